This is an optimization exercise on Yosys and OpenROAD, whose aim is small area, a short achievable clock period and few clock cycles, not a production implementation. RTL that was checked went through simulation tests only; none was proved equivalent to the original. Order is by start time. A run may have started before the one above it ended, and the first run may already hold edits. The series may have gaps, and a smaller design here may also do less where the tests do not look. Function not checked in runs 2 to 15, 21, 27 to 31, 35 to 37, 39 and 42: the RTL went through the layout flow alone. No activity file was given, so power comes from the tool's default toggle rates.

$ cat design/flow/config.mk
export PLATFORM = sky130hd
export DESIGN_NAME = SimpleCPU
export DESIGN_NICKNAME = SimpleCPU
export VERILOG_FILES = /design/flow/design.v
export SDC_FILE = /design/flow/constraint.sdc
export NUM_CORES = 4
export LEC_CHECK = 0
export CAP_MARGIN = 20
export CORE_MARGIN = 2
export CORE_UTILIZATION = 40
export SLEW_MARGIN = 20
$ cat design/flow/constraint.sdc
create_clock -name core_clock -period 10.0 [get_ports {clk}]
set_input_delay 2.0000 -clock core_clock [delete_from_list [all_inputs] [get_ports {clk}]]
set_output_delay 2.0000 -clock core_clock [all_outputs]
set_load 0.01 [all_outputs]
$ cat design/flow/design.v
`timescale 1ns / 1ps
module SimpleCPU(clk, rst, data_fromRAM, wrEn, addr_toRAM, data_toRAM);
parameter SIZE = 10;
parameter ADD 	= 0;
parameter NAND	= 1;
parameter SRL 	= 2;
parameter LT 	= 3;
parameter CP 	= 4;
parameter CPI 	= 5;
parameter BZJ 	= 6;
parameter MUL 	= 7;
parameter FETCH			= 0;  
parameter DECODE 		= 1;  
parameter GET_DATA_1 	= 2;  
parameter GET_DATA_2 	= 3;  
parameter EXECUTE 		= 4;  
parameter WRITE 		= 5;  
input clk, rst;
input wire [31:0] data_fromRAM;
output reg wrEn;
output reg [SIZE-1:0] addr_toRAM;
output reg [31:0] data_toRAM;
reg [2:0] state, stateNext;
reg [SIZE-1:0] PC, PCNext;
reg [31:0] R1, R1Next;
reg [31:0] R2, R2Next;
reg [31:0] IW, IWNext;
reg CPIdata, CPIdataNext;
wire [2:0] opcode;
wire immediate;
wire [SIZE-1:0] addrA;
wire [SIZE-1:0] addrB;
assign opcode 		= IW[31:29];
assign immediate 	= IW[28];
assign addrA 		= IW[27:14];
assign addrB 		= IW[13:0];
always@(posedge clk) begin
	state 	<= stateNext;
	PC 		<= PCNext;
	R1 		<= R1Next;
	R2 		<= R2Next;
	IW 		<= IWNext;
	CPIdata <= CPIdataNext;
end
always@(*) begin
	stateNext	= state;
	PCNext 		= PC;
	R1Next 		= R1;
	R2Next 		= R2;
	IWNext 		= IW;
	wrEn 		= 0;
	addr_toRAM 	= 0;
	data_toRAM 	= 0;
	CPIdataNext = CPIdata;
	if(rst) begin
		wrEn 		= 0;
		PCNext 		= 0;
		R1Next 		= 0;
		R2Next 		= 0;
		IWNext 		= 0;
		stateNext 	= 0;
		addr_toRAM 	= 0;
		data_toRAM 	= 0;
		CPIdataNext = 0;
	end
	else begin
		case(state)
			FETCH : begin
				wrEn 		= 0;
				addr_toRAM	= PC;
				stateNext 	= DECODE;
			end
			DECODE : begin
				IWNext		= data_fromRAM;
				addr_toRAM 	= data_fromRAM[27:14];
				if(data_fromRAM[28]) R2Next = data_fromRAM[13:0];
				stateNext = GET_DATA_1;
				case(data_fromRAM[31:29])
					CP : begin
						if(data_fromRAM[28]) stateNext = EXECUTE;
						else begin
							addr_toRAM = data_fromRAM[13:0];
							stateNext 	= GET_DATA_2;
						end
					end
					CPI : begin
						if(!data_fromRAM[28]) begin
							addr_toRAM 	= data_fromRAM[13:0];
							stateNext 	= GET_DATA_2;
						end
					end
				endcase
			end
			GET_DATA_1 : begin
				R1Next = data_fromRAM;
				if(immediate && ~(opcode == CPI)) stateNext = EXECUTE;
				else begin
					addr_toRAM = addrB;
					stateNext  = GET_DATA_2;
				end
				case(opcode)
						CPI : IWNext = {IW[31:28], 4'b0000, data_fromRAM[SIZE-1:0], IW[13:0]};
				endcase
			end
			GET_DATA_2 : begin
				R2Next 		= data_fromRAM;
				stateNext 	= EXECUTE;
				case(opcode)
					CPI : begin
						if(~immediate && ~CPIdata) begin
							 IWNext 			= {IW[31:14], 4'b0000, data_fromRAM[SIZE-1:0]};
							 addr_toRAM 	= data_fromRAM[SIZE-1:0];
							 stateNext 		= GET_DATA_2;
							 CPIdataNext 	= 1;
						end
					end
				endcase
			end
			EXECUTE : begin
				stateNext = WRITE;
				case(opcode)
					ADD 	: 	R1Next = R1 + R2;
					NAND 	: 	R1Next = ~(R1 & R2);
					SRL 	: 	R1Next = (R2<32)?(R1 >> R2):(R1 << (R2 - 32));   
					LT 		: 	R1Next = (R1 < R2)?1:0;  
					CP 		: 	R1Next = R2;
					CPI 	: 	begin
									CPIdataNext = 0;
									R1Next = R2;
								end
					BZJ 	: 	begin 
									PCNext = (immediate) ? (R1 + addrB) : (R2==0) ? R1 : (PC + 1);	
									stateNext = FETCH;
								end
					MUL 	: R1Next = R1 * R2;                    
				endcase
			end
			WRITE : begin
				PCNext 		= PC + 1;
				wrEn 		= 1;
				data_toRAM	= R1;
				addr_toRAM	= addrA;
				stateNext 	= FETCH;
			end
		endcase
	end
end
endmodule
$ cat design/flow/run.sh
#!/bin/bash
# synth_recipe.tcl (not shown) runs the flow's synth.tcl, then flattens the netlist and writes it again
# the make line also repeats each setting of config.mk as NAME=value (left out here)
make -C /OpenROAD-flow-scripts/flow DESIGN_CONFIG=/design/flow/config.mk WORK_HOME=/design/flow/orfs CLKGATE_MAP_FILE= SYNTH_SCRIPT=/design/flow/synth_recipe.tcl finish
==> results.sh, run 1 <==
export IMPL_worstSetupPathType="reg2reg"
export IMPL_ys_seq_elements=102
export IMPL_avgSynthCellArea_um2=7.929
export IMPL_power_uw=3243
export IMPL_p_per_area_nw_per_um2=108.6
export IMPL_r2r_setup_slack_ns=1.26
export IMPL_num_rows=96
export IMPL_synth_cell_types=86
export IMPL_mostFrequentLayoutCell="inv_1"
export IMPL_regToRegEndpoint="R1[31]"
export IMPL_grt_max_degree=74
export IMPL_worstSkewPairLatency_ns=0.38
export IMPL_p_int_uw=1333
export IMPL_grt_pass1_vias=26530
export IMPL_cts_buffers=9
export IMPL_synthArstFlopShare_pct=0
export IMPL_holdPathEnd="IW[9]"
export IMPL_yosys_warnings=1
export IMPL_combPwrFrac_pct=68.6
export IMPL_run_status="no timing/DRC/antenna violations"
export IMPL_htree_levels=3
export IMPL_cts_root_buf="clkbuf_16"
export IMPL_ys_flop_type="dfxtp_1"
export IMPL_critPathMostFrequentCell="fa_1"
export IMPL_hpwl_mm=92.99
export IMPL_synth_edf_count=0
export IMPL_holdPathStages=2
export IMPL_cts_hold_buffers=0
export IMPL_firstDrtPassIters=6
export IMPL_synth_xor_area_share_pct=3.656
export IMPL_place_area_um2=29580
export IMPL_path_delay_family="adder cells"
export IMPL_hold_violations=0
export IMPL_antenna_found_initial=1
export IMPL_clock_skew_ns=0.01800
export IMPL_rsz0062_at_grt="no"
export IMPL_vias=26680
export IMPL_start_kind="flip-flop"
export IMPL_ys_seq_area_share_pct=7.348
export IMPL_globalplace_congestion=1.066
export IMPL_clk_path_buf_depth=2
export IMPL_path_max_fanout=17
export IMPL_fin_area_um2=29870
export IMPL_setup_violations=0
export IMPL_hold_start="IW[9]"
export IMPL_core_um2=68710
export IMPL_clock_fmax_mhz=114.4
export IMPL_path_clk_slew_ns=0.10
export IMPL_grt_pass1_wl_mm=179.0
export IMPL_ff2ff_path_depth=25
export IMPL_drc=0
export IMPL_synth_top_family_by_area="adder cells"
export IMPL_grt_use_total_pct=34.16
export IMPL_postCtsSetupBuffers=0
export IMPL_cts_sinks=102
export IMPL_endpoint_kind="flip-flop"
export IMPL_leakagePower_uw=0.01311
export IMPL_drive_above_1_share_pct=5.678
export IMPL_drt_iter0_markers=3135
export IMPL_dieArea_um2=71600
export IMPL_p_switching_uw=1910
export IMPL_die_x_um=267.6
export IMPL_ant_nets=0
export IMPL_drv_cap=0
export IMPL_max_slew_margin_rel_pct=18.55
export IMPL_r2r_start="R1[12]"
export IMPL_fin_crit_sh_pct=87.40
export IMPL_slowest_stage="dfxtp_1"
export IMPL_grt_ovfl_total=0
export IMPL_ctsResizeCount=0
export IMPL_post_synth_fa_ha_maj_area_fraction_pct=38.45
export IMPL_synth_area_mux_share_pct=5.092
export IMPL_wl_mm=121.5
export IMPL_worst_ep_arrival_time_ns=9.02
export IMPL_vias_per_cell=6.086
export IMPL_synth_compound_gate_area_share_pct=15.91
export IMPL_syn_to_final_growth_pct=7.478
export IMPL_vdd_ir_drop_worst_v=0.00009055
export IMPL_synthCells=3505
export IMPL_wire_per_inst_um=27.72
export IMPL_cts_tree="yes"
export IMPL_start_util_pct=40.45
export IMPL_slew_violations=0
export IMPL_fin_crit_ns=8.740
export IMPL_setup_tns_ns=0
export IMPL_syn_cell_area_um2=27790
export IMPL_worst_slack_ns=1.260
export IMPL_post_place_ws_ns=1.474
export IMPL_hold_path_class="reg2reg"
export IMPL_tightest_slew_ns=1.211
export IMPL_port_buffers=76
export IMPL_power_frac_clock_pct=12.1
export IMPL_critical_path_buf_inv_count=6
export IMPL_die_y_um=267.6
export IMPL_worstPathRequired_ns=10.28
export IMPL_seqPwrFrac_pct=19.4
export IMPL_num_io_pins=77
export IMPL_yosys_area_share_simple_pct=19.80
export IMPL_finalNetCount=4089
export IMPL_crit_path_max_incr_delay_ns=0.96
export IMPL_layout_common_cells="454 x inv_1, 410 x fa_1, 384 x nand2_1"
export IMPL_switching_share_pct=58.89
[cell usage after synthesis, types with 12 or more instances]
master	count	share of area, %
nor3_1	62	1.1
a21oi_1	225	4.1
nand2_1	384	5.2
clkbuf_1	217	2.9
o21ai_0	115	2.1
o31ai_1	21	0.57
buf_1	20	0.27
ha_1	198	8.9
o221ai_1	13	0.41
a221oi_1	15	0.47
a31oi_1	40	0.90
and3_1	44	0.99
mux2i_1	66	2.4
mux4_2	26	2.1
mux2_2	15	0.61
a211oi_1	43	1.2
xnor2_1	93	2.9
a22oi_1	26	0.70
inv_1	455	6.1
nor3b_1	12	0.32
a21o_1	17	0.46
o21ai_1	26	0.47
o22ai_1	31	0.70
nor2_1	309	4.2
and2_1	216	4.9
nand3_1	41	0.74
nand2b_1	25	0.56
fa_1	410	30
xor2_1	23	0.72
dfxtp_1	102	7.3
or3_1	15	0.34
[state kept, by name, indices dropped and copies added, names as in the netlist]
register	cells
CPIdata	1
IW	24
PC	10
R1	32
R2	32
state	3
[power groups by stage]
stage | Combinational (uW) | Clock [uW] | Sequential, uW
after global routing | 2340 | 397 | 633
final | 2220 | 391 | 628
after global placement | 2130 | 0 | 632
after detailed placement | 2120 | 0 | 631
after CTS | 2130 | 385 | 622
after floorplan | 1380 | 0 | 520
[worst min-delay path: cells and delay by family, from the launching register on]
kind               cells  cell delay (ns)
and+or+nand+nor        1             0.06
AOI/OAI and AO/OA      1             0.05
DFF                    1             0.34
[final cells by class]
cell class | instances | area [um2]
antenna | 1 | 2.502
clock buffer | 10 | 229.0
clock inverter | 6 | 55.05
fill | 7096 | 38840
inverter | 464 | 1742
multi-input combinational | 2689 | 23050
sequential | 102 | 2062
tap | 931 | 1165
timing repair buffer | 181 | 1559
[kinds of logic (layout without fill, tap and decap cells)]
family	Yosys count	count (layout)
buffers and inverters	714	661
AO/OA/AOI/OAI	695	695
flip-flops	102	102
XOR/XNOR	116	116
adder cells (fa/ha/maj)	608	608
other	0	1
AND/OR/NAND/NOR	1163	1163
multiplexers	107	107
[per-stage QoR]
step	hold WS, ns	std cells	utilization [%]
floorplan	0.4488	3505	-
global placement	0.4747	4367	43.05
detailed placement	0.4785	4367	43.05
CTS	0.4904	4383	43.46
global route	0.5170	4383	43.47
finish	0.4869	4384	43.47
[how the worst max path moves through the flow]
stage | startpoint | end | slack (ns) | depth (start not counted)
after floorplan | R2[2] | R1[31] | 2.04 | 26
after global placement | R1[12] | R1[31] | 1.44 | 25
after detailed placement | R1[12] | R1[31] | 1.47 | 25
after CTS | R1[12] | R1[31] | 1.42 | 25
after global routing | R1[12] | R1[29] | 1.05 | 24
final | R1[12] | R1[31] | 1.26 | 25
[layer usage]
layer | wire [um] | track usage [%]
met5 | 293 | 2.911
met4 | 6795 | 15.16
met3 | 13570 | 7.788
met2 | 53070 | 52.78
met1 | 47810 | 45.36
Testbench counts, summed over its fixed seeds: cycles 240,137.
==> run 2, diff against run 1 <==
==> design/flow/design.v (replaced) <==
`timescale 1ns / 1ps
module SimpleCPU(clk, rst, data_fromRAM, wrEn, addr_toRAM, data_toRAM);
input clk, rst;
input wire [31:0] data_fromRAM;
output wire wrEn;
output wire [9:0] addr_toRAM;
output wire [31:0] data_toRAM;
localparam ADD = 3'd0, NAND = 3'd1, SRL = 3'd2, LT = 3'd3,
           CP  = 3'd4, CPI  = 3'd5, BZJ = 3'd6, MUL = 3'd7;
localparam S_FW  = 3'd0,   
           S_DEC = 3'd1,   
           S_G1  = 3'd2,
           S_G2  = 3'd3,
           S_G3  = 3'd4,
           S_EX  = 3'd5,   
           S_M   = 3'd6,   
           S_BT  = 3'd7;   
reg [2:0]  state;
reg [9:0]  pc;
reg [9:0]  addr;
reg        wr;
reg [2:0]  op;
reg        im;
reg [9:0]  fa;
reg [31:0] r1, r2;
reg [4:0]  cnt;
reg        sdir;
reg        bt2;
wire [31:0] d = data_fromRAM;
assign wrEn       = wr & ~rst;
assign addr_toRAM = addr;
assign data_toRAM = r2;
reg  [31:0] ax, ay;
reg         acin;
wire [32:0] asum = {1'b0, ax} + {1'b0, ay} + {32'd0, acin};
wire [9:0] pc1 = pc + 10'd1;
wire [2:0]  dop = d[31:29];
wire        dim = d[28];
reg        n_big;
reg [4:0]  n_k;
reg        n_left;
reg [2:0]  state_n;
reg [9:0]  pc_n, addr_n, fa_n;
reg        wr_n, im_n, sdir_n, bt2_n;
reg [2:0]  op_n;
reg [31:0] r1_n, r2_n;
reg [4:0]  cnt_n;
always @(*) begin
	state_n = state;
	pc_n    = pc;
	addr_n  = addr;
	wr_n    = 1'b0;
	op_n    = op;
	im_n    = im;
	fa_n    = fa;
	r1_n    = r1;
	r2_n    = r2;
	cnt_n   = cnt;
	sdir_n  = sdir;
	bt2_n   = bt2;
	ax      = d;
	ay      = 32'd0;
	acin    = 1'b0;
	n_big   = 1'b0;
	n_k     = 5'd0;
	n_left  = 1'b0;
	case (state)
	S_FW: begin
		state_n = S_DEC;
	end
	S_DEC: begin
		op_n = dop;
		im_n = dim;
		fa_n = d[23:14];
		ax   = {18'd0, d[13:0]};
		if (wr && addr == pc) begin
			addr_n  = pc;
			state_n = S_FW;
		end else begin
			state_n = S_G1;
			addr_n  = d[9:0];
			if (dim) begin
				case (dop)
				ADD, NAND, LT, BZJ: begin
					r2_n   = asum[31:0];
					addr_n = d[23:14];
				end
				MUL: begin
					r1_n   = {d[13:0], 18'd0};
					r2_n   = 32'd0;
					cnt_n  = 5'd13;
					sdir_n = 1'b0;
					addr_n = d[23:14];
				end
				SRL: begin
					n_big  = |d[13:6];
					n_k    = d[4:0];
					n_left = d[5];
					r1_n   = n_big ? 32'd0 : 32'h8000_0000;
					r2_n   = 32'd0;
					cnt_n  = n_big ? 5'd0 : n_k;
					sdir_n = ~n_left;
					addr_n = d[23:14];
				end
				CP: begin
					r2_n    = asum[31:0];
					addr_n  = pc1;
					pc_n    = pc1;
					state_n = S_EX;
				end
				default: ;  
				endcase
			end
		end
	end
	S_G1: begin
		state_n = S_G2;
		addr_n  = fa;
		case (op)
		ADD, NAND, LT: if (im) begin
			addr_n  = pc1;
			pc_n    = pc1;
			state_n = S_EX;
		end
		MUL, SRL: if (im) begin
			if (cnt == 5'd0) begin
				addr_n = pc1;
				pc_n   = pc1;
			end
			state_n = S_M;
		end
		CP: begin
			addr_n  = pc1;
			pc_n    = pc1;
			state_n = S_EX;
		end
		BZJ: if (!im) begin
			addr_n = pc1;
			pc_n   = pc1;
		end
		default: ;
		endcase
	end
	S_G2: begin
		state_n = S_EX;
		addr_n  = pc1;
		pc_n    = pc1;
		case (op)
		ADD, NAND, LT: r2_n = asum[31:0];
		MUL: begin
			r1_n    = d;
			r2_n    = 32'd0;
			cnt_n   = 5'd31;
			sdir_n  = 1'b0;
			addr_n  = fa;
			pc_n    = pc;
			state_n = S_M;
		end
		SRL: begin
			n_big  = |d[31:6];
			n_k    = d[4:0];
			n_left = d[5];
			r1_n   = n_big ? 32'd0 : 32'h8000_0000;
			r2_n   = 32'd0;
			cnt_n  = n_big ? 5'd0 : n_k;
			sdir_n = ~n_left;
			if (n_big || n_k == 5'd0) begin
				addr_n = pc1;
				pc_n   = pc1;
			end else begin
				addr_n = fa;
				pc_n   = pc;
			end
			state_n = S_M;
		end
		CPI: if (im) begin
			r2_n = asum[31:0];
		end else begin
			addr_n  = d[9:0];
			pc_n    = pc;
			state_n = S_G3;
		end
		BZJ: if (im) begin
			ay      = r2;
			pc_n    = asum[9:0];
			addr_n  = asum[9:0];
			state_n = S_FW;
		end else if (d != 32'd0) begin
			addr_n  = fa;
			pc_n    = pc;
			state_n = S_DEC;
		end else begin
			addr_n  = fa;
			pc_n    = pc;
			bt2_n   = 1'b0;
			state_n = S_BT;
		end
		default: ;
		endcase
	end
	S_G3: begin
		addr_n  = pc1;
		pc_n    = pc1;
		state_n = S_EX;
	end
	S_EX: begin
		wr_n    = 1'b1;
		addr_n  = fa;
		state_n = S_DEC;
		case (op)
		ADD: begin
			ay   = r2;
			r2_n = asum[31:0];
		end
		LT: begin
			ay   = ~r2;
			acin = 1'b1;
			r2_n = {31'd0, ~asum[32]};
		end
		NAND: r2_n = ~(d & r2);
		CP:   if (!im) r2_n = asum[31:0];
		CPI:  if (im) addr_n = d[9:0]; else r2_n = asum[31:0];
		default: ;
		endcase
	end
	S_M: begin
		ax    = d & {32{r1[31]}};
		ay    = {r2[30:0], 1'b0};
		r1_n  = {r1[30:0], 1'b0};
		r2_n  = (sdir && !r1[31]) ? {1'b0, r2[31:1]} : asum[31:0];
		cnt_n = cnt - 5'd1;
		if (cnt == 5'd1) begin
			addr_n = pc1;
			pc_n   = pc1;
		end
		if (cnt == 5'd0) begin
			wr_n    = 1'b1;
			addr_n  = fa;
			state_n = S_DEC;
		end
	end
	S_BT: begin
		bt2_n = 1'b1;
		if (bt2) begin
			pc_n    = d[9:0];
			addr_n  = d[9:0];
			state_n = S_FW;
		end
	end
	endcase
	if (rst) begin
		state_n = S_FW;
		pc_n    = 10'd0;
		addr_n  = 10'd0;
		wr_n    = 1'b0;
	end
end
always @(posedge clk) begin
	state <= state_n;
	pc    <= pc_n;
	addr  <= addr_n;
	wr    <= wr_n;
	op    <= op_n;
	im    <= im_n;
	fa    <= fa_n;
	r1    <= r1_n;
	r2    <= r2_n;
	cnt   <= cnt_n;
	sdir  <= sdir_n;
	bt2   <= bt2_n;
end
endmodule
==> run 2 against run 1 <==
  * Hold slack improved by 0.017 ns
  * Combinational power fell by 51%
  * Critical path depth fell by 12
  * Largest power group unchanged
==> results.sh, run 2 <==
export IMPL_run_status="no timing/DRC/antenna violations"
export IMPL_worst_ep_arrival_time_ns=5.79
export IMPL_core_um2=24960
export IMPL_tightest_slew_ns=1.196
export IMPL_hold_path_class="reg2reg"
export IMPL_place_area_um2=11190
export IMPL_antenna_found_initial=0
export IMPL_synth_edf_count=85
export IMPL_globalplace_congestion=0.9864
export IMPL_slew_violations=0
export IMPL_power_uw=2276
export IMPL_wl_mm=43.18
export IMPL_mostFrequentLayoutCell="a21oi_1"
export IMPL_fin_area_um2=11520
export IMPL_crit_path_max_incr_delay_ns=0.67
export IMPL_start_util_pct=40.50
export IMPL_synthCells=1276
export IMPL_yosysMostFrequentCell="a21oi_1"
export IMPL_cts_tree="yes"
export IMPL_r2r_start="op[0]"
export IMPL_vias=11010
export IMPL_clock_skew_ns=0.01937
export IMPL_grt_max_degree=67
export IMPL_rsz0062_at_grt="no"
export IMPL_worstPathRequired_ns=10.21
export IMPL_ctsResizeCount=0
export IMPL_grt_pass1_vias=10190
export IMPL_drt_iter0_markers=1424
export IMPL_port_buffers=76
export IMPL_worstSetupPathType="in2reg"
export IMPL_endpoint_kind="flip-flop"
export IMPL_top_regs="r1 x32, r2 x32"
export IMPL_worstSkewPairLatency_ns=0.39
export IMPL_cts_hold_buffers=0
export IMPL_postCtsSetupBuffers=0
export IMPL_ys_seq_area_share_pct=30.00
export IMPL_wire_per_inst_um=26.41
export IMPL_setup_violations=0
export IMPL_drv_cap=0
export IMPL_num_io_pins=77
export IMPL_ys_seq_elements=109
export IMPL_drive_above_1_share_pct=6.130
export IMPL_start_kind="primary input"
export IMPL_cts_sinks=109
export IMPL_yosysTopAreaCell="edfxtp_1"
export IMPL_num_antenna_cells=0
export IMPL_num_rows=58
export IMPL_vdd_ir_drop_worst_v=0.00009536
export IMPL_clock_fmax_mhz=179.1
export IMPL_firstDrtPassIters=8
export IMPL_finalNetCount=1370
export IMPL_clk_path_buf_depth=2
export IMPL_htree_levels=3
export IMPL_leakagePower_uw=0.004149
export IMPL_die_y_um=163.0
export IMPL_vias_per_cell=6.731
export IMPL_layout_common_cells="135 x a21oi_1, 131 x nor2_1, 113 x nand2_1"
export IMPL_grt_ovfl_total=0
export IMPL_cp_cell_sequence="clkdlybuf4s50_1, nor2b_1, fa_1, fa_1, a21oi_1, nor3_1, o21bai_1, a21oi_1, a221o_1, o31ai_1, nor2b_1, nor3_1, a311oi_1"
export IMPL_cts_buffers=9
export IMPL_synthTopCellsByCount="137 x a21oi_1, 132 x nor2_1, 113 x nand2_1"
export IMPL_path_max_fanout=11
export IMPL_max_slew_margin_rel_pct=19.67
export IMPL_path_clk_slew_ns=0.09
export IMPL_setup_tns_ns=0
export IMPL_hold_start="addr[0]"
export IMPL_p_per_area_nw_per_um2=197.6
export IMPL_fin_crit_ns=5.584
export IMPL_synth_cell_types=79
export IMPL_slowest_stage="clkdlybuf4s50_1"
export IMPL_fin_util_pct=46.15
export IMPL_ys_flop_type="edfxtp_1"
export IMPL_syn_cell_area_um2=10110
export IMPL_startpoint="data_fromRAM[0]"
export IMPL_synthArstFlopShare_pct=0
export IMPL_grt_use_total_pct=32.01
export IMPL_ant_nets=0
export IMPL_syn_to_final_growth_pct=13.96
export IMPL_hold_violations=0
export IMPL_avgSynthCellArea_um2=7.923
export IMPL_hpwl_mm=29.56
export IMPL_synthTopCellsByArea="edfxtp_1 25%, a21oi_1 6.8%, nor2_1 4.9%"
export IMPL_grt_pass1_wl_mm=64.06
export IMPL_synth_top_area_share_pct=25.25
export IMPL_die_x_um=163.0
export IMPL_fin_crit_sh_pct=55.84
export IMPL_cts_root_buf="clkbuf_16"
export IMPL_yosys_warnings=1
export IMPL_dieArea_um2=26560
export IMPL_drc=0
[run 2: power breakdown]
| part | switching, uW | total (uW) | internal [uW] |
|---|---|---|---|
| Clock | 225 | 410 | 186 |
| Sequential | 139 | 782 | 643 |
| Combinational | 685 | 1080 | 399 |
[run 2: final timing paths]
path                                 to  slack (ns)  cells past startpoint
worst max-delay path              r2[0]        4.42                     13
worst min-delay path            addr[0]        0.50                      2
worst max register to register   r2[29]        4.64                     16
worst min register to register  addr[0]        0.50                      2
[run 2: final cells by class]
cell class | count | area [um2]
multi-input cells | 1032 | 6580
clock inverters | 7 | 103.9
well taps | 330 | 412.9
flip-flops and latches | 109 | 3033
repair buffers | 112 | 1031
clock buffers | 9 | 225.2
fillers | 2555 | 13440
inverters | 36 | 135.1
[run 2: stage by stage]
step                      hold WS (ns)  std cells  setup WS, ns
after global placement          0.4973       1619         4.148
after global routing            0.5399       1635         4.132
after floorplan                 0.4938       1276         4.564
after detailed placement        0.4962       1619         4.022
after CTS                       0.5091       1635         4.415
final                           0.5040       1635         4.416
[run 2: worst max-delay path, delay by kind of cell]
family | cells | cell delay [ns]
buf+inv | 1 | 0.67
fa+ha+maj | 2 | 0.91
compound gates | 6 | 1.55
simple gates | 4 | 0.65
[run 2: logic make-up after synthesis]
group,synth area share (%)
xor gates and xnor gates,4.678
and+or+nand+nor,19.43
muxes,0.4951
DFF,30.00
AOI/OAI and AO/OA,35.62
adders and majority gates,4.604
buffers and inverters,5.173
[run 2: metal layers]
layer,vias to the layer above,share of wire [%],routed length (um),track usage [%]
li1,4934,-,-,-
met1,5255,41,17570,42.14
met2,684,44,19140,50.13
met3,133,9.3,4006,5.780
met4,0,5.7,2458,16.69
met5,-,0,0,0
==> run 3, diff against run 2 <==
--- a/design/flow/config.mk
+++ b/design/flow/config.mk
@@ -5,7 +5,9 @@
 export SDC_FILE = /design/flow/constraint.sdc
 export NUM_CORES = 4
 export LEC_CHECK = 0
+export ABC_CLOCK_PERIOD_IN_PS = 2500
 export CAP_MARGIN = 20
 export CORE_MARGIN = 2
-export CORE_UTILIZATION = 40
+export CORE_UTILIZATION = 60
+export SETUP_SLACK_MARGIN = 5
 export SLEW_MARGIN = 20
==> run 3 against run 2 <==
  * Die area down 33%
  * Combinational power about the same
  * Highest routed layer unchanged
  * Synthesized area did not move
  * Routed wire length is 5.2% lower
  * Clock power down 6.6%
  * Sequential power grew 1%
==> results.sh, run 3 <==
export IMPL_syn_to_final_growth_pct=13.19
export IMPL_grt_max_degree=68
export IMPL_synthCells=1276
export IMPL_hold_path_class="reg2reg"
export IMPL_worstSkewPairLatency_ns=0.38
export IMPL_mostFrequentLayoutCell="a21oi_1"
export IMPL_fin_util_pct=69.25
export IMPL_synth_compound_gate_area_share_pct=35.62
export IMPL_die_y_um=133.8
export IMPL_drt_iter0_markers=2156
export IMPL_tightest_slew_ns=1.018
export IMPL_wire_per_inst_um=26.87
export IMPL_avgSynthCellArea_um2=7.923
export IMPL_worstSetupPathType="in2reg"
export IMPL_finalNetCount=1370
export IMPL_vdd_ir_drop_worst_v=0.0001343
export IMPL_synth_edf_count=85
export IMPL_ys_seq_elements=109
export IMPL_place_area_um2=10990
export IMPL_fin_area_um2=11440
export IMPL_yosysMostFrequentCell="a21oi_1"
export IMPL_htree_levels=3
export IMPL_grt_use_total_pct=44.38
export IMPL_synthTopCellsByCount="137 x a21oi_1, 132 x nor2_1, 113 x nand2_1"
export IMPL_worst_slack_ns=4.993
export IMPL_endpoint_kind="flip-flop"
export IMPL_p_per_area_nw_per_um2=198.7
export IMPL_start_util_pct=61.18
export IMPL_ant_nets=0
export IMPL_clk_path_buf_depth=2
export IMPL_dieArea_um2=17900
export IMPL_max_slew_margin_rel_pct=31.65
export IMPL_hpwl_mm=27.67
export IMPL_synthArstFlopShare_pct=0
export IMPL_yosys_warnings=1
export IMPL_wl_mm=40.95
export IMPL_antenna_found_initial=0
export IMPL_synth_top_area_share_pct=25.25
export IMPL_grt_pass1_vias=10280
export IMPL_grt_pass1_wl_mm=60.84
export IMPL_drc=0
export IMPL_setup_tns_ns=0
export IMPL_fill_cells=1386
export IMPL_syn_cell_area_um2=10110
export IMPL_synth_area_mux_share_pct=0.4950
export IMPL_fin_crit_sh_pct=50.07
export IMPL_num_antenna_cells=0
export IMPL_slew_violations=0
export IMPL_cts_buffers=9
export IMPL_die_x_um=133.8
export IMPL_rsz0062_at_grt="yes"
export IMPL_ys_seq_area_share_pct=30.00
export IMPL_synth_top_family_by_area="compound AO/OA/AOI/OAI gates"
export IMPL_top_regs="r1 x32, r2 x32"
export IMPL_run_status="no timing/DRC/antenna violations"
export IMPL_fin_crit_ns=5.007
export IMPL_yosys_area_share_simple_pct=19.43
export IMPL_cts_sinks=109
export IMPL_start_kind="primary input"
export IMPL_ys_flop_type="edfxtp_1"
export IMPL_post_synth_fa_ha_maj_area_fraction_pct=4.604
export IMPL_grt_ovfl_total=0
export IMPL_drv_cap=0
export IMPL_multi_input_area_um2=6663
export IMPL_setup_violations=0
export IMPL_yosysTopAreaCell="edfxtp_1"
export IMPL_synth_cell_types=79
export IMPL_seqCellArea_um2=3034
export IMPL_post_place_ws_ns=4.096
export IMPL_worst_ep_arrival_time_ns=5.13
export IMPL_drive_above_1_share_pct=7.745
export IMPL_num_rows=47
export IMPL_worstPathRequired_ns=10.12
export IMPL_cts_tree="yes"
export IMPL_cts_root_buf="clkbuf_16"
export IMPL_clock_skew_ns=0.01430
export IMPL_core_um2=16520
export IMPL_port_buffers=76
export IMPL_vias_per_cell=7.547
export IMPL_layout_common_cells="134 x a21oi_1, 129 x nor2_1, 112 x nand2_1"
export IMPL_clock_fmax_mhz=199.7
export IMPL_synthTopCellsByArea="edfxtp_1 25%, a21oi_1 6.8%, nor2_1 4.9%"
export IMPL_cts_hold_buffers=0
export IMPL_path_clk_slew_ns=0.09
export IMPL_synth_xor_area_share_pct=4.678
export IMPL_num_io_pins=77
export IMPL_path_max_fanout=9
export IMPL_hold_violations=0
export IMPL_firstDrtPassIters=8
export IMPL_leakagePower_uw=0.004184
export IMPL_globalplace_congestion=1.023
export IMPL_vias=11500
-- run 3: cell counts after synthesis --
No cell type changed its count.
-- run 3: cell type report --
cell class	instances	area share (%)
clock buffers	10	2.001
clock inverters	5	0.5248
inverters	36	1.214
multi-input cells	1032	58.22
flip-flops and latches	109	26.51
well taps	220	2.405
repair buffers	112	9.119
-- run 3: cell families after synthesis --
| family | Yosys count |
|---|---|
| AOI/OAI and AO/OA | 525 |
| xor gates and xnor gates | 54 |
| adders and majority gates | 36 |
| buffers and inverters | 135 |
| DFF | 109 |
| muxes | 5 |
| and+or+nand+nor | 412 |
-- run 3: final timing paths --
path | startpoint | end | slack, ns | cells after the start
worst min register to register | addr[0] | addr[0] | 0.50 | 2
worst max register to register | state[1] | r2[29] | 5.19 | 14
worst min-delay path | addr[0] | addr[0] | 0.50 | 2
worst max-delay path | data_fromRAM[8] | r2[29] | 4.99 | 12
-- run 3: per-layer routing --
layer | wire length [um] | track usage, %
met5 | 0 | 0
met4 | 2870 | 24.29
met3 | 6019 | 12.21
met2 | 17620 | 67.55
met1 | 14440 | 57.38
-- run 3: power by group --
part / total, uW / internal [uW] / switching, uW
clock network: 383 / 195 / 188
registers: 792 / 644 / 148
logic: 1100 / 408 / 691
-- run 3: what timing repair did --
item,in CTS,in global routing
gates resized for setup,26,31
endpoints found under the hold margin,0,0
pin swaps,1,3
setup endpoints to repair,32,21
setup buffers,2,6
-- run 3: stage by stage --
stage	instances	hold WS [ns]	power, uW
after detailed placement	1500	0.4936	1814
after floorplan	1276	0.4938	1408
after global placement	1500	0.4749	1802
final	1524	0.5007	2274
after global routing	1524	0.5352	2351
after CTS	1517	0.5047	2189
-- run 3: worst max-delay path, stage by stage --
cell           delay [ns]
dlygate4sd2_1        0.61
nor2b_1              0.22
ha_1                 0.31
nand4_1              0.13
and4b_4              0.29
a2bb2oi_4            0.17
a21oi_2              0.08
a311oi_2             0.34
a21oi_2              0.17
a311o_1              0.39
xor2_1               0.15
o32a_1               0.28
==> run 4, diff against run 3 <==
==> design/flow/config.mk (replaced) <==
export PLATFORM = sky130hd
export DESIGN_NAME = SimpleCPU
export DESIGN_NICKNAME = SimpleCPU
export VERILOG_FILES = /design/flow/design.v
export SDC_FILE = /design/flow/constraint.sdc
export NUM_CORES = 4
export LEC_CHECK = 0
export CAP_MARGIN = 20
export CORE_MARGIN = 2
export CORE_UTILIZATION = 40
export SETUP_SLACK_MARGIN = 5
export SLEW_MARGIN = 20
==> run 4 against run 3 <==
  * Still clean on timing, DRC and antenna
  * Synthesized cell count stayed put
  * Synthesized area stayed put
  * Hold slack better by 0.032 ns
  * Clock-buffer cell count is 1 lower
  * First-iteration DRC count is 27% lower
  * Largest power group unchanged
==> results.sh, run 4 <==
export IMPL_run_status="no timing/DRC/antenna violations"
export IMPL_worstSetupPathType="in2reg"
export IMPL_synth_top_area_share_pct=25.25
export IMPL_ys_seq_elements=109
export IMPL_wl_mm=43.48
export IMPL_globalplace_congestion=0.9956
export IMPL_layout_common_cells="134 x a21oi_1, 129 x nor2_1, 112 x nand2_1"
export IMPL_num_rows=58
export IMPL_fill_cells=2520
export IMPL_path_clk_slew_ns=0.09
export IMPL_grt_use_total_pct=32.23
export IMPL_grt_pass1_vias=10470
export IMPL_tightest_slew_ns=1.113
export IMPL_ys_seq_area_share_pct=30.00
export IMPL_p_per_area_nw_per_um2=196.2
export IMPL_grt_pass1_wl_mm=64.87
export IMPL_port_buffers=76
export IMPL_worst_ep_arrival_time_ns=5.08
export IMPL_crit_path_max_incr_delay_ns=0.87
export IMPL_start_util_pct=40.50
export IMPL_drt_iter0_markers=1584
export IMPL_yosysMostFrequentCell="a21oi_1"
export IMPL_drc=0
export IMPL_fin_crit_sh_pct=49.71
export IMPL_synthTopCellsByCount="137 x a21oi_1, 132 x nor2_1, 113 x nand2_1"
export IMPL_syn_cell_area_um2=10110
export IMPL_clock_skew_ns=0.02480
export IMPL_core_um2=24960
export IMPL_setup_tns_ns=0
export IMPL_cts_tree="yes"
export IMPL_cts_sinks=109
export IMPL_synthArstFlopShare_pct=0
export IMPL_htree_levels=3
export IMPL_cts_hold_buffers=0
export IMPL_worstSkewPairLatency_ns=0.39
export IMPL_max_slew_margin_rel_pct=25.25
export IMPL_leakagePower_uw=0.004231
export IMPL_clock_fmax_mhz=201.2
export IMPL_num_io_pins=77
export IMPL_worstPathRequired_ns=10.11
export IMPL_top_regs="r1 x32, r2 x32"
export IMPL_drv_cap=0
export IMPL_synth_cell_types=79
export IMPL_mostFrequentLayoutCell="a21oi_1"
export IMPL_grt_max_degree=57
export IMPL_synthCells=1276
export IMPL_antenna_found_initial=0
export IMPL_hpwl_mm=29.35
export IMPL_firstDrtPassIters=6
export IMPL_hold_path_class="reg2reg"
export IMPL_vdd_ir_drop_worst_v=0.0001314
export IMPL_die_x_um=163.0
export IMPL_hold_violations=0
export IMPL_slowest_stage="clkdlybuf4s50_1"
export IMPL_avgSynthCellArea_um2=7.923
export IMPL_setup_violations=0
export IMPL_synthTopCellsByArea="edfxtp_1 25%, a21oi_1 6.8%, nor2_1 4.9%"
export IMPL_start_kind="primary input"
export IMPL_yosysTopAreaCell="edfxtp_1"
export IMPL_vias=11020
export IMPL_clk_path_buf_depth=2
export IMPL_endpoint_kind="flip-flop"
export IMPL_cp_cell_sequence="clkdlybuf4s50_1, nor3b_2, a21oi_1, a311o_1, o221a_2, a221oi_1, nand3_1, nor3_1, a311oi_1"
export IMPL_cts_buffers=9
export IMPL_cts_root_buf="clkbuf_16"
export IMPL_rsz0062_at_grt="yes"
export IMPL_syn_to_final_growth_pct=15.14
export IMPL_finalNetCount=1374
export IMPL_synth_edf_count=85
export IMPL_yosys_warnings=1
export IMPL_vias_per_cell=6.717
export IMPL_wire_per_inst_um=26.51
export IMPL_whs_ns=0.5332
export IMPL_grt_ovfl_total=0
export IMPL_drive_above_1_share_pct=8.327
export IMPL_die_y_um=163.0
export IMPL_path_max_fanout=10
export IMPL_ys_flop_type="edfxtp_1"
export IMPL_slew_violations=0
export IMPL_fin_crit_ns=4.971
export IMPL_dieArea_um2=26560
export IMPL_ant_nets=0
run 4: layout make-up:
class,instances,area [um2],share of cell area [%]
Multi-Input combinational cell,1033,6661,57.23
Sequential cell,109,3033,26.06
Timing Repair Buffer,115,1065,9.148
Tap cell,330,412.9,3.547
Clock buffer,9,225.2,1.935
Inverter,36,138.9,1.193
Clock inverter,7,101.3,0.8707
Antenna cell,1,2.502,0.02150
run 4: path summary, 6_finish.rpt:
check | endpoint | slack [ns] | cells past startpoint | from
setup / recovery | r2[0] | 5.03 | 9 | data_fromRAM[30]
hold / removal | addr[0] | 0.53 | 2 | addr[0]
setup reg to reg | r2[29] | 5.20 | 18 | state[2]
hold reg to reg | addr[0] | 0.53 | 2 | addr[0]
run 4: cell families (layout without fill, tap and decap cells):
| family | Yosys count | after routing | share of synthesized area, % |
|---|---|---|---|
| multiplexers | 5 | 5 | 0.4951 |
| AND/OR/NAND/NOR | 412 | 413 | 19.43 |
| flip-flops | 109 | 109 | 30.00 |
| adder cells (fa/ha/maj) | 36 | 36 | 4.604 |
| XOR/XNOR | 54 | 54 | 4.678 |
| other | 0 | 1 | 0 |
| AO/OA/AOI/OAI | 525 | 525 | 35.62 |
| buffers and inverters | 135 | 167 | 5.173 |
run 4: worst max-delay path: cells and delay by family:
family                 cells  cell delay [ns]
AO/OA/AOI/OAI              5             1.49
buffers and inverters      1             0.87
AND/OR/NAND/NOR            3             0.68
run 4: metrics by stage:
stage | area, um2 | power (uW) | std cells | utilization [%] | setup slack (ns)
floorplan | 10110 | 1408 | 1276 | - | 5.037
global placement | 11180 | 1839 | 1616 | 44.77 | 4.116
detailed placement | 11180 | 1835 | 1616 | 44.77 | 4.049
CTS | 11550 | 2245 | 1636 | 46.25 | 4.946
global route | 11640 | 2395 | 1639 | 46.62 | 4.974
finish | 11640 | 2284 | 1640 | 46.63 | 5.029
run 4: report_power, final:
part | internal, uW | switching (uW)
Clock | 186 | 223
Combinational | 404 | 684
Sequential | 643 | 143
Total | 1230 | 1050
run 4: timing repair:
action                                  4_1_cts  5_1_grt
endpoints found under the setup margin       32       23
pin swaps                                     2        1
setup buffers                                 4        2
resized for setup                            29       34
gates cloned                                  0        1
run 4: metal layers:
layer | up-vias | GRT usage (%) | share of wire, %
met4 | 0 | 16.49 | 5.4
li1 | 4949 | - | -
met2 | 694 | 50.39 | 45
met1 | 5222 | 42.26 | 40
met3 | 151 | 6.443 | 9.6
met5 | - | 0 | 0
==> run 5, diff against run 4 <==
==> design/flow/design.v (replaced) <==
`timescale 1ns / 1ps
module SimpleCPU(clk, rst, data_fromRAM, wrEn, addr_toRAM, data_toRAM);
input clk, rst;
input wire [31:0] data_fromRAM;
output wire wrEn;
output wire [9:0] addr_toRAM;
output wire [31:0] data_toRAM;
localparam ADD = 3'd0, NAND = 3'd1, SRL = 3'd2, LT = 3'd3,
           CP  = 3'd4, CPI  = 3'd5, BZJ = 3'd6, MUL = 3'd7;
localparam S_FW  = 3'd0,   
           S_DEC = 3'd1,   
           S_G1  = 3'd2,
           S_G2  = 3'd3,
           S_G3  = 3'd4,
           S_EX  = 3'd5,   
           S_M   = 3'd6,   
           S_BT  = 3'd7;   
reg [2:0]  state;
reg [9:0]  pc;
reg [9:0]  addr;
reg        wr;
reg [2:0]  op;
reg        im;
reg [9:0]  fa;
reg [31:0] r1, r2;
reg [4:0]  cnt;
reg        first, sleft, sodd, sbig, bt2;
wire [31:0] d = data_fromRAM;
assign wrEn       = wr & ~rst;
assign addr_toRAM = addr;
assign data_toRAM = r2;
wire [9:0] pc1 = pc + 10'd1;
reg  [1:0]  xsel;    
reg         xand;    
reg         xneg;
reg  [2:0]  ysel;    
reg         cin;
reg  [31:0] ax, ay;
always @(*) begin
	case (xsel)
	2'd0: ax = 32'd0;
	2'd1: ax = d;
	2'd2: ax = {d[30:0], 1'b0};
	default: ax = {18'd0, d[13:0]};
	endcase
	if (xand) ax = ax & r2;
	if (xneg) ax = ~ax;
	case (ysel)
	3'd1: ay = r2;
	3'd2: ay = {r2[29:0], 2'b00};
	3'd3: ay = {1'b0, r2[31:1]};
	3'd4: ay = {2'b00, r2[31:2]};
	default: ay = 32'd0;
	endcase
end
wire [33:0] asum0 = {1'b0, ax, 1'b1} + {1'b0, ay, cin};
wire [32:0] asum = asum0[33:1];
wire [2:0] bd = r1[31:29];
wire booth_zero = (bd == 3'b000) || (bd == 3'b111);
wire booth_two  = (bd == 3'b011) || (bd == 3'b100);
wire booth_neg  = bd[2] && !booth_zero;
function [4:0] srl_cnt(input [5:0] n);
	srl_cnt = {1'b0, n[4:1]} + {4'd0, n[0] & ~n[5]};
endfunction
localparam R_HOLD = 2'd0, R_SUM = 2'd1, R_LT = 2'd2;
reg [1:0]  r2sel;
reg [2:0]  state_n;
reg [9:0]  pc_n, addr_n;
reg        wr_n;
reg        r1_ld_d, r1_ld_imm, r1_shift;
reg [4:0]  cnt_n;
reg        first_n, sleft_n, sodd_n, sbig_n, bt2_n;
wire dec_big = |d[13:6];
wire dop_is_mul = (d[31:29] == MUL);
wire g2_big  = |d[31:6];
always @(*) begin
	state_n   = state;
	pc_n      = pc;
	addr_n    = addr;
	wr_n      = 1'b0;
	r1_ld_d   = 1'b0;
	r1_ld_imm = 1'b0;
	r1_shift  = 1'b0;
	cnt_n     = cnt;
	first_n   = first;
	sleft_n   = sleft;
	sodd_n    = sodd;
	sbig_n    = sbig;
	bt2_n     = bt2;
	xsel      = 2'd1;
	xneg      = 1'b0;
	xand      = 1'b0;
	ysel      = 3'd0;
	cin       = 1'b0;
	r2sel     = R_HOLD;
	case (state)
	S_FW: begin
		state_n = S_DEC;
	end
	S_DEC: begin
		xsel      = 2'd3;
		r2sel     = R_SUM;
		r1_ld_imm = 1'b1;
		first_n   = 1'b1;
		sleft_n   = d[5];
		sodd_n    = d[0];
		sbig_n    = dec_big;
		cnt_n     = (dop_is_mul) ? 5'd7 : (dec_big ? 5'd0 : srl_cnt(d[5:0]));
		if (wr && addr == pc) begin
			addr_n  = pc;
			state_n = S_FW;
		end else begin
			state_n = S_G1;
			addr_n  = d[9:0];
			if (d[28]) begin
				case (d[31:29])
				ADD, NAND, LT, BZJ, MUL, SRL: addr_n = d[23:14];
				CP: begin
					addr_n  = pc1;
					pc_n    = pc1;
					state_n = S_EX;
				end
				default: ;  
				endcase
			end
		end
	end
	S_G1: begin
		state_n = S_G2;
		addr_n  = fa;
		case (op)
		ADD, NAND, LT: if (im) begin
			addr_n  = pc1;
			pc_n    = pc1;
			state_n = S_EX;
		end
		MUL, SRL: if (im) begin
			if (cnt == 5'd0) begin
				addr_n = pc1;
				pc_n   = pc1;
			end
			state_n = S_M;
		end
		CP: begin
			addr_n  = pc1;
			pc_n    = pc1;
			state_n = S_EX;
		end
		BZJ: if (!im) begin
			addr_n = pc1;
			pc_n   = pc1;
		end
		default: ;
		endcase
	end
	S_G2: begin
		state_n = S_EX;
		addr_n  = pc1;
		pc_n    = pc1;
		case (op)
		ADD, NAND, LT: begin
			r2sel = R_SUM;
		end
		MUL: begin
			r1_ld_d = 1'b1;
			cnt_n   = 5'd15;
			addr_n  = fa;
			pc_n    = pc;
			state_n = S_M;
		end
		SRL: begin
			sleft_n = d[5];
			sodd_n  = d[0];
			cnt_n   = g2_big ? 5'd0 : srl_cnt(d[5:0]);
			if (g2_big || srl_cnt(d[5:0]) == 5'd0) begin
				addr_n = pc1;
				pc_n   = pc1;
			end else begin
				addr_n = fa;
				pc_n   = pc;
			end
			sbig_n  = g2_big;
			state_n = S_M;
		end
		CPI: if (im) begin
			r2sel = R_SUM;
		end else begin
			addr_n  = d[9:0];
			pc_n    = pc;
			state_n = S_G3;
		end
		BZJ: if (im) begin
			ysel    = 3'd1;
			pc_n    = asum[9:0];
			addr_n  = asum[9:0];
			state_n = S_FW;
		end else if (d != 32'd0) begin
			addr_n  = fa;
			pc_n    = pc;
			state_n = S_DEC;
		end else begin
			addr_n  = fa;
			pc_n    = pc;
			bt2_n   = 1'b0;
			state_n = S_BT;
		end
		default: ;
		endcase
	end
	S_G3: begin
		addr_n  = pc1;
		pc_n    = pc1;
		state_n = S_EX;
	end
	S_EX: begin
		wr_n    = 1'b1;
		addr_n  = fa;
		state_n = S_DEC;
		case (op)
		ADD: begin
			ysel  = 3'd1;
			r2sel = R_SUM;
		end
		LT: begin
			xneg  = 1'b1;
			ysel  = 3'd1;
			r2sel = R_LT;
		end
		NAND: begin
			xand  = 1'b1;
			xneg  = 1'b1;
			r2sel = R_SUM;
		end
		CP:   if (!im) r2sel = R_SUM;
		CPI:  if (im) addr_n = d[9:0]; else r2sel = R_SUM;
		default: ;
		endcase
	end
	S_M: begin
		first_n = 1'b0;
		if (op == MUL) begin
			xsel     = booth_zero ? 2'd0 : (booth_two ? 2'd2 : 2'd1);
			xneg     = booth_neg;
			cin      = booth_neg;
			ysel     = first ? 3'd0 : 3'd2;
			r1_shift = 1'b1;
			r2sel    = R_SUM;
		end else if (sbig) begin
			xsel  = 2'd0;
			r2sel = R_SUM;
		end else if (first) begin
			xsel  = (sleft && sodd) ? 2'd2 : 2'd1;
			r2sel = R_SUM;
		end else begin
			xsel   = 2'd0;
			ysel   = sleft ? 3'd2 : (sodd ? 3'd3 : 3'd4);
			r2sel  = R_SUM;
			sodd_n = 1'b0;
		end
		cnt_n = cnt - 5'd1;
		if (cnt == 5'd1) begin
			addr_n = pc1;
			pc_n   = pc1;
		end
		if (cnt == 5'd0) begin
			wr_n    = 1'b1;
			addr_n  = fa;
			state_n = S_DEC;
		end
	end
	S_BT: begin
		bt2_n = 1'b1;
		if (bt2) begin
			pc_n    = d[9:0];
			addr_n  = d[9:0];
			state_n = S_FW;
		end
	end
	endcase
	if (rst) begin
		state_n = S_FW;
		pc_n    = 10'd0;
		addr_n  = 10'd0;
		wr_n    = 1'b0;
	end
end
always @(posedge clk) begin
	state <= state_n;
	pc    <= pc_n;
	addr  <= addr_n;
	wr    <= wr_n;
	cnt   <= cnt_n;
	first <= first_n;
	sleft <= sleft_n;
	sodd  <= sodd_n;
	sbig  <= sbig_n;
	bt2   <= bt2_n;
	if (state == S_DEC) begin
		op <= d[31:29];
		im <= d[28];
		fa <= d[23:14];
	end
	if (r1_ld_imm)     r1 <= {2'b00, d[13:0], 16'd0};
	else if (r1_ld_d)  r1 <= d;
	else if (r1_shift) r1 <= {r1[29:0], 2'b00};
	case (r2sel)
	R_SUM:  r2 <= asum[31:0];
	R_LT:   r2 <= {31'd0, asum[32]};
	default: ;
	endcase
end
endmodule
==> design/flow/flow/run.sh (new file) <==
#!/bin/bash
# Standard ORFS layout, with repair_timing aiming past the clock period the
# SDC states so that the achieved period gets as short as the design allows.
set -euo pipefail
export SETUP_SLACK_MARGIN=5.6
bash standard.sh > standard.log 2>&1
==> design/flow/standard.sh (new file) <==
#!/bin/bash
# synth_recipe.tcl (not shown) runs the flow's synth.tcl, then flattens the netlist and writes it again
# the make line also repeats each setting of config.mk as NAME=value (left out here)
make -C /OpenROAD-flow-scripts/flow DESIGN_CONFIG=/design/flow/config.mk WORK_HOME=/design/flow/orfs CLKGATE_MAP_FILE= SYNTH_SCRIPT=/design/flow/synth_recipe.tcl "${@:-finish}"
--- a/design/flow/config.mk
+++ b/design/flow/config.mk
@@ -8,5 +8,4 @@
 export CAP_MARGIN = 20
 export CORE_MARGIN = 2
 export CORE_UTILIZATION = 40
-export SETUP_SLACK_MARGIN = 5
 export SLEW_MARGIN = 20
removed: design/flow/run.sh
==> run 5 against run 4 <==
  * Still clean on timing, DRC and antenna
  * Die area rose by 7.6%
  * Final area rose by 15%
  * Combinational power rose by 61%
  * Clock skew rose by 0.0072 ns
  * Largest cell class unchanged
==> results.sh, run 5 <==
export IMPL_run_status="no timing/DRC/antenna violations"
export IMPL_port_buffers=76
export IMPL_r2r_setup_slack_ns=5.53
export IMPL_seqCellArea_um2=2943
export IMPL_globalplace_congestion=1.003
export IMPL_drive_above_1_share_pct=17.27
export IMPL_finalNetCount=1529
export IMPL_hpwl_mm=30.19
export IMPL_worst_path_stages=15
export IMPL_num_io_pins=77
export IMPL_vias=11840
export IMPL_grt_pass1_wl_mm=65.73
export IMPL_rsz0062_at_grt="yes"
export IMPL_drt_iter0_markers=1582
export IMPL_die_x_um=169.0
export IMPL_slowest_stage="mux2_2"
export IMPL_start_kind="primary input"
export IMPL_place_area_um2=11900
export IMPL_hold_violations=0
export IMPL_start_util_pct=40.54
export IMPL_wl_mm=44.89
export IMPL_worstSkewPairLatency_ns=0.40
export IMPL_avgSynthCellArea_um2=7.946
export IMPL_path_clk_slew_ns=0.10
export IMPL_vias_per_cell=6.571
export IMPL_cts_hold_buffers=0
export IMPL_fin_area_um2=13360
export IMPL_r2r_start="op[1]"
export IMPL_clock_skew_ns=0.03199
export IMPL_firstDrtPassIters=6
export IMPL_grt_max_degree=50
export IMPL_wire_per_inst_um=24.91
export IMPL_synthTopCellsByArea="edfxtp_1 19%, dfxtp_1 7.7%, mux2i_1 6.5%"
export IMPL_drv_cap=0
export IMPL_synthArstFlopShare_pct=0
export IMPL_critPathCapture="r2[21]"
export IMPL_p_per_area_nw_per_um2=228.7
export IMPL_regToRegEndpoint="r2[21]"
export IMPL_grt_use_total_pct=29.97
export IMPL_ff2ff_path_depth=20
export IMPL_tightest_slew_ns=0.9216
export IMPL_fill_cells=2595
export IMPL_fin_crit_sh_pct=45.67
export IMPL_endpoint_kind="flip-flop"
export IMPL_critPathMostFrequentCell="buf_4"
export IMPL_die_y_um=169.0
export IMPL_ys_flop_type="edfxtp_1"
export IMPL_cts_tree="yes"
export IMPL_htree_levels=3
export IMPL_synth_cell_types=86
export IMPL_cts_buffers=9
export IMPL_dieArea_um2=28570
export IMPL_worstSetupPathType="in2reg"
export IMPL_syn_cell_area_um2=10890
export IMPL_cp_cell_sequence="buf_6, a22o_1, o21ai_2, xnor2_2, ha_4, buf_4, o21ai_0, nand2b_1, nand4_1, a21o_1, buf_4, nand2_2, a311o_1, a21oi_1, mux2_2"
export IMPL_worst_ep_arrival_time_ns=4.71
export IMPL_layout_common_cells="146 x nor2_1, 124 x o21ai_0, 118 x nand2_1"
export IMPL_slew_violations=0
export IMPL_setup_tns_ns=0
export IMPL_core_um2=26880
export IMPL_cts_root_buf="clkbuf_16"
export IMPL_num_rows=60
export IMPL_synth_top_area_share_pct=19.29
export IMPL_clock_fmax_mhz=219.0
export IMPL_multi_input_area_um2=7925
export IMPL_synthCells=1371
export IMPL_synthTopCellsByCount="149 x nor2_1, 137 x o21ai_0, 122 x nand2_1"
export IMPL_yosysTopAreaCell="edfxtp_1"
export IMPL_ant_nets=0
export IMPL_yosysMostFrequentCell="nor2_1"
export IMPL_path_delay_family="compound AO/OA/AOI/OAI gates"
export IMPL_holdPathStages=2
export IMPL_clk_path_buf_depth=2
export IMPL_yosys_warnings=1
export IMPL_antenna_found_initial=2
export IMPL_startpoint="data_fromRAM[7]"
export IMPL_leakagePower_uw=0.004927
export IMPL_syn_to_final_growth_pct=22.65
export IMPL_ys_seq_elements=112
export IMPL_cts_sinks=112
export IMPL_mostFrequentLayoutCell="nor2_1"
export IMPL_ys_seq_area_share_pct=27.01
export IMPL_crit_path_max_incr_delay_ns=0.34
export IMPL_grt_ovfl_total=0
export IMPL_vdd_ir_drop_worst_v=0.0001107
export IMPL_top_regs="r1 x32, r2 x32"
export IMPL_worstPathRequired_ns=10.15
export IMPL_hold_path_class="reg2reg"
export IMPL_grt_pass1_vias=10800
export IMPL_max_slew_margin_rel_pct=38.56
export IMPL_drc=0
export IMPL_critical_path_buf_inv_count=3
export IMPL_fin_crit_ns=4.567
export IMPL_synth_edf_count=70
export IMPL_path_max_fanout=10
export IMPL_setup_violations=0
[run 5: routing by layer]
metal  wire (um)  GRT usage, %
met1       18720         41.09
met2       19180         45.31
met3        5101         7.225
met4        1895         12.15
met5           0             0
[run 5: power breakdown]
part / switching [uW] / internal [uW] / leakage, uW
combinational: 1020 / 735 / 0.00377
sequential: 201 / 689 / 0.00100
clock: 231 / 186 / 0.000156
total: 1450 / 1610 / 0.00493
[run 5: kinds of logic (layout without fill, tap and decap cells)]
kind of cell,count (synthesis),after routing,synth area share (%)
other,0,2,0
and+or+nand+nor,424,425,18.25
adders and majority gates,41,41,4.916
muxes,78,78,7.247
AOI/OAI and AO/OA,495,495,30.81
DFF,112,112,27.01
xor gates and xnor gates,84,84,6.753
buffers and inverters,137,224,5.008
[run 5: per-stage QoR]
step	util, %	setup slack [ns]	power [uW]	instances	hold slack [ns]
2_1_floorplan	-	5.299	1819	1371	0.4244
5_1_grt	49.70	5.334	3201	1800	0.5010
6_report	49.72	5.433	3056	1802	0.4697
3_3_place_gp	44.24	4.097	2372	1705	0.4366
4_1_cts	47.72	5.507	2926	1775	0.4727
3_5_place_dp	44.27	3.936	2380	1706	0.4488
[run 5: what timing repair did]
item,CTS,global route
buffers inserted,53,21
endpoints found under the setup margin,54,35
cloned,0,3
pin swaps,55,43
gates resized for setup,206,71
[run 5: area by class of cell]
cell class,count,area share [%]
clock inverters,7,0.7210
inverters,33,0.9739
well taps,341,3.193
clock buffers,9,1.686
flip-flops and latches,112,22.02
diodes,2,0.03746
repair buffers,175,12.05
multi-input cells,1123,59.31
[run 5: worst min-delay path by stage]
stage | slack [ns] | endpoint | startpoint
finish | 0.47 | r1[4] | r1[4]
global route | 0.50 | r1[8] | r1[8]
CTS | 0.47 | r1[10] | r1[10]
detailed placement | 0.45 | r1[10] | r1[10]
global placement | 0.44 | r1[6] | r1[6]
floorplan | 0.42 | r1[10] | r1[10]
[run 5: worst min-delay path, cell delays in order (launching register included)]
cell     delay, ns
dfxtp_1       0.34
nand2_1       0.04
o21ai_0       0.06
==> run 6, diff against run 5 <==
==> design/flow/flow/run.sh (replaced) <==
#!/bin/bash
# Standard ORFS layout, with repair_timing aiming past the clock period the
# SDC states so that the achieved period gets as short as the design allows.
set -euo pipefail
export SETUP_SLACK_MARGIN=5.3
bash standard.sh > standard.log 2>&1
==> run 6 against run 5 <==
  * First-iteration DRC count is 6.7% lower
  * Sequential power shrank 0.4%
  * Critical path depth decreased by 6
  * Sequential share of layout area rose by 0.52 points
  * Routed wire length down 1.9%
  * Final cell count fell by 0.67%
  * Combinational power fell by 5%
==> results.sh, run 6 <==
export IMPL_startpoint="data_fromRAM[29]"
export IMPL_vdd_ir_drop_worst_v=0.00009547
export IMPL_synth_top_area_share_pct=19.29
export IMPL_hold_path_class="reg2reg"
export IMPL_worst_ep_arrival_time_ns=4.97
export IMPL_drive_above_1_share_pct=15.04
export IMPL_critPathCapture="addr[5]"
export IMPL_drc=0
export IMPL_port_buffers=76
export IMPL_top_regs="r1 x32, r2 x32"
export IMPL_die_y_um=169.0
export IMPL_grt_ovfl_total=0
export IMPL_gr_max_usage_layer="met2"
export IMPL_tightest_slew_ns=1.098
export IMPL_num_rows=60
export IMPL_drv_cap=0
export IMPL_start_kind="primary input"
export IMPL_worst_slack_ns=5.314
export IMPL_dieArea_um2=28570
export IMPL_p_switching_uw=1418
export IMPL_ys_seq_area_share_pct=27.01
export IMPL_synthArstFlopShare_pct=0
export IMPL_ys_flop_type="edfxtp_1"
export IMPL_mostFrequentLayoutCell="nor2_1"
export IMPL_fill_cells=2670
export IMPL_clk_path_buf_depth=2
export IMPL_hpwl_mm=30.32
export IMPL_yosysTopAreaCell="edfxtp_1"
export IMPL_grtUsageMet2_pct=44.23
export IMPL_setup_tns_ns=0
export IMPL_num_io_pins=77
export IMPL_fin_crit_sh_pct=46.86
export IMPL_yosysMostFrequentCell="nor2_1"
export IMPL_synthTopCellsByArea="edfxtp_1 19%, dfxtp_1 7.7%, mux2i_1 6.5%"
export IMPL_synthTopCellsByCount="149 x nor2_1, 137 x o21ai_0, 122 x nand2_1"
export IMPL_wl_mm=44.03
export IMPL_power_frac_clock_pct=13.9
export IMPL_p_per_area_nw_per_um2=227.9
export IMPL_max_slew_margin_rel_pct=26.64
export IMPL_path_max_fanout=9
export IMPL_synthCells=1371
export IMPL_drt_iter0_markers=1476
export IMPL_ys_seq_elements=112
export IMPL_setup_violations=0
export IMPL_seqPwrFrac_pct=29.8
export IMPL_switching_share_pct=47.64
export IMPL_run_status="no timing/DRC/antenna violations"
export IMPL_layout_common_cells="146 x nor2_1, 128 x o21ai_0, 119 x nand2_1"
export IMPL_num_antenna_cells=0
export IMPL_syn_to_final_growth_pct=19.85
export IMPL_fin_crit_ns=4.686
export IMPL_multi_input_area_um2=7802
export IMPL_grt_pass1_vias=10740
export IMPL_worstPathRequired_ns=10.29
export IMPL_avgSynthCellArea_um2=7.946
export IMPL_grt_max_degree=50
export IMPL_antenna_found_initial=1
export IMPL_yosys_warnings=1
export IMPL_cts_root_buf="clkbuf_16"
export IMPL_fin_area_um2=13060
export IMPL_endpoint_kind="flip-flop"
export IMPL_path_clk_slew_ns=0.10
export IMPL_met1_usage_pct=42.37
export IMPL_start_util_pct=40.54
export IMPL_seqCellArea_um2=2943
export IMPL_synth_edf_count=70
export IMPL_hold_violations=0
export IMPL_synth_cell_types=86
export IMPL_grt_pass1_wl_mm=65.11
export IMPL_grt_use_total_pct=29.75
export IMPL_leakagePower_uw=0.004808
export IMPL_r2r_setup_slack_ns=5.44
export IMPL_cts_sinks=112
export IMPL_wire_per_inst_um=24.60
export IMPL_cts_tree="yes"
export IMPL_ant_nets=0
export IMPL_vias=11680
export IMPL_place_area_um2=11920
export IMPL_core_um2=26880
export IMPL_syn_cell_area_um2=10890
export IMPL_regToRegEndpoint="r2[31]"
export IMPL_vias_per_cell=6.525
export IMPL_combPwrFrac_pct=56.3
export IMPL_htree_levels=3
export IMPL_ff2ff_path_depth=18
export IMPL_worstSkewPairLatency_ns=0.39
export IMPL_finalNetCount=1519
export IMPL_die_x_um=169.0
export IMPL_globalplace_congestion=0.9943
export IMPL_firstDrtPassIters=5
export IMPL_fin_util_pct=48.58
export IMPL_rsz0062_at_grt="yes"
export IMPL_post_place_ws_ns=3.917
export IMPL_clock_fmax_mhz=213.4
export IMPL_worstSetupPathType="in2reg"
export IMPL_cts_buffers=9
export IMPL_met3_usage_pct=5.378
export IMPL_r2r_start="op[0]"
export IMPL_whs_ns=0.4711
export IMPL_clock_skew_ns=0.02178
export IMPL_p_int_uw=1558
export IMPL_slew_violations=0
-- run 6: how the worst min path moves through the flow --
stage / end / slack, ns / from / cells after the start
4_1_cts: r1[2] / 0.47 / r1[2] / 2
3_5_place_dp: r1[9] / 0.45 / r1[9] / 2
6_report: r1[8] / 0.47 / r1[8] / 2
3_3_place_gp: r1[15] / 0.44 / r1[15] / 2
2_1_floorplan: r1[10] / 0.42 / r1[10] / 2
5_1_grt: r1[1] / 0.48 / r1[1] / 1
-- run 6: power groups by stage --
stage | Clock [uW] | Combinational (uW) | Sequential, uW
final | 415 | 1670 | 886
after global routing | 432 | 1790 | 902
after CTS | 421 | 1580 | 880
after detailed placement | 0 | 1480 | 902
after global placement | 0 | 1470 | 902
after floorplan | 0 | 978 | 839
-- run 6: per-stage QoR --
| step | cells | power [uW] |
|---|---|---|
| 2_1_floorplan | 1371 | 1816 |
| 3_3_place_gp | 1709 | 2374 |
| 3_5_place_dp | 1709 | 2380 |
| 4_1_cts | 1762 | 2880 |
| 5_1_grt | 1790 | 3128 |
| 6_report | 1790 | 2976 |
-- run 6: final cells by class --
type	instances	share of cell area (%)
Clock buffer	9	1.725
Clock inverter	7	0.7379
Inverter	33	0.9966
Multi-Input combinational cell	1123	59.76
Sequential cell	112	22.54
Tap cell	341	3.268
Timing Repair Buffer	165	10.97
-- run 6: layer usage --
layer  routed length [um]  part of all wire (%)
met5                    0                     0
met4                 1654                   3.8
met3                 4375                   9.9
met2                18820                    43
met1                19180                    44
-- run 6: logic make-up after synthesis --
family          after synthesis  share of synthesized area [%]
compound gates              495                          30.81
xor+xnor                     84                          6.753
fa+ha+maj                    41                          4.916
buf+inv                     137                          5.008
flops                       112                          27.01
mux                          78                          7.247
simple gates                424                          18.25
-- run 6: what timing repair did --
action | CTS | global route
setup endpoints to repair | 49 | 32
hold buffers | 0 | 0
gates cloned | 0 | 2
setup buffers | 37 | 25
pin swaps | 38 | 53
gates resized for setup | 114 | 98
-- run 6: critical path, stage by stage --
cell and delay [ns]:
clkdlybuf4s50_1 0.63, nor4_1 0.34, nand4_1 0.42, a2111oi_4 0.57
o21a_1 0.24, nor2_1 0.07, o21ai_2 0.19, a2111oi_1 0.16
a211oi_1 0.35
==> run 7, diff against run 6 <==
==> design/flow/flow/run.sh (replaced) <==
#!/bin/bash
# Standard ORFS layout, with repair_timing aiming past the clock period the
# SDC states so that the achieved period gets as short as the design allows.
set -euo pipefail
export SETUP_SLACK_MARGIN=5.0
bash standard.sh > standard.log 2>&1
==> run 7 against run 6 <==
  * Sequential share of layout area grew 0.65 points
  * Routed wire length shrank 0.97%
  * Hold slack lost 0.0070 ns
  * First-iteration DRC count shrank 3.9%
  * Final cell count shrank 1.7%
  * Synthesized area is the same
  * Clock skew is essentially flat
  * Critical path type is now in2out
  * Clock-buffer cell count is the same
  * Core utilization shrank 1.4 points
  * Still clean
  * Die area is the same
  * Largest cell class unchanged
  * Sequential cell count is the same
==> results.sh, run 7 <==
export IMPL_syn_to_final_growth_pct=16.47
export IMPL_synthArstFlopShare_pct=0
export IMPL_synthTopCellsByCount="149 x nor2_1, 137 x o21ai_0, 122 x nand2_1"
export IMPL_num_antenna_cells=0
export IMPL_max_slew_margin_rel_pct=33.31
export IMPL_tightest_slew_ns=1.000
export IMPL_die_y_um=169.0
export IMPL_num_io_pins=77
export IMPL_top_regs="r1 x32, r2 x32"
export IMPL_drive_above_1_share_pct=10.71
export IMPL_ant_nets=0
export IMPL_slowest_stage="clkdlybuf4s50_1"
export IMPL_startpoint="rst"
export IMPL_syn_cell_area_um2=10890
export IMPL_grt_pass1_vias=10410
export IMPL_worst_ep_arrival_time_ns=2.92
export IMPL_worstPathRequired_ns=8.00
export IMPL_ys_flop_type="edfxtp_1"
export IMPL_grt_pass1_wl_mm=64.74
export IMPL_fin_crit_ns=4.916
export IMPL_r2r_start="state[2]"
export IMPL_switching_share_pct=47.74
export IMPL_critical_path_buf_inv_count=2
export IMPL_grt_max_degree=50
export IMPL_finalNetCount=1489
export IMPL_drt_iter0_markers=1418
export IMPL_clock_skew_ns=0.02187
export IMPL_power_frac_clock_pct=14.1
export IMPL_port_buffers=76
export IMPL_grt_ovfl_total=0
export IMPL_cp_cell_sequence="buf_2, nor2b_1, clkdlybuf4s50_1"
export IMPL_endpoint_kind="output port"
export IMPL_clock_fmax_mhz=203.4
export IMPL_seqPwrFrac_pct=30.4
export IMPL_post_place_ws_ns=3.929
export IMPL_setup_tns_ns=0
export IMPL_globalplace_congestion=0.9848
export IMPL_path_max_fanout=16
export IMPL_synth_cell_types=86
export IMPL_core_um2=26880
export IMPL_p_switching_uw=1395
export IMPL_synthTopCellsByArea="edfxtp_1 19%, dfxtp_1 7.7%, mux2i_1 6.5%"
export IMPL_fin_crit_sh_pct=49.16
export IMPL_worstSetupPathType="in2out"
export IMPL_vias=11550
export IMPL_synth_top_area_share_pct=19.29
export IMPL_path_delay_family="buffers and inverters"
export IMPL_path_clk_slew_ns=0.10
export IMPL_leakagePower_uw=0.004716
export IMPL_vdd_ir_drop_worst_v=0.0001218
export IMPL_run_status="no timing/DRC/antenna violations"
export IMPL_clk_path_buf_depth=2
export IMPL_hold_path_class="reg2reg"
export IMPL_drc=0
export IMPL_p_per_area_nw_per_um2=230.3
export IMPL_ys_seq_elements=112
export IMPL_grt_use_total_pct=29.76
export IMPL_synthCells=1371
export IMPL_cts_sinks=112
export IMPL_worst_path_stages=3
export IMPL_synth_edf_count=70
export IMPL_layout_common_cells="146 x nor2_1, 134 x o21ai_0, 120 x nand2_1"
export IMPL_start_util_pct=40.54
export IMPL_vias_per_cell=6.565
export IMPL_cts_tree="yes"
export IMPL_drv_cap=0
export IMPL_htree_levels=3
export IMPL_yosysMostFrequentCell="nor2_1"
export IMPL_yosys_warnings=1
export IMPL_wire_per_inst_um=24.78
export IMPL_ff2ff_path_depth=16
export IMPL_setup_violations=0
export IMPL_critPathCapture="wrEn"
export IMPL_start_kind="primary input"
export IMPL_wl_mm=43.60
export IMPL_worst_slack_ns=5.084
export IMPL_firstDrtPassIters=6
export IMPL_hpwl_mm=30.49
export IMPL_avgSynthCellArea_um2=7.946
export IMPL_hold_violations=0
export IMPL_cts_root_buf="clkbuf_16"
export IMPL_num_rows=60
export IMPL_mostFrequentLayoutCell="nor2_1"
export IMPL_crit_path_max_incr_delay_ns=0.54
export IMPL_cts_hold_buffers=0
export IMPL_die_x_um=169.0
export IMPL_combPwrFrac_pct=55.5
export IMPL_slew_violations=0
export IMPL_p_int_uw=1527
export IMPL_antenna_found_initial=0
export IMPL_worstSkewPairLatency_ns=0.39
export IMPL_ys_seq_area_share_pct=27.01
export IMPL_dieArea_um2=28570
export IMPL_rsz0062_at_grt="yes"
export IMPL_cts_buffers=9
export IMPL_r2r_setup_slack_ns=5.17
export IMPL_regToRegEndpoint="r2[21]"
export IMPL_yosysTopAreaCell="edfxtp_1"
[run 7: power by group through the flow]
stage	Sequential (uW)	Combinational, uW	Clock, uW
floorplan	839	974	0
global placement	896	1490	0
detailed placement	896	1490	0
CTS	881	1530	415
global route	905	1740	429
finish	888	1620	412
[run 7: worst register-to-register path: cells and delay by family (launching register included)]
| family | cells | cell delay [ns] |
|---|---|---|
| multiplexers | 1 | 0.34 |
| AND/OR/NAND/NOR | 4 | 1.07 |
| adder cells (fa/ha/maj) | 1 | 0.49 |
| buffers and inverters | 2 | 0.57 |
| AO/OA/AOI/OAI | 7 | 1.68 |
| XOR/XNOR | 1 | 0.14 |
| flip-flops | 1 | 0.32 |
[run 7: stage by stage]
| stage | hold WS [ns] | instances | power (uW) | cell area, um2 | utilization (%) |
|---|---|---|---|---|---|
| floorplan | 0.4244 | 1371 | 1812 | 10900 | - |
| global placement | 0.4393 | 1706 | 2382 | 11870 | 44.15 |
| detailed placement | 0.4450 | 1707 | 2387 | 11880 | 44.20 |
| CTS | 0.4691 | 1738 | 2828 | 12400 | 46.14 |
| global route | 0.4940 | 1760 | 3070 | 12690 | 47.21 |
| finish | 0.4641 | 1760 | 2923 | 12690 | 47.21 |
[run 7: logic make-up (layout without fill, tap and decap cells)]
logic type	after synthesis	count (layout)	synth area share (%)
AO/OA/AOI/OAI	495	495	30.81
XOR/XNOR	84	84	6.753
adder cells (fa/ha/maj)	41	41	4.916
buffers and inverters	137	184	5.008
flip-flops	112	112	27.01
multiplexers	78	78	7.247
AND/OR/NAND/NOR	424	425	18.25
[run 7: area by class of cell]
cell class | count | area [um2]
clock buffer | 9 | 225.2
clock inverter | 7 | 96.34
fill | 2687 | 14190
inverter | 33 | 127.6
multi-input combinational | 1123 | 7639
sequential | 112 | 2943
tap | 341 | 426.7
timing repair buffer | 135 | 1231
[run 7: routing by layer]
layer | share of wire, % | routed length (um) | global-route usage [%] | up-vias
met1 | 43 | 18870 | 42.68 | 5566
met4 | 3.4 | 1481 | 9.848 | 0
met2 | 43 | 18790 | 44.30 | 659
li1 | - | - | - | 5231
met3 | 10 | 4461 | 6.453 | 98
met5 | 0 | 0 | 0 | -
[run 7: timing repair]
| action | 4_1_cts | 5_1_grt |
|---|---|---|
| resized for setup | 58 | 62 |
| hold endpoints to repair | 0 | 0 |
| pin swaps | 8 | 16 |
| setup endpoints to repair | 47 | 28 |
| cloned | 1 | 0 |
| setup buffers | 14 | 20 |
[run 7: how the worst min path moves through the flow]
stage | from | end | slack [ns] | cells after the start
2_1_floorplan | r1[10] | r1[10] | 0.42 | 2
3_3_place_gp | r1[8] | r1[8] | 0.44 | 2
3_5_place_dp | r1[6] | r1[6] | 0.44 | 2
4_1_cts | r1[9] | r1[9] | 0.47 | 2
5_1_grt | r1[9] | r1[9] | 0.49 | 2
6_report | r1[9] | r1[9] | 0.46 | 2
==> run 8, diff against run 7 <==
--- a/design/flow/design.v
+++ b/design/flow/design.v
@@ -65,21 +65,24 @@
 localparam R_HOLD = 2'd0, R_SUM = 2'd1, R_LT = 2'd2;
 reg [1:0]  r2sel;
 reg [2:0]  state_n;
-reg [9:0]  pc_n, addr_n;
 reg        wr_n;
-reg        r1_ld_d, r1_ld_imm, r1_shift;
+reg        r1_ld_d, r1_ld_imm, r1_b14, r1_shift;
 reg [4:0]  cnt_n;
 reg        first_n, sleft_n, sodd_n, sbig_n, bt2_n;
+reg        a_A, a_B, a_pc1, a_pc, a_sum;
+reg [9:0]  addr_n;
 wire dec_big = |d[13:6];
+wire g2_big  = |d[31:6];
+wire g2_short = ~|d[31:15];
 wire dop_is_mul = (d[31:29] == MUL);
-wire g2_big  = |d[31:6];
+wire [4:0] g2_cnt = g2_big ? 5'd0 : srl_cnt(d[5:0]);
+wire is_alu = (op == ADD) || (op == NAND) || (op == LT);
 always @(*) begin
 	state_n   = state;
-	pc_n      = pc;
-	addr_n    = addr;
 	wr_n      = 1'b0;
 	r1_ld_d   = 1'b0;
 	r1_ld_imm = 1'b0;
+	r1_b14    = 1'b0;
 	r1_shift  = 1'b0;
 	cnt_n     = cnt;
 	first_n   = first;
@@ -87,6 +90,11 @@
 	sodd_n    = sodd;
 	sbig_n    = sbig;
 	bt2_n     = bt2;
+	a_A       = 1'b0;
+	a_B       = 1'b0;
+	a_pc1     = 1'b0;
+	a_pc      = 1'b0;
+	a_sum     = 1'b0;
 	xsel      = 2'd1;
 	xneg      = 1'b0;
 	xand      = 1'b0;
@@ -94,9 +102,7 @@
 	cin       = 1'b0;
 	r2sel     = R_HOLD;
 	case (state)
-	S_FW: begin
-		state_n = S_DEC;
-	end
+	S_FW: state_n = S_DEC;
 	S_DEC: begin
 		xsel      = 2'd3;
 		r2sel     = R_SUM;
@@ -105,102 +111,70 @@
 		sleft_n   = d[5];
 		sodd_n    = d[0];
 		sbig_n    = dec_big;
-		cnt_n     = (dop_is_mul) ? 5'd7 : (dec_big ? 5'd0 : srl_cnt(d[5:0]));
+		cnt_n     = dop_is_mul ? 5'd7 : (dec_big ? 5'd0 : srl_cnt(d[5:0]));
 		if (wr && addr == pc) begin
-			addr_n  = pc;
+			a_pc    = 1'b1;
 			state_n = S_FW;
-		end else begin
+		end else if (d[28] && d[31:29] == CP) begin
+			a_pc1   = 1'b1;
+			state_n = S_EX;
+		end else begin
+			a_A     = d[28] && d[31:29] != CPI;
+			a_B     = !(d[28] && d[31:29] != CPI);
 			state_n = S_G1;
-			addr_n  = d[9:0];
-			if (d[28]) begin
-				case (d[31:29])
-				ADD, NAND, LT, BZJ, MUL, SRL: addr_n = d[23:14];
-				CP: begin
-					addr_n  = pc1;
-					pc_n    = pc1;
-					state_n = S_EX;
-				end
-				default: ;  
-				endcase
-			end
 		end
 	end
 	S_G1: begin
 		state_n = S_G2;
-		addr_n  = fa;
-		case (op)
-		ADD, NAND, LT: if (im) begin
-			addr_n  = pc1;
-			pc_n    = pc1;
+		if (im && is_alu) begin
+			a_pc1   = 1'b1;
 			state_n = S_EX;
-		end
-		MUL, SRL: if (im) begin
-			if (cnt == 5'd0) begin
-				addr_n = pc1;
-				pc_n   = pc1;
-			end
+		end else if (im && (op == MUL || op == SRL)) begin
+			a_pc1   = (cnt == 5'd0);
 			state_n = S_M;
-		end
-		CP: begin
-			addr_n  = pc1;
-			pc_n    = pc1;
+		end else if (op == CP) begin
+			a_pc1   = 1'b1;
 			state_n = S_EX;
-		end
-		BZJ: if (!im) begin
-			addr_n = pc1;
-			pc_n   = pc1;
-		end
-		default: ;
-		endcase
+		end else if (op == BZJ && !im) begin
+			a_pc1   = 1'b1;
+		end
 	end
 	S_G2: begin
 		state_n = S_EX;
-		addr_n  = pc1;
-		pc_n    = pc1;
 		case (op)
 		ADD, NAND, LT: begin
 			r2sel = R_SUM;
+			a_pc1 = 1'b1;
 		end
 		MUL: begin
-			r1_ld_d = 1'b1;
-			cnt_n   = 5'd15;
-			addr_n  = fa;
-			pc_n    = pc;
-			state_n = S_M;
+			r1_ld_d   = !g2_short;
+			r1_ld_imm = g2_short;
+			r1_b14    = 1'b1;
+			cnt_n     = g2_short ? 5'd7 : 5'd15;
+			state_n   = S_M;
 		end
 		SRL: begin
 			sleft_n = d[5];
 			sodd_n  = d[0];
-			cnt_n   = g2_big ? 5'd0 : srl_cnt(d[5:0]);
-			if (g2_big || srl_cnt(d[5:0]) == 5'd0) begin
-				addr_n = pc1;
-				pc_n   = pc1;
-			end else begin
-				addr_n = fa;
-				pc_n   = pc;
-			end
 			sbig_n  = g2_big;
+			cnt_n   = g2_cnt;
+			a_pc1   = (g2_cnt == 5'd0);
 			state_n = S_M;
 		end
 		CPI: if (im) begin
 			r2sel = R_SUM;
-		end else begin
-			addr_n  = d[9:0];
-			pc_n    = pc;
+			a_pc1 = 1'b1;
+		end else begin
+			a_B     = 1'b1;
 			state_n = S_G3;
 		end
 		BZJ: if (im) begin
 			ysel    = 3'd1;
-			pc_n    = asum[9:0];
-			addr_n  = asum[9:0];
+			a_sum   = 1'b1;
 			state_n = S_FW;
 		end else if (d != 32'd0) begin
-			addr_n  = fa;
-			pc_n    = pc;
 			state_n = S_DEC;
 		end else begin
-			addr_n  = fa;
-			pc_n    = pc;
 			bt2_n   = 1'b0;
 			state_n = S_BT;
 		end
@@ -208,13 +182,11 @@
 		endcase
 	end
 	S_G3: begin
-		addr_n  = pc1;
-		pc_n    = pc1;
+		a_pc1   = 1'b1;
 		state_n = S_EX;
 	end
 	S_EX: begin
 		wr_n    = 1'b1;
-		addr_n  = fa;
 		state_n = S_DEC;
 		case (op)
 		ADD: begin
@@ -232,7 +204,7 @@
 			r2sel = R_SUM;
 		end
 		CP:   if (!im) r2sel = R_SUM;
-		CPI:  if (im) addr_n = d[9:0]; else r2sel = R_SUM;
+		CPI:  if (im) a_B = 1'b1; else r2sel = R_SUM;
 		default: ;
 		endcase
 	end
@@ -258,36 +230,36 @@
 			sodd_n = 1'b0;
 		end
 		cnt_n = cnt - 5'd1;
-		if (cnt == 5'd1) begin
-			addr_n = pc1;
-			pc_n   = pc1;
-		end
+		a_pc1 = (cnt == 5'd1);
 		if (cnt == 5'd0) begin
 			wr_n    = 1'b1;
-			addr_n  = fa;
 			state_n = S_DEC;
 		end
 	end
 	S_BT: begin
 		bt2_n = 1'b1;
 		if (bt2) begin
-			pc_n    = d[9:0];
-			addr_n  = d[9:0];
+			a_B     = 1'b1;
 			state_n = S_FW;
 		end
 	end
 	endcase
 	if (rst) begin
 		state_n = S_FW;
-		pc_n    = 10'd0;
-		addr_n  = 10'd0;
 		wr_n    = 1'b0;
 	end
+	addr_n = ({10{a_A}}   & d[23:14])
+	       | ({10{a_B}}   & d[9:0])
+	       | ({10{a_pc1}} & pc1)
+	       | ({10{a_pc}}  & pc)
+	       | ({10{a_sum}} & asum[9:0])
+	       | ({10{!(a_A || a_B || a_pc1 || a_pc || a_sum)}} & fa);
+	if (rst) addr_n = 10'd0;
 end
 always @(posedge clk) begin
 	state <= state_n;
-	pc    <= pc_n;
 	addr  <= addr_n;
+	if (rst || a_pc1 || a_sum || (state == S_BT && bt2)) pc <= addr_n;
 	wr    <= wr_n;
 	cnt   <= cnt_n;
 	first <= first_n;
@@ -300,7 +272,7 @@
 		im <= d[28];
 		fa <= d[23:14];
 	end
-	if (r1_ld_imm)     r1 <= {2'b00, d[13:0], 16'd0};
+	if (r1_ld_imm)     r1 <= {1'b0, d[14] & r1_b14, d[13:0], 16'd0};
 	else if (r1_ld_d)  r1 <= d;
 	else if (r1_shift) r1 <= {r1[29:0], 2'b00};
 	case (r2sel)
==> design/flow/flow/run.sh (replaced) <==
#!/bin/bash
# Standard ORFS layout, with repair_timing aiming past the clock period the
# SDC states so that the achieved period gets as short as the design allows.
set -euo pipefail
export SETUP_SLACK_MARGIN=5.6
bash standard.sh > standard.log 2>&1
==> run 8 against run 7 <==
  * Highest routed layer unchanged
  * Largest cell class unchanged
  * Global-route usage down 4.3 points
  * Final area down 12%
  * Non-clock buffer count up 19
  * Maximum frequency up 11%
  * Synthesized area down 16%
==> results.sh, run 8 <==
export IMPL_run_status="no timing/DRC/antenna violations"
export IMPL_grt_pass1_vias=8524
export IMPL_p_int_uw=1437
export IMPL_hold_path_class="reg2reg"
export IMPL_synth_edf_count=81
export IMPL_rsz0062_at_grt="yes"
export IMPL_vdd_ir_drop_worst_v=0.00009050
export IMPL_highest_layer="met4"
export IMPL_cts_tree="yes"
export IMPL_setup_violations=0
export IMPL_core_um2=22500
export IMPL_place_area_um2=10070
export IMPL_regToRegEndpoint="r2[20]"
export IMPL_ys_seq_area_share_pct=33.50
export IMPL_yosys_area_share_simple_pct=20.35
export IMPL_syn_to_final_growth_pct=22.72
export IMPL_hpwl_mm=20.78
export IMPL_leakagePower_uw=0.004495
export IMPL_met2WireLength_mm=14.03
export IMPL_slew_violations=0
export IMPL_crit_path_max_incr_delay_ns=0.45
export IMPL_holdPathStages=2
export IMPL_firstDrtPassIters=10
export IMPL_hold_violations=0
export IMPL_grt_max_degree=49
export IMPL_worst_path_stages=12
export IMPL_cts_buffers=9
export IMPL_vias=9011
export IMPL_critPathMostFrequentCell="a21o_1"
export IMPL_ant_nets=0
export IMPL_startpoint="data_fromRAM[7]"
export IMPL_p_switching_uw=1008
export IMPL_drive_above_1_share_pct=18.58
export IMPL_dpl_cell_count=1355
export IMPL_max_slew_margin_rel_pct=34.68
export IMPL_synthTopCellsByCount="158 x nand2_1, 85 x o21ai_0, 81 x edfxtp_1"
export IMPL_synth_top_area_share_pct=26.69
export IMPL_post_place_ws_ns=4.228
export IMPL_setup_tns_ns=0
export IMPL_r2r_setup_slack_ns=5.67
export IMPL_num_antenna_cells=0
export IMPL_seqPwrFrac_pct=36.4
export IMPL_path_clk_slew_ns=0.08
export IMPL_mostFrequentLayoutCell="nand2_1"
export IMPL_cts_hold_buffers=0
export IMPL_met3_length_mm=2.277
export IMPL_syn_cell_area_um2=9112
export IMPL_ys_flop_type="edfxtp_1"
export IMPL_num_io_pins=77
export IMPL_worstSkewPairLatency_ns=0.37
export IMPL_synthCells=1051
export IMPL_wl_mm=30.90
export IMPL_critical_path_buf_inv_count=1
export IMPL_synth_cell_types=82
export IMPL_globalplace_congestion=0.8873
export IMPL_antenna_found_initial=0
export IMPL_wire_per_inst_um=21.50
export IMPL_synthTopCellsByArea="edfxtp_1 27%, dfxtp_1 6.8%, nand2_1 6.5%"
export IMPL_start_kind="primary input"
export IMPL_start_util_pct=40.49
export IMPL_port_buffers=76
export IMPL_post_synth_fa_ha_maj_area_fraction_pct=6.014
export IMPL_yosys_warnings=1
export IMPL_critPathCapture="r2[20]"
export IMPL_p_per_area_nw_per_um2=218.7
export IMPL_r2r_start="state[0]"
export IMPL_die_x_um=154.9
export IMPL_synthArstFlopShare_pct=0
export IMPL_cts_sinks=112
export IMPL_cp_cell_sequence="buf_4, a22o_1, o21ai_0, xnor2_1, ha_1, a21o_1, a21o_1, a221o_2, a31oi_4, a21boi_2, o41ai_2, mux2_2"
export IMPL_die_y_um=154.9
export IMPL_path_delay_family="compound AO/OA/AOI/OAI gates"
export IMPL_finalNetCount=1223
export IMPL_m1WireLength_mm=13.49
export IMPL_power_frac_clock_pct=15.9
export IMPL_grt_pass1_wl_mm=48.03
export IMPL_fin_crit_sh_pct=44.10
export IMPL_ff2ff_path_depth=18
export IMPL_whs_ns=0.4789
export IMPL_synth_top_family_by_area="compound AO/OA/AOI/OAI gates"
export IMPL_synth_area_mux_share_pct=2.623
export IMPL_slowest_stage="a221o_2"
export IMPL_endpoint_kind="flip-flop"
export IMPL_htree_levels=3
export IMPL_fin_crit_ns=4.410
export IMPL_worst_slack_ns=5.590
export IMPL_worstPathRequired_ns=10.12
export IMPL_dieArea_um2=24000
export IMPL_clock_fmax_mhz=226.7
export IMPL_switching_share_pct=41.21
export IMPL_cts_root_buf="clkbuf_16"
export IMPL_combPwrFrac_pct=47.7
export IMPL_grt_ovfl_total=0
export IMPL_num_rows=55
export IMPL_drt_iter0_markers=915
export IMPL_worst_ep_arrival_time_ns=4.53
export IMPL_vias_per_cell=6.271
export IMPL_yosysMostFrequentCell="nand2_1"
export IMPL_synth_compound_gate_area_share_pct=26.06
export IMPL_synth_xor_area_share_pct=7.112
export IMPL_avgSynthCellArea_um2=8.670
export IMPL_fin_area_um2=11180
export IMPL_worstSetupPathType="in2reg"
export IMPL_layout_common_cells="155 x nand2_1, 81 x edfxtp_1, 79 x o21ai_0"
export IMPL_top_regs="r1 x32, r2 x32"
export IMPL_ys_seq_elements=112
export IMPL_path_max_fanout=6
export IMPL_clk_path_buf_depth=2
export IMPL_yosysTopAreaCell="edfxtp_1"
export IMPL_drc=0
export IMPL_finalNonFillerCells=1437
export IMPL_fill_cells=2152
export IMPL_drv_cap=0
export IMPL_clock_skew_ns=0.01499
export IMPL_grt_use_total_pct=25.43
export IMPL_tightest_slew_ns=0.9662
[run 8: cell types whose count changed after synthesis, moves of 14 or more]
cell,change
nor2_1,-74
nand2_1,+36
buf_2,-14
a21oi_1,-55
a221o_1,-25
a222oi_1,+30
clkbuf_1,-23
o21ai_0,-52
xnor2_1,-18
mux2i_1,-55
[run 8: logic make-up after synthesis]
group                      count (synthesis)
buffers and inverters                     89
muxes                                     23
adders and majority gates                 42
DFF                                      112
AOI/OAI and AO/OA                        330
and+or+nand+nor                          381
xor gates and xnor gates                  74
[run 8: power groups by stage]
stage | clock, uW | combinational, uW | sequential, uW
4_1_cts | 395 | 1090 | 890
5_1_grt | 411 | 1270 | 910
3_5_place_dp | 0 | 1010 | 907
6_report | 389 | 1170 | 891
3_3_place_gp | 0 | 1010 | 907
2_1_floorplan | 0 | 681 | 855
[run 8: metal layers]
metal | vias up | GRT usage (%)
met1 | 4385 | 35.27
met3 | 53 | 3.398
met2 | 389 | 40.42
met5 | - | 0
met4 | 0 | 9.832
li1 | 4184 | -
[run 8: cell type report]
type / count / area [um2] / area share [%]
repair buffers: 154 / 1393 / 12.45
clock buffers: 9 / 225.2 / 2.014
clock inverters: 7 / 77.57 / 0.6937
inverters: 19 / 71.32 / 0.6377
multi-input cells: 851 / 5996 / 53.61
flip-flops and latches: 112 / 3064 / 27.40
well taps: 285 / 356.6 / 3.189
[run 8: worst reg2reg max path: stages, from the launching register on]
cell and delay (ns):
dfxtp_4 0.39, nand3b_2 0.22, buf_8 0.19, nor2_1 0.15, nand2_1 0.13, nor3b_2 0.21, clkbuf_8 0.32, nor4bb_4 0.10
buf_12 0.18, nand2_1 0.09, nand2_1 0.08, ha_1 0.34, a21o_1 0.18, a21o_1 0.15, a221o_2 0.45, a31oi_4 0.25
a21boi_2 0.10, o41ai_2 0.22, mux2_2 0.36
[run 8: per-stage QoR]
| stage | total power [uW] | util, % |
|---|---|---|
| 6_report | 2445 | 49.70 |
| 4_1_cts | 2372 | 48.17 |
| 3_3_place_gp | 1920 | 44.75 |
| 2_1_floorplan | 1536 | - |
| 5_1_grt | 2596 | 49.70 |
| 3_5_place_dp | 1921 | 44.75 |
[run 8: timing repair]
action	CTS	global route
pin swaps	39	41
gates resized for setup	184	65
gates cloned	1	0
buffers inserted	43	22
setup endpoints to repair	67	40
[run 8: how the worst min path moves through the flow]
stage / slack (ns) / from / end
6_report: 0.48 / r1[10] / r1[12]
2_1_floorplan: 0.44 / r1[0] / r1[0]
3_3_place_gp: 0.46 / r1[10] / r1[12]
3_5_place_dp: 0.47 / r1[0] / r1[0]
4_1_cts: 0.48 / r1[11] / r1[13]
5_1_grt: 0.49 / r1[14] / r1[14]
==> run 9, diff against run 8 <==
==> design/flow/flow/run.sh (replaced) <==
#!/bin/bash
# Standard ORFS layout, with repair_timing aiming past the clock period the
# SDC states so that the achieved period gets as short as the design allows.
set -euo pipefail
export SETUP_SLACK_MARGIN=5.8
bash standard.sh > standard.log 2>&1
==> run 9 against run 8 <==
  * Global-route usage rose by 0.90 points
  * Die area did not move
  * Sequential share of layout area fell by 0.89 points
  * Final cell count rose by 0.35%
  * Synthesized area did not move
  * Hold slack barely moved
  * Clock power fell by 7.5%
  * Critical path type unchanged
  * Critical endpoint is now r2[24]
  * Largest cell class unchanged
  * Largest power group unchanged
==> results.sh, run 9 <==
export IMPL_gr_max_usage_layer="met2"
export IMPL_p_int_uw=1439
export IMPL_crit_path_max_incr_delay_ns=0.37
export IMPL_p_switching_uw=1040
export IMPL_synth_top_area_share_pct=26.69
export IMPL_grt_ovfl_total=0
export IMPL_cts_sinks=112
export IMPL_synthCells=1051
export IMPL_ant_nets=0
export IMPL_vdd_ir_drop_worst_v=0.00009284
export IMPL_finalNetCount=1228
export IMPL_wl_mm=32.06
export IMPL_die_y_um=154.9
export IMPL_num_io_pins=77
export IMPL_grtUsageMet2_pct=42.29
export IMPL_switching_share_pct=41.94
export IMPL_place_area_um2=10090
export IMPL_synth_top_family_by_area="compound AO/OA/AOI/OAI gates"
export IMPL_drt_iter0_markers=939
export IMPL_drc=0
export IMPL_antenna_found_initial=0
export IMPL_post_place_ws_ns=4.331
export IMPL_worstSetupPathType="in2reg"
export IMPL_cts_hold_buffers=0
export IMPL_top_regs="r1 x32, r2 x32"
export IMPL_hold_violations=0
export IMPL_clk_path_buf_depth=2
export IMPL_port_buffers=76
export IMPL_grt_pass1_wl_mm=49.60
export IMPL_fin_crit_ns=4.436
export IMPL_mostFrequentLayoutCell="nand2_1"
export IMPL_htree_levels=3
export IMPL_hpwl_mm=21.12
export IMPL_start_util_pct=40.49
export IMPL_clock_skew_ns=0.01621
export IMPL_leakagePower_uw=0.004606
export IMPL_run_status="no timing/DRC/antenna violations"
export IMPL_avgSynthCellArea_um2=8.670
export IMPL_synthTopCellsByCount="158 x nand2_1, 85 x o21ai_0, 81 x edfxtp_1"
export IMPL_wire_per_inst_um=22.23
export IMPL_slew_violations=0
export IMPL_fin_util_pct=51.36
export IMPL_r2r_start="state[0]"
export IMPL_cp_cell_sequence="buf_4, a22o_1, o21ai_0, xnor2_1, ha_1, buf_4, buf_4, a31oi_1, a21oi_1, a211oi_2, a22oi_2, a31oi_1, mux2_2"
export IMPL_power_frac_clock_pct=14.5
export IMPL_critPathMostFrequentCell="buf_4"
export IMPL_startpoint="data_fromRAM[16]"
export IMPL_vias=9029
export IMPL_grt_max_degree=49
export IMPL_cts_tree="yes"
export IMPL_synthArstFlopShare_pct=0
export IMPL_core_um2=22500
export IMPL_clock_fmax_mhz=225.4
export IMPL_drv_cap=0
export IMPL_worst_ep_arrival_time_ns=4.57
export IMPL_setup_violations=0
export IMPL_num_rows=55
export IMPL_syn_cell_area_um2=9112
export IMPL_seqPwrFrac_pct=36.2
export IMPL_yosys_area_share_simple_pct=20.35
export IMPL_yosysTopAreaCell="edfxtp_1"
export IMPL_post_synth_fa_ha_maj_area_fraction_pct=6.014
export IMPL_path_max_fanout=6
export IMPL_tightest_slew_ns=0.9199
export IMPL_yosysMostFrequentCell="nand2_1"
export IMPL_slowest_stage="ha_1"
export IMPL_synth_area_mux_share_pct=2.623
export IMPL_grt_use_total_pct=26.33
export IMPL_rsz0062_at_grt="yes"
export IMPL_synthTopCellsByArea="edfxtp_1 27%, dfxtp_1 6.8%, nand2_1 6.5%"
export IMPL_ys_flop_type="edfxtp_1"
export IMPL_layout_common_cells="153 x nand2_1, 81 x edfxtp_1, 77 x buf_4"
export IMPL_ff2ff_path_depth=18
export IMPL_worstSkewPairLatency_ns=0.37
export IMPL_combPwrFrac_pct=49.3
export IMPL_ys_seq_elements=112
export IMPL_met1_usage_pct=36.39
export IMPL_fin_area_um2=11560
export IMPL_worstPathRequired_ns=10.13
export IMPL_path_clk_slew_ns=0.09
export IMPL_synth_xor_area_share_pct=7.112
export IMPL_critPathCapture="r2[24]"
export IMPL_fin_crit_sh_pct=44.36
export IMPL_met3_usage_pct=3.955
export IMPL_endpoint_kind="flip-flop"
export IMPL_yosys_warnings=1
export IMPL_firstDrtPassIters=9
export IMPL_start_kind="primary input"
export IMPL_cts_buffers=9
export IMPL_grt_pass1_vias=8724
export IMPL_synth_cell_types=82
export IMPL_num_antenna_cells=0
export IMPL_dieArea_um2=24000
export IMPL_synth_compound_gate_area_share_pct=26.06
export IMPL_worst_slack_ns=5.564
export IMPL_r2r_setup_slack_ns=5.72
export IMPL_vias_per_cell=6.261
export IMPL_die_x_um=154.9
export IMPL_setup_tns_ns=0
export IMPL_globalplace_congestion=0.8731
export IMPL_hold_path_class="reg2reg"
export IMPL_synth_edf_count=81
export IMPL_drive_above_1_share_pct=22.30
export IMPL_p_per_area_nw_per_um2=214.5
export IMPL_ys_seq_area_share_pct=33.50
export IMPL_max_slew_margin_rel_pct=37.81
export IMPL_cts_root_buf="clkbuf_16"
export IMPL_regToRegEndpoint="r2[24]"
export IMPL_syn_to_final_growth_pct=26.83
run 9: area by class of cell:
type | count | area [um2]
Fill cell | 2061 | 10950
Multi-Input combinational cell | 850 | 6264
Sequential cell | 112 | 3064
Timing Repair Buffer | 160 | 1530
Tap cell | 285 | 356.6
Clock buffer | 10 | 229.0
Inverter | 19 | 71.32
Clock inverter | 6 | 42.54
run 9: repair_timing:
item,4_1_cts,5_1_grt
hold endpoints to repair,0,0
gates resized for setup,230,107
endpoints found under the setup margin,73,42
setup buffers,41,27
gates cloned,1,1
pin swaps,52,61
run 9: cell families (layout without fill, tap and decap cells):
family                   Yosys count  after routing
AND/OR/NAND/NOR                  381            381
AO/OA/AOI/OAI                    330            330
flip-flops                       112            112
buffers and inverters             89            195
XOR/XNOR                          74             74
adder cells (fa/ha/maj)           42             42
multiplexers                      23             23
run 9: power by group through the flow:
stage	logic (uW)	registers, uW	clock network, uW
2_1_floorplan	684	855	0
3_3_place_gp	1020	906	0
3_5_place_dp	1020	906	0
4_1_cts	1110	888	365
5_1_grt	1330	920	383
6_report	1220	897	360
run 9: metal layers:
layer  up-vias  share of wire (%)  wire length (um)
met5         -                  0                 0
met1      4353                 43             13770
met4         0                3.3              1061
met2       421                 46             14760
li1       4193                  -                 -
met3        62                7.7              2468
run 9: worst min path at each step:
stage	from	to	slack, ns	cells past startpoint
after floorplan	r1[0]	r1[0]	0.44	1
after global placement	r1[0]	r1[0]	0.46	1
after detailed placement	r1[1]	r1[1]	0.47	1
after CTS	r1[13]	r1[15]	0.48	2
after global routing	r1[11]	r1[13]	0.51	2
final	r1[13]	r1[15]	0.48	2
run 9: critical path, delay by kind of cell:
| kind | cells | cell delay [ns] |
|---|---|---|
| AO/OA/AOI/OAI | 7 | 1.25 |
| XOR/XNOR | 1 | 0.13 |
| adder cells (fa/ha/maj) | 1 | 0.37 |
| buffers and inverters | 3 | 0.45 |
| multiplexers | 1 | 0.36 |
run 9: stage by stage:
stage	cells	hold slack, ns	total power, uW
finish	1442	0.4794	2479
global route	1442	0.5147	2635
CTS	1414	0.4825	2367
detailed placement	1356	0.4687	1928
global placement	1356	0.4573	1929
floorplan	1051	0.4423	1539
==> run 10, diff against run 9 <==
--- a/design/flow/design.v
+++ b/design/flow/design.v
@@ -55,7 +55,8 @@
 end
 wire [33:0] asum0 = {1'b0, ax, 1'b1} + {1'b0, ay, cin};
 wire [32:0] asum = asum0[33:1];
-wire [2:0] bd = r1[31:29];
+reg        mwin;
+wire [2:0] bd = mwin ? {r1[15:14] & {2{~first}}, r1[13]} : r1[31:29];
 wire booth_zero = (bd == 3'b000) || (bd == 3'b111);
 wire booth_two  = (bd == 3'b011) || (bd == 3'b100);
 wire booth_neg  = bd[2] && !booth_zero;
@@ -66,23 +67,20 @@
 reg [1:0]  r2sel;
 reg [2:0]  state_n;
 reg        wr_n;
-reg        r1_ld_d, r1_ld_imm, r1_b14, r1_shift;
+reg        r1_shift;
 reg [4:0]  cnt_n;
-reg        first_n, sleft_n, sodd_n, sbig_n, bt2_n;
+reg        first_n, sleft_n, sodd_n, sbig_n, bt2_n, mwin_n;
 reg        a_A, a_B, a_pc1, a_pc, a_sum;
 reg [9:0]  addr_n;
 wire dec_big = |d[13:6];
 wire g2_big  = |d[31:6];
-wire g2_short = ~|d[31:15];
+wire g2_short = ~|d[31:14];
 wire dop_is_mul = (d[31:29] == MUL);
 wire [4:0] g2_cnt = g2_big ? 5'd0 : srl_cnt(d[5:0]);
 wire is_alu = (op == ADD) || (op == NAND) || (op == LT);
 always @(*) begin
 	state_n   = state;
 	wr_n      = 1'b0;
-	r1_ld_d   = 1'b0;
-	r1_ld_imm = 1'b0;
-	r1_b14    = 1'b0;
 	r1_shift  = 1'b0;
 	cnt_n     = cnt;
 	first_n   = first;
@@ -90,6 +88,7 @@
 	sodd_n    = sodd;
 	sbig_n    = sbig;
 	bt2_n     = bt2;
+	mwin_n    = mwin;
 	a_A       = 1'b0;
 	a_B       = 1'b0;
 	a_pc1     = 1'b0;
@@ -106,7 +105,7 @@
 	S_DEC: begin
 		xsel      = 2'd3;
 		r2sel     = R_SUM;
-		r1_ld_imm = 1'b1;
+		mwin_n    = 1'b1;
 		first_n   = 1'b1;
 		sleft_n   = d[5];
 		sodd_n    = d[0];
@@ -137,6 +136,10 @@
 			state_n = S_EX;
 		end else if (op == BZJ && !im) begin
 			a_pc1   = 1'b1;
+		end else if (op == BZJ) begin
+			xsel    = 2'd0;
+			ysel    = 3'd1;
+			a_sum   = 1'b1;
 		end
 	end
 	S_G2: begin
@@ -147,11 +150,9 @@
 			a_pc1 = 1'b1;
 		end
 		MUL: begin
-			r1_ld_d   = !g2_short;
-			r1_ld_imm = g2_short;
-			r1_b14    = 1'b1;
-			cnt_n     = g2_short ? 5'd7 : 5'd15;
-			state_n   = S_M;
+			mwin_n  = g2_short;
+			cnt_n   = g2_short ? 5'd7 : 5'd15;
+			state_n = S_M;
 		end
 		SRL: begin
 			sleft_n = d[5];
@@ -171,7 +172,7 @@
 		BZJ: if (im) begin
 			ysel    = 3'd1;
 			a_sum   = 1'b1;
-			state_n = S_FW;
+			state_n = (d[9:0] == 10'd0) ? S_DEC : S_FW;
 		end else if (d != 32'd0) begin
 			state_n = S_DEC;
 		end else begin
@@ -272,9 +273,9 @@
 		im <= d[28];
 		fa <= d[23:14];
 	end
-	if (r1_ld_imm)     r1 <= {1'b0, d[14] & r1_b14, d[13:0], 16'd0};
-	else if (r1_ld_d)  r1 <= d;
-	else if (r1_shift) r1 <= {r1[29:0], 2'b00};
+	if (state == S_DEC || state == S_G2) r1 <= d;
+	else if (r1_shift)                   r1 <= {r1[29:0], 2'b00};
+	mwin  <= mwin_n;
 	case (r2sel)
 	R_SUM:  r2 <= asum[31:0];
 	R_LT:   r2 <= {31'd0, asum[32]};
==> design/flow/flow/run.sh (replaced) <==
#!/bin/bash
# Standard ORFS layout, with repair_timing aiming past the clock period the
# SDC states so that the achieved period gets as short as the design allows.
set -euo pipefail
export SETUP_SLACK_MARGIN=5.6
bash standard.sh > standard.log 2>&1
==> run 10 against run 9 <==
  * Global-route usage about the same
  * Critical path depth down 1
  * Non-clock buffer count up 1
  * First-iteration DRC count down 2.6%
  * Clock-buffer cell count up 7
  * Worst setup slack worse by 0.14 ns
  * Clock skew down 0.0046 ns
  * Hold slack better by 0.035 ns
  * Combinational power down 48%
  * Critical path type unchanged
  * Largest power group is now sequential cells
==> results.sh, run 10 <==
export IMPL_run_status="no timing/DRC/antenna violations"
export IMPL_synthTopCellsByCount="140 x nand2_1, 99 x edfxtp_1, 79 x nor2_1"
export IMPL_worstSkewPairLatency_ns=0.43
export IMPL_synthCells=1051
export IMPL_drv_cap=0
export IMPL_cts_hold_buffers=0
export IMPL_vias_per_cell=6.291
export IMPL_num_antenna_cells=0
export IMPL_wire_per_inst_um=22.26
export IMPL_clock_skew_ns=0.01164
export IMPL_finalNetCount=1243
export IMPL_clk_path_buf_depth=2
export IMPL_synthArstFlopShare_pct=0
export IMPL_globalplace_congestion=0.9081
export IMPL_drc=0
export IMPL_max_slew_margin_rel_pct=36.12
export IMPL_die_x_um=156.4
export IMPL_firstDrtPassIters=6
export IMPL_hpwl_mm=21.25
export IMPL_fin_util_pct=53.65
export IMPL_dieArea_um2=24470
export IMPL_path_clk_slew_ns=0.07
export IMPL_endpoint_kind="flip-flop"
export IMPL_cts_buffers=17
export IMPL_wl_mm=32.60
export IMPL_start_util_pct=40.93
export IMPL_worstPathRequired_ns=10.18
export IMPL_setup_violations=0
export IMPL_grt_ovfl_total=0
export IMPL_port_buffers=76
export IMPL_ys_seq_area_share_pct=35.00
export IMPL_start_kind="primary input"
export IMPL_syn_to_final_growth_pct=31.08
export IMPL_ys_flop_type="edfxtp_1"
export IMPL_yosys_warnings=1
export IMPL_cts_tree="yes"
export IMPL_layout_common_cells="138 x nand2_1, 99 x edfxtp_1, 75 x nor2_1"
export IMPL_fin_crit_sh_pct=45.73
export IMPL_fin_crit_ns=4.573
export IMPL_drt_iter0_markers=915
export IMPL_vias=9216
export IMPL_place_area_um2=10340
export IMPL_worstSetupPathType="in2reg"
export IMPL_tightest_slew_ns=0.9448
export IMPL_ant_nets=0
export IMPL_worst_ep_arrival_time_ns=4.76
export IMPL_leakagePower_uw=0.004768
export IMPL_vdd_ir_drop_worst_v=0.00008083
export IMPL_grt_pass1_vias=8717
export IMPL_clock_fmax_mhz=218.7
export IMPL_cts_sinks=113
export IMPL_power_uw=1989
export IMPL_die_y_um=156.4
export IMPL_ys_seq_elements=113
export IMPL_synth_cell_types=85
export IMPL_yosysTopAreaCell="edfxtp_1"
export IMPL_grt_use_total_pct=26.37
export IMPL_mostFrequentLayoutCell="nand2_1"
export IMPL_syn_cell_area_um2=9295
export IMPL_yosysMostFrequentCell="nand2_1"
export IMPL_p_per_area_nw_per_um2=163.3
export IMPL_synth_top_area_share_pct=31.98
export IMPL_num_rows=55
export IMPL_htree_levels=4
export IMPL_rsz0062_at_grt="yes"
export IMPL_fin_area_um2=12180
export IMPL_synth_edf_count=99
export IMPL_cts_root_buf="clkbuf_16"
export IMPL_num_io_pins=77
export IMPL_setup_tns_ns=0
export IMPL_drive_above_1_share_pct=23.81
export IMPL_antenna_found_initial=0
export IMPL_grt_pass1_wl_mm=49.97
export IMPL_slew_violations=0
export IMPL_path_max_fanout=8
export IMPL_hold_violations=0
export IMPL_top_regs="r1 x32, r2 x32"
export IMPL_core_um2=22710
export IMPL_grt_max_degree=40
export IMPL_synthTopCellsByArea="edfxtp_1 32%, nand2_1 5.7%, ha_1 5.5%"
export IMPL_avgSynthCellArea_um2=8.844
export IMPL_hold_path_class="reg2reg"
==> run 10: cells by family after synthesis <==
logic type                 count (synthesis)  share of synthesized area [%]
and+or+nand+nor                          422                          22.72
AOI/OAI and AO/OA                        297                          23.75
DFF                                      113                          35.00
buffers and inverters                     85                          3.756
xor gates and xnor gates                  71                          6.690
adders and majority gates                 42                          5.734
muxes                                     21                          2.356
==> run 10: final timing paths <==
kind	from	to	slack, ns	depth (start not counted)
worst min-delay path	r1[0]	r1[2]	0.51	2
worst max register to register	mwin	r2[28]	5.45	19
worst max-delay path	data_fromRAM[9]	r2[28]	5.43	12
worst min register to register	r1[0]	r1[2]	0.51	2
==> run 10: routing by layer <==
layer	track usage [%]	wire (um)	up-vias
met5	0	0	-
met4	11.27	1393	0
met1	36.09	13710	4453
li1	-	-	4215
met3	3.600	2597	93
met2	41.85	14910	455
==> run 10: critical path, stage by stage <==
cell and delay [ns]:
clkdlybuf4s18_2 0.32, mux2i_1 0.13, nor3_1 0.19, xnor2_1 0.15, ha_2 0.35, a211oi_1 0.33
o211ai_1 0.21, o2111ai_4 0.19, o2111ai_4 0.24, a31oi_4 0.26, a21boi_2 0.10, mux2_2 0.28
==> run 10: area by class of cell <==
| class | count | area (um2) |
|---|---|---|
| sequential | 113 | 3264 |
| clock inverter | 15 | 167.7 |
| multi-input combinational | 854 | 6395 |
| tap | 285 | 356.6 |
| clock buffer | 17 | 425.4 |
| fill | 2030 | 10530 |
| timing repair buffer | 161 | 1500 |
| inverter | 20 | 75.07 |
==> run 10: metrics by stage <==
step	setup WS, ns	hold WS [ns]	cells
CTS	5.600	0.5187	1442
floorplan	5.559	0.4905	1051
finish	5.427	0.5142	1465
global placement	4.459	0.4969	1362
detailed placement	4.404	0.5032	1362
global route	5.264	0.5354	1465
==> run 10: what timing repair did <==
item	4_1_cts	5_1_grt
pin swaps	32	35
gates cloned	6	3
buffers inserted	42	20
hold endpoints to repair	0	0
resized for setup	181	93
setup endpoints to repair	61	36
==> run 10: where the power goes <==
part           internal [uW]  total, uW  switching, uW
clock                    389        625            236
sequential               636        731           95.7
combinational            275        632            358
==> run 11, diff against run 10 <==
--- a/design/flow/design.v
+++ b/design/flow/design.v
@@ -136,10 +136,6 @@
 			state_n = S_EX;
 		end else if (op == BZJ && !im) begin
 			a_pc1   = 1'b1;
-		end else if (op == BZJ) begin
-			xsel    = 2'd0;
-			ysel    = 3'd1;
-			a_sum   = 1'b1;
 		end
 	end
 	S_G2: begin
@@ -172,7 +168,7 @@
 		BZJ: if (im) begin
 			ysel    = 3'd1;
 			a_sum   = 1'b1;
-			state_n = (d[9:0] == 10'd0) ? S_DEC : S_FW;
+			state_n = S_FW;
 		end else if (d != 32'd0) begin
 			state_n = S_DEC;
 		end else begin
==> run 11 against run 10 <==
  * Power grew 79%
  * Routed wire length shrank 0.18%
  * Sequential share of layout area grew 0.23 points
  * Critical path type is now reg2reg
  * Largest cell class unchanged
==> results.sh, run 11 <==
export IMPL_cts_sinks=113
export IMPL_hpwl_mm=20.57
export IMPL_dieArea_um2=23480
export IMPL_firstDrtPassIters=8
export IMPL_p_per_area_nw_per_um2=294.1
export IMPL_num_rows=54
export IMPL_met3_length_mm=2.723
export IMPL_cts_root_buf="clkbuf_16"
export IMPL_grt_pass1_vias=8458
export IMPL_worstPathRequired_ns=10.17
export IMPL_fin_crit_sh_pct=46.93
export IMPL_post_place_ws_ns=3.979
export IMPL_highest_layer="met5"
export IMPL_start_kind="flip-flop"
export IMPL_path_max_fanout=5
export IMPL_cts_tree="yes"
export IMPL_ys_seq_area_share_pct=36.52
export IMPL_synth_top_area_share_pct=33.37
export IMPL_path_clk_slew_ns=0.06
export IMPL_worstSetupPathType="reg2reg"
export IMPL_die_y_um=153.2
export IMPL_cts_hold_buffers=0
export IMPL_leakagePower_uw=0.004783
export IMPL_mostFrequentLayoutCell="nand2_1"
export IMPL_syn_to_final_growth_pct=35.60
export IMPL_core_um2=21820
export IMPL_clock_skew_ns=0.008965
export IMPL_synthCells=1073
export IMPL_power_uw=3553
export IMPL_met2WireLength_mm=14.86
export IMPL_worst_ep_arrival_time_ns=4.87
export IMPL_clock_fmax_mhz=213.1
export IMPL_htree_levels=4
export IMPL_drv_cap=0
export IMPL_top_regs="r1 x32, r2 x32"
export IMPL_vias_per_cell=6.078
export IMPL_num_io_pins=77
export IMPL_ant_nets=0
export IMPL_cts_buffers=17
export IMPL_run_status="no timing/DRC/antenna violations"
export IMPL_hold_path_class="reg2reg"
export IMPL_num_antenna_cells=0
export IMPL_grt_ovfl_total=0
export IMPL_layout_common_cells="215 x nand2_1, 99 x edfxtp_1, 93 x buf_4"
export IMPL_yosysMostFrequentCell="nand2_1"
export IMPL_clk_path_buf_depth=2
export IMPL_synth_cell_types=69
export IMPL_max_slew_margin_rel_pct=57.87
export IMPL_vdd_ir_drop_worst_v=0.0001402
export IMPL_vias=9141
export IMPL_fin_crit_ns=4.693
export IMPL_synthTopCellsByCount="221 x nand2_1, 99 x edfxtp_1, 92 x nor2_1"
export IMPL_drive_above_1_share_pct=24.84
export IMPL_die_x_um=153.2
export IMPL_grt_pass1_wl_mm=49.40
export IMPL_port_buffers=76
export IMPL_drt_iter0_markers=1219
export IMPL_wire_per_inst_um=21.64
export IMPL_avgSynthCellArea_um2=8.302
export IMPL_grt_max_degree=38
export IMPL_tightest_slew_ns=0.6296
export IMPL_yosys_warnings=1
export IMPL_antenna_found_initial=1
export IMPL_worstSkewPairLatency_ns=0.42
export IMPL_m1WireLength_mm=14.16
export IMPL_ys_flop_type="edfxtp_1"
export IMPL_syn_cell_area_um2=8909
export IMPL_rsz0062_at_grt="yes"
export IMPL_worst_slack_ns=5.307
export IMPL_synthTopCellsByArea="edfxtp_1 33%, nand2_1 9.3%, ha_1 5.6%"
export IMPL_drc=0
export IMPL_endpoint_kind="flip-flop"
export IMPL_wl_mm=32.55
export IMPL_synthArstFlopShare_pct=0
export IMPL_yosysTopAreaCell="edfxtp_1"
export IMPL_hold_violations=0
export IMPL_start_util_pct=40.82
export IMPL_synth_edf_count=99
export IMPL_finalNetCount=1288
export IMPL_globalplace_congestion=0.9111
export IMPL_slew_violations=0
export IMPL_setup_violations=0
export IMPL_ys_seq_elements=113
export IMPL_grt_use_total_pct=26.60
export IMPL_setup_tns_ns=0
==> run 11: cell count changes in the layout (fill, tap and decap cells not counted), sizes merged, moves of 15 or more <==
cell and change:
nand2 +80, a221o -29, a222oi +29, a21oi +22, buf +22, nor3 -21
inv +15
==> run 11: timing repair <==
| item | in CTS | in global routing |
|---|---|---|
| endpoints found under the hold margin | 0 | 0 |
| pin swaps | 50 | 49 |
| gates cloned | 3 | 0 |
| setup buffers | 57 | 34 |
| endpoints found under the setup margin | 62 | 51 |
| resized for setup | 188 | 65 |
==> run 11: cell families after synthesis <==
| group | Yosys count | share of synthesized area, % |
|---|---|---|
| flip-flops | 113 | 36.52 |
| AO/OA/AOI/OAI | 280 | 21.91 |
| buffers and inverters | 102 | 4.410 |
| adder cells (fa/ha/maj) | 43 | 6.292 |
| multiplexers | 3 | 0.3652 |
| AND/OR/NAND/NOR | 457 | 23.13 |
| XOR/XNOR | 75 | 7.374 |
==> run 11: per-stage QoR <==
stage          cell area (um2)  std cells  hold WS, ns  utilization, %
2_1_floorplan             9084       1073       0.4905               -
3_3_place_gp             10020       1378       0.4983           45.91
3_5_place_dp             10020       1378       0.4988           45.91
4_1_cts                  11440       1470       0.5077           52.42
5_1_grt                  12080       1504       0.5336           55.35
6_report                 12080       1504       0.5067           55.35
==> run 11: final cells by class <==
type                            instances  area [um2]
Clock buffer                           24       524.3
Clock inverter                          8       50.05
Fill cell                            1937        9743
Inverter                               36       135.1
Multi-Input combinational cell        861        6131
Sequential cell                       113        3264
Tap cell                              280       350.3
Timing Repair Buffer                  182        1625
==> run 11: path summary, 6_finish.rpt <==
check / start / end / slack, ns / depth (start not counted)
max: mwin / r2[25] / 5.31 / 19
max reg2reg: mwin / r2[25] / 5.31 / 19
min: r1[1] / r1[3] / 0.51 / 2
min reg2reg: r1[1] / r1[3] / 0.51 / 2
==> run 11: report_power, final <==
group / total, uW / internal [uW] / switching, uW
Combinational: 1850 / 825 / 1020
Clock: 595 / 364 / 231
Sequential: 1110 / 854 / 257
Total: 3550 / 2040 / 1510
==> run 11: critical path, cell delays in order, from the launching register on <==
cell	delay (ns)
edfxtp_1	0.47
mux2i_2	0.30
buf_4	0.16
ha_4	0.14
and4b_1	0.21
o21ai_2	0.17
a21oi_4	0.10
or2_4	0.28
buf_6	0.14
nand3_2	0.07
a21oi_2	0.06
xor2_1	0.15
ha_2	0.20
or3_4	0.39
a211o_1	0.29
o211ai_1	0.40
a21oi_2	0.13
a21o_1	0.19
a221oi_2	0.25
mux2_4	0.32
==> run 11: metal layers <==
metal	up-vias	global-route usage, %
met5	-	0
met4	2	8.862
met3	59	4.877
met2	476	40.45
met1	4389	38.18
li1	4215	-
==> run 12, diff against run 11 <==
--- a/design/flow/design.v
+++ b/design/flow/design.v
@@ -55,8 +55,7 @@
 end
 wire [33:0] asum0 = {1'b0, ax, 1'b1} + {1'b0, ay, cin};
 wire [32:0] asum = asum0[33:1];
-reg        mwin;
-wire [2:0] bd = mwin ? {r1[15:14] & {2{~first}}, r1[13]} : r1[31:29];
+wire [2:0] bd = r1[31:29];
 wire booth_zero = (bd == 3'b000) || (bd == 3'b111);
 wire booth_two  = (bd == 3'b011) || (bd == 3'b100);
 wire booth_neg  = bd[2] && !booth_zero;
@@ -67,20 +66,23 @@
 reg [1:0]  r2sel;
 reg [2:0]  state_n;
 reg        wr_n;
-reg        r1_shift;
+reg        r1_ld_d, r1_ld_imm, r1_b14, r1_shift;
 reg [4:0]  cnt_n;
-reg        first_n, sleft_n, sodd_n, sbig_n, bt2_n, mwin_n;
+reg        first_n, sleft_n, sodd_n, sbig_n, bt2_n;
 reg        a_A, a_B, a_pc1, a_pc, a_sum;
 reg [9:0]  addr_n;
 wire dec_big = |d[13:6];
 wire g2_big  = |d[31:6];
-wire g2_short = ~|d[31:14];
+wire g2_short = ~|d[31:15];
 wire dop_is_mul = (d[31:29] == MUL);
 wire [4:0] g2_cnt = g2_big ? 5'd0 : srl_cnt(d[5:0]);
 wire is_alu = (op == ADD) || (op == NAND) || (op == LT);
 always @(*) begin
 	state_n   = state;
 	wr_n      = 1'b0;
+	r1_ld_d   = 1'b0;
+	r1_ld_imm = 1'b0;
+	r1_b14    = 1'b0;
 	r1_shift  = 1'b0;
 	cnt_n     = cnt;
 	first_n   = first;
@@ -88,7 +90,6 @@
 	sodd_n    = sodd;
 	sbig_n    = sbig;
 	bt2_n     = bt2;
-	mwin_n    = mwin;
 	a_A       = 1'b0;
 	a_B       = 1'b0;
 	a_pc1     = 1'b0;
@@ -105,7 +106,7 @@
 	S_DEC: begin
 		xsel      = 2'd3;
 		r2sel     = R_SUM;
-		mwin_n    = 1'b1;
+		r1_ld_imm = 1'b1;
 		first_n   = 1'b1;
 		sleft_n   = d[5];
 		sodd_n    = d[0];
@@ -146,9 +147,11 @@
 			a_pc1 = 1'b1;
 		end
 		MUL: begin
-			mwin_n  = g2_short;
-			cnt_n   = g2_short ? 5'd7 : 5'd15;
-			state_n = S_M;
+			r1_ld_d   = !g2_short;
+			r1_ld_imm = g2_short;
+			r1_b14    = 1'b1;
+			cnt_n     = g2_short ? 5'd7 : 5'd15;
+			state_n   = S_M;
 		end
 		SRL: begin
 			sleft_n = d[5];
@@ -269,9 +272,9 @@
 		im <= d[28];
 		fa <= d[23:14];
 	end
-	if (state == S_DEC || state == S_G2) r1 <= d;
-	else if (r1_shift)                   r1 <= {r1[29:0], 2'b00};
-	mwin  <= mwin_n;
+	if (r1_ld_imm)     r1 <= {1'b0, d[14] & r1_b14, d[13:0], 16'd0};
+	else if (r1_ld_d)  r1 <= d;
+	else if (r1_shift) r1 <= {r1[29:0], 2'b00};
 	case (r2sel)
 	R_SUM:  r2 <= asum[31:0];
 	R_LT:   r2 <= {31'd0, asum[32]};
==> design/flow/flow/run.sh (replaced) <==
#!/bin/bash
# Standard ORFS layout, with repair_timing aiming past the clock period the
# SDC states so that the achieved period gets as short as the design allows,
# and plain buffers on the ports.
set -euo pipefail
export SETUP_SLACK_MARGIN=5.6
export BUFFER_PORTS_ARGS="-buffer_cell sky130_fd_sc_hd__buf_2"
bash standard.sh > standard.log 2>&1
==> run 12 against run 11 <==
  * Clock skew is 0.00098 ns higher
  * Critical path type is now in2reg
  * Clock power is 36% lower
  * Routed wire length is 5.8% lower
  * Power is 34% lower
==> results.sh, run 12 <==
export IMPL_grt_ovfl_total=0
export IMPL_leakagePower_uw=0.004366
export IMPL_regToRegEndpoint="r2[28]"
export IMPL_grt_pass1_vias=8290
export IMPL_die_y_um=154.9
export IMPL_critical_path_buf_inv_count=1
export IMPL_drc=0
export IMPL_yosysTopAreaCell="edfxtp_1"
export IMPL_clock_skew_ns=0.009947
export IMPL_drv_cap=0
export IMPL_core_um2=22500
export IMPL_power_frac_clock_pct=16.3
export IMPL_seqPwrFrac_pct=38.3
export IMPL_yosys_warnings=1
export IMPL_r2r_setup_slack_ns=5.65
export IMPL_hpwl_mm=20.51
export IMPL_top_regs="r1 x32, r2 x32"
export IMPL_path_clk_slew_ns=0.08
export IMPL_ys_seq_elements=112
export IMPL_synth_edf_count=81
export IMPL_avgSynthCellArea_um2=8.670
export IMPL_synthTopCellsByCount="158 x nand2_1, 85 x o21ai_0, 81 x edfxtp_1"
export IMPL_p_per_area_nw_per_um2=218.0
export IMPL_cts_tree="yes"
export IMPL_max_slew_margin_rel_pct=39.48
export IMPL_synthTopCellsByArea="edfxtp_1 27%, dfxtp_1 6.8%, nand2_1 6.5%"
export IMPL_vias=8940
export IMPL_endpoint_kind="flip-flop"
export IMPL_num_antenna_cells=0
export IMPL_worst_ep_arrival_time_ns=4.60
export IMPL_hold_path_class="reg2reg"
export IMPL_tightest_slew_ns=0.8952
export IMPL_num_rows=55
export IMPL_cp_cell_sequence="buf_6, a22o_1, o21ai_2, xnor2_1, ha_1, nand2_1, o41a_1, o211ai_2, nand3_1, a22oi_2, a31o_2, mux2_2"
export IMPL_combPwrFrac_pct=45.4
export IMPL_finalNetCount=1208
export IMPL_switching_share_pct=42.27
export IMPL_htree_levels=3
export IMPL_worst_path_stages=12
export IMPL_startpoint="data_fromRAM[1]"
export IMPL_ys_seq_area_share_pct=33.50
export IMPL_met1_usage_pct=34.86
export IMPL_synth_top_area_share_pct=26.69
export IMPL_syn_to_final_growth_pct=18.01
export IMPL_syn_cell_area_um2=9112
export IMPL_drt_iter0_markers=990
export IMPL_r2r_start="op[0]"
export IMPL_start_kind="primary input"
export IMPL_fin_crit_sh_pct=44.82
export IMPL_globalplace_congestion=0.8967
export IMPL_critPathCapture="r2[28]"
export IMPL_setup_violations=0
export IMPL_rsz0062_at_grt="yes"
export IMPL_dieArea_um2=24000
export IMPL_synth_cell_types=82
export IMPL_whs_ns=0.4736
export IMPL_vdd_ir_drop_worst_v=0.0001136
export IMPL_synthCells=1051
export IMPL_drive_above_1_share_pct=20.67
export IMPL_yosysMostFrequentCell="nand2_1"
export IMPL_die_x_um=154.9
export IMPL_synthArstFlopShare_pct=0
export IMPL_num_io_pins=77
export IMPL_grtUsageMet2_pct=39.70
export IMPL_p_switching_uw=990.9
export IMPL_cts_root_buf="clkbuf_16"
export IMPL_worstPathRequired_ns=10.12
export IMPL_cts_sinks=112
export IMPL_ant_nets=0
export IMPL_p_int_uw=1353
export IMPL_met3_usage_pct=3.259
export IMPL_grt_max_degree=49
export IMPL_vias_per_cell=6.287
export IMPL_wire_per_inst_um=21.56
export IMPL_clk_path_buf_depth=2
export IMPL_setup_tns_ns=0
export IMPL_fin_crit_ns=4.482
export IMPL_path_delay_family="compound AO/OA/AOI/OAI gates"
export IMPL_run_status="no timing/DRC/antenna violations"
export IMPL_wl_mm=30.66
export IMPL_layout_common_cells="154 x nand2_1, 81 x edfxtp_1, 79 x o21ai_0"
export IMPL_gr_max_usage_layer="met2"
export IMPL_worstSetupPathType="in2reg"
export IMPL_slowest_stage="o41a_1"
export IMPL_path_max_fanout=7
export IMPL_ff2ff_path_depth=16
export IMPL_clock_fmax_mhz=223.1
export IMPL_firstDrtPassIters=8
export IMPL_grt_pass1_wl_mm=47.44
export IMPL_ys_flop_type="edfxtp_1"
export IMPL_grt_use_total_pct=25.09
export IMPL_hold_violations=0
export IMPL_start_util_pct=40.49
export IMPL_cts_buffers=9
export IMPL_antenna_found_initial=0
export IMPL_mostFrequentLayoutCell="nand2_1"
export IMPL_port_buffers=76
export IMPL_slew_violations=0
export IMPL_crit_path_max_incr_delay_ns=0.45
export IMPL_worstSkewPairLatency_ns=0.36
export IMPL_cts_hold_buffers=0
## run 12: worst min-delay path: stages (launching register included)
cell      delay [ns]
dfxtp_1         0.31
nand2_1         0.05
a311oi_1        0.07
## run 12: power groups by stage
| stage | Clock [uW] | Combinational (uW) | Sequential (uW) |
|---|---|---|---|
| after CTS | 388 | 1000 | 894 |
| after global placement | 0 | 938 | 906 |
| after global routing | 406 | 1170 | 920 |
| after detailed placement | 0 | 941 | 907 |
| final | 383 | 1060 | 898 |
| after floorplan | 0 | 681 | 855 |
## run 12: how the worst min path moves through the flow
stage,from,end,depth (start not counted)
floorplan,r1[0],r1[0],1
CTS,r1[13],r1[15],2
finish,r1[13],r1[15],2
global route,r1[0],r1[0],1
detailed placement,r1[0],r1[0],1
global placement,r1[8],r1[10],2
## run 12: routing by layer
layer	up-vias	part of all wire, %
li1	4156	-
met1	4313	44
met2	408	45
met3	63	6.6
met4	0	3.6
met5	-	0
## run 12: logic make-up (layout without fill, tap and decap cells)
logic type	count (synthesis)	after routing	synth area share (%)
AO/OA/AOI/OAI	330	331	26.06
XOR/XNOR	74	74	7.112
adder cells (fa/ha/maj)	42	42	6.014
buffers and inverters	89	172	4.339
flip-flops	112	112	33.50
multiplexers	23	23	2.623
AND/OR/NAND/NOR	381	383	20.35
## run 12: per-stage QoR
step | area (um2) | total power (uW) | setup slack (ns) | cells | util, %
after CTS | 10470 | 2281 | 5.557 | 1407 | 46.51
after detailed placement | 9668 | 1848 | 3.842 | 1352 | 42.96
after global routing | 10750 | 2497 | 5.432 | 1422 | 47.79
after global placement | 9668 | 1844 | 4.019 | 1352 | 42.96
final | 10750 | 2344 | 5.518 | 1422 | 47.79
after floorplan | 9149 | 1536 | 5.406 | 1051 | -
## run 12: repair_timing
action / CTS / global route
resized for setup: 48 / 47
endpoints found under the hold margin: 0 / 0
setup endpoints to repair: 53 / 33
gates cloned: 2 / 1
pin swaps: 24 / 35
setup buffers: 37 / 14
## run 12: final cells by class
class                      instances  area, um2
tap                              285      356.6
timing repair buffer             137      975.9
inverter                          19      71.32
clock buffer                      11      275.3
fill                            2137      11750
multi-input combinational        853       5977
sequential                       112       3064
clock inverter                     5      33.78
==> run 13, diff against run 12 <==
--- a/design/flow/flow/run.sh
+++ b/design/flow/flow/run.sh
@@ -4,5 +4,5 @@
 # and plain buffers on the ports.
 set -euo pipefail
 export SETUP_SLACK_MARGIN=5.6
-export BUFFER_PORTS_ARGS="-buffer_cell sky130_fd_sc_hd__buf_2"
+export BUFFER_PORTS_ARGS="-buffer_cell sky130_fd_sc_hd__buf_1"
 bash standard.sh > standard.log 2>&1
==> run 13 against run 12 <==
  * Critical path depth unchanged
  * Die area unchanged
  * Final cell count is 1.1% higher
  * Maximum frequency down 1.0%
  * Sequential power grew 1%
  * Power increased by 0.15%
  * Sequential cell count unchanged
  * Clock power down 3%
  * Sequential share of layout area fell by 0.35 points
  * Synthesized cell count did not move
  * Global-route usage is 0.17 points higher
  * Clock-buffer cell count unchanged
  * Largest cell class unchanged
==> results.sh, run 13 <==
export IMPL_seqPwrFrac_pct=38.6
export IMPL_endpoint_kind="flip-flop"
export IMPL_drc=0
export IMPL_ys_seq_elements=112
export IMPL_grt_use_total_pct=25.26
export IMPL_start_util_pct=40.49
export IMPL_globalplace_congestion=0.9004
export IMPL_top_regs="r1 x32, r2 x32"
export IMPL_cts_root_buf="clkbuf_16"
export IMPL_cts_hold_buffers=0
export IMPL_p_switching_uw=1007
export IMPL_path_clk_slew_ns=0.08
export IMPL_worstSetupPathType="in2reg"
export IMPL_regToRegEndpoint="r2[20]"
export IMPL_leakagePower_uw=0.004324
export IMPL_wl_mm=31.02
export IMPL_critPathCapture="r2[20]"
export IMPL_setup_tns_ns=0
export IMPL_hpwl_mm=20.62
export IMPL_synthTopCellsByCount="158 x nand2_1, 85 x o21ai_0, 81 x edfxtp_1"
export IMPL_drive_above_1_share_pct=18.14
export IMPL_mostFrequentLayoutCell="nand2_1"
export IMPL_path_max_fanout=6
export IMPL_worstPathRequired_ns=10.12
export IMPL_die_y_um=154.9
export IMPL_fin_crit_sh_pct=45.27
export IMPL_firstDrtPassIters=8
export IMPL_slew_violations=0
export IMPL_hold_violations=0
export IMPL_startpoint="data_fromRAM[7]"
export IMPL_start_kind="primary input"
export IMPL_avgSynthCellArea_um2=8.670
export IMPL_dieArea_um2=24000
export IMPL_fin_crit_ns=4.527
export IMPL_clock_fmax_mhz=220.9
export IMPL_synthArstFlopShare_pct=0
export IMPL_yosysTopAreaCell="edfxtp_1"
export IMPL_cts_buffers=9
export IMPL_grt_pass1_wl_mm=47.38
export IMPL_r2r_setup_slack_ns=5.57
export IMPL_synth_edf_count=81
export IMPL_cts_tree="yes"
export IMPL_hold_start="r1[13]"
export IMPL_vias_per_cell=6.253
export IMPL_layout_common_cells="153 x nand2_1, 81 x edfxtp_1, 74 x nor2_1"
export IMPL_yosysMostFrequentCell="nand2_1"
export IMPL_grt_max_degree=49
export IMPL_rsz0062_at_grt="yes"
export IMPL_port_buffers=76
export IMPL_setup_violations=0
export IMPL_num_antenna_cells=0
export IMPL_synth_cell_types=82
export IMPL_yosys_warnings=1
export IMPL_place_area_um2=9618
export IMPL_p_int_uw=1340
export IMPL_power_frac_clock_pct=15.9
export IMPL_hold_path_class="reg2reg"
export IMPL_ff2ff_path_depth=16
export IMPL_finalNetCount=1224
export IMPL_fin_area_um2=10890
export IMPL_vdd_ir_drop_worst_v=0.00009813
export IMPL_drv_cap=0
export IMPL_clock_skew_ns=0.01256
export IMPL_max_slew_margin_rel_pct=28.76
export IMPL_num_io_pins=77
export IMPL_drt_iter0_markers=920
export IMPL_clk_path_buf_depth=2
export IMPL_syn_cell_area_um2=9112
export IMPL_vias=8985
export IMPL_combPwrFrac_pct=45.5
export IMPL_cts_sinks=112
export IMPL_ant_nets=0
export IMPL_synthCells=1051
export IMPL_core_um2=22500
export IMPL_grt_ovfl_total=0
export IMPL_wire_per_inst_um=21.59
export IMPL_grt_pass1_vias=8251
export IMPL_run_status="no timing/DRC/antenna violations"
export IMPL_syn_to_final_growth_pct=19.47
export IMPL_num_rows=55
export IMPL_ys_flop_type="edfxtp_1"
export IMPL_switching_share_pct=42.90
export IMPL_antenna_found_initial=0
export IMPL_ys_seq_area_share_pct=33.50
export IMPL_worstSkewPairLatency_ns=0.37
export IMPL_die_x_um=154.9
export IMPL_synthTopCellsByArea="edfxtp_1 27%, dfxtp_1 6.8%, nand2_1 6.5%"
export IMPL_worst_ep_arrival_time_ns=4.65
export IMPL_htree_levels=3
export IMPL_r2r_start="op[1]"
export IMPL_synth_top_area_share_pct=26.69
export IMPL_p_per_area_nw_per_um2=215.6
export IMPL_tightest_slew_ns=1.054
[run 13: cell count changes in the layout (fill, tap and decap cells not counted), sizes merged]
cell    delta
a211oi     -1
buf       +17
inv        -1
[run 13: stage by stage]
stage	setup slack [ns]	instances	power, uW	util, %	hold slack, ns
after floorplan	5.406	1051	1536	-	0.4423
after global placement	4.296	1358	1827	42.74	0.4589
after detailed placement	4.198	1358	1836	42.74	0.4662
after CTS	5.539	1409	2264	46.24	0.4754
after global routing	5.446	1437	2497	48.38	0.5079
final	5.473	1437	2348	48.38	0.4751
[run 13: per-layer routing]
layer | part of all wire, % | up-vias | track usage, % | wire length, um
li1 | - | 4182 | - | -
met1 | 43 | 4306 | 34.74 | 13270
met2 | 47 | 440 | 40.06 | 14480
met3 | 7.7 | 57 | 4.011 | 2387
met4 | 2.9 | 0 | 9.656 | 885
met5 | 0 | - | 0 | 0
[run 13: kinds of logic (layout without fill, tap and decap cells)]
group                      Yosys count  in the layout  share of synthesized area [%]
DFF                                112            112                          33.50
AOI/OAI and AO/OA                  330            330                          26.06
buffers and inverters               89            188                          4.339
xor gates and xnor gates            74             74                          7.112
muxes                               23             23                          2.623
and+or+nand+nor                    381            383                          20.35
adders and majority gates           42             42                          6.014
[run 13: layout make-up]
| cell class | instances | area (um2) |
|---|---|---|
| clock buffers | 11 | 264.0 |
| clock inverters | 4 | 26.28 |
| fillers | 2147 | 11620 |
| inverters | 19 | 71.32 |
| multi-input cells | 852 | 6017 |
| flip-flops and latches | 112 | 3064 |
| well taps | 285 | 356.6 |
| repair buffers | 154 | 1087 |
[run 13: power groups by stage]
stage / logic, uW / registers (uW) / clock network [uW]
2_1_floorplan: 681 / 855 / 0
3_3_place_gp: 920 / 907 / 0
3_5_place_dp: 926 / 910 / 0
4_1_cts: 992 / 896 / 377
5_1_grt: 1180 / 924 / 394
6_report: 1070 / 907 / 372
[run 13: worst min path at each step]
stage / endpoint / slack, ns / cells past startpoint
2_1_floorplan: r1[0] / 0.44 / 1
3_3_place_gp: r1[0] / 0.46 / 1
3_5_place_dp: r1[0] / 0.47 / 1
4_1_cts: r1[15] / 0.48 / 2
5_1_grt: r1[14] / 0.51 / 2
6_report: r1[15] / 0.48 / 2
[run 13: what timing repair did]
item                                    CTS  global route
buffers inserted                         34            27
resized for setup                        75            71
pin swaps                                29            58
endpoints found under the setup margin   62            27
gates cloned                              2             1
[run 13: worst max-delay path: stages]
cell	delay (ns)
buf_6	0.13
a22o_1	0.17
o21ai_0	0.12
xnor2_1	0.17
ha_2	0.19
a21o_1	0.19
a21o_1	0.15
a221o_1	0.40
a31oi_2	0.28
a21boi_2	0.10
o41ai_2	0.36
mux2_2	0.37
==> run 14, diff against run 13 <==
--- a/design/flow/design.v
+++ b/design/flow/design.v
@@ -24,7 +24,7 @@
 reg [9:0]  fa;
 reg [31:0] r1, r2;
 reg [4:0]  cnt;
-reg        first, sleft, sodd, sbig, bt2;
+reg        first, sleft, sodd, sbig, bt2, ltf;
 wire [31:0] d = data_fromRAM;
 assign wrEn       = wr & ~rst;
 assign addr_toRAM = addr;
@@ -35,16 +35,12 @@
 reg         xneg;
 reg  [2:0]  ysel;    
 reg         cin;
-reg  [31:0] ax, ay;
+reg  [31:0] ay;
+wire [31:0] m1 = ({32{xsel == 2'd1}} & ({32{~xand}} | r2))
+               | ({32{xsel == 2'd3}} & {18'd0, 14'h3fff});
+wire [31:0] m2 = {32{xsel == 2'd2}};
+wire [31:0] ax = ((d & m1) | ({d[30:0], 1'b0} & m2)) ^ {32{xneg}};
 always @(*) begin
-	case (xsel)
-	2'd0: ax = 32'd0;
-	2'd1: ax = d;
-	2'd2: ax = {d[30:0], 1'b0};
-	default: ax = {18'd0, d[13:0]};
-	endcase
-	if (xand) ax = ax & r2;
-	if (xneg) ax = ~ax;
 	case (ysel)
 	3'd1: ay = r2;
 	3'd2: ay = {r2[29:0], 2'b00};
@@ -55,34 +51,30 @@
 end
 wire [33:0] asum0 = {1'b0, ax, 1'b1} + {1'b0, ay, cin};
 wire [32:0] asum = asum0[33:1];
-wire [2:0] bd = r1[31:29];
+reg        mwin;
+wire [2:0] bd = mwin ? {r1[15:14] & {2{~first}}, r1[13]} : r1[31:29];
 wire booth_zero = (bd == 3'b000) || (bd == 3'b111);
 wire booth_two  = (bd == 3'b011) || (bd == 3'b100);
 wire booth_neg  = bd[2] && !booth_zero;
 function [4:0] srl_cnt(input [5:0] n);
 	srl_cnt = {1'b0, n[4:1]} + {4'd0, n[0] & ~n[5]};
 endfunction
-localparam R_HOLD = 2'd0, R_SUM = 2'd1, R_LT = 2'd2;
-reg [1:0]  r2sel;
 reg [2:0]  state_n;
 reg        wr_n;
-reg        r1_ld_d, r1_ld_imm, r1_b14, r1_shift;
+reg        r1_shift;
 reg [4:0]  cnt_n;
-reg        first_n, sleft_n, sodd_n, sbig_n, bt2_n;
+reg        first_n, sleft_n, sodd_n, sbig_n, bt2_n, mwin_n, ltf_n;
 reg        a_A, a_B, a_pc1, a_pc, a_sum;
 reg [9:0]  addr_n;
 wire dec_big = |d[13:6];
 wire g2_big  = |d[31:6];
-wire g2_short = ~|d[31:15];
+wire g2_short = ~|d[31:14];
 wire dop_is_mul = (d[31:29] == MUL);
 wire [4:0] g2_cnt = g2_big ? 5'd0 : srl_cnt(d[5:0]);
 wire is_alu = (op == ADD) || (op == NAND) || (op == LT);
 always @(*) begin
 	state_n   = state;
 	wr_n      = 1'b0;
-	r1_ld_d   = 1'b0;
-	r1_ld_imm = 1'b0;
-	r1_b14    = 1'b0;
 	r1_shift  = 1'b0;
 	cnt_n     = cnt;
 	first_n   = first;
@@ -90,23 +82,24 @@
 	sodd_n    = sodd;
 	sbig_n    = sbig;
 	bt2_n     = bt2;
+	mwin_n    = mwin;
 	a_A       = 1'b0;
 	a_B       = 1'b0;
 	a_pc1     = 1'b0;
 	a_pc      = 1'b0;
 	a_sum     = 1'b0;
-	xsel      = 2'd1;
+	xsel      = 2'd0;
 	xneg      = 1'b0;
 	xand      = 1'b0;
-	ysel      = 3'd0;
+	ysel      = 3'd1;
 	cin       = 1'b0;
-	r2sel     = R_HOLD;
+	ltf_n     = ltf;
 	case (state)
 	S_FW: state_n = S_DEC;
 	S_DEC: begin
 		xsel      = 2'd3;
-		r2sel     = R_SUM;
-		r1_ld_imm = 1'b1;
+		ysel      = 3'd0;
+		mwin_n    = 1'b1;
 		first_n   = 1'b1;
 		sleft_n   = d[5];
 		sodd_n    = d[0];
@@ -126,8 +119,10 @@
 	end
 	S_G1: begin
 		state_n = S_G2;
-		if (im && is_alu) begin
-			a_pc1   = 1'b1;
+		if (im && is_alu && op != LT) begin
+			a_pc1   = 1'b1;
+			state_n = S_EX;
+		end else if (im && op == LT) begin
 			state_n = S_EX;
 		end else if (im && (op == MUL || op == SRL)) begin
 			a_pc1   = (cnt == 5'd0);
@@ -137,21 +132,24 @@
 			state_n = S_EX;
 		end else if (op == BZJ && !im) begin
 			a_pc1   = 1'b1;
+		end else if (op == BZJ) begin
+			xsel    = 2'd0;
+			ysel    = 3'd1;
+			a_sum   = 1'b1;
 		end
 	end
 	S_G2: begin
 		state_n = S_EX;
 		case (op)
 		ADD, NAND, LT: begin
-			r2sel = R_SUM;
-			a_pc1 = 1'b1;
+			xsel  = 2'd1;
+			ysel  = 3'd0;
+			a_pc1 = (op != LT);
 		end
 		MUL: begin
-			r1_ld_d   = !g2_short;
-			r1_ld_imm = g2_short;
-			r1_b14    = 1'b1;
-			cnt_n     = g2_short ? 5'd7 : 5'd15;
-			state_n   = S_M;
+			mwin_n  = g2_short;
+			cnt_n   = g2_short ? 5'd7 : 5'd15;
+			state_n = S_M;
 		end
 		SRL: begin
 			sleft_n = d[5];
@@ -162,16 +160,17 @@
 			state_n = S_M;
 		end
 		CPI: if (im) begin
-			r2sel = R_SUM;
+			xsel  = 2'd1;
+			ysel  = 3'd0;
 			a_pc1 = 1'b1;
 		end else begin
 			a_B     = 1'b1;
 			state_n = S_G3;
 		end
 		BZJ: if (im) begin
-			ysel    = 3'd1;
+			xsel    = 2'd1;
 			a_sum   = 1'b1;
-			state_n = S_FW;
+			state_n = (d[9:0] == 10'd0) ? S_DEC : S_FW;
 		end else if (d != 32'd0) begin
 			state_n = S_DEC;
 		end else begin
@@ -189,44 +188,51 @@
 		wr_n    = 1'b1;
 		state_n = S_DEC;
 		case (op)
-		ADD: begin
-			ysel  = 3'd1;
-			r2sel = R_SUM;
-		end
+		ADD: xsel = 2'd1;
 		LT: begin
-			xneg  = 1'b1;
-			ysel  = 3'd1;
-			r2sel = R_LT;
+			xsel    = 2'd1;
+			xneg    = 1'b1;
+			ltf_n   = asum[32];
+			wr_n    = 1'b0;
+			a_pc1   = 1'b1;
+			cnt_n   = 5'd0;
+			state_n = S_M;
 		end
 		NAND: begin
+			xsel  = 2'd1;
 			xand  = 1'b1;
 			xneg  = 1'b1;
-			r2sel = R_SUM;
-		end
-		CP:   if (!im) r2sel = R_SUM;
-		CPI:  if (im) a_B = 1'b1; else r2sel = R_SUM;
+			ysel  = 3'd0;
+		end
+		CP: if (!im) begin
+			xsel  = 2'd1;
+			ysel  = 3'd0;
+		end
+		CPI: if (im) a_B = 1'b1; else begin
+			xsel  = 2'd1;
+			ysel  = 3'd0;
+		end
 		default: ;
 		endcase
 	end
 	S_M: begin
 		first_n = 1'b0;
-		if (op == MUL) begin
+		if (op == LT) begin
+			ysel     = 3'd0;
+			cin      = ltf;
+		end else if (op == MUL) begin
 			xsel     = booth_zero ? 2'd0 : (booth_two ? 2'd2 : 2'd1);
 			xneg     = booth_neg;
 			cin      = booth_neg;
 			ysel     = first ? 3'd0 : 3'd2;
 			r1_shift = 1'b1;
-			r2sel    = R_SUM;
 		end else if (sbig) begin
-			xsel  = 2'd0;
-			r2sel = R_SUM;
+			ysel  = 3'd0;
 		end else if (first) begin
 			xsel  = (sleft && sodd) ? 2'd2 : 2'd1;
-			r2sel = R_SUM;
-		end else begin
-			xsel   = 2'd0;
+			ysel  = 3'd0;
+		end else begin
 			ysel   = sleft ? 3'd2 : (sodd ? 3'd3 : 3'd4);
-			r2sel  = R_SUM;
 			sodd_n = 1'b0;
 		end
 		cnt_n = cnt - 5'd1;
@@ -272,13 +278,10 @@
 		im <= d[28];
 		fa <= d[23:14];
 	end
-	if (r1_ld_imm)     r1 <= {1'b0, d[14] & r1_b14, d[13:0], 16'd0};
-	else if (r1_ld_d)  r1 <= d;
-	else if (r1_shift) r1 <= {r1[29:0], 2'b00};
-	case (r2sel)
-	R_SUM:  r2 <= asum[31:0];
-	R_LT:   r2 <= {31'd0, asum[32]};
-	default: ;
-	endcase
+	if (state == S_DEC || state == S_G2) r1 <= d;
+	else if (r1_shift)                   r1 <= {r1[29:0], 2'b00};
+	mwin  <= mwin_n;
+	r2    <= asum[31:0];
+	ltf   <= ltf_n;
 end
 endmodule
--- a/design/flow/flow/run.sh
+++ b/design/flow/flow/run.sh
@@ -4,5 +4,5 @@
 # and plain buffers on the ports.
 set -euo pipefail
 export SETUP_SLACK_MARGIN=5.6
-export BUFFER_PORTS_ARGS="-buffer_cell sky130_fd_sc_hd__buf_1"
+export BUFFER_PORTS_ARGS="-buffer_cell sky130_fd_sc_hd__buf_2"
 bash standard.sh > standard.log 2>&1
==> run 14 against run 13 <==
  * Die area is 6.0% lower
  * Hold slack improved by 0.067 ns
  * Sequential power decreased by about 10%
  * Non-clock buffer count fell by 23
  * Register-to-register slack improved by 0.06 ns
  * Critical path depth rose by 4
  * Largest cell class unchanged
  * Largest power group unchanged
==> results.sh, run 14 <==
export IMPL_run_status="no timing/DRC/antenna violations"
export IMPL_path_clk_slew_ns=0.06
export IMPL_ant_nets=0
export IMPL_synthArstFlopShare_pct=0
export IMPL_start_util_pct=40.70
export IMPL_startpoint="data_fromRAM[16]"
export IMPL_synthCells=952
export IMPL_met2WireLength_mm=12.03
export IMPL_num_rows=53
export IMPL_met3_length_mm=1.903
export IMPL_die_y_um=150.3
export IMPL_setup_tns_ns=0
export IMPL_drc=0
export IMPL_synth_cell_types=71
export IMPL_grt_ovfl_total=0
export IMPL_post_synth_fa_ha_maj_area_fraction_pct=5.791
export IMPL_rsz0062_at_grt="yes"
export IMPL_ys_seq_area_share_pct=34.63
export IMPL_firstDrtPassIters=5
export IMPL_wl_mm=26.40
export IMPL_finalNetCount=1123
export IMPL_cts_sinks=114
export IMPL_tightest_slew_ns=0.7513
export IMPL_die_x_um=150.3
export IMPL_htree_levels=4
export IMPL_clock_fmax_mhz=225.9
export IMPL_hold_start="fa[7]"
export IMPL_yosys_area_share_simple_pct=16.54
export IMPL_hold_path_class="reg2reg"
export IMPL_layout_common_cells="103 x nor2_1, 72 x a21oi_1, 71 x nand2_1"
export IMPL_wire_per_inst_um=19.74
export IMPL_synthTopCellsByArea="edfxtp_1 24%, dfxtp_1 11%, xnor2_1 6.9%"
export IMPL_mostFrequentLayoutCell="nor2_1"
export IMPL_grt_pass1_wl_mm=40.29
export IMPL_ys_flop_type="edfxtp_1"
export IMPL_num_io_pins=77
export IMPL_synthTopCellsByCount="108 x nor2_1, 85 x a21oi_1, 73 x nand2_1"
export IMPL_fin_util_pct=49.90
export IMPL_clk_path_buf_depth=2
export IMPL_leakagePower_uw=0.004361
export IMPL_drive_above_1_share_pct=25.05
export IMPL_syn_cell_area_um2=8556
export IMPL_grt_pass1_vias=7177
export IMPL_vdd_ir_drop_worst_v=0.0001143
export IMPL_hold_violations=0
export IMPL_syn_to_final_growth_pct=22.59
export IMPL_synth_edf_count=68
export IMPL_highest_layer="met4"
export IMPL_avgSynthCellArea_um2=8.987
export IMPL_grt_use_total_pct=23.03
export IMPL_yosysMostFrequentCell="nor2_1"
export IMPL_worstSetupPathType="in2reg"
export IMPL_start_kind="primary input"
export IMPL_setup_violations=0
export IMPL_port_buffers=76
export IMPL_ys_seq_elements=114
export IMPL_globalplace_congestion=0.8901
export IMPL_synth_area_mux_share_pct=7.692
export IMPL_grt_max_degree=34
export IMPL_max_slew_margin_rel_pct=49.38
export IMPL_yosysTopAreaCell="edfxtp_1"
export IMPL_num_antenna_cells=0
export IMPL_clock_skew_ns=0.01729
export IMPL_synth_top_area_share_pct=23.87
export IMPL_worstPathRequired_ns=10.29
export IMPL_top_regs="r1 x32, r2 x32"
export IMPL_synth_compound_gate_area_share_pct=23.02
export IMPL_dieArea_um2=22580
export IMPL_cts_buffers=17
export IMPL_worst_ep_arrival_time_ns=4.72
export IMPL_path_max_fanout=6
export IMPL_endpoint_kind="flip-flop"
export IMPL_vias=7893
export IMPL_drv_cap=0
export IMPL_cts_root_buf="clkbuf_16"
export IMPL_m1WireLength_mm=11.74
export IMPL_vias_per_cell=5.904
export IMPL_core_um2=21020
export IMPL_synth_top_family_by_area="compound AO/OA/AOI/OAI gates"
export IMPL_antenna_found_initial=1
export IMPL_hpwl_mm=18.05
export IMPL_fin_crit_sh_pct=44.28
export IMPL_fin_crit_ns=4.428
export IMPL_cts_tree="yes"
export IMPL_r2r_start="op[2]"
export IMPL_p_per_area_nw_per_um2=236.4
export IMPL_yosys_warnings=1
export IMPL_slew_violations=0
export IMPL_synth_xor_area_share_pct=8.804
export IMPL_cts_hold_buffers=0
export IMPL_drt_iter0_markers=784
export IMPL_worstSkewPairLatency_ns=0.43
## run 14: path summary, 6_finish.rpt
kind	cells past startpoint	endpoint	slack, ns
hold reg to reg	2	addr[7]	0.54
setup / recovery	16	r2[31]	5.57
setup reg to reg	17	r2[31]	5.63
hold / removal	2	addr[7]	0.54
## run 14: report_power, final
part           switching, uW  internal, uW  leakage (uW)
registers                163           653       0.00103
logic                    544           469       0.00303
clock network            230           421      0.000301
## run 14: per-layer routing
metal / track usage [%] / vias to the layer above
met1: 31.78 / 3780
met4: 8.302 / 0
met5: 0 / -
met3: 4.515 / 49
li1: - / 3755
met2: 35.91 / 309
## run 14: through the flow
stage / worst slack (ns) / area [um2] / power, uW / hold slack, ns / instances
after detailed placement: 4.195 / 9191 / 1701 / 0.5296 / 1261
after global routing: 5.404 / 10490 / 2616 / 0.5656 / 1337
final: 5.572 / 10490 / 2479 / 0.5419 / 1337
after CTS: 5.533 / 10160 / 2413 / 0.5423 / 1313
after global placement: 4.270 / 9191 / 1700 / 0.5258 / 1261
after floorplan: 5.382 / 8579 / 1430 / 0.4926 / 952
## run 14: area by class of cell
cell class / count / area (um2)
well taps: 275 / 344.1
clock inverters: 11 / 148.9
inverters: 20 / 82.58
clock buffers: 20 / 479.2
flip-flops and latches: 114 / 2974
fillers: 1957 / 10530
repair buffers: 131 / 890.9
multi-input cells: 766 / 5569
## run 14: logic make-up after synthesis
kind of cell	Yosys count
and+or+nand+nor	293
AOI/OAI and AO/OA	285
DFF	114
xor gates and xnor gates	86
buffers and inverters	73
muxes	62
adders and majority gates	39
## run 14: timing repair
item	in CTS	in global routing
setup endpoints to repair	56	22
gates resized for setup	44	41
pin swaps	23	35
gates cloned	1	1
setup buffers	20	23
## run 14: worst max-delay path, cell delays in order
cell and delay, ns:
buf_12 0.10, o21ai_2 0.05, nor2_2 0.12, a21oi_2 0.05, xnor2_1 0.20, ha_1 0.27, a21o_1 0.19, a21o_1 0.16
a21oi_2 0.14, nor3b_4 0.22, nor3_2 0.06, a211oi_2 0.30, a311oi_4 0.17, a221oi_4 0.33, mux2i_1 0.23, o2111ai_1 0.11
==> run 15, diff against run 14 <==
==> design/flow/flow/run.sh (replaced) <==
#!/bin/bash
# Standard ORFS layout, with repair_timing aiming past the clock period the
# SDC states so that the achieved period gets as short as the design allows,
# and plain buffers on the ports.
set -euo pipefail
export SETUP_SLACK_MARGIN=5.4
export BUFFER_PORTS_ARGS="-buffer_cell sky130_fd_sc_hd__buf_2"
bash standard.sh > standard.log 2>&1
==> run 15 against run 14 <==
  * Sequential power barely moved
  * Still clean on timing, DRC and antenna
  * Largest cell class unchanged
  * Die area unchanged
  * Maximum frequency is 2.7% lower
==> results.sh, run 15 <==
export IMPL_holdPathStages=1
export IMPL_die_x_um=150.3
export IMPL_synthArstFlopShare_pct=0
export IMPL_synthCells=952
export IMPL_drv_cap=0
export IMPL_hold_path_class="reg2reg"
export IMPL_port_buffers=76
export IMPL_worst_ep_arrival_time_ns=4.84
export IMPL_cts_tree="yes"
export IMPL_synth_top_family_by_area="compound AO/OA/AOI/OAI gates"
export IMPL_p_per_area_nw_per_um2=235.3
export IMPL_synthTopCellsByCount="108 x nor2_1, 85 x a21oi_1, 73 x nand2_1"
export IMPL_synth_edf_count=68
export IMPL_setup_tns_ns=0
export IMPL_grt_use_total_pct=22.97
export IMPL_startpoint="data_fromRAM[1]"
export IMPL_ant_nets=0
export IMPL_endpoint_kind="flip-flop"
export IMPL_synth_xor_area_share_pct=8.804
export IMPL_fin_crit_sh_pct=45.50
export IMPL_top_regs="r1 x32, r2 x32"
export IMPL_synth_compound_gate_area_share_pct=23.02
export IMPL_layout_common_cells="106 x nor2_1, 77 x a21oi_1, 71 x nand2_1"
export IMPL_max_slew_margin_rel_pct=45.68
export IMPL_holdPathEnd="r1[2]"
export IMPL_ys_seq_area_share_pct=34.63
export IMPL_met3_usage_pct=4.394
export IMPL_tightest_slew_ns=0.8073
export IMPL_num_io_pins=77
export IMPL_globalplace_congestion=0.8888
export IMPL_post_synth_fa_ha_maj_area_fraction_pct=5.791
export IMPL_fin_util_pct=48.68
export IMPL_die_y_um=150.3
export IMPL_grt_pass1_wl_mm=39.96
export IMPL_synth_top_area_share_pct=23.87
export IMPL_worstPathRequired_ns=10.29
export IMPL_met1_usage_pct=31.98
export IMPL_ys_seq_elements=114
export IMPL_yosysMostFrequentCell="nor2_1"
export IMPL_syn_to_final_growth_pct=19.60
export IMPL_antenna_found_initial=1
export IMPL_setup_violations=0
export IMPL_yosysTopAreaCell="edfxtp_1"
export IMPL_path_max_fanout=6
export IMPL_synth_cell_types=71
export IMPL_ff2ff_path_depth=19
export IMPL_gr_max_usage_layer="met2"
export IMPL_num_rows=53
export IMPL_synthTopCellsByArea="edfxtp_1 24%, dfxtp_1 11%, xnor2_1 6.9%"
export IMPL_clk_path_buf_depth=2
export IMPL_yosys_area_share_simple_pct=16.54
export IMPL_rsz0062_at_grt="yes"
export IMPL_cts_root_buf="clkbuf_16"
export IMPL_firstDrtPassIters=5
export IMPL_synth_area_mux_share_pct=7.692
export IMPL_dieArea_um2=22580
export IMPL_path_clk_slew_ns=0.05
export IMPL_hold_violations=0
export IMPL_wl_mm=26.13
export IMPL_wire_per_inst_um=19.73
export IMPL_worstSetupPathType="in2reg"
export IMPL_mostFrequentLayoutCell="nor2_1"
export IMPL_hpwl_mm=18.02
export IMPL_run_status="no timing/DRC/antenna violations"
export IMPL_grt_pass1_vias=7107
export IMPL_r2r_start="op[1]"
export IMPL_vias=7783
export IMPL_start_kind="primary input"
export IMPL_ys_flop_type="edfxtp_1"
export IMPL_grt_ovfl_total=0
export IMPL_finalNetCount=1110
export IMPL_fill_cells=1978
export IMPL_slew_violations=0
export IMPL_drt_iter0_markers=659
export IMPL_syn_cell_area_um2=8556
export IMPL_clock_fmax_mhz=219.8
export IMPL_drive_above_1_share_pct=22.59
export IMPL_vias_per_cell=5.878
export IMPL_cts_buffers=17
export IMPL_hold_start="r1[0]"
export IMPL_vdd_ir_drop_worst_v=0.0001608
export IMPL_htree_levels=4
export IMPL_num_antenna_cells=0
export IMPL_drc=0
export IMPL_regToRegEndpoint="r2[31]"
export IMPL_clock_skew_ns=0.009745
export IMPL_grtUsageMet2_pct=36.35
export IMPL_grt_max_degree=34
export IMPL_cts_sinks=114
export IMPL_fin_crit_ns=4.550
export IMPL_r2r_setup_slack_ns=5.53
export IMPL_core_um2=21020
export IMPL_worstSkewPairLatency_ns=0.42
export IMPL_start_util_pct=40.70
export IMPL_leakagePower_uw=0.004234
export IMPL_avgSynthCellArea_um2=8.987
export IMPL_yosys_warnings=1
[run 15: cell counts after synthesis]
Identical to the previous run, type by type.
[run 15: stage by stage]
step           power [uW]  instance area (um2)  std cells  worst slack [ns]  hold slack, ns
2_1_floorplan        1429                 8573        952             5.382          0.4926
4_1_cts              2354                 9971       1303             5.277          0.5472
3_5_place_dp         1704                 9185       1261             4.181          0.5334
5_1_grt              2553                10230       1324             5.266          0.5624
3_3_place_gp         1698                 9185       1261             4.305          0.5242
6_report             2408                10230       1324             5.450          0.5482
[run 15: per-layer routing]
layer | part of all wire, % | wire (um) | up-vias
li1 | - | - | 3722
met3 | 6.2 | 1608 | 46
met2 | 46 | 11890 | 278
met5 | 0 | 0 | -
met4 | 2.3 | 593 | 0
met1 | 46 | 12040 | 3737
[run 15: power by group]
part	switching, uW	internal, uW	leakage (uW)
combinational	529	450	0.00291
sequential	165	652	0.00103
clock	226	386	0.000293
total	920	1490	0.00423
[run 15: worst max-delay path: stages]
cell and delay (ns):
buf_2 0.21, o211a_1 0.18, a21oi_1 0.05, xnor2_1 0.15, ha_1 0.36, nor2b_1 0.16
o21a_1 0.19, o21ai_2 0.18, a21oi_2 0.10, a41o_1 0.32, nand2_2 0.12, a311oi_2 0.13
a221oi_2 0.34, mux2i_1 0.22, o2111ai_1 0.12
[run 15: layout make-up]
| cell class | count | area, um2 | share of cell area, % |
|---|---|---|---|
| timing repair buffer | 119 | 774.5 | 7.569 |
| sequential | 114 | 2972 | 29.04 |
| tap | 275 | 344.1 | 3.363 |
| clock buffer | 21 | 504.2 | 4.928 |
| clock inverter | 10 | 95.09 | 0.9293 |
| multi-input combinational | 765 | 5460 | 53.36 |
| inverter | 20 | 82.58 | 0.8070 |
[run 15: how the worst max path moves through the flow]
| stage | end | slack (ns) | depth (start not counted) |
|---|---|---|---|
| 2_1_floorplan | r2[31] | 5.38 | 14 |
| 3_5_place_dp | r2[31] | 4.18 | 22 |
| 6_report | r2[31] | 5.45 | 15 |
| 3_3_place_gp | r2[31] | 4.31 | 22 |
| 4_1_cts | r2[31] | 5.28 | 15 |
| 5_1_grt | r2[31] | 5.27 | 21 |
[run 15: repair_timing]
action,CTS,global route
endpoints found under the setup margin,48,18
hold buffers,0,0
buffers inserted,10,21
cloned,1,0
resized for setup,21,38
pin swaps,4,10
[run 15: cells by family (layout without fill, tap and decap cells)]
group,Yosys count,count (layout)
buffers and inverters,73,170
flip-flops,114,114
multiplexers,62,62
AND/OR/NAND/NOR,293,293
AO/OA/AOI/OAI,285,285
XOR/XNOR,86,86
adder cells (fa/ha/maj),39,39
==> run 16, diff against run 15 <==
--- a/design/flow/design.v
+++ b/design/flow/design.v
@@ -24,7 +24,7 @@
 reg [9:0]  fa;
 reg [31:0] r1, r2;
 reg [4:0]  cnt;
-reg        first, sleft, sodd, sbig, bt2, ltf;
+reg        first, sleft, sodd, sbig, ltf;
 wire [31:0] d = data_fromRAM;
 assign wrEn       = wr & ~rst;
 assign addr_toRAM = addr;
@@ -52,7 +52,7 @@
 wire [33:0] asum0 = {1'b0, ax, 1'b1} + {1'b0, ay, cin};
 wire [32:0] asum = asum0[33:1];
 reg        mwin;
-wire [2:0] bd = mwin ? {r1[15:14] & {2{~first}}, r1[13]} : r1[31:29];
+wire [2:0] bd = mwin ? {r1[17:16] & {2{~first}}, r1[15]} : r1[31:29];
 wire booth_zero = (bd == 3'b000) || (bd == 3'b111);
 wire booth_two  = (bd == 3'b011) || (bd == 3'b100);
 wire booth_neg  = bd[2] && !booth_zero;
@@ -61,27 +61,24 @@
 endfunction
 reg [2:0]  state_n;
 reg        wr_n;
-reg        r1_shift;
 reg [4:0]  cnt_n;
-reg        first_n, sleft_n, sodd_n, sbig_n, bt2_n, mwin_n, ltf_n;
+reg        first_n, sleft_n, sodd_n, sbig_n, mwin_n, ltf_n;
 reg        a_A, a_B, a_pc1, a_pc, a_sum;
 reg [9:0]  addr_n;
 wire dec_big = |d[13:6];
 wire g2_big  = |d[31:6];
-wire g2_short = ~|d[31:14];
+wire g2_short = ~|d[31:16];
 wire dop_is_mul = (d[31:29] == MUL);
 wire [4:0] g2_cnt = g2_big ? 5'd0 : srl_cnt(d[5:0]);
 wire is_alu = (op == ADD) || (op == NAND) || (op == LT);
 always @(*) begin
 	state_n   = state;
 	wr_n      = 1'b0;
-	r1_shift  = 1'b0;
 	cnt_n     = cnt;
 	first_n   = first;
 	sleft_n   = sleft;
 	sodd_n    = sodd;
 	sbig_n    = sbig;
-	bt2_n     = bt2;
 	mwin_n    = mwin;
 	a_A       = 1'b0;
 	a_B       = 1'b0;
@@ -148,7 +145,7 @@
 		end
 		MUL: begin
 			mwin_n  = g2_short;
-			cnt_n   = g2_short ? 5'd7 : 5'd15;
+			cnt_n   = g2_short ? 5'd8 : 5'd15;
 			state_n = S_M;
 		end
 		SRL: begin
@@ -174,7 +171,6 @@
 		end else if (d != 32'd0) begin
 			state_n = S_DEC;
 		end else begin
-			bt2_n   = 1'b0;
 			state_n = S_BT;
 		end
 		default: ;
@@ -225,7 +221,6 @@
 			xneg     = booth_neg;
 			cin      = booth_neg;
 			ysel     = first ? 3'd0 : 3'd2;
-			r1_shift = 1'b1;
 		end else if (sbig) begin
 			ysel  = 3'd0;
 		end else if (first) begin
@@ -243,8 +238,8 @@
 		end
 	end
 	S_BT: begin
-		bt2_n = 1'b1;
-		if (bt2) begin
+		first_n = 1'b0;
+		if (!first) begin
 			a_B     = 1'b1;
 			state_n = S_FW;
 		end
@@ -265,21 +260,20 @@
 always @(posedge clk) begin
 	state <= state_n;
 	addr  <= addr_n;
-	if (rst || a_pc1 || a_sum || (state == S_BT && bt2)) pc <= addr_n;
+	if (rst || a_pc1 || a_sum || (state == S_BT && !first)) pc <= addr_n;
 	wr    <= wr_n;
 	cnt   <= cnt_n;
 	first <= first_n;
 	sleft <= sleft_n;
 	sodd  <= sodd_n;
 	sbig  <= sbig_n;
-	bt2   <= bt2_n;
 	if (state == S_DEC) begin
 		op <= d[31:29];
 		im <= d[28];
 		fa <= d[23:14];
 	end
 	if (state == S_DEC || state == S_G2) r1 <= d;
-	else if (r1_shift)                   r1 <= {r1[29:0], 2'b00};
+	else                                 r1 <= {r1[29:0], 2'b00};
 	mwin  <= mwin_n;
 	r2    <= asum[31:0];
 	ltf   <= ltf_n;
==> design/flow/flow/run.sh (replaced) <==
#!/bin/bash
# Standard ORFS layout, with repair_timing aiming past the clock period the
# SDC states so that the achieved period gets as short as the design allows,
# and plain buffers on the ports.
set -euo pipefail
export SETUP_SLACK_MARGIN=5.7
export BUFFER_PORTS_ARGS="-buffer_cell sky130_fd_sc_hd__buf_2"
bash standard.sh > standard.log 2>&1
==> run 16 against run 15 <==
  * Synthesized area down 3.5%
  * Non-clock buffer count increased by 18
  * Core utilization up 1.8 points
  * Final area shrank 0.16%
==> results.sh, run 16 <==
export IMPL_run_status="no timing/DRC/antenna violations"
export IMPL_rsz0062_at_grt="yes"
export IMPL_avgSynthCellArea_um2=8.076
export IMPL_ys_flop_type="dfxtp_1"
export IMPL_critPathMostFrequentCell="xnor2_1"
export IMPL_worstSkewPairLatency_ns=0.43
export IMPL_synth_edf_count=35
export IMPL_ant_nets=0
export IMPL_num_rows=52
export IMPL_globalplace_congestion=0.8798
export IMPL_drt_iter0_markers=694
export IMPL_worst_path_stages=11
export IMPL_start_util_pct=40.79
export IMPL_setup_violations=0
export IMPL_finalNonFillerCells=1401
export IMPL_cts_hold_buffers=0
export IMPL_port_buffers=76
export IMPL_vias=8296
export IMPL_worstSetupPathType="in2reg"
export IMPL_die_y_um=147.7
export IMPL_cp_cell_sequence="buf_4, o211a_1, a21oi_1, xnor2_1, ha_1, nand4_1, o41a_1, o31ai_4, a311oi_2, or3_1, xnor2_1"
export IMPL_worstPathRequired_ns=10.32
export IMPL_switching_share_pct=45.07
export IMPL_mostFrequentLayoutCell="nand2_1"
export IMPL_cts_sinks=113
export IMPL_max_slew_margin_rel_pct=55.66
export IMPL_p_per_area_nw_per_um2=328.0
export IMPL_finalNetCount=1191
export IMPL_hold_path_class="reg2reg"
export IMPL_vias_per_cell=5.921
export IMPL_seqPwrFrac_pct=28.0
export IMPL_hold_violations=0
export IMPL_dpl_cell_count=1315
export IMPL_critical_path_buf_inv_count=1
export IMPL_worst_ep_arrival_time_ns=4.67
export IMPL_ys_seq_area_share_pct=31.65
export IMPL_drc=0
export IMPL_holdPathStages=2
export IMPL_wire_per_inst_um=20.43
export IMPL_drv_cap=0
export IMPL_path_clk_slew_ns=0.06
export IMPL_fin_crit_ns=4.353
export IMPL_synth_cell_types=76
export IMPL_grt_pass1_vias=7768
export IMPL_grt_use_total_pct=25.59
export IMPL_slew_violations=0
export IMPL_num_io_pins=77
export IMPL_htree_levels=4
export IMPL_power_frac_clock_pct=17.5
export IMPL_synthCells=1022
export IMPL_syn_cell_area_um2=8254
export IMPL_p_switching_uw=1510
export IMPL_yosysTopAreaCell="dfxtp_1"
export IMPL_drive_above_1_share_pct=21.40
export IMPL_fin_crit_sh_pct=43.53
export IMPL_endpoint_kind="flip-flop"
export IMPL_grt_max_degree=37
export IMPL_combPwrFrac_pct=54.5
export IMPL_clock_fmax_mhz=229.7
export IMPL_synthTopCellsByArea="dfxtp_1 19%, edfxtp_1 13%, nand2_1 8.4%"
export IMPL_antenna_found_initial=0
export IMPL_num_antenna_cells=0
export IMPL_core_um2=20230
export IMPL_path_max_fanout=7
export IMPL_synthTopCellsByCount="184 x nand2_1, 78 x dfxtp_1, 78 x nor2_1"
export IMPL_cts_tree="yes"
export IMPL_syn_to_final_growth_pct=23.77
export IMPL_grt_pass1_wl_mm=43.59
export IMPL_cts_buffers=17
export IMPL_top_regs="r1 x32, r2 x32"
export IMPL_slowest_stage="o41a_1"
export IMPL_wl_mm=28.62
export IMPL_yosysMostFrequentCell="nand2_1"
export IMPL_clk_path_buf_depth=2
export IMPL_setup_tns_ns=0
export IMPL_die_x_um=147.7
export IMPL_synth_top_area_share_pct=18.92
export IMPL_p_int_uw=1841
export IMPL_start_kind="primary input"
export IMPL_ys_seq_elements=113
export IMPL_fill_cells=1961
export IMPL_leakagePower_uw=0.004563
export IMPL_firstDrtPassIters=5
export IMPL_dieArea_um2=21800
export IMPL_yosys_warnings=1
export IMPL_vdd_ir_drop_worst_v=0.0001124
export IMPL_cts_root_buf="clkbuf_16"
export IMPL_synthArstFlopShare_pct=0
export IMPL_layout_common_cells="180 x nand2_1, 76 x nor2_1, 75 x dfxtp_1"
export IMPL_clock_skew_ns=0.01356
export IMPL_whs_ns=0.4231
export IMPL_grt_ovfl_total=0
export IMPL_path_delay_family="compound AO/OA/AOI/OAI gates"
export IMPL_ff2ff_path_depth=17
export IMPL_hpwl_mm=19.31
export IMPL_tightest_slew_ns=0.6638
export IMPL_crit_path_max_incr_delay_ns=0.53
-- run 16: stage by stage --
| step | power, uW | utilization [%] | setup slack [ns] | instance area, um2 |
|---|---|---|---|---|
| floorplan | 2025 | - | 5.526 | 8333 |
| global placement | 2489 | 43.79 | 4.590 | 8860 |
| detailed placement | 2491 | 43.79 | 4.572 | 8860 |
| CTS | 3186 | 48.39 | 5.660 | 9791 |
| global route | 3561 | 50.49 | 5.569 | 10220 |
| finish | 3351 | 50.49 | 5.647 | 10220 |
-- run 16: worst paths after layout --
path	startpoint	endpoint	slack (ns)
worst max-delay path	data_fromRAM[2]	r2[22]	5.65
worst min-delay path	r1[23]	r1[25]	0.42
worst max register to register	op[1]	r2[22]	5.77
worst min register to register	r1[23]	r1[25]	0.42
-- run 16: layer usage --
metal  up-vias  GRT usage (%)  share of wire [%]
li1       3947              -                  -
met1      3972          33.20                 43
met2       311          41.91                 47
met3        66          5.031                6.7
met4         0          10.29                3.3
met5         -              0                  0
-- run 16: what timing repair did --
action / 4_1_cts / 5_1_grt
setup buffers: 24 / 28
setup endpoints to repair: 54 / 29
pin swaps: 13 / 25
gates resized for setup: 45 / 49
gates cloned: 1 / 1
-- run 16: worst reg2reg max path, stage by stage (launching register included) --
cell	delay, ns
edfxtp_1	0.51
buf_4	0.20
a21oi_2	0.23
a32oi_1	0.15
o21ai_1	0.19
buf_6	0.18
clkbuf_4	0.22
o211a_1	0.16
a21oi_1	0.05
xnor2_1	0.14
ha_1	0.43
a21oi_1	0.13
a211o_1	0.31
buf_4	0.17
o31ai_4	0.31
a311oi_2	0.18
or3_1	0.42
xnor2_1	0.14
-- run 16: kinds of logic after synthesis --
group                      Yosys count  share of synthesized area, %
muxes                               30                         3.638
buffers and inverters               74                         3.471
DFF                                113                         31.65
and+or+nand+nor                    390                         21.66
AOI/OAI and AO/OA                  295                         24.98
xor gates and xnor gates            81                         8.595
adders and majority gates           39                         6.003
-- run 16: final cells by class --
| cell class | count | area, um2 | area share (%) |
|---|---|---|---|
| Tap cell | 270 | 337.8 | 3.307 |
| Clock buffer | 23 | 478.0 | 4.679 |
| Timing Repair Buffer | 137 | 957.2 | 9.369 |
| Inverter | 13 | 48.80 | 0.4777 |
| Sequential cell | 113 | 2621 | 25.66 |
| Multi-Input combinational cell | 836 | 5690 | 55.70 |
| Clock inverter | 9 | 82.58 | 0.8083 |
-- run 16: power by group through the flow --
stage / Clock [uW] / Sequential (uW) / Combinational, uW
after floorplan: 0 / 869 / 1160
after global placement: 0 / 956 / 1530
after detailed placement: 0 / 955 / 1540
after CTS: 590 / 934 / 1660
after global routing: 613 / 967 / 1980
final: 585 / 939 / 1830
Testbench counts for the RTL of run 16, summed over its fixed seeds: cycles 204,733.
==> run 17, diff against run 16 <==
==> design/flow/flow/run.sh (replaced) <==
#!/bin/bash
# Standard ORFS layout, with repair_timing aiming past the clock period the
# SDC states so that the achieved period gets as short as the design allows,
# and plain buffers on the ports.
set -euo pipefail
export SETUP_SLACK_MARGIN=5.5
export BUFFER_PORTS_ARGS="-buffer_cell sky130_fd_sc_hd__buf_2"
bash standard.sh > standard.log 2>&1
==> run 17 against run 16 <==
  * Critical path depth shrank 8
  * Maximum frequency shrank 1.9%
  * Core utilization shrank 1.6 points
  * Combinational power shrank 5%
  * Routed wire length shrank 2.7%
  * Critical path type is now in2out
  * Critical endpoint is now wrEn
  * Highest routed layer unchanged
==> results.sh, run 17 <==
export IMPL_worstSkewPairLatency_ns=0.43
export IMPL_ys_flop_type="dfxtp_1"
export IMPL_globalplace_congestion=0.9069
export IMPL_yosysTopAreaCell="dfxtp_1"
export IMPL_worst_slack_ns=5.565
export IMPL_rsz0062_at_grt="yes"
export IMPL_ant_nets=0
export IMPL_setup_violations=0
export IMPL_slew_violations=0
export IMPL_drc=0
export IMPL_synthTopCellsByCount="184 x nand2_1, 78 x dfxtp_1, 78 x nor2_1"
export IMPL_leakagePower_uw=0.004432
export IMPL_ys_seq_elements=113
export IMPL_synthTopCellsByArea="dfxtp_1 19%, edfxtp_1 13%, nand2_1 8.4%"
export IMPL_firstDrtPassIters=5
export IMPL_drive_above_1_share_pct=17.71
export IMPL_post_place_ws_ns=4.136
export IMPL_fin_crit_ns=4.435
export IMPL_path_max_fanout=16
export IMPL_mostFrequentLayoutCell="nand2_1"
export IMPL_endpoint_kind="output port"
export IMPL_synth_cell_types=76
export IMPL_cts_root_buf="clkbuf_16"
export IMPL_vias_per_cell=5.960
export IMPL_die_y_um=147.7
export IMPL_worstSetupPathType="in2out"
export IMPL_run_status="no timing/DRC/antenna violations"
export IMPL_hpwl_mm=19.43
export IMPL_synthArstFlopShare_pct=0
export IMPL_p_per_area_nw_per_um2=338.4
export IMPL_p_int_uw=1856
export IMPL_seqPwrFrac_pct=28.0
export IMPL_yosysMostFrequentCell="nand2_1"
export IMPL_worst_ep_arrival_time_ns=2.44
export IMPL_drt_iter0_markers=789
export IMPL_vias=8207
export IMPL_switching_share_pct=44.50
export IMPL_vdd_ir_drop_worst_v=0.0001723
export IMPL_synth_top_area_share_pct=18.92
export IMPL_die_x_um=147.7
export IMPL_synth_edf_count=35
export IMPL_layout_common_cells="182 x nand2_1, 76 x nor2_1, 75 x dfxtp_1"
export IMPL_start_util_pct=40.79
export IMPL_tightest_slew_ns=0.6632
export IMPL_grt_pass1_wl_mm=43.17
export IMPL_clock_fmax_mhz=225.5
export IMPL_fin_util_pct=48.84
export IMPL_syn_cell_area_um2=8254
export IMPL_drv_cap=0
export IMPL_synthCells=1022
export IMPL_power_frac_clock_pct=20.0
export IMPL_dieArea_um2=21800
export IMPL_avgSynthCellArea_um2=8.076
export IMPL_hold_path_class="reg2reg"
export IMPL_clock_skew_ns=0.008450
export IMPL_cts_buffers=17
export IMPL_max_slew_margin_rel_pct=55.70
export IMPL_cts_tree="yes"
export IMPL_ys_seq_area_share_pct=31.65
export IMPL_start_kind="primary input"
export IMPL_p_switching_uw=1488
export IMPL_cts_sinks=113
export IMPL_worstPathRequired_ns=8.00
export IMPL_combPwrFrac_pct=52.1
export IMPL_path_clk_slew_ns=0.06
export IMPL_htree_levels=4
export IMPL_wire_per_inst_um=20.23
export IMPL_num_antenna_cells=0
export IMPL_cts_hold_buffers=0
export IMPL_hold_violations=0
export IMPL_yosys_warnings=1
export IMPL_clk_path_buf_depth=2
export IMPL_grt_pass1_vias=7656
export IMPL_syn_to_final_growth_pct=19.74
export IMPL_setup_tns_ns=0
export IMPL_fin_crit_sh_pct=44.35
export IMPL_core_um2=20230
export IMPL_grt_ovfl_total=0
export IMPL_num_io_pins=77
export IMPL_finalNetCount=1167
export IMPL_wl_mm=27.86
export IMPL_grt_max_degree=37
export IMPL_top_regs="r1 x32, r2 x32"
export IMPL_num_rows=52
export IMPL_antenna_found_initial=0
export IMPL_port_buffers=76
export IMPL_grt_use_total_pct=25.50
-- run 17: worst paths after layout --
kind | from | cells past startpoint | slack [ns] | to
setup / recovery | rst | 3 | 5.56 | wrEn
hold reg to reg | r1[0] | 2 | 0.42 | r1[2]
hold / removal | r1[0] | 2 | 0.42 | r1[2]
setup reg to reg | state[2] | 17 | 5.70 | ltf
-- run 17: layout make-up --
| type | count | area (um2) |
|---|---|---|
| clock buffer | 17 | 425.4 |
| clock inverter | 15 | 203.9 |
| fill | 1970 | 10350 |
| inverter | 13 | 48.80 |
| multi-input combinational | 836 | 5538 |
| sequential | 113 | 2619 |
| tap | 270 | 337.8 |
| timing repair buffer | 113 | 710.7 |
-- run 17: worst max-delay path: stages --
cell and delay (ns):
buf_4 0.18, nor2b_1 0.12, buf_2 0.13
-- run 17: routing by layer --
metal,up-vias,wire length (um),global-route usage (%)
met5,-,0,0
met4,0,897,11.15
met3,58,1877,4.383
met2,349,13260,42.93
met1,3894,11830,32.15
li1,3906,-,-
-- run 17: power groups by stage --
stage,clock (uW),sequential (uW),combinational (uW)
3_3_place_gp,0,949,1530
3_5_place_dp,0,948,1530
2_1_floorplan,0,869,1150
5_1_grt,689,958,1910
6_report,667,935,1740
4_1_cts,669,930,1650
-- run 17: logic make-up after synthesis --
| logic type | share of synthesized area, % |
|---|---|
| compound gates | 24.98 |
| xor+xnor | 8.595 |
| fa+ha+maj | 6.003 |
| buf+inv | 3.471 |
| flops | 31.65 |
| mux | 3.638 |
| simple gates | 21.66 |
-- run 17: per-stage QoR --
| stage | hold slack [ns] | cell area, um2 | total power [uW] | std cells |
|---|---|---|---|---|
| floorplan | 0.3988 | 8275 | 2017 | 1022 |
| global placement | 0.4026 | 8826 | 2480 | 1315 |
| detailed placement | 0.4043 | 8826 | 2478 | 1315 |
| CTS | 0.4195 | 9676 | 3246 | 1363 |
| global route | 0.4353 | 9883 | 3557 | 1377 |
| finish | 0.4188 | 9883 | 3345 | 1377 |
-- run 17: repair_timing --
action | in CTS | in global routing
pin swaps | 5 | 14
gates resized for setup | 21 | 29
hold endpoints to repair | 0 | 0
cloned | 1 | 0
setup buffers | 15 | 14
setup endpoints to repair | 59 | 32
==> run 18, diff against run 17 <==
--- a/design/flow/flow/run.sh
+++ b/design/flow/flow/run.sh
@@ -4,5 +4,6 @@
 # and plain buffers on the ports.
 set -euo pipefail
 export SETUP_SLACK_MARGIN=5.5
+export REMOVE_ABC_BUFFERS=1
 export BUFFER_PORTS_ARGS="-buffer_cell sky130_fd_sc_hd__buf_2"
 bash standard.sh > standard.log 2>&1
==> run 18 against run 17 <==
  * Still clean on timing, DRC and antenna
  * Register-to-register slack about the same
  * Synthesized cell count did not move
  * Synthesized area unchanged
  * Sequential share of layout area shrank 0.15 points
  * Final cell count grew 0.80%
  * Power shrank 2.0%
  * Sequential power fell by 1%
  * Combinational power is essentially flat
  * Hold slack about the same
  * Non-clock buffer count up 11
  * Critical path type unchanged
==> results.sh, run 18 <==
export IMPL_drv_cap=0
export IMPL_power_uw=3277
export IMPL_synth_top_area_share_pct=18.92
export IMPL_synthTopCellsByArea="dfxtp_1 19%, edfxtp_1 13%, nand2_1 8.4%"
export IMPL_worstSkewPairLatency_ns=0.42
export IMPL_p_switching_uw=1435
export IMPL_synthArstFlopShare_pct=0
export IMPL_die_x_um=147.7
export IMPL_synthTopCellsByCount="184 x nand2_1, 78 x dfxtp_1, 78 x nor2_1"
export IMPL_cts_sinks=113
export IMPL_r2r_setup_slack_ns=5.69
export IMPL_ys_seq_area_share_pct=31.65
export IMPL_avgSynthCellArea_um2=8.076
export IMPL_synth_edf_count=35
export IMPL_run_status="no timing/DRC/antenna violations"
export IMPL_drt_iter0_markers=638
export IMPL_tightest_slew_ns=0.6856
export IMPL_globalplace_congestion=0.9078
export IMPL_switching_share_pct=43.78
export IMPL_dieArea_um2=21800
export IMPL_dpl_cell_count=1316
export IMPL_path_max_fanout=16
export IMPL_start_kind="primary input"
export IMPL_path_delay_family="buffers and inverters"
export IMPL_clk_path_buf_depth=2
export IMPL_vias=8181
export IMPL_seqCellArea_um2=2619
export IMPL_p_per_area_nw_per_um2=329.6
export IMPL_cts_hold_buffers=0
export IMPL_p_int_uw=1842
export IMPL_cts_root_buf="clkbuf_16"
export IMPL_firstDrtPassIters=7
export IMPL_crit_path_max_incr_delay_ns=0.18
export IMPL_fill_cells=1972
export IMPL_finalNonFillerCells=1388
export IMPL_hpwl_mm=18.56
export IMPL_drc=0
export IMPL_num_io_pins=77
export IMPL_setup_violations=0
export IMPL_vias_per_cell=5.894
export IMPL_hold_start="r1[28]"
export IMPL_setup_tns_ns=0
export IMPL_worst_ep_arrival_time_ns=2.41
export IMPL_worstPathRequired_ns=8.00
export IMPL_htree_levels=4
export IMPL_seqPwrFrac_pct=28.2
export IMPL_regToRegEndpoint="r2[26]"
export IMPL_path_clk_slew_ns=0.05
export IMPL_ys_seq_elements=113
export IMPL_synthCells=1022
export IMPL_grt_pass1_wl_mm=42.01
export IMPL_grt_ovfl_total=0
export IMPL_wl_mm=27.05
export IMPL_antenna_found_initial=0
export IMPL_slowest_stage="buf_4"
export IMPL_critical_path_buf_inv_count=2
export IMPL_ant_nets=0
export IMPL_start_util_pct=40.79
export IMPL_fin_crit_sh_pct=44.15
export IMPL_r2r_start="op[1]"
export IMPL_leakagePower_uw=0.004459
export IMPL_port_buffers=76
export IMPL_power_frac_clock_pct=19.3
export IMPL_worstSetupPathType="in2out"
export IMPL_num_rows=52
export IMPL_grt_max_degree=36
export IMPL_cts_tree="yes"
export IMPL_num_antenna_cells=0
export IMPL_grt_pass1_vias=7479
export IMPL_max_slew_margin_rel_pct=54.20
export IMPL_mostFrequentLayoutCell="nand2_1"
export IMPL_slew_violations=0
export IMPL_synth_cell_types=76
export IMPL_syn_to_final_growth_pct=20.43
export IMPL_vdd_ir_drop_worst_v=0.0001447
export IMPL_yosysTopAreaCell="dfxtp_1"
export IMPL_layout_common_cells="182 x nand2_1, 76 x nor2_1, 75 x dfxtp_1"
export IMPL_top_regs="r1 x32, r2 x32"
export IMPL_fin_crit_ns=4.415
export IMPL_grt_use_total_pct=24.61
export IMPL_holdPathStages=2
export IMPL_clock_fmax_mhz=226.5
export IMPL_place_area_um2=8825
export IMPL_yosys_warnings=1
export IMPL_rsz0062_at_grt="yes"
export IMPL_hold_violations=0
export IMPL_combPwrFrac_pct=52.5
export IMPL_finalNetCount=1178
export IMPL_core_um2=20230
export IMPL_cp_cell_sequence="buf_4, nor2b_1, buf_2"
export IMPL_cts_buffers=17
export IMPL_fin_area_um2=9941
export IMPL_wire_per_inst_um=19.49
export IMPL_hold_path_class="reg2reg"
export IMPL_holdPathEnd="r1[30]"
export IMPL_clock_skew_ns=0.01085
export IMPL_yosysMostFrequentCell="nand2_1"
export IMPL_endpoint_kind="output port"
export IMPL_ys_flop_type="dfxtp_1"
export IMPL_syn_cell_area_um2=8254
export IMPL_ff2ff_path_depth=17
export IMPL_drive_above_1_share_pct=17.98
export IMPL_multi_input_area_um2=5523
export IMPL_die_y_um=147.7
==> run 18: cells by family after synthesis <==
kind of cell | count (synthesis) | synth area share [%]
AO/OA/AOI/OAI | 295 | 24.98
XOR/XNOR | 81 | 8.595
buffers and inverters | 74 | 3.471
AND/OR/NAND/NOR | 390 | 21.66
adder cells (fa/ha/maj) | 39 | 6.003
flip-flops | 113 | 31.65
multiplexers | 30 | 3.638
==> run 18: how the worst max path moves through the flow <==
stage / cells past startpoint / start / slack, ns / end
2_1_floorplan: 17 / state[0] / 4.46 / r2[30]
5_1_grt: 11 / data_fromRAM[2] / 5.48 / r2[26]
3_3_place_gp: 15 / op[2] / 4.05 / r2[30]
3_5_place_dp: 7 / data_fromRAM[13] / 4.40 / pc[9]
4_1_cts: 12 / data_fromRAM[1] / 5.53 / pc[8]
6_report: 3 / rst / 5.59 / wrEn
==> run 18: routing by layer <==
metal	track usage (%)	share of wire, %
met4	6.875	1.9
met5	0	0
met1	34.08	46
met3	4.414	6.7
met2	39.49	45
==> run 18: metrics by stage <==
| step | worst slack (ns) | util, % | hold slack (ns) |
|---|---|---|---|
| after CTS | 5.533 | 47.84 | 0.4214 |
| final | 5.585 | 49.13 | 0.4192 |
| after global routing | 5.478 | 49.13 | 0.4420 |
| after detailed placement | 4.401 | 43.61 | 0.4077 |
| after global placement | 4.049 | 43.59 | 0.4031 |
| after floorplan | 4.458 | - | 0.3988 |
==> run 18: final cells by class <==
type                            count  area share [%]
Multi-Input combinational cell    836           55.56
Sequential cell                   113           26.34
Timing Repair Buffer              124           8.018
Clock buffer                       20           4.594
Tap cell                          270           3.398
Clock inverter                     12           1.598
Inverter                           13          0.4909
==> run 18: worst reg2reg max path: stages (launching register included) <==
cell and delay, ns:
edfxtp_1 0.55, nor2b_1 0.26, o21bai_1 0.15, a21oi_1 0.09
a21oi_1 0.23, o21ai_4 0.10, buf_12 0.16, buf_4 0.15
o211a_1 0.12, a21oi_1 0.14, xnor2_1 0.09, ha_2 0.38
nand4_1 0.18, o41a_1 0.53, o31ai_4 0.35, a311oi_2 0.18
o41ai_2 0.39, xor2_1 0.20
==> run 18: power by group through the flow <==
stage               combinational (uW)  clock (uW)  sequential (uW)
finish                            1720         632              924
global route                      1880         664              949
CTS                               1620         642              922
detailed placement                1510           0              940
global placement                  1520           0              942
floorplan                         1070           0              914
==> run 18: repair_timing <==
| item | in CTS | in global routing |
|---|---|---|
| resized for setup | 21 | 31 |
| gates cloned | 1 | 0 |
| pin swaps | 3 | 16 |
| endpoints found under the hold margin | 0 | 0 |
| setup buffers | 18 | 21 |
| endpoints found under the setup margin | 55 | 18 |
==> run 19, diff against run 18 <==
--- a/design/flow/design.v
+++ b/design/flow/design.v
@@ -24,7 +24,8 @@
 reg [9:0]  fa;
 reg [31:0] r1, r2;
 reg [4:0]  cnt;
-reg        first, sleft, sodd, sbig, ltf;
+reg        first, sleft, sodd, sbig;
+wire       ltf = sodd;    
 wire [31:0] d = data_fromRAM;
 assign wrEn       = wr & ~rst;
 assign addr_toRAM = addr;
@@ -51,7 +52,7 @@
 end
 wire [33:0] asum0 = {1'b0, ax, 1'b1} + {1'b0, ay, cin};
 wire [32:0] asum = asum0[33:1];
-reg        mwin;
+wire       mwin = sleft;
 wire [2:0] bd = mwin ? {r1[17:16] & {2{~first}}, r1[15]} : r1[31:29];
 wire booth_zero = (bd == 3'b000) || (bd == 3'b111);
 wire booth_two  = (bd == 3'b011) || (bd == 3'b100);
@@ -62,7 +63,7 @@
 reg [2:0]  state_n;
 reg        wr_n;
 reg [4:0]  cnt_n;
-reg        first_n, sleft_n, sodd_n, sbig_n, mwin_n, ltf_n;
+reg        first_n, sleft_n, sodd_n, sbig_n;
 reg        a_A, a_B, a_pc1, a_pc, a_sum;
 reg [9:0]  addr_n;
 wire dec_big = |d[13:6];
@@ -74,12 +75,11 @@
 always @(*) begin
 	state_n   = state;
 	wr_n      = 1'b0;
-	cnt_n     = cnt;
+	cnt_n     = cnt - 5'd1;
 	first_n   = first;
 	sleft_n   = sleft;
 	sodd_n    = sodd;
 	sbig_n    = sbig;
-	mwin_n    = mwin;
 	a_A       = 1'b0;
 	a_B       = 1'b0;
 	a_pc1     = 1'b0;
@@ -90,18 +90,16 @@
 	xand      = 1'b0;
 	ysel      = 3'd1;
 	cin       = 1'b0;
-	ltf_n     = ltf;
 	case (state)
 	S_FW: state_n = S_DEC;
 	S_DEC: begin
 		xsel      = 2'd3;
 		ysel      = 3'd0;
-		mwin_n    = 1'b1;
 		first_n   = 1'b1;
-		sleft_n   = d[5];
+		sleft_n   = dop_is_mul | d[5];
 		sodd_n    = d[0];
 		sbig_n    = dec_big;
-		cnt_n     = dop_is_mul ? 5'd7 : (dec_big ? 5'd0 : srl_cnt(d[5:0]));
+		cnt_n     = dop_is_mul ? 5'd8 : (dec_big ? 5'd1 : srl_cnt(d[5:0]) + 5'd1);
 		if (wr && addr == pc) begin
 			a_pc    = 1'b1;
 			state_n = S_FW;
@@ -122,7 +120,7 @@
 		end else if (im && op == LT) begin
 			state_n = S_EX;
 		end else if (im && (op == MUL || op == SRL)) begin
-			a_pc1   = (cnt == 5'd0);
+			a_pc1   = (cnt == 5'd1);
 			state_n = S_M;
 		end else if (op == CP) begin
 			a_pc1   = 1'b1;
@@ -144,7 +142,7 @@
 			a_pc1 = (op != LT);
 		end
 		MUL: begin
-			mwin_n  = g2_short;
+			sleft_n = g2_short;
 			cnt_n   = g2_short ? 5'd8 : 5'd15;
 			state_n = S_M;
 		end
@@ -188,7 +186,7 @@
 		LT: begin
 			xsel    = 2'd1;
 			xneg    = 1'b1;
-			ltf_n   = asum[32];
+			sodd_n  = asum[32];
 			wr_n    = 1'b0;
 			a_pc1   = 1'b1;
 			cnt_n   = 5'd0;
@@ -230,7 +228,6 @@
 			ysel   = sleft ? 3'd2 : (sodd ? 3'd3 : 3'd4);
 			sodd_n = 1'b0;
 		end
-		cnt_n = cnt - 5'd1;
 		a_pc1 = (cnt == 5'd1);
 		if (cnt == 5'd0) begin
 			wr_n    = 1'b1;
@@ -274,8 +271,6 @@
 	end
 	if (state == S_DEC || state == S_G2) r1 <= d;
 	else                                 r1 <= {r1[29:0], 2'b00};
-	mwin  <= mwin_n;
 	r2    <= asum[31:0];
-	ltf   <= ltf_n;
 end
 endmodule
--- a/design/flow/flow/run.sh
+++ b/design/flow/flow/run.sh
@@ -4,6 +4,5 @@
 # and plain buffers on the ports.
 set -euo pipefail
 export SETUP_SLACK_MARGIN=5.5
-export REMOVE_ABC_BUFFERS=1
 export BUFFER_PORTS_ARGS="-buffer_cell sky130_fd_sc_hd__buf_2"
 bash standard.sh > standard.log 2>&1
==> run 19 against run 18 <==
  * Global-route usage grew 1.1 points
  * Clock skew is essentially flat
  * Via count grew 2.1%
  * Worst setup slack lost 0.024 ns
  * Power shrank 32%
  * Maximum frequency shrank 0.53%
  * Clock power shrank about 40%
  * Critical path depth is the same
  * Non-clock buffer count shrank 19
  * Routed wire length grew 3.0%
  * Final area shrank 4.9%
  * Highest routed layer unchanged
==> results.sh, run 19 <==
export IMPL_finalNetCount=1205
export IMPL_top_regs="r1 x32, r2 x32"
export IMPL_setup_violations=0
export IMPL_fin_crit_ns=4.438
export IMPL_critical_path_buf_inv_count=2
export IMPL_wl_mm=27.85
export IMPL_die_y_um=147.2
export IMPL_yosys_warnings=1
export IMPL_vias_per_cell=5.940
export IMPL_ys_flop_type="dfxtp_1"
export IMPL_clock_skew_ns=0.01081
export IMPL_grt_max_degree=34
export IMPL_syn_to_final_growth_pct=15.17
export IMPL_drc=0
export IMPL_slew_violations=0
export IMPL_worstPathRequired_ns=8.00
export IMPL_port_buffers=76
export IMPL_wire_per_inst_um=19.81
export IMPL_synth_edf_count=28
export IMPL_combPwrFrac_pct=46.0
export IMPL_antenna_found_initial=0
export IMPL_cp_cell_sequence="buf_4, nor2b_1, buf_2"
export IMPL_synthArstFlopShare_pct=0
export IMPL_globalplace_congestion=0.9498
export IMPL_ys_seq_elements=111
export IMPL_ant_nets=0
export IMPL_dpl_cell_count=1372
export IMPL_fin_crit_sh_pct=44.38
export IMPL_path_max_fanout=16
export IMPL_p_switching_uw=1005
export IMPL_cts_root_buf="clkbuf_16"
export IMPL_vdd_ir_drop_worst_v=0.0001009
export IMPL_endpoint_kind="output port"
export IMPL_num_rows=52
export IMPL_clk_path_buf_depth=2
export IMPL_slowest_stage="buf_4"
export IMPL_synthTopCellsByArea="dfxtp_1 20%, nand2_1 12%, edfxtp_1 10%"
export IMPL_synthCells=1076
export IMPL_synthTopCellsByCount="254 x nand2_1, 102 x o21ai_0, 83 x dfxtp_1"
export IMPL_avgSynthCellArea_um2=7.627
export IMPL_grt_pass1_wl_mm=43.99
export IMPL_syn_cell_area_um2=8207
export IMPL_die_x_um=147.2
export IMPL_finalNonFillerCells=1406
export IMPL_hold_violations=0
export IMPL_max_slew_margin_rel_pct=30.00
export IMPL_holdPathStages=2
export IMPL_switching_share_pct=44.80
export IMPL_tightest_slew_ns=1.046
export IMPL_mostFrequentLayoutCell="nand2_1"
export IMPL_num_io_pins=77
export IMPL_num_antenna_cells=0
export IMPL_p_int_uw=1238
export IMPL_worst_ep_arrival_time_ns=2.44
export IMPL_hold_path_class="reg2reg"
export IMPL_grt_use_total_pct=25.70
export IMPL_cts_buffers=9
export IMPL_path_delay_family="buffers and inverters"
export IMPL_drt_iter0_markers=874
export IMPL_layout_common_cells="251 x nand2_1, 92 x o21ai_0, 81 x dfxtp_1"
export IMPL_ff2ff_path_depth=15
export IMPL_worst_path_stages=3
export IMPL_cts_tree="yes"
export IMPL_grt_ovfl_total=0
export IMPL_vias=8352
export IMPL_worstSetupPathType="in2out"
export IMPL_dieArea_um2=21680
export IMPL_yosysTopAreaCell="dfxtp_1"
export IMPL_r2r_setup_slack_ns=5.67
export IMPL_rsz0062_at_grt="yes"
export IMPL_firstDrtPassIters=8
export IMPL_cts_sinks=111
export IMPL_core_um2=20170
export IMPL_drive_above_1_share_pct=16.02
export IMPL_p_per_area_nw_per_um2=237.3
export IMPL_setup_tns_ns=0
export IMPL_grt_pass1_vias=7798
export IMPL_hpwl_mm=19.71
export IMPL_yosysMostFrequentCell="nand2_1"
export IMPL_fill_cells=2049
export IMPL_worstSkewPairLatency_ns=0.37
export IMPL_path_clk_slew_ns=0.09
export IMPL_synth_cell_types=80
export IMPL_power_frac_clock_pct=17.0
export IMPL_seqPwrFrac_pct=37.0
export IMPL_crit_path_max_incr_delay_ns=0.19
export IMPL_start_kind="primary input"
export IMPL_htree_levels=3
export IMPL_run_status="no timing/DRC/antenna violations"
export IMPL_start_util_pct=40.69
export IMPL_synth_top_area_share_pct=20.25
export IMPL_drv_cap=0
export IMPL_leakagePower_uw=0.003956
export IMPL_clock_fmax_mhz=225.3
export IMPL_ys_seq_area_share_pct=30.49
run 19: changes by cell type after synthesis, sizes merged, moves of 12 or more:
cell,change
xnor2,+27
xor2,-24
nand3,+13
a222oi,+31
a221o,-33
o211a,-12
nand2,+70
mux2i,-30
o21ai,+31
nor2,-25
run 19: final timing paths:
check	to	from
max	wrEn	rst
min reg2reg	r1[2]	r1[0]
min	r1[2]	r1[0]
max reg2reg	r2[21]	first
run 19: repair_timing:
item | CTS | global route
hold buffers | 0 | 0
setup endpoints to repair | 44 | 46
resized for setup | 14 | 44
pin swaps | 0 | 8
setup buffers | 8 | 10
run 19: stage by stage:
stage	utilization, %	instance area [um2]	hold slack (ns)	worst slack (ns)	power, uW
after floorplan	-	8212	0.3988	5.502	1463
after global placement	43.55	8783	0.4016	4.837	1790
after detailed placement	43.55	8783	0.4058	4.626	1788
after CTS	45.68	9213	0.4266	5.445	2188
after global routing	46.86	9452	0.4420	5.438	2401
final	46.86	9452	0.4215	5.562	2243
run 19: power groups by stage:
stage	sequential (uW)	clock [uW]	combinational [uW]
after floorplan	796	0	666
after global placement	844	0	946
after detailed placement	841	0	947
after CTS	826	388	974
after global routing	852	404	1150
final	830	382	1030
run 19: worst min-delay path, cell delays in order (launching register included):
cell and delay, ns:
dfxtp_1 0.30, nand2_1 0.05, nand2_1 0.04
run 19: area by class of cell:
type | instances | area, um2 | area share [%]
Clock buffer | 9 | 225.2 | 2.383
Sequential cell | 111 | 2507 | 26.53
Timing Repair Buffer | 105 | 641.9 | 6.791
Tap cell | 270 | 337.8 | 3.574
Clock inverter | 7 | 86.33 | 0.9134
Multi-Input combinational cell | 882 | 5562 | 58.84
Inverter | 22 | 91.34 | 0.9664
run 19: per-layer routing:
layer  wire length, um  up-vias  track usage, %
met5                 0        -               0
met4               767        0           9.904
met3              2052       43           5.031
met2             12620      340           40.33
met1             12420     3950           34.96
li1                  -     4019               -
run 19: kinds of logic after synthesis:
kind of cell / share of synthesized area (%)
simple gates: 24.97
compound gates: 25.08
flops: 30.49
xor+xnor: 8.965
buf+inv: 4.162
fa+ha+maj: 6.190
mux: 0.1372
Testbench counts for the RTL of run 19, summed over its fixed seeds: cycles 204,733.
==> run 20, diff against run 19 <==
--- a/design/flow/config.mk
+++ b/design/flow/config.mk
@@ -8,4 +8,7 @@
 export CAP_MARGIN = 20
 export CORE_MARGIN = 2
 export CORE_UTILIZATION = 40
+export CTS_BUF_LIST = sky130_fd_sc_hd__clkbuf_16
+export CTS_CLUSTER_DIAMETER = 100
+export CTS_CLUSTER_SIZE = 30
 export SLEW_MARGIN = 20
==> run 20 against run 19 <==
  * Non-clock buffer count is the same
  * Final cell count unchanged
  * Sequential share of layout area stayed put
  * Critical path depth unchanged
  * Final area unchanged
  * Routed wire length stayed put
  * Power unchanged
  * Largest cell class unchanged
  * Critical path type unchanged
  * Hold slack unchanged
  * Register-to-register slack is essentially flat
  * Clock-buffer cell count stayed put
  * Synthesized area unchanged
==> results.sh, run 20 <==
export IMPL_num_io_pins=77
export IMPL_grt_max_degree=34
export IMPL_leakagePower_uw=0.003956
export IMPL_run_status="no timing/DRC/antenna violations"
export IMPL_ys_seq_area_share_pct=30.49
export IMPL_drt_iter0_markers=874
export IMPL_worstPathRequired_ns=8.00
export IMPL_globalplace_congestion=0.9498
export IMPL_grt_ovfl_total=0
export IMPL_hold_path_class="reg2reg"
export IMPL_ys_seq_elements=111
export IMPL_antenna_found_initial=0
export IMPL_grt_use_total_pct=25.70
export IMPL_core_um2=20170
export IMPL_worstSetupPathType="in2out"
export IMPL_drv_cap=0
export IMPL_vdd_ir_drop_worst_v=0.0001009
export IMPL_worstSkewPairLatency_ns=0.37
export IMPL_rsz0062_at_grt="yes"
export IMPL_port_buffers=76
export IMPL_path_max_fanout=16
export IMPL_firstDrtPassIters=8
export IMPL_clock_skew_ns=0.01081
export IMPL_tightest_slew_ns=1.046
export IMPL_num_rows=52
export IMPL_htree_levels=3
export IMPL_clock_fmax_mhz=225.3
export IMPL_worst_ep_arrival_time_ns=2.44
export IMPL_synth_edf_count=28
export IMPL_drc=0
export IMPL_finalNetCount=1205
export IMPL_vias_per_cell=5.940
export IMPL_yosys_warnings=1
export IMPL_synthTopCellsByCount="254 x nand2_1, 102 x o21ai_0, 83 x dfxtp_1"
export IMPL_ant_nets=0
export IMPL_setup_violations=0
export IMPL_yosysMostFrequentCell="nand2_1"
export IMPL_avgSynthCellArea_um2=7.627
export IMPL_endpoint_kind="output port"
export IMPL_drive_above_1_share_pct=16.02
export IMPL_dieArea_um2=21680
export IMPL_start_util_pct=40.69
export IMPL_fin_util_pct=46.86
export IMPL_num_antenna_cells=0
export IMPL_cts_buffers=9
export IMPL_cts_root_buf="clkbuf_16"
export IMPL_cts_hold_buffers=0
export IMPL_syn_to_final_growth_pct=15.17
export IMPL_yosysTopAreaCell="dfxtp_1"
export IMPL_clk_path_buf_depth=2
export IMPL_syn_cell_area_um2=8207
export IMPL_hold_violations=0
export IMPL_cts_sinks=111
export IMPL_wl_mm=27.85
export IMPL_slew_violations=0
export IMPL_hpwl_mm=19.71
export IMPL_max_slew_margin_rel_pct=30.00
export IMPL_fin_crit_ns=4.438
export IMPL_wire_per_inst_um=19.81
export IMPL_die_y_um=147.2
export IMPL_fin_crit_sh_pct=44.38
export IMPL_die_x_um=147.2
export IMPL_layout_common_cells="251 x nand2_1, 92 x o21ai_0, 81 x dfxtp_1"
export IMPL_p_per_area_nw_per_um2=237.3
export IMPL_top_regs="r1 x32, r2 x32"
export IMPL_synthTopCellsByArea="dfxtp_1 20%, nand2_1 12%, edfxtp_1 10%"
export IMPL_setup_tns_ns=0
export IMPL_synth_cell_types=80
export IMPL_path_clk_slew_ns=0.09
export IMPL_grt_pass1_wl_mm=43.99
export IMPL_cts_tree="yes"
export IMPL_synth_top_area_share_pct=20.25
export IMPL_ys_flop_type="dfxtp_1"
export IMPL_synthCells=1076
export IMPL_mostFrequentLayoutCell="nand2_1"
export IMPL_vias=8352
export IMPL_synthArstFlopShare_pct=0
export IMPL_grt_pass1_vias=7798
export IMPL_start_kind="primary input"
run 20: cell counts in the layout (fill, tap and decap cells not counted):
No cell type changed its count.
run 20: layout make-up:
cell class                      instances  area, um2
Fill cell                            2049      10720
Multi-Input combinational cell        882       5562
Sequential cell                       111       2507
Timing Repair Buffer                  105      641.9
Tap cell                              270      337.8
Clock buffer                            9      225.2
Inverter                               22      91.34
Clock inverter                          7      86.33
run 20: repair_timing:
| action | CTS | global route |
|---|---|---|
| setup endpoints to repair | 44 | 46 |
| setup buffers | 8 | 10 |
| resized for setup | 14 | 44 |
| pin swaps | 0 | 8 |
run 20: layer usage:
metal	GRT usage, %	routed length [um]	part of all wire (%)	vias up
met5	0	0	0	-
met2	40.33	12620	45	340
met4	9.904	767	2.8	0
li1	-	-	-	4019
met3	5.031	2052	7.4	43
met1	34.96	12420	45	3950
run 20: final timing paths:
kind / from / endpoint / slack, ns / cells after the start
min reg2reg: r1[0] / r1[2] / 0.42 / 2
max reg2reg: first / r2[21] / 5.67 / 15
max: rst / wrEn / 5.56 / 3
min: r1[0] / r1[2] / 0.42 / 2
run 20: metrics by stage:
step           setup slack, ns  hold slack (ns)  std cells  instance area (um2)  power, uW
2_1_floorplan            5.502           0.3988       1076                 8212       1463
3_3_place_gp             4.837           0.4016       1372                 8783       1790
3_5_place_dp             4.626           0.4058       1372                 8783       1788
4_1_cts                  5.445           0.4266       1396                 9213       2188
5_1_grt                  5.438           0.4420       1406                 9452       2401
6_report                 5.562           0.4215       1406                 9452       2243
run 20: cell families after synthesis:
family | share of synthesized area [%]
AOI/OAI and AO/OA | 25.08
xor gates and xnor gates | 8.965
adders and majority gates | 6.190
buffers and inverters | 4.162
DFF | 30.49
muxes | 0.1372
and+or+nand+nor | 24.97
run 20: where the power goes:
group | switching (uW) | internal (uW) | leakage (uW) | total (uW)
combinational | 616 | 416 | 0.00285 | 1030
sequential | 187 | 643 | 0.000959 | 830
clock | 202 | 180 | 0.000150 | 382
run 20: worst max-delay path: stages:
cell and delay [ns]:
buf_4 0.19, nor2b_1 0.11, buf_2 0.14
==> run 21, diff against run 20 <==
--- a/design/flow/design.v
+++ b/design/flow/design.v
@@ -25,7 +25,8 @@
 reg [31:0] r1, r2;
 reg [4:0]  cnt;
 reg        first, sleft, sodd, sbig;
-wire       ltf = sodd;    
+reg        rs;            
+reg        ltf;           
 wire [31:0] d = data_fromRAM;
 assign wrEn       = wr & ~rst;
 assign addr_toRAM = addr;
@@ -186,7 +187,6 @@
 		LT: begin
 			xsel    = 2'd1;
 			xneg    = 1'b1;
-			sodd_n  = asum[32];
 			wr_n    = 1'b0;
 			a_pc1   = 1'b1;
 			cnt_n   = 5'd0;
@@ -242,7 +242,8 @@
 		end
 	end
 	endcase
-	if (rst) begin
+	if (rst) wr_n = 1'b0;
+	if (rs) begin
 		state_n = S_FW;
 		wr_n    = 1'b0;
 	end
@@ -252,17 +253,19 @@
 	       | ({10{a_pc}}  & pc)
 	       | ({10{a_sum}} & asum[9:0])
 	       | ({10{!(a_A || a_B || a_pc1 || a_pc || a_sum)}} & fa);
-	if (rst) addr_n = 10'd0;
+	if (rs) addr_n = 10'd0;
 end
 always @(posedge clk) begin
 	state <= state_n;
 	addr  <= addr_n;
-	if (rst || a_pc1 || a_sum || (state == S_BT && !first)) pc <= addr_n;
+	if (rs || a_pc1 || a_sum || (state == S_BT && !first)) pc <= addr_n;
+	rs    <= rst;
 	wr    <= wr_n;
 	cnt   <= cnt_n;
 	first <= first_n;
 	sleft <= sleft_n;
 	sodd  <= sodd_n;
+	ltf   <= asum[32];
 	sbig  <= sbig_n;
 	if (state == S_DEC) begin
 		op <= d[31:29];
--- a/design/flow/flow/run.sh
+++ b/design/flow/flow/run.sh
@@ -4,5 +4,6 @@
 # and plain buffers on the ports.
 set -euo pipefail
 export SETUP_SLACK_MARGIN=5.5
+export CTS_ARGS="-sink_clustering_enable -repair_clock_nets -dont_use_dummy_load"
 export BUFFER_PORTS_ARGS="-buffer_cell sky130_fd_sc_hd__buf_2"
 bash standard.sh > standard.log 2>&1
--- a/design/flow/config.mk
+++ b/design/flow/config.mk
@@ -8,7 +8,4 @@
 export CAP_MARGIN = 20
 export CORE_MARGIN = 2
 export CORE_UTILIZATION = 40
-export CTS_BUF_LIST = sky130_fd_sc_hd__clkbuf_16
-export CTS_CLUSTER_DIAMETER = 100
-export CTS_CLUSTER_SIZE = 30
 export SLEW_MARGIN = 20
==> run 21 against run 20 <==
  * Largest power group unchanged
  * Critical path depth is 10 higher
  * Critical endpoint is now pc[8]
  * Clock-buffer cell count is 8 higher
  * Clock power is 26% higher
  * Worst setup slack worse by 0.019 ns
==> results.sh, run 21 <==
export IMPL_path_delay_family="compound AO/OA/AOI/OAI gates"
export IMPL_path_clk_slew_ns=0.06
export IMPL_num_io_pins=77
export IMPL_clock_fmax_mhz=224.4
export IMPL_antenna_found_initial=0
export IMPL_synthTopCellsByCount="107 x nand2_1, 99 x o21ai_0, 85 x dfxtp_1"
export IMPL_hold_path_class="reg2reg"
export IMPL_cts_root_buf="clkbuf_16"
export IMPL_syn_cell_area_um2=8283
export IMPL_wire_per_inst_um=20.21
export IMPL_slowest_stage="nor4b_2"
export IMPL_fin_crit_ns=4.457
export IMPL_setup_violations=0
export IMPL_startpoint="data_fromRAM[1]"
export IMPL_worst_slack_ns=5.543
export IMPL_finalNetCount=1177
export IMPL_ys_seq_area_share_pct=30.69
export IMPL_globalplace_congestion=0.9196
export IMPL_gr_max_usage_layer="met2"
export IMPL_r2r_setup_slack_ns=5.61
export IMPL_fin_area_um2=10080
export IMPL_start_kind="primary input"
export IMPL_whs_ns=0.4456
export IMPL_grt_use_total_pct=25.25
export IMPL_fin_crit_sh_pct=44.57
export IMPL_run_status="no timing/DRC/antenna violations"
export IMPL_synthArstFlopShare_pct=0
export IMPL_grt_pass1_wl_mm=43.50
export IMPL_cts_buffers=17
export IMPL_vias=8210
export IMPL_hold_start="r1[10]"
export IMPL_drc=0
export IMPL_drive_above_1_share_pct=24.52
export IMPL_r2r_start="op[2]"
export IMPL_met3_usage_pct=3.981
export IMPL_num_antenna_cells=0
export IMPL_drt_iter0_markers=993
export IMPL_holdPathStages=1
export IMPL_rsz0062_at_grt="yes"
export IMPL_ys_seq_elements=113
export IMPL_core_um2=20300
export IMPL_cts_tree="yes"
export IMPL_endpoint_kind="flip-flop"
export IMPL_cts_sinks=113
export IMPL_critPathMostFrequentCell="nor2_1"
export IMPL_hold_violations=0
export IMPL_p_per_area_nw_per_um2=237.4
export IMPL_worstSetupPathType="in2reg"
export IMPL_synth_cell_types=76
export IMPL_worst_ep_arrival_time_ns=4.60
export IMPL_yosysMostFrequentCell="nand2_1"
export IMPL_synthTopCellsByArea="dfxtp_1 21%, edfxtp_1 10%, xnor2_1 7.6%"
export IMPL_place_area_um2=8831
export IMPL_layout_common_cells="106 x nand2_1, 82 x dfxtp_1, 81 x o21ai_0"
export IMPL_avgSynthCellArea_um2=8.283
export IMPL_setup_tns_ns=0
export IMPL_hpwl_mm=18.98
export IMPL_met1_usage_pct=35.48
export IMPL_slew_violations=0
export IMPL_synth_edf_count=28
export IMPL_grt_max_degree=40
export IMPL_clk_path_buf_depth=2
export IMPL_ff2ff_path_depth=21
export IMPL_regToRegEndpoint="r2[29]"
export IMPL_post_place_ws_ns=4.525
export IMPL_grtUsageMet2_pct=39.77
export IMPL_die_x_um=147.9
export IMPL_ys_flop_type="dfxtp_1"
export IMPL_port_buffers=76
export IMPL_worstSkewPairLatency_ns=0.42
export IMPL_top_regs="r1 x32, r2 x32"
export IMPL_critical_path_buf_inv_count=1
export IMPL_path_max_fanout=6
export IMPL_yosysTopAreaCell="dfxtp_1"
export IMPL_cp_cell_sequence="buf_4, o21ai_0, o21ai_1, xnor2_1, ha_1, nor2_1, nor4b_2, o21ai_2, nor2_1, o21bai_2, xor2_2, a221oi_1, a21oi_1"
export IMPL_wl_mm=27.71
export IMPL_grt_pass1_vias=7680
export IMPL_dieArea_um2=21870
export IMPL_crit_path_max_incr_delay_ns=0.45
export IMPL_ant_nets=0
export IMPL_synthCells=1000
export IMPL_drv_cap=0
export IMPL_start_util_pct=40.80
export IMPL_worstPathRequired_ns=10.14
export IMPL_synth_top_area_share_pct=20.54
export IMPL_holdPathEnd="r1[12]"
export IMPL_num_rows=52
export IMPL_vdd_ir_drop_worst_v=0.0001286
export IMPL_firstDrtPassIters=6
export IMPL_leakagePower_uw=0.004009
export IMPL_htree_levels=4
export IMPL_clock_skew_ns=0.02160
export IMPL_yosys_warnings=1
export IMPL_mostFrequentLayoutCell="nand2_1"
export IMPL_vias_per_cell=5.988
export IMPL_die_y_um=147.9
export IMPL_grt_ovfl_total=0
export IMPL_syn_to_final_growth_pct=21.65
export IMPL_max_slew_margin_rel_pct=26.58
export IMPL_tightest_slew_ns=1.097
[run 21: cell count changes after synthesis, sizes merged, moves of 12 or more]
cell and change:
o21ai +44, nand3 -12, mux2i +29, clkbuf -23
nand2 -144, buf +12, a222oi -31, mux2 +28
nor2 +16, a22oi +26
[run 21: layout make-up]
cell class                 count  area [um2]
clock buffer                  17       425.4
timing repair buffer         134       947.2
sequential                   113        2554
multi-input combinational    814        5723
inverter                      23       88.84
fill                        1970       10220
tap                          270       337.8
[run 21: layer usage]
| layer | vias up | part of all wire [%] |
|---|---|---|
| met2 | 372 | 45 |
| met4 | 0 | 2.8 |
| met1 | 3912 | 45 |
| met5 | - | 0 |
| met3 | 59 | 6.9 |
| li1 | 3867 | - |
[run 21: worst max path at each step]
| stage | to | slack (ns) | cells after the start |
|---|---|---|---|
| global route | ltf | 5.42 | 19 |
| finish | pc[8] | 5.54 | 13 |
| global placement | ltf | 4.62 | 19 |
| CTS | ltf | 5.46 | 19 |
| floorplan | r2[31] | 5.46 | 14 |
| detailed placement | ltf | 4.52 | 19 |
[run 21: timing repair]
item	CTS	global route
setup buffers	25	24
cloned	1	1
setup endpoints to repair	47	36
resized for setup	46	66
hold buffers	0	0
pin swaps	15	28
[run 21: report_power, final]
group / switching (uW) / internal [uW] / total, uW
registers: 195 / 634 / 830
logic: 592 / 487 / 1080
clock network: 191 / 292 / 483
total: 979 / 1410 / 2390
[run 21: per-stage QoR]
step / total power (uW) / cells / utilization, %
2_1_floorplan: 1465 / 1000 / -
3_3_place_gp: 1766 / 1302 / 43.50
3_5_place_dp: 1768 / 1302 / 43.50
4_1_cts: 2310 / 1345 / 47.49
5_1_grt: 2540 / 1371 / 49.64
6_report: 2392 / 1371 / 49.64
[run 21: worst register-to-register path, cell delays in order (launching register included)]
cell and delay, ns:
edfxtp_1 0.46, buf_4 0.21, nand2_1 0.14, o21ai_1 0.12
a221oi_4 0.35, nor2_4 0.10, buf_12 0.16, nor3_4 0.23
buf_12 0.18, a22oi_1 0.07, o21ai_0 0.10, ha_2 0.34
o21a_1 0.20, o31a_1 0.19, o311ai_4 0.28, o31a_1 0.23
o31ai_4 0.09, buf_4 0.17, a21o_1 0.16, a211o_1 0.26
a21oi_1 0.17, xnor2_1 0.13
[run 21: cells by family (layout without fill, tap and decap cells)]
| family | Yosys count | after routing | synth area share, % |
|---|---|---|---|
| AND/OR/NAND/NOR | 288 | 288 | 16.83 |
| AO/OA/AOI/OAI | 340 | 340 | 25.65 |
| multiplexers | 58 | 58 | 7.447 |
| buffers and inverters | 73 | 174 | 3.943 |
| adder cells (fa/ha/maj) | 40 | 40 | 6.133 |
| XOR/XNOR | 88 | 88 | 9.305 |
| flip-flops | 113 | 113 | 30.69 |
==> run 22, diff against run 21 <==
--- a/design/flow/design.v
+++ b/design/flow/design.v
@@ -26,7 +26,7 @@
 reg [4:0]  cnt;
 reg        first, sleft, sodd, sbig;
 reg        rs;            
-reg        ltf;           
+wire       ltf = sodd;    
 wire [31:0] d = data_fromRAM;
 assign wrEn       = wr & ~rst;
 assign addr_toRAM = addr;
@@ -187,6 +187,7 @@
 		LT: begin
 			xsel    = 2'd1;
 			xneg    = 1'b1;
+			sodd_n  = asum[32];
 			wr_n    = 1'b0;
 			a_pc1   = 1'b1;
 			cnt_n   = 5'd0;
@@ -265,7 +266,6 @@
 	first <= first_n;
 	sleft <= sleft_n;
 	sodd  <= sodd_n;
-	ltf   <= asum[32];
 	sbig  <= sbig_n;
 	if (state == S_DEC) begin
 		op <= d[31:29];
==> run 22 against run 21 <==
  * Hold slack gained 0.0062 ns
  * Non-clock buffer count down 19
  * Clock-buffer cell count is 8 lower
  * Still clean on timing, DRC and antenna
  * Via count decreased by 4.0%
  * Power is 16% lower
  * Sequential power fell by 4.2%
  * Sequential share of layout area is 1.4 points higher
  * Die area is 1.5% lower
  * Sequential cell count shrank 1
  * First-iteration DRC count fell by 30%
==> results.sh, run 22 <==
export IMPL_firstDrtPassIters=7
export IMPL_yosys_warnings=1
export IMPL_die_x_um=146.8
export IMPL_ant_nets=0
export IMPL_die_y_um=146.8
export IMPL_hold_violations=0
export IMPL_worstPathRequired_ns=10.24
export IMPL_ys_flop_type="dfxtp_1"
export IMPL_synth_top_area_share_pct=20.61
export IMPL_fin_crit_sh_pct=44.35
export IMPL_worst_slack_ns=5.565
export IMPL_synthCells=952
export IMPL_worstSkewPairLatency_ns=0.36
export IMPL_synth_edf_count=28
export IMPL_synthArstFlopShare_pct=0
export IMPL_ys_seq_area_share_pct=30.92
export IMPL_whs_ns=0.4518
export IMPL_finalNetCount=1091
export IMPL_hold_path_class="reg2reg"
export IMPL_fin_crit_ns=4.435
export IMPL_ys_seq_elements=112
export IMPL_layout_common_cells="82 x dfxtp_1, 81 x nor2_1, 77 x nand2_1"
export IMPL_drive_above_1_share_pct=20.30
export IMPL_max_slew_margin_rel_pct=34.45
export IMPL_yosysTopAreaCell="dfxtp_1"
export IMPL_fin_util_pct=47.04
export IMPL_htree_levels=3
export IMPL_ff2ff_path_depth=16
export IMPL_leakagePower_uw=0.004048
export IMPL_setup_tns_ns=0
export IMPL_worst_ep_arrival_time_ns=4.67
export IMPL_num_rows=52
export IMPL_regToRegEndpoint="r2[27]"
export IMPL_grt_pass1_wl_mm=40.97
export IMPL_cts_hold_buffers=0
export IMPL_rsz0062_at_grt="yes"
export IMPL_drv_cap=0
export IMPL_avgSynthCellArea_um2=8.569
export IMPL_slew_violations=0
export IMPL_yosysMostFrequentCell="nor2_1"
export IMPL_clock_skew_ns=0.02516
export IMPL_grt_ovfl_total=0
export IMPL_num_antenna_cells=0
export IMPL_globalplace_congestion=0.9583
export IMPL_grt_use_total_pct=23.94
export IMPL_clk_path_buf_depth=2
export IMPL_synthTopCellsByCount="87 x nor2_1, 84 x dfxtp_1, 80 x a21oi_1"
export IMPL_cts_buffers=9
export IMPL_worstSetupPathType="in2reg"
export IMPL_vdd_ir_drop_worst_v=0.00008064
export IMPL_tightest_slew_ns=0.9832
export IMPL_holdPathEnd="r1[30]"
export IMPL_port_buffers=76
export IMPL_vias_per_cell=6.136
export IMPL_p_per_area_nw_per_um2=213.7
export IMPL_run_status="no timing/DRC/antenna violations"
export IMPL_setup_violations=0
export IMPL_cts_sinks=112
export IMPL_wl_mm=26.51
export IMPL_syn_to_final_growth_pct=15.92
export IMPL_path_clk_slew_ns=0.07
export IMPL_cts_root_buf="clkbuf_16"
export IMPL_r2r_setup_slack_ns=5.71
export IMPL_fin_area_um2=9457
export IMPL_wire_per_inst_um=20.63
export IMPL_start_kind="primary input"
export IMPL_post_place_ws_ns=4.677
export IMPL_mostFrequentLayoutCell="dfxtp_1"
export IMPL_grt_max_degree=39
export IMPL_top_regs="r1 x32, r2 x32"
export IMPL_vias=7885
export IMPL_holdPathStages=1
export IMPL_start_util_pct=40.58
export IMPL_clock_fmax_mhz=225.5
export IMPL_grt_pass1_vias=7184
export IMPL_core_um2=20100
export IMPL_syn_cell_area_um2=8158
export IMPL_endpoint_kind="flip-flop"
export IMPL_drc=0
export IMPL_synth_cell_types=67
export IMPL_place_area_um2=8792
export IMPL_hpwl_mm=18.63
export IMPL_dieArea_um2=21550
export IMPL_num_io_pins=77
export IMPL_fill_cells=1976
export IMPL_drt_iter0_markers=699
export IMPL_path_max_fanout=6
export IMPL_synthTopCellsByArea="dfxtp_1 21%, edfxtp_1 10%, xnor2_1 6.9%"
export IMPL_hold_start="r1[28]"
export IMPL_r2r_start="state[0]"
export IMPL_cts_tree="yes"
export IMPL_antenna_found_initial=0
## run 22: changes by cell type in the layout (fill, tap and decap cells not counted), sizes merged, moves of 8 or more
cell	previous run	this run
o211a	0	20
xnor2	72	64
a222oi	0	9
a22oi	31	15
a221o	2	30
clkbuf	21	12
a21oi	58	80
buf	129	111
nand2b	12	4
o21ai	147	40
nor2	69	87
a31oi	21	9
o21a	4	20
nand2	110	77
## run 22: timing repair
item | CTS | global route
endpoints found under the setup margin | 39 | 37
setup buffers | 10 | 14
resized for setup | 19 | 41
pin swaps | 6 | 26
gates cloned | 0 | 1
## run 22: how the worst max path moves through the flow
stage,from,to,depth (start not counted)
final,data_fromRAM[7],r2[27],14
after global routing,data_fromRAM[6],r2[27],14
after CTS,data_fromRAM[7],sodd,13
after detailed placement,state[2],r2[27],16
after global placement,state[2],r2[27],16
after floorplan,data_fromRAM[3],r2[27],14
## run 22: area by class of cell
cell class / count / area, um2 / area share [%]
repair buffers: 115 / 715.7 / 7.568
multi-input cells: 762 / 5587 / 59.08
well taps: 270 / 337.8 / 3.572
inverters: 17 / 63.81 / 0.6748
clock buffers: 9 / 225.2 / 2.382
flip-flops and latches: 112 / 2527 / 26.73
## run 22: metal layers
metal / track usage, % / wire, um / share of wire (%)
met4: 10.10 / 879 / 3.3
met1: 34.11 / 11940 / 45
met2: 37.11 / 11920 / 45
met5: 0 / 0 / 0
met3: 2.298 / 1777 / 6.7
## run 22: power breakdown
group	switching (uW)	total, uW	leakage (uW)	internal (uW)
registers	175	795	0.000968	620
clock network	156	316	0.000111	160
logic	500	910	0.00297	410
## run 22: worst max-delay path, cell delays in order
cell and delay (ns):
buf_4 0.15, o21a_1 0.11, a22oi_2 0.15, xnor2_1 0.10, ha_1 0.34, and2_4 0.16
a221o_1 0.35, a21oi_2 0.16, o21ai_2 0.10, a31oi_4 0.27, o41ai_4 0.12, a31oi_4 0.21
nor4b_1 0.07, or3_1 0.37
## run 22: cell families (layout without fill, tap and decap cells)
kind of cell	count (synthesis)	after routing	share of synthesized area (%)
AOI/OAI and AO/OA	296	296	25.95
and+or+nand+nor	279	279	16.14
DFF	112	112	30.92
xor gates and xnor gates	87	87	9.340
buffers and inverters	78	141	3.604
muxes	60	60	7.822
adders and majority gates	40	40	6.227
## run 22: per-stage QoR
stage / total power [uW] / cells
floorplan: 1355 / 952
global placement: 1637 / 1251
detailed placement: 1638 / 1251
CTS: 1968 / 1270
global route: 2141 / 1285
finish: 2021 / 1285
Testbench counts for the RTL of run 22, summed over its fixed seeds: cycles 205,053.
==> run 23, diff against run 22 <==
--- a/design/flow/config.mk
+++ b/design/flow/config.mk
@@ -7,5 +7,6 @@
 export LEC_CHECK = 0
 export CAP_MARGIN = 20
 export CORE_MARGIN = 2
-export CORE_UTILIZATION = 40
+export CORE_UTILIZATION = 50
+export GPL_TIMING_DRIVEN = 1
 export SLEW_MARGIN = 20
==> run 23 against run 22 <==
  * Maximum frequency decreased by 1.3%
  * Final cell count shrank 3.7%
  * Sequential share of layout area shrank 0.061 points
  * Power increased by 1.7%
  * Sequential cell count did not move
  * Final area rose by 0.28%
  * Non-clock buffer count grew 7
  * Combinational power rose by 3.1%
  * Hold slack improved by 0.0015 ns
  * Critical path depth did not move
  * Core utilization increased by 12 points
  * Global-route usage rose by 5.1 points
==> results.sh, run 23 <==
export IMPL_num_io_pins=77
export IMPL_whs_ns=0.4533
export IMPL_num_antenna_cells=0
export IMPL_path_max_fanout=4
export IMPL_run_status="no timing/DRC/antenna violations"
export IMPL_syn_cell_area_um2=8158
export IMPL_synth_edf_count=28
export IMPL_setup_violations=0
export IMPL_drc=0
export IMPL_grt_max_degree=39
export IMPL_cts_hold_buffers=0
export IMPL_hold_path_class="reg2reg"
export IMPL_antenna_found_initial=0
export IMPL_leakagePower_uw=0.004080
export IMPL_fill_cells=1456
export IMPL_die_y_um=131.7
export IMPL_start_util_pct=51.17
export IMPL_combPwrFrac_pct=45.6
export IMPL_vias_per_cell=6.363
export IMPL_finalNonFillerCells=1238
export IMPL_wl_mm=26.25
export IMPL_synthArstFlopShare_pct=0
export IMPL_wire_per_inst_um=21.20
export IMPL_endpoint_kind="flip-flop"
export IMPL_yosys_warnings=1
export IMPL_switching_share_pct=41.23
export IMPL_syn_to_final_growth_pct=16.24
export IMPL_tightest_slew_ns=0.9752
export IMPL_worstSetupPathType="in2reg"
export IMPL_p_int_uw=1208
export IMPL_met1_usage_pct=38.82
export IMPL_rsz0062_at_grt="yes"
export IMPL_hold_violations=0
export IMPL_grtUsageMet2_pct=50.17
export IMPL_synthTopCellsByArea="dfxtp_1 21%, edfxtp_1 10%, xnor2_1 6.9%"
export IMPL_layout_common_cells="81 x nor2_1, 81 x dfxtp_1, 77 x nand2_1"
export IMPL_grt_pass1_wl_mm=40.61
export IMPL_die_x_um=131.7
export IMPL_start_kind="primary input"
export IMPL_globalplace_congestion=0.8921
export IMPL_synth_top_area_share_pct=20.61
export IMPL_firstDrtPassIters=7
export IMPL_max_slew_margin_rel_pct=34.99
export IMPL_clk_path_buf_depth=2
export IMPL_worstPathRequired_ns=10.24
export IMPL_worstSkewPairLatency_ns=0.37
export IMPL_grt_pass1_vias=7492
export IMPL_ys_seq_elements=112
export IMPL_grt_ovfl_total=0
export IMPL_cts_buffers=9
export IMPL_port_buffers=76
export IMPL_met3_usage_pct=2.845
export IMPL_htree_levels=3
export IMPL_p_per_area_nw_per_um2=216.7
export IMPL_fin_crit_sh_pct=44.91
export IMPL_ant_nets=0
export IMPL_vias=7877
export IMPL_setup_tns_ns=0
export IMPL_fin_crit_ns=4.491
export IMPL_worst_ep_arrival_time_ns=4.73
export IMPL_vdd_ir_drop_worst_v=0.0001104
export IMPL_ys_flop_type="dfxtp_1"
export IMPL_dpl_cell_count=1195
export IMPL_dieArea_um2=17350
export IMPL_drive_above_1_share_pct=21.43
export IMPL_yosysTopAreaCell="dfxtp_1"
export IMPL_core_um2=15940
export IMPL_seqPwrFrac_pct=38.7
export IMPL_synthCells=952
export IMPL_drv_cap=0
export IMPL_synthTopCellsByCount="87 x nor2_1, 84 x dfxtp_1, 80 x a21oi_1"
export IMPL_path_clk_slew_ns=0.07
export IMPL_synth_cell_types=67
export IMPL_p_switching_uw=847.3
export IMPL_avgSynthCellArea_um2=8.569
export IMPL_yosysMostFrequentCell="nor2_1"
export IMPL_top_regs="r1 x32, r2 x32"
export IMPL_clock_skew_ns=0.02394
export IMPL_finalNetCount=1098
export IMPL_num_rows=46
export IMPL_slew_violations=0
export IMPL_cts_sinks=112
export IMPL_cts_tree="yes"
export IMPL_clock_fmax_mhz=222.6
export IMPL_cts_root_buf="clkbuf_16"
export IMPL_grt_use_total_pct=29.03
export IMPL_drt_iter0_markers=801
export IMPL_ys_seq_area_share_pct=30.92
export IMPL_power_frac_clock_pct=15.6
export IMPL_gr_max_usage_layer="met2"
export IMPL_hpwl_mm=18.75
run 23: critical path: stages:
cell and delay, ns:
buf_12 0.11, o21a_1 0.10, a22oi_2 0.13, xnor2_1 0.10, ha_1 0.37, and2_4 0.18
a221o_1 0.37, a21oi_2 0.16, o21ai_2 0.11, a31oi_4 0.28, o41ai_4 0.11, a31oi_2 0.26
nor4b_2 0.08, or3_1 0.35
run 23: timing repair:
item,CTS,global route
pin swaps,16,39
buffers inserted,17,17
setup endpoints to repair,47,36
resized for setup,29,45
run 23: worst paths after layout:
kind	startpoint	to	cells after the start	slack (ns)
worst max-delay path	data_fromRAM[7]	r2[27]	14	5.51
worst min-delay path	r1[27]	r1[29]	1	0.45
worst max register to register	op[2]	r2[27]	18	5.60
worst min register to register	r1[27]	r1[29]	1	0.45
run 23: power by group through the flow:
stage / clock network, uW / registers (uW) / logic, uW
floorplan: 0 / 760 / 595
global placement: 0 / 802 / 819
detailed placement: 0 / 804 / 828
CTS: 328 / 791 / 874
global route: 340 / 815 / 1020
finish: 321 / 796 / 938
run 23: routing by layer:
| layer | share of wire [%] | vias to the layer above |
|---|---|---|
| met1 | 44 | 3809 |
| met4 | 1.7 | 0 |
| met5 | 0 | - |
| li1 | - | 3717 |
| met2 | 49 | 316 |
| met3 | 6.2 | 35 |
run 23: cell families after synthesis:
| group | after synthesis | synth area share, % |
|---|---|---|
| mux | 60 | 7.822 |
| compound gates | 296 | 25.95 |
| buf+inv | 78 | 3.604 |
| xor+xnor | 87 | 9.340 |
| simple gates | 279 | 16.14 |
| fa+ha+maj | 40 | 6.227 |
| flops | 112 | 30.92 |
run 23: area by class of cell:
class	instances	area [um2]	share of cell area, %
Timing Repair Buffer	122	775.7	8.181
Clock buffer	9	225.2	2.375
Tap cell	216	270.3	2.850
Sequential cell	112	2529	26.67
Inverter	17	63.81	0.6729
Multi-Input combinational cell	762	5619	59.26
run 23: metrics by stage:
stage | util, % | power [uW] | cell area [um2] | setup slack [ns]
after floorplan | - | 1355 | 8199 | 5.347
after global routing | 59.48 | 2172 | 9483 | 5.365
after CTS | 57.54 | 1993 | 9174 | 5.494
after detailed placement | 54.61 | 1632 | 8707 | 4.270
after global placement | 54.61 | 1621 | 8707 | 4.327
final | 59.48 | 2055 | 9483 | 5.509
==> run 24, diff against run 23 <==
==> design/flow/flow/run.sh (replaced) <==
#!/bin/bash
# Standard ORFS layout, with repair_timing aiming past the clock period the
# SDC states so that the achieved period gets as short as the design allows,
# and plain buffers on the ports.
set -euo pipefail
export SETUP_SLACK_MARGIN=5.6
export CTS_ARGS="-sink_clustering_enable -repair_clock_nets -dont_use_dummy_load -sink_clustering_size 12 -sink_clustering_max_diameter 40 -buf_list sky130_fd_sc_hd__clkbuf_8"
export BUFFER_PORTS_ARGS="-buffer_cell sky130_fd_sc_hd__buf_2"
bash standard.sh > standard.log 2>&1
--- a/design/flow/config.mk
+++ b/design/flow/config.mk
@@ -7,6 +7,5 @@
 export LEC_CHECK = 0
 export CAP_MARGIN = 20
 export CORE_MARGIN = 2
-export CORE_UTILIZATION = 50
-export GPL_TIMING_DRIVEN = 1
+export CORE_UTILIZATION = 40
 export SLEW_MARGIN = 20
==> run 24 against run 23 <==
  * Largest cell class unchanged
  * Highest routed layer unchanged
  * Critical endpoint is now sodd
  * Hold slack better by 0.0016 ns
  * Synthesized area stayed put
  * Die area is 24% higher
  * Via count is 3.4% higher
  * Routed wire length is 5.6% higher
  * Critical path depth is 1 lower
  * Clock power is 28% lower
==> results.sh, run 24 <==
export IMPL_yosysTopAreaCell="dfxtp_1"
export IMPL_finalNetCount=1125
export IMPL_syn_cell_area_um2=8158
export IMPL_synth_edf_count=28
export IMPL_synth_cell_types=67
export IMPL_power_uw=2009
export IMPL_rsz0062_at_grt="yes"
export IMPL_worst_slack_ns=5.576
export IMPL_worstSetupPathType="in2reg"
export IMPL_cts_sinks=112
export IMPL_globalplace_congestion=0.9512
export IMPL_drt_iter0_markers=710
export IMPL_leakagePower_uw=0.004208
export IMPL_drive_above_1_share_pct=25.17
export IMPL_drv_cap=0
export IMPL_finalNonFillerCells=1319
export IMPL_clock_skew_ns=0.03724
export IMPL_vias_per_cell=6.177
export IMPL_grt_max_degree=39
export IMPL_worst_ep_arrival_time_ns=4.56
export IMPL_setup_violations=0
export IMPL_num_antenna_cells=0
export IMPL_slew_violations=0
export IMPL_fin_crit_sh_pct=44.24
export IMPL_dieArea_um2=21550
export IMPL_grt_use_total_pct=24.82
export IMPL_whs_ns=0.4550
export IMPL_endpoint_kind="flip-flop"
export IMPL_wire_per_inst_um=21.02
export IMPL_post_place_ws_ns=4.739
export IMPL_yosysMostFrequentCell="nor2_1"
export IMPL_ant_nets=0
export IMPL_path_max_fanout=5
export IMPL_grt_pass1_wl_mm=42.48
export IMPL_vdd_ir_drop_worst_v=0.00009935
export IMPL_hold_start="r1[21]"
export IMPL_top_regs="r1 x32, r2 x32"
export IMPL_cts_root_buf="clkbuf_8"
export IMPL_drc=0
export IMPL_synthTopCellsByCount="87 x nor2_1, 84 x dfxtp_1, 80 x a21oi_1"
export IMPL_grt_pass1_vias=7490
export IMPL_avgSynthCellArea_um2=8.569
export IMPL_synthArstFlopShare_pct=0
export IMPL_ys_flop_type="dfxtp_1"
export IMPL_antenna_found_initial=0
export IMPL_hold_violations=0
export IMPL_num_io_pins=77
export IMPL_htree_levels=3
export IMPL_wl_mm=27.73
export IMPL_port_buffers=76
export IMPL_syn_to_final_growth_pct=20.72
export IMPL_synthTopCellsByArea="dfxtp_1 21%, edfxtp_1 10%, xnor2_1 6.9%"
export IMPL_worstPathRequired_ns=10.13
export IMPL_hold_path_class="reg2reg"
export IMPL_hpwl_mm=18.91
export IMPL_ys_seq_area_share_pct=30.92
export IMPL_cts_buffers=9
export IMPL_cts_tree="yes"
export IMPL_vias=8148
export IMPL_clk_path_buf_depth=2
export IMPL_start_util_pct=40.58
export IMPL_dpl_cell_count=1248
export IMPL_r2r_start="state[2]"
export IMPL_die_y_um=146.8
export IMPL_r2r_setup_slack_ns=5.71
export IMPL_core_um2=20100
export IMPL_clock_fmax_mhz=226.1
export IMPL_tightest_slew_ns=0.9875
export IMPL_startpoint="data_fromRAM[7]"
export IMPL_firstDrtPassIters=7
export IMPL_yosys_warnings=1
export IMPL_layout_common_cells="81 x dfxtp_1, 79 x nor2_1, 76 x nand2_1"
export IMPL_mostFrequentLayoutCell="dfxtp_1"
export IMPL_fin_crit_ns=4.424
export IMPL_setup_tns_ns=0
export IMPL_synth_top_area_share_pct=20.61
export IMPL_ys_seq_elements=112
export IMPL_start_kind="primary input"
export IMPL_run_status="no timing/DRC/antenna violations"
export IMPL_max_slew_margin_rel_pct=33.92
export IMPL_fill_cells=1949
export IMPL_die_x_um=146.8
export IMPL_grt_ovfl_total=0
export IMPL_worstSkewPairLatency_ns=0.40
export IMPL_num_rows=52
export IMPL_p_per_area_nw_per_um2=204.0
export IMPL_synthCells=952
export IMPL_path_clk_slew_ns=0.11
run 24: cell count changes in the layout (fill, tap and decap cells not counted), sizes merged:
cell	change
buf	+27
clkbuf	-1
nor3	+1
run 24: cells by family after synthesis:
logic type	after synthesis	share of synthesized area, %
DFF	112	30.92
adders and majority gates	40	6.227
buffers and inverters	78	3.604
AOI/OAI and AO/OA	296	25.95
xor gates and xnor gates	87	9.340
muxes	60	7.822
and+or+nand+nor	279	16.14
run 24: layer usage:
metal	up-vias	track usage (%)	share of wire, %
met4	0	9.563	3.3
li1	3763	-	-
met3	54	4.441	8.7
met1	3921	34.54	44
met5	-	0	0
met2	410	38.38	44
run 24: what timing repair did:
item	in CTS	in global routing
gates cloned	0	1
hold buffers	0	0
endpoints found under the hold margin	0	0
pin swaps	22	47
resized for setup	42	71
endpoints found under the setup margin	46	34
buffers inserted	41	20
run 24: cell type report:
type | instances | area, um2 | share of cell area (%)
clock buffer | 9 | 123.9 | 1.258
multi-input combinational | 763 | 5754 | 58.43
timing repair buffer | 148 | 1035 | 10.51
sequential | 112 | 2529 | 25.68
inverter | 17 | 68.82 | 0.6988
tap | 270 | 337.8 | 3.430
run 24: final timing paths:
path | endpoint | cells past startpoint
setup / recovery | sodd | 13
hold / removal | r1[23] | 1
setup reg to reg | sodd | 15
hold reg to reg | r1[23] | 1
run 24: power breakdown:
part / internal (uW) / total (uW) / switching, uW
Clock: 81.6 / 231 / 149
Sequential: 619 / 802 / 182
Combinational: 451 / 976 / 524
Total: 1150 / 2010 / 856
run 24: critical path, stage by stage:
cell and delay, ns:
buf_12 0.11, o21a_1 0.10, a22oi_2 0.15, xnor2_1 0.17
ha_1 0.31, and2_4 0.18, a221o_1 0.38, a22oi_2 0.27
o221a_4 0.25, o31a_1 0.18, o21a_2 0.18, o211a_1 0.20
o22ai_1 0.08
run 24: per-stage QoR:
stage	utilization, %	instance area (um2)
floorplan	-	8240
detailed placement	43.82	8810
CTS	46.69	9387
global placement	43.82	8810
finish	48.99	9848
global route	48.99	9848
==> run 25, diff against run 24 <==
--- a/design/flow/design.v
+++ b/design/flow/design.v
@@ -25,7 +25,6 @@
 reg [31:0] r1, r2;
 reg [4:0]  cnt;
 reg        first, sleft, sodd, sbig;
-reg        rs;            
 wire       ltf = sodd;    
 wire [31:0] d = data_fromRAM;
 assign wrEn       = wr & ~rst;
@@ -243,8 +242,7 @@
 		end
 	end
 	endcase
-	if (rst) wr_n = 1'b0;
-	if (rs) begin
+	if (rst) begin
 		state_n = S_FW;
 		wr_n    = 1'b0;
 	end
@@ -254,13 +252,12 @@
 	       | ({10{a_pc}}  & pc)
 	       | ({10{a_sum}} & asum[9:0])
 	       | ({10{!(a_A || a_B || a_pc1 || a_pc || a_sum)}} & fa);
-	if (rs) addr_n = 10'd0;
+	if (rst) addr_n = 10'd0;
 end
 always @(posedge clk) begin
 	state <= state_n;
 	addr  <= addr_n;
-	if (rs || a_pc1 || a_sum || (state == S_BT && !first)) pc <= addr_n;
-	rs    <= rst;
+	if (rst || a_pc1 || a_sum || (state == S_BT && !first)) pc <= addr_n;
 	wr    <= wr_n;
 	cnt   <= cnt_n;
 	first <= first_n;
==> design/flow/flow/run.sh (replaced) <==
#!/bin/bash
# Standard ORFS layout, with repair_timing aiming past the clock period the
# SDC states so that the achieved period gets as short as the design allows,
# and plain buffers on the ports.
set -euo pipefail
export SETUP_SLACK_MARGIN=5.5
export CTS_ARGS="-sink_clustering_enable -repair_clock_nets -dont_use_dummy_load"
export BUFFER_PORTS_ARGS="-buffer_cell sky130_fd_sc_hd__buf_2"
bash standard.sh > standard.log 2>&1
==> run 25 against run 24 <==
  * Sequential share of layout area rose by 0.97 points
  * Via count rose by 1.4%
  * Final cell count rose by 5.9%
  * Critical path depth fell by 10
  * Clock skew fell by 0.012 ns
  * Combinational power rose by 7%
  * Largest cell class unchanged
  * Largest power group unchanged
==> results.sh, run 25 <==
export IMPL_run_status="no timing/DRC/antenna violations"
export IMPL_leakagePower_uw=0.003919
export IMPL_firstDrtPassIters=7
export IMPL_syn_cell_area_um2=8207
export IMPL_vdd_ir_drop_worst_v=0.0001073
export IMPL_globalplace_congestion=0.9498
export IMPL_r2r_start="first"
export IMPL_avgSynthCellArea_um2=7.627
export IMPL_grt_max_degree=34
export IMPL_synth_compound_gate_area_share_pct=25.08
export IMPL_clock_skew_ns=0.02487
export IMPL_synth_top_family_by_area="compound AO/OA/AOI/OAI gates"
export IMPL_ant_nets=0
export IMPL_max_slew_margin_rel_pct=34.38
export IMPL_finalNetCount=1203
export IMPL_fill_cells=2057
export IMPL_seqCellArea_um2=2507
export IMPL_r2r_setup_slack_ns=5.65
export IMPL_grt_use_total_pct=25.63
export IMPL_cts_root_buf="clkbuf_16"
export IMPL_hold_start="r1[0]"
export IMPL_worst_ep_arrival_time_ns=2.44
export IMPL_setup_violations=0
export IMPL_dieArea_um2=21680
export IMPL_p_per_area_nw_per_um2=233.1
export IMPL_synthArstFlopShare_pct=0
export IMPL_endpoint_kind="output port"
export IMPL_synthCells=1076
export IMPL_yosysMostFrequentCell="nand2_1"
export IMPL_cts_buffers=9
export IMPL_worstSetupPathType="in2out"
export IMPL_ys_flop_type="dfxtp_1"
export IMPL_cp_cell_sequence="buf_4, nor2b_1, buf_2"
export IMPL_vias=8265
export IMPL_hold_violations=0
export IMPL_hpwl_mm=19.71
export IMPL_rsz0062_at_grt="yes"
export IMPL_clock_fmax_mhz=225.4
export IMPL_grt_pass1_wl_mm=43.90
export IMPL_core_um2=20170
export IMPL_worstPathRequired_ns=8.00
export IMPL_tightest_slew_ns=0.9807
export IMPL_worstSkewPairLatency_ns=0.37
export IMPL_clk_path_buf_depth=2
export IMPL_vias_per_cell=5.916
export IMPL_synth_top_area_share_pct=20.25
export IMPL_start_kind="primary input"
export IMPL_yosysTopAreaCell="dfxtp_1"
export IMPL_post_synth_fa_ha_maj_area_fraction_pct=6.190
export IMPL_top_regs="r1 x32, r2 x32"
export IMPL_regToRegEndpoint="r2[21]"
export IMPL_wl_mm=27.86
export IMPL_path_delay_family="buffers and inverters"
export IMPL_yosys_area_share_simple_pct=24.97
export IMPL_crit_path_max_incr_delay_ns=0.19
export IMPL_synth_edf_count=28
export IMPL_slew_violations=0
export IMPL_drv_cap=0
export IMPL_drive_above_1_share_pct=15.62
export IMPL_layout_common_cells="251 x nand2_1, 92 x o21ai_0, 81 x dfxtp_1"
export IMPL_num_io_pins=77
export IMPL_antenna_found_initial=0
export IMPL_drt_iter0_markers=950
export IMPL_holdPathStages=2
export IMPL_startpoint="rst"
export IMPL_yosys_warnings=1
export IMPL_path_clk_slew_ns=0.08
export IMPL_grt_pass1_vias=7786
export IMPL_die_y_um=147.2
export IMPL_path_max_fanout=16
export IMPL_grt_ovfl_total=0
export IMPL_port_buffers=76
export IMPL_holdPathEnd="r1[2]"
export IMPL_fin_util_pct=46.66
export IMPL_fin_crit_ns=4.437
export IMPL_place_area_um2=8783
export IMPL_cts_tree="yes"
export IMPL_num_antenna_cells=0
export IMPL_power_uw=2194
export IMPL_setup_tns_ns=0
export IMPL_num_rows=52
export IMPL_slowest_stage="buf_4"
export IMPL_hold_path_class="reg2reg"
export IMPL_ff2ff_path_depth=15
export IMPL_critical_path_buf_inv_count=2
export IMPL_mostFrequentLayoutCell="nand2_1"
export IMPL_syn_to_final_growth_pct=14.68
export IMPL_ys_seq_area_share_pct=30.49
export IMPL_synth_area_mux_share_pct=0.1372
export IMPL_synthTopCellsByCount="254 x nand2_1, 102 x o21ai_0, 83 x dfxtp_1"
export IMPL_fin_crit_sh_pct=44.37
export IMPL_cts_sinks=111
export IMPL_htree_levels=3
export IMPL_drc=0
export IMPL_die_x_um=147.2
export IMPL_ys_seq_elements=111
export IMPL_synthTopCellsByArea="dfxtp_1 20%, nand2_1 12%, edfxtp_1 10%"
export IMPL_fin_area_um2=9412
export IMPL_multi_input_area_um2=5612
export IMPL_wire_per_inst_um=19.95
export IMPL_synth_cell_types=80
export IMPL_start_util_pct=40.69
export IMPL_synth_xor_area_share_pct=8.965
[run 25: metrics by stage]
step	instances	hold slack (ns)	worst slack, ns
6_report	1397	0.4074	5.563
5_1_grt	1397	0.4268	5.432
4_1_cts	1389	0.4142	5.426
3_5_place_dp	1372	0.4058	4.626
3_3_place_gp	1372	0.4016	4.837
2_1_floorplan	1076	0.3988	5.502
[run 25: cell type report]
class                   instances  area share [%]
multi-input cells             882           59.63
flip-flops and latches        111           26.64
repair buffers                103           6.780
well taps                     270           3.589
clock buffers                   9           2.393
inverters                      22          0.9705
[run 25: per-layer routing]
layer / up-vias / track usage (%) / share of wire [%]
met5: - / 0 / 0
met4: 0 / 9.615 / 2.7
met3: 39 / 4.752 / 6.8
met2: 323 / 40.63 / 45
met1: 3897 / 34.80 / 45
li1: 4006 / - / -
[run 25: power by group]
part           internal [uW]  leakage (uW)  total [uW]  switching, uW
clock                    160      0.000111         322            162
combinational            422       0.00285        1040            621
sequential               643      0.000959         829            186
total                   1220       0.00392        2190            970
[run 25: cell families after synthesis]
logic type | after synthesis
simple gates | 446
fa+ha+maj | 40
mux | 1
xor+xnor | 84
buf+inv | 83
compound gates | 311
flops | 111
[run 25: worst max path at each step]
| stage | endpoint | cells past startpoint | slack, ns |
|---|---|---|---|
| final | wrEn | 3 | 5.56 |
| after global routing | r2[21] | 13 | 5.43 |
| after CTS | r2[21] | 13 | 5.43 |
| after detailed placement | r2[18] | 15 | 4.63 |
| after global placement | r2[28] | 16 | 4.84 |
| after floorplan | r2[21] | 13 | 5.50 |
[run 25: worst register-to-register path, delay by kind of cell, from the launching register on]
| kind | cells | cell delay (ns) |
|---|---|---|
| AOI/OAI and AO/OA | 9 | 2.46 |
| DFF | 1 | 0.52 |
| and+or+nand+nor | 3 | 0.48 |
| adders and majority gates | 1 | 0.38 |
| buffers and inverters | 1 | 0.24 |
| xor gates and xnor gates | 1 | 0.22 |
[run 25: repair_timing]
item / in CTS / in global routing
setup buffers: 8 / 8
pin swaps: 0 / 13
hold buffers: 0 / 0
resized for setup: 15 / 54
setup endpoints to repair: 44 / 46
endpoints found under the hold margin: 0 / 0
Testbench counts for the RTL of run 25, summed over its fixed seeds: cycles 204,733.
==> run 26, diff against run 25 <==
--- a/design/flow/design.v
+++ b/design/flow/design.v
@@ -25,6 +25,7 @@
 reg [31:0] r1, r2;
 reg [4:0]  cnt;
 reg        first, sleft, sodd, sbig;
+reg        rs;            
 wire       ltf = sodd;    
 wire [31:0] d = data_fromRAM;
 assign wrEn       = wr & ~rst;
@@ -242,7 +243,8 @@
 		end
 	end
 	endcase
-	if (rst) begin
+	if (rst) wr_n = 1'b0;
+	if (rs) begin
 		state_n = S_FW;
 		wr_n    = 1'b0;
 	end
@@ -252,12 +254,13 @@
 	       | ({10{a_pc}}  & pc)
 	       | ({10{a_sum}} & asum[9:0])
 	       | ({10{!(a_A || a_B || a_pc1 || a_pc || a_sum)}} & fa);
-	if (rst) addr_n = 10'd0;
+	if (rs) addr_n = 10'd0;
 end
 always @(posedge clk) begin
 	state <= state_n;
 	addr  <= addr_n;
-	if (rst || a_pc1 || a_sum || (state == S_BT && !first)) pc <= addr_n;
+	if (rs || a_pc1 || a_sum || (state == S_BT && !first)) pc <= addr_n;
+	rs    <= rst;
 	wr    <= wr_n;
 	cnt   <= cnt_n;
 	first <= first_n;
==> design/flow/flow/run.sh (replaced) <==
#!/bin/bash
# Standard ORFS layout, with repair_timing aiming past the clock period the
# SDC states so that the achieved period gets as short as the design allows,
# and plain buffers on the ports.
set -euo pipefail
export SETUP_SLACK_MARGIN=5.5
export CTS_ARGS="-sink_clustering_enable -repair_clock_nets -dont_use_dummy_load -sink_clustering_size 12 -sink_clustering_max_diameter 40 -buf_list sky130_fd_sc_hd__clkbuf_8"
export BUFFER_PORTS_ARGS="-buffer_cell sky130_fd_sc_hd__buf_2"
bash standard.sh > standard.log 2>&1
==> run 26 against run 25 <==
  * Hold slack improved by 0.046 ns
  * Critical endpoint is now r2[27]
  * Maximum frequency down 0.64%
  * Via count shrank 4.9%
  * Highest routed layer unchanged
  * Power decreased by 13%
  * Sequential cell count rose by 1
  * Worst setup slack worse by 0.029 ns
  * Final area fell by 1.2%
  * Still clean
  * Largest power group unchanged
  * Non-clock buffer count up 10
==> results.sh, run 26 <==
export IMPL_p_per_area_nw_per_um2=206.2
export IMPL_mostFrequentLayoutCell="nor2_1"
export IMPL_synth_edf_count=28
export IMPL_path_delay_family="compound AO/OA/AOI/OAI gates"
export IMPL_rsz0062_at_grt="yes"
export IMPL_setup_violations=0
export IMPL_vias_per_cell=6.125
export IMPL_drc=0
export IMPL_finalNonFillerCells=1283
export IMPL_num_antenna_cells=0
export IMPL_slew_violations=0
export IMPL_synthTopCellsByArea="dfxtp_1 21%, edfxtp_1 10%, xnor2_1 6.9%"
export IMPL_grt_pass1_wl_mm=40.81
export IMPL_critPathMostFrequentCell="a31oi_4"
export IMPL_yosysMostFrequentCell="nor2_1"
export IMPL_vias=7859
export IMPL_path_clk_slew_ns=0.10
export IMPL_wire_per_inst_um=20.56
export IMPL_worstSetupPathType="in2reg"
export IMPL_grt_pass1_vias=7140
export IMPL_worst_ep_arrival_time_ns=4.74
export IMPL_cts_sinks=112
export IMPL_yosysTopAreaCell="dfxtp_1"
export IMPL_drive_above_1_share_pct=19.64
export IMPL_r2r_setup_slack_ns=5.68
export IMPL_dpl_cell_count=1251
export IMPL_fin_util_pct=46.27
export IMPL_firstDrtPassIters=6
export IMPL_top_regs="r1 x32, r2 x32"
export IMPL_cts_tree="yes"
export IMPL_num_io_pins=77
export IMPL_ys_seq_area_share_pct=30.92
export IMPL_clock_fmax_mhz=223.9
export IMPL_syn_to_final_growth_pct=14.03
export IMPL_yosys_warnings=1
export IMPL_fill_cells=1982
export IMPL_crit_path_max_incr_delay_ns=0.37
export IMPL_num_rows=52
export IMPL_ys_seq_elements=112
export IMPL_finalNetCount=1089
export IMPL_hold_path_class="reg2reg"
export IMPL_layout_common_cells="83 x nor2_1, 81 x dfxtp_1, 77 x nand2_1"
export IMPL_wl_mm=26.38
export IMPL_start_util_pct=40.58
export IMPL_dieArea_um2=21550
export IMPL_ys_flop_type="dfxtp_1"
export IMPL_synthTopCellsByCount="87 x nor2_1, 84 x dfxtp_1, 80 x a21oi_1"
export IMPL_hpwl_mm=18.63
export IMPL_core_um2=20100
export IMPL_leakagePower_uw=0.003981
export IMPL_start_kind="primary input"
export IMPL_worstSkewPairLatency_ns=0.40
export IMPL_critical_path_buf_inv_count=1
export IMPL_synthCells=952
export IMPL_fin_crit_sh_pct=44.65
export IMPL_synth_top_area_share_pct=20.61
export IMPL_grt_max_degree=39
export IMPL_path_max_fanout=6
export IMPL_grt_ovfl_total=0
export IMPL_cts_buffers=9
export IMPL_die_y_um=146.8
export IMPL_endpoint_kind="flip-flop"
export IMPL_grt_use_total_pct=23.85
export IMPL_cp_cell_sequence="clkbuf_4, o21a_1, a22oi_2, xnor2_1, ha_1, and2_1, a221o_1, a21oi_2, o21ai_2, a31oi_4, o41ai_4, a31oi_4, nor4b_1, or3_1"
export IMPL_ant_nets=0
export IMPL_globalplace_congestion=0.9583
export IMPL_htree_levels=3
export IMPL_syn_cell_area_um2=8158
export IMPL_avgSynthCellArea_um2=8.569
export IMPL_drt_iter0_markers=714
export IMPL_cts_root_buf="clkbuf_8"
export IMPL_vdd_ir_drop_worst_v=0.00007788
export IMPL_clock_skew_ns=0.04051
export IMPL_die_x_um=146.8
export IMPL_hold_violations=0
export IMPL_run_status="no timing/DRC/antenna violations"
export IMPL_tightest_slew_ns=0.9886
export IMPL_synthArstFlopShare_pct=0
export IMPL_port_buffers=76
export IMPL_antenna_found_initial=0
export IMPL_drv_cap=0
export IMPL_worstPathRequired_ns=10.27
export IMPL_cts_hold_buffers=0
export IMPL_synth_cell_types=67
export IMPL_slowest_stage="or3_1"
export IMPL_setup_tns_ns=0
export IMPL_max_slew_margin_rel_pct=34.09
export IMPL_clk_path_buf_depth=2
export IMPL_fin_crit_ns=4.465
## run 26: changes by cell type in the layout (fill, tap and decap cells not counted), sizes merged, moves of 9 or more
| cell | change |
|---|---|
| nand2 | -177 |
| o21ai | -63 |
| nor2 | +34 |
| a221o | +30 |
| mux2i | +30 |
| mux2 | +29 |
| a222oi | -22 |
| o211a | +19 |
| a21oi | +16 |
| o21a | +14 |
| a22oi | +10 |
| xor2 | +10 |
| a31oi | -9 |
## run 26: cell type report
class | count | area (um2) | area share, %
clock buffers | 9 | 123.9 | 1.332
repair buffers | 113 | 694.4 | 7.465
multi-input cells | 762 | 5554 | 59.70
flip-flops and latches | 112 | 2529 | 27.18
well taps | 270 | 337.8 | 3.631
inverters | 17 | 63.81 | 0.6859
## run 26: path summary, 6_finish.rpt
| path | depth (start not counted) | to | from |
|---|---|---|---|
| min | 1 | r1[30] | r1[28] |
| max | 14 | r2[27] | data_fromRAM[7] |
| min reg2reg | 1 | r1[30] | r1[28] |
| max reg2reg | 17 | r2[27] | sleft |
## run 26: logic make-up after synthesis
family,Yosys count,synth area share (%)
and+or+nand+nor,279,16.14
xor gates and xnor gates,87,9.340
AOI/OAI and AO/OA,296,25.95
buffers and inverters,78,3.604
adders and majority gates,40,6.227
DFF,112,30.92
muxes,60,7.822
## run 26: stage by stage
stage / setup WS [ns] / hold WS, ns / instance area, um2 / power (uW)
after global placement: 4.643 / 0.4364 / 8792 / 1637
after floorplan: 5.347 / 0.4329 / 8199 / 1355
after global routing: 5.465 / 0.4712 / 9303 / 2043
final: 5.535 / 0.4534 / 9303 / 1919
after detailed placement: 4.677 / 0.4404 / 8792 / 1638
after CTS: 5.463 / 0.4584 / 9049 / 1878
## run 26: routing by layer
layer	vias up	share of wire [%]	global-route usage [%]
met2	343	45	36.85
met4	0	2.8	8.835
met5	-	0	0
met3	51	6.4	2.857
met1	3777	46	34.23
li1	3688	-	-
## run 26: timing repair
| item | in CTS | in global routing |
|---|---|---|
| buffers inserted | 7 | 15 |
| gates cloned | 0 | 1 |
| endpoints found under the setup margin | 30 | 22 |
| resized for setup | 16 | 35 |
| endpoints found under the hold margin | 0 | 0 |
| pin swaps | 3 | 21 |
## run 26: report_power, final
part / switching (uW) / leakage, uW / internal [uW]
Sequential: 176 / 0.000968 / 619
Combinational: 494 / 0.00295 / 403
Clock: 145 / 0.0000647 / 81.5
Testbench counts for the RTL of run 26, summed over its fixed seeds: cycles 205,053.
==> run 27, diff against run 26 <==
--- a/design/flow/design.v
+++ b/design/flow/design.v
@@ -27,10 +27,11 @@
 reg        first, sleft, sodd, sbig;
 reg        rs;            
 wire       ltf = sodd;    
+reg        ltw;           
 wire [31:0] d = data_fromRAM;
 assign wrEn       = wr & ~rst;
 assign addr_toRAM = addr;
-assign data_toRAM = r2;
+assign data_toRAM = ltw ? {31'd0, ltf} : r2;
 wire [9:0] pc1 = pc + 10'd1;
 reg  [1:0]  xsel;    
 reg         xand;    
@@ -115,10 +116,8 @@
 	end
 	S_G1: begin
 		state_n = S_G2;
-		if (im && is_alu && op != LT) begin
-			a_pc1   = 1'b1;
-			state_n = S_EX;
-		end else if (im && op == LT) begin
+		if (im && is_alu) begin
+			a_pc1   = 1'b1;
 			state_n = S_EX;
 		end else if (im && (op == MUL || op == SRL)) begin
 			a_pc1   = (cnt == 5'd1);
@@ -140,7 +139,7 @@
 		ADD, NAND, LT: begin
 			xsel  = 2'd1;
 			ysel  = 3'd0;
-			a_pc1 = (op != LT);
+			a_pc1 = 1'b1;
 		end
 		MUL: begin
 			sleft_n = g2_short;
@@ -188,10 +187,6 @@
 			xsel    = 2'd1;
 			xneg    = 1'b1;
 			sodd_n  = asum[32];
-			wr_n    = 1'b0;
-			a_pc1   = 1'b1;
-			cnt_n   = 5'd0;
-			state_n = S_M;
 		end
 		NAND: begin
 			xsel  = 2'd1;
@@ -212,10 +207,7 @@
 	end
 	S_M: begin
 		first_n = 1'b0;
-		if (op == LT) begin
-			ysel     = 3'd0;
-			cin      = ltf;
-		end else if (op == MUL) begin
+		if (op == MUL) begin
 			xsel     = booth_zero ? 2'd0 : (booth_two ? 2'd2 : 2'd1);
 			xneg     = booth_neg;
 			cin      = booth_neg;
@@ -261,6 +253,7 @@
 	addr  <= addr_n;
 	if (rs || a_pc1 || a_sum || (state == S_BT && !first)) pc <= addr_n;
 	rs    <= rst;
+	ltw   <= (state == S_EX) && (op == LT);
 	wr    <= wr_n;
 	cnt   <= cnt_n;
 	first <= first_n;
==> design/flow/flow/run.sh (replaced) <==
#!/bin/bash
# Standard ORFS layout, with repair_timing aiming past the clock period the
# SDC states so that the achieved period gets as short as the design allows,
# and plain buffers on the ports.
set -euo pipefail
export SETUP_SLACK_MARGIN=5.5
export CTS_ARGS="-sink_clustering_enable -repair_clock_nets -dont_use_dummy_load -sink_clustering_size 10 -sink_clustering_max_diameter 35 -buf_list sky130_fd_sc_hd__clkbuf_8"
export BUFFER_PORTS_ARGS="-buffer_cell sky130_fd_sc_hd__buf_2"
bash standard.sh > standard.log 2>&1
==> run 27 against run 26 <==
  * Still clean on timing, DRC and antenna
  * Non-clock buffer count up 6
  * Die area up 1.9%
  * Final cell count up 9.7%
  * Critical path depth unchanged
  * Final area up 2.7%
  * Worst setup slack worse by 0.022 ns
  * Routed wire length up 7.1%
  * Combinational power up 42%
  * Via count up 6.7%
  * Power up 28%
  * Critical path type unchanged
  * Critical endpoint is now pc[8]
  * Highest routed layer unchanged
==> results.sh, run 27 <==
export IMPL_run_status="no timing/DRC/antenna violations"
export IMPL_die_y_um=148.2
export IMPL_fin_crit_ns=4.487
export IMPL_cts_sinks=113
export IMPL_clock_fmax_mhz=222.9
export IMPL_yosysMostFrequentCell="nand2_1"
export IMPL_path_max_fanout=6
export IMPL_firstDrtPassIters=6
export IMPL_vias_per_cell=5.961
export IMPL_grt_ovfl_total=0
export IMPL_port_buffers=76
export IMPL_dieArea_um2=21960
export IMPL_htree_levels=4
export IMPL_core_um2=20300
export IMPL_synthTopCellsByArea="dfxtp_1 20%, edfxtp_1 10%, nand2_1 9.5%"
export IMPL_cts_buffers=17
export IMPL_grt_max_degree=39
export IMPL_num_io_pins=77
export IMPL_drive_above_1_share_pct=15.92
export IMPL_grt_use_total_pct=24.88
export IMPL_hold_violations=0
export IMPL_start_kind="primary input"
export IMPL_mostFrequentLayoutCell="nand2_1"
export IMPL_cts_tree="yes"
export IMPL_max_slew_margin_rel_pct=48.69
export IMPL_finalNetCount=1212
export IMPL_antenna_found_initial=0
export IMPL_worstPathRequired_ns=10.26
export IMPL_top_regs="r1 x32, r2 x32"
export IMPL_syn_cell_area_um2=8318
export IMPL_synthCells=1065
export IMPL_hold_path_class="reg2reg"
export IMPL_ant_nets=0
export IMPL_layout_common_cells="208 x nand2_1, 82 x dfxtp_1, 69 x a21oi_1"
export IMPL_drt_iter0_markers=916
export IMPL_vdd_ir_drop_worst_v=0.0001234
export IMPL_endpoint_kind="flip-flop"
export IMPL_die_x_um=148.2
export IMPL_wire_per_inst_um=20.08
export IMPL_worst_ep_arrival_time_ns=4.75
export IMPL_globalplace_congestion=0.9013
export IMPL_fin_crit_sh_pct=44.87
export IMPL_num_rows=52
export IMPL_clock_skew_ns=0.01205
export IMPL_setup_violations=0
export IMPL_grt_pass1_wl_mm=42.72
export IMPL_num_antenna_cells=0
export IMPL_ys_seq_area_share_pct=30.57
export IMPL_setup_tns_ns=0
export IMPL_cts_root_buf="clkbuf_8"
export IMPL_ys_seq_elements=113
export IMPL_yosysTopAreaCell="dfxtp_1"
export IMPL_tightest_slew_ns=0.7689
export IMPL_worstSetupPathType="in2reg"
export IMPL_synthTopCellsByCount="210 x nand2_1, 85 x dfxtp_1, 73 x a21oi_1"
export IMPL_finalNonFillerCells=1407
export IMPL_clk_path_buf_depth=2
export IMPL_fill_cells=2062
export IMPL_leakagePower_uw=0.004141
export IMPL_path_clk_slew_ns=0.06
export IMPL_p_per_area_nw_per_um2=256.4
export IMPL_avgSynthCellArea_um2=7.810
export IMPL_synth_cell_types=76
export IMPL_grt_pass1_vias=7521
export IMPL_start_util_pct=40.98
export IMPL_dpl_cell_count=1356
export IMPL_synth_top_area_share_pct=20.46
export IMPL_synth_edf_count=28
export IMPL_drc=0
export IMPL_drv_cap=0
export IMPL_syn_to_final_growth_pct=14.91
export IMPL_ys_flop_type="dfxtp_1"
export IMPL_wl_mm=28.25
export IMPL_yosys_warnings=1
export IMPL_synthArstFlopShare_pct=0
export IMPL_whs_ns=0.4200
export IMPL_rsz0062_at_grt="yes"
export IMPL_slew_violations=0
export IMPL_vias=8387
export IMPL_hpwl_mm=19.34
export IMPL_worstSkewPairLatency_ns=0.45
==> run 27: changes by cell type after synthesis, sizes merged, moves of 20 or more <==
cell	change
nand2	+133
nor2b	+33
mux2i	-29
a221o	-28
mux2	-28
o21ai	+25
nor2	-22
xnor2	-22
a222oi	+21
o211a	-20
==> run 27: final cells by class <==
cell class	instances	area, um2	share of cell area (%)
clock buffer	17	234.0	2.448
inverter	20	77.57	0.8116
multi-input combinational	868	5578	58.36
sequential	113	2554	26.72
tap	270	337.8	3.534
timing repair buffer	119	777.0	8.129
==> run 27: kinds of logic (layout without fill, tap and decap cells) <==
| family | count (synthesis) | count (layout) | synth area share (%) |
|---|---|---|---|
| adders and majority gates | 39 | 39 | 5.957 |
| DFF | 113 | 113 | 30.57 |
| buffers and inverters | 85 | 156 | 4.152 |
| AOI/OAI and AO/OA | 291 | 291 | 23.81 |
| xor gates and xnor gates | 84 | 84 | 9.025 |
| and+or+nand+nor | 450 | 451 | 26.10 |
| muxes | 3 | 3 | 0.3911 |
==> run 27: critical path, stage by stage <==
cell and delay (ns):
buf_2 0.18, o21ai_0 0.11, nor2_1 0.10, a21oi_1 0.05, xnor2_1 0.14, ha_1 0.39
a21oi_1 0.21, o21ai_0 0.14, a22o_2 0.32, or2_1 0.25, a221oi_1 0.33, xnor2_1 0.21
nand2_1 0.09, a31oi_1 0.23
==> run 27: per-stage QoR <==
stage	area (um2)	total power, uW	util, %	worst slack (ns)
3_3_place_gp	8897	2051	43.83	4.941
6_report	9558	2450	47.08	5.513
3_5_place_dp	8897	2047	43.83	4.839
5_1_grt	9558	2631	47.08	5.368
2_1_floorplan	8341	1694	-	5.498
4_1_cts	9215	2386	45.40	5.454
==> run 27: what timing repair did <==
action / CTS / global route
cloned: 0 / 2
pin swaps: 1 / 18
resized for setup: 10 / 44
buffers inserted: 7 / 25
hold buffers: 0 / 0
setup endpoints to repair: 32 / 29
==> run 27: path summary, 6_finish.rpt <==
check	start	endpoint	slack, ns	cells after the start
max reg2reg	state[0]	r2[31]	5.62	18
min	r1[0]	r1[2]	0.42	2
max	data_fromRAM[1]	pc[8]	5.51	14
min reg2reg	r1[0]	r1[2]	0.42	2
==> run 27: layer usage <==
metal	track usage, %	part of all wire (%)	vias to the layer above
met5	0	0	-
met4	8.524	3.0	0
met3	3.957	7.3	50
met2	38.84	45	379
met1	35.01	45	3947
li1	-	-	4011
==> run 27: power by group <==
part	internal, uW	leakage (uW)	switching (uW)
logic	529	0.00304	741
registers	667	0.000980	195
clock network	149	0.000122	169
==> run 28, diff against run 27 <==
==> design/flow/flow/run.sh (replaced) <==
#!/bin/bash
# Standard ORFS layout, with repair_timing aiming past the clock period the
# SDC states so that the achieved period gets as short as the design allows,
# and plain buffers on the ports.
set -euo pipefail
export SETUP_SLACK_MARGIN=5.5
export CTS_ARGS="-sink_clustering_enable -repair_clock_nets -dont_use_dummy_load"
export BUFFER_PORTS_ARGS="-buffer_cell sky130_fd_sc_hd__buf_2"
bash standard.sh > standard.log 2>&1
==> run 28 against run 27 <==
  * Non-clock buffer count is 2 higher
  * Critical endpoint is now sodd
  * Clock-buffer cell count is the same
  * Combinational power barely moved
  * First-iteration DRC count shrank 0.33%
  * Register-to-register slack better by 0.02 ns
  * Highest routed layer unchanged
  * Via count grew 0.50%
  * Die area unchanged
  * Clock skew is 0.0017 ns higher
  * Still clean
  * Sequential share of layout area is 0.55 points lower
  * Largest power group unchanged
==> results.sh, run 28 <==
export IMPL_port_buffers=76
export IMPL_slowest_stage="ha_1"
export IMPL_cts_root_buf="clkbuf_16"
export IMPL_cts_buffers=17
export IMPL_synth_top_area_share_pct=20.46
export IMPL_start_util_pct=40.98
export IMPL_firstDrtPassIters=8
export IMPL_rsz0062_at_grt="yes"
export IMPL_finalNetCount=1214
export IMPL_synthCells=1065
export IMPL_synthTopCellsByCount="210 x nand2_1, 85 x dfxtp_1, 73 x a21oi_1"
export IMPL_yosys_warnings=1
export IMPL_ys_seq_area_share_pct=30.57
export IMPL_die_x_um=148.2
export IMPL_grt_max_degree=39
export IMPL_globalplace_congestion=0.9013
export IMPL_multi_input_area_um2=5584
export IMPL_ys_seq_elements=113
export IMPL_fin_crit_sh_pct=44.84
export IMPL_syn_to_final_growth_pct=17.34
export IMPL_avgSynthCellArea_um2=7.810
export IMPL_fin_crit_ns=4.484
export IMPL_grt_ovfl_total=0
export IMPL_clock_skew_ns=0.01379
export IMPL_fin_area_um2=9761
export IMPL_vias=8429
export IMPL_crit_path_max_incr_delay_ns=0.40
export IMPL_antenna_found_initial=0
export IMPL_num_io_pins=77
export IMPL_path_clk_slew_ns=0.05
export IMPL_start_kind="primary input"
export IMPL_mostFrequentLayoutCell="nand2_1"
export IMPL_ant_nets=0
export IMPL_worstSetupPathType="in2reg"
export IMPL_fill_cells=2042
export IMPL_place_area_um2=8897
export IMPL_setup_violations=0
export IMPL_drive_above_1_share_pct=16.24
export IMPL_worstPathRequired_ns=10.15
export IMPL_yosysMostFrequentCell="nand2_1"
export IMPL_worst_ep_arrival_time_ns=4.64
export IMPL_hold_path_class="reg2reg"
export IMPL_r2r_setup_slack_ns=5.64
export IMPL_die_y_um=148.2
export IMPL_layout_common_cells="208 x nand2_1, 82 x dfxtp_1, 70 x a21oi_1"
export IMPL_run_status="no timing/DRC/antenna violations"
export IMPL_wire_per_inst_um=19.96
export IMPL_drc=0
export IMPL_synth_cell_types=76
export IMPL_yosysTopAreaCell="dfxtp_1"
export IMPL_p_per_area_nw_per_um2=268.5
export IMPL_ys_flop_type="dfxtp_1"
export IMPL_dieArea_um2=21960
export IMPL_clock_fmax_mhz=223.0
export IMPL_worstSkewPairLatency_ns=0.42
export IMPL_seqCellArea_um2=2554
export IMPL_htree_levels=4
export IMPL_num_antenna_cells=0
export IMPL_syn_cell_area_um2=8318
export IMPL_fin_util_pct=48.08
export IMPL_max_slew_margin_rel_pct=48.25
export IMPL_finalNonFillerCells=1409
export IMPL_top_regs="r1 x32, r2 x32"
export IMPL_hold_violations=0
export IMPL_power_uw=2621
export IMPL_clk_path_buf_depth=2
export IMPL_wl_mm=28.12
export IMPL_synthArstFlopShare_pct=0
export IMPL_grt_pass1_wl_mm=42.72
export IMPL_hpwl_mm=19.34
export IMPL_drt_iter0_markers=913
export IMPL_drv_cap=0
export IMPL_dpl_cell_count=1356
export IMPL_leakagePower_uw=0.004230
export IMPL_path_max_fanout=6
export IMPL_setup_tns_ns=0
export IMPL_num_rows=52
export IMPL_slew_violations=0
export IMPL_grt_pass1_vias=7513
export IMPL_core_um2=20300
export IMPL_cts_sinks=113
export IMPL_vias_per_cell=5.982
export IMPL_vdd_ir_drop_worst_v=0.0001359
export IMPL_cp_cell_sequence="buf_2, o21ai_0, nor2_1, a21oi_1, xnor2_1, ha_1, a21oi_1, o21ai_0, a22o_2, a221oi_2, a211oi_2, nor2b_2, o31a_1, o31ai_1"
export IMPL_grt_use_total_pct=24.88
export IMPL_cts_tree="yes"
export IMPL_synth_edf_count=28
export IMPL_tightest_slew_ns=0.7754
export IMPL_synthTopCellsByArea="dfxtp_1 20%, edfxtp_1 10%, nand2_1 9.5%"
export IMPL_endpoint_kind="flip-flop"
-- run 28: cell counts after synthesis --
Identical to the previous run, type by type.
-- run 28: metrics by stage --
| stage | worst slack (ns) | hold WS [ns] |
|---|---|---|
| after floorplan | 5.498 | 0.3988 |
| after global placement | 4.941 | 0.4027 |
| after detailed placement | 4.839 | 0.4070 |
| after CTS | 5.464 | 0.4134 |
| after global routing | 5.386 | 0.4413 |
| final | 5.516 | 0.4148 |
-- run 28: layout make-up --
class	count	area share [%]
clock buffers	17	4.358
inverters	20	0.7948
multi-input cells	868	57.21
flip-flops and latches	113	26.16
well taps	270	3.461
repair buffers	121	8.012
-- run 28: worst max-delay path, delay by kind of cell --
family	cells	cell delay (ns)
compound gates	9	1.62
xor+xnor	1	0.15
simple gates	2	0.28
buf+inv	1	0.19
fa+ha+maj	1	0.40
-- run 28: path summary, 6_finish.rpt --
check                  startpoint  endpoint  cells past startpoint
setup / recovery  data_fromRAM[1]      sodd                     14
hold / removal              r1[0]     r1[2]                      2
setup reg to reg         state[0]    r2[31]                     19
hold reg to reg             r1[0]     r1[2]                      2
-- run 28: routing by layer --
layer | wire length, um | part of all wire (%) | vias to the layer above | track usage [%]
met5 | 0 | 0 | - | 0
met4 | 859 | 3.1 | 0 | 8.429
met3 | 2341 | 8.3 | 45 | 4.509
met2 | 12590 | 45 | 407 | 38.77
met1 | 12330 | 44 | 3954 | 34.77
li1 | - | - | 4023 | -
-- run 28: cells by family after synthesis --
group / synth area share, %
simple gates: 26.10
fa+ha+maj: 5.957
compound gates: 23.81
mux: 0.3911
buf+inv: 4.152
flops: 30.57
xor+xnor: 9.025
-- run 28: where the power goes --
group | total (uW) | internal [uW] | switching, uW
logic | 1280 | 538 | 742
registers | 864 | 668 | 195
clock network | 478 | 292 | 186
-- run 28: what timing repair did --
item	CTS	global route
hold buffers	0	0
gates cloned	0	2
setup buffers	8	26
setup endpoints to repair	32	41
gates resized for setup	10	43
pin swaps	1	19
==> run 29, diff against run 28 <==
--- a/design/flow/design.v
+++ b/design/flow/design.v
@@ -27,11 +27,10 @@
 reg        first, sleft, sodd, sbig;
 reg        rs;            
 wire       ltf = sodd;    
-reg        ltw;           
 wire [31:0] d = data_fromRAM;
 assign wrEn       = wr & ~rst;
 assign addr_toRAM = addr;
-assign data_toRAM = ltw ? {31'd0, ltf} : r2;
+assign data_toRAM = r2;
 wire [9:0] pc1 = pc + 10'd1;
 reg  [1:0]  xsel;    
 reg         xand;    
@@ -116,8 +115,10 @@
 	end
 	S_G1: begin
 		state_n = S_G2;
-		if (im && is_alu) begin
-			a_pc1   = 1'b1;
+		if (im && is_alu && op != LT) begin
+			a_pc1   = 1'b1;
+			state_n = S_EX;
+		end else if (im && op == LT) begin
 			state_n = S_EX;
 		end else if (im && (op == MUL || op == SRL)) begin
 			a_pc1   = (cnt == 5'd1);
@@ -139,7 +140,7 @@
 		ADD, NAND, LT: begin
 			xsel  = 2'd1;
 			ysel  = 3'd0;
-			a_pc1 = 1'b1;
+			a_pc1 = (op != LT);
 		end
 		MUL: begin
 			sleft_n = g2_short;
@@ -150,9 +151,8 @@
 			sleft_n = d[5];
 			sodd_n  = d[0];
 			sbig_n  = g2_big;
-			cnt_n   = g2_cnt;
-			a_pc1   = (g2_cnt == 5'd0);
-			state_n = S_M;
+			cnt_n   = (g2_cnt == 5'd0) ? 5'd1 : g2_cnt;
+			state_n = (g2_cnt == 5'd0) ? S_G3 : S_M;
 		end
 		CPI: if (im) begin
 			xsel  = 2'd1;
@@ -176,7 +176,7 @@
 	end
 	S_G3: begin
 		a_pc1   = 1'b1;
-		state_n = S_EX;
+		state_n = (op == SRL) ? S_M : S_EX;
 	end
 	S_EX: begin
 		wr_n    = 1'b1;
@@ -187,6 +187,10 @@
 			xsel    = 2'd1;
 			xneg    = 1'b1;
 			sodd_n  = asum[32];
+			wr_n    = 1'b0;
+			a_pc1   = 1'b1;
+			cnt_n   = 5'd0;
+			state_n = S_M;
 		end
 		NAND: begin
 			xsel  = 2'd1;
@@ -207,7 +211,10 @@
 	end
 	S_M: begin
 		first_n = 1'b0;
-		if (op == MUL) begin
+		if (op == LT) begin
+			ysel     = 3'd0;
+			cin      = ltf;
+		end else if (op == MUL) begin
 			xsel     = booth_zero ? 2'd0 : (booth_two ? 2'd2 : 2'd1);
 			xneg     = booth_neg;
 			cin      = booth_neg;
@@ -253,7 +260,6 @@
 	addr  <= addr_n;
 	if (rs || a_pc1 || a_sum || (state == S_BT && !first)) pc <= addr_n;
 	rs    <= rst;
-	ltw   <= (state == S_EX) && (op == LT);
 	wr    <= wr_n;
 	cnt   <= cnt_n;
 	first <= first_n;
==> run 29 against run 28 <==
  * Sequential cell count down 1
  * Worst setup slack better by 0.094 ns
  * Critical path depth unchanged
  * Critical path type unchanged
  * Clock-buffer cell count down 8
  * Highest routed layer unchanged
  * Hold slack worse by 0.0051 ns
  * Core utilization down 1.1 points
  * Routed wire length down 2.3%
  * Power up 2.9%
  * Non-clock buffer count down 14
  * Die area down 1.2%
  * Synthesized cell count down 1.0%
==> results.sh, run 29 <==
export IMPL_run_status="no timing/DRC/antenna violations"
export IMPL_hold_path_class="reg2reg"
export IMPL_start_util_pct=40.74
export IMPL_top_regs="r1 x32, r2 x32"
export IMPL_cts_tree="yes"
export IMPL_synthTopCellsByArea="dfxtp_1 20%, edfxtp_1 10%, nand2_1 10%"
export IMPL_worstSkewPairLatency_ns=0.36
export IMPL_grt_ovfl_total=0
export IMPL_cts_sinks=112
export IMPL_fin_crit_ns=4.390
export IMPL_worst_ep_arrival_time_ns=4.68
export IMPL_vias=8357
export IMPL_syn_cell_area_um2=8218
export IMPL_yosysTopAreaCell="dfxtp_1"
export IMPL_layout_common_cells="219 x nand2_1, 96 x a21oi_1, 81 x dfxtp_1"
export IMPL_slowest_stage="o211ai_1"
export IMPL_rsz0062_at_grt="yes"
export IMPL_critical_path_buf_inv_count=1
export IMPL_port_buffers=76
export IMPL_drc=0
export IMPL_ys_seq_area_share_pct=30.69
export IMPL_worstPathRequired_ns=10.29
export IMPL_synthCells=1054
export IMPL_num_io_pins=77
export IMPL_clock_fmax_mhz=227.8
export IMPL_slew_violations=0
export IMPL_num_rows=52
export IMPL_clock_skew_ns=0.01106
export IMPL_finalNetCount=1182
export IMPL_fin_area_um2=9477
export IMPL_yosysMostFrequentCell="nand2_1"
export IMPL_firstDrtPassIters=9
export IMPL_endpoint_kind="flip-flop"
export IMPL_vias_per_cell=6.073
export IMPL_drv_cap=0
export IMPL_p_per_area_nw_per_um2=284.7
export IMPL_mostFrequentLayoutCell="nand2_1"
export IMPL_wl_mm=27.47
export IMPL_synth_edf_count=28
export IMPL_cts_buffers=9
export IMPL_path_max_fanout=5
export IMPL_max_slew_margin_rel_pct=39.68
export IMPL_clk_path_buf_depth=2
export IMPL_vdd_ir_drop_worst_v=0.0001195
export IMPL_finalNonFillerCells=1376
export IMPL_hpwl_mm=19.15
export IMPL_cp_cell_sequence="clkbuf_4, o21ai_1, a21oi_1, a21oi_1, xnor2_1, ha_1, and3_4, and3_4, a22oi_2, o21ai_4, o211ai_1, a21oi_2, or4_1, nand3_1"
export IMPL_core_um2=20170
export IMPL_grt_max_degree=34
export IMPL_worstSetupPathType="in2reg"
export IMPL_wire_per_inst_um=19.96
export IMPL_avgSynthCellArea_um2=7.797
export IMPL_htree_levels=3
export IMPL_num_antenna_cells=0
export IMPL_grt_use_total_pct=24.91
export IMPL_ys_flop_type="dfxtp_1"
export IMPL_syn_to_final_growth_pct=15.32
export IMPL_setup_tns_ns=0
export IMPL_antenna_found_initial=0
export IMPL_synth_cell_types=78
export IMPL_path_clk_slew_ns=0.07
export IMPL_cts_root_buf="clkbuf_16"
export IMPL_dpl_cell_count=1342
export IMPL_place_area_um2=8747
export IMPL_grt_pass1_vias=7665
export IMPL_crit_path_max_incr_delay_ns=0.42
export IMPL_fin_crit_sh_pct=43.90
export IMPL_drive_above_1_share_pct=16.91
export IMPL_setup_violations=0
export IMPL_ys_seq_elements=112
export IMPL_synth_top_area_share_pct=20.46
export IMPL_hold_violations=0
export IMPL_globalplace_congestion=0.9283
export IMPL_start_kind="primary input"
export IMPL_drt_iter0_markers=1112
export IMPL_ant_nets=0
export IMPL_yosys_warnings=1
export IMPL_die_y_um=147.3
export IMPL_dieArea_um2=21710
export IMPL_synthArstFlopShare_pct=0
export IMPL_leakagePower_uw=0.004079
export IMPL_synthTopCellsByCount="221 x nand2_1, 109 x a21oi_1, 84 x dfxtp_1"
export IMPL_path_delay_family="compound AO/OA/AOI/OAI gates"
export IMPL_die_x_um=147.3
export IMPL_tightest_slew_ns=0.8981
export IMPL_grt_pass1_wl_mm=43.25
[run 29: cell types whose count changed after synthesis, sizes merged, moves of 18 or more]
cell	before	now
xnor2	42	64
nor2b	43	12
xor2	42	15
a21oi	73	110
o2bb2ai	19	1
o211a	0	18
[run 29: logic make-up after synthesis]
kind of cell / synth area share (%)
AND/OR/NAND/NOR: 22.87
AO/OA/AOI/OAI: 26.92
flip-flops: 30.69
buffers and inverters: 4.552
XOR/XNOR: 8.420
adder cells (fa/ha/maj): 6.182
multiplexers: 0.3654
[run 29: worst paths after layout]
kind / slack (ns) / startpoint / cells past startpoint / end
max reg2reg: 5.64 / state[1] / 16 / r2[31]
min reg2reg: 0.41 / r1[27] / 2 / r1[29]
max: 5.61 / data_fromRAM[13] / 14 / r2[31]
min: 0.41 / r1[27] / 2 / r1[29]
[run 29: repair_timing]
item                                    CTS  global route
endpoints found under the setup margin   32            23
gates cloned                              1             0
pin swaps                                 6            32
resized for setup                        25            53
setup buffers                            13            11
hold buffers                              0             0
[run 29: worst register-to-register path, cell delays in order (launching register included)]
cell and delay [ns]:
dfxtp_2 0.42, inv_1 0.26, nand3_2 0.29, or3_4 0.64
o21ai_0 0.23, a21oi_1 0.06, a21oi_1 0.16, xnor2_1 0.14
ha_2 0.33, and3_4 0.19, and3_4 0.20, a22oi_2 0.23
o21ai_4 0.12, o211ai_1 0.42, a21oi_2 0.13, or4_1 0.41
nand3_1 0.08
[run 29: final cells by class]
class / count / area [um2]
multi-input cells: 850 / 5627
clock buffers: 9 / 225.2
inverters: 28 / 108.9
well taps: 270 / 337.8
flip-flops and latches: 112 / 2529
repair buffers: 107 / 649.4
fillers: 2033 / 10690
[run 29: per-stage QoR]
stage	total power (uW)	util (%)	worst slack, ns	hold slack [ns]
final	2698	46.99	5.610	0.4097
after global routing	2890	46.99	5.450	0.4182
after CTS	2601	45.58	5.506	0.4086
after detailed placement	2221	43.37	4.832	0.4062
after global placement	2219	43.37	4.916	0.4028
after floorplan	1824	-	5.503	0.3988
[run 29: report_power, final]
part | total [uW] | switching, uW | internal (uW)
Combinational | 1440 | 857 | 584
Sequential | 937 | 244 | 693
Clock | 321 | 161 | 160
Total | 2700 | 1260 | 1440
[run 29: layer usage]
layer | vias up | global-route usage [%] | wire, um
met1 | 3957 | 35.88 | 12360
met5 | - | 0 | 0
met3 | 45 | 3.882 | 2319
met4 | 0 | 6.731 | 690
met2 | 418 | 38.86 | 12100
li1 | 3937 | - | -
==> run 30, diff against run 29 <==
--- a/design/flow/design.v
+++ b/design/flow/design.v
@@ -27,10 +27,11 @@
 reg        first, sleft, sodd, sbig;
 reg        rs;            
 wire       ltf = sodd;    
+reg        ltw;           
 wire [31:0] d = data_fromRAM;
 assign wrEn       = wr & ~rst;
 assign addr_toRAM = addr;
-assign data_toRAM = r2;
+assign data_toRAM = ltw ? {31'd0, ltf} : r2;
 wire [9:0] pc1 = pc + 10'd1;
 reg  [1:0]  xsel;    
 reg         xand;    
@@ -115,10 +116,8 @@
 	end
 	S_G1: begin
 		state_n = S_G2;
-		if (im && is_alu && op != LT) begin
-			a_pc1   = 1'b1;
-			state_n = S_EX;
-		end else if (im && op == LT) begin
+		if (im && is_alu) begin
+			a_pc1   = 1'b1;
 			state_n = S_EX;
 		end else if (im && (op == MUL || op == SRL)) begin
 			a_pc1   = (cnt == 5'd1);
@@ -140,7 +139,7 @@
 		ADD, NAND, LT: begin
 			xsel  = 2'd1;
 			ysel  = 3'd0;
-			a_pc1 = (op != LT);
+			a_pc1 = 1'b1;
 		end
 		MUL: begin
 			sleft_n = g2_short;
@@ -187,10 +186,6 @@
 			xsel    = 2'd1;
 			xneg    = 1'b1;
 			sodd_n  = asum[32];
-			wr_n    = 1'b0;
-			a_pc1   = 1'b1;
-			cnt_n   = 5'd0;
-			state_n = S_M;
 		end
 		NAND: begin
 			xsel  = 2'd1;
@@ -211,10 +206,7 @@
 	end
 	S_M: begin
 		first_n = 1'b0;
-		if (op == LT) begin
-			ysel     = 3'd0;
-			cin      = ltf;
-		end else if (op == MUL) begin
+		if (op == MUL) begin
 			xsel     = booth_zero ? 2'd0 : (booth_two ? 2'd2 : 2'd1);
 			xneg     = booth_neg;
 			cin      = booth_neg;
@@ -260,6 +252,7 @@
 	addr  <= addr_n;
 	if (rs || a_pc1 || a_sum || (state == S_BT && !first)) pc <= addr_n;
 	rs    <= rst;
+	ltw   <= (state == S_EX) && (op == LT);
 	wr    <= wr_n;
 	cnt   <= cnt_n;
 	first <= first_n;
==> run 30 against run 29 <==
  * Worst setup slack worse by 0.00053 ns
  * Clock-buffer cell count up 8
  * Power down 16%
  * Maximum frequency about the same
  * Synthesized cell count up 4.1%
  * Sequential cell count up 1
  * Combinational power down 33%
  * Global-route usage up 0.37 points
==> results.sh, run 30 <==
export IMPL_run_status="no timing/DRC/antenna violations"
export IMPL_clock_fmax_mhz=227.8
export IMPL_drv_cap=0
export IMPL_synth_compound_gate_area_share_pct=25.10
export IMPL_worst_ep_arrival_time_ns=4.54
export IMPL_path_delay_family="compound AO/OA/AOI/OAI gates"
export IMPL_endpoint_kind="flip-flop"
export IMPL_switching_share_pct=41.27
export IMPL_yosys_area_share_simple_pct=25.79
export IMPL_synthCells=1097
export IMPL_vdd_ir_drop_worst_v=0.00008283
export IMPL_synth_area_mux_share_pct=0.6050
export IMPL_wire_per_inst_um=19.69
export IMPL_die_y_um=149.6
export IMPL_setup_violations=0
export IMPL_hold_violations=0
export IMPL_cts_buffers=17
export IMPL_yosysTopAreaCell="dfxtp_1"
export IMPL_grt_max_degree=35
export IMPL_core_um2=20890
export IMPL_globalplace_congestion=0.9630
export IMPL_finalNetCount=1229
export IMPL_synth_edf_count=28
export IMPL_slowest_stage="nor4_2"
export IMPL_place_area_um2=9045
export IMPL_grt_use_total_pct=25.28
export IMPL_synth_xor_area_share_pct=8.263
export IMPL_ant_nets=0
export IMPL_clock_skew_ns=0.02208
export IMPL_mostFrequentLayoutCell="nand2_1"
export IMPL_dieArea_um2=22380
export IMPL_yosys_warnings=1
export IMPL_synth_top_area_share_pct=20.07
export IMPL_synthTopCellsByArea="dfxtp_1 20%, edfxtp_1 9.9%, nand2_1 9.5%"
export IMPL_power_frac_clock_pct=21.2
export IMPL_num_rows=53
export IMPL_layout_common_cells="214 x nand2_1, 82 x dfxtp_1, 79 x a21oi_1"
export IMPL_cts_hold_buffers=0
export IMPL_synth_cell_types=86
export IMPL_power_uw=2263
export IMPL_firstDrtPassIters=10
export IMPL_ys_seq_area_share_pct=29.98
export IMPL_p_per_area_nw_per_um2=232.2
export IMPL_leakagePower_uw=0.004231
export IMPL_fin_area_um2=9746
export IMPL_post_synth_fa_ha_maj_area_fraction_pct=5.991
export IMPL_tightest_slew_ns=0.8074
export IMPL_path_clk_slew_ns=0.05
export IMPL_drc=0
export IMPL_vias=8516
export IMPL_start_kind="primary input"
export IMPL_num_antenna_cells=0
export IMPL_htree_levels=4
export IMPL_top_regs="r1 x32, r2 x32"
export IMPL_yosysMostFrequentCell="nand2_1"
export IMPL_fin_crit_ns=4.390
export IMPL_grt_pass1_wl_mm=44.35
export IMPL_ys_seq_elements=113
export IMPL_rsz0062_at_grt="yes"
export IMPL_synthTopCellsByCount="214 x nand2_1, 85 x dfxtp_1, 82 x a21oi_1"
export IMPL_cts_sinks=113
export IMPL_cts_tree="yes"
export IMPL_fin_crit_sh_pct=43.90
export IMPL_cp_cell_sequence="buf_2, o21ai_0, o21ai_1, xor2_1, ha_1, a21oi_2, nor2_1, nor4_2, a21o_1, o221ai_4, a211oi_2, nor4_1, or2_1"
export IMPL_syn_to_final_growth_pct=14.93
export IMPL_worst_slack_ns=5.610
export IMPL_hold_path_class="reg2reg"
export IMPL_whs_ns=0.4145
export IMPL_crit_path_max_incr_delay_ns=0.34
export IMPL_ys_flop_type="dfxtp_1"
export IMPL_slew_violations=0
export IMPL_clk_path_buf_depth=2
export IMPL_r2r_setup_slack_ns=5.65
export IMPL_drt_iter0_markers=1002
export IMPL_synthArstFlopShare_pct=0
export IMPL_worstPathRequired_ns=10.15
export IMPL_syn_cell_area_um2=8479
export IMPL_cts_root_buf="clkbuf_16"
export IMPL_num_io_pins=77
export IMPL_drive_above_1_share_pct=14.66
export IMPL_critical_path_buf_inv_count=1
export IMPL_die_x_um=149.6
export IMPL_start_util_pct=40.59
export IMPL_synth_top_family_by_area="simple AND/OR/NAND/NOR gates"
export IMPL_port_buffers=76
export IMPL_avgSynthCellArea_um2=7.730
export IMPL_antenna_found_initial=0
export IMPL_combPwrFrac_pct=42.8
export IMPL_p_switching_uw=934.0
export IMPL_worstSetupPathType="in2reg"
export IMPL_path_max_fanout=6
export IMPL_p_int_uw=1329
export IMPL_grt_pass1_vias=7997
export IMPL_vias_per_cell=5.964
export IMPL_max_slew_margin_rel_pct=45.98
export IMPL_seqPwrFrac_pct=36.0
export IMPL_post_place_ws_ns=4.528
export IMPL_grt_ovfl_total=0
export IMPL_hpwl_mm=20.07
export IMPL_worstSkewPairLatency_ns=0.43
export IMPL_setup_tns_ns=0
export IMPL_wl_mm=28.12
[run 30: path summary, 6_finish.rpt]
kind         cells past startpoint  endpoint             from
min                              2    r1[27]           r1[25]
max reg2reg                     17      sodd            op[0]
max                             13      sodd  data_fromRAM[1]
min reg2reg                      2    r1[27]           r1[25]
[run 30: cell families after synthesis]
| family | count (synthesis) |
|---|---|
| buf+inv | 86 |
| flops | 113 |
| simple gates | 455 |
| mux | 5 |
| fa+ha+maj | 40 |
| xor+xnor | 80 |
| compound gates | 318 |
[run 30: repair_timing]
action | CTS | global route
buffers inserted | 13 | 3
pin swaps | 2 | 8
cloned | 0 | 1
endpoints found under the setup margin | 48 | 20
gates resized for setup | 10 | 25
[run 30: through the flow]
step / util, % / cells
floorplan: - / 1097
global placement: 43.30 / 1394
detailed placement: 43.30 / 1394
CTS: 45.98 / 1424
global route: 46.65 / 1428
finish: 46.65 / 1428
[run 30: cell type report]
class,count,area [um2]
multi-input cells,899,5751
clock buffers,17,425.4
flip-flops and latches,113,2551
inverters,22,82.58
well taps,275,344.1
fillers,2079,11140
repair buffers,102,591.8
[run 30: tightest hold or removal path, delay by kind of cell, from the launching register on]
kind	cells	cell delay, ns
flip-flops	1	0.30
AND/OR/NAND/NOR	2	0.09
[run 30: per-layer routing]
metal  wire length (um)  part of all wire, %  vias up  track usage [%]
li1                   -                    -     4088                -
met1              12640                   45     4057            35.07
met2              12740                   45      329            39.75
met3               2098                  7.5       42            4.329
met4                642                  2.3        0            8.571
met5                  0                    0        -                0
[run 30: power by group through the flow]
stage / combinational [uW] / clock, uW / sequential [uW]
finish: 970 / 480 / 814
global route: 1070 / 505 / 831
CTS: 938 / 486 / 810
detailed placement: 908 / 0 / 825
global placement: 906 / 0 / 827
floorplan: 688 / 0 / 744
==> run 31, diff against run 30 <==
--- a/design/flow/design.v
+++ b/design/flow/design.v
@@ -26,7 +26,7 @@
 reg [4:0]  cnt;
 reg        first, sleft, sodd, sbig;
 reg        rs;            
-wire       ltf = sodd;    
+reg        ltf;           
 reg        ltw;           
 wire [31:0] d = data_fromRAM;
 assign wrEn       = wr & ~rst;
@@ -185,7 +185,6 @@
 		LT: begin
 			xsel    = 2'd1;
 			xneg    = 1'b1;
-			sodd_n  = asum[32];
 		end
 		NAND: begin
 			xsel  = 2'd1;
@@ -258,6 +257,7 @@
 	first <= first_n;
 	sleft <= sleft_n;
 	sodd  <= sodd_n;
+	ltf   <= asum[32];
 	sbig  <= sbig_n;
 	if (state == S_DEC) begin
 		op <= d[31:29];
==> run 31 against run 30 <==
  * Still clean on timing, DRC and antenna
  * Critical path depth rose by 1
  * Clock power about the same
  * Worst setup slack better by 0.0024 ns
  * Register-to-register slack better by 0.03 ns
  * Final area increased by 1.2%
  * Clock-buffer cell count is the same
  * Critical endpoint is now ltf
  * Largest power group unchanged
==> results.sh, run 31 <==
export IMPL_run_status="no timing/DRC/antenna violations"
export IMPL_core_um2=20360
export IMPL_wire_per_inst_um=20.28
export IMPL_yosys_area_share_simple_pct=22.41
export IMPL_ys_seq_area_share_pct=30.64
export IMPL_grt_use_total_pct=25.04
export IMPL_worstSkewPairLatency_ns=0.42
export IMPL_synthArstFlopShare_pct=0
export IMPL_die_x_um=148.6
export IMPL_r2r_start="op[2]"
export IMPL_grt_ovfl_total=0
export IMPL_cts_hold_buffers=0
export IMPL_synth_top_area_share_pct=20.59
export IMPL_fin_crit_sh_pct=43.88
export IMPL_cts_sinks=114
export IMPL_clk_path_buf_depth=2
export IMPL_num_antenna_cells=0
export IMPL_synth_xor_area_share_pct=9.530
export IMPL_vias_per_cell=5.958
export IMPL_hold_violations=0
export IMPL_max_slew_margin_rel_pct=27.17
export IMPL_rsz0062_at_grt="no"
export IMPL_top_regs="r1 x32, r2 x32"
export IMPL_worst_ep_arrival_time_ns=4.74
export IMPL_htree_levels=4
export IMPL_drv_cap=0
export IMPL_fin_crit_ns=4.388
export IMPL_yosysMostFrequentCell="nand2_1"
export IMPL_synth_compound_gate_area_share_pct=24.01
export IMPL_clock_fmax_mhz=227.9
export IMPL_synth_cell_types=70
export IMPL_layout_common_cells="180 x nand2_1, 109 x o21ai_0, 82 x dfxtp_1"
export IMPL_syn_cell_area_um2=8363
export IMPL_cts_tree="yes"
export IMPL_start_kind="primary input"
export IMPL_startpoint="data_fromRAM[0]"
export IMPL_fin_util_pct=48.41
export IMPL_setup_violations=0
export IMPL_fin_area_um2=9858
export IMPL_drive_above_1_share_pct=16.83
export IMPL_firstDrtPassIters=8
export IMPL_yosys_warnings=1
export IMPL_syn_to_final_growth_pct=17.88
export IMPL_hpwl_mm=19.25
export IMPL_port_buffers=76
export IMPL_dieArea_um2=22080
export IMPL_yosysTopAreaCell="dfxtp_1"
export IMPL_grt_pass1_wl_mm=43.03
export IMPL_num_rows=52
export IMPL_grt_pass1_vias=7542
export IMPL_p_per_area_nw_per_um2=219.5
export IMPL_synthTopCellsByCount="184 x nand2_1, 111 x o21ai_0, 86 x dfxtp_1"
export IMPL_leakagePower_uw=0.004228
export IMPL_fill_cells=2006
export IMPL_num_io_pins=77
export IMPL_cts_buffers=17
export IMPL_hold_start="r1[2]"
export IMPL_vias=8407
export IMPL_ys_seq_elements=114
export IMPL_start_util_pct=41.07
export IMPL_endpoint_kind="flip-flop"
export IMPL_avgSynthCellArea_um2=7.853
export IMPL_globalplace_congestion=0.9027
export IMPL_tightest_slew_ns=1.088
export IMPL_synth_edf_count=28
export IMPL_setup_tns_ns=0
export IMPL_path_max_fanout=7
export IMPL_ant_nets=0
export IMPL_worstPathRequired_ns=10.36
export IMPL_worstSetupPathType="in2reg"
export IMPL_synthCells=1065
export IMPL_mostFrequentLayoutCell="nand2_1"
export IMPL_path_clk_slew_ns=0.05
export IMPL_drc=0
export IMPL_wl_mm=28.62
export IMPL_die_y_um=148.6
export IMPL_vdd_ir_drop_worst_v=0.0001232
export IMPL_cts_root_buf="clkbuf_16"
export IMPL_hold_path_class="reg2reg"
export IMPL_grt_max_degree=38
export IMPL_place_area_um2=8887
export IMPL_synth_top_family_by_area="compound AO/OA/AOI/OAI gates"
export IMPL_post_synth_fa_ha_maj_area_fraction_pct=6.074
export IMPL_slew_violations=0
export IMPL_synthTopCellsByArea="dfxtp_1 21%, edfxtp_1 10%, nand2_1 8.3%"
export IMPL_ys_flop_type="dfxtp_1"
export IMPL_antenna_found_initial=0
export IMPL_clock_skew_ns=0.01706
export IMPL_finalNetCount=1217
export IMPL_drt_iter0_markers=824
export IMPL_synth_area_mux_share_pct=3.486
run 31: cell count changes after synthesis, moves of 8 or more:
cell      change
a21oi_1      -12
nand2_1      -30
nor2_1       -10
mux2i_1      +24
xor2_1        +8
a222oi_1     -23
a22oi_1      +33
o21ai_0      +33
run 31: what timing repair did:
item | CTS | global route
gates resized for setup | 17 | 49
pin swaps | 4 | 21
buffers inserted | 11 | 24
hold endpoints to repair | 0 | 0
endpoints found under the setup margin | 44 | 25
gates cloned | 0 | 3
run 31: area by class of cell:
cell class / count / area (um2) / area share [%]
Clock buffer: 17 / 425.4 / 4.315
Multi-Input combinational cell: 874 / 5634 / 57.15
Sequential cell: 114 / 2575 / 26.12
Timing Repair Buffer: 121 / 829.5 / 8.415
Inverter: 15 / 56.30 / 0.5711
Tap cell: 270 / 337.8 / 3.427
run 31: worst paths after layout:
check / to / slack (ns) / depth (start not counted)
worst max-delay path: ltf / 5.61 / 14
worst min-delay path: r1[4] / 0.42 / 2
worst max register to register: ltf / 5.68 / 17
worst min register to register: r1[4] / 0.42 / 2
run 31: where the power goes:
group | switching, uW | leakage, uW | internal (uW) | total (uW)
Clock | 189 | 0.000209 | 292 | 481
Combinational | 505 | 0.00303 | 390 | 895
Sequential | 175 | 0.000988 | 614 | 788
Total | 868 | 0.00423 | 1300 | 2160
run 31: logic make-up (layout without fill, tap and decap cells):
logic type | count (synthesis) | count (layout)
compound gates | 319 | 319
mux | 29 | 29
flops | 114 | 114
simple gates | 395 | 395
xor+xnor | 91 | 91
buf+inv | 77 | 153
fa+ha+maj | 40 | 40
run 31: critical path: stages:
cell and delay [ns]:
buf_6 0.11, o21ai_0 0.09, nor2_1 0.19, xnor2_2 0.17, inv_2 0.08, ha_4 0.27, nand3_4 0.06, o31ai_4 0.31
o21ai_2 0.12, o31a_1 0.34, o41ai_4 0.35, a31oi_1 0.15, or3_1 0.37, a21oi_2 0.13
run 31: stage by stage:
stage | worst slack, ns | power [uW] | instances | hold slack (ns)
after floorplan | 5.506 | 1327 | 1065 | 0.3988
after global placement | 4.489 | 1609 | 1356 | 0.4037
after detailed placement | 4.500 | 1607 | 1356 | 0.4049
after CTS | 5.486 | 2105 | 1384 | 0.4187
after global routing | 5.467 | 2294 | 1411 | 0.4384
final | 5.612 | 2164 | 1411 | 0.4158
run 31: routing by layer:
layer  global-route usage (%)  vias up  share of wire [%]
li1                         -     3973                  -
met1                    35.10     3974                 45
met2                    38.73      399                 45
met3                    4.049       61                7.6
met4                    9.619        0                2.9
met5                        0        -                  0
==> run 32, diff against run 31 <==
--- a/design/flow/design.v
+++ b/design/flow/design.v
@@ -26,12 +26,11 @@
 reg [4:0]  cnt;
 reg        first, sleft, sodd, sbig;
 reg        rs;            
-reg        ltf;           
-reg        ltw;           
+wire       ltf = sodd;    
 wire [31:0] d = data_fromRAM;
 assign wrEn       = wr & ~rst;
 assign addr_toRAM = addr;
-assign data_toRAM = ltw ? {31'd0, ltf} : r2;
+assign data_toRAM = r2;
 wire [9:0] pc1 = pc + 10'd1;
 reg  [1:0]  xsel;    
 reg         xand;    
@@ -116,8 +115,10 @@
 	end
 	S_G1: begin
 		state_n = S_G2;
-		if (im && is_alu) begin
-			a_pc1   = 1'b1;
+		if (im && is_alu && op != LT) begin
+			a_pc1   = 1'b1;
+			state_n = S_EX;
+		end else if (im && op == LT) begin
 			state_n = S_EX;
 		end else if (im && (op == MUL || op == SRL)) begin
 			a_pc1   = (cnt == 5'd1);
@@ -139,7 +140,7 @@
 		ADD, NAND, LT: begin
 			xsel  = 2'd1;
 			ysel  = 3'd0;
-			a_pc1 = 1'b1;
+			a_pc1 = (op != LT);
 		end
 		MUL: begin
 			sleft_n = g2_short;
@@ -150,8 +151,9 @@
 			sleft_n = d[5];
 			sodd_n  = d[0];
 			sbig_n  = g2_big;
-			cnt_n   = (g2_cnt == 5'd0) ? 5'd1 : g2_cnt;
-			state_n = (g2_cnt == 5'd0) ? S_G3 : S_M;
+			cnt_n   = g2_cnt;
+			a_pc1   = (g2_cnt == 5'd0);
+			state_n = S_M;
 		end
 		CPI: if (im) begin
 			xsel  = 2'd1;
@@ -175,7 +177,7 @@
 	end
 	S_G3: begin
 		a_pc1   = 1'b1;
-		state_n = (op == SRL) ? S_M : S_EX;
+		state_n = S_EX;
 	end
 	S_EX: begin
 		wr_n    = 1'b1;
@@ -185,6 +187,11 @@
 		LT: begin
 			xsel    = 2'd1;
 			xneg    = 1'b1;
+			sodd_n  = asum[32];
+			wr_n    = 1'b0;
+			a_pc1   = 1'b1;
+			cnt_n   = 5'd0;
+			state_n = S_M;
 		end
 		NAND: begin
 			xsel  = 2'd1;
@@ -205,7 +212,10 @@
 	end
 	S_M: begin
 		first_n = 1'b0;
-		if (op == MUL) begin
+		if (op == LT) begin
+			ysel     = 3'd0;
+			cin      = ltf;
+		end else if (op == MUL) begin
 			xsel     = booth_zero ? 2'd0 : (booth_two ? 2'd2 : 2'd1);
 			xneg     = booth_neg;
 			cin      = booth_neg;
@@ -251,13 +261,11 @@
 	addr  <= addr_n;
 	if (rs || a_pc1 || a_sum || (state == S_BT && !first)) pc <= addr_n;
 	rs    <= rst;
-	ltw   <= (state == S_EX) && (op == LT);
 	wr    <= wr_n;
 	cnt   <= cnt_n;
 	first <= first_n;
 	sleft <= sleft_n;
 	sodd  <= sodd_n;
-	ltf   <= asum[32];
 	sbig  <= sbig_n;
 	if (state == S_DEC) begin
 		op <= d[31:29];
==> design/flow/flow/run.sh (replaced) <==
#!/bin/bash
# Standard ORFS layout, with repair_timing aiming past the clock period the
# SDC states so that the achieved period gets as short as the design allows,
# and plain buffers on the ports.
set -euo pipefail
export SETUP_SLACK_MARGIN=5.5
export CTS_ARGS="-sink_clustering_enable -repair_clock_nets -dont_use_dummy_load -sink_clustering_size 10 -sink_clustering_max_diameter 40 -buf_list sky130_fd_sc_hd__clkbuf_8"
export BUFFER_PORTS_ARGS="-buffer_cell sky130_fd_sc_hd__buf_2"
bash standard.sh > standard.log 2>&1
==> run 32 against run 31 <==
  * Power shrank 11%
  * Clock skew grew 0.023 ns
  * Die area shrank 2.4%
  * Synthesized cell count shrank 11%
  * Worst setup slack lost 0.077 ns
  * Hold slack gained 0.038 ns
  * Final cell count shrank 9.1%
  * Clock-buffer cell count shrank 8
  * Sequential cell count shrank 2
==> results.sh, run 32 <==
export IMPL_combPwrFrac_pct=46.7
export IMPL_core_um2=20100
export IMPL_vdd_ir_drop_worst_v=0.00007788
export IMPL_num_rows=52
export IMPL_run_status="no timing/DRC/antenna violations"
export IMPL_synthCells=952
export IMPL_syn_to_final_growth_pct=14.03
export IMPL_yosys_warnings=1
export IMPL_ff2ff_path_depth=17
export IMPL_p_switching_uw=814.6
export IMPL_holdPathStages=1
export IMPL_vias_per_cell=6.125
export IMPL_cts_hold_buffers=0
export IMPL_worst_ep_arrival_time_ns=4.74
export IMPL_synthTopCellsByArea="dfxtp_1 21%, edfxtp_1 10%, xnor2_1 6.9%"
export IMPL_path_max_fanout=6
export IMPL_p_per_area_nw_per_um2=206.2
export IMPL_grt_max_degree=39
export IMPL_place_area_um2=8792
export IMPL_num_io_pins=77
export IMPL_clock_skew_ns=0.04051
export IMPL_path_clk_slew_ns=0.10
export IMPL_finalNetCount=1089
export IMPL_ys_seq_elements=112
export IMPL_cts_sinks=112
export IMPL_cts_root_buf="clkbuf_8"
export IMPL_globalplace_congestion=0.9583
export IMPL_synthTopCellsByCount="87 x nor2_1, 84 x dfxtp_1, 80 x a21oi_1"
export IMPL_grt_ovfl_total=0
export IMPL_tightest_slew_ns=0.9886
export IMPL_synth_cell_types=67
export IMPL_p_int_uw=1104
export IMPL_clock_fmax_mhz=223.9
export IMPL_rsz0062_at_grt="yes"
export IMPL_wire_per_inst_um=20.56
export IMPL_clk_path_buf_depth=2
export IMPL_ys_flop_type="dfxtp_1"
export IMPL_worstSkewPairLatency_ns=0.40
export IMPL_setup_violations=0
export IMPL_htree_levels=3
export IMPL_die_y_um=146.8
export IMPL_drive_above_1_share_pct=19.64
export IMPL_dieArea_um2=21550
export IMPL_yosysMostFrequentCell="nor2_1"
export IMPL_fin_area_um2=9303
export IMPL_fin_util_pct=46.27
export IMPL_ant_nets=0
export IMPL_worstPathRequired_ns=10.27
export IMPL_start_util_pct=40.58
export IMPL_cts_tree="yes"
export IMPL_grt_use_total_pct=23.85
export IMPL_hold_path_class="reg2reg"
export IMPL_ys_seq_area_share_pct=30.92
export IMPL_whs_ns=0.4534
export IMPL_drt_iter0_markers=714
export IMPL_endpoint_kind="flip-flop"
export IMPL_drc=0
export IMPL_port_buffers=76
export IMPL_avgSynthCellArea_um2=8.569
export IMPL_hpwl_mm=18.63
export IMPL_syn_cell_area_um2=8158
export IMPL_worstSetupPathType="in2reg"
export IMPL_num_antenna_cells=0
export IMPL_drv_cap=0
export IMPL_slew_violations=0
export IMPL_synth_edf_count=28
export IMPL_hold_violations=0
export IMPL_wl_mm=26.38
export IMPL_vias=7859
export IMPL_firstDrtPassIters=6
export IMPL_mostFrequentLayoutCell="nor2_1"
export IMPL_setup_tns_ns=0
export IMPL_die_x_um=146.8
export IMPL_switching_share_pct=42.46
export IMPL_synth_top_area_share_pct=20.61
export IMPL_grt_pass1_wl_mm=40.81
export IMPL_antenna_found_initial=0
export IMPL_yosysTopAreaCell="dfxtp_1"
export IMPL_power_frac_clock_pct=11.8
export IMPL_cts_buffers=9
export IMPL_seqPwrFrac_pct=41.4
export IMPL_leakagePower_uw=0.003981
export IMPL_top_regs="r1 x32, r2 x32"
export IMPL_fin_crit_sh_pct=44.65
export IMPL_synthArstFlopShare_pct=0
export IMPL_layout_common_cells="83 x nor2_1, 81 x dfxtp_1, 77 x nand2_1"
export IMPL_start_kind="primary input"
export IMPL_max_slew_margin_rel_pct=34.09
export IMPL_grt_pass1_vias=7140
export IMPL_fin_crit_ns=4.465
## run 32: cell type report
class	count	area, um2
inverters	17	63.81
multi-input cells	762	5554
flip-flops and latches	112	2529
clock buffers	9	123.9
repair buffers	113	694.4
fillers	1982	10800
well taps	270	337.8
## run 32: kinds of logic (layout without fill, tap and decap cells)
kind of cell / count (synthesis) / after routing / synth area share (%)
adder cells (fa/ha/maj): 40 / 40 / 6.227
multiplexers: 60 / 60 / 7.822
XOR/XNOR: 87 / 87 / 9.340
buffers and inverters: 78 / 139 / 3.604
AND/OR/NAND/NOR: 279 / 279 / 16.14
AO/OA/AOI/OAI: 296 / 296 / 25.95
flip-flops: 112 / 112 / 30.92
## run 32: critical path: stages
cell	delay, ns
clkbuf_4	0.17
o21a_1	0.13
a22oi_2	0.15
xnor2_1	0.14
ha_1	0.29
and2_1	0.18
a221o_1	0.35
a21oi_2	0.17
o21ai_2	0.10
a31oi_4	0.25
o41ai_4	0.11
a31oi_4	0.25
nor4b_1	0.07
or3_1	0.37
## run 32: what timing repair did
action | CTS | global route
gates cloned | 0 | 1
buffers inserted | 7 | 15
setup endpoints to repair | 30 | 22
gates resized for setup | 16 | 35
pin swaps | 3 | 21
## run 32: final timing paths
kind / from / endpoint / slack (ns)
worst min register to register: r1[28] / r1[30] / 0.45
worst min-delay path: r1[28] / r1[30] / 0.45
worst max-delay path: data_fromRAM[7] / r2[27] / 5.53
worst max register to register: sleft / r2[27] / 5.68
## run 32: stage by stage
| step | setup slack, ns | cells | power, uW |
|---|---|---|---|
| 6_report | 5.535 | 1283 | 1919 |
| 5_1_grt | 5.465 | 1283 | 2043 |
| 4_1_cts | 5.463 | 1267 | 1878 |
| 3_5_place_dp | 4.677 | 1251 | 1638 |
| 3_3_place_gp | 4.643 | 1251 | 1637 |
| 2_1_floorplan | 5.347 | 952 | 1355 |
## run 32: power by group through the flow
stage          Sequential [uW]  Clock, uW  Combinational, uW
2_1_floorplan              760          0                595
3_3_place_gp               804          0                833
3_5_place_dp               803          0                835
4_1_cts                    793        234                852
5_1_grt                    814        247                982
6_report                   795        227                897
## run 32: routing by layer
metal  vias up  GRT usage, %  share of wire [%]
met2       343         36.85                 45
met5         -             0                  0
met4         0         8.835                2.8
met1      3777         34.23                 46
li1       3688             -                  -
met3        51         2.857                6.4
Testbench counts for the RTL of run 32, summed over its fixed seeds: cycles 205,053.
==> run 33, diff against run 32 <==
==> design/flow/flow/run.sh (replaced) <==
#!/bin/bash
# Standard ORFS layout, with repair_timing aiming past the clock period the
# SDC states so that the achieved period gets as short as the design allows,
# and plain buffers on the ports.
set -euo pipefail
export SETUP_SLACK_MARGIN=5.5
export CTS_ARGS="-sink_clustering_enable -repair_clock_nets -dont_use_dummy_load -sink_clustering_size 16 -sink_clustering_max_diameter 50 -buf_list {sky130_fd_sc_hd__clkbuf_8 sky130_fd_sc_hd__clkbuf_16}"
export BUFFER_PORTS_ARGS="-buffer_cell sky130_fd_sc_hd__buf_2"
bash standard.sh > standard.log 2>&1
==> run 33 against run 32 <==
  * Sequential cell count is the same
  * Critical path depth unchanged
  * First-iteration DRC count fell by 2.1%
  * Combinational power increased by 1%
  * Still clean on timing, DRC and antenna
  * Final cell count up 0.16%
  * Maximum frequency up 0.69%
==> results.sh, run 33 <==
export IMPL_tightest_slew_ns=0.9832
export IMPL_clock_skew_ns=0.02516
export IMPL_drt_iter0_markers=699
export IMPL_yosysMostFrequentCell="nor2_1"
export IMPL_grt_pass1_wl_mm=40.97
export IMPL_r2r_setup_slack_ns=5.71
export IMPL_rsz0062_at_grt="yes"
export IMPL_core_um2=20100
export IMPL_die_y_um=146.8
export IMPL_ys_seq_elements=112
export IMPL_layout_common_cells="82 x dfxtp_1, 81 x nor2_1, 77 x nand2_1"
export IMPL_htree_levels=3
export IMPL_cts_root_buf="clkbuf_16"
export IMPL_grt_use_total_pct=23.94
export IMPL_fill_cells=1976
export IMPL_worstSetupPathType="in2reg"
export IMPL_worst_slack_ns=5.565
export IMPL_start_util_pct=40.58
export IMPL_power_uw=2021
export IMPL_drive_above_1_share_pct=20.30
export IMPL_start_kind="primary input"
export IMPL_startpoint="data_fromRAM[7]"
export IMPL_worstPathRequired_ns=10.24
export IMPL_avgSynthCellArea_um2=8.569
export IMPL_worstSkewPairLatency_ns=0.36
export IMPL_r2r_start="state[0]"
export IMPL_ff2ff_path_depth=16
export IMPL_wire_per_inst_um=20.63
export IMPL_post_place_ws_ns=4.677
export IMPL_hpwl_mm=18.63
export IMPL_hold_path_class="reg2reg"
export IMPL_cts_hold_buffers=0
export IMPL_clock_fmax_mhz=225.5
export IMPL_p_per_area_nw_per_um2=213.7
export IMPL_run_status="no timing/DRC/antenna violations"
export IMPL_grt_ovfl_total=0
export IMPL_synth_top_area_share_pct=20.61
export IMPL_top_regs="r1 x32, r2 x32"
export IMPL_path_max_fanout=6
export IMPL_cts_tree="yes"
export IMPL_drv_cap=0
export IMPL_slew_violations=0
export IMPL_multi_input_area_um2=5587
export IMPL_num_antenna_cells=0
export IMPL_synthCells=952
export IMPL_wl_mm=26.51
export IMPL_fin_crit_sh_pct=44.35
export IMPL_syn_cell_area_um2=8158
export IMPL_cts_sinks=112
export IMPL_die_x_um=146.8
export IMPL_setup_violations=0
export IMPL_yosys_warnings=1
export IMPL_worst_ep_arrival_time_ns=4.67
export IMPL_num_io_pins=77
export IMPL_mostFrequentLayoutCell="dfxtp_1"
export IMPL_globalplace_congestion=0.9583
export IMPL_drc=0
export IMPL_regToRegEndpoint="r2[27]"
export IMPL_setup_tns_ns=0
export IMPL_grt_max_degree=39
export IMPL_dieArea_um2=21550
export IMPL_finalNetCount=1091
export IMPL_antenna_found_initial=0
export IMPL_synthTopCellsByCount="87 x nor2_1, 84 x dfxtp_1, 80 x a21oi_1"
export IMPL_synth_cell_types=67
export IMPL_synthTopCellsByArea="dfxtp_1 21%, edfxtp_1 10%, xnor2_1 6.9%"
export IMPL_synth_edf_count=28
export IMPL_max_slew_margin_rel_pct=34.45
export IMPL_firstDrtPassIters=7
export IMPL_clk_path_buf_depth=2
export IMPL_holdPathStages=1
export IMPL_cts_buffers=9
export IMPL_fin_crit_ns=4.435
export IMPL_grt_pass1_vias=7184
export IMPL_endpoint_kind="flip-flop"
export IMPL_seqCellArea_um2=2527
export IMPL_path_clk_slew_ns=0.07
export IMPL_yosysTopAreaCell="dfxtp_1"
export IMPL_ys_seq_area_share_pct=30.92
export IMPL_syn_to_final_growth_pct=15.92
export IMPL_vdd_ir_drop_worst_v=0.00008064
export IMPL_synthArstFlopShare_pct=0
export IMPL_ys_flop_type="dfxtp_1"
export IMPL_leakagePower_uw=0.004048
export IMPL_vias=7885
export IMPL_hold_violations=0
export IMPL_critPathCapture="r2[27]"
export IMPL_num_rows=52
export IMPL_port_buffers=76
export IMPL_ant_nets=0
export IMPL_vias_per_cell=6.136
[run 33: cell counts after synthesis]
Identical to the previous run, type by type.
[run 33: cell type report]
| cell class | instances | area share (%) |
|---|---|---|
| well taps | 270 | 3.572 |
| repair buffers | 115 | 7.568 |
| multi-input cells | 762 | 59.08 |
| clock buffers | 9 | 2.382 |
| inverters | 17 | 0.6748 |
| flip-flops and latches | 112 | 26.73 |
[run 33: cell families (layout without fill, tap and decap cells)]
group	after synthesis	in the layout	synth area share [%]
compound gates	296	296	25.95
xor+xnor	87	87	9.340
fa+ha+maj	40	40	6.227
buf+inv	78	141	3.604
flops	112	112	30.92
mux	60	60	7.822
simple gates	279	279	16.14
[run 33: repair_timing]
item / 4_1_cts / 5_1_grt
resized for setup: 19 / 41
setup buffers: 10 / 14
setup endpoints to repair: 39 / 37
endpoints found under the hold margin: 0 / 0
pin swaps: 6 / 26
gates cloned: 0 / 1
[run 33: routing by layer]
| layer | GRT usage (%) | wire [um] |
|---|---|---|
| met1 | 34.11 | 11940 |
| met2 | 37.11 | 11920 |
| met3 | 2.298 | 1777 |
| met4 | 10.10 | 879 |
| met5 | 0 | 0 |
[run 33: metrics by stage]
step	utilization, %	cell area [um2]	std cells	hold WS [ns]
final	47.04	9457	1285	0.4518
after global routing	47.04	9457	1285	0.4650
after CTS	45.70	9188	1270	0.4563
after detailed placement	43.73	8792	1251	0.4404
after global placement	43.73	8792	1251	0.4364
after floorplan	-	8199	952	0.4329
[run 33: power breakdown]
part / switching, uW / total, uW / internal [uW]
clock: 156 / 316 / 160
sequential: 175 / 795 / 620
combinational: 500 / 910 / 410
[run 33: how the worst min path moves through the flow]
stage / startpoint / end / slack, ns
global route: r1[27] / r1[29] / 0.46
global placement: r1[27] / r1[29] / 0.44
floorplan: r1[24] / r1[26] / 0.43
CTS: r1[26] / r1[28] / 0.46
finish: r1[28] / r1[30] / 0.45
detailed placement: r1[14] / r1[16] / 0.44
[run 33: critical path, stage by stage]
cell     delay, ns
buf_4         0.15
o21a_1        0.11
a22oi_2       0.15
xnor2_1       0.10
ha_1          0.34
and2_4        0.16
a221o_1       0.35
a21oi_2       0.16
o21ai_2       0.10
a31oi_4       0.27
o41ai_4       0.12
a31oi_4       0.21
nor4b_1       0.07
or3_1         0.37
==> run 34, diff against run 33 <==
==> design/flow/flow/run.sh (replaced) <==
#!/bin/bash
# Standard ORFS layout, with repair_timing aiming past the clock period the
# SDC states so that the achieved period gets as short as the design allows,
# and plain buffers on the ports.
set -euo pipefail
export SETUP_SLACK_MARGIN=5.55
export CTS_ARGS="-sink_clustering_enable -repair_clock_nets -dont_use_dummy_load -sink_clustering_size 12 -sink_clustering_max_diameter 40 -buf_list sky130_fd_sc_hd__clkbuf_8"
export BUFFER_PORTS_ARGS="-buffer_cell sky130_fd_sc_hd__buf_2"
bash standard.sh > standard.log 2>&1
==> run 34 against run 33 <==
  * Sequential share of layout area is essentially flat
  * Hold slack better by 0.0093 ns
  * Worst setup slack improved by 0.0027 ns
  * Core utilization shrank 0.062 points
  * Largest cell class unchanged
  * Largest power group unchanged
==> results.sh, run 34 <==
export IMPL_leakagePower_uw=0.004037
export IMPL_yosysTopAreaCell="dfxtp_1"
export IMPL_synthTopCellsByArea="dfxtp_1 21%, edfxtp_1 10%, xnor2_1 6.9%"
export IMPL_slew_violations=0
export IMPL_finalNonFillerCells=1291
export IMPL_firstDrtPassIters=7
export IMPL_path_max_fanout=5
export IMPL_layout_common_cells="82 x nor2_1, 81 x dfxtp_1, 77 x nand2_1"
export IMPL_cts_sinks=112
export IMPL_vias_per_cell=6.082
export IMPL_fin_util_pct=46.98
export IMPL_yosysMostFrequentCell="nor2_1"
export IMPL_vdd_ir_drop_worst_v=0.00007823
export IMPL_grt_max_degree=39
export IMPL_drive_above_1_share_pct=20.76
export IMPL_num_antenna_cells=0
export IMPL_cts_root_buf="clkbuf_8"
export IMPL_max_slew_margin_rel_pct=32.68
export IMPL_synthArstFlopShare_pct=0
export IMPL_worst_ep_arrival_time_ns=4.66
export IMPL_mostFrequentLayoutCell="nor2_1"
export IMPL_synthTopCellsByCount="87 x nor2_1, 84 x dfxtp_1, 80 x a21oi_1"
export IMPL_clock_fmax_mhz=225.6
export IMPL_wl_mm=26.72
export IMPL_ant_nets=0
export IMPL_cts_buffers=9
export IMPL_post_synth_fa_ha_maj_area_fraction_pct=6.227
export IMPL_finalNetCount=1097
export IMPL_yosys_warnings=1
export IMPL_setup_violations=0
export IMPL_start_kind="primary input"
export IMPL_clock_skew_ns=0.04333
export IMPL_core_um2=20100
export IMPL_port_buffers=76
export IMPL_seqPwrFrac_pct=40.7
export IMPL_power_frac_clock_pct=11.8
export IMPL_syn_to_final_growth_pct=15.77
export IMPL_syn_cell_area_um2=8158
export IMPL_p_int_uw=1124
export IMPL_vias=7852
export IMPL_fill_cells=1985
export IMPL_start_util_pct=40.58
export IMPL_antenna_found_initial=0
export IMPL_htree_levels=3
export IMPL_synth_area_mux_share_pct=7.822
export IMPL_worstSetupPathType="in2reg"
export IMPL_grt_pass1_wl_mm=41.26
export IMPL_dpl_cell_count=1249
export IMPL_synth_cell_types=67
export IMPL_dieArea_um2=21550
export IMPL_synth_top_family_by_area="compound AO/OA/AOI/OAI gates"
export IMPL_num_io_pins=77
export IMPL_drc=0
export IMPL_synth_xor_area_share_pct=9.340
export IMPL_post_place_ws_ns=4.687
export IMPL_regToRegEndpoint="sodd"
export IMPL_fin_crit_sh_pct=44.32
export IMPL_power_uw=1955
export IMPL_combPwrFrac_pct=47.5
export IMPL_worst_slack_ns=5.568
export IMPL_fin_crit_ns=4.432
export IMPL_r2r_start="op[1]"
export IMPL_ys_flop_type="dfxtp_1"
export IMPL_synth_top_area_share_pct=20.61
export IMPL_ys_seq_area_share_pct=30.92
export IMPL_p_switching_uw=830.3
export IMPL_globalplace_congestion=0.9181
export IMPL_tightest_slew_ns=1.006
export IMPL_ys_seq_elements=112
export IMPL_rsz0062_at_grt="yes"
export IMPL_critPathCapture="sodd"
export IMPL_avgSynthCellArea_um2=8.569
export IMPL_ff2ff_path_depth=16
export IMPL_cts_tree="yes"
export IMPL_grt_use_total_pct=24.31
export IMPL_drv_cap=0
export IMPL_grt_pass1_vias=7166
export IMPL_clk_path_buf_depth=2
export IMPL_switching_share_pct=42.48
export IMPL_num_rows=52
export IMPL_die_y_um=146.8
export IMPL_hpwl_mm=18.33
export IMPL_hold_path_class="reg2reg"
export IMPL_wire_per_inst_um=20.69
export IMPL_die_x_um=146.8
export IMPL_top_regs="r1 x32, r2 x32"
export IMPL_synth_compound_gate_area_share_pct=25.95
export IMPL_worstPathRequired_ns=10.23
export IMPL_endpoint_kind="flip-flop"
export IMPL_r2r_setup_slack_ns=5.69
export IMPL_run_status="no timing/DRC/antenna violations"
export IMPL_p_per_area_nw_per_um2=207.0
export IMPL_path_clk_slew_ns=0.09
export IMPL_hold_violations=0
export IMPL_cts_hold_buffers=0
export IMPL_synthCells=952
export IMPL_drt_iter0_markers=691
export IMPL_worstSkewPairLatency_ns=0.40
export IMPL_yosys_area_share_simple_pct=16.13
export IMPL_synth_edf_count=28
export IMPL_setup_tns_ns=0
export IMPL_startpoint="data_fromRAM[1]"
export IMPL_grt_ovfl_total=0
==> run 34: area by class of cell <==
| type | count | area, um2 | area share, % |
|---|---|---|---|
| sequential | 112 | 2526 | 26.75 |
| tap | 270 | 337.8 | 3.577 |
| inverter | 17 | 66.31 | 0.7022 |
| timing repair buffer | 120 | 762.0 | 8.068 |
| multi-input combinational | 763 | 5628 | 59.59 |
| clock buffer | 9 | 123.9 | 1.312 |
==> run 34: critical path: stages <==
cell and delay, ns:
buf_12 0.11, inv_4 0.04, nor2_1 0.03, a22oi_1 0.17, xnor2_1 0.10, ha_1 0.34, nand2_1 0.07, a211o_1 0.31
a21o_1 0.21, o221a_4 0.28, o31a_1 0.32, o21a_2 0.26, o211a_1 0.22, o22ai_1 0.17
==> run 34: logic make-up after synthesis <==
logic type	count (synthesis)
multiplexers	60
flip-flops	112
XOR/XNOR	87
adder cells (fa/ha/maj)	40
AO/OA/AOI/OAI	296
buffers and inverters	78
AND/OR/NAND/NOR	279
==> run 34: layer usage <==
| metal | track usage [%] | vias to the layer above | routed length [um] |
|---|---|---|---|
| met5 | 0 | - | 0 |
| met4 | 8.204 | 0 | 592 |
| met3 | 3.354 | 38 | 1842 |
| met2 | 38.57 | 307 | 12210 |
| met1 | 34.13 | 3803 | 12070 |
| li1 | - | 3704 | - |
==> run 34: worst min path at each step <==
stage	slack (ns)	to	startpoint	cells past startpoint
floorplan	0.43	r1[26]	r1[24]	1
global placement	0.44	r1[2]	r1[0]	1
detailed placement	0.44	r1[21]	r1[19]	1
CTS	0.46	r1[30]	r1[28]	1
global route	0.48	r1[22]	r1[20]	1
finish	0.46	r1[30]	r1[28]	1
==> run 34: per-stage QoR <==
step	instance area, um2	hold slack [ns]
5_1_grt	9444	0.4776
6_report	9444	0.4612
3_3_place_gp	8802	0.4364
3_5_place_dp	8802	0.4399
4_1_cts	9109	0.4631
2_1_floorplan	8228	0.4329
==> run 34: timing repair <==
item,CTS,global route
endpoints found under the setup margin,46,36
gates resized for setup,22,44
setup buffers,13,19
pin swaps,10,40
cloned,0,1
==> run 34: power groups by stage <==
stage | logic (uW) | registers (uW) | clock network (uW)
6_report | 929 | 796 | 230
5_1_grt | 1010 | 816 | 252
4_1_cts | 861 | 792 | 236
3_5_place_dp | 830 | 807 | 0
3_3_place_gp | 827 | 809 | 0
2_1_floorplan | 598 | 760 | 0
==> run 35, diff against run 34 <==
--- a/design/flow/design.v
+++ b/design/flow/design.v
@@ -51,8 +51,23 @@
 	default: ay = 32'd0;
 	endcase
 end
-wire [33:0] asum0 = {1'b0, ax, 1'b1} + {1'b0, ay, cin};
-wire [32:0] asum = asum0[33:1];
+wire [31:0] ag0 = ax & ay;
+wire [31:0] ap0 = ax ^ ay;
+reg  [31:0] ag, ap;
+integer ai, al, aj;
+always @(*) begin
+	ag = ag0;
+	ap = ap0;
+	ag[0] = ag0[0] | (ap0[0] & cin);
+	for (al = 1; al < 32; al = al * 2)
+		for (ai = 0; ai < 32; ai = ai + 1)
+			if ((ai / al) % 2 == 1) begin
+				aj = (ai / al) * al - 1;
+				ag[ai] = ag[ai] | (ap[ai] & ag[aj]);
+				ap[ai] = ap[ai] & ap[aj];
+			end
+end
+wire [32:0] asum = {ag[31], ap0 ^ {ag[30:0], cin}};
 wire       mwin = sleft;
 wire [2:0] bd = mwin ? {r1[17:16] & {2{~first}}, r1[15]} : r1[31:29];
 wire booth_zero = (bd == 3'b000) || (bd == 3'b111);
==> design/flow/flow/run.sh (replaced) <==
#!/bin/bash
# Standard ORFS layout, with repair_timing aiming past the clock period the
# SDC states so that the achieved period gets as short as the design allows,
# and plain buffers on the ports.
set -euo pipefail
export SETUP_SLACK_MARGIN=5.5
export CTS_ARGS="-sink_clustering_enable -repair_clock_nets -dont_use_dummy_load"
export BUFFER_PORTS_ARGS="-buffer_cell sky130_fd_sc_hd__buf_2"
bash standard.sh > standard.log 2>&1
==> run 35 against run 34 <==
  * Still clean on timing, DRC and antenna
  * Sequential cell count unchanged
  * Sequential share of layout area increased by 1.7 points
  * Power increased by 14%
  * Synthesized cell count decreased by 3.4%
  * Maximum frequency decreased by 3.2%
  * Register-to-register slack got worse by 0.16 ns
  * Core utilization increased by 0.64 points
  * Clock power increased by 37%
  * Clock-buffer cell count unchanged
  * Synthesized area decreased by 6.5%
  * Die area decreased by 6.3%
  * Largest power group unchanged
==> results.sh, run 35 <==
export IMPL_ys_flop_type="dfxtp_1"
export IMPL_tightest_slew_ns=0.9082
export IMPL_ff2ff_path_depth=17
export IMPL_combPwrFrac_pct=46.3
export IMPL_clk_path_buf_depth=2
export IMPL_wl_mm=25.63
export IMPL_antenna_found_initial=0
export IMPL_place_area_um2=8237
export IMPL_worstPathRequired_ns=10.10
export IMPL_htree_levels=3
export IMPL_ys_seq_area_share_pct=33.05
export IMPL_synth_xor_area_share_pct=9.411
export IMPL_post_synth_fa_ha_maj_area_fraction_pct=7.641
export IMPL_cts_tree="yes"
export IMPL_hpwl_mm=17.34
export IMPL_synthCells=920
export IMPL_start_kind="primary input"
export IMPL_slew_violations=0
export IMPL_synth_cell_types=66
export IMPL_drc=0
export IMPL_dieArea_um2=20200
export IMPL_yosys_warnings=1
export IMPL_core_um2=18710
export IMPL_run_status="no timing/DRC/antenna violations"
export IMPL_mostFrequentLayoutCell="nand2_1"
export IMPL_num_io_pins=77
export IMPL_setup_violations=0
export IMPL_clock_fmax_mhz=218.3
export IMPL_worstSkewPairLatency_ns=0.36
export IMPL_grt_ovfl_total=0
export IMPL_synthArstFlopShare_pct=0
export IMPL_top_regs="r1 x32, r2 x32"
export IMPL_vdd_ir_drop_worst_v=0.0001238
export IMPL_worstSetupPathType="in2reg"
export IMPL_rsz0062_at_grt="yes"
export IMPL_die_x_um=142.1
export IMPL_synth_compound_gate_area_share_pct=24.84
export IMPL_die_y_um=142.1
export IMPL_vias=7486
export IMPL_port_buffers=76
export IMPL_p_per_area_nw_per_um2=250.3
export IMPL_hold_violations=0
export IMPL_cts_sinks=112
export IMPL_drive_above_1_share_pct=18.44
export IMPL_fin_crit_sh_pct=45.81
export IMPL_ys_seq_elements=112
export IMPL_firstDrtPassIters=8
export IMPL_fin_area_um2=8906
export IMPL_yosysMostFrequentCell="nand2_1"
export IMPL_synth_top_area_share_pct=22.04
export IMPL_num_rows=50
export IMPL_drt_iter0_markers=1076
export IMPL_cts_root_buf="clkbuf_16"
export IMPL_finalNetCount=1077
export IMPL_cts_buffers=9
export IMPL_holdPathStages=2
export IMPL_yosysTopAreaCell="dfxtp_1"
export IMPL_ant_nets=0
export IMPL_grt_use_total_pct=24.68
export IMPL_syn_cell_area_um2=7631
export IMPL_path_max_fanout=7
export IMPL_p_switching_uw=968.5
export IMPL_synthTopCellsByArea="dfxtp_1 22%, edfxtp_1 11%, nand2_1 9.5%"
export IMPL_vias_per_cell=6.076
export IMPL_seqPwrFrac_pct=39.5
export IMPL_leakagePower_uw=0.003790
export IMPL_power_frac_clock_pct=14.2
export IMPL_worst_ep_arrival_time_ns=4.68
export IMPL_yosys_area_share_simple_pct=20.46
export IMPL_wire_per_inst_um=20.80
export IMPL_globalplace_congestion=0.8958
export IMPL_clock_skew_ns=0.03230
export IMPL_fin_crit_ns=4.581
export IMPL_seqCellArea_um2=2531
export IMPL_path_clk_slew_ns=0.07
export IMPL_synthTopCellsByCount="193 x nand2_1, 84 x dfxtp_1, 65 x xnor2_1"
export IMPL_synth_area_mux_share_pct=0.5575
export IMPL_grt_pass1_vias=6745
export IMPL_synth_top_family_by_area="compound AO/OA/AOI/OAI gates"
export IMPL_drv_cap=0
export IMPL_setup_tns_ns=0
export IMPL_fill_cells=1859
export IMPL_max_slew_margin_rel_pct=38.99
export IMPL_hold_path_class="reg2reg"
export IMPL_switching_share_pct=43.44
export IMPL_syn_to_final_growth_pct=16.71
export IMPL_grt_pass1_wl_mm=38.81
export IMPL_avgSynthCellArea_um2=8.295
export IMPL_synth_edf_count=28
export IMPL_endpoint_kind="flip-flop"
export IMPL_start_util_pct=40.80
export IMPL_p_int_uw=1261
export IMPL_num_antenna_cells=0
export IMPL_grt_max_degree=35
export IMPL_multi_input_area_um2=4992
export IMPL_layout_common_cells="193 x nand2_1, 81 x dfxtp_1, 74 x buf_2"
## run 35: final timing paths
| path | to | startpoint | slack, ns |
|---|---|---|---|
| hold / removal | r1[7] | r1[5] | 0.41 |
| setup / recovery | pc[9] | data_fromRAM[2] | 5.42 |
| setup reg to reg | pc[9] | op[1] | 5.53 |
| hold reg to reg | r1[7] | r1[5] | 0.41 |
## run 35: cell type report
class                   count  area share, %
clock buffers               9          2.529
inverters                  27          1.194
multi-input cells         729          56.06
flip-flops and latches    112          28.42
well taps                 234          3.287
repair buffers            121          8.514
## run 35: cell families (layout without fill, tap and decap cells)
| logic type | Yosys count | in the layout |
|---|---|---|
| compound gates | 266 | 266 |
| buf+inv | 80 | 157 |
| xor+xnor | 82 | 82 |
| simple gates | 333 | 334 |
| fa+ha+maj | 43 | 43 |
| mux | 4 | 4 |
| flops | 112 | 112 |
## run 35: timing repair
action | in CTS | in global routing
pin swaps | 16 | 18
hold buffers | 0 | 0
gates resized for setup | 18 | 36
setup buffers | 14 | 21
endpoints found under the setup margin | 48 | 30
gates cloned | 1 | 1
## run 35: stage by stage
stage                     hold WS, ns  cells  power (uW)  setup WS, ns  utilization, %
after floorplan                0.3988    920        1505         5.292               -
after global placement         0.4030   1186        1834         4.698           44.01
after detailed placement       0.4078   1186        1839         4.797           44.03
after CTS                      0.4049   1210        2188         5.277           46.22
after global routing           0.4413   1232        2381         5.345           47.61
final                          0.4051   1232        2229         5.419           47.61
## run 35: critical path, stage by stage
cell       delay, ns
buf_2           0.21
o21ai_0         0.16
o2bb2ai_2       0.21
xnor2_2         0.11
ha_1            0.37
a211oi_4        0.30
o21ai_2         0.09
nand3_1         0.07
nand2_1         0.07
fa_2            0.36
xor2_2          0.17
a22oi_1         0.15
a31oi_1         0.10
a221o_1         0.30
## run 35: layer usage
metal	track usage (%)	part of all wire (%)	up-vias
li1	-	-	3530
met1	34.07	44	3544
met2	39.23	46	353
met3	4.105	7.3	59
met4	8.316	3.1	0
met5	0	0	-
## run 35: power groups by stage
stage / Combinational, uW / Clock [uW] / Sequential, uW
after global placement: 940 / 0 / 894
final: 1030 / 316 / 880
after global routing: 1140 / 338 / 903
after CTS: 984 / 326 / 878
after floorplan: 670 / 0 / 834
after detailed placement: 945 / 0 / 894
==> run 36, diff against run 35 <==
==> design/flow/flow/run.sh (replaced) <==
#!/bin/bash
# Standard ORFS layout, with repair_timing aiming past the clock period the
# SDC states so that the achieved period gets as short as the design allows,
# and plain buffers on the ports.
set -euo pipefail
export SETUP_SLACK_MARGIN=5.6
export CTS_ARGS="-sink_clustering_enable -repair_clock_nets -dont_use_dummy_load"
export BUFFER_PORTS_ARGS="-buffer_cell sky130_fd_sc_hd__buf_2"
bash standard.sh > standard.log 2>&1
==> run 36 against run 35 <==
  * Synthesized cell count unchanged
  * Via count increased by 1.4%
  * Clock-buffer cell count is the same
  * Largest power group unchanged
  * Highest routed layer unchanged
==> results.sh, run 36 <==
export IMPL_worstPathRequired_ns=10.13
export IMPL_r2r_setup_slack_ns=5.41
export IMPL_vdd_ir_drop_worst_v=0.0001042
export IMPL_fin_crit_ns=4.637
export IMPL_post_place_ws_ns=4.330
export IMPL_synthCells=920
export IMPL_synth_cell_types=66
export IMPL_dieArea_um2=20200
export IMPL_port_buffers=76
export IMPL_cts_tree="yes"
export IMPL_grt_ovfl_total=0
export IMPL_ys_seq_elements=112
export IMPL_firstDrtPassIters=9
export IMPL_ys_seq_area_share_pct=33.05
export IMPL_cts_root_buf="clkbuf_16"
export IMPL_hpwl_mm=17.39
export IMPL_slew_violations=0
export IMPL_cts_sinks=112
export IMPL_whs_ns=0.4217
export IMPL_worst_slack_ns=5.363
export IMPL_mostFrequentLayoutCell="nand2_1"
export IMPL_cts_hold_buffers=0
export IMPL_top_regs="r1 x32, r2 x32"
export IMPL_worstSkewPairLatency_ns=0.37
export IMPL_vias_per_cell=6.131
export IMPL_tightest_slew_ns=1.195
export IMPL_num_antenna_cells=0
export IMPL_worst_ep_arrival_time_ns=4.76
export IMPL_fill_cells=1819
export IMPL_syn_cell_area_um2=7631
export IMPL_syn_to_final_growth_pct=18.95
export IMPL_synthTopCellsByArea="dfxtp_1 22%, edfxtp_1 11%, nand2_1 9.5%"
export IMPL_endpoint_kind="flip-flop"
export IMPL_synth_edf_count=28
export IMPL_max_slew_margin_rel_pct=19.70
export IMPL_synthTopCellsByCount="193 x nand2_1, 84 x dfxtp_1, 65 x xnor2_1"
export IMPL_die_y_um=142.1
export IMPL_start_util_pct=40.80
export IMPL_setup_violations=0
export IMPL_worstSetupPathType="in2reg"
export IMPL_clk_path_buf_depth=2
export IMPL_layout_common_cells="192 x nand2_1, 81 x dfxtp_1, 71 x buf_2"
export IMPL_avgSynthCellArea_um2=8.295
export IMPL_p_per_area_nw_per_um2=249.1
export IMPL_drc=0
export IMPL_htree_levels=3
export IMPL_synthArstFlopShare_pct=0
export IMPL_yosysMostFrequentCell="nand2_1"
export IMPL_num_rows=50
export IMPL_grt_pass1_wl_mm=39.58
export IMPL_path_clk_slew_ns=0.09
export IMPL_globalplace_congestion=0.9191
export IMPL_antenna_found_initial=0
export IMPL_wl_mm=25.69
export IMPL_clock_skew_ns=0.03038
export IMPL_grt_max_degree=35
export IMPL_clock_fmax_mhz=215.6
export IMPL_fin_crit_sh_pct=46.37
export IMPL_leakagePower_uw=0.003840
export IMPL_cts_buffers=9
export IMPL_rsz0062_at_grt="yes"
export IMPL_num_io_pins=77
export IMPL_vias=7590
export IMPL_setup_tns_ns=0
export IMPL_ant_nets=0
export IMPL_yosys_warnings=1
export IMPL_wire_per_inst_um=20.75
export IMPL_drive_above_1_share_pct=19.82
export IMPL_hold_path_class="reg2reg"
export IMPL_die_x_um=142.1
export IMPL_yosysTopAreaCell="dfxtp_1"
export IMPL_grt_use_total_pct=25.14
export IMPL_power_uw=2262
export IMPL_run_status="no timing/DRC/antenna violations"
export IMPL_path_max_fanout=2
export IMPL_finalNetCount=1083
export IMPL_grt_pass1_vias=6970
export IMPL_synth_top_area_share_pct=22.04
export IMPL_start_kind="primary input"
export IMPL_drv_cap=0
export IMPL_core_um2=18710
export IMPL_drt_iter0_markers=1094
export IMPL_hold_violations=0
export IMPL_ys_flop_type="dfxtp_1"
## run 36: worst max-delay path, cell delays in order
cell and delay [ns]:
buf_12 0.08, o21ai_4 0.05, nor2_4 0.12, xor2_2 0.17, fa_2 0.22, inv_2 0.04, fa_2 0.37, buf_6 0.14
buf_6 0.10, a21o_1 0.14, a21o_1 0.19, fa_2 0.37, xor2_2 0.17, a22oi_1 0.19, a31oi_1 0.10, a221o_1 0.30
## run 36: path summary, 6_finish.rpt
path                                      start     end  cells after the start
worst min-delay path                     r1[12]  r1[14]                      2
worst max-delay path            data_fromRAM[0]   pc[5]                     16
worst max register to register            op[1]   pc[5]                     17
worst min register to register           r1[12]  r1[14]                      2
## run 36: logic make-up after synthesis
| family | Yosys count | share of synthesized area (%) |
|---|---|---|
| AO/OA/AOI/OAI | 266 | 24.84 |
| XOR/XNOR | 82 | 9.411 |
| AND/OR/NAND/NOR | 333 | 20.46 |
| buffers and inverters | 80 | 4.033 |
| multiplexers | 4 | 0.5575 |
| flip-flops | 112 | 33.05 |
| adder cells (fa/ha/maj) | 43 | 7.641 |
## run 36: repair_timing
item / CTS / global route
pin swaps: 17 / 26
setup buffers: 25 / 17
gates resized for setup: 21 / 47
gates cloned: 0 / 1
endpoints found under the setup margin: 54 / 48
## run 36: power by group
| part | switching, uW | internal [uW] |
|---|---|---|
| logic | 615 | 447 |
| clock network | 160 | 160 |
| registers | 207 | 674 |
## run 36: cell type report
class	instances	area [um2]	share of cell area, %
inverter	27	103.9	1.144
clock buffer	9	225.2	2.481
multi-input combinational	728	5062	55.77
sequential	112	2534	27.91
timing repair buffer	128	859.6	9.469
tap	234	292.8	3.225
## run 36: layer usage
| metal | GRT usage (%) | vias to the layer above | wire, um |
|---|---|---|---|
| li1 | - | 3545 | - |
| met5 | 0 | - | 0 |
| met1 | 34.63 | 3595 | 11050 |
| met3 | 3.869 | 76 | 1884 |
| met4 | 11.79 | 0 | 1043 |
| met2 | 38.72 | 374 | 11720 |
## run 36: per-stage QoR
stage                     cells  cell area [um2]  util, %
after floorplan             920             7664        -
after global placement     1185             8228    43.99
after detailed placement   1186             8243    44.07
after CTS                  1220             8756    46.81
after global routing       1238             9077    48.53
final                      1238             9077    48.53
==> run 37, diff against run 36 <==
--- a/design/flow/design.v
+++ b/design/flow/design.v
@@ -80,7 +80,7 @@
 reg        wr_n;
 reg [4:0]  cnt_n;
 reg        first_n, sleft_n, sodd_n, sbig_n;
-reg        a_A, a_B, a_pc1, a_pc, a_sum;
+reg        a_A, a_B, a_pc1, a_pc, a_r2;
 reg [9:0]  addr_n;
 wire dec_big = |d[13:6];
 wire g2_big  = |d[31:6];
@@ -100,7 +100,7 @@
 	a_B       = 1'b0;
 	a_pc1     = 1'b0;
 	a_pc      = 1'b0;
-	a_sum     = 1'b0;
+	a_r2      = 1'b0;
 	xsel      = 2'd0;
 	xneg      = 1'b0;
 	xand      = 1'b0;
@@ -144,9 +144,7 @@
 		end else if (op == BZJ && !im) begin
 			a_pc1   = 1'b1;
 		end else if (op == BZJ) begin
-			xsel    = 2'd0;
-			ysel    = 3'd1;
-			a_sum   = 1'b1;
+			a_r2    = 1'b1;
 		end
 	end
 	S_G2: begin
@@ -166,9 +164,8 @@
 			sleft_n = d[5];
 			sodd_n  = d[0];
 			sbig_n  = g2_big;
-			cnt_n   = g2_cnt;
-			a_pc1   = (g2_cnt == 5'd0);
-			state_n = S_M;
+			cnt_n   = (g2_cnt == 5'd0) ? 5'd1 : g2_cnt;
+			state_n = (g2_cnt == 5'd0) ? S_G3 : S_M;
 		end
 		CPI: if (im) begin
 			xsel  = 2'd1;
@@ -180,8 +177,7 @@
 		end
 		BZJ: if (im) begin
 			xsel    = 2'd1;
-			a_sum   = 1'b1;
-			state_n = (d[9:0] == 10'd0) ? S_DEC : S_FW;
+			state_n = (d[9:0] == 10'd0) ? S_DEC : S_G3;
 		end else if (d != 32'd0) begin
 			state_n = S_DEC;
 		end else begin
@@ -191,8 +187,13 @@
 		endcase
 	end
 	S_G3: begin
-		a_pc1   = 1'b1;
-		state_n = S_EX;
+		if (op == BZJ) begin
+			a_r2    = 1'b1;
+			state_n = S_FW;
+		end else begin
+			a_pc1   = 1'b1;
+			state_n = (op == SRL) ? S_M : S_EX;
+		end
 	end
 	S_EX: begin
 		wr_n    = 1'b1;
@@ -267,14 +268,14 @@
 	       | ({10{a_B}}   & d[9:0])
 	       | ({10{a_pc1}} & pc1)
 	       | ({10{a_pc}}  & pc)
-	       | ({10{a_sum}} & asum[9:0])
-	       | ({10{!(a_A || a_B || a_pc1 || a_pc || a_sum)}} & fa);
+	       | ({10{a_r2}}  & r2[9:0])
+	       | ({10{!(a_A || a_B || a_pc1 || a_pc || a_r2)}} & fa);
 	if (rs) addr_n = 10'd0;
 end
 always @(posedge clk) begin
 	state <= state_n;
 	addr  <= addr_n;
-	if (rs || a_pc1 || a_sum || (state == S_BT && !first)) pc <= addr_n;
+	if (rs || a_pc1 || a_r2 || (state == S_BT && !first)) pc <= addr_n;
 	rs    <= rst;
 	wr    <= wr_n;
 	cnt   <= cnt_n;
==> design/flow/flow/run.sh (replaced) <==
#!/bin/bash
# Standard ORFS layout, with repair_timing aiming past the clock period the
# SDC states so that the achieved period gets as short as the design allows,
# and plain buffers on the ports.
set -euo pipefail
export SETUP_SLACK_MARGIN=5.5
export CTS_ARGS="-sink_clustering_enable -repair_clock_nets -dont_use_dummy_load"
export BUFFER_PORTS_ARGS="-buffer_cell sky130_fd_sc_hd__buf_2"
bash standard.sh > standard.log 2>&1
==> run 37 against run 36 <==
  * Sequential cell count is the same
  * Largest power group unchanged
  * Critical endpoint is now sodd
  * Sequential power up 12%
  * Critical path type is now reg2reg
  * Register-to-register slack is essentially flat
  * Via count is 2.5% lower
  * Worst setup slack improved by 0.056 ns
  * Global-route usage down 1.0 points
==> results.sh, run 37 <==
export IMPL_globalplace_congestion=0.8984
export IMPL_worst_slack_ns=5.418
export IMPL_run_status="no timing/DRC/antenna violations"
export IMPL_drive_above_1_share_pct=21.56
export IMPL_htree_levels=3
export IMPL_synthArstFlopShare_pct=0
export IMPL_worstSetupPathType="reg2reg"
export IMPL_synth_edf_count=28
export IMPL_setup_violations=0
export IMPL_worstSkewPairLatency_ns=0.37
export IMPL_leakagePower_uw=0.003726
export IMPL_yosys_warnings=1
export IMPL_grt_pass1_wl_mm=37.87
export IMPL_start_kind="flip-flop"
export IMPL_synthTopCellsByArea="dfxtp_1 22%, edfxtp_1 11%, nand2_1 7.2%"
export IMPL_cts_buffers=9
export IMPL_port_buffers=76
export IMPL_critical_path_buf_inv_count=2
export IMPL_top_regs="r1 x32, r2 x32"
export IMPL_yosysTopAreaCell="dfxtp_1"
export IMPL_ys_flop_type="dfxtp_1"
export IMPL_ys_seq_elements=112
export IMPL_finalNetCount=1067
export IMPL_num_rows=50
export IMPL_fin_crit_sh_pct=45.82
export IMPL_p_per_area_nw_per_um2=305.6
export IMPL_grt_use_total_pct=24.14
export IMPL_cts_sinks=112
export IMPL_firstDrtPassIters=9
export IMPL_tightest_slew_ns=0.8071
export IMPL_wl_mm=24.96
export IMPL_vdd_ir_drop_worst_v=0.0001595
export IMPL_critPathMostFrequentCell="a21oi_4"
export IMPL_cts_root_buf="clkbuf_16"
export IMPL_synth_cell_types=61
export IMPL_synthCells=905
export IMPL_syn_cell_area_um2=7607
export IMPL_die_x_um=141.9
export IMPL_core_um2=18710
export IMPL_vias_per_cell=6.056
export IMPL_hpwl_mm=16.98
export IMPL_mostFrequentLayoutCell="nand2_1"
export IMPL_grt_ovfl_total=0
export IMPL_slew_violations=0
export IMPL_vias=7401
export IMPL_synth_top_area_share_pct=22.11
export IMPL_worstPathRequired_ns=10.19
export IMPL_ant_nets=0
export IMPL_yosysMostFrequentCell="nand2_1"
export IMPL_clock_fmax_mhz=218.3
export IMPL_crit_path_max_incr_delay_ns=0.53
export IMPL_worst_ep_arrival_time_ns=4.78
export IMPL_grt_pass1_vias=6798
export IMPL_syn_to_final_growth_pct=18.44
export IMPL_post_place_ws_ns=4.439
export IMPL_num_io_pins=77
export IMPL_clk_path_buf_depth=2
export IMPL_dieArea_um2=20140
export IMPL_fin_crit_ns=4.582
export IMPL_setup_tns_ns=0
export IMPL_path_clk_slew_ns=0.08
export IMPL_drv_cap=0
export IMPL_die_y_um=141.9
export IMPL_hold_path_class="reg2reg"
export IMPL_fill_cells=1781
export IMPL_num_antenna_cells=0
export IMPL_cp_cell_sequence="nand2_4, or2_4, or4_4, nor3b_4, buf_12, a21oi_4, a21oi_4, buf_12, a222oi_1, fa_2, fa_2, nand2b_4, a21o_1, a31oi_4, o2bb2ai_4, a21oi_4, o21ai_2, and4_4, a2111oi_4, o22ai_1"
export IMPL_endpoint_kind="flip-flop"
export IMPL_path_delay_family="simple AND/OR/NAND/NOR gates"
export IMPL_grt_max_degree=37
export IMPL_ys_seq_area_share_pct=33.16
export IMPL_max_slew_margin_rel_pct=45.99
export IMPL_clock_skew_ns=0.02138
export IMPL_cts_tree="yes"
export IMPL_path_max_fanout=7
export IMPL_hold_violations=0
export IMPL_start_util_pct=40.67
export IMPL_layout_common_cells="145 x nand2_1, 81 x dfxtp_1, 76 x buf_2"
export IMPL_slowest_stage="or4_4"
export IMPL_antenna_found_initial=0
export IMPL_synthTopCellsByCount="145 x nand2_1, 84 x dfxtp_1, 74 x o21ai_0"
export IMPL_wire_per_inst_um=20.42
export IMPL_rsz0062_at_grt="yes"
export IMPL_drc=0
export IMPL_avgSynthCellArea_um2=8.406
export IMPL_drt_iter0_markers=787
[run 37: cell types whose count changed after synthesis, sizes merged, moves of 9 or more]
cell,before,now
o211ai,7,28
mux2,2,30
nand2,193,147
o21ai,62,74
nor2,30,58
o2bb2ai,31,1
a22oi,11,0
xor2,17,31
a221o,11,2
a21oi,45,60
[run 37: where the power goes]
group	total, uW	switching (uW)	internal, uW	leakage (uW)
Sequential	985	279	706	0.000968
Clock	324	164	160	0.000111
Combinational	1440	795	649	0.00265
Total	2750	1240	1520	0.00373
[run 37: area by class of cell]
type                    count  area [um2]  share of cell area [%]
clock buffers               9       225.2                   2.500
inverters                  20       75.07                  0.8332
multi-input cells         726        5090                   56.49
flip-flops and latches    112        2534                   28.12
well taps                 234       292.8                   3.250
repair buffers            121       793.3                   8.804
[run 37: per-layer routing]
layer  up-vias  routed length, um  GRT usage, %
met3        60               1967         4.016
met2       333              11450         39.45
met4         0                857         9.421
met1      3514              10680         31.97
met5         -                  0             0
li1       3494                  -             -
[run 37: stage by stage]
| step | cell area [um2] | cells | hold slack, ns | power, uW | util [%] |
|---|---|---|---|---|---|
| CTS | 8760 | 1203 | 0.4495 | 2668 | 46.83 |
| detailed placement | 8200 | 1176 | 0.4410 | 2241 | 43.84 |
| finish | 9010 | 1222 | 0.4469 | 2754 | 48.17 |
| floorplan | 7647 | 905 | 0.4328 | 1843 | - |
| global route | 9010 | 1222 | 0.4594 | 2945 | 48.17 |
| global placement | 8195 | 1176 | 0.4377 | 2239 | 43.81 |
[run 37: path summary, 6_finish.rpt]
check	start	to	slack [ns]	depth (start not counted)
worst max-delay path	state[2]	sodd	5.42	20
worst min-delay path	r1[28]	r1[30]	0.45	1
worst max register to register	state[2]	sodd	5.42	20
worst min register to register	r1[28]	r1[30]	0.45	1
[run 37: cells by family after synthesis]
logic type | Yosys count | share of synthesized area [%]
buf+inv | 70 | 3.898
flops | 112 | 33.16
simple gates | 310 | 18.78
mux | 30 | 4.441
xor+xnor | 88 | 10.13
compound gates | 252 | 21.92
fa+ha+maj | 43 | 7.664
[run 37: what timing repair did]
item / 4_1_cts / 5_1_grt
hold endpoints to repair: 0 / 0
pin swaps: 7 / 15
buffers inserted: 15 / 17
setup endpoints to repair: 28 / 17
gates cloned: 3 / 2
hold buffers: 0 / 0
resized for setup: 31 / 24
==> run 38, diff against run 37 <==
--- a/design/flow/design.v
+++ b/design/flow/design.v
@@ -164,8 +164,9 @@
 			sleft_n = d[5];
 			sodd_n  = d[0];
 			sbig_n  = g2_big;
-			cnt_n   = (g2_cnt == 5'd0) ? 5'd1 : g2_cnt;
-			state_n = (g2_cnt == 5'd0) ? S_G3 : S_M;
+			cnt_n   = g2_cnt;
+			a_pc1   = (g2_cnt == 5'd0);
+			state_n = S_M;
 		end
 		CPI: if (im) begin
 			xsel  = 2'd1;
@@ -192,7 +193,7 @@
 			state_n = S_FW;
 		end else begin
 			a_pc1   = 1'b1;
-			state_n = (op == SRL) ? S_M : S_EX;
+			state_n = S_EX;
 		end
 	end
 	S_EX: begin
==> run 38 against run 37 <==
  * Synthesized cell count is 7.3% lower
  * Clock power fell by 2%
  * Final cell count fell by 6.8%
  * Die area rose by 1.1%
  * Register-to-register slack better by 0.27 ns
  * Worst setup slack better by 0.23 ns
  * Sequential power fell by 3.2%
  * Combinational power decreased by 11%
  * Final area decreased by 1.9%
  * Non-clock buffer count down 13
  * Critical path type is now in2reg
  * Largest power group unchanged
==> results.sh, run 38 <==
export IMPL_clock_skew_ns=0.02934
export IMPL_ys_flop_type="dfxtp_1"
export IMPL_clk_path_buf_depth=2
export IMPL_hold_path_class="reg2reg"
export IMPL_synthCells=839
export IMPL_combPwrFrac_pct=50.1
export IMPL_hpwl_mm=16.71
export IMPL_die_x_um=142.7
export IMPL_clock_fmax_mhz=229.6
export IMPL_drive_above_1_share_pct=22.76
export IMPL_mostFrequentLayoutCell="nand2_1"
export IMPL_worstSetupPathType="in2reg"
export IMPL_cts_tree="yes"
export IMPL_layout_common_cells="101 x nand2_1, 81 x dfxtp_1, 75 x buf_2"
export IMPL_seqPwrFrac_pct=37.4
export IMPL_wl_mm=23.89
export IMPL_start_kind="primary input"
export IMPL_cts_root_buf="clkbuf_16"
export IMPL_grt_ovfl_total=0
export IMPL_holdPathEnd="r1[10]"
export IMPL_drc=0
export IMPL_run_status="no timing/DRC/antenna violations"
export IMPL_power_frac_clock_pct=12.5
export IMPL_syn_to_final_growth_pct=14.92
export IMPL_p_switching_uw=1096
export IMPL_avgSynthCellArea_um2=9.167
export IMPL_synthTopCellsByArea="dfxtp_1 22%, edfxtp_1 11%, xnor2_1 7.4%"
export IMPL_hold_violations=0
export IMPL_finalNetCount=984
export IMPL_ant_nets=0
export IMPL_vias_per_cell=6.176
export IMPL_slew_violations=0
export IMPL_leakagePower_uw=0.003633
export IMPL_firstDrtPassIters=9
export IMPL_worstPathRequired_ns=10.10
export IMPL_port_buffers=76
export IMPL_syn_cell_area_um2=7691
export IMPL_fin_crit_sh_pct=43.55
export IMPL_synth_top_area_share_pct=21.86
export IMPL_rsz0062_at_grt="no"
export IMPL_num_antenna_cells=0
export IMPL_drt_iter0_markers=845
export IMPL_grt_pass1_vias=6443
export IMPL_grt_max_degree=38
export IMPL_path_max_fanout=5
export IMPL_power_uw=2550
export IMPL_start_util_pct=40.98
export IMPL_synthArstFlopShare_pct=0
export IMPL_htree_levels=3
export IMPL_vdd_ir_drop_worst_v=0.0001102
export IMPL_holdPathStages=1
export IMPL_r2r_setup_slack_ns=5.69
export IMPL_cts_sinks=112
export IMPL_fin_crit_ns=4.355
export IMPL_core_um2=18770
export IMPL_num_rows=50
export IMPL_synth_edf_count=28
export IMPL_yosysMostFrequentCell="nand2_1"
export IMPL_worstSkewPairLatency_ns=0.37
export IMPL_cts_hold_buffers=0
export IMPL_num_io_pins=77
export IMPL_vias=7034
export IMPL_setup_tns_ns=0
export IMPL_die_y_um=142.7
export IMPL_max_slew_margin_rel_pct=52.07
export IMPL_path_clk_slew_ns=0.07
export IMPL_p_int_uw=1454
export IMPL_r2r_start="op[1]"
export IMPL_endpoint_kind="flip-flop"
export IMPL_tightest_slew_ns=0.7179
export IMPL_ys_seq_elements=112
export IMPL_worst_ep_arrival_time_ns=4.46
export IMPL_drv_cap=0
export IMPL_dieArea_um2=20350
export IMPL_grt_use_total_pct=23.29
export IMPL_synth_cell_types=77
export IMPL_grt_pass1_wl_mm=36.78
export IMPL_globalplace_congestion=0.9298
export IMPL_p_per_area_nw_per_um2=288.5
export IMPL_cts_buffers=9
export IMPL_synthTopCellsByCount="105 x nand2_1, 84 x dfxtp_1, 65 x xnor2_1"
export IMPL_yosysTopAreaCell="dfxtp_1"
export IMPL_ff2ff_path_depth=18
export IMPL_yosys_warnings=1
export IMPL_setup_violations=0
export IMPL_switching_share_pct=42.96
export IMPL_antenna_found_initial=0
export IMPL_regToRegEndpoint="sodd"
export IMPL_hold_start="r1[8]"
export IMPL_top_regs="r1 x32, r2 x32"
export IMPL_ys_seq_area_share_pct=32.80
export IMPL_wire_per_inst_um=20.97
## run 38: cells by family after synthesis
logic type	count (synthesis)	share of synthesized area (%)
multiplexers	33	4.799
AND/OR/NAND/NOR	237	16.06
adder cells (fa/ha/maj)	43	7.581
XOR/XNOR	85	9.680
flip-flops	112	32.80
buffers and inverters	77	5.124
AO/OA/AOI/OAI	252	23.96
## run 38: layout make-up
class / count / area, um2
Clock buffer: 9 / 225.2
Fill cell: 1827 / 9930
Inverter: 26 / 97.59
Multi-Input combinational cell: 650 / 4997
Sequential cell: 112 / 2531
Tap cell: 234 / 292.8
Timing Repair Buffer: 108 / 694.4
## run 38: through the flow
step / cell area (um2) / hold WS (ns) / cells / utilization [%] / worst slack, ns
after CTS: 8568 / 0.4594 / 1120 / 45.65 / 5.473
final: 8838 / 0.4537 / 1139 / 47.09 / 5.645
after floorplan: 7710 / 0.4328 / 839 / - / 5.509
after global placement: 8173 / 0.4375 / 1106 / 43.55 / 4.816
after detailed placement: 8173 / 0.4424 / 1106 / 43.55 / 4.843
after global routing: 8838 / 0.4723 / 1139 / 47.09 / 5.455
## run 38: metal layers
layer  GRT usage [%]  routed length [um]
met5               0                   0
met2           35.75               10710
met4           7.712                 692
met1           33.36               10900
met3           3.722                1586
## run 38: worst max-delay path: stages
cell       delay, ns
buf_2           0.22
o21ai_0         0.13
a2bb2oi_1       0.18
xor2_1          0.18
ha_1            0.33
o21ai_0         0.20
nand2b_1        0.12
a21oi_4         0.24
nor4_4          0.09
o21ai_2         0.21
nand2_2         0.14
a221oi_4        0.29
o21ai_0         0.12
## run 38: repair_timing
action	4_1_cts	5_1_grt
pin swaps	5	11
endpoints found under the hold margin	0	0
buffers inserted	4	18
setup endpoints to repair	25	39
gates resized for setup	28	21
gates cloned	1	1
## run 38: worst max path at each step
stage / from / endpoint / slack [ns] / depth (start not counted)
after global placement: state[2] / r2[29] / 4.82 / 17
after detailed placement: state[2] / r2[29] / 4.84 / 15
after floorplan: data_fromRAM[0] / r2[17] / 5.51 / 12
final: data_fromRAM[8] / sodd / 5.64 / 13
after global routing: op[1] / sodd / 5.45 / 18
after CTS: data_fromRAM[0] / r2[17] / 5.47 / 13
## run 38: power by group through the flow
stage               Sequential, uW  Combinational, uW  Clock [uW]
detailed placement             963               1130           0
global placement               965               1130           0
finish                         953               1280         318
global route                   977               1410         337
floorplan                      868                884           0
CTS                            956               1200         320
Testbench counts for the RTL of run 38, summed over its fixed seeds: cycles 205,053.
==> run 39, diff against run 38 <==
--- a/design/flow/design.v
+++ b/design/flow/design.v
@@ -26,7 +26,7 @@
 reg [4:0]  cnt;
 reg        first, sleft, sodd, sbig;
 reg        rs;            
-wire       ltf = sodd;    
+reg        ltf;           
 wire [31:0] d = data_fromRAM;
 assign wrEn       = wr & ~rst;
 assign addr_toRAM = addr;
@@ -204,7 +204,6 @@
 		LT: begin
 			xsel    = 2'd1;
 			xneg    = 1'b1;
-			sodd_n  = asum[32];
 			wr_n    = 1'b0;
 			a_pc1   = 1'b1;
 			cnt_n   = 5'd0;
@@ -283,6 +282,7 @@
 	first <= first_n;
 	sleft <= sleft_n;
 	sodd  <= sodd_n;
+	ltf   <= asum[32];
 	sbig  <= sbig_n;
 	if (state == S_DEC) begin
 		op <= d[31:29];
==> run 39 against run 38 <==
  * Still clean on timing, DRC and antenna
  * Power increased by 1.8%
  * Core utilization increased by 0.66 points
  * Combinational power decreased by 4%
  * First-iteration DRC count decreased by 40%
  * Maximum frequency decreased by 1.2%
  * Hold slack got worse by 0.0064 ns
  * Critical endpoint is now ltf
  * Largest cell class unchanged
==> results.sh, run 39 <==
export IMPL_run_status="no timing/DRC/antenna violations"
export IMPL_yosysMostFrequentCell="nand2_1"
export IMPL_path_clk_slew_ns=0.05
export IMPL_ys_flop_type="dfxtp_1"
export IMPL_cts_root_buf="clkbuf_16"
export IMPL_synth_top_area_share_pct=21.65
export IMPL_worstSetupPathType="in2reg"
export IMPL_layout_common_cells="137 x nand2_1, 82 x dfxtp_1, 74 x buf_2"
export IMPL_endpoint_kind="flip-flop"
export IMPL_die_y_um=144.2
export IMPL_die_x_um=144.2
export IMPL_start_kind="primary input"
export IMPL_leakagePower_uw=0.003683
export IMPL_yosys_warnings=1
export IMPL_drc=0
export IMPL_clk_path_buf_depth=2
export IMPL_met1_usage_pct=31.54
export IMPL_htree_levels=4
export IMPL_fin_crit_ns=4.406
export IMPL_worstSkewPairLatency_ns=0.42
export IMPL_fin_crit_sh_pct=44.06
export IMPL_antenna_found_initial=0
export IMPL_num_antenna_cells=0
export IMPL_core_um2=19400
export IMPL_finalNetCount=1084
export IMPL_avgSynthCellArea_um2=8.461
export IMPL_grt_use_total_pct=23.40
export IMPL_grt_max_degree=39
export IMPL_wire_per_inst_um=18.81
export IMPL_synthTopCellsByCount="138 x nand2_1, 85 x dfxtp_1, 73 x a21oi_1"
export IMPL_synth_edf_count=28
export IMPL_start_util_pct=40.52
export IMPL_worst_slack_ns=5.594
export IMPL_syn_cell_area_um2=7860
export IMPL_post_place_ws_ns=4.870
export IMPL_cts_sinks=113
export IMPL_yosysTopAreaCell="dfxtp_1"
export IMPL_wl_mm=23.89
export IMPL_grt_pass1_vias=7122
export IMPL_top_regs="r1 x32, r2 x32"
export IMPL_vdd_ir_drop_worst_v=0.0001270
export IMPL_setup_tns_ns=0
export IMPL_port_buffers=76
export IMPL_setup_violations=0
export IMPL_drt_iter0_markers=503
export IMPL_globalplace_congestion=0.9088
export IMPL_synthTopCellsByArea="dfxtp_1 22%, edfxtp_1 11%, xnor2_1 6.9%"
export IMPL_ant_nets=0
export IMPL_hpwl_mm=17.14
export IMPL_max_slew_margin_rel_pct=36.03
export IMPL_drive_above_1_share_pct=20.10
export IMPL_synth_cell_types=68
export IMPL_syn_to_final_growth_pct=17.84
export IMPL_firstDrtPassIters=5
export IMPL_rsz0062_at_grt="yes"
export IMPL_clock_skew_ns=0.02232
export IMPL_hold_path_class="reg2reg"
export IMPL_grt_pass1_wl_mm=38.15
export IMPL_vias_per_cell=5.809
export IMPL_hold_violations=0
export IMPL_vias=7377
export IMPL_cts_hold_buffers=0
export IMPL_worst_ep_arrival_time_ns=4.68
export IMPL_grt_ovfl_total=0
export IMPL_slew_violations=0
export IMPL_cts_buffers=17
export IMPL_cts_tree="yes"
export IMPL_num_rows=51
export IMPL_tightest_slew_ns=0.9516
export IMPL_ys_seq_elements=113
export IMPL_drv_cap=0
export IMPL_synthArstFlopShare_pct=0
export IMPL_gr_max_usage_layer="met2"
export IMPL_dieArea_um2=20790
export IMPL_mostFrequentLayoutCell="nand2_1"
export IMPL_grtUsageMet2_pct=38.50
export IMPL_met3_usage_pct=4.139
export IMPL_worstPathRequired_ns=10.28
export IMPL_num_io_pins=77
export IMPL_p_per_area_nw_per_um2=280.4
export IMPL_synthCells=929
export IMPL_clock_fmax_mhz=227.0
export IMPL_ys_seq_area_share_pct=32.35
export IMPL_path_max_fanout=12
run 39: cell count changes after synthesis, moves of 8 or more:
cell / delta
a21oi_1: +20
nor2_1: +24
a221o_1: +23
nand2_1: +33
a222oi_1: -39
nor3_1: -8
a31oi_1: +13
a22oi_1: +8
run 39: worst max-delay path: stages:
cell	delay, ns
buf_2	0.26
o21ai_0	0.14
o2bb2ai_1	0.19
xnor2_1	0.09
ha_1	0.36
o21a_1	0.19
o31a_1	0.13
a211o_4	0.37
a32o_2	0.31
a31oi_4	0.23
o21bai_4	0.12
a31oi_4	0.21
o31ai_1	0.08
run 39: final cells by class:
type / instances / area, um2
Inverter: 28 / 105.1
Sequential cell: 113 / 2551
Multi-Input combinational cell: 735 / 5174
Timing Repair Buffer: 112 / 675.6
Fill cell: 1929 / 10140
Tap cell: 265 / 331.6
Clock buffer: 17 / 425.4
run 39: per-layer routing:
layer / part of all wire (%) / wire length (um)
met5: 0 / 0
met4: 1.5 / 360
met3: 5.7 / 1350
met2: 47 / 11340
met1: 45 / 10840
run 39: timing repair:
item,in CTS,in global routing
resized for setup,24,23
setup buffers,21,5
setup endpoints to repair,20,35
pin swaps,8,6
hold endpoints to repair,0,0
run 39: cells by family after synthesis:
logic type / share of synthesized area [%]
simple gates: 17.73
compound gates: 24.47
flops: 32.35
xor+xnor: 9.137
buf+inv: 4.107
fa+ha+maj: 7.545
mux: 4.664
run 39: power breakdown:
| part | switching, uW | internal, uW |
|---|---|---|
| Clock | 179 | 292 |
| Sequential | 208 | 693 |
| Combinational | 677 | 550 |
| Total | 1060 | 1530 |
run 39: path summary, 6_finish.rpt:
path              depth (start not counted)             from     end  slack [ns]
setup reg to reg                         17         state[2]     ltf        5.66
setup / recovery                         13  data_fromRAM[3]     ltf        5.59
hold reg to reg                           1           r1[11]  r1[13]        0.45
hold / removal                            1           r1[11]  r1[13]        0.45
run 39: stage by stage:
step                      util (%)  total power, uW  std cells  cell area [um2]  hold WS, ns
after floorplan                  -             1721        929             7865       0.4329
after global placement       43.62             2061       1227             8462       0.4374
after detailed placement     43.62             2061       1227             8462       0.4439
after CTS                    47.04             2575       1265             9125       0.4535
after global routing         47.75             2778       1270             9263       0.4620
final                        47.75             2597       1270             9263       0.4473
==> run 40, diff against run 39 <==
--- a/design/flow/design.v
+++ b/design/flow/design.v
@@ -26,7 +26,7 @@
 reg [4:0]  cnt;
 reg        first, sleft, sodd, sbig;
 reg        rs;            
-reg        ltf;           
+wire       ltf = sodd;    
 wire [31:0] d = data_fromRAM;
 assign wrEn       = wr & ~rst;
 assign addr_toRAM = addr;
@@ -204,6 +204,7 @@
 		LT: begin
 			xsel    = 2'd1;
 			xneg    = 1'b1;
+			sodd_n  = asum[32];
 			wr_n    = 1'b0;
 			a_pc1   = 1'b1;
 			cnt_n   = 5'd0;
@@ -282,7 +283,6 @@
 	first <= first_n;
 	sleft <= sleft_n;
 	sodd  <= sodd_n;
-	ltf   <= asum[32];
 	sbig  <= sbig_n;
 	if (state == S_DEC) begin
 		op <= d[31:29];
==> design/flow/flow/run.sh (replaced) <==
#!/bin/bash
# Standard ORFS layout, with repair_timing aiming past the clock period the
# SDC states so that the achieved period gets as short as the design allows,
# and plain buffers on the ports.
set -euo pipefail
export SETUP_SLACK_MARGIN=5.4
export CTS_ARGS="-sink_clustering_enable -repair_clock_nets -dont_use_dummy_load"
export BUFFER_PORTS_ARGS="-buffer_cell sky130_fd_sc_hd__buf_2"
bash standard.sh > standard.log 2>&1
==> run 40 against run 39 <==
  * Still clean
  * Core utilization fell by 0.84 points
  * Power decreased by 2.5%
  * Highest routed layer unchanged
  * Largest cell class unchanged
  * Clock skew fell by 0.00096 ns
  * Hold slack improved by 0.0046 ns
  * Sequential power is 5.6% higher
  * Die area is 2.1% lower
  * Via count decreased by 4.6%
  * Worst setup slack worse by 0.055 ns
  * Final cell count down 10%
  * Sequential cell count is 1 lower
  * First-iteration DRC count is 96% higher
==> results.sh, run 40 <==
export IMPL_hold_path_class="reg2reg"
export IMPL_synthTopCellsByArea="dfxtp_1 22%, edfxtp_1 11%, xnor2_1 7.4%"
export IMPL_top_regs="r1 x32, r2 x32"
export IMPL_clk_path_buf_depth=2
export IMPL_synthArstFlopShare_pct=0
export IMPL_hold_violations=0
export IMPL_setup_violations=0
export IMPL_cts_root_buf="clkbuf_16"
export IMPL_antenna_found_initial=1
export IMPL_num_rows=50
export IMPL_fin_crit_sh_pct=44.61
export IMPL_fin_crit_ns=4.461
export IMPL_grt_use_total_pct=23.01
export IMPL_endpoint_kind="flip-flop"
export IMPL_yosys_warnings=1
export IMPL_ff2ff_path_depth=18
export IMPL_leakagePower_uw=0.003622
export IMPL_path_clk_slew_ns=0.08
export IMPL_num_io_pins=77
export IMPL_start_util_pct=40.98
export IMPL_wire_per_inst_um=21.01
export IMPL_synthTopCellsByCount="105 x nand2_1, 84 x dfxtp_1, 65 x xnor2_1"
export IMPL_drive_above_1_share_pct=22.59
export IMPL_vdd_ir_drop_worst_v=0.0001132
export IMPL_syn_cell_area_um2=7691
export IMPL_setup_tns_ns=0
export IMPL_ant_nets=0
export IMPL_grt_max_degree=38
export IMPL_r2r_setup_slack_ns=5.55
export IMPL_cts_buffers=9
export IMPL_tightest_slew_ns=0.6992
export IMPL_hpwl_mm=16.64
export IMPL_firstDrtPassIters=9
export IMPL_p_per_area_nw_per_um2=287.7
export IMPL_holdPathStages=1
export IMPL_cts_hold_buffers=0
export IMPL_clock_skew_ns=0.02135
export IMPL_place_area_um2=8162
export IMPL_port_buffers=76
export IMPL_ys_seq_elements=112
export IMPL_vias=7035
export IMPL_grt_pass1_wl_mm=36.43
export IMPL_vias_per_cell=6.187
export IMPL_worstPathRequired_ns=10.26
export IMPL_drt_iter0_markers=987
export IMPL_path_max_fanout=6
export IMPL_ys_flop_type="dfxtp_1"
export IMPL_num_antenna_cells=0
export IMPL_globalplace_congestion=0.9201
export IMPL_synthCells=839
export IMPL_finalNetCount=982
export IMPL_die_x_um=142.7
export IMPL_synth_edf_count=28
export IMPL_worst_ep_arrival_time_ns=4.72
export IMPL_dieArea_um2=20350
export IMPL_grt_ovfl_total=0
export IMPL_layout_common_cells="101 x nand2_1, 81 x dfxtp_1, 75 x buf_2"
export IMPL_drc=0
export IMPL_synth_top_area_share_pct=21.86
export IMPL_die_y_um=142.7
export IMPL_start_kind="primary input"
export IMPL_yosysTopAreaCell="dfxtp_1"
export IMPL_max_slew_margin_rel_pct=53.32
export IMPL_rsz0062_at_grt="yes"
export IMPL_cts_tree="yes"
export IMPL_drv_cap=0
export IMPL_run_status="no timing/DRC/antenna violations"
export IMPL_slew_violations=0
export IMPL_wl_mm=23.89
export IMPL_yosysMostFrequentCell="nand2_1"
export IMPL_fin_area_um2=8805
export IMPL_avgSynthCellArea_um2=9.167
export IMPL_htree_levels=3
export IMPL_core_um2=18770
export IMPL_synth_cell_types=77
export IMPL_clock_fmax_mhz=224.2
export IMPL_worstSetupPathType="in2reg"
export IMPL_grt_pass1_vias=6529
export IMPL_worstSkewPairLatency_ns=0.37
export IMPL_cts_sinks=112
export IMPL_mostFrequentLayoutCell="nand2_1"
export IMPL_ys_seq_area_share_pct=32.80
export IMPL_syn_to_final_growth_pct=14.48
## run 40: cell types whose count changed after synthesis, sizes merged, moves of 5 or more
cell / change
nor2: -23
a31oi: -12
a222oi: +39
a21oi: -20
a22o: +5
nand2: -32
a22oi: -8
nor4: -6
a221o: -22
nor3: +10
## run 40: metal layers
metal | up-vias | part of all wire (%) | GRT usage, %
li1 | 3283 | - | -
met1 | 3348 | 43 | 31.48
met2 | 360 | 46 | 36.06
met3 | 44 | 9.6 | 4.594
met4 | 0 | 2.3 | 8.390
met5 | - | 0 | 0
## run 40: final timing paths
path,start,to
worst max register to register,op[1],r2[19]
worst max-delay path,data_fromRAM[0],r2[19]
worst min-delay path,r1[8],r1[10]
worst min register to register,r1[8],r1[10]
## run 40: kinds of logic after synthesis
family                     Yosys count  share of synthesized area (%)
and+or+nand+nor                    237                          16.06
buffers and inverters               77                          5.124
DFF                                112                          32.80
AOI/OAI and AO/OA                  252                          23.96
adders and majority gates           43                          7.581
muxes                               33                          4.799
xor gates and xnor gates            85                          9.680
## run 40: report_power, final
part | leakage, uW | internal, uW | switching [uW]
registers | 0.000968 | 699 | 251
logic | 0.00254 | 579 | 682
clock network | 0.000111 | 160 | 162
## run 40: cell type report
| cell class | instances | area (um2) |
|---|---|---|
| fillers | 1761 | 9963 |
| multi-input cells | 651 | 4990 |
| flip-flops and latches | 112 | 2531 |
| repair buffers | 105 | 668.1 |
| well taps | 234 | 292.8 |
| clock buffers | 9 | 225.2 |
| inverters | 26 | 97.59 |
## run 40: what timing repair did
action / in CTS / in global routing
pin swaps: 0 / 13
setup endpoints to repair: 20 / 21
gates resized for setup: 24 / 27
setup buffers: 1 / 18
gates cloned: 0 / 3
## run 40: stage by stage
stage	std cells	utilization, %	power (uW)	hold WS, ns	worst slack, ns
3_5_place_dp	1106	43.49	2084	0.4399	4.593
3_3_place_gp	1106	43.49	2081	0.4395	4.643
2_1_floorplan	839	-	1750	0.4328	5.428
4_1_cts	1116	45.25	2436	0.4514	5.409
6_report	1137	46.91	2533	0.4518	5.539
5_1_grt	1137	46.91	2701	0.4578	5.331
## run 40: worst max-delay path, cell delays in order
cell and delay, ns:
buf_4 0.14, o21ai_0 0.09, nor2_1 0.14, xor2_1 0.10, fa_2 0.37, fa_2 0.35, nand2b_4 0.16, a21oi_4 0.19
a211oi_4 0.11, nor4_4 0.40, nor2_2 0.10, o21ai_0 0.29, a21oi_1 0.14, xnor2_1 0.13
Testbench counts for the RTL of run 40, summed over its fixed seeds: cycles 205,053.
==> run 41, diff against run 40 <==
==> design/flow/flow/run.sh (replaced) <==
#!/bin/bash
# Standard ORFS layout, with repair_timing aiming past the clock period the
# SDC states so that the achieved period gets as short as the design allows,
# and plain buffers on the ports.
set -euo pipefail
export SETUP_SLACK_MARGIN=5.6
export CTS_ARGS="-sink_clustering_enable -repair_clock_nets -dont_use_dummy_load"
export BUFFER_PORTS_ARGS="-buffer_cell sky130_fd_sc_hd__buf_2"
bash standard.sh > standard.log 2>&1
==> run 41 against run 40 <==
  * Maximum frequency up 2.8%
  * Highest routed layer unchanged
  * Via count up 1.3%
  * Sequential power is 0.5% lower
  * Critical path type is now in2out
  * Largest cell class unchanged
  * Hold slack improved by 0.0045 ns
  * Synthesized cell count stayed put
  * Global-route usage up 0.68 points
  * Power is 2.7% higher
==> results.sh, run 41 <==
export IMPL_worst_ep_arrival_time_ns=2.34
export IMPL_worstSkewPairLatency_ns=0.36
export IMPL_globalplace_congestion=0.9564
export IMPL_vias_per_cell=6.163
export IMPL_drc=0
export IMPL_startpoint="rst"
export IMPL_synthTopCellsByArea="dfxtp_1 22%, edfxtp_1 11%, xnor2_1 7.4%"
export IMPL_htree_levels=3
export IMPL_num_antenna_cells=0
export IMPL_port_buffers=76
export IMPL_synthTopCellsByCount="105 x nand2_1, 84 x dfxtp_1, 65 x xnor2_1"
export IMPL_slew_violations=0
export IMPL_hold_start="r1[10]"
export IMPL_ant_nets=0
export IMPL_mostFrequentLayoutCell="nand2_1"
export IMPL_clock_fmax_mhz=230.3
export IMPL_critPathMostFrequentCell="buf_2"
export IMPL_yosysMostFrequentCell="nand2_1"
export IMPL_max_slew_margin_rel_pct=53.69
export IMPL_drive_above_1_share_pct=24.95
export IMPL_grt_pass1_wl_mm=37.56
export IMPL_clock_skew_ns=0.02339
export IMPL_setup_tns_ns=0
export IMPL_num_io_pins=77
export IMPL_worstSetupPathType="in2out"
export IMPL_cts_sinks=112
export IMPL_rsz0062_at_grt="yes"
export IMPL_layout_common_cells="100 x nand2_1, 81 x dfxtp_1, 70 x buf_2"
export IMPL_fin_util_pct=48.25
export IMPL_vdd_ir_drop_worst_v=0.0001236
export IMPL_setup_violations=0
export IMPL_fin_crit_sh_pct=43.42
export IMPL_drt_iter0_markers=1082
export IMPL_finalNetCount=1001
export IMPL_critical_path_buf_inv_count=2
export IMPL_hpwl_mm=16.60
export IMPL_die_y_um=142.7
export IMPL_hold_violations=0
export IMPL_r2r_start="op[1]"
export IMPL_cp_cell_sequence="buf_2, nor2b_1, buf_2"
export IMPL_synth_cell_types=77
export IMPL_wl_mm=24.32
export IMPL_tightest_slew_ns=0.6937
export IMPL_path_clk_slew_ns=0.07
export IMPL_cts_buffers=9
export IMPL_p_per_area_nw_per_um2=287.2
export IMPL_cts_tree="yes"
export IMPL_die_x_um=142.7
export IMPL_yosys_warnings=1
export IMPL_start_util_pct=40.98
export IMPL_vias=7124
export IMPL_ys_flop_type="dfxtp_1"
export IMPL_yosysTopAreaCell="dfxtp_1"
export IMPL_syn_cell_area_um2=7691
export IMPL_antenna_found_initial=0
export IMPL_dieArea_um2=20350
export IMPL_leakagePower_uw=0.003771
export IMPL_synth_top_area_share_pct=21.86
export IMPL_ys_seq_elements=112
export IMPL_firstDrtPassIters=7
export IMPL_synthArstFlopShare_pct=0
export IMPL_core_um2=18770
export IMPL_synth_edf_count=28
export IMPL_fin_crit_ns=4.342
export IMPL_cts_root_buf="clkbuf_16"
export IMPL_grt_use_total_pct=23.69
export IMPL_path_delay_family="buffers and inverters"
export IMPL_grt_pass1_vias=6744
export IMPL_num_rows=50
export IMPL_crit_path_max_incr_delay_ns=0.13
export IMPL_wire_per_inst_um=21.04
export IMPL_path_max_fanout=3
export IMPL_clk_path_buf_depth=2
export IMPL_grt_ovfl_total=0
export IMPL_grt_max_degree=38
export IMPL_run_status="no timing/DRC/antenna violations"
export IMPL_avgSynthCellArea_um2=9.167
export IMPL_start_kind="primary input"
export IMPL_worstPathRequired_ns=8.00
export IMPL_slowest_stage="buf_2"
export IMPL_synthCells=839
export IMPL_ys_seq_area_share_pct=32.80
export IMPL_endpoint_kind="output port"
export IMPL_drv_cap=0
export IMPL_top_regs="r1 x32, r2 x32"
export IMPL_hold_path_class="reg2reg"
export IMPL_syn_to_final_growth_pct=17.75
run 41: path summary, 6_finish.rpt:
path | endpoint | slack (ns) | cells after the start
worst min register to register | r1[12] | 0.46 | 1
worst max register to register | sodd | 5.78 | 17
worst min-delay path | r1[12] | 0.46 | 1
worst max-delay path | wrEn | 5.66 | 3
run 41: final cells by class:
| type | count | area [um2] |
|---|---|---|
| fillers | 1802 | 9712 |
| multi-input cells | 650 | 5017 |
| flip-flops and latches | 112 | 2531 |
| repair buffers | 125 | 892.1 |
| well taps | 234 | 292.8 |
| clock buffers | 9 | 225.2 |
| inverters | 26 | 97.59 |
run 41: cells by family after synthesis:
logic type / share of synthesized area (%)
AND/OR/NAND/NOR: 16.06
XOR/XNOR: 9.680
multiplexers: 4.799
buffers and inverters: 5.124
flip-flops: 32.80
adder cells (fa/ha/maj): 7.581
AO/OA/AOI/OAI: 23.96
run 41: per-stage QoR:
stage               instances  hold slack (ns)  total power, uW  instance area, um2  setup WS, ns
detailed placement       1106           0.4407             2092                8187         4.771
CTS                      1138           0.4616             2519                8782         5.586
finish                   1156           0.4563             2601                9056         5.658
floorplan                 839           0.4328             1756                7725         5.596
global placement         1106           0.4392             2088                8187         4.814
global route             1156           0.4780             2774                9056         5.557
run 41: power breakdown:
part / switching (uW) / internal, uW / total, uW
Sequential: 246 / 699 / 945
Clock: 157 / 160 / 316
Combinational: 705 / 634 / 1340
run 41: timing repair:
| item | 4_1_cts | 5_1_grt |
|---|---|---|
| pin swaps | 14 | 13 |
| gates cloned | 2 | 0 |
| gates resized for setup | 44 | 26 |
| hold endpoints to repair | 0 | 0 |
| hold buffers | 0 | 0 |
| setup endpoints to repair | 30 | 19 |
| buffers inserted | 21 | 18 |
run 41: per-layer routing:
layer | up-vias | wire [um] | global-route usage, %
met5 | - | 0 | 0
met3 | 59 | 2053 | 4.225
met1 | 3374 | 10350 | 32.72
li1 | 3323 | - | -
met4 | 0 | 739 | 7.608
met2 | 368 | 11180 | 37.63
==> run 42, diff against run 41 <==
--- a/design/flow/design.v
+++ b/design/flow/design.v
@@ -27,10 +27,11 @@
 reg        first, sleft, sodd, sbig;
 reg        rs;            
 wire       ltf = sodd;    
+reg        ltw;           
 wire [31:0] d = data_fromRAM;
 assign wrEn       = wr & ~rst;
 assign addr_toRAM = addr;
-assign data_toRAM = r2;
+assign data_toRAM = ltw ? {31'd0, ltf} : r2;
 wire [9:0] pc1 = pc + 10'd1;
 reg  [1:0]  xsel;    
 reg         xand;    
@@ -130,10 +131,8 @@
 	end
 	S_G1: begin
 		state_n = S_G2;
-		if (im && is_alu && op != LT) begin
-			a_pc1   = 1'b1;
-			state_n = S_EX;
-		end else if (im && op == LT) begin
+		if (im && is_alu) begin
+			a_pc1   = 1'b1;
 			state_n = S_EX;
 		end else if (im && (op == MUL || op == SRL)) begin
 			a_pc1   = (cnt == 5'd1);
@@ -153,7 +152,7 @@
 		ADD, NAND, LT: begin
 			xsel  = 2'd1;
 			ysel  = 3'd0;
-			a_pc1 = (op != LT);
+			a_pc1 = 1'b1;
 		end
 		MUL: begin
 			sleft_n = g2_short;
@@ -205,10 +204,6 @@
 			xsel    = 2'd1;
 			xneg    = 1'b1;
 			sodd_n  = asum[32];
-			wr_n    = 1'b0;
-			a_pc1   = 1'b1;
-			cnt_n   = 5'd0;
-			state_n = S_M;
 		end
 		NAND: begin
 			xsel  = 2'd1;
@@ -229,10 +224,7 @@
 	end
 	S_M: begin
 		first_n = 1'b0;
-		if (op == LT) begin
-			ysel     = 3'd0;
-			cin      = ltf;
-		end else if (op == MUL) begin
+		if (op == MUL) begin
 			xsel     = booth_zero ? 2'd0 : (booth_two ? 2'd2 : 2'd1);
 			xneg     = booth_neg;
 			cin      = booth_neg;
@@ -278,6 +270,7 @@
 	addr  <= addr_n;
 	if (rs || a_pc1 || a_r2 || (state == S_BT && !first)) pc <= addr_n;
 	rs    <= rst;
+	ltw   <= (state == S_EX) && (op == LT);
 	wr    <= wr_n;
 	cnt   <= cnt_n;
 	first <= first_n;
==> design/flow/flow/run.sh (replaced) <==
#!/bin/bash
# Standard ORFS layout, with repair_timing aiming past the clock period the
# SDC states so that the achieved period gets as short as the design allows,
# and plain buffers on the ports.
set -euo pipefail
export SETUP_SLACK_MARGIN=5.5
export CTS_ARGS="-sink_clustering_enable -repair_clock_nets -dont_use_dummy_load"
export BUFFER_PORTS_ARGS="-buffer_cell sky130_fd_sc_hd__buf_2"
bash standard.sh > standard.log 2>&1
==> run 42 against run 41 <==
  * Still clean
  * Final cell count grew 13%
  * Maximum frequency shrank 2.9%
  * Sequential power shrank 1%
  * Final area grew 4.4%
  * Synthesized area grew 6.8%
  * Worst setup slack lost 0.13 ns
  * Via count grew 6.8%
  * Critical path type is now in2reg
==> results.sh, run 42 <==
export IMPL_run_status="no timing/DRC/antenna violations"
export IMPL_endpoint_kind="flip-flop"
export IMPL_setup_violations=0
export IMPL_grt_use_total_pct=23.53
export IMPL_drc=0
export IMPL_wire_per_inst_um=19.69
export IMPL_dieArea_um2=21700
export IMPL_grt_pass1_vias=6828
export IMPL_ys_seq_elements=113
export IMPL_fin_crit_ns=4.470
export IMPL_cts_tree="yes"
export IMPL_ff2ff_path_depth=14
export IMPL_die_x_um=147.3
export IMPL_slew_violations=0
export IMPL_seqCellArea_um2=2551
export IMPL_vias_per_cell=5.838
export IMPL_setup_tns_ns=0
export IMPL_clock_fmax_mhz=223.7
export IMPL_drt_iter0_markers=806
export IMPL_whs_ns=0.4178
export IMPL_num_antenna_cells=0
export IMPL_tightest_slew_ns=0.8034
export IMPL_worstSetupPathType="in2reg"
export IMPL_syn_to_final_growth_pct=15.05
export IMPL_syn_cell_area_um2=8214
export IMPL_die_y_um=147.3
export IMPL_grt_max_degree=38
export IMPL_drive_above_1_share_pct=15.78
export IMPL_synthArstFlopShare_pct=0
export IMPL_holdPathStages=2
export IMPL_cts_root_buf="clkbuf_16"
export IMPL_fill_cells=2008
export IMPL_yosysTopAreaCell="dfxtp_1"
export IMPL_worstSkewPairLatency_ns=0.41
export IMPL_path_clk_slew_ns=0.05
export IMPL_finalNetCount=1111
export IMPL_grt_ovfl_total=0
export IMPL_yosysMostFrequentCell="nand2_1"
export IMPL_synthTopCellsByArea="dfxtp_1 21%, edfxtp_1 10%, xnor2_1 7.3%"
export IMPL_drv_cap=0
export IMPL_wl_mm=25.66
export IMPL_highest_layer="met4"
export IMPL_top_regs="r1 x32, r2 x32"
export IMPL_ant_nets=0
export IMPL_startpoint="data_fromRAM[2]"
export IMPL_clk_path_buf_depth=2
export IMPL_synth_edf_count=28
export IMPL_firstDrtPassIters=6
export IMPL_multi_input_area_um2=5488
export IMPL_hpwl_mm=17.51
export IMPL_worst_ep_arrival_time_ns=4.81
export IMPL_avgSynthCellArea_um2=8.451
export IMPL_vias=7607
export IMPL_max_slew_margin_rel_pct=46.11
export IMPL_leakagePower_uw=0.003988
export IMPL_synth_top_area_share_pct=20.72
export IMPL_m1WireLength_mm=12.07
export IMPL_vdd_ir_drop_worst_v=0.0001395
export IMPL_start_util_pct=40.73
export IMPL_cts_hold_buffers=0
export IMPL_clock_skew_ns=0.01633
export IMPL_synthCells=972
export IMPL_power_uw=2872
export IMPL_core_um2=20170
export IMPL_met3_length_mm=1.673
export IMPL_r2r_start="state[1]"
export IMPL_hold_start="r1[24]"
export IMPL_fin_crit_sh_pct=44.70
export IMPL_p_per_area_nw_per_um2=303.9
export IMPL_cts_sinks=113
export IMPL_synth_cell_types=71
export IMPL_htree_levels=4
export IMPL_met2WireLength_mm=11.12
export IMPL_ys_flop_type="dfxtp_1"
export IMPL_path_max_fanout=7
export IMPL_layout_common_cells="134 x nand2_1, 82 x dfxtp_1, 74 x buf_2"
export IMPL_worstPathRequired_ns=10.34
export IMPL_cts_buffers=17
export IMPL_globalplace_congestion=0.8945
export IMPL_num_io_pins=77
export IMPL_yosys_warnings=1
export IMPL_hold_path_class="reg2reg"
export IMPL_mostFrequentLayoutCell="nand2_1"
export IMPL_num_rows=52
export IMPL_fin_util_pct=46.85
export IMPL_antenna_found_initial=0
export IMPL_start_kind="primary input"
export IMPL_hold_violations=0
export IMPL_grt_pass1_wl_mm=39.96
export IMPL_port_buffers=76
export IMPL_synthTopCellsByCount="134 x nand2_1, 85 x dfxtp_1, 68 x nor2_1, 68 x xnor2_1, 47 x nor2b_1"
export IMPL_ys_seq_area_share_pct=30.95
export IMPL_rsz0062_at_grt="yes"
run 42: power by group:
group          switching, uW  internal (uW)
logic                    788            672
registers                238            696
clock network            186            292
total                   1210           1660
run 42: final timing paths:
kind | end | slack (ns)
setup / recovery | r2[22] | 5.53
hold / removal | r1[26] | 0.42
hold reg to reg | r1[26] | 0.42
setup reg to reg | r2[17] | 5.67
run 42: per-layer routing:
metal | vias to the layer above | GRT usage [%]
met1 | 3591 | 34.62
met5 | - | 0
met2 | 299 | 34.65
met3 | 44 | 3.540
met4 | 0 | 8.942
li1 | 3673 | -
run 42: kinds of logic (layout without fill, tap and decap cells):
family                   Yosys count  count (layout)  synth area share (%)
AND/OR/NAND/NOR                  370             371                 22.85
multiplexers                      33              33                 4.037
AO/OA/AOI/OAI                    255             255                 22.91
flip-flops                       113             113                 30.95
XOR/XNOR                          81              81                 8.637
buffers and inverters             78             138                 3.671
adder cells (fa/ha/maj)           42              42                 6.946
run 42: critical path: stages:
cell       delay, ns
buf_2           0.21
o21ai_0         0.17
a2bb2oi_2       0.18
xnor2_2         0.17
ha_1            0.29
nor2b_2         0.16
o31a_1          0.31
o211ai_1        0.34
a21boi_2        0.17
a2111o_1        0.45
a211o_1         0.27
o211ai_1        0.09
run 42: cell type report:
class / instances / area share [%]
Timing Repair Buffer: 100 / 6.024
Clock buffer: 17 / 4.502
Tap cell: 270 / 3.575
Sequential cell: 113 / 27.00
Multi-Input combinational cell: 782 / 58.07
Inverter: 21 / 0.8341
run 42: through the flow:
step	instance area (um2)	cells	setup WS, ns
2_1_floorplan	8228	972	5.516
3_3_place_gp	8813	1270	4.629
3_5_place_dp	8813	1270	4.475
4_1_cts	9341	1295	5.507
5_1_grt	9450	1303	5.408
6_report	9450	1303	5.530
run 42: timing repair:
action                                  in CTS  in global routing
setup buffers                                7                  8
resized for setup                           10                 11
gates cloned                                 1                  0
pin swaps                                    4                 10
endpoints found under the setup margin      29                 33
==> run 43, diff against run 42 <==
--- a/design/flow/design.v
+++ b/design/flow/design.v
@@ -27,11 +27,10 @@
 reg        first, sleft, sodd, sbig;
 reg        rs;            
 wire       ltf = sodd;    
-reg        ltw;           
 wire [31:0] d = data_fromRAM;
 assign wrEn       = wr & ~rst;
 assign addr_toRAM = addr;
-assign data_toRAM = ltw ? {31'd0, ltf} : r2;
+assign data_toRAM = r2;
 wire [9:0] pc1 = pc + 10'd1;
 reg  [1:0]  xsel;    
 reg         xand;    
@@ -131,8 +130,10 @@
 	end
 	S_G1: begin
 		state_n = S_G2;
-		if (im && is_alu) begin
-			a_pc1   = 1'b1;
+		if (im && is_alu && op != LT) begin
+			a_pc1   = 1'b1;
+			state_n = S_EX;
+		end else if (im && op == LT) begin
 			state_n = S_EX;
 		end else if (im && (op == MUL || op == SRL)) begin
 			a_pc1   = (cnt == 5'd1);
@@ -152,7 +153,7 @@
 		ADD, NAND, LT: begin
 			xsel  = 2'd1;
 			ysel  = 3'd0;
-			a_pc1 = 1'b1;
+			a_pc1 = (op != LT);
 		end
 		MUL: begin
 			sleft_n = g2_short;
@@ -204,6 +205,10 @@
 			xsel    = 2'd1;
 			xneg    = 1'b1;
 			sodd_n  = asum[32];
+			wr_n    = 1'b0;
+			a_pc1   = 1'b1;
+			cnt_n   = 5'd0;
+			state_n = S_M;
 		end
 		NAND: begin
 			xsel  = 2'd1;
@@ -224,7 +229,10 @@
 	end
 	S_M: begin
 		first_n = 1'b0;
-		if (op == MUL) begin
+		if (op == LT) begin
+			ysel     = 3'd0;
+			cin      = ltf;
+		end else if (op == MUL) begin
 			xsel     = booth_zero ? 2'd0 : (booth_two ? 2'd2 : 2'd1);
 			xneg     = booth_neg;
 			cin      = booth_neg;
@@ -270,7 +278,6 @@
 	addr  <= addr_n;
 	if (rs || a_pc1 || a_r2 || (state == S_BT && !first)) pc <= addr_n;
 	rs    <= rst;
-	ltw   <= (state == S_EX) && (op == LT);
 	wr    <= wr_n;
 	cnt   <= cnt_n;
 	first <= first_n;
--- a/design/flow/config.mk
+++ b/design/flow/config.mk
@@ -7,5 +7,5 @@
 export LEC_CHECK = 0
 export CAP_MARGIN = 20
 export CORE_MARGIN = 2
-export CORE_UTILIZATION = 40
+export CORE_UTILIZATION = 50
 export SLEW_MARGIN = 20
==> run 43 against run 42 <==
  * Routed wire length down 4.7%
  * First-iteration DRC count up 40%
  * Critical endpoint is now r2[16]
  * Combinational power down 9.6%
  * Still clean
==> results.sh, run 43 <==
export IMPL_run_status="no timing/DRC/antenna violations"
export IMPL_tightest_slew_ns=0.7035
export IMPL_grt_pass1_wl_mm=37.23
export IMPL_cts_tree="yes"
export IMPL_drt_iter0_markers=1131
export IMPL_port_buffers=76
export IMPL_dpl_cell_count=1060
export IMPL_synthTopCellsByCount="105 x nand2_1, 84 x dfxtp_1, 65 x xnor2_1"
export IMPL_htree_levels=3
export IMPL_yosysTopAreaCell="dfxtp_1"
export IMPL_clock_skew_ns=0.03183
export IMPL_synthTopCellsByArea="dfxtp_1 22%, edfxtp_1 11%, xnor2_1 7.4%"
export IMPL_ys_seq_elements=112
export IMPL_layout_common_cells="101 x nand2_1, 81 x dfxtp_1, 71 x buf_2"
export IMPL_grt_use_total_pct=29.24
export IMPL_die_y_um=128.0
export IMPL_setup_violations=0
export IMPL_globalplace_congestion=0.9961
export IMPL_hold_path_class="reg2reg"
export IMPL_clk_path_buf_depth=2
export IMPL_drc=0
export IMPL_synthArstFlopShare_pct=0
export IMPL_synthCells=839
export IMPL_ys_seq_area_share_pct=32.80
export IMPL_top_regs="r1 x32, r2 x32"
export IMPL_fin_crit_sh_pct=44.30
export IMPL_fin_crit_ns=4.430
export IMPL_path_max_fanout=6
export IMPL_yosysMostFrequentCell="nand2_1"
export IMPL_slew_violations=0
export IMPL_worstSkewPairLatency_ns=0.37
export IMPL_drive_above_1_share_pct=24.75
export IMPL_syn_cell_area_um2=7691
export IMPL_cts_sinks=112
export IMPL_num_rows=45
export IMPL_grt_pass1_vias=6681
export IMPL_max_slew_margin_rel_pct=53.04
export IMPL_path_clk_slew_ns=0.06
export IMPL_finalNetCount=996
export IMPL_fin_util_pct=59.00
export IMPL_synth_cell_types=77
export IMPL_start_kind="primary input"
export IMPL_grt_ovfl_total=0
export IMPL_fill_cells=1367
export IMPL_endpoint_kind="flip-flop"
export IMPL_vdd_ir_drop_worst_v=0.0001419
export IMPL_whs_ns=0.4569
export IMPL_num_io_pins=77
export IMPL_cts_root_buf="clkbuf_16"
export IMPL_rsz0062_at_grt="no"
export IMPL_mostFrequentLayoutCell="nand2_1"
export IMPL_worstSetupPathType="in2reg"
export IMPL_dieArea_um2=16390
export IMPL_firstDrtPassIters=10
export IMPL_worstPathRequired_ns=10.25
export IMPL_setup_tns_ns=0
export IMPL_cts_buffers=9
export IMPL_num_antenna_cells=0
export IMPL_cts_hold_buffers=0
export IMPL_ys_flop_type="dfxtp_1"
export IMPL_hold_violations=0
export IMPL_hpwl_mm=16.80
export IMPL_synth_edf_count=28
export IMPL_p_per_area_nw_per_um2=291.5
export IMPL_antenna_found_initial=0
export IMPL_vias=7205
export IMPL_syn_to_final_growth_pct=15.75
export IMPL_worst_ep_arrival_time_ns=4.68
export IMPL_yosys_warnings=1
export IMPL_ant_nets=0
export IMPL_core_um2=15090
export IMPL_worst_slack_ns=5.570
export IMPL_grt_max_degree=37
export IMPL_vias_per_cell=6.520
export IMPL_drv_cap=0
export IMPL_die_x_um=128.0
export IMPL_wire_per_inst_um=22.12
export IMPL_wl_mm=24.45
export IMPL_post_place_ws_ns=4.709
export IMPL_synth_top_area_share_pct=21.86
export IMPL_avgSynthCellArea_um2=9.167
export IMPL_finalNonFillerCells=1105
export IMPL_start_util_pct=50.97
export IMPL_clock_fmax_mhz=225.7
export IMPL_leakagePower_uw=0.003706
-- run 43: cell types whose count changed in the layout (fill, tap and decap cells not counted), sizes merged, moves of 10 or more --
cell,delta
a221o,-28
mux2i,-30
or3b,-11
nand3,-10
nor2b,-37
nand2,-29
a2bb2oi,-24
buf,+16
mux2,+30
a21oi,+17
a31oi,-12
a222oi,+39
o2bb2ai,+20
nor2,-35
-- run 43: area by class of cell --
cell class / count / area (um2) / share of cell area [%]
clock buffer: 9 / 225.2 / 2.530
tap: 188 / 235.2 / 2.642
sequential: 112 / 2531 / 28.43
timing repair buffer: 120 / 797.0 / 8.953
inverter: 26 / 97.59 / 1.096
multi-input combinational: 650 / 5016 / 56.35
-- run 43: final timing paths --
path                        start     end  slack, ns  cells past startpoint
setup / recovery  data_fromRAM[0]  r2[16]       5.57                     14
hold / removal              r1[0]   r1[2]       0.46                      1
setup reg to reg            op[1]  r2[16]       5.70                     18
hold reg to reg             r1[0]   r1[2]       0.46                      1
-- run 43: what timing repair did --
action | CTS | global route
cloned | 0 | 2
pin swaps | 5 | 12
resized for setup | 35 | 28
endpoints found under the setup margin | 26 | 18
buffers inserted | 7 | 27
-- run 43: cells by family after synthesis --
logic type,after synthesis,share of synthesized area [%]
adders and majority gates,43,7.581
xor gates and xnor gates,85,9.680
AOI/OAI and AO/OA,252,23.96
and+or+nand+nor,237,16.06
buffers and inverters,77,5.124
muxes,33,4.799
DFF,112,32.80
-- run 43: report_power, final --
group | leakage, uW | switching, uW | internal [uW]
Sequential | 0.000968 | 257 | 699
Combinational | 0.00263 | 701 | 619
Clock | 0.000111 | 159 | 160
-- run 43: worst max-delay path: stages --
cell and delay [ns]:
buf_4 0.14, o21ai_1 0.10, nor2_1 0.07, xor2_1 0.16, fa_2 0.36, fa_2 0.35, nand2b_4 0.16, a21oi_4 0.19
a211oi_4 0.09, nor4_4 0.20, buf_4 0.18, nor2_2 0.05, fa_2 0.57, inv_1 0.04
-- run 43: routing by layer --
metal	GRT usage [%]	share of wire (%)	routed length, um
met1	38.77	41	10140
met2	48.44	48	11800
met3	4.341	7.7	1890
met4	10.99	2.5	619
met5	0	0	0
-- run 43: per-stage QoR --
stage	power (uW)	area, um2
6_report	2595	8902
2_1_floorplan	1752	7710
5_1_grt	2759	8902
3_3_place_gp	2078	8113
3_5_place_dp	2097	8114
4_1_cts	2468	8517
Testbench counts for the RTL of run 43, summed over its fixed seeds: cycles 205,053.
==> run 44, diff against run 43 <==
--- a/design/flow/config.mk
+++ b/design/flow/config.mk
@@ -7,5 +7,6 @@
 export LEC_CHECK = 0
 export CAP_MARGIN = 20
 export CORE_MARGIN = 2
-export CORE_UTILIZATION = 50
+export CORE_UTILIZATION = 40
+export GPL_TIMING_DRIVEN = 1
 export SLEW_MARGIN = 20
==> run 44 against run 43 <==
  * Clock skew is 0.0025 ns lower
  * Critical path depth is 1 lower
  * Clock power hardly changed
  * Hold slack worse by 0.0033 ns
  * Clock-buffer cell count stayed put
  * Synthesized area stayed put
  * Combinational power is 3% lower
  * Final cell count is 3.1% higher
  * Maximum frequency is 1.7% higher
  * Sequential power hardly changed
  * Power is 1.8% lower
  * Synthesized cell count stayed put
  * Largest power group unchanged
==> results.sh, run 44 <==
export IMPL_clock_fmax_mhz=229.6
export IMPL_synthTopCellsByArea="dfxtp_1 22%, edfxtp_1 11%, xnor2_1 7.4%"
export IMPL_finalNonFillerCells=1139
export IMPL_setup_tns_ns=0
export IMPL_synth_edf_count=28
export IMPL_rsz0062_at_grt="no"
export IMPL_grt_max_degree=38
export IMPL_hpwl_mm=16.71
export IMPL_start_util_pct=40.98
export IMPL_grt_use_total_pct=23.29
export IMPL_drt_iter0_markers=845
export IMPL_synthTopCellsByCount="105 x nand2_1, 84 x dfxtp_1, 65 x xnor2_1"
export IMPL_dpl_cell_count=1106
export IMPL_wl_mm=23.89
export IMPL_worstSkewPairLatency_ns=0.37
export IMPL_syn_cell_area_um2=7691
export IMPL_p_int_uw=1454
export IMPL_ant_nets=0
export IMPL_cts_tree="yes"
export IMPL_power_uw=2550
export IMPL_whs_ns=0.4537
export IMPL_endpoint_kind="flip-flop"
export IMPL_power_frac_clock_pct=12.5
export IMPL_seqPwrFrac_pct=37.4
export IMPL_grt_pass1_wl_mm=36.78
export IMPL_drc=0
export IMPL_mostFrequentLayoutCell="nand2_1"
export IMPL_port_buffers=76
export IMPL_p_per_area_nw_per_um2=288.5
export IMPL_num_io_pins=77
export IMPL_max_slew_margin_rel_pct=52.07
export IMPL_cts_buffers=9
export IMPL_tightest_slew_ns=0.7179
export IMPL_wire_per_inst_um=20.97
export IMPL_grt_ovfl_total=0
export IMPL_cts_root_buf="clkbuf_16"
export IMPL_cts_sinks=112
export IMPL_slew_violations=0
export IMPL_drive_above_1_share_pct=22.76
export IMPL_hold_violations=0
export IMPL_cts_hold_buffers=0
export IMPL_vias_per_cell=6.176
export IMPL_synth_top_area_share_pct=21.86
export IMPL_clock_skew_ns=0.02934
export IMPL_p_switching_uw=1096
export IMPL_worstPathRequired_ns=10.10
export IMPL_worst_ep_arrival_time_ns=4.46
export IMPL_run_status="no timing/DRC/antenna violations"
export IMPL_switching_share_pct=42.96
export IMPL_vias=7034
export IMPL_setup_violations=0
export IMPL_die_y_um=142.7
export IMPL_syn_to_final_growth_pct=14.92
export IMPL_synthArstFlopShare_pct=0
export IMPL_dieArea_um2=20350
export IMPL_drv_cap=0
export IMPL_top_regs="r1 x32, r2 x32"
export IMPL_clk_path_buf_depth=2
export IMPL_antenna_found_initial=0
export IMPL_core_um2=18770
export IMPL_path_max_fanout=5
export IMPL_synth_cell_types=77
export IMPL_path_clk_slew_ns=0.07
export IMPL_yosysTopAreaCell="dfxtp_1"
export IMPL_combPwrFrac_pct=50.1
export IMPL_fill_cells=1827
export IMPL_yosysMostFrequentCell="nand2_1"
export IMPL_ys_seq_area_share_pct=32.80
export IMPL_finalNetCount=984
export IMPL_fin_crit_sh_pct=43.55
export IMPL_start_kind="primary input"
export IMPL_hold_path_class="reg2reg"
export IMPL_num_antenna_cells=0
export IMPL_ys_seq_elements=112
export IMPL_worstSetupPathType="in2reg"
export IMPL_die_x_um=142.7
export IMPL_grt_pass1_vias=6443
export IMPL_layout_common_cells="101 x nand2_1, 81 x dfxtp_1, 75 x buf_2"
export IMPL_firstDrtPassIters=9
export IMPL_ys_flop_type="dfxtp_1"
export IMPL_synthCells=839
export IMPL_yosys_warnings=1
export IMPL_avgSynthCellArea_um2=9.167
export IMPL_fin_util_pct=47.09
export IMPL_fin_crit_ns=4.355
export IMPL_num_rows=50
export IMPL_htree_levels=3
export IMPL_globalplace_congestion=0.9298
export IMPL_leakagePower_uw=0.003633
export IMPL_vdd_ir_drop_worst_v=0.0001102
-- run 44: cell counts after synthesis --
No cell type changed its count.
-- run 44: final timing paths --
check	cells after the start	to	slack, ns	start
worst max-delay path	13	sodd	5.64	data_fromRAM[8]
worst min-delay path	1	r1[10]	0.45	r1[8]
worst max register to register	18	sodd	5.69	op[1]
worst min register to register	1	r1[10]	0.45	r1[8]
-- run 44: kinds of logic (layout without fill, tap and decap cells) --
group	Yosys count	in the layout	share of synthesized area, %
AOI/OAI and AO/OA	252	252	23.96
xor gates and xnor gates	85	85	9.680
adders and majority gates	43	43	7.581
buffers and inverters	77	143	5.124
DFF	112	112	32.80
muxes	33	33	4.799
and+or+nand+nor	237	237	16.06
-- run 44: area by class of cell --
cell class	instances	area, um2	share of cell area, %
Clock buffer	9	225.2	2.548
Sequential cell	112	2531	28.64
Timing Repair Buffer	108	694.4	7.857
Multi-Input combinational cell	650	4997	56.54
Tap cell	234	292.8	3.313
Inverter	26	97.59	1.104
-- run 44: metal layers --
layer  global-route usage, %  routed length, um  vias up
met5                       0                  0        -
met4                   7.712                692        0
met3                   3.722               1586       54
met2                   35.75              10710      299
met1                   33.36              10900     3399
li1                        -                  -     3282
-- run 44: worst max-delay path, cell delays in order --
cell       delay, ns
buf_2           0.22
o21ai_0         0.13
a2bb2oi_1       0.18
xor2_1          0.18
ha_1            0.33
o21ai_0         0.20
nand2b_1        0.12
a21oi_4         0.24
nor4_4          0.09
o21ai_2         0.21
nand2_2         0.14
a221oi_4        0.29
o21ai_0         0.12
-- run 44: power groups by stage --
| stage | Sequential (uW) | Clock, uW | Combinational (uW) |
|---|---|---|---|
| 3_5_place_dp | 963 | 0 | 1130 |
| 4_1_cts | 956 | 320 | 1200 |
| 3_3_place_gp | 965 | 0 | 1130 |
| 6_report | 953 | 318 | 1280 |
| 5_1_grt | 977 | 337 | 1410 |
| 2_1_floorplan | 868 | 0 | 884 |
-- run 44: what timing repair did --
item                                    in CTS  in global routing
pin swaps                                    5                 11
gates cloned                                 1                  1
resized for setup                           28                 21
hold endpoints to repair                     0                  0
endpoints found under the setup margin      25                 39
setup buffers                                4                 18
-- run 44: per-stage QoR --
step | instance area (um2) | worst slack [ns]
floorplan | 7710 | 5.509
detailed placement | 8173 | 4.843
finish | 8838 | 5.645
CTS | 8568 | 5.473
global route | 8838 | 5.455
global placement | 8173 | 4.816
==> run 45, diff against run 44 <==
==> design/flow/flow/run.sh (replaced) <==
#!/bin/bash
# Standard ORFS layout, with repair_timing aiming past the clock period the
# SDC states so that the achieved period gets as short as the design allows,
# and plain buffers on the ports.
set -euo pipefail
export SETUP_SLACK_MARGIN=5.5
export CTS_ARGS="-sink_clustering_enable -repair_clock_nets -dont_use_dummy_load -root_buf sky130_fd_sc_hd__clkbuf_16 -buf_list {sky130_fd_sc_hd__clkbuf_8 sky130_fd_sc_hd__clkbuf_16} -sink_clustering_buffer sky130_fd_sc_hd__clkbuf_16"
export BUFFER_PORTS_ARGS="-buffer_cell sky130_fd_sc_hd__buf_2"
bash standard.sh > standard.log 2>&1
--- a/design/flow/config.mk
+++ b/design/flow/config.mk
@@ -8,5 +8,4 @@
 export CAP_MARGIN = 20
 export CORE_MARGIN = 2
 export CORE_UTILIZATION = 40
-export GPL_TIMING_DRIVEN = 1
 export SLEW_MARGIN = 20
==> run 45 against run 44 <==
  * Highest routed layer unchanged
  * Critical endpoint unchanged
  * Critical path type unchanged
  * Global-route usage unchanged
  * Final cell count is the same
  * Clock power hardly changed
==> results.sh, run 45 <==
export IMPL_start_kind="primary input"
export IMPL_cts_sinks=112
export IMPL_port_buffers=76
export IMPL_cts_tree="yes"
export IMPL_power_frac_clock_pct=12.5
export IMPL_wl_mm=23.89
export IMPL_vdd_ir_drop_worst_v=0.0001102
export IMPL_startpoint="data_fromRAM[8]"
export IMPL_whs_ns=0.4537
export IMPL_setup_tns_ns=0
export IMPL_combPwrFrac_pct=50.1
export IMPL_drt_iter0_markers=845
export IMPL_grt_use_total_pct=23.29
export IMPL_clock_skew_ns=0.02934
export IMPL_die_y_um=142.7
export IMPL_ys_seq_elements=112
export IMPL_antenna_found_initial=0
export IMPL_power_uw=2550
export IMPL_dieArea_um2=20350
export IMPL_fin_crit_ns=4.355
export IMPL_top_regs="r1 x32, r2 x32"
export IMPL_synthTopCellsByArea="dfxtp_1 22%, edfxtp_1 11%, xnor2_1 7.4%"
export IMPL_layout_common_cells="101 x nand2_1, 81 x dfxtp_1, 75 x buf_2"
export IMPL_synth_edf_count=28
export IMPL_hold_path_class="reg2reg"
export IMPL_synth_top_area_share_pct=21.86
export IMPL_p_per_area_nw_per_um2=288.5
export IMPL_dpl_cell_count=1106
export IMPL_clock_fmax_mhz=229.6
export IMPL_clk_path_buf_depth=2
export IMPL_core_um2=18770
export IMPL_path_clk_slew_ns=0.07
export IMPL_avgSynthCellArea_um2=9.167
export IMPL_drive_above_1_share_pct=22.76
export IMPL_cts_root_buf="clkbuf_16"
export IMPL_tightest_slew_ns=0.7179
export IMPL_worst_ep_arrival_time_ns=4.46
export IMPL_ys_flop_type="dfxtp_1"
export IMPL_grt_pass1_wl_mm=36.78
export IMPL_fin_crit_sh_pct=43.55
export IMPL_synth_cell_types=77
export IMPL_worstSkewPairLatency_ns=0.37
export IMPL_r2r_start="op[1]"
export IMPL_syn_cell_area_um2=7691
export IMPL_switching_share_pct=42.96
export IMPL_finalNonFillerCells=1139
export IMPL_yosysTopAreaCell="dfxtp_1"
export IMPL_num_rows=50
export IMPL_start_util_pct=40.98
export IMPL_yosysMostFrequentCell="nand2_1"
export IMPL_run_status="no timing/DRC/antenna violations"
export IMPL_globalplace_congestion=0.9298
export IMPL_synthTopCellsByCount="105 x nand2_1, 84 x dfxtp_1, 65 x xnor2_1"
export IMPL_drv_cap=0
export IMPL_vias=7034
export IMPL_num_antenna_cells=0
export IMPL_grt_pass1_vias=6443
export IMPL_p_switching_uw=1096
export IMPL_slew_violations=0
export IMPL_mostFrequentLayoutCell="nand2_1"
export IMPL_worstSetupPathType="in2reg"
export IMPL_htree_levels=3
export IMPL_rsz0062_at_grt="no"
export IMPL_wire_per_inst_um=20.97
export IMPL_grt_max_degree=38
export IMPL_path_max_fanout=5
export IMPL_setup_violations=0
export IMPL_endpoint_kind="flip-flop"
export IMPL_cts_buffers=9
export IMPL_p_int_uw=1454
export IMPL_seqPwrFrac_pct=37.4
export IMPL_hold_start="r1[8]"
export IMPL_hpwl_mm=16.71
export IMPL_drc=0
export IMPL_vias_per_cell=6.176
export IMPL_grt_ovfl_total=0
export IMPL_synthArstFlopShare_pct=0
export IMPL_synthCells=839
export IMPL_firstDrtPassIters=9
export IMPL_yosys_warnings=1
export IMPL_max_slew_margin_rel_pct=52.07
export IMPL_die_x_um=142.7
export IMPL_hold_violations=0
export IMPL_leakagePower_uw=0.003633
export IMPL_syn_to_final_growth_pct=14.92
export IMPL_finalNetCount=984
export IMPL_ys_seq_area_share_pct=32.80
export IMPL_num_io_pins=77
export IMPL_worstPathRequired_ns=10.10
export IMPL_ant_nets=0
-- run 45: cell counts after synthesis --
No cell type changed its count.
-- run 45: worst max-delay path, stage by stage --
cell	delay (ns)
buf_2	0.22
o21ai_0	0.13
a2bb2oi_1	0.18
xor2_1	0.18
ha_1	0.33
o21ai_0	0.20
nand2b_1	0.12
a21oi_4	0.24
nor4_4	0.09
o21ai_2	0.21
nand2_2	0.14
a221oi_4	0.29
o21ai_0	0.12
-- run 45: stage by stage --
stage	cell area [um2]	setup slack [ns]	util, %
3_3_place_gp	8173	4.816	43.55
6_report	8838	5.645	47.09
3_5_place_dp	8173	4.843	43.55
5_1_grt	8838	5.455	47.09
2_1_floorplan	7710	5.509	-
4_1_cts	8568	5.473	45.65
-- run 45: path summary, 6_finish.rpt --
kind / to / slack (ns) / cells after the start
min: r1[10] / 0.45 / 1
min reg2reg: r1[10] / 0.45 / 1
max: sodd / 5.64 / 13
max reg2reg: sodd / 5.69 / 18
-- run 45: cell type report --
| class | instances | area, um2 |
|---|---|---|
| Fill cell | 1827 | 9930 |
| Multi-Input combinational cell | 650 | 4997 |
| Sequential cell | 112 | 2531 |
| Timing Repair Buffer | 108 | 694.4 |
| Tap cell | 234 | 292.8 |
| Clock buffer | 9 | 225.2 |
| Inverter | 26 | 97.59 |
-- run 45: routing by layer --
layer | track usage (%) | routed length, um | part of all wire (%) | vias to the layer above
met2 | 35.75 | 10710 | 45 | 299
li1 | - | - | - | 3282
met3 | 3.722 | 1586 | 6.6 | 54
met1 | 33.36 | 10900 | 46 | 3399
met4 | 7.712 | 692 | 2.9 | 0
met5 | 0 | 0 | 0 | -
-- run 45: power by group through the flow --
| stage | clock (uW) | sequential (uW) | combinational (uW) |
|---|---|---|---|
| after global placement | 0 | 965 | 1130 |
| after global routing | 337 | 977 | 1410 |
| final | 318 | 953 | 1280 |
| after CTS | 320 | 956 | 1200 |
| after detailed placement | 0 | 963 | 1130 |
| after floorplan | 0 | 868 | 884 |
-- run 45: cell families (layout without fill, tap and decap cells) --
| family | Yosys count | in the layout | share of synthesized area, % |
|---|---|---|---|
| compound gates | 252 | 252 | 23.96 |
| xor+xnor | 85 | 85 | 9.680 |
| fa+ha+maj | 43 | 43 | 7.581 |
| buf+inv | 77 | 143 | 5.124 |
| flops | 112 | 112 | 32.80 |
| mux | 33 | 33 | 4.799 |
| simple gates | 237 | 237 | 16.06 |
-- run 45: what timing repair did --
item,CTS,global route
pin swaps,5,11
endpoints found under the setup margin,25,39
hold endpoints to repair,0,0
cloned,1,1
resized for setup,28,21
setup buffers,4,18
hold buffers,0,0
==> run 46, diff against run 45 <==
==> design/flow/flow/run.sh (replaced) <==
#!/bin/bash
# Standard ORFS layout, with repair_timing aiming past the clock period the
# SDC states so that the achieved period gets as short as the design allows,
# and plain buffers on the ports.
set -euo pipefail
export SETUP_SLACK_MARGIN=5.5
export CTS_ARGS="-repair_clock_nets -dont_use_dummy_load"
export BUFFER_PORTS_ARGS="-buffer_cell sky130_fd_sc_hd__buf_2"
bash standard.sh > standard.log 2>&1
==> run 46 against run 45 <==
  * Non-clock buffer count is the same
  * Hold slack is the same
  * Sequential share of layout area is the same
  * Routed wire length is the same
  * Final cell count is the same
==> results.sh, run 46 <==
export IMPL_mostFrequentLayoutCell="nand2_1"
export IMPL_vdd_ir_drop_worst_v=0.0001102
export IMPL_critical_path_buf_inv_count=1
export IMPL_die_x_um=142.7
export IMPL_die_y_um=142.7
export IMPL_finalNonFillerCells=1139
export IMPL_num_rows=50
export IMPL_path_max_fanout=5
export IMPL_avgSynthCellArea_um2=9.167
export IMPL_ys_seq_elements=112
export IMPL_top_regs="r1 x32, r2 x32"
export IMPL_path_delay_family="compound AO/OA/AOI/OAI gates"
export IMPL_drv_cap=0
export IMPL_synth_cell_types=77
export IMPL_grt_max_degree=38
export IMPL_globalplace_congestion=0.9298
export IMPL_dieArea_um2=20350
export IMPL_synth_top_area_share_pct=21.86
export IMPL_hold_path_class="reg2reg"
export IMPL_path_clk_slew_ns=0.07
export IMPL_cp_cell_sequence="buf_2, o21ai_0, a2bb2oi_1, xor2_1, ha_1, o21ai_0, nand2b_1, a21oi_4, nor4_4, o21ai_2, nand2_2, a221oi_4, o21ai_0"
export IMPL_yosysTopAreaCell="dfxtp_1"
export IMPL_drive_above_1_share_pct=22.76
export IMPL_slew_violations=0
export IMPL_ff2ff_path_depth=18
export IMPL_hold_start="r1[8]"
export IMPL_wire_per_inst_um=20.97
export IMPL_drc=0
export IMPL_firstDrtPassIters=9
export IMPL_grt_pass1_wl_mm=36.78
export IMPL_drt_iter0_markers=845
export IMPL_grt_pass1_vias=6443
export IMPL_crit_path_max_incr_delay_ns=0.33
export IMPL_synthArstFlopShare_pct=0
export IMPL_start_util_pct=40.98
export IMPL_syn_to_final_growth_pct=14.92
export IMPL_cts_tree="yes"
export IMPL_htree_levels=3
export IMPL_p_per_area_nw_per_um2=288.5
export IMPL_ys_flop_type="dfxtp_1"
export IMPL_worstPathRequired_ns=10.10
export IMPL_endpoint_kind="flip-flop"
export IMPL_cts_buffers=9
export IMPL_port_buffers=76
export IMPL_rsz0062_at_grt="no"
export IMPL_wl_mm=23.89
export IMPL_layout_common_cells="101 x nand2_1, 81 x dfxtp_1, 75 x buf_2"
export IMPL_yosysMostFrequentCell="nand2_1"
export IMPL_num_antenna_cells=0
export IMPL_finalNetCount=984
export IMPL_fill_cells=1827
export IMPL_yosys_warnings=1
export IMPL_run_status="no timing/DRC/antenna violations"
export IMPL_fin_crit_ns=4.355
export IMPL_synthTopCellsByArea="dfxtp_1 22%, edfxtp_1 11%, xnor2_1 7.4%"
export IMPL_synthCells=839
export IMPL_clk_path_buf_depth=2
export IMPL_grt_use_total_pct=23.29
export IMPL_max_slew_margin_rel_pct=52.07
export IMPL_ys_seq_area_share_pct=32.80
export IMPL_num_io_pins=77
export IMPL_holdPathStages=1
export IMPL_slowest_stage="ha_1"
export IMPL_cts_root_buf="clkbuf_16"
export IMPL_cts_sinks=112
export IMPL_tightest_slew_ns=0.7179
export IMPL_regToRegEndpoint="sodd"
export IMPL_r2r_start="op[1]"
export IMPL_holdPathEnd="r1[10]"
export IMPL_vias=7034
export IMPL_antenna_found_initial=0
export IMPL_synth_edf_count=28
export IMPL_hpwl_mm=16.71
export IMPL_fin_crit_sh_pct=43.55
export IMPL_worst_ep_arrival_time_ns=4.46
export IMPL_worstSetupPathType="in2reg"
export IMPL_core_um2=18770
export IMPL_dpl_cell_count=1106
export IMPL_leakagePower_uw=0.003633
export IMPL_worstSkewPairLatency_ns=0.37
export IMPL_critPathMostFrequentCell="o21ai_0"
export IMPL_grt_ovfl_total=0
export IMPL_start_kind="primary input"
export IMPL_syn_cell_area_um2=7691
export IMPL_synthTopCellsByCount="105 x nand2_1, 84 x dfxtp_1, 65 x xnor2_1"
export IMPL_ant_nets=0
export IMPL_r2r_setup_slack_ns=5.69
export IMPL_clock_fmax_mhz=229.6
export IMPL_setup_violations=0
export IMPL_setup_tns_ns=0
export IMPL_hold_violations=0
export IMPL_vias_per_cell=6.176
export IMPL_clock_skew_ns=0.02934
## run 46: cell counts in the layout (fill, tap and decap cells not counted)
No cell type changed its count.
## run 46: cell type report
type / count / area, um2 / area share (%)
inverter: 26 / 97.59 / 1.104
timing repair buffer: 108 / 694.4 / 7.857
clock buffer: 9 / 225.2 / 2.548
sequential: 112 / 2531 / 28.64
tap: 234 / 292.8 / 3.313
multi-input combinational: 650 / 4997 / 56.54
## run 46: repair_timing
action,CTS,global route
cloned,1,1
buffers inserted,4,18
hold buffers,0,0
pin swaps,5,11
endpoints found under the setup margin,25,39
resized for setup,28,21
## run 46: metal layers
| layer | GRT usage [%] | wire, um | vias up |
|---|---|---|---|
| li1 | - | - | 3282 |
| met1 | 33.36 | 10900 | 3399 |
| met2 | 35.75 | 10710 | 299 |
| met3 | 3.722 | 1586 | 54 |
| met4 | 7.712 | 692 | 0 |
| met5 | 0 | 0 | - |
## run 46: how the worst max path moves through the flow
stage,endpoint,slack [ns],depth (start not counted),start
6_report,sodd,5.64,13,data_fromRAM[8]
5_1_grt,sodd,5.45,18,op[1]
4_1_cts,r2[17],5.47,13,data_fromRAM[0]
3_3_place_gp,r2[29],4.82,17,state[2]
2_1_floorplan,r2[17],5.51,12,data_fromRAM[0]
3_5_place_dp,r2[29],4.84,15,state[2]
## run 46: stage by stage
| stage | area [um2] | util, % | hold slack (ns) | setup slack, ns | total power [uW] |
|---|---|---|---|---|---|
| 6_report | 8838 | 47.09 | 0.4537 | 5.645 | 2550 |
| 3_5_place_dp | 8173 | 43.55 | 0.4424 | 4.843 | 2090 |
| 2_1_floorplan | 7710 | - | 0.4328 | 5.509 | 1752 |
| 4_1_cts | 8568 | 45.65 | 0.4594 | 5.473 | 2471 |
| 5_1_grt | 8838 | 47.09 | 0.4723 | 5.455 | 2724 |
| 3_3_place_gp | 8173 | 43.55 | 0.4375 | 4.816 | 2090 |
## run 46: cell families after synthesis
| kind of cell | count (synthesis) | share of synthesized area [%] |
|---|---|---|
| muxes | 33 | 4.799 |
| adders and majority gates | 43 | 7.581 |
| and+or+nand+nor | 237 | 16.06 |
| DFF | 112 | 32.80 |
| buffers and inverters | 77 | 5.124 |
| AOI/OAI and AO/OA | 252 | 23.96 |
| xor gates and xnor gates | 85 | 9.680 |
## run 46: report_power, final
group          total, uW  switching (uW)  internal (uW)
sequential           953             254            699
combinational       1280             683            595
clock                318             159            160
## run 46: worst reg2reg max path: cells and delay by family (launching register included)
kind | cells | cell delay, ns
compound gates | 10 | 2.19
fa+ha+maj | 1 | 0.19
buf+inv | 4 | 0.74
flops | 1 | 0.44
simple gates | 3 | 0.49

## what the ideal ports hide
Ports are ideal in the flow. The routed layouts listed here were re-timed in OpenROAD.
Step 1, drivers: a clkbuf_16 drives clk and a buf_2 each remaining input, both assumed.
Step 2 adds t to the input delays and takes it off the output delays; t is the mean of the earliest and latest rising clock arrival at the registers after step 1. Input paths then give back, and output paths get back, about the clock's delay inside the block.
Slacks: ideal ports / drivers / drivers and shift; pairs: ideal ports / drivers.
run	t (ns)	slack for setup (ns)	latest minus earliest clock arrival (ns)
run 1	0.422	1.260 / 1.260 / 1.260	0.018 / 0.018
run 2	0.424	4.416 / 4.445 / 4.020	0.019 / 0.019
run 3	0.415	4.993 / 5.013 / 4.598	0.014 / 0.014
run 4	0.428	5.029 / 5.041 / 4.618	0.025 / 0.025
run 5	0.428	5.433 / 5.441 / 5.013	0.032 / 0.032
run 6	0.429	5.314 / 5.343 / 4.914	0.022 / 0.022
run 7	0.421	5.084 / 5.065 / 4.685	0.022 / 0.022
run 8	0.406	5.590 / 5.589 / 5.188	0.016 / 0.015
run 9	0.413	5.564 / 5.575 / 5.161	0.017 / 0.017
run 10	0.467	5.427 / 5.450 / 4.983	0.012 / 0.011
run 11	0.463	5.307 / 5.307 / 4.942	0.009 / 0.009
run 12	0.406	5.518 / 5.533 / 5.126	0.011 / 0.011
run 13	0.406	5.473 / 5.463 / 5.057	0.013 / 0.013
run 14	0.459	5.572 / 5.542 / 5.083	0.017 / 0.018
run 15	0.456	5.450 / 5.470 / 5.014	0.010 / 0.010
run 16	0.472	5.647 / 5.651 / 5.201	0.014 / 0.014
run 17	0.480	5.565 / 5.539 / 5.156	0.009 / 0.009
run 18	0.459	5.585 / 5.564 / 5.157	0.011 / 0.011
run 19	0.411	5.562 / 5.531 / 5.222	0.011 / 0.011
run 20	0.411	5.562 / 5.531 / 5.222	0.011 / 0.011
run 21	0.456	5.543 / 5.525 / 5.069	0.021 / 0.022
run 22	0.397	5.565 / 5.586 / 5.189	0.026 / 0.025
run 23	0.397	5.509 / 5.504 / 5.107	0.024 / 0.024
run 24	0.422	5.576 / 5.564 / 5.142	0.038 / 0.037
run 25	0.404	5.563 / 5.534 / 5.219	0.025 / 0.025
run 26	0.418	5.535 / 5.546 / 5.128	0.040 / 0.040
run 27	0.479	5.513 / 5.527 / 5.048	0.012 / 0.012
run 28	0.455	5.516 / 5.534 / 5.079	0.014 / 0.014
run 29	0.397	5.610 / 5.623 / 5.227	0.013 / 0.013
run 30	0.462	5.610 / 5.625 / 5.164	0.024 / 0.023
run 31	0.458	5.612 / 5.616 / 5.158	0.017 / 0.018
run 32	0.418	5.535 / 5.546 / 5.128	0.040 / 0.040
run 33	0.397	5.565 / 5.586 / 5.189	0.026 / 0.025
run 34	0.420	5.568 / 5.558 / 5.138	0.044 / 0.044
run 35	0.394	5.419 / 5.414 / 5.019	0.033 / 0.033
run 36	0.399	5.363 / 5.333 / 4.934	0.031 / 0.031
run 37	0.403	5.418 / 5.418 / 5.070	0.022 / 0.023
run 38	0.402	5.645 / 5.645 / 5.268	0.030 / 0.029
run 39	0.453	5.594 / 5.615 / 5.162	0.025 / 0.024
run 40	0.397	5.539 / 5.550 / 5.159	0.023 / 0.023
run 41	0.392	5.658 / 5.635 / 5.357	0.024 / 0.025
run 42	0.452	5.530 / 5.552 / 5.100	0.016 / 0.016
run 43	0.397	5.570 / 5.592 / 5.195	0.032 / 0.032
run 44	0.402	5.645 / 5.645 / 5.268	0.030 / 0.029
run 45	0.402	5.645 / 5.645 / 5.268	0.030 / 0.029
run 46	0.402	5.645 / 5.645 / 5.268	0.030 / 0.029
After both steps setup and hold are still met in every run listed. The setup slack of run 14, which loses most, moves by -0.030 ns with the drivers and by -0.489 ns with both steps.
